Source: an optimization exercise on an open RTL-to-GDS flow (aim: small area and a short achievable clock period). Production flows keep margins and buffers that such runs may drop.
Function was checked by simulation only, so behaviour that the tests miss may differ from the original.
Order is by start time. A run may have started before the one above it ended, and the first run may already hold edits.
Not every run is shown, and edits may drop behaviour that the tests do not exercise.
No activity file was given, so power comes from the tool's default toggle rates.

===== flow/design.v =====
module simd_vector_mac (
    input clk, input rst_n, input valid_i, input start_i, input last_i,
    input [63:0] A, input [63:0] B,
    output vector_mac_valid_o, output [37:0] vector_mac_data_o);
    wire one1;
    wire two2;
    wire neg3;
    wire bp4;
    wire bp5;
    wire bp6;
    wire bp7;
    wire bp8;
    wire bp9;
    wire bp10;
    wire bp11;
    wire bp12;
    wire bp13;
    wire bp14;
    wire bp15;
    wire bp16;
    wire bp17;
    wire bp18;
    wire bp19;
    wire bp20;
    wire bn21;
    wire one22;
    wire two23;
    wire neg24;
    wire bp25;
    wire bp26;
    wire bp27;
    wire bp28;
    wire bp29;
    wire bp30;
    wire bp31;
    wire bp32;
    wire bp33;
    wire bp34;
    wire bp35;
    wire bp36;
    wire bp37;
    wire bp38;
    wire bp39;
    wire bp40;
    wire bp41;
    wire bn42;
    wire one43;
    wire two44;
    wire neg45;
    wire bp46;
    wire bp47;
    wire bp48;
    wire bp49;
    wire bp50;
    wire bp51;
    wire bp52;
    wire bp53;
    wire bp54;
    wire bp55;
    wire bp56;
    wire bp57;
    wire bp58;
    wire bp59;
    wire bp60;
    wire bp61;
    wire bp62;
    wire bn63;
    wire one64;
    wire two65;
    wire neg66;
    wire bp67;
    wire bp68;
    wire bp69;
    wire bp70;
    wire bp71;
    wire bp72;
    wire bp73;
    wire bp74;
    wire bp75;
    wire bp76;
    wire bp77;
    wire bp78;
    wire bp79;
    wire bp80;
    wire bp81;
    wire bp82;
    wire bp83;
    wire bn84;
    wire one85;
    wire two86;
    wire neg87;
    wire bp88;
    wire bp89;
    wire bp90;
    wire bp91;
    wire bp92;
    wire bp93;
    wire bp94;
    wire bp95;
    wire bp96;
    wire bp97;
    wire bp98;
    wire bp99;
    wire bp100;
    wire bp101;
    wire bp102;
    wire bp103;
    wire bp104;
    wire bn105;
    wire one106;
    wire two107;
    wire neg108;
    wire bp109;
    wire bp110;
    wire bp111;
    wire bp112;
    wire bp113;
    wire bp114;
    wire bp115;
    wire bp116;
    wire bp117;
    wire bp118;
    wire bp119;
    wire bp120;
    wire bp121;
    wire bp122;
    wire bp123;
    wire bp124;
    wire bp125;
    wire bn126;
    wire one127;
    wire two128;
    wire neg129;
    wire bp130;
    wire bp131;
    wire bp132;
    wire bp133;
    wire bp134;
    wire bp135;
    wire bp136;
    wire bp137;
    wire bp138;
    wire bp139;
    wire bp140;
    wire bp141;
    wire bp142;
    wire bp143;
    wire bp144;
    wire bp145;
    wire bp146;
    wire bn147;
    wire one148;
    wire two149;
    wire neg150;
    wire bp151;
    wire bp152;
    wire bp153;
    wire bp154;
    wire bp155;
    wire bp156;
    wire bp157;
    wire bp158;
    wire bp159;
    wire bp160;
    wire bp161;
    wire bp162;
    wire bp163;
    wire bp164;
    wire bp165;
    wire bp166;
    wire bp167;
    wire bn168;
    wire one169;
    wire two170;
    wire neg171;
    wire bp172;
    wire bp173;
    wire bp174;
    wire bp175;
    wire bp176;
    wire bp177;
    wire bp178;
    wire bp179;
    wire bp180;
    wire bp181;
    wire bp182;
    wire bp183;
    wire bp184;
    wire bp185;
    wire bp186;
    wire bp187;
    wire bp188;
    wire bn189;
    wire one190;
    wire two191;
    wire neg192;
    wire bp193;
    wire bp194;
    wire bp195;
    wire bp196;
    wire bp197;
    wire bp198;
    wire bp199;
    wire bp200;
    wire bp201;
    wire bp202;
    wire bp203;
    wire bp204;
    wire bp205;
    wire bp206;
    wire bp207;
    wire bp208;
    wire bp209;
    wire bn210;
    wire one211;
    wire two212;
    wire neg213;
    wire bp214;
    wire bp215;
    wire bp216;
    wire bp217;
    wire bp218;
    wire bp219;
    wire bp220;
    wire bp221;
    wire bp222;
    wire bp223;
    wire bp224;
    wire bp225;
    wire bp226;
    wire bp227;
    wire bp228;
    wire bp229;
    wire bp230;
    wire bn231;
    wire one232;
    wire two233;
    wire neg234;
    wire bp235;
    wire bp236;
    wire bp237;
    wire bp238;
    wire bp239;
    wire bp240;
    wire bp241;
    wire bp242;
    wire bp243;
    wire bp244;
    wire bp245;
    wire bp246;
    wire bp247;
    wire bp248;
    wire bp249;
    wire bp250;
    wire bp251;
    wire bn252;
    wire one253;
    wire two254;
    wire neg255;
    wire bp256;
    wire bp257;
    wire bp258;
    wire bp259;
    wire bp260;
    wire bp261;
    wire bp262;
    wire bp263;
    wire bp264;
    wire bp265;
    wire bp266;
    wire bp267;
    wire bp268;
    wire bp269;
    wire bp270;
    wire bp271;
    wire bp272;
    wire bn273;
    wire one274;
    wire two275;
    wire neg276;
    wire bp277;
    wire bp278;
    wire bp279;
    wire bp280;
    wire bp281;
    wire bp282;
    wire bp283;
    wire bp284;
    wire bp285;
    wire bp286;
    wire bp287;
    wire bp288;
    wire bp289;
    wire bp290;
    wire bp291;
    wire bp292;
    wire bp293;
    wire bn294;
    wire one295;
    wire two296;
    wire neg297;
    wire bp298;
    wire bp299;
    wire bp300;
    wire bp301;
    wire bp302;
    wire bp303;
    wire bp304;
    wire bp305;
    wire bp306;
    wire bp307;
    wire bp308;
    wire bp309;
    wire bp310;
    wire bp311;
    wire bp312;
    wire bp313;
    wire bp314;
    wire bn315;
    wire one316;
    wire two317;
    wire neg318;
    wire bp319;
    wire bp320;
    wire bp321;
    wire bp322;
    wire bp323;
    wire bp324;
    wire bp325;
    wire bp326;
    wire bp327;
    wire bp328;
    wire bp329;
    wire bp330;
    wire bp331;
    wire bp332;
    wire bp333;
    wire bp334;
    wire bp335;
    wire bn336;
    wire one337;
    wire two338;
    wire neg339;
    wire bp340;
    wire bp341;
    wire bp342;
    wire bp343;
    wire bp344;
    wire bp345;
    wire bp346;
    wire bp347;
    wire bp348;
    wire bp349;
    wire bp350;
    wire bp351;
    wire bp352;
    wire bp353;
    wire bp354;
    wire bp355;
    wire bp356;
    wire bn357;
    wire one358;
    wire two359;
    wire neg360;
    wire bp361;
    wire bp362;
    wire bp363;
    wire bp364;
    wire bp365;
    wire bp366;
    wire bp367;
    wire bp368;
    wire bp369;
    wire bp370;
    wire bp371;
    wire bp372;
    wire bp373;
    wire bp374;
    wire bp375;
    wire bp376;
    wire bp377;
    wire bn378;
    wire one379;
    wire two380;
    wire neg381;
    wire bp382;
    wire bp383;
    wire bp384;
    wire bp385;
    wire bp386;
    wire bp387;
    wire bp388;
    wire bp389;
    wire bp390;
    wire bp391;
    wire bp392;
    wire bp393;
    wire bp394;
    wire bp395;
    wire bp396;
    wire bp397;
    wire bp398;
    wire bn399;
    wire one400;
    wire two401;
    wire neg402;
    wire bp403;
    wire bp404;
    wire bp405;
    wire bp406;
    wire bp407;
    wire bp408;
    wire bp409;
    wire bp410;
    wire bp411;
    wire bp412;
    wire bp413;
    wire bp414;
    wire bp415;
    wire bp416;
    wire bp417;
    wire bp418;
    wire bp419;
    wire bn420;
    wire one421;
    wire two422;
    wire neg423;
    wire bp424;
    wire bp425;
    wire bp426;
    wire bp427;
    wire bp428;
    wire bp429;
    wire bp430;
    wire bp431;
    wire bp432;
    wire bp433;
    wire bp434;
    wire bp435;
    wire bp436;
    wire bp437;
    wire bp438;
    wire bp439;
    wire bp440;
    wire bn441;
    wire one442;
    wire two443;
    wire neg444;
    wire bp445;
    wire bp446;
    wire bp447;
    wire bp448;
    wire bp449;
    wire bp450;
    wire bp451;
    wire bp452;
    wire bp453;
    wire bp454;
    wire bp455;
    wire bp456;
    wire bp457;
    wire bp458;
    wire bp459;
    wire bp460;
    wire bp461;
    wire bn462;
    wire one463;
    wire two464;
    wire neg465;
    wire bp466;
    wire bp467;
    wire bp468;
    wire bp469;
    wire bp470;
    wire bp471;
    wire bp472;
    wire bp473;
    wire bp474;
    wire bp475;
    wire bp476;
    wire bp477;
    wire bp478;
    wire bp479;
    wire bp480;
    wire bp481;
    wire bp482;
    wire bn483;
    wire one484;
    wire two485;
    wire neg486;
    wire bp487;
    wire bp488;
    wire bp489;
    wire bp490;
    wire bp491;
    wire bp492;
    wire bp493;
    wire bp494;
    wire bp495;
    wire bp496;
    wire bp497;
    wire bp498;
    wire bp499;
    wire bp500;
    wire bp501;
    wire bp502;
    wire bp503;
    wire bn504;
    wire one505;
    wire two506;
    wire neg507;
    wire bp508;
    wire bp509;
    wire bp510;
    wire bp511;
    wire bp512;
    wire bp513;
    wire bp514;
    wire bp515;
    wire bp516;
    wire bp517;
    wire bp518;
    wire bp519;
    wire bp520;
    wire bp521;
    wire bp522;
    wire bp523;
    wire bp524;
    wire bn525;
    wire one526;
    wire two527;
    wire neg528;
    wire bp529;
    wire bp530;
    wire bp531;
    wire bp532;
    wire bp533;
    wire bp534;
    wire bp535;
    wire bp536;
    wire bp537;
    wire bp538;
    wire bp539;
    wire bp540;
    wire bp541;
    wire bp542;
    wire bp543;
    wire bp544;
    wire bp545;
    wire bn546;
    wire one547;
    wire two548;
    wire neg549;
    wire bp550;
    wire bp551;
    wire bp552;
    wire bp553;
    wire bp554;
    wire bp555;
    wire bp556;
    wire bp557;
    wire bp558;
    wire bp559;
    wire bp560;
    wire bp561;
    wire bp562;
    wire bp563;
    wire bp564;
    wire bp565;
    wire bp566;
    wire bn567;
    wire one568;
    wire two569;
    wire neg570;
    wire bp571;
    wire bp572;
    wire bp573;
    wire bp574;
    wire bp575;
    wire bp576;
    wire bp577;
    wire bp578;
    wire bp579;
    wire bp580;
    wire bp581;
    wire bp582;
    wire bp583;
    wire bp584;
    wire bp585;
    wire bp586;
    wire bp587;
    wire bn588;
    wire one589;
    wire two590;
    wire neg591;
    wire bp592;
    wire bp593;
    wire bp594;
    wire bp595;
    wire bp596;
    wire bp597;
    wire bp598;
    wire bp599;
    wire bp600;
    wire bp601;
    wire bp602;
    wire bp603;
    wire bp604;
    wire bp605;
    wire bp606;
    wire bp607;
    wire bp608;
    wire bn609;
    wire one610;
    wire two611;
    wire neg612;
    wire bp613;
    wire bp614;
    wire bp615;
    wire bp616;
    wire bp617;
    wire bp618;
    wire bp619;
    wire bp620;
    wire bp621;
    wire bp622;
    wire bp623;
    wire bp624;
    wire bp625;
    wire bp626;
    wire bp627;
    wire bp628;
    wire bp629;
    wire bn630;
    wire one631;
    wire two632;
    wire neg633;
    wire bp634;
    wire bp635;
    wire bp636;
    wire bp637;
    wire bp638;
    wire bp639;
    wire bp640;
    wire bp641;
    wire bp642;
    wire bp643;
    wire bp644;
    wire bp645;
    wire bp646;
    wire bp647;
    wire bp648;
    wire bp649;
    wire bp650;
    wire bn651;
    wire one652;
    wire two653;
    wire neg654;
    wire bp655;
    wire bp656;
    wire bp657;
    wire bp658;
    wire bp659;
    wire bp660;
    wire bp661;
    wire bp662;
    wire bp663;
    wire bp664;
    wire bp665;
    wire bp666;
    wire bp667;
    wire bp668;
    wire bp669;
    wire bp670;
    wire bp671;
    wire bn672;
    wire s673;
    wire c674;
    wire s675;
    wire c676;
    wire s677;
    wire c678;
    wire s679;
    wire c680;
    wire s681;
    wire c682;
    wire s683;
    wire c684;
    wire s685;
    wire c686;
    wire s687;
    wire c688;
    wire s689;
    wire c690;
    wire s691;
    wire c692;
    wire s693;
    wire c694;
    wire s695;
    wire c696;
    wire s697;
    wire c698;
    wire s699;
    wire c700;
    wire s701;
    wire c702;
    wire s703;
    wire c704;
    wire s705;
    wire c706;
    wire s707;
    wire c708;
    wire s709;
    wire c710;
    wire s711;
    wire c712;
    wire s713;
    wire c714;
    wire s715;
    wire c716;
    wire s717;
    wire c718;
    wire s719;
    wire c720;
    wire s721;
    wire c722;
    wire s723;
    wire c724;
    wire s725;
    wire c726;
    wire s727;
    wire c728;
    wire s729;
    wire c730;
    wire s731;
    wire c732;
    wire s733;
    wire c734;
    wire s735;
    wire c736;
    wire s737;
    wire c738;
    wire s739;
    wire c740;
    wire s741;
    wire c742;
    wire s743;
    wire c744;
    wire s745;
    wire c746;
    wire s747;
    wire c748;
    wire s749;
    wire c750;
    wire s751;
    wire c752;
    wire s753;
    wire c754;
    wire s755;
    wire c756;
    wire s757;
    wire c758;
    wire s759;
    wire c760;
    wire s761;
    wire c762;
    wire s763;
    wire c764;
    wire s765;
    wire c766;
    wire s767;
    wire c768;
    wire s769;
    wire c770;
    wire s771;
    wire c772;
    wire s773;
    wire c774;
    wire s775;
    wire c776;
    wire s777;
    wire c778;
    wire s779;
    wire c780;
    wire s781;
    wire c782;
    wire s783;
    wire c784;
    wire s785;
    wire c786;
    wire s787;
    wire c788;
    wire s789;
    wire c790;
    wire s791;
    wire c792;
    wire s793;
    wire c794;
    wire s795;
    wire c796;
    wire s797;
    wire c798;
    wire s799;
    wire c800;
    wire s801;
    wire c802;
    wire s803;
    wire c804;
    wire s805;
    wire c806;
    wire s807;
    wire c808;
    wire s809;
    wire c810;
    wire s811;
    wire c812;
    wire s813;
    wire c814;
    wire s815;
    wire c816;
    wire s817;
    wire c818;
    wire s819;
    wire c820;
    wire s821;
    wire c822;
    wire s823;
    wire c824;
    wire s825;
    wire c826;
    wire s827;
    wire c828;
    wire s829;
    wire c830;
    wire s831;
    wire c832;
    wire s833;
    wire c834;
    wire s835;
    wire c836;
    wire s837;
    wire c838;
    wire s839;
    wire c840;
    wire s841;
    wire c842;
    wire s843;
    wire c844;
    wire s845;
    wire c846;
    wire s847;
    wire c848;
    wire s849;
    wire c850;
    wire s851;
    wire c852;
    wire s853;
    wire c854;
    wire s855;
    wire c856;
    wire s857;
    wire c858;
    wire s859;
    wire c860;
    wire s861;
    wire c862;
    wire s863;
    wire c864;
    wire s865;
    wire c866;
    wire s867;
    wire c868;
    wire s869;
    wire c870;
    wire s871;
    wire c872;
    wire s873;
    wire c874;
    wire s875;
    wire c876;
    wire s877;
    wire c878;
    wire s879;
    wire c880;
    wire s881;
    wire c882;
    wire s883;
    wire c884;
    wire s885;
    wire c886;
    wire s887;
    wire c888;
    wire s889;
    wire c890;
    wire s891;
    wire c892;
    wire s893;
    wire c894;
    wire s895;
    wire c896;
    wire s897;
    wire c898;
    wire s899;
    wire c900;
    wire s901;
    wire c902;
    wire s903;
    wire c904;
    wire s905;
    wire c906;
    wire s907;
    wire c908;
    wire s909;
    wire c910;
    wire s911;
    wire c912;
    wire s913;
    wire c914;
    wire s915;
    wire c916;
    wire s917;
    wire c918;
    wire s919;
    wire c920;
    wire s921;
    wire c922;
    wire s923;
    wire c924;
    wire s925;
    wire c926;
    wire s927;
    wire c928;
    wire s929;
    wire c930;
    wire s931;
    wire c932;
    wire s933;
    wire c934;
    wire s935;
    wire c936;
    wire s937;
    wire c938;
    wire s939;
    wire c940;
    wire s941;
    wire c942;
    wire s943;
    wire c944;
    wire s945;
    wire c946;
    wire s947;
    wire c948;
    wire s949;
    wire c950;
    wire s951;
    wire c952;
    wire s953;
    wire c954;
    wire s955;
    wire c956;
    wire s957;
    wire c958;
    wire s959;
    wire c960;
    wire s961;
    wire c962;
    wire s963;
    wire c964;
    wire s965;
    wire c966;
    wire s967;
    wire c968;
    wire s969;
    wire c970;
    wire s971;
    wire c972;
    wire s973;
    wire c974;
    wire s975;
    wire c976;
    wire s977;
    wire c978;
    wire s979;
    wire c980;
    wire s981;
    wire c982;
    wire s983;
    wire c984;
    wire s985;
    wire c986;
    wire s987;
    wire c988;
    wire s989;
    wire c990;
    wire s991;
    wire c992;
    wire s993;
    wire c994;
    wire s995;
    wire c996;
    wire s997;
    wire c998;
    wire s999;
    wire c1000;
    wire s1001;
    wire c1002;
    wire s1003;
    wire c1004;
    wire s1005;
    wire c1006;
    wire s1007;
    wire c1008;
    wire s1009;
    wire c1010;
    wire s1011;
    wire c1012;
    wire s1013;
    wire c1014;
    wire s1015;
    wire c1016;
    wire s1017;
    wire c1018;
    wire s1019;
    wire c1020;
    wire s1021;
    wire c1022;
    wire s1023;
    wire c1024;
    wire s1025;
    wire c1026;
    wire s1027;
    wire c1028;
    wire s1029;
    wire c1030;
    wire s1031;
    wire c1032;
    wire s1033;
    wire c1034;
    wire s1035;
    wire c1036;
    wire s1037;
    wire c1038;
    wire s1039;
    wire c1040;
    wire s1041;
    wire c1042;
    wire s1043;
    wire c1044;
    wire s1045;
    wire c1046;
    wire s1047;
    wire c1048;
    wire s1049;
    wire c1050;
    wire s1051;
    wire c1052;
    wire s1053;
    wire c1054;
    wire s1055;
    wire c1056;
    wire s1057;
    wire c1058;
    wire s1059;
    wire c1060;
    wire s1061;
    wire c1062;
    wire s1063;
    wire c1064;
    wire s1065;
    wire c1066;
    wire s1067;
    wire c1068;
    wire s1069;
    wire c1070;
    wire s1071;
    wire c1072;
    wire s1073;
    wire c1074;
    wire s1075;
    wire c1076;
    wire s1077;
    wire c1078;
    wire s1079;
    wire c1080;
    wire s1081;
    wire c1082;
    wire s1083;
    wire c1084;
    wire s1085;
    wire c1086;
    wire s1087;
    wire c1088;
    wire s1089;
    wire c1090;
    wire s1091;
    wire c1092;
    wire s1093;
    wire c1094;
    wire s1095;
    wire c1096;
    wire s1097;
    wire c1098;
    wire s1099;
    wire c1100;
    wire s1101;
    wire c1102;
    wire s1103;
    wire c1104;
    wire s1105;
    wire c1106;
    wire s1107;
    wire c1108;
    wire s1109;
    wire c1110;
    wire s1111;
    wire c1112;
    wire s1113;
    wire c1114;
    wire s1115;
    wire c1116;
    wire s1117;
    wire c1118;
    wire s1119;
    wire c1120;
    wire s1121;
    wire c1122;
    wire s1123;
    wire c1124;
    wire s1125;
    wire c1126;
    wire s1127;
    wire c1128;
    wire s1129;
    wire c1130;
    wire s1131;
    wire c1132;
    wire s1133;
    wire c1134;
    wire s1135;
    wire c1136;
    wire s1137;
    wire c1138;
    wire s1139;
    wire c1140;
    wire s1141;
    wire c1142;
    wire s1143;
    wire c1144;
    wire s1145;
    wire c1146;
    wire s1147;
    wire c1148;
    wire s1149;
    wire c1150;
    wire s1151;
    wire c1152;
    wire s1153;
    wire c1154;
    wire s1155;
    wire c1156;
    wire s1157;
    wire c1158;
    wire s1159;
    wire c1160;
    wire s1161;
    wire c1162;
    wire s1163;
    wire c1164;
    wire s1165;
    wire c1166;
    wire s1167;
    wire c1168;
    wire s1169;
    wire c1170;
    wire s1171;
    wire c1172;
    wire s1173;
    wire c1174;
    wire s1175;
    wire c1176;
    wire s1177;
    wire c1178;
    wire s1179;
    wire c1180;
    wire s1181;
    wire c1182;
    wire s1183;
    wire c1184;
    wire s1185;
    wire c1186;
    wire s1187;
    wire c1188;
    wire s1189;
    wire c1190;
    wire s1191;
    wire c1192;
    wire s1193;
    wire c1194;
    wire s1195;
    wire c1196;
    wire s1197;
    wire c1198;
    wire s1199;
    wire c1200;
    wire s1201;
    wire c1202;
    wire s1203;
    wire c1204;
    wire s1205;
    wire c1206;
    wire s1207;
    wire c1208;
    wire s1209;
    wire c1210;
    wire s1211;
    wire c1212;
    wire s1213;
    wire c1214;
    wire s1215;
    wire c1216;
    wire s1217;
    wire c1218;
    wire s1219;
    wire c1220;
    wire s1221;
    wire c1222;
    wire s1223;
    wire c1224;
    wire s1225;
    wire c1226;
    wire s1227;
    wire c1228;
    wire s1229;
    wire c1230;
    wire s1231;
    wire c1232;
    wire s1233;
    wire c1234;
    wire s1235;
    wire c1236;
    wire s1237;
    wire c1238;
    wire s1239;
    wire c1240;
    wire s1241;
    wire c1242;
    wire s1243;
    wire c1244;
    wire s1245;
    wire c1246;
    wire s1247;
    wire c1248;
    wire s1249;
    wire c1250;
    wire s1251;
    wire c1252;
    wire s1253;
    wire c1254;
    wire s1255;
    wire c1256;
    wire s1257;
    wire c1258;
    wire s1259;
    wire c1260;
    wire s1261;
    wire c1262;
    wire s1263;
    wire c1264;
    wire s1265;
    wire c1266;
    wire s1267;
    wire c1268;
    wire s1269;
    wire c1270;
    wire s1271;
    wire c1272;
    wire s1273;
    wire c1274;
    wire s1275;
    wire c1276;
    wire s1277;
    wire c1278;
    wire s1279;
    wire c1280;
    wire s1281;
    wire c1282;
    wire s1283;
    wire c1284;
    wire s1285;
    wire c1286;
    wire s1287;
    wire c1288;
    wire s1289;
    wire c1290;
    wire s1291;
    wire c1292;
    wire s1293;
    wire c1294;
    wire s1295;
    wire c1296;
    wire s1297;
    wire c1298;
    wire s1299;
    wire c1300;
    wire s1301;
    wire c1302;
    wire s1303;
    wire c1304;
    wire s1305;
    wire c1306;
    wire s1307;
    wire c1308;
    wire s1309;
    wire c1310;
    wire s1311;
    wire c1312;
    wire s1313;
    wire c1314;
    wire s1315;
    wire c1316;
    wire s1317;
    wire c1318;
    wire s1319;
    wire c1320;
    wire s1321;
    wire c1322;
    wire s1323;
    wire c1324;
    wire s1325;
    wire c1326;
    wire s1327;
    wire c1328;
    wire s1329;
    wire c1330;
    wire s1331;
    wire c1332;
    wire s1333;
    wire c1334;
    wire s1335;
    wire c1336;
    wire s1337;
    wire c1338;
    wire s1339;
    wire c1340;
    wire s1341;
    wire c1342;
    wire s1343;
    wire c1344;
    wire s1345;
    wire c1346;
    wire s1347;
    wire c1348;
    wire s1349;
    wire c1350;
    wire s1351;
    wire c1352;
    wire s1353;
    wire c1354;
    logic q4_0;
    logic q4_1;
    logic q4_2;
    logic q4_3;
    logic q4_4;
    logic q4_5;
    logic q4_6;
    logic q4_7;
    logic q4_8;
    logic q4_9;
    logic q4_10;
    logic q4_11;
    logic q4_12;
    logic q4_13;
    logic q4_14;
    logic q4_15;
    logic q4_16;
    logic q4_17;
    logic q4_18;
    logic q4_19;
    logic q4_20;
    logic q4_21;
    logic q4_22;
    logic q4_23;
    logic q4_24;
    logic q4_25;
    logic q4_26;
    logic q4_27;
    logic q4_28;
    logic q4_29;
    logic q4_30;
    logic q4_31;
    logic q4_32;
    logic q4_33;
    logic q4_34;
    logic q4_35;
    logic q4_36;
    logic q4_37;
    logic q4_38;
    logic q4_39;
    logic q4_40;
    logic q4_41;
    logic q4_42;
    logic q4_43;
    logic q4_44;
    logic q4_45;
    logic q4_46;
    logic q4_47;
    logic q4_48;
    logic q4_49;
    logic q4_50;
    logic q4_51;
    logic q4_52;
    logic q4_53;
    logic q4_54;
    logic q4_55;
    logic q4_56;
    logic q4_57;
    logic q4_58;
    logic q4_59;
    logic q4_60;
    logic q4_61;
    logic q4_62;
    logic q4_63;
    logic q4_64;
    logic q4_65;
    logic q4_66;
    logic q4_67;
    logic q4_68;
    logic q4_69;
    logic q4_70;
    logic q4_71;
    logic q4_72;
    logic q4_73;
    logic q4_74;
    logic q4_75;
    logic q4_76;
    logic q4_77;
    logic q4_78;
    logic q4_79;
    logic q4_80;
    logic q4_81;
    logic q4_82;
    logic q4_83;
    logic q4_84;
    logic q4_85;
    logic q4_86;
    logic q4_87;
    logic q4_88;
    logic q4_89;
    logic q4_90;
    logic q4_91;
    logic q4_92;
    logic q4_93;
    logic q4_94;
    logic q4_95;
    logic q4_96;
    logic q4_97;
    logic q4_98;
    logic q4_99;
    logic q4_100;
    logic q4_101;
    logic q4_102;
    logic q4_103;
    logic q4_104;
    logic q4_105;
    logic q4_106;
    logic q4_107;
    logic q4_108;
    logic q4_109;
    logic q4_110;
    logic q4_111;
    logic q4_112;
    logic q4_113;
    logic q4_114;
    logic q4_115;
    logic q4_116;
    logic q4_117;
    logic q4_118;
    logic q4_119;
    logic q4_120;
    logic q4_121;
    logic q4_122;
    logic q4_123;
    logic q4_124;
    logic q4_125;
    logic q4_126;
    logic q4_127;
    logic q4_128;
    logic q4_129;
    logic q4_130;
    logic q4_131;
    logic q4_132;
    logic q4_133;
    logic q4_134;
    logic q4_135;
    logic q4_136;
    logic q4_137;
    logic q4_138;
    logic q4_139;
    logic q4_140;
    logic q4_141;
    logic q4_142;
    logic q4_143;
    logic q4_144;
    logic q4_145;
    logic q4_146;
    logic q4_147;
    logic q4_148;
    logic q4_149;
    logic q4_150;
    logic q4_151;
    logic q4_152;
    logic q4_153;
    logic q4_154;
    logic q4_155;
    logic q4_156;
    logic q4_157;
    logic q4_158;
    logic q4_159;
    logic q4_160;
    logic q4_161;
    logic q4_162;
    logic q4_163;
    logic q4_164;
    logic q4_165;
    logic q4_166;
    logic q4_167;
    logic q4_168;
    logic q4_169;
    logic q4_170;
    logic q4_171;
    logic q4_172;
    logic q4_173;
    logic q4_174;
    logic q4_175;
    logic q4_176;
    logic q4_177;
    logic q4_178;
    logic q4_179;
    logic q4_180;
    logic q4_181;
    logic q4_182;
    logic q4_183;
    logic q4_184;
    logic q4_185;
    logic q4_186;
    logic q4_187;
    logic q4_188;
    logic q4_189;
    logic q4_190;
    logic q4_191;
    logic q4_192;
    logic q4_193;
    logic q4_194;
    logic q4_195;
    logic q4_196;
    logic q4_197;
    logic q4_198;
    logic q4_199;
    logic q4_200;
    logic q4_201;
    logic q4_202;
    logic q4_203;
    logic q4_204;
    logic q4_205;
    logic q4_206;
    logic q4_207;
    logic q4_208;
    logic q4_209;
    logic q4_210;
    logic q4_211;
    logic q4_212;
    logic q4_213;
    logic q4_214;
    logic q4_215;
    logic q4_216;
    logic q4_217;
    logic q4_218;
    logic q4_219;
    logic q4_220;
    logic q4_221;
    logic q4_222;
    logic q4_223;
    logic q4_224;
    logic q4_225;
    logic q4_226;
    logic q4_227;
    logic q4_228;
    logic q4_229;
    logic q4_230;
    logic q4_231;
    logic q4_232;
    logic q4_233;
    logic q4_234;
    logic q4_235;
    logic q4_236;
    logic q4_237;
    logic q4_238;
    logic q4_239;
    logic q4_240;
    logic q4_241;
    logic q4_242;
    logic q4_243;
    logic q4_244;
    logic q4_245;
    logic q4_246;
    logic q4_247;
    logic q4_248;
    logic q4_249;
    logic q4_250;
    logic q4_251;
    logic q4_252;
    logic q4_253;
    logic q4_254;
    logic q4_255;
    logic q4_256;
    logic q4_257;
    logic q4_258;
    logic q4_259;
    logic q4_260;
    logic q4_261;
    logic q4_262;
    wire s1355;
    wire c1356;
    wire s1357;
    wire c1358;
    wire s1359;
    wire c1360;
    wire s1361;
    wire c1362;
    wire s1363;
    wire c1364;
    wire s1365;
    wire c1366;
    wire s1367;
    wire c1368;
    wire s1369;
    wire c1370;
    wire s1371;
    wire c1372;
    wire s1373;
    wire c1374;
    wire s1375;
    wire c1376;
    wire s1377;
    wire c1378;
    wire s1379;
    wire c1380;
    wire s1381;
    wire c1382;
    wire s1383;
    wire c1384;
    wire s1385;
    wire c1386;
    wire s1387;
    wire c1388;
    wire s1389;
    wire c1390;
    wire s1391;
    wire c1392;
    wire s1393;
    wire c1394;
    wire s1395;
    wire c1396;
    wire s1397;
    wire c1398;
    wire s1399;
    wire c1400;
    wire s1401;
    wire c1402;
    wire s1403;
    wire c1404;
    wire s1405;
    wire c1406;
    wire s1407;
    wire c1408;
    wire s1409;
    wire c1410;
    wire s1411;
    wire c1412;
    wire s1413;
    wire c1414;
    wire s1415;
    wire c1416;
    wire s1417;
    wire c1418;
    wire s1419;
    wire c1420;
    wire s1421;
    wire c1422;
    wire s1423;
    wire c1424;
    wire s1425;
    wire c1426;
    wire s1427;
    wire c1428;
    wire s1429;
    wire c1430;
    wire s1431;
    wire c1432;
    wire s1433;
    wire c1434;
    wire s1435;
    wire c1436;
    wire s1437;
    wire c1438;
    wire s1439;
    wire c1440;
    wire s1441;
    wire c1442;
    wire s1443;
    wire c1444;
    wire s1445;
    wire c1446;
    wire s1447;
    wire c1448;
    wire s1449;
    wire c1450;
    wire s1451;
    wire c1452;
    wire s1453;
    wire c1454;
    wire s1455;
    wire c1456;
    wire s1457;
    wire c1458;
    wire s1459;
    wire c1460;
    wire s1461;
    wire c1462;
    wire s1463;
    wire c1464;
    wire s1465;
    wire c1466;
    wire s1467;
    wire c1468;
    wire s1469;
    wire c1470;
    wire s1471;
    wire c1472;
    wire s1473;
    wire c1474;
    wire s1475;
    wire c1476;
    wire s1477;
    wire c1478;
    wire s1479;
    wire c1480;
    wire s1481;
    wire c1482;
    wire s1483;
    wire c1484;
    wire s1485;
    wire c1486;
    wire s1487;
    wire c1488;
    wire s1489;
    wire c1490;
    wire s1491;
    wire c1492;
    wire s1493;
    wire c1494;
    wire s1495;
    wire c1496;
    wire s1497;
    wire c1498;
    wire s1499;
    wire c1500;
    wire s1501;
    wire c1502;
    wire s1503;
    wire c1504;
    wire s1505;
    wire c1506;
    wire s1507;
    wire c1508;
    wire s1509;
    wire c1510;
    wire s1511;
    wire c1512;
    wire s1513;
    wire c1514;
    wire s1515;
    wire c1516;
    wire s1517;
    wire c1518;
    wire s1519;
    wire c1520;
    wire s1521;
    wire c1522;
    wire s1523;
    wire c1524;
    wire s1525;
    wire c1526;
    wire s1527;
    wire c1528;
    wire s1529;
    wire c1530;
    wire s1531;
    wire c1532;
    wire s1533;
    wire c1534;
    wire s1535;
    wire c1536;
    wire s1537;
    wire c1538;
    wire s1539;
    wire c1540;
    wire s1541;
    wire c1542;
    wire s1543;
    wire c1544;
    wire s1545;
    wire c1546;
    wire s1547;
    wire c1548;
    wire s1549;
    wire c1550;
    wire s1551;
    wire c1552;
    wire s1553;
    wire c1554;
    wire s1555;
    wire c1556;
    wire s1557;
    wire c1558;
    wire s1559;
    wire c1560;
    wire s1561;
    wire c1562;
    wire s1563;
    wire c1564;
    wire s1565;
    wire c1566;
    wire s1567;
    wire c1568;
    wire s1569;
    wire c1570;
    wire s1571;
    wire c1572;
    wire s1573;
    wire c1574;
    wire s1575;
    wire c1576;
    wire s1577;
    wire c1578;
    wire s1579;
    wire c1580;
    wire s1581;
    wire c1582;
    wire s1583;
    wire c1584;
    wire s1585;
    wire c1586;
    wire s1587;
    wire c1588;
    wire s1589;
    wire c1590;
    wire s1591;
    wire c1592;
    wire s1593;
    wire c1594;
    wire s1595;
    wire c1596;
    wire s1597;
    wire c1598;
    wire s1599;
    wire c1600;
    wire s1601;
    wire c1602;
    wire s1603;
    wire c1604;
    wire s1605;
    wire c1606;
    wire s1607;
    wire c1608;
    wire s1609;
    wire c1610;
    wire s1611;
    wire c1612;
    wire s1613;
    wire c1614;
    wire s1615;
    wire c1616;
    wire s1617;
    wire c1618;
    wire s1619;
    wire c1620;
    wire s1621;
    wire c1622;
    wire s1623;
    wire c1624;
    wire s1625;
    wire c1626;
    wire s1627;
    wire c1628;
    wire s1629;
    wire c1630;
    wire s1631;
    wire c1632;
    wire s1633;
    wire c1634;
    wire s1635;
    wire c1636;
    wire s1637;
    wire c1638;
    wire s1639;
    wire c1640;
    wire s1641;
    wire c1642;
    wire s1643;
    wire c1644;
    wire s1645;
    wire c1646;
    wire s1647;
    wire c1648;
    wire s1649;
    wire c1650;
    wire s1651;
    wire c1652;
    wire s1653;
    wire c1654;
    wire s1655;
    wire c1656;
    wire s1657;
    wire c1658;
    wire s1659;
    wire c1660;
    wire s1661;
    wire c1662;
    wire s1663;
    wire c1664;
    wire s1665;
    wire c1666;
    wire s1667;
    wire c1668;
    wire s1669;
    wire c1670;
    wire s1671;
    wire c1672;
    wire s1673;
    wire c1674;
    wire s1675;
    wire c1676;
    wire s1677;
    wire c1678;
    wire s1679;
    wire c1680;
    wire s1681;
    wire c1682;
    wire s1683;
    wire c1684;
    wire s1685;
    wire c1686;
    wire s1687;
    wire c1688;
    wire s1689;
    wire c1690;
    wire s1691;
    wire c1692;
    wire s1693;
    wire c1694;
    wire s1695;
    wire c1696;
    wire s1697;
    wire c1698;
    wire s1699;
    wire c1700;
    wire s1701;
    wire c1702;
    wire s1703;
    wire c1704;
    wire s1705;
    wire c1706;
    wire s1707;
    wire c1708;
    wire s1709;
    wire c1710;
    wire s1711;
    wire c1712;
    wire s1713;
    wire c1714;
    wire s1715;
    wire c1716;
    wire s1717;
    wire c1718;
    wire s1719;
    wire c1720;
    wire s1721;
    wire c1722;
    wire s1723;
    wire c1724;
    wire s1725;
    wire c1726;
    wire s1727;
    wire c1728;
    wire s1729;
    wire c1730;
    wire s1731;
    wire c1732;
    wire s1733;
    wire c1734;
    wire s1735;
    wire c1736;
    wire s1737;
    wire c1738;
    wire s1739;
    wire c1740;
    wire s1741;
    wire c1742;
    wire s1743;
    wire c1744;
    wire s1745;
    wire c1746;
    wire s1747;
    wire c1748;
    wire s1749;
    wire c1750;
    wire s1751;
    wire c1752;
    wire s1753;
    wire c1754;
    wire s1755;
    wire c1756;
    wire s1757;
    wire c1758;
    wire s1759;
    wire c1760;
    wire s1761;
    wire c1762;
    wire s1763;
    wire c1764;
    wire s1765;
    wire c1766;
    wire s1767;
    wire c1768;
    assign one1 = B[0] ^ 1'b0;
    assign two2 = (B[1] & ~B[0] & ~1'b0) | (~B[1] & B[0] & 1'b0);
    assign neg3 = B[1];
    assign bp4 = ((one1 & A[0]) | (two2 & 1'b0)) ^ neg3;
    assign bp5 = ((one1 & A[1]) | (two2 & A[0])) ^ neg3;
    assign bp6 = ((one1 & A[2]) | (two2 & A[1])) ^ neg3;
    assign bp7 = ((one1 & A[3]) | (two2 & A[2])) ^ neg3;
    assign bp8 = ((one1 & A[4]) | (two2 & A[3])) ^ neg3;
    assign bp9 = ((one1 & A[5]) | (two2 & A[4])) ^ neg3;
    assign bp10 = ((one1 & A[6]) | (two2 & A[5])) ^ neg3;
    assign bp11 = ((one1 & A[7]) | (two2 & A[6])) ^ neg3;
    assign bp12 = ((one1 & A[8]) | (two2 & A[7])) ^ neg3;
    assign bp13 = ((one1 & A[9]) | (two2 & A[8])) ^ neg3;
    assign bp14 = ((one1 & A[10]) | (two2 & A[9])) ^ neg3;
    assign bp15 = ((one1 & A[11]) | (two2 & A[10])) ^ neg3;
    assign bp16 = ((one1 & A[12]) | (two2 & A[11])) ^ neg3;
    assign bp17 = ((one1 & A[13]) | (two2 & A[12])) ^ neg3;
    assign bp18 = ((one1 & A[14]) | (two2 & A[13])) ^ neg3;
    assign bp19 = ((one1 & A[15]) | (two2 & A[14])) ^ neg3;
    assign bp20 = ((one1 & A[15]) | (two2 & A[15])) ^ neg3;
    assign bn21 = ~bp20;
    assign one22 = B[2] ^ B[1];
    assign two23 = (B[3] & ~B[2] & ~B[1]) | (~B[3] & B[2] & B[1]);
    assign neg24 = B[3];
    assign bp25 = ((one22 & A[0]) | (two23 & 1'b0)) ^ neg24;
    assign bp26 = ((one22 & A[1]) | (two23 & A[0])) ^ neg24;
    assign bp27 = ((one22 & A[2]) | (two23 & A[1])) ^ neg24;
    assign bp28 = ((one22 & A[3]) | (two23 & A[2])) ^ neg24;
    assign bp29 = ((one22 & A[4]) | (two23 & A[3])) ^ neg24;
    assign bp30 = ((one22 & A[5]) | (two23 & A[4])) ^ neg24;
    assign bp31 = ((one22 & A[6]) | (two23 & A[5])) ^ neg24;
    assign bp32 = ((one22 & A[7]) | (two23 & A[6])) ^ neg24;
    assign bp33 = ((one22 & A[8]) | (two23 & A[7])) ^ neg24;
    assign bp34 = ((one22 & A[9]) | (two23 & A[8])) ^ neg24;
    assign bp35 = ((one22 & A[10]) | (two23 & A[9])) ^ neg24;
    assign bp36 = ((one22 & A[11]) | (two23 & A[10])) ^ neg24;
    assign bp37 = ((one22 & A[12]) | (two23 & A[11])) ^ neg24;
    assign bp38 = ((one22 & A[13]) | (two23 & A[12])) ^ neg24;
    assign bp39 = ((one22 & A[14]) | (two23 & A[13])) ^ neg24;
    assign bp40 = ((one22 & A[15]) | (two23 & A[14])) ^ neg24;
    assign bp41 = ((one22 & A[15]) | (two23 & A[15])) ^ neg24;
    assign bn42 = ~bp41;
    assign one43 = B[4] ^ B[3];
    assign two44 = (B[5] & ~B[4] & ~B[3]) | (~B[5] & B[4] & B[3]);
    assign neg45 = B[5];
    assign bp46 = ((one43 & A[0]) | (two44 & 1'b0)) ^ neg45;
    assign bp47 = ((one43 & A[1]) | (two44 & A[0])) ^ neg45;
    assign bp48 = ((one43 & A[2]) | (two44 & A[1])) ^ neg45;
    assign bp49 = ((one43 & A[3]) | (two44 & A[2])) ^ neg45;
    assign bp50 = ((one43 & A[4]) | (two44 & A[3])) ^ neg45;
    assign bp51 = ((one43 & A[5]) | (two44 & A[4])) ^ neg45;
    assign bp52 = ((one43 & A[6]) | (two44 & A[5])) ^ neg45;
    assign bp53 = ((one43 & A[7]) | (two44 & A[6])) ^ neg45;
    assign bp54 = ((one43 & A[8]) | (two44 & A[7])) ^ neg45;
    assign bp55 = ((one43 & A[9]) | (two44 & A[8])) ^ neg45;
    assign bp56 = ((one43 & A[10]) | (two44 & A[9])) ^ neg45;
    assign bp57 = ((one43 & A[11]) | (two44 & A[10])) ^ neg45;
    assign bp58 = ((one43 & A[12]) | (two44 & A[11])) ^ neg45;
    assign bp59 = ((one43 & A[13]) | (two44 & A[12])) ^ neg45;
    assign bp60 = ((one43 & A[14]) | (two44 & A[13])) ^ neg45;
    assign bp61 = ((one43 & A[15]) | (two44 & A[14])) ^ neg45;
    assign bp62 = ((one43 & A[15]) | (two44 & A[15])) ^ neg45;
    assign bn63 = ~bp62;
    assign one64 = B[6] ^ B[5];
    assign two65 = (B[7] & ~B[6] & ~B[5]) | (~B[7] & B[6] & B[5]);
    assign neg66 = B[7];
    assign bp67 = ((one64 & A[0]) | (two65 & 1'b0)) ^ neg66;
    assign bp68 = ((one64 & A[1]) | (two65 & A[0])) ^ neg66;
    assign bp69 = ((one64 & A[2]) | (two65 & A[1])) ^ neg66;
    assign bp70 = ((one64 & A[3]) | (two65 & A[2])) ^ neg66;
    assign bp71 = ((one64 & A[4]) | (two65 & A[3])) ^ neg66;
    assign bp72 = ((one64 & A[5]) | (two65 & A[4])) ^ neg66;
    assign bp73 = ((one64 & A[6]) | (two65 & A[5])) ^ neg66;
    assign bp74 = ((one64 & A[7]) | (two65 & A[6])) ^ neg66;
    assign bp75 = ((one64 & A[8]) | (two65 & A[7])) ^ neg66;
    assign bp76 = ((one64 & A[9]) | (two65 & A[8])) ^ neg66;
    assign bp77 = ((one64 & A[10]) | (two65 & A[9])) ^ neg66;
    assign bp78 = ((one64 & A[11]) | (two65 & A[10])) ^ neg66;
    assign bp79 = ((one64 & A[12]) | (two65 & A[11])) ^ neg66;
    assign bp80 = ((one64 & A[13]) | (two65 & A[12])) ^ neg66;
    assign bp81 = ((one64 & A[14]) | (two65 & A[13])) ^ neg66;
    assign bp82 = ((one64 & A[15]) | (two65 & A[14])) ^ neg66;
    assign bp83 = ((one64 & A[15]) | (two65 & A[15])) ^ neg66;
    assign bn84 = ~bp83;
    assign one85 = B[8] ^ B[7];
    assign two86 = (B[9] & ~B[8] & ~B[7]) | (~B[9] & B[8] & B[7]);
    assign neg87 = B[9];
    assign bp88 = ((one85 & A[0]) | (two86 & 1'b0)) ^ neg87;
    assign bp89 = ((one85 & A[1]) | (two86 & A[0])) ^ neg87;
    assign bp90 = ((one85 & A[2]) | (two86 & A[1])) ^ neg87;
    assign bp91 = ((one85 & A[3]) | (two86 & A[2])) ^ neg87;
    assign bp92 = ((one85 & A[4]) | (two86 & A[3])) ^ neg87;
    assign bp93 = ((one85 & A[5]) | (two86 & A[4])) ^ neg87;
    assign bp94 = ((one85 & A[6]) | (two86 & A[5])) ^ neg87;
    assign bp95 = ((one85 & A[7]) | (two86 & A[6])) ^ neg87;
    assign bp96 = ((one85 & A[8]) | (two86 & A[7])) ^ neg87;
    assign bp97 = ((one85 & A[9]) | (two86 & A[8])) ^ neg87;
    assign bp98 = ((one85 & A[10]) | (two86 & A[9])) ^ neg87;
    assign bp99 = ((one85 & A[11]) | (two86 & A[10])) ^ neg87;
    assign bp100 = ((one85 & A[12]) | (two86 & A[11])) ^ neg87;
    assign bp101 = ((one85 & A[13]) | (two86 & A[12])) ^ neg87;
    assign bp102 = ((one85 & A[14]) | (two86 & A[13])) ^ neg87;
    assign bp103 = ((one85 & A[15]) | (two86 & A[14])) ^ neg87;
    assign bp104 = ((one85 & A[15]) | (two86 & A[15])) ^ neg87;
    assign bn105 = ~bp104;
    assign one106 = B[10] ^ B[9];
    assign two107 = (B[11] & ~B[10] & ~B[9]) | (~B[11] & B[10] & B[9]);
    assign neg108 = B[11];
    assign bp109 = ((one106 & A[0]) | (two107 & 1'b0)) ^ neg108;
    assign bp110 = ((one106 & A[1]) | (two107 & A[0])) ^ neg108;
    assign bp111 = ((one106 & A[2]) | (two107 & A[1])) ^ neg108;
    assign bp112 = ((one106 & A[3]) | (two107 & A[2])) ^ neg108;
    assign bp113 = ((one106 & A[4]) | (two107 & A[3])) ^ neg108;
    assign bp114 = ((one106 & A[5]) | (two107 & A[4])) ^ neg108;
    assign bp115 = ((one106 & A[6]) | (two107 & A[5])) ^ neg108;
    assign bp116 = ((one106 & A[7]) | (two107 & A[6])) ^ neg108;
    assign bp117 = ((one106 & A[8]) | (two107 & A[7])) ^ neg108;
    assign bp118 = ((one106 & A[9]) | (two107 & A[8])) ^ neg108;
    assign bp119 = ((one106 & A[10]) | (two107 & A[9])) ^ neg108;
    assign bp120 = ((one106 & A[11]) | (two107 & A[10])) ^ neg108;
    assign bp121 = ((one106 & A[12]) | (two107 & A[11])) ^ neg108;
    assign bp122 = ((one106 & A[13]) | (two107 & A[12])) ^ neg108;
    assign bp123 = ((one106 & A[14]) | (two107 & A[13])) ^ neg108;
    assign bp124 = ((one106 & A[15]) | (two107 & A[14])) ^ neg108;
    assign bp125 = ((one106 & A[15]) | (two107 & A[15])) ^ neg108;
    assign bn126 = ~bp125;
    assign one127 = B[12] ^ B[11];
    assign two128 = (B[13] & ~B[12] & ~B[11]) | (~B[13] & B[12] & B[11]);
    assign neg129 = B[13];
    assign bp130 = ((one127 & A[0]) | (two128 & 1'b0)) ^ neg129;
    assign bp131 = ((one127 & A[1]) | (two128 & A[0])) ^ neg129;
    assign bp132 = ((one127 & A[2]) | (two128 & A[1])) ^ neg129;
    assign bp133 = ((one127 & A[3]) | (two128 & A[2])) ^ neg129;
    assign bp134 = ((one127 & A[4]) | (two128 & A[3])) ^ neg129;
    assign bp135 = ((one127 & A[5]) | (two128 & A[4])) ^ neg129;
    assign bp136 = ((one127 & A[6]) | (two128 & A[5])) ^ neg129;
    assign bp137 = ((one127 & A[7]) | (two128 & A[6])) ^ neg129;
    assign bp138 = ((one127 & A[8]) | (two128 & A[7])) ^ neg129;
    assign bp139 = ((one127 & A[9]) | (two128 & A[8])) ^ neg129;
    assign bp140 = ((one127 & A[10]) | (two128 & A[9])) ^ neg129;
    assign bp141 = ((one127 & A[11]) | (two128 & A[10])) ^ neg129;
    assign bp142 = ((one127 & A[12]) | (two128 & A[11])) ^ neg129;
    assign bp143 = ((one127 & A[13]) | (two128 & A[12])) ^ neg129;
    assign bp144 = ((one127 & A[14]) | (two128 & A[13])) ^ neg129;
    assign bp145 = ((one127 & A[15]) | (two128 & A[14])) ^ neg129;
    assign bp146 = ((one127 & A[15]) | (two128 & A[15])) ^ neg129;
    assign bn147 = ~bp146;
    assign one148 = B[14] ^ B[13];
    assign two149 = (B[15] & ~B[14] & ~B[13]) | (~B[15] & B[14] & B[13]);
    assign neg150 = B[15];
    assign bp151 = ((one148 & A[0]) | (two149 & 1'b0)) ^ neg150;
    assign bp152 = ((one148 & A[1]) | (two149 & A[0])) ^ neg150;
    assign bp153 = ((one148 & A[2]) | (two149 & A[1])) ^ neg150;
    assign bp154 = ((one148 & A[3]) | (two149 & A[2])) ^ neg150;
    assign bp155 = ((one148 & A[4]) | (two149 & A[3])) ^ neg150;
    assign bp156 = ((one148 & A[5]) | (two149 & A[4])) ^ neg150;
    assign bp157 = ((one148 & A[6]) | (two149 & A[5])) ^ neg150;
    assign bp158 = ((one148 & A[7]) | (two149 & A[6])) ^ neg150;
    assign bp159 = ((one148 & A[8]) | (two149 & A[7])) ^ neg150;
    assign bp160 = ((one148 & A[9]) | (two149 & A[8])) ^ neg150;
    assign bp161 = ((one148 & A[10]) | (two149 & A[9])) ^ neg150;
    assign bp162 = ((one148 & A[11]) | (two149 & A[10])) ^ neg150;
    assign bp163 = ((one148 & A[12]) | (two149 & A[11])) ^ neg150;
    assign bp164 = ((one148 & A[13]) | (two149 & A[12])) ^ neg150;
    assign bp165 = ((one148 & A[14]) | (two149 & A[13])) ^ neg150;
    assign bp166 = ((one148 & A[15]) | (two149 & A[14])) ^ neg150;
    assign bp167 = ((one148 & A[15]) | (two149 & A[15])) ^ neg150;
    assign bn168 = ~bp167;
    assign one169 = B[16] ^ 1'b0;
    assign two170 = (B[17] & ~B[16] & ~1'b0) | (~B[17] & B[16] & 1'b0);
    assign neg171 = B[17];
    assign bp172 = ((one169 & A[16]) | (two170 & 1'b0)) ^ neg171;
    assign bp173 = ((one169 & A[17]) | (two170 & A[16])) ^ neg171;
    assign bp174 = ((one169 & A[18]) | (two170 & A[17])) ^ neg171;
    assign bp175 = ((one169 & A[19]) | (two170 & A[18])) ^ neg171;
    assign bp176 = ((one169 & A[20]) | (two170 & A[19])) ^ neg171;
    assign bp177 = ((one169 & A[21]) | (two170 & A[20])) ^ neg171;
    assign bp178 = ((one169 & A[22]) | (two170 & A[21])) ^ neg171;
    assign bp179 = ((one169 & A[23]) | (two170 & A[22])) ^ neg171;
    assign bp180 = ((one169 & A[24]) | (two170 & A[23])) ^ neg171;
    assign bp181 = ((one169 & A[25]) | (two170 & A[24])) ^ neg171;
    assign bp182 = ((one169 & A[26]) | (two170 & A[25])) ^ neg171;
    assign bp183 = ((one169 & A[27]) | (two170 & A[26])) ^ neg171;
    assign bp184 = ((one169 & A[28]) | (two170 & A[27])) ^ neg171;
    assign bp185 = ((one169 & A[29]) | (two170 & A[28])) ^ neg171;
    assign bp186 = ((one169 & A[30]) | (two170 & A[29])) ^ neg171;
    assign bp187 = ((one169 & A[31]) | (two170 & A[30])) ^ neg171;
    assign bp188 = ((one169 & A[31]) | (two170 & A[31])) ^ neg171;
    assign bn189 = ~bp188;
    assign one190 = B[18] ^ B[17];
    assign two191 = (B[19] & ~B[18] & ~B[17]) | (~B[19] & B[18] & B[17]);
    assign neg192 = B[19];
    assign bp193 = ((one190 & A[16]) | (two191 & 1'b0)) ^ neg192;
    assign bp194 = ((one190 & A[17]) | (two191 & A[16])) ^ neg192;
    assign bp195 = ((one190 & A[18]) | (two191 & A[17])) ^ neg192;
    assign bp196 = ((one190 & A[19]) | (two191 & A[18])) ^ neg192;
    assign bp197 = ((one190 & A[20]) | (two191 & A[19])) ^ neg192;
    assign bp198 = ((one190 & A[21]) | (two191 & A[20])) ^ neg192;
    assign bp199 = ((one190 & A[22]) | (two191 & A[21])) ^ neg192;
    assign bp200 = ((one190 & A[23]) | (two191 & A[22])) ^ neg192;
    assign bp201 = ((one190 & A[24]) | (two191 & A[23])) ^ neg192;
    assign bp202 = ((one190 & A[25]) | (two191 & A[24])) ^ neg192;
    assign bp203 = ((one190 & A[26]) | (two191 & A[25])) ^ neg192;
    assign bp204 = ((one190 & A[27]) | (two191 & A[26])) ^ neg192;
    assign bp205 = ((one190 & A[28]) | (two191 & A[27])) ^ neg192;
    assign bp206 = ((one190 & A[29]) | (two191 & A[28])) ^ neg192;
    assign bp207 = ((one190 & A[30]) | (two191 & A[29])) ^ neg192;
    assign bp208 = ((one190 & A[31]) | (two191 & A[30])) ^ neg192;
    assign bp209 = ((one190 & A[31]) | (two191 & A[31])) ^ neg192;
    assign bn210 = ~bp209;
    assign one211 = B[20] ^ B[19];
    assign two212 = (B[21] & ~B[20] & ~B[19]) | (~B[21] & B[20] & B[19]);
    assign neg213 = B[21];
    assign bp214 = ((one211 & A[16]) | (two212 & 1'b0)) ^ neg213;
    assign bp215 = ((one211 & A[17]) | (two212 & A[16])) ^ neg213;
    assign bp216 = ((one211 & A[18]) | (two212 & A[17])) ^ neg213;
    assign bp217 = ((one211 & A[19]) | (two212 & A[18])) ^ neg213;
    assign bp218 = ((one211 & A[20]) | (two212 & A[19])) ^ neg213;
    assign bp219 = ((one211 & A[21]) | (two212 & A[20])) ^ neg213;
    assign bp220 = ((one211 & A[22]) | (two212 & A[21])) ^ neg213;
    assign bp221 = ((one211 & A[23]) | (two212 & A[22])) ^ neg213;
    assign bp222 = ((one211 & A[24]) | (two212 & A[23])) ^ neg213;
    assign bp223 = ((one211 & A[25]) | (two212 & A[24])) ^ neg213;
    assign bp224 = ((one211 & A[26]) | (two212 & A[25])) ^ neg213;
    assign bp225 = ((one211 & A[27]) | (two212 & A[26])) ^ neg213;
    assign bp226 = ((one211 & A[28]) | (two212 & A[27])) ^ neg213;
    assign bp227 = ((one211 & A[29]) | (two212 & A[28])) ^ neg213;
    assign bp228 = ((one211 & A[30]) | (two212 & A[29])) ^ neg213;
    assign bp229 = ((one211 & A[31]) | (two212 & A[30])) ^ neg213;
    assign bp230 = ((one211 & A[31]) | (two212 & A[31])) ^ neg213;
    assign bn231 = ~bp230;
    assign one232 = B[22] ^ B[21];
    assign two233 = (B[23] & ~B[22] & ~B[21]) | (~B[23] & B[22] & B[21]);
    assign neg234 = B[23];
    assign bp235 = ((one232 & A[16]) | (two233 & 1'b0)) ^ neg234;
    assign bp236 = ((one232 & A[17]) | (two233 & A[16])) ^ neg234;
    assign bp237 = ((one232 & A[18]) | (two233 & A[17])) ^ neg234;
    assign bp238 = ((one232 & A[19]) | (two233 & A[18])) ^ neg234;
    assign bp239 = ((one232 & A[20]) | (two233 & A[19])) ^ neg234;
    assign bp240 = ((one232 & A[21]) | (two233 & A[20])) ^ neg234;
    assign bp241 = ((one232 & A[22]) | (two233 & A[21])) ^ neg234;
    assign bp242 = ((one232 & A[23]) | (two233 & A[22])) ^ neg234;
    assign bp243 = ((one232 & A[24]) | (two233 & A[23])) ^ neg234;
    assign bp244 = ((one232 & A[25]) | (two233 & A[24])) ^ neg234;
    assign bp245 = ((one232 & A[26]) | (two233 & A[25])) ^ neg234;
    assign bp246 = ((one232 & A[27]) | (two233 & A[26])) ^ neg234;
    assign bp247 = ((one232 & A[28]) | (two233 & A[27])) ^ neg234;
    assign bp248 = ((one232 & A[29]) | (two233 & A[28])) ^ neg234;
    assign bp249 = ((one232 & A[30]) | (two233 & A[29])) ^ neg234;
    assign bp250 = ((one232 & A[31]) | (two233 & A[30])) ^ neg234;
    assign bp251 = ((one232 & A[31]) | (two233 & A[31])) ^ neg234;
    assign bn252 = ~bp251;
    assign one253 = B[24] ^ B[23];
    assign two254 = (B[25] & ~B[24] & ~B[23]) | (~B[25] & B[24] & B[23]);
    assign neg255 = B[25];
    assign bp256 = ((one253 & A[16]) | (two254 & 1'b0)) ^ neg255;
    assign bp257 = ((one253 & A[17]) | (two254 & A[16])) ^ neg255;
    assign bp258 = ((one253 & A[18]) | (two254 & A[17])) ^ neg255;
    assign bp259 = ((one253 & A[19]) | (two254 & A[18])) ^ neg255;
    assign bp260 = ((one253 & A[20]) | (two254 & A[19])) ^ neg255;
    assign bp261 = ((one253 & A[21]) | (two254 & A[20])) ^ neg255;
    assign bp262 = ((one253 & A[22]) | (two254 & A[21])) ^ neg255;
    assign bp263 = ((one253 & A[23]) | (two254 & A[22])) ^ neg255;
    assign bp264 = ((one253 & A[24]) | (two254 & A[23])) ^ neg255;
    assign bp265 = ((one253 & A[25]) | (two254 & A[24])) ^ neg255;
    assign bp266 = ((one253 & A[26]) | (two254 & A[25])) ^ neg255;
    assign bp267 = ((one253 & A[27]) | (two254 & A[26])) ^ neg255;
    assign bp268 = ((one253 & A[28]) | (two254 & A[27])) ^ neg255;
    assign bp269 = ((one253 & A[29]) | (two254 & A[28])) ^ neg255;
    assign bp270 = ((one253 & A[30]) | (two254 & A[29])) ^ neg255;
    assign bp271 = ((one253 & A[31]) | (two254 & A[30])) ^ neg255;
    assign bp272 = ((one253 & A[31]) | (two254 & A[31])) ^ neg255;
    assign bn273 = ~bp272;
    assign one274 = B[26] ^ B[25];
    assign two275 = (B[27] & ~B[26] & ~B[25]) | (~B[27] & B[26] & B[25]);
    assign neg276 = B[27];
    assign bp277 = ((one274 & A[16]) | (two275 & 1'b0)) ^ neg276;
    assign bp278 = ((one274 & A[17]) | (two275 & A[16])) ^ neg276;
    assign bp279 = ((one274 & A[18]) | (two275 & A[17])) ^ neg276;
    assign bp280 = ((one274 & A[19]) | (two275 & A[18])) ^ neg276;
    assign bp281 = ((one274 & A[20]) | (two275 & A[19])) ^ neg276;
    assign bp282 = ((one274 & A[21]) | (two275 & A[20])) ^ neg276;
    assign bp283 = ((one274 & A[22]) | (two275 & A[21])) ^ neg276;
    assign bp284 = ((one274 & A[23]) | (two275 & A[22])) ^ neg276;
    assign bp285 = ((one274 & A[24]) | (two275 & A[23])) ^ neg276;
    assign bp286 = ((one274 & A[25]) | (two275 & A[24])) ^ neg276;
    assign bp287 = ((one274 & A[26]) | (two275 & A[25])) ^ neg276;
    assign bp288 = ((one274 & A[27]) | (two275 & A[26])) ^ neg276;
    assign bp289 = ((one274 & A[28]) | (two275 & A[27])) ^ neg276;
    assign bp290 = ((one274 & A[29]) | (two275 & A[28])) ^ neg276;
    assign bp291 = ((one274 & A[30]) | (two275 & A[29])) ^ neg276;
    assign bp292 = ((one274 & A[31]) | (two275 & A[30])) ^ neg276;
    assign bp293 = ((one274 & A[31]) | (two275 & A[31])) ^ neg276;
    assign bn294 = ~bp293;
    assign one295 = B[28] ^ B[27];
    assign two296 = (B[29] & ~B[28] & ~B[27]) | (~B[29] & B[28] & B[27]);
    assign neg297 = B[29];
    assign bp298 = ((one295 & A[16]) | (two296 & 1'b0)) ^ neg297;
    assign bp299 = ((one295 & A[17]) | (two296 & A[16])) ^ neg297;
    assign bp300 = ((one295 & A[18]) | (two296 & A[17])) ^ neg297;
    assign bp301 = ((one295 & A[19]) | (two296 & A[18])) ^ neg297;
    assign bp302 = ((one295 & A[20]) | (two296 & A[19])) ^ neg297;
    assign bp303 = ((one295 & A[21]) | (two296 & A[20])) ^ neg297;
    assign bp304 = ((one295 & A[22]) | (two296 & A[21])) ^ neg297;
    assign bp305 = ((one295 & A[23]) | (two296 & A[22])) ^ neg297;
    assign bp306 = ((one295 & A[24]) | (two296 & A[23])) ^ neg297;
    assign bp307 = ((one295 & A[25]) | (two296 & A[24])) ^ neg297;
    assign bp308 = ((one295 & A[26]) | (two296 & A[25])) ^ neg297;
    assign bp309 = ((one295 & A[27]) | (two296 & A[26])) ^ neg297;
    assign bp310 = ((one295 & A[28]) | (two296 & A[27])) ^ neg297;
    assign bp311 = ((one295 & A[29]) | (two296 & A[28])) ^ neg297;
    assign bp312 = ((one295 & A[30]) | (two296 & A[29])) ^ neg297;
    assign bp313 = ((one295 & A[31]) | (two296 & A[30])) ^ neg297;
    assign bp314 = ((one295 & A[31]) | (two296 & A[31])) ^ neg297;
    assign bn315 = ~bp314;
    assign one316 = B[30] ^ B[29];
    assign two317 = (B[31] & ~B[30] & ~B[29]) | (~B[31] & B[30] & B[29]);
    assign neg318 = B[31];
    assign bp319 = ((one316 & A[16]) | (two317 & 1'b0)) ^ neg318;
    assign bp320 = ((one316 & A[17]) | (two317 & A[16])) ^ neg318;
    assign bp321 = ((one316 & A[18]) | (two317 & A[17])) ^ neg318;
    assign bp322 = ((one316 & A[19]) | (two317 & A[18])) ^ neg318;
    assign bp323 = ((one316 & A[20]) | (two317 & A[19])) ^ neg318;
    assign bp324 = ((one316 & A[21]) | (two317 & A[20])) ^ neg318;
    assign bp325 = ((one316 & A[22]) | (two317 & A[21])) ^ neg318;
    assign bp326 = ((one316 & A[23]) | (two317 & A[22])) ^ neg318;
    assign bp327 = ((one316 & A[24]) | (two317 & A[23])) ^ neg318;
    assign bp328 = ((one316 & A[25]) | (two317 & A[24])) ^ neg318;
    assign bp329 = ((one316 & A[26]) | (two317 & A[25])) ^ neg318;
    assign bp330 = ((one316 & A[27]) | (two317 & A[26])) ^ neg318;
    assign bp331 = ((one316 & A[28]) | (two317 & A[27])) ^ neg318;
    assign bp332 = ((one316 & A[29]) | (two317 & A[28])) ^ neg318;
    assign bp333 = ((one316 & A[30]) | (two317 & A[29])) ^ neg318;
    assign bp334 = ((one316 & A[31]) | (two317 & A[30])) ^ neg318;
    assign bp335 = ((one316 & A[31]) | (two317 & A[31])) ^ neg318;
    assign bn336 = ~bp335;
    assign one337 = B[32] ^ 1'b0;
    assign two338 = (B[33] & ~B[32] & ~1'b0) | (~B[33] & B[32] & 1'b0);
    assign neg339 = B[33];
    assign bp340 = ((one337 & A[32]) | (two338 & 1'b0)) ^ neg339;
    assign bp341 = ((one337 & A[33]) | (two338 & A[32])) ^ neg339;
    assign bp342 = ((one337 & A[34]) | (two338 & A[33])) ^ neg339;
    assign bp343 = ((one337 & A[35]) | (two338 & A[34])) ^ neg339;
    assign bp344 = ((one337 & A[36]) | (two338 & A[35])) ^ neg339;
    assign bp345 = ((one337 & A[37]) | (two338 & A[36])) ^ neg339;
    assign bp346 = ((one337 & A[38]) | (two338 & A[37])) ^ neg339;
    assign bp347 = ((one337 & A[39]) | (two338 & A[38])) ^ neg339;
    assign bp348 = ((one337 & A[40]) | (two338 & A[39])) ^ neg339;
    assign bp349 = ((one337 & A[41]) | (two338 & A[40])) ^ neg339;
    assign bp350 = ((one337 & A[42]) | (two338 & A[41])) ^ neg339;
    assign bp351 = ((one337 & A[43]) | (two338 & A[42])) ^ neg339;
    assign bp352 = ((one337 & A[44]) | (two338 & A[43])) ^ neg339;
    assign bp353 = ((one337 & A[45]) | (two338 & A[44])) ^ neg339;
    assign bp354 = ((one337 & A[46]) | (two338 & A[45])) ^ neg339;
    assign bp355 = ((one337 & A[47]) | (two338 & A[46])) ^ neg339;
    assign bp356 = ((one337 & A[47]) | (two338 & A[47])) ^ neg339;
    assign bn357 = ~bp356;
    assign one358 = B[34] ^ B[33];
    assign two359 = (B[35] & ~B[34] & ~B[33]) | (~B[35] & B[34] & B[33]);
    assign neg360 = B[35];
    assign bp361 = ((one358 & A[32]) | (two359 & 1'b0)) ^ neg360;
    assign bp362 = ((one358 & A[33]) | (two359 & A[32])) ^ neg360;
    assign bp363 = ((one358 & A[34]) | (two359 & A[33])) ^ neg360;
    assign bp364 = ((one358 & A[35]) | (two359 & A[34])) ^ neg360;
    assign bp365 = ((one358 & A[36]) | (two359 & A[35])) ^ neg360;
    assign bp366 = ((one358 & A[37]) | (two359 & A[36])) ^ neg360;
    assign bp367 = ((one358 & A[38]) | (two359 & A[37])) ^ neg360;
    assign bp368 = ((one358 & A[39]) | (two359 & A[38])) ^ neg360;
    assign bp369 = ((one358 & A[40]) | (two359 & A[39])) ^ neg360;
    assign bp370 = ((one358 & A[41]) | (two359 & A[40])) ^ neg360;
    assign bp371 = ((one358 & A[42]) | (two359 & A[41])) ^ neg360;
    assign bp372 = ((one358 & A[43]) | (two359 & A[42])) ^ neg360;
    assign bp373 = ((one358 & A[44]) | (two359 & A[43])) ^ neg360;
    assign bp374 = ((one358 & A[45]) | (two359 & A[44])) ^ neg360;
    assign bp375 = ((one358 & A[46]) | (two359 & A[45])) ^ neg360;
    assign bp376 = ((one358 & A[47]) | (two359 & A[46])) ^ neg360;
    assign bp377 = ((one358 & A[47]) | (two359 & A[47])) ^ neg360;
    assign bn378 = ~bp377;
    assign one379 = B[36] ^ B[35];
    assign two380 = (B[37] & ~B[36] & ~B[35]) | (~B[37] & B[36] & B[35]);
    assign neg381 = B[37];
    assign bp382 = ((one379 & A[32]) | (two380 & 1'b0)) ^ neg381;
    assign bp383 = ((one379 & A[33]) | (two380 & A[32])) ^ neg381;
    assign bp384 = ((one379 & A[34]) | (two380 & A[33])) ^ neg381;
    assign bp385 = ((one379 & A[35]) | (two380 & A[34])) ^ neg381;
    assign bp386 = ((one379 & A[36]) | (two380 & A[35])) ^ neg381;
    assign bp387 = ((one379 & A[37]) | (two380 & A[36])) ^ neg381;
    assign bp388 = ((one379 & A[38]) | (two380 & A[37])) ^ neg381;
    assign bp389 = ((one379 & A[39]) | (two380 & A[38])) ^ neg381;
    assign bp390 = ((one379 & A[40]) | (two380 & A[39])) ^ neg381;
    assign bp391 = ((one379 & A[41]) | (two380 & A[40])) ^ neg381;
    assign bp392 = ((one379 & A[42]) | (two380 & A[41])) ^ neg381;
    assign bp393 = ((one379 & A[43]) | (two380 & A[42])) ^ neg381;
    assign bp394 = ((one379 & A[44]) | (two380 & A[43])) ^ neg381;
    assign bp395 = ((one379 & A[45]) | (two380 & A[44])) ^ neg381;
    assign bp396 = ((one379 & A[46]) | (two380 & A[45])) ^ neg381;
    assign bp397 = ((one379 & A[47]) | (two380 & A[46])) ^ neg381;
    assign bp398 = ((one379 & A[47]) | (two380 & A[47])) ^ neg381;
    assign bn399 = ~bp398;
    assign one400 = B[38] ^ B[37];
    assign two401 = (B[39] & ~B[38] & ~B[37]) | (~B[39] & B[38] & B[37]);
    assign neg402 = B[39];
    assign bp403 = ((one400 & A[32]) | (two401 & 1'b0)) ^ neg402;
    assign bp404 = ((one400 & A[33]) | (two401 & A[32])) ^ neg402;
    assign bp405 = ((one400 & A[34]) | (two401 & A[33])) ^ neg402;
    assign bp406 = ((one400 & A[35]) | (two401 & A[34])) ^ neg402;
    assign bp407 = ((one400 & A[36]) | (two401 & A[35])) ^ neg402;
    assign bp408 = ((one400 & A[37]) | (two401 & A[36])) ^ neg402;
    assign bp409 = ((one400 & A[38]) | (two401 & A[37])) ^ neg402;
    assign bp410 = ((one400 & A[39]) | (two401 & A[38])) ^ neg402;
    assign bp411 = ((one400 & A[40]) | (two401 & A[39])) ^ neg402;
    assign bp412 = ((one400 & A[41]) | (two401 & A[40])) ^ neg402;
    assign bp413 = ((one400 & A[42]) | (two401 & A[41])) ^ neg402;
    assign bp414 = ((one400 & A[43]) | (two401 & A[42])) ^ neg402;
    assign bp415 = ((one400 & A[44]) | (two401 & A[43])) ^ neg402;
    assign bp416 = ((one400 & A[45]) | (two401 & A[44])) ^ neg402;
    assign bp417 = ((one400 & A[46]) | (two401 & A[45])) ^ neg402;
    assign bp418 = ((one400 & A[47]) | (two401 & A[46])) ^ neg402;
    assign bp419 = ((one400 & A[47]) | (two401 & A[47])) ^ neg402;
    assign bn420 = ~bp419;
    assign one421 = B[40] ^ B[39];
    assign two422 = (B[41] & ~B[40] & ~B[39]) | (~B[41] & B[40] & B[39]);
    assign neg423 = B[41];
    assign bp424 = ((one421 & A[32]) | (two422 & 1'b0)) ^ neg423;
    assign bp425 = ((one421 & A[33]) | (two422 & A[32])) ^ neg423;
    assign bp426 = ((one421 & A[34]) | (two422 & A[33])) ^ neg423;
    assign bp427 = ((one421 & A[35]) | (two422 & A[34])) ^ neg423;
    assign bp428 = ((one421 & A[36]) | (two422 & A[35])) ^ neg423;
    assign bp429 = ((one421 & A[37]) | (two422 & A[36])) ^ neg423;
    assign bp430 = ((one421 & A[38]) | (two422 & A[37])) ^ neg423;
    assign bp431 = ((one421 & A[39]) | (two422 & A[38])) ^ neg423;
    assign bp432 = ((one421 & A[40]) | (two422 & A[39])) ^ neg423;
    assign bp433 = ((one421 & A[41]) | (two422 & A[40])) ^ neg423;
    assign bp434 = ((one421 & A[42]) | (two422 & A[41])) ^ neg423;
    assign bp435 = ((one421 & A[43]) | (two422 & A[42])) ^ neg423;
    assign bp436 = ((one421 & A[44]) | (two422 & A[43])) ^ neg423;
    assign bp437 = ((one421 & A[45]) | (two422 & A[44])) ^ neg423;
    assign bp438 = ((one421 & A[46]) | (two422 & A[45])) ^ neg423;
    assign bp439 = ((one421 & A[47]) | (two422 & A[46])) ^ neg423;
    assign bp440 = ((one421 & A[47]) | (two422 & A[47])) ^ neg423;
    assign bn441 = ~bp440;
    assign one442 = B[42] ^ B[41];
    assign two443 = (B[43] & ~B[42] & ~B[41]) | (~B[43] & B[42] & B[41]);
    assign neg444 = B[43];
    assign bp445 = ((one442 & A[32]) | (two443 & 1'b0)) ^ neg444;
    assign bp446 = ((one442 & A[33]) | (two443 & A[32])) ^ neg444;
    assign bp447 = ((one442 & A[34]) | (two443 & A[33])) ^ neg444;
    assign bp448 = ((one442 & A[35]) | (two443 & A[34])) ^ neg444;
    assign bp449 = ((one442 & A[36]) | (two443 & A[35])) ^ neg444;
    assign bp450 = ((one442 & A[37]) | (two443 & A[36])) ^ neg444;
    assign bp451 = ((one442 & A[38]) | (two443 & A[37])) ^ neg444;
    assign bp452 = ((one442 & A[39]) | (two443 & A[38])) ^ neg444;
    assign bp453 = ((one442 & A[40]) | (two443 & A[39])) ^ neg444;
    assign bp454 = ((one442 & A[41]) | (two443 & A[40])) ^ neg444;
    assign bp455 = ((one442 & A[42]) | (two443 & A[41])) ^ neg444;
    assign bp456 = ((one442 & A[43]) | (two443 & A[42])) ^ neg444;
    assign bp457 = ((one442 & A[44]) | (two443 & A[43])) ^ neg444;
    assign bp458 = ((one442 & A[45]) | (two443 & A[44])) ^ neg444;
    assign bp459 = ((one442 & A[46]) | (two443 & A[45])) ^ neg444;
    assign bp460 = ((one442 & A[47]) | (two443 & A[46])) ^ neg444;
    assign bp461 = ((one442 & A[47]) | (two443 & A[47])) ^ neg444;
    assign bn462 = ~bp461;
    assign one463 = B[44] ^ B[43];
    assign two464 = (B[45] & ~B[44] & ~B[43]) | (~B[45] & B[44] & B[43]);
    assign neg465 = B[45];
    assign bp466 = ((one463 & A[32]) | (two464 & 1'b0)) ^ neg465;
    assign bp467 = ((one463 & A[33]) | (two464 & A[32])) ^ neg465;
    assign bp468 = ((one463 & A[34]) | (two464 & A[33])) ^ neg465;
    assign bp469 = ((one463 & A[35]) | (two464 & A[34])) ^ neg465;
    assign bp470 = ((one463 & A[36]) | (two464 & A[35])) ^ neg465;
    assign bp471 = ((one463 & A[37]) | (two464 & A[36])) ^ neg465;
    assign bp472 = ((one463 & A[38]) | (two464 & A[37])) ^ neg465;
    assign bp473 = ((one463 & A[39]) | (two464 & A[38])) ^ neg465;
    assign bp474 = ((one463 & A[40]) | (two464 & A[39])) ^ neg465;
    assign bp475 = ((one463 & A[41]) | (two464 & A[40])) ^ neg465;
    assign bp476 = ((one463 & A[42]) | (two464 & A[41])) ^ neg465;
    assign bp477 = ((one463 & A[43]) | (two464 & A[42])) ^ neg465;
    assign bp478 = ((one463 & A[44]) | (two464 & A[43])) ^ neg465;
    assign bp479 = ((one463 & A[45]) | (two464 & A[44])) ^ neg465;
    assign bp480 = ((one463 & A[46]) | (two464 & A[45])) ^ neg465;
    assign bp481 = ((one463 & A[47]) | (two464 & A[46])) ^ neg465;
    assign bp482 = ((one463 & A[47]) | (two464 & A[47])) ^ neg465;
    assign bn483 = ~bp482;
    assign one484 = B[46] ^ B[45];
    assign two485 = (B[47] & ~B[46] & ~B[45]) | (~B[47] & B[46] & B[45]);
    assign neg486 = B[47];
    assign bp487 = ((one484 & A[32]) | (two485 & 1'b0)) ^ neg486;
    assign bp488 = ((one484 & A[33]) | (two485 & A[32])) ^ neg486;
    assign bp489 = ((one484 & A[34]) | (two485 & A[33])) ^ neg486;
    assign bp490 = ((one484 & A[35]) | (two485 & A[34])) ^ neg486;
    assign bp491 = ((one484 & A[36]) | (two485 & A[35])) ^ neg486;
    assign bp492 = ((one484 & A[37]) | (two485 & A[36])) ^ neg486;
    assign bp493 = ((one484 & A[38]) | (two485 & A[37])) ^ neg486;
    assign bp494 = ((one484 & A[39]) | (two485 & A[38])) ^ neg486;
    assign bp495 = ((one484 & A[40]) | (two485 & A[39])) ^ neg486;
    assign bp496 = ((one484 & A[41]) | (two485 & A[40])) ^ neg486;
    assign bp497 = ((one484 & A[42]) | (two485 & A[41])) ^ neg486;
    assign bp498 = ((one484 & A[43]) | (two485 & A[42])) ^ neg486;
    assign bp499 = ((one484 & A[44]) | (two485 & A[43])) ^ neg486;
    assign bp500 = ((one484 & A[45]) | (two485 & A[44])) ^ neg486;
    assign bp501 = ((one484 & A[46]) | (two485 & A[45])) ^ neg486;
    assign bp502 = ((one484 & A[47]) | (two485 & A[46])) ^ neg486;
    assign bp503 = ((one484 & A[47]) | (two485 & A[47])) ^ neg486;
    assign bn504 = ~bp503;
    assign one505 = B[48] ^ 1'b0;
    assign two506 = (B[49] & ~B[48] & ~1'b0) | (~B[49] & B[48] & 1'b0);
    assign neg507 = B[49];
    assign bp508 = ((one505 & A[48]) | (two506 & 1'b0)) ^ neg507;
    assign bp509 = ((one505 & A[49]) | (two506 & A[48])) ^ neg507;
    assign bp510 = ((one505 & A[50]) | (two506 & A[49])) ^ neg507;
    assign bp511 = ((one505 & A[51]) | (two506 & A[50])) ^ neg507;
    assign bp512 = ((one505 & A[52]) | (two506 & A[51])) ^ neg507;
    assign bp513 = ((one505 & A[53]) | (two506 & A[52])) ^ neg507;
    assign bp514 = ((one505 & A[54]) | (two506 & A[53])) ^ neg507;
    assign bp515 = ((one505 & A[55]) | (two506 & A[54])) ^ neg507;
    assign bp516 = ((one505 & A[56]) | (two506 & A[55])) ^ neg507;
    assign bp517 = ((one505 & A[57]) | (two506 & A[56])) ^ neg507;
    assign bp518 = ((one505 & A[58]) | (two506 & A[57])) ^ neg507;
    assign bp519 = ((one505 & A[59]) | (two506 & A[58])) ^ neg507;
    assign bp520 = ((one505 & A[60]) | (two506 & A[59])) ^ neg507;
    assign bp521 = ((one505 & A[61]) | (two506 & A[60])) ^ neg507;
    assign bp522 = ((one505 & A[62]) | (two506 & A[61])) ^ neg507;
    assign bp523 = ((one505 & A[63]) | (two506 & A[62])) ^ neg507;
    assign bp524 = ((one505 & A[63]) | (two506 & A[63])) ^ neg507;
    assign bn525 = ~bp524;
    assign one526 = B[50] ^ B[49];
    assign two527 = (B[51] & ~B[50] & ~B[49]) | (~B[51] & B[50] & B[49]);
    assign neg528 = B[51];
    assign bp529 = ((one526 & A[48]) | (two527 & 1'b0)) ^ neg528;
    assign bp530 = ((one526 & A[49]) | (two527 & A[48])) ^ neg528;
    assign bp531 = ((one526 & A[50]) | (two527 & A[49])) ^ neg528;
    assign bp532 = ((one526 & A[51]) | (two527 & A[50])) ^ neg528;
    assign bp533 = ((one526 & A[52]) | (two527 & A[51])) ^ neg528;
    assign bp534 = ((one526 & A[53]) | (two527 & A[52])) ^ neg528;
    assign bp535 = ((one526 & A[54]) | (two527 & A[53])) ^ neg528;
    assign bp536 = ((one526 & A[55]) | (two527 & A[54])) ^ neg528;
    assign bp537 = ((one526 & A[56]) | (two527 & A[55])) ^ neg528;
    assign bp538 = ((one526 & A[57]) | (two527 & A[56])) ^ neg528;
    assign bp539 = ((one526 & A[58]) | (two527 & A[57])) ^ neg528;
    assign bp540 = ((one526 & A[59]) | (two527 & A[58])) ^ neg528;
    assign bp541 = ((one526 & A[60]) | (two527 & A[59])) ^ neg528;
    assign bp542 = ((one526 & A[61]) | (two527 & A[60])) ^ neg528;
    assign bp543 = ((one526 & A[62]) | (two527 & A[61])) ^ neg528;
    assign bp544 = ((one526 & A[63]) | (two527 & A[62])) ^ neg528;
    assign bp545 = ((one526 & A[63]) | (two527 & A[63])) ^ neg528;
    assign bn546 = ~bp545;
    assign one547 = B[52] ^ B[51];
    assign two548 = (B[53] & ~B[52] & ~B[51]) | (~B[53] & B[52] & B[51]);
    assign neg549 = B[53];
    assign bp550 = ((one547 & A[48]) | (two548 & 1'b0)) ^ neg549;
    assign bp551 = ((one547 & A[49]) | (two548 & A[48])) ^ neg549;
    assign bp552 = ((one547 & A[50]) | (two548 & A[49])) ^ neg549;
    assign bp553 = ((one547 & A[51]) | (two548 & A[50])) ^ neg549;
    assign bp554 = ((one547 & A[52]) | (two548 & A[51])) ^ neg549;
    assign bp555 = ((one547 & A[53]) | (two548 & A[52])) ^ neg549;
    assign bp556 = ((one547 & A[54]) | (two548 & A[53])) ^ neg549;
    assign bp557 = ((one547 & A[55]) | (two548 & A[54])) ^ neg549;
    assign bp558 = ((one547 & A[56]) | (two548 & A[55])) ^ neg549;
    assign bp559 = ((one547 & A[57]) | (two548 & A[56])) ^ neg549;
    assign bp560 = ((one547 & A[58]) | (two548 & A[57])) ^ neg549;
    assign bp561 = ((one547 & A[59]) | (two548 & A[58])) ^ neg549;
    assign bp562 = ((one547 & A[60]) | (two548 & A[59])) ^ neg549;
    assign bp563 = ((one547 & A[61]) | (two548 & A[60])) ^ neg549;
    assign bp564 = ((one547 & A[62]) | (two548 & A[61])) ^ neg549;
    assign bp565 = ((one547 & A[63]) | (two548 & A[62])) ^ neg549;
    assign bp566 = ((one547 & A[63]) | (two548 & A[63])) ^ neg549;
    assign bn567 = ~bp566;
    assign one568 = B[54] ^ B[53];
    assign two569 = (B[55] & ~B[54] & ~B[53]) | (~B[55] & B[54] & B[53]);
    assign neg570 = B[55];
    assign bp571 = ((one568 & A[48]) | (two569 & 1'b0)) ^ neg570;
    assign bp572 = ((one568 & A[49]) | (two569 & A[48])) ^ neg570;
    assign bp573 = ((one568 & A[50]) | (two569 & A[49])) ^ neg570;
    assign bp574 = ((one568 & A[51]) | (two569 & A[50])) ^ neg570;
    assign bp575 = ((one568 & A[52]) | (two569 & A[51])) ^ neg570;
    assign bp576 = ((one568 & A[53]) | (two569 & A[52])) ^ neg570;
    assign bp577 = ((one568 & A[54]) | (two569 & A[53])) ^ neg570;
    assign bp578 = ((one568 & A[55]) | (two569 & A[54])) ^ neg570;
    assign bp579 = ((one568 & A[56]) | (two569 & A[55])) ^ neg570;
    assign bp580 = ((one568 & A[57]) | (two569 & A[56])) ^ neg570;
    assign bp581 = ((one568 & A[58]) | (two569 & A[57])) ^ neg570;
    assign bp582 = ((one568 & A[59]) | (two569 & A[58])) ^ neg570;
    assign bp583 = ((one568 & A[60]) | (two569 & A[59])) ^ neg570;
    assign bp584 = ((one568 & A[61]) | (two569 & A[60])) ^ neg570;
    assign bp585 = ((one568 & A[62]) | (two569 & A[61])) ^ neg570;
    assign bp586 = ((one568 & A[63]) | (two569 & A[62])) ^ neg570;
    assign bp587 = ((one568 & A[63]) | (two569 & A[63])) ^ neg570;
    assign bn588 = ~bp587;
    assign one589 = B[56] ^ B[55];
    assign two590 = (B[57] & ~B[56] & ~B[55]) | (~B[57] & B[56] & B[55]);
    assign neg591 = B[57];
    assign bp592 = ((one589 & A[48]) | (two590 & 1'b0)) ^ neg591;
    assign bp593 = ((one589 & A[49]) | (two590 & A[48])) ^ neg591;
    assign bp594 = ((one589 & A[50]) | (two590 & A[49])) ^ neg591;
    assign bp595 = ((one589 & A[51]) | (two590 & A[50])) ^ neg591;
    assign bp596 = ((one589 & A[52]) | (two590 & A[51])) ^ neg591;
    assign bp597 = ((one589 & A[53]) | (two590 & A[52])) ^ neg591;
    assign bp598 = ((one589 & A[54]) | (two590 & A[53])) ^ neg591;
    assign bp599 = ((one589 & A[55]) | (two590 & A[54])) ^ neg591;
    assign bp600 = ((one589 & A[56]) | (two590 & A[55])) ^ neg591;
    assign bp601 = ((one589 & A[57]) | (two590 & A[56])) ^ neg591;
    assign bp602 = ((one589 & A[58]) | (two590 & A[57])) ^ neg591;
    assign bp603 = ((one589 & A[59]) | (two590 & A[58])) ^ neg591;
    assign bp604 = ((one589 & A[60]) | (two590 & A[59])) ^ neg591;
    assign bp605 = ((one589 & A[61]) | (two590 & A[60])) ^ neg591;
    assign bp606 = ((one589 & A[62]) | (two590 & A[61])) ^ neg591;
    assign bp607 = ((one589 & A[63]) | (two590 & A[62])) ^ neg591;
    assign bp608 = ((one589 & A[63]) | (two590 & A[63])) ^ neg591;
    assign bn609 = ~bp608;
    assign one610 = B[58] ^ B[57];
    assign two611 = (B[59] & ~B[58] & ~B[57]) | (~B[59] & B[58] & B[57]);
    assign neg612 = B[59];
    assign bp613 = ((one610 & A[48]) | (two611 & 1'b0)) ^ neg612;
    assign bp614 = ((one610 & A[49]) | (two611 & A[48])) ^ neg612;
    assign bp615 = ((one610 & A[50]) | (two611 & A[49])) ^ neg612;
    assign bp616 = ((one610 & A[51]) | (two611 & A[50])) ^ neg612;
    assign bp617 = ((one610 & A[52]) | (two611 & A[51])) ^ neg612;
    assign bp618 = ((one610 & A[53]) | (two611 & A[52])) ^ neg612;
    assign bp619 = ((one610 & A[54]) | (two611 & A[53])) ^ neg612;
    assign bp620 = ((one610 & A[55]) | (two611 & A[54])) ^ neg612;
    assign bp621 = ((one610 & A[56]) | (two611 & A[55])) ^ neg612;
    assign bp622 = ((one610 & A[57]) | (two611 & A[56])) ^ neg612;
    assign bp623 = ((one610 & A[58]) | (two611 & A[57])) ^ neg612;
    assign bp624 = ((one610 & A[59]) | (two611 & A[58])) ^ neg612;
    assign bp625 = ((one610 & A[60]) | (two611 & A[59])) ^ neg612;
    assign bp626 = ((one610 & A[61]) | (two611 & A[60])) ^ neg612;
    assign bp627 = ((one610 & A[62]) | (two611 & A[61])) ^ neg612;
    assign bp628 = ((one610 & A[63]) | (two611 & A[62])) ^ neg612;
    assign bp629 = ((one610 & A[63]) | (two611 & A[63])) ^ neg612;
    assign bn630 = ~bp629;
    assign one631 = B[60] ^ B[59];
    assign two632 = (B[61] & ~B[60] & ~B[59]) | (~B[61] & B[60] & B[59]);
    assign neg633 = B[61];
    assign bp634 = ((one631 & A[48]) | (two632 & 1'b0)) ^ neg633;
    assign bp635 = ((one631 & A[49]) | (two632 & A[48])) ^ neg633;
    assign bp636 = ((one631 & A[50]) | (two632 & A[49])) ^ neg633;
    assign bp637 = ((one631 & A[51]) | (two632 & A[50])) ^ neg633;
    assign bp638 = ((one631 & A[52]) | (two632 & A[51])) ^ neg633;
    assign bp639 = ((one631 & A[53]) | (two632 & A[52])) ^ neg633;
    assign bp640 = ((one631 & A[54]) | (two632 & A[53])) ^ neg633;
    assign bp641 = ((one631 & A[55]) | (two632 & A[54])) ^ neg633;
    assign bp642 = ((one631 & A[56]) | (two632 & A[55])) ^ neg633;
    assign bp643 = ((one631 & A[57]) | (two632 & A[56])) ^ neg633;
    assign bp644 = ((one631 & A[58]) | (two632 & A[57])) ^ neg633;
    assign bp645 = ((one631 & A[59]) | (two632 & A[58])) ^ neg633;
    assign bp646 = ((one631 & A[60]) | (two632 & A[59])) ^ neg633;
    assign bp647 = ((one631 & A[61]) | (two632 & A[60])) ^ neg633;
    assign bp648 = ((one631 & A[62]) | (two632 & A[61])) ^ neg633;
    assign bp649 = ((one631 & A[63]) | (two632 & A[62])) ^ neg633;
    assign bp650 = ((one631 & A[63]) | (two632 & A[63])) ^ neg633;
    assign bn651 = ~bp650;
    assign one652 = B[62] ^ B[61];
    assign two653 = (B[63] & ~B[62] & ~B[61]) | (~B[63] & B[62] & B[61]);
    assign neg654 = B[63];
    assign bp655 = ((one652 & A[48]) | (two653 & 1'b0)) ^ neg654;
    assign bp656 = ((one652 & A[49]) | (two653 & A[48])) ^ neg654;
    assign bp657 = ((one652 & A[50]) | (two653 & A[49])) ^ neg654;
    assign bp658 = ((one652 & A[51]) | (two653 & A[50])) ^ neg654;
    assign bp659 = ((one652 & A[52]) | (two653 & A[51])) ^ neg654;
    assign bp660 = ((one652 & A[53]) | (two653 & A[52])) ^ neg654;
    assign bp661 = ((one652 & A[54]) | (two653 & A[53])) ^ neg654;
    assign bp662 = ((one652 & A[55]) | (two653 & A[54])) ^ neg654;
    assign bp663 = ((one652 & A[56]) | (two653 & A[55])) ^ neg654;
    assign bp664 = ((one652 & A[57]) | (two653 & A[56])) ^ neg654;
    assign bp665 = ((one652 & A[58]) | (two653 & A[57])) ^ neg654;
    assign bp666 = ((one652 & A[59]) | (two653 & A[58])) ^ neg654;
    assign bp667 = ((one652 & A[60]) | (two653 & A[59])) ^ neg654;
    assign bp668 = ((one652 & A[61]) | (two653 & A[60])) ^ neg654;
    assign bp669 = ((one652 & A[62]) | (two653 & A[61])) ^ neg654;
    assign bp670 = ((one652 & A[63]) | (two653 & A[62])) ^ neg654;
    assign bp671 = ((one652 & A[63]) | (two653 & A[63])) ^ neg654;
    assign bn672 = ~bp671;
    assign s673 = bp16 ^ bp35 ^ bp54;
    assign c674 = (bp16 & bp35) | (bp16 & bp54) | (bp35 & bp54);
    assign s675 = bp73 ^ bp92 ^ bp111;
    assign c676 = (bp73 & bp92) | (bp73 & bp111) | (bp92 & bp111);
    assign s677 = bp17 ^ bp36 ^ bp55;
    assign c678 = (bp17 & bp36) | (bp17 & bp55) | (bp36 & bp55);
    assign s679 = bp18 ^ bp37 ^ bp56;
    assign c680 = (bp18 & bp37) | (bp18 & bp56) | (bp37 & bp56);
    assign s681 = bp75 ^ bp94 ^ bp113;
    assign c682 = (bp75 & bp94) | (bp75 & bp113) | (bp94 & bp113);
    assign s683 = bp132 ^ bp151 ^ neg150;
    assign c684 = (bp132 & bp151) | (bp132 & neg150) | (bp151 & neg150);
    assign s685 = bp186 ^ bp205 ^ bp224;
    assign c686 = (bp186 & bp205) | (bp186 & bp224) | (bp205 & bp224);
    assign s687 = bp243 ^ bp262;
    assign c688 = bp243 & bp262;
    assign s689 = bp19 ^ bp38 ^ bp57;
    assign c690 = (bp19 & bp38) | (bp19 & bp57) | (bp38 & bp57);
    assign s691 = bp76 ^ bp95 ^ bp114;
    assign c692 = (bp76 & bp95) | (bp76 & bp114) | (bp95 & bp114);
    assign s693 = bp133 ^ bp152 ^ bp187;
    assign c694 = (bp133 & bp152) | (bp133 & bp187) | (bp152 & bp187);
    assign s695 = bp206 ^ bp225 ^ bp244;
    assign c696 = (bp206 & bp225) | (bp206 & bp244) | (bp225 & bp244);
    assign s697 = bp263 ^ bp282;
    assign c698 = bp263 & bp282;
    assign s699 = bn21 ^ bp39 ^ bp58;
    assign c700 = (bn21 & bp39) | (bn21 & bp58) | (bp39 & bp58);
    assign s701 = bp77 ^ bp96 ^ bp115;
    assign c702 = (bp77 & bp96) | (bp77 & bp115) | (bp96 & bp115);
    assign s703 = bp134 ^ bp153 ^ bn189;
    assign c704 = (bp134 & bp153) | (bp134 & bn189) | (bp153 & bn189);
    assign s705 = bp207 ^ bp226 ^ bp245;
    assign c706 = (bp207 & bp226) | (bp207 & bp245) | (bp226 & bp245);
    assign s707 = bp264 ^ bp283;
    assign c708 = bp264 & bp283;
    assign s709 = bp40 ^ bp59 ^ bp78;
    assign c710 = (bp40 & bp59) | (bp40 & bp78) | (bp59 & bp78);
    assign s711 = bp97 ^ bp116 ^ bp135;
    assign c712 = (bp97 & bp116) | (bp97 & bp135) | (bp116 & bp135);
    assign s713 = bp154 ^ bp208;
    assign c714 = bp154 & bp208;
    assign s715 = bn42 ^ bp60 ^ bp79;
    assign c716 = (bn42 & bp60) | (bn42 & bp79) | (bp60 & bp79);
    assign s717 = bp98 ^ bp117 ^ bp136;
    assign c718 = (bp98 & bp117) | (bp98 & bp136) | (bp117 & bp136);
    assign s719 = bp10 ^ bp29;
    assign c720 = bp10 & bp29;
    assign s721 = bp12 ^ bp31 ^ bp50;
    assign c722 = (bp12 & bp31) | (bp12 & bp50) | (bp31 & bp50);
    assign s723 = bp69 ^ bp88 ^ neg87;
    assign c724 = (bp69 & bp88) | (bp69 & neg87) | (bp88 & neg87);
    assign s725 = bp180 ^ bp199;
    assign c726 = bp180 & bp199;
    assign s727 = bp13 ^ bp32 ^ bp51;
    assign c728 = (bp13 & bp32) | (bp13 & bp51) | (bp32 & bp51);
    assign s729 = bp70 ^ bp89 ^ bp181;
    assign c730 = (bp70 & bp89) | (bp70 & bp181) | (bp89 & bp181);
    assign s731 = bp14 ^ bp33 ^ bp52;
    assign c732 = (bp14 & bp33) | (bp14 & bp52) | (bp33 & bp52);
    assign s733 = bp71 ^ bp90 ^ bp109;
    assign c734 = (bp71 & bp90) | (bp71 & bp109) | (bp90 & bp109);
    assign s735 = neg108 ^ bp182 ^ bp201;
    assign c736 = (neg108 & bp182) | (neg108 & bp201) | (bp182 & bp201);
    assign s737 = bp220 ^ bp239 ^ bp258;
    assign c738 = (bp220 & bp239) | (bp220 & bp258) | (bp239 & bp258);
    assign s739 = bp277 ^ neg276 ^ bp350;
    assign c740 = (bp277 & neg276) | (bp277 & bp350) | (neg276 & bp350);
    assign s741 = bp369 ^ bp388;
    assign c742 = bp369 & bp388;
    assign s743 = bp15 ^ bp34 ^ bp53;
    assign c744 = (bp15 & bp34) | (bp15 & bp53) | (bp34 & bp53);
    assign s745 = bp72 ^ bp91 ^ bp110;
    assign c746 = (bp72 & bp91) | (bp72 & bp110) | (bp91 & bp110);
    assign s747 = bp183 ^ bp202 ^ bp221;
    assign c748 = (bp183 & bp202) | (bp183 & bp221) | (bp202 & bp221);
    assign s749 = bp240 ^ bp259 ^ bp278;
    assign c750 = (bp240 & bp259) | (bp240 & bp278) | (bp259 & bp278);
    assign s751 = bp351 ^ bp370 ^ bp389;
    assign c752 = (bp351 & bp370) | (bp351 & bp389) | (bp370 & bp389);
    assign s753 = bp408 ^ bp427;
    assign c754 = bp408 & bp427;
    assign s755 = s673 ^ s675 ^ bp130;
    assign c756 = (s673 & s675) | (s673 & bp130) | (s675 & bp130);
    assign s757 = neg129 ^ bp184 ^ bp203;
    assign c758 = (neg129 & bp184) | (neg129 & bp203) | (bp184 & bp203);
    assign s759 = bp222 ^ bp241 ^ bp260;
    assign c760 = (bp222 & bp241) | (bp222 & bp260) | (bp241 & bp260);
    assign s761 = bp279 ^ bp298 ^ neg297;
    assign c762 = (bp279 & bp298) | (bp279 & neg297) | (bp298 & neg297);
    assign s763 = bp352 ^ bp371 ^ bp390;
    assign c764 = (bp352 & bp371) | (bp352 & bp390) | (bp371 & bp390);
    assign s765 = bp409 ^ bp428 ^ bp447;
    assign c766 = (bp409 & bp428) | (bp409 & bp447) | (bp428 & bp447);
    assign s767 = bp466 ^ neg465 ^ bp520;
    assign c768 = (bp466 & neg465) | (bp466 & bp520) | (neg465 & bp520);
    assign s769 = bp539 ^ bp558;
    assign c770 = bp539 & bp558;
    assign s771 = s677 ^ bp74 ^ bp93;
    assign c772 = (s677 & bp74) | (s677 & bp93) | (bp74 & bp93);
    assign s773 = bp112 ^ bp131 ^ bp185;
    assign c774 = (bp112 & bp131) | (bp112 & bp185) | (bp131 & bp185);
    assign s775 = bp204 ^ bp223 ^ bp242;
    assign c776 = (bp204 & bp223) | (bp204 & bp242) | (bp223 & bp242);
    assign s777 = bp261 ^ bp280 ^ bp299;
    assign c778 = (bp261 & bp280) | (bp261 & bp299) | (bp280 & bp299);
    assign s779 = bp353 ^ bp372 ^ bp391;
    assign c780 = (bp353 & bp372) | (bp353 & bp391) | (bp372 & bp391);
    assign s781 = bp410 ^ bp429 ^ bp448;
    assign c782 = (bp410 & bp429) | (bp410 & bp448) | (bp429 & bp448);
    assign s783 = bp467 ^ bp521 ^ bp540;
    assign c784 = (bp467 & bp521) | (bp467 & bp540) | (bp521 & bp540);
    assign s785 = bp559 ^ bp578 ^ bp597;
    assign c786 = (bp559 & bp578) | (bp559 & bp597) | (bp578 & bp597);
    assign s787 = bp616 ^ bp635;
    assign c788 = bp616 & bp635;
    assign s789 = s679 ^ s681 ^ s683;
    assign c790 = (s679 & s681) | (s679 & s683) | (s681 & s683);
    assign s791 = s685 ^ s687 ^ bp281;
    assign c792 = (s685 & s687) | (s685 & bp281) | (s687 & bp281);
    assign s793 = bp300 ^ bp319 ^ neg318;
    assign c794 = (bp300 & bp319) | (bp300 & neg318) | (bp319 & neg318);
    assign s795 = bp354 ^ bp373 ^ bp392;
    assign c796 = (bp354 & bp373) | (bp354 & bp392) | (bp373 & bp392);
    assign s797 = bp411 ^ bp430 ^ bp449;
    assign c798 = (bp411 & bp430) | (bp411 & bp449) | (bp430 & bp449);
    assign s799 = bp468 ^ bp487 ^ neg486;
    assign c800 = (bp468 & bp487) | (bp468 & neg486) | (bp487 & neg486);
    assign s801 = bp522 ^ bp541 ^ bp560;
    assign c802 = (bp522 & bp541) | (bp522 & bp560) | (bp541 & bp560);
    assign s803 = bp579 ^ bp598 ^ bp617;
    assign c804 = (bp579 & bp598) | (bp579 & bp617) | (bp598 & bp617);
    assign s805 = bp636 ^ bp655 ^ neg654;
    assign c806 = (bp636 & bp655) | (bp636 & neg654) | (bp655 & neg654);
    assign s807 = s689 ^ s691 ^ s693;
    assign c808 = (s689 & s691) | (s689 & s693) | (s691 & s693);
    assign s809 = s695 ^ s697 ^ bp301;
    assign c810 = (s695 & s697) | (s695 & bp301) | (s697 & bp301);
    assign s811 = bp320 ^ bp355 ^ bp374;
    assign c812 = (bp320 & bp355) | (bp320 & bp374) | (bp355 & bp374);
    assign s813 = bp393 ^ bp412 ^ bp431;
    assign c814 = (bp393 & bp412) | (bp393 & bp431) | (bp412 & bp431);
    assign s815 = bp450 ^ bp469 ^ bp488;
    assign c816 = (bp450 & bp469) | (bp450 & bp488) | (bp469 & bp488);
    assign s817 = bp523 ^ bp542 ^ bp561;
    assign c818 = (bp523 & bp542) | (bp523 & bp561) | (bp542 & bp561);
    assign s819 = bp580 ^ bp599 ^ bp618;
    assign c820 = (bp580 & bp599) | (bp580 & bp618) | (bp599 & bp618);
    assign s821 = bp637 ^ bp656 ^ c680;
    assign c822 = (bp637 & bp656) | (bp637 & c680) | (bp656 & c680);
    assign s823 = c682 ^ c684 ^ c686;
    assign c824 = (c682 & c684) | (c682 & c686) | (c684 & c686);
    assign s825 = s699 ^ s701 ^ s703;
    assign c826 = (s699 & s701) | (s699 & s703) | (s701 & s703);
    assign s827 = s705 ^ s707 ^ bp302;
    assign c828 = (s705 & s707) | (s705 & bp302) | (s707 & bp302);
    assign s829 = bp321 ^ bn357 ^ bp375;
    assign c830 = (bp321 & bn357) | (bp321 & bp375) | (bn357 & bp375);
    assign s831 = bp394 ^ bp413 ^ bp432;
    assign c832 = (bp394 & bp413) | (bp394 & bp432) | (bp413 & bp432);
    assign s833 = bp451 ^ bp470 ^ bp489;
    assign c834 = (bp451 & bp470) | (bp451 & bp489) | (bp470 & bp489);
    assign s835 = bn525 ^ bp543 ^ bp562;
    assign c836 = (bn525 & bp543) | (bn525 & bp562) | (bp543 & bp562);
    assign s837 = bp581 ^ bp600 ^ bp619;
    assign c838 = (bp581 & bp600) | (bp581 & bp619) | (bp600 & bp619);
    assign s839 = bp638 ^ bp657 ^ c690;
    assign c840 = (bp638 & bp657) | (bp638 & c690) | (bp657 & c690);
    assign s841 = c692 ^ c694 ^ c696;
    assign c842 = (c692 & c694) | (c692 & c696) | (c694 & c696);
    assign s843 = s709 ^ s711 ^ s713;
    assign c844 = (s709 & s711) | (s709 & s713) | (s711 & s713);
    assign s845 = bp227 ^ bp246 ^ bp265;
    assign c846 = (bp227 & bp246) | (bp227 & bp265) | (bp246 & bp265);
    assign s847 = bp284 ^ bp303 ^ bp322;
    assign c848 = (bp284 & bp303) | (bp284 & bp322) | (bp303 & bp322);
    assign s849 = bp376 ^ bp395 ^ bp414;
    assign c850 = (bp376 & bp395) | (bp376 & bp414) | (bp395 & bp414);
    assign s851 = bp433 ^ bp452 ^ bp471;
    assign c852 = (bp433 & bp452) | (bp433 & bp471) | (bp452 & bp471);
    assign s853 = bp490 ^ bp544 ^ bp563;
    assign c854 = (bp490 & bp544) | (bp490 & bp563) | (bp544 & bp563);
    assign s855 = bp582 ^ bp601 ^ bp620;
    assign c856 = (bp582 & bp601) | (bp582 & bp620) | (bp601 & bp620);
    assign s857 = bp639 ^ bp658 ^ c700;
    assign c858 = (bp639 & bp658) | (bp639 & c700) | (bp658 & c700);
    assign s859 = c702 ^ c704 ^ c706;
    assign c860 = (c702 & c704) | (c702 & c706) | (c704 & c706);
    assign s861 = s715 ^ s717 ^ bp155;
    assign c862 = (s715 & s717) | (s715 & bp155) | (s717 & bp155);
    assign s863 = bn210 ^ bp228 ^ bp247;
    assign c864 = (bn210 & bp228) | (bn210 & bp247) | (bp228 & bp247);
    assign s865 = bp266 ^ bp285 ^ bp304;
    assign c866 = (bp266 & bp285) | (bp266 & bp304) | (bp285 & bp304);
    assign s867 = bp323 ^ bn378 ^ bp396;
    assign c868 = (bp323 & bn378) | (bp323 & bp396) | (bn378 & bp396);
    assign s869 = bp415 ^ bp434 ^ bp453;
    assign c870 = (bp415 & bp434) | (bp415 & bp453) | (bp434 & bp453);
    assign s871 = bp472 ^ bp491 ^ bn546;
    assign c872 = (bp472 & bp491) | (bp472 & bn546) | (bp491 & bn546);
    assign s873 = bp564 ^ bp583 ^ bp602;
    assign c874 = (bp564 & bp583) | (bp564 & bp602) | (bp583 & bp602);
    assign s875 = bp621 ^ bp640 ^ bp659;
    assign c876 = (bp621 & bp640) | (bp621 & bp659) | (bp640 & bp659);
    assign s877 = 1'b1 ^ c710 ^ c712;
    assign c878 = (1'b1 & c710) | (1'b1 & c712) | (c710 & c712);
    assign s879 = bp61 ^ bp80 ^ bp99;
    assign c880 = (bp61 & bp80) | (bp61 & bp99) | (bp80 & bp99);
    assign s881 = bp118 ^ bp137 ^ bp156;
    assign c882 = (bp118 & bp137) | (bp118 & bp156) | (bp137 & bp156);
    assign s883 = bp229 ^ bp248 ^ bp267;
    assign c884 = (bp229 & bp248) | (bp229 & bp267) | (bp248 & bp267);
    assign s885 = bp286 ^ bp305 ^ bp324;
    assign c886 = (bp286 & bp305) | (bp286 & bp324) | (bp305 & bp324);
    assign s887 = bp397 ^ bp416 ^ bp435;
    assign c888 = (bp397 & bp416) | (bp397 & bp435) | (bp416 & bp435);
    assign s889 = bp454 ^ bp473 ^ bp492;
    assign c890 = (bp454 & bp473) | (bp454 & bp492) | (bp473 & bp492);
    assign s891 = bp565 ^ bp584 ^ bp603;
    assign c892 = (bp565 & bp584) | (bp565 & bp603) | (bp584 & bp603);
    assign s893 = bp622 ^ bp641 ^ bp660;
    assign c894 = (bp622 & bp641) | (bp622 & bp660) | (bp641 & bp660);
    assign s895 = 1'b1 ^ c716;
    assign c896 = 1'b1 & c716;
    assign s897 = bn63 ^ bp81 ^ bp100;
    assign c898 = (bn63 & bp81) | (bn63 & bp100) | (bp81 & bp100);
    assign s899 = bp119 ^ bp138 ^ bp157;
    assign c900 = (bp119 & bp138) | (bp119 & bp157) | (bp138 & bp157);
    assign s901 = bn231 ^ bp249 ^ bp268;
    assign c902 = (bn231 & bp249) | (bn231 & bp268) | (bp249 & bp268);
    assign s903 = bp287 ^ bp306 ^ bp325;
    assign c904 = (bp287 & bp306) | (bp287 & bp325) | (bp306 & bp325);
    assign s905 = bn399 ^ bp417 ^ bp436;
    assign c906 = (bn399 & bp417) | (bn399 & bp436) | (bp417 & bp436);
    assign s907 = bp455 ^ bp474 ^ bp493;
    assign c908 = (bp455 & bp474) | (bp455 & bp493) | (bp474 & bp493);
    assign s909 = bn567 ^ bp585 ^ bp604;
    assign c910 = (bn567 & bp585) | (bn567 & bp604) | (bp585 & bp604);
    assign s911 = bp82 ^ bp101 ^ bp120;
    assign c912 = (bp82 & bp101) | (bp82 & bp120) | (bp101 & bp120);
    assign s913 = bp139 ^ bp158 ^ bp250;
    assign c914 = (bp139 & bp158) | (bp139 & bp250) | (bp158 & bp250);
    assign s915 = bp269 ^ bp288 ^ bp307;
    assign c916 = (bp269 & bp288) | (bp269 & bp307) | (bp288 & bp307);
    assign s917 = bp326 ^ bp418 ^ bp437;
    assign c918 = (bp326 & bp418) | (bp326 & bp437) | (bp418 & bp437);
    assign s919 = bp456 ^ bp475;
    assign c920 = bp456 & bp475;
    assign s921 = bn84 ^ bp102 ^ bp121;
    assign c922 = (bn84 & bp102) | (bn84 & bp121) | (bp102 & bp121);
    assign s923 = bp140 ^ bp159 ^ bn252;
    assign c924 = (bp140 & bp159) | (bp140 & bn252) | (bp159 & bn252);
    assign s925 = bp270 ^ bp289 ^ bp308;
    assign c926 = (bp270 & bp289) | (bp270 & bp308) | (bp289 & bp308);
    assign s927 = bp103 ^ bp122;
    assign c928 = bp103 & bp122;
    assign s929 = bp8 ^ bp27 ^ bp46;
    assign c930 = (bp8 & bp27) | (bp8 & bp46) | (bp27 & bp46);
    assign s931 = neg45 ^ bp176;
    assign c932 = neg45 & bp176;
    assign s933 = bp9 ^ bp28;
    assign c934 = bp9 & bp28;
    assign s935 = s719 ^ bp48 ^ bp67;
    assign c936 = (s719 & bp48) | (s719 & bp67) | (bp48 & bp67);
    assign s937 = neg66 ^ bp178 ^ bp197;
    assign c938 = (neg66 & bp178) | (neg66 & bp197) | (bp178 & bp197);
    assign s939 = bp216 ^ bp235 ^ neg234;
    assign c940 = (bp216 & bp235) | (bp216 & neg234) | (bp235 & neg234);
    assign s941 = bp346 ^ bp365;
    assign c942 = bp346 & bp365;
    assign s943 = bp11 ^ bp30 ^ bp49;
    assign c944 = (bp11 & bp30) | (bp11 & bp49) | (bp30 & bp49);
    assign s945 = bp68 ^ bp179 ^ bp198;
    assign c946 = (bp68 & bp179) | (bp68 & bp198) | (bp179 & bp198);
    assign s947 = bp217 ^ bp236 ^ bp347;
    assign c948 = (bp217 & bp236) | (bp217 & bp347) | (bp236 & bp347);
    assign s949 = bp366 ^ bp385 ^ bp404;
    assign c950 = (bp366 & bp385) | (bp366 & bp404) | (bp385 & bp404);
    assign s951 = s721 ^ s723 ^ s725;
    assign c952 = (s721 & s723) | (s721 & s725) | (s723 & s725);
    assign s953 = bp218 ^ bp237 ^ bp256;
    assign c954 = (bp218 & bp237) | (bp218 & bp256) | (bp237 & bp256);
    assign s955 = neg255 ^ bp348 ^ bp367;
    assign c956 = (neg255 & bp348) | (neg255 & bp367) | (bp348 & bp367);
    assign s957 = bp386 ^ bp405 ^ bp424;
    assign c958 = (bp386 & bp405) | (bp386 & bp424) | (bp405 & bp424);
    assign s959 = neg423 ^ bp516 ^ bp535;
    assign c960 = (neg423 & bp516) | (neg423 & bp535) | (bp516 & bp535);
    assign s961 = s727 ^ s729 ^ bp200;
    assign c962 = (s727 & s729) | (s727 & bp200) | (s729 & bp200);
    assign s963 = bp219 ^ bp238 ^ bp257;
    assign c964 = (bp219 & bp238) | (bp219 & bp257) | (bp238 & bp257);
    assign s965 = bp349 ^ bp368 ^ bp387;
    assign c966 = (bp349 & bp368) | (bp349 & bp387) | (bp368 & bp387);
    assign s967 = bp406 ^ bp425 ^ bp517;
    assign c968 = (bp406 & bp425) | (bp406 & bp517) | (bp425 & bp517);
    assign s969 = bp536 ^ bp555 ^ bp574;
    assign c970 = (bp536 & bp555) | (bp536 & bp574) | (bp555 & bp574);
    assign s971 = bp593 ^ c722;
    assign c972 = bp593 & c722;
    assign s973 = s731 ^ s733 ^ s735;
    assign c974 = (s731 & s733) | (s731 & s735) | (s733 & s735);
    assign s975 = s737 ^ s739 ^ s741;
    assign c976 = (s737 & s739) | (s737 & s741) | (s739 & s741);
    assign s977 = bp407 ^ bp426 ^ bp445;
    assign c978 = (bp407 & bp426) | (bp407 & bp445) | (bp426 & bp445);
    assign s979 = neg444 ^ bp518 ^ bp537;
    assign c980 = (neg444 & bp518) | (neg444 & bp537) | (bp518 & bp537);
    assign s981 = bp556 ^ bp575 ^ bp594;
    assign c982 = (bp556 & bp575) | (bp556 & bp594) | (bp575 & bp594);
    assign s983 = bp613 ^ neg612 ^ c728;
    assign c984 = (bp613 & neg612) | (bp613 & c728) | (neg612 & c728);
    assign s985 = s743 ^ s745 ^ s747;
    assign c986 = (s743 & s745) | (s743 & s747) | (s745 & s747);
    assign s987 = s749 ^ s751 ^ s753;
    assign c988 = (s749 & s751) | (s749 & s753) | (s751 & s753);
    assign s989 = bp446 ^ bp519 ^ bp538;
    assign c990 = (bp446 & bp519) | (bp446 & bp538) | (bp519 & bp538);
    assign s991 = bp557 ^ bp576 ^ bp595;
    assign c992 = (bp557 & bp576) | (bp557 & bp595) | (bp576 & bp595);
    assign s993 = bp614 ^ c732 ^ c734;
    assign c994 = (bp614 & c732) | (bp614 & c734) | (c732 & c734);
    assign s995 = c736 ^ c738 ^ c740;
    assign c996 = (c736 & c738) | (c736 & c740) | (c738 & c740);
    assign s997 = s755 ^ s757 ^ s759;
    assign c998 = (s755 & s757) | (s755 & s759) | (s757 & s759);
    assign s999 = s761 ^ s763 ^ s765;
    assign c1000 = (s761 & s763) | (s761 & s765) | (s763 & s765);
    assign s1001 = s767 ^ s769 ^ bp577;
    assign c1002 = (s767 & s769) | (s767 & bp577) | (s769 & bp577);
    assign s1003 = bp596 ^ bp615 ^ bp634;
    assign c1004 = (bp596 & bp615) | (bp596 & bp634) | (bp615 & bp634);
    assign s1005 = neg633 ^ c744 ^ c746;
    assign c1006 = (neg633 & c744) | (neg633 & c746) | (c744 & c746);
    assign s1007 = c748 ^ c750 ^ c752;
    assign c1008 = (c748 & c750) | (c748 & c752) | (c750 & c752);
    assign s1009 = s771 ^ s773 ^ s775;
    assign c1010 = (s771 & s773) | (s771 & s775) | (s773 & s775);
    assign s1011 = s777 ^ s779 ^ s781;
    assign c1012 = (s777 & s779) | (s777 & s781) | (s779 & s781);
    assign s1013 = s783 ^ s785 ^ s787;
    assign c1014 = (s783 & s785) | (s783 & s787) | (s785 & s787);
    assign s1015 = c674 ^ c676 ^ c756;
    assign c1016 = (c674 & c676) | (c674 & c756) | (c676 & c756);
    assign s1017 = c758 ^ c760 ^ c762;
    assign c1018 = (c758 & c760) | (c758 & c762) | (c760 & c762);
    assign s1019 = c764 ^ c766 ^ c768;
    assign c1020 = (c764 & c766) | (c764 & c768) | (c766 & c768);
    assign s1021 = s789 ^ s791 ^ s793;
    assign c1022 = (s789 & s791) | (s789 & s793) | (s791 & s793);
    assign s1023 = s795 ^ s797 ^ s799;
    assign c1024 = (s795 & s797) | (s795 & s799) | (s797 & s799);
    assign s1025 = s801 ^ s803 ^ s805;
    assign c1026 = (s801 & s803) | (s801 & s805) | (s803 & s805);
    assign s1027 = c678 ^ c772 ^ c774;
    assign c1028 = (c678 & c772) | (c678 & c774) | (c772 & c774);
    assign s1029 = c776 ^ c778 ^ c780;
    assign c1030 = (c776 & c778) | (c776 & c780) | (c778 & c780);
    assign s1031 = c782 ^ c784 ^ c786;
    assign c1032 = (c782 & c784) | (c782 & c786) | (c784 & c786);
    assign s1033 = s807 ^ s809 ^ s811;
    assign c1034 = (s807 & s809) | (s807 & s811) | (s809 & s811);
    assign s1035 = s813 ^ s815 ^ s817;
    assign c1036 = (s813 & s815) | (s813 & s817) | (s815 & s817);
    assign s1037 = s819 ^ s821 ^ s823;
    assign c1038 = (s819 & s821) | (s819 & s823) | (s821 & s823);
    assign s1039 = c688 ^ c790 ^ c792;
    assign c1040 = (c688 & c790) | (c688 & c792) | (c790 & c792);
    assign s1041 = c794 ^ c796 ^ c798;
    assign c1042 = (c794 & c796) | (c794 & c798) | (c796 & c798);
    assign s1043 = c800 ^ c802 ^ c804;
    assign c1044 = (c800 & c802) | (c800 & c804) | (c802 & c804);
    assign s1045 = s825 ^ s827 ^ s829;
    assign c1046 = (s825 & s827) | (s825 & s829) | (s827 & s829);
    assign s1047 = s831 ^ s833 ^ s835;
    assign c1048 = (s831 & s833) | (s831 & s835) | (s833 & s835);
    assign s1049 = s837 ^ s839 ^ s841;
    assign c1050 = (s837 & s839) | (s837 & s841) | (s839 & s841);
    assign s1051 = c698 ^ c808 ^ c810;
    assign c1052 = (c698 & c808) | (c698 & c810) | (c808 & c810);
    assign s1053 = c812 ^ c814 ^ c816;
    assign c1054 = (c812 & c814) | (c812 & c816) | (c814 & c816);
    assign s1055 = c818 ^ c820 ^ c822;
    assign c1056 = (c818 & c820) | (c818 & c822) | (c820 & c822);
    assign s1057 = s843 ^ s845 ^ s847;
    assign c1058 = (s843 & s845) | (s843 & s847) | (s845 & s847);
    assign s1059 = s849 ^ s851 ^ s853;
    assign c1060 = (s849 & s851) | (s849 & s853) | (s851 & s853);
    assign s1061 = s855 ^ s857 ^ s859;
    assign c1062 = (s855 & s857) | (s855 & s859) | (s857 & s859);
    assign s1063 = c708 ^ c826 ^ c828;
    assign c1064 = (c708 & c826) | (c708 & c828) | (c826 & c828);
    assign s1065 = c830 ^ c832 ^ c834;
    assign c1066 = (c830 & c832) | (c830 & c834) | (c832 & c834);
    assign s1067 = c836 ^ c838 ^ c840;
    assign c1068 = (c836 & c838) | (c836 & c840) | (c838 & c840);
    assign s1069 = s861 ^ s863 ^ s865;
    assign c1070 = (s861 & s863) | (s861 & s865) | (s863 & s865);
    assign s1071 = s867 ^ s869 ^ s871;
    assign c1072 = (s867 & s869) | (s867 & s871) | (s869 & s871);
    assign s1073 = s873 ^ s875 ^ s877;
    assign c1074 = (s873 & s875) | (s873 & s877) | (s875 & s877);
    assign s1075 = c714 ^ c844 ^ c846;
    assign c1076 = (c714 & c844) | (c714 & c846) | (c844 & c846);
    assign s1077 = c848 ^ c850 ^ c852;
    assign c1078 = (c848 & c850) | (c848 & c852) | (c850 & c852);
    assign s1079 = c854 ^ c856 ^ c858;
    assign c1080 = (c854 & c856) | (c854 & c858) | (c856 & c858);
    assign s1081 = s879 ^ s881 ^ s883;
    assign c1082 = (s879 & s881) | (s879 & s883) | (s881 & s883);
    assign s1083 = s885 ^ s887 ^ s889;
    assign c1084 = (s885 & s887) | (s885 & s889) | (s887 & s889);
    assign s1085 = s891 ^ s893 ^ s895;
    assign c1086 = (s891 & s893) | (s891 & s895) | (s893 & s895);
    assign s1087 = c718 ^ c862 ^ c864;
    assign c1088 = (c718 & c862) | (c718 & c864) | (c862 & c864);
    assign s1089 = c866 ^ c868 ^ c870;
    assign c1090 = (c866 & c868) | (c866 & c870) | (c868 & c870);
    assign s1091 = c872 ^ c874 ^ c876;
    assign c1092 = (c872 & c874) | (c872 & c876) | (c874 & c876);
    assign s1093 = s897 ^ s899 ^ s901;
    assign c1094 = (s897 & s899) | (s897 & s901) | (s899 & s901);
    assign s1095 = s903 ^ s905 ^ s907;
    assign c1096 = (s903 & s905) | (s903 & s907) | (s905 & s907);
    assign s1097 = s909 ^ bp623 ^ bp642;
    assign c1098 = (s909 & bp623) | (s909 & bp642) | (bp623 & bp642);
    assign s1099 = bp661 ^ c880 ^ c882;
    assign c1100 = (bp661 & c880) | (bp661 & c882) | (c880 & c882);
    assign s1101 = c884 ^ c886 ^ c888;
    assign c1102 = (c884 & c886) | (c884 & c888) | (c886 & c888);
    assign s1103 = c890 ^ c892 ^ c894;
    assign c1104 = (c890 & c892) | (c890 & c894) | (c892 & c894);
    assign s1105 = s911 ^ s913 ^ s915;
    assign c1106 = (s911 & s913) | (s911 & s915) | (s913 & s915);
    assign s1107 = s917 ^ s919 ^ bp494;
    assign c1108 = (s917 & s919) | (s917 & bp494) | (s919 & bp494);
    assign s1109 = bp586 ^ bp605 ^ bp624;
    assign c1110 = (bp586 & bp605) | (bp586 & bp624) | (bp605 & bp624);
    assign s1111 = bp643 ^ bp662 ^ 1'b1;
    assign c1112 = (bp643 & bp662) | (bp643 & 1'b1) | (bp662 & 1'b1);
    assign s1113 = c898 ^ c900 ^ c902;
    assign c1114 = (c898 & c900) | (c898 & c902) | (c900 & c902);
    assign s1115 = c904 ^ c906 ^ c908;
    assign c1116 = (c904 & c906) | (c904 & c908) | (c906 & c908);
    assign s1117 = s921 ^ s923 ^ s925;
    assign c1118 = (s921 & s923) | (s921 & s925) | (s923 & s925);
    assign s1119 = bp327 ^ bn420 ^ bp438;
    assign c1120 = (bp327 & bn420) | (bp327 & bp438) | (bn420 & bp438);
    assign s1121 = bp457 ^ bp476 ^ bp495;
    assign c1122 = (bp457 & bp476) | (bp457 & bp495) | (bp476 & bp495);
    assign s1123 = bn588 ^ bp606 ^ bp625;
    assign c1124 = (bn588 & bp606) | (bn588 & bp625) | (bp606 & bp625);
    assign s1125 = bp644 ^ bp663 ^ c912;
    assign c1126 = (bp644 & bp663) | (bp644 & c912) | (bp663 & c912);
    assign s1127 = c914 ^ c916 ^ c918;
    assign c1128 = (c914 & c916) | (c914 & c918) | (c916 & c918);
    assign s1129 = s927 ^ bp141 ^ bp160;
    assign c1130 = (s927 & bp141) | (s927 & bp160) | (bp141 & bp160);
    assign s1131 = bp271 ^ bp290 ^ bp309;
    assign c1132 = (bp271 & bp290) | (bp271 & bp309) | (bp290 & bp309);
    assign s1133 = bp328 ^ bp439 ^ bp458;
    assign c1134 = (bp328 & bp439) | (bp328 & bp458) | (bp439 & bp458);
    assign s1135 = bp477 ^ bp496 ^ bp607;
    assign c1136 = (bp477 & bp496) | (bp477 & bp607) | (bp496 & bp607);
    assign s1137 = bp626 ^ bp645 ^ bp664;
    assign c1138 = (bp626 & bp645) | (bp626 & bp664) | (bp645 & bp664);
    assign s1139 = 1'b1 ^ c922 ^ c924;
    assign c1140 = (1'b1 & c922) | (1'b1 & c924) | (c922 & c924);
    assign s1141 = bn105 ^ bp123 ^ bp142;
    assign c1142 = (bn105 & bp123) | (bn105 & bp142) | (bp123 & bp142);
    assign s1143 = bp161 ^ bn273 ^ bp291;
    assign c1144 = (bp161 & bn273) | (bp161 & bp291) | (bn273 & bp291);
    assign s1145 = bp310 ^ bp329 ^ bn441;
    assign c1146 = (bp310 & bp329) | (bp310 & bn441) | (bp329 & bn441);
    assign s1147 = bp459 ^ bp478 ^ bp497;
    assign c1148 = (bp459 & bp478) | (bp459 & bp497) | (bp478 & bp497);
    assign s1149 = bn609 ^ bp627 ^ bp646;
    assign c1150 = (bn609 & bp627) | (bn609 & bp646) | (bp627 & bp646);
    assign s1151 = bp124 ^ bp143 ^ bp162;
    assign c1152 = (bp124 & bp143) | (bp124 & bp162) | (bp143 & bp162);
    assign s1153 = bp292 ^ bp311 ^ bp330;
    assign c1154 = (bp292 & bp311) | (bp292 & bp330) | (bp311 & bp330);
    assign s1155 = bp460 ^ bp479;
    assign c1156 = bp460 & bp479;
    assign s1157 = bn126 ^ bp144 ^ bp163;
    assign c1158 = (bn126 & bp144) | (bn126 & bp163) | (bp144 & bp163);
    assign s1159 = bp6 ^ bp25 ^ neg24;
    assign c1160 = (bp6 & bp25) | (bp6 & neg24) | (bp25 & neg24);
    assign s1161 = bp174 ^ bp193;
    assign c1162 = bp174 & bp193;
    assign s1163 = bp7 ^ bp26;
    assign c1164 = bp7 & bp26;
    assign s1165 = s929 ^ s931 ^ bp195;
    assign c1166 = (s929 & s931) | (s929 & bp195) | (s931 & bp195);
    assign s1167 = bp214 ^ neg213 ^ bp344;
    assign c1168 = (bp214 & neg213) | (bp214 & bp344) | (neg213 & bp344);
    assign s1169 = bp363 ^ bp382;
    assign c1170 = bp363 & bp382;
    assign s1171 = s933 ^ bp47 ^ bp177;
    assign c1172 = (s933 & bp47) | (s933 & bp177) | (bp47 & bp177);
    assign s1173 = bp196 ^ bp215 ^ bp345;
    assign c1174 = (bp196 & bp215) | (bp196 & bp345) | (bp215 & bp345);
    assign s1175 = bp364 ^ bp383 ^ bp513;
    assign c1176 = (bp364 & bp383) | (bp364 & bp513) | (bp383 & bp513);
    assign s1177 = bp532 ^ bp551;
    assign c1178 = bp532 & bp551;
    assign s1179 = s935 ^ s937 ^ s939;
    assign c1180 = (s935 & s937) | (s935 & s939) | (s937 & s939);
    assign s1181 = s941 ^ bp384 ^ bp403;
    assign c1182 = (s941 & bp384) | (s941 & bp403) | (bp384 & bp403);
    assign s1183 = neg402 ^ bp514 ^ bp533;
    assign c1184 = (neg402 & bp514) | (neg402 & bp533) | (bp514 & bp533);
    assign s1185 = bp552 ^ bp571 ^ neg570;
    assign c1186 = (bp552 & bp571) | (bp552 & neg570) | (bp571 & neg570);
    assign s1187 = s943 ^ s945 ^ s947;
    assign c1188 = (s943 & s945) | (s943 & s947) | (s945 & s947);
    assign s1189 = s949 ^ bp515 ^ bp534;
    assign c1190 = (s949 & bp515) | (s949 & bp534) | (bp515 & bp534);
    assign s1191 = bp553 ^ bp572 ^ c720;
    assign c1192 = (bp553 & bp572) | (bp553 & c720) | (bp572 & c720);
    assign s1193 = c936 ^ c938 ^ c940;
    assign c1194 = (c936 & c938) | (c936 & c940) | (c938 & c940);
    assign s1195 = s951 ^ s953 ^ s955;
    assign c1196 = (s951 & s953) | (s951 & s955) | (s953 & s955);
    assign s1197 = s957 ^ s959 ^ bp554;
    assign c1198 = (s957 & s959) | (s957 & bp554) | (s959 & bp554);
    assign s1199 = bp573 ^ bp592 ^ neg591;
    assign c1200 = (bp573 & bp592) | (bp573 & neg591) | (bp592 & neg591);
    assign s1201 = c944 ^ c946 ^ c948;
    assign c1202 = (c944 & c946) | (c944 & c948) | (c946 & c948);
    assign s1203 = s961 ^ s963 ^ s965;
    assign c1204 = (s961 & s963) | (s961 & s965) | (s963 & s965);
    assign s1205 = s967 ^ s969 ^ s971;
    assign c1206 = (s967 & s969) | (s967 & s971) | (s969 & s971);
    assign s1207 = c724 ^ c726 ^ c952;
    assign c1208 = (c724 & c726) | (c724 & c952) | (c726 & c952);
    assign s1209 = c954 ^ c956 ^ c958;
    assign c1210 = (c954 & c956) | (c954 & c958) | (c956 & c958);
    assign s1211 = s973 ^ s975 ^ s977;
    assign c1212 = (s973 & s975) | (s973 & s977) | (s975 & s977);
    assign s1213 = s979 ^ s981 ^ s983;
    assign c1214 = (s979 & s981) | (s979 & s983) | (s981 & s983);
    assign s1215 = c730 ^ c962 ^ c964;
    assign c1216 = (c730 & c962) | (c730 & c964) | (c962 & c964);
    assign s1217 = c966 ^ c968 ^ c970;
    assign c1218 = (c966 & c968) | (c966 & c970) | (c968 & c970);
    assign s1219 = s985 ^ s987 ^ s989;
    assign c1220 = (s985 & s987) | (s985 & s989) | (s987 & s989);
    assign s1221 = s991 ^ s993 ^ s995;
    assign c1222 = (s991 & s993) | (s991 & s995) | (s993 & s995);
    assign s1223 = c742 ^ c974 ^ c976;
    assign c1224 = (c742 & c974) | (c742 & c976) | (c974 & c976);
    assign s1225 = c978 ^ c980 ^ c982;
    assign c1226 = (c978 & c980) | (c978 & c982) | (c980 & c982);
    assign s1227 = s997 ^ s999 ^ s1001;
    assign c1228 = (s997 & s999) | (s997 & s1001) | (s999 & s1001);
    assign s1229 = s1003 ^ s1005 ^ s1007;
    assign c1230 = (s1003 & s1005) | (s1003 & s1007) | (s1005 & s1007);
    assign s1231 = c754 ^ c986 ^ c988;
    assign c1232 = (c754 & c986) | (c754 & c988) | (c986 & c988);
    assign s1233 = c990 ^ c992 ^ c994;
    assign c1234 = (c990 & c992) | (c990 & c994) | (c992 & c994);
    assign s1235 = s1009 ^ s1011 ^ s1013;
    assign c1236 = (s1009 & s1011) | (s1009 & s1013) | (s1011 & s1013);
    assign s1237 = s1015 ^ s1017 ^ s1019;
    assign c1238 = (s1015 & s1017) | (s1015 & s1019) | (s1017 & s1019);
    assign s1239 = c770 ^ c998 ^ c1000;
    assign c1240 = (c770 & c998) | (c770 & c1000) | (c998 & c1000);
    assign s1241 = c1002 ^ c1004 ^ c1006;
    assign c1242 = (c1002 & c1004) | (c1002 & c1006) | (c1004 & c1006);
    assign s1243 = s1021 ^ s1023 ^ s1025;
    assign c1244 = (s1021 & s1023) | (s1021 & s1025) | (s1023 & s1025);
    assign s1245 = s1027 ^ s1029 ^ s1031;
    assign c1246 = (s1027 & s1029) | (s1027 & s1031) | (s1029 & s1031);
    assign s1247 = c788 ^ c1010 ^ c1012;
    assign c1248 = (c788 & c1010) | (c788 & c1012) | (c1010 & c1012);
    assign s1249 = c1014 ^ c1016 ^ c1018;
    assign c1250 = (c1014 & c1016) | (c1014 & c1018) | (c1016 & c1018);
    assign s1251 = s1033 ^ s1035 ^ s1037;
    assign c1252 = (s1033 & s1035) | (s1033 & s1037) | (s1035 & s1037);
    assign s1253 = s1039 ^ s1041 ^ s1043;
    assign c1254 = (s1039 & s1041) | (s1039 & s1043) | (s1041 & s1043);
    assign s1255 = c806 ^ c1022 ^ c1024;
    assign c1256 = (c806 & c1022) | (c806 & c1024) | (c1022 & c1024);
    assign s1257 = c1026 ^ c1028 ^ c1030;
    assign c1258 = (c1026 & c1028) | (c1026 & c1030) | (c1028 & c1030);
    assign s1259 = s1045 ^ s1047 ^ s1049;
    assign c1260 = (s1045 & s1047) | (s1045 & s1049) | (s1047 & s1049);
    assign s1261 = s1051 ^ s1053 ^ s1055;
    assign c1262 = (s1051 & s1053) | (s1051 & s1055) | (s1053 & s1055);
    assign s1263 = c824 ^ c1034 ^ c1036;
    assign c1264 = (c824 & c1034) | (c824 & c1036) | (c1034 & c1036);
    assign s1265 = c1038 ^ c1040 ^ c1042;
    assign c1266 = (c1038 & c1040) | (c1038 & c1042) | (c1040 & c1042);
    assign s1267 = s1057 ^ s1059 ^ s1061;
    assign c1268 = (s1057 & s1059) | (s1057 & s1061) | (s1059 & s1061);
    assign s1269 = s1063 ^ s1065 ^ s1067;
    assign c1270 = (s1063 & s1065) | (s1063 & s1067) | (s1065 & s1067);
    assign s1271 = c842 ^ c1046 ^ c1048;
    assign c1272 = (c842 & c1046) | (c842 & c1048) | (c1046 & c1048);
    assign s1273 = c1050 ^ c1052 ^ c1054;
    assign c1274 = (c1050 & c1052) | (c1050 & c1054) | (c1052 & c1054);
    assign s1275 = s1069 ^ s1071 ^ s1073;
    assign c1276 = (s1069 & s1071) | (s1069 & s1073) | (s1071 & s1073);
    assign s1277 = s1075 ^ s1077 ^ s1079;
    assign c1278 = (s1075 & s1077) | (s1075 & s1079) | (s1077 & s1079);
    assign s1279 = c860 ^ c1058 ^ c1060;
    assign c1280 = (c860 & c1058) | (c860 & c1060) | (c1058 & c1060);
    assign s1281 = c1062 ^ c1064 ^ c1066;
    assign c1282 = (c1062 & c1064) | (c1062 & c1066) | (c1064 & c1066);
    assign s1283 = s1081 ^ s1083 ^ s1085;
    assign c1284 = (s1081 & s1083) | (s1081 & s1085) | (s1083 & s1085);
    assign s1285 = s1087 ^ s1089 ^ s1091;
    assign c1286 = (s1087 & s1089) | (s1087 & s1091) | (s1089 & s1091);
    assign s1287 = c878 ^ c1070 ^ c1072;
    assign c1288 = (c878 & c1070) | (c878 & c1072) | (c1070 & c1072);
    assign s1289 = c1074 ^ c1076 ^ c1078;
    assign c1290 = (c1074 & c1076) | (c1074 & c1078) | (c1076 & c1078);
    assign s1291 = s1093 ^ s1095 ^ s1097;
    assign c1292 = (s1093 & s1095) | (s1093 & s1097) | (s1095 & s1097);
    assign s1293 = s1099 ^ s1101 ^ s1103;
    assign c1294 = (s1099 & s1101) | (s1099 & s1103) | (s1101 & s1103);
    assign s1295 = c896 ^ c1082 ^ c1084;
    assign c1296 = (c896 & c1082) | (c896 & c1084) | (c1082 & c1084);
    assign s1297 = c1086 ^ c1088 ^ c1090;
    assign c1298 = (c1086 & c1088) | (c1086 & c1090) | (c1088 & c1090);
    assign s1299 = s1105 ^ s1107 ^ s1109;
    assign c1300 = (s1105 & s1107) | (s1105 & s1109) | (s1107 & s1109);
    assign s1301 = s1111 ^ s1113 ^ s1115;
    assign c1302 = (s1111 & s1113) | (s1111 & s1115) | (s1113 & s1115);
    assign s1303 = c910 ^ c1094 ^ c1096;
    assign c1304 = (c910 & c1094) | (c910 & c1096) | (c1094 & c1096);
    assign s1305 = c1098 ^ c1100 ^ c1102;
    assign c1306 = (c1098 & c1100) | (c1098 & c1102) | (c1100 & c1102);
    assign s1307 = s1117 ^ s1119 ^ s1121;
    assign c1308 = (s1117 & s1119) | (s1117 & s1121) | (s1119 & s1121);
    assign s1309 = s1123 ^ s1125 ^ s1127;
    assign c1310 = (s1123 & s1125) | (s1123 & s1127) | (s1125 & s1127);
    assign s1311 = c920 ^ c1106 ^ c1108;
    assign c1312 = (c920 & c1106) | (c920 & c1108) | (c1106 & c1108);
    assign s1313 = c1110 ^ c1112 ^ c1114;
    assign c1314 = (c1110 & c1112) | (c1110 & c1114) | (c1112 & c1114);
    assign s1315 = s1129 ^ s1131 ^ s1133;
    assign c1316 = (s1129 & s1131) | (s1129 & s1133) | (s1131 & s1133);
    assign s1317 = s1135 ^ s1137 ^ s1139;
    assign c1318 = (s1135 & s1137) | (s1135 & s1139) | (s1137 & s1139);
    assign s1319 = c926 ^ c1118 ^ c1120;
    assign c1320 = (c926 & c1118) | (c926 & c1120) | (c1118 & c1120);
    assign s1321 = c1122 ^ c1124 ^ c1126;
    assign c1322 = (c1122 & c1124) | (c1122 & c1126) | (c1124 & c1126);
    assign s1323 = s1141 ^ s1143 ^ s1145;
    assign c1324 = (s1141 & s1143) | (s1141 & s1145) | (s1143 & s1145);
    assign s1325 = s1147 ^ s1149 ^ bp665;
    assign c1326 = (s1147 & s1149) | (s1147 & bp665) | (s1149 & bp665);
    assign s1327 = c928 ^ c1130 ^ c1132;
    assign c1328 = (c928 & c1130) | (c928 & c1132) | (c1130 & c1132);
    assign s1329 = c1134 ^ c1136 ^ c1138;
    assign c1330 = (c1134 & c1136) | (c1134 & c1138) | (c1136 & c1138);
    assign s1331 = s1151 ^ s1153 ^ s1155;
    assign c1332 = (s1151 & s1153) | (s1151 & s1155) | (s1153 & s1155);
    assign s1333 = bp498 ^ bp628 ^ bp647;
    assign c1334 = (bp498 & bp628) | (bp498 & bp647) | (bp628 & bp647);
    assign s1335 = bp666 ^ 1'b1 ^ c1142;
    assign c1336 = (bp666 & 1'b1) | (bp666 & c1142) | (1'b1 & c1142);
    assign s1337 = c1144 ^ c1146 ^ c1148;
    assign c1338 = (c1144 & c1146) | (c1144 & c1148) | (c1146 & c1148);
    assign s1339 = s1157 ^ bn294 ^ bp312;
    assign c1340 = (s1157 & bn294) | (s1157 & bp312) | (bn294 & bp312);
    assign s1341 = bp331 ^ bn462 ^ bp480;
    assign c1342 = (bp331 & bn462) | (bp331 & bp480) | (bn462 & bp480);
    assign s1343 = bp499 ^ bn630 ^ bp648;
    assign c1344 = (bp499 & bn630) | (bp499 & bp648) | (bn630 & bp648);
    assign s1345 = bp667 ^ c1152 ^ c1154;
    assign c1346 = (bp667 & c1152) | (bp667 & c1154) | (c1152 & c1154);
    assign s1347 = bp145 ^ bp164 ^ bp313;
    assign c1348 = (bp145 & bp164) | (bp145 & bp313) | (bp164 & bp313);
    assign s1349 = bp332 ^ bp481 ^ bp500;
    assign c1350 = (bp332 & bp481) | (bp332 & bp500) | (bp481 & bp500);
    assign s1351 = bp649 ^ bp668;
    assign c1352 = bp649 & bp668;
    assign s1353 = bn147 ^ bp165 ^ bn315;
    assign c1354 = (bn147 & bp165) | (bn147 & bn315) | (bp165 & bn315);
    assign s1355 = q4_0 ^ q4_1 ^ q4_2;
    assign c1356 = (q4_0 & q4_1) | (q4_0 & q4_2) | (q4_1 & q4_2);
    assign s1357 = q4_12 ^ q4_13 ^ q4_14;
    assign c1358 = (q4_12 & q4_13) | (q4_12 & q4_14) | (q4_13 & q4_14);
    assign s1359 = q4_15 ^ q4_16;
    assign c1360 = q4_15 & q4_16;
    assign s1361 = q4_21 ^ q4_22 ^ q4_23;
    assign c1362 = (q4_21 & q4_22) | (q4_21 & q4_23) | (q4_22 & q4_23);
    assign s1363 = q4_24 ^ q4_25 ^ q4_26;
    assign c1364 = (q4_24 & q4_25) | (q4_24 & q4_26) | (q4_25 & q4_26);
    assign s1365 = q4_27 ^ q4_28;
    assign c1366 = q4_27 & q4_28;
    assign s1367 = q4_30 ^ q4_31 ^ q4_32;
    assign c1368 = (q4_30 & q4_31) | (q4_30 & q4_32) | (q4_31 & q4_32);
    assign s1369 = q4_33 ^ q4_34 ^ q4_35;
    assign c1370 = (q4_33 & q4_34) | (q4_33 & q4_35) | (q4_34 & q4_35);
    assign s1371 = q4_36 ^ q4_37 ^ q4_38;
    assign c1372 = (q4_36 & q4_37) | (q4_36 & q4_38) | (q4_37 & q4_38);
    assign s1373 = q4_39 ^ q4_40 ^ q4_41;
    assign c1374 = (q4_39 & q4_40) | (q4_39 & q4_41) | (q4_40 & q4_41);
    assign s1375 = q4_42 ^ q4_43 ^ q4_44;
    assign c1376 = (q4_42 & q4_43) | (q4_42 & q4_44) | (q4_43 & q4_44);
    assign s1377 = q4_45 ^ q4_46 ^ q4_47;
    assign c1378 = (q4_45 & q4_46) | (q4_45 & q4_47) | (q4_46 & q4_47);
    assign s1379 = q4_48 ^ q4_49 ^ q4_50;
    assign c1380 = (q4_48 & q4_49) | (q4_48 & q4_50) | (q4_49 & q4_50);
    assign s1381 = q4_51 ^ q4_52 ^ q4_53;
    assign c1382 = (q4_51 & q4_52) | (q4_51 & q4_53) | (q4_52 & q4_53);
    assign s1383 = q4_54 ^ q4_55 ^ q4_56;
    assign c1384 = (q4_54 & q4_55) | (q4_54 & q4_56) | (q4_55 & q4_56);
    assign s1385 = q4_57 ^ q4_58 ^ q4_59;
    assign c1386 = (q4_57 & q4_58) | (q4_57 & q4_59) | (q4_58 & q4_59);
    assign s1387 = q4_60 ^ q4_61 ^ q4_62;
    assign c1388 = (q4_60 & q4_61) | (q4_60 & q4_62) | (q4_61 & q4_62);
    assign s1389 = q4_63 ^ q4_64 ^ q4_65;
    assign c1390 = (q4_63 & q4_64) | (q4_63 & q4_65) | (q4_64 & q4_65);
    assign s1391 = q4_66 ^ q4_67 ^ q4_68;
    assign c1392 = (q4_66 & q4_67) | (q4_66 & q4_68) | (q4_67 & q4_68);
    assign s1393 = q4_69 ^ q4_70 ^ q4_71;
    assign c1394 = (q4_69 & q4_70) | (q4_69 & q4_71) | (q4_70 & q4_71);
    assign s1395 = q4_72 ^ q4_73 ^ q4_74;
    assign c1396 = (q4_72 & q4_73) | (q4_72 & q4_74) | (q4_73 & q4_74);
    assign s1397 = q4_75 ^ q4_76 ^ q4_77;
    assign c1398 = (q4_75 & q4_76) | (q4_75 & q4_77) | (q4_76 & q4_77);
    assign s1399 = q4_78 ^ q4_79 ^ q4_80;
    assign c1400 = (q4_78 & q4_79) | (q4_78 & q4_80) | (q4_79 & q4_80);
    assign s1401 = q4_81 ^ q4_82 ^ q4_83;
    assign c1402 = (q4_81 & q4_82) | (q4_81 & q4_83) | (q4_82 & q4_83);
    assign s1403 = q4_84 ^ q4_85 ^ q4_86;
    assign c1404 = (q4_84 & q4_85) | (q4_84 & q4_86) | (q4_85 & q4_86);
    assign s1405 = q4_87 ^ q4_88 ^ q4_89;
    assign c1406 = (q4_87 & q4_88) | (q4_87 & q4_89) | (q4_88 & q4_89);
    assign s1407 = q4_90 ^ q4_91 ^ q4_92;
    assign c1408 = (q4_90 & q4_91) | (q4_90 & q4_92) | (q4_91 & q4_92);
    assign s1409 = q4_93 ^ q4_94 ^ q4_95;
    assign c1410 = (q4_93 & q4_94) | (q4_93 & q4_95) | (q4_94 & q4_95);
    assign s1411 = q4_96 ^ q4_97 ^ q4_98;
    assign c1412 = (q4_96 & q4_97) | (q4_96 & q4_98) | (q4_97 & q4_98);
    assign s1413 = q4_99 ^ q4_100 ^ q4_101;
    assign c1414 = (q4_99 & q4_100) | (q4_99 & q4_101) | (q4_100 & q4_101);
    assign s1415 = q4_102 ^ q4_103 ^ q4_104;
    assign c1416 = (q4_102 & q4_103) | (q4_102 & q4_104) | (q4_103 & q4_104);
    assign s1417 = q4_105 ^ q4_106 ^ q4_107;
    assign c1418 = (q4_105 & q4_106) | (q4_105 & q4_107) | (q4_106 & q4_107);
    assign s1419 = q4_108 ^ q4_109 ^ q4_110;
    assign c1420 = (q4_108 & q4_109) | (q4_108 & q4_110) | (q4_109 & q4_110);
    assign s1421 = q4_111 ^ q4_112 ^ q4_113;
    assign c1422 = (q4_111 & q4_112) | (q4_111 & q4_113) | (q4_112 & q4_113);
    assign s1423 = q4_114 ^ q4_115 ^ q4_116;
    assign c1424 = (q4_114 & q4_115) | (q4_114 & q4_116) | (q4_115 & q4_116);
    assign s1425 = q4_117 ^ q4_118 ^ q4_119;
    assign c1426 = (q4_117 & q4_118) | (q4_117 & q4_119) | (q4_118 & q4_119);
    assign s1427 = q4_120 ^ q4_121 ^ q4_122;
    assign c1428 = (q4_120 & q4_121) | (q4_120 & q4_122) | (q4_121 & q4_122);
    assign s1429 = q4_123 ^ q4_124 ^ q4_125;
    assign c1430 = (q4_123 & q4_124) | (q4_123 & q4_125) | (q4_124 & q4_125);
    assign s1431 = q4_126 ^ q4_127 ^ q4_128;
    assign c1432 = (q4_126 & q4_127) | (q4_126 & q4_128) | (q4_127 & q4_128);
    assign s1433 = q4_129 ^ q4_130 ^ q4_131;
    assign c1434 = (q4_129 & q4_130) | (q4_129 & q4_131) | (q4_130 & q4_131);
    assign s1435 = q4_132 ^ q4_133 ^ q4_134;
    assign c1436 = (q4_132 & q4_133) | (q4_132 & q4_134) | (q4_133 & q4_134);
    assign s1437 = q4_135 ^ q4_136 ^ q4_137;
    assign c1438 = (q4_135 & q4_136) | (q4_135 & q4_137) | (q4_136 & q4_137);
    assign s1439 = q4_138 ^ q4_139 ^ q4_140;
    assign c1440 = (q4_138 & q4_139) | (q4_138 & q4_140) | (q4_139 & q4_140);
    assign s1441 = q4_141 ^ q4_142 ^ q4_143;
    assign c1442 = (q4_141 & q4_142) | (q4_141 & q4_143) | (q4_142 & q4_143);
    assign s1443 = q4_144 ^ q4_145 ^ q4_146;
    assign c1444 = (q4_144 & q4_145) | (q4_144 & q4_146) | (q4_145 & q4_146);
    assign s1445 = q4_147 ^ q4_148 ^ q4_149;
    assign c1446 = (q4_147 & q4_148) | (q4_147 & q4_149) | (q4_148 & q4_149);
    assign s1447 = q4_150 ^ q4_151 ^ q4_152;
    assign c1448 = (q4_150 & q4_151) | (q4_150 & q4_152) | (q4_151 & q4_152);
    assign s1449 = q4_153 ^ q4_154 ^ q4_155;
    assign c1450 = (q4_153 & q4_154) | (q4_153 & q4_155) | (q4_154 & q4_155);
    assign s1451 = q4_156 ^ q4_157 ^ q4_158;
    assign c1452 = (q4_156 & q4_157) | (q4_156 & q4_158) | (q4_157 & q4_158);
    assign s1453 = q4_159 ^ q4_160 ^ q4_161;
    assign c1454 = (q4_159 & q4_160) | (q4_159 & q4_161) | (q4_160 & q4_161);
    assign s1455 = q4_162 ^ q4_163 ^ q4_164;
    assign c1456 = (q4_162 & q4_163) | (q4_162 & q4_164) | (q4_163 & q4_164);
    assign s1457 = q4_165 ^ q4_166 ^ q4_167;
    assign c1458 = (q4_165 & q4_166) | (q4_165 & q4_167) | (q4_166 & q4_167);
    assign s1459 = q4_168 ^ q4_169 ^ q4_170;
    assign c1460 = (q4_168 & q4_169) | (q4_168 & q4_170) | (q4_169 & q4_170);
    assign s1461 = q4_171 ^ q4_172 ^ q4_173;
    assign c1462 = (q4_171 & q4_172) | (q4_171 & q4_173) | (q4_172 & q4_173);
    assign s1463 = q4_174 ^ q4_175 ^ q4_176;
    assign c1464 = (q4_174 & q4_175) | (q4_174 & q4_176) | (q4_175 & q4_176);
    assign s1465 = q4_177 ^ q4_178 ^ q4_179;
    assign c1466 = (q4_177 & q4_178) | (q4_177 & q4_179) | (q4_178 & q4_179);
    assign s1467 = q4_180 ^ q4_181 ^ q4_182;
    assign c1468 = (q4_180 & q4_181) | (q4_180 & q4_182) | (q4_181 & q4_182);
    assign s1469 = q4_183 ^ q4_184 ^ q4_185;
    assign c1470 = (q4_183 & q4_184) | (q4_183 & q4_185) | (q4_184 & q4_185);
    assign s1471 = q4_186 ^ q4_187 ^ q4_188;
    assign c1472 = (q4_186 & q4_187) | (q4_186 & q4_188) | (q4_187 & q4_188);
    assign s1473 = q4_189 ^ q4_190 ^ q4_191;
    assign c1474 = (q4_189 & q4_190) | (q4_189 & q4_191) | (q4_190 & q4_191);
    assign s1475 = q4_192 ^ q4_193 ^ q4_194;
    assign c1476 = (q4_192 & q4_193) | (q4_192 & q4_194) | (q4_193 & q4_194);
    assign s1477 = q4_195 ^ q4_196 ^ q4_197;
    assign c1478 = (q4_195 & q4_196) | (q4_195 & q4_197) | (q4_196 & q4_197);
    assign s1479 = q4_198 ^ q4_199 ^ q4_200;
    assign c1480 = (q4_198 & q4_199) | (q4_198 & q4_200) | (q4_199 & q4_200);
    assign s1481 = q4_201 ^ q4_202 ^ q4_203;
    assign c1482 = (q4_201 & q4_202) | (q4_201 & q4_203) | (q4_202 & q4_203);
    assign s1483 = q4_204 ^ q4_205 ^ q4_206;
    assign c1484 = (q4_204 & q4_205) | (q4_204 & q4_206) | (q4_205 & q4_206);
    assign s1485 = q4_207 ^ q4_208 ^ q4_209;
    assign c1486 = (q4_207 & q4_208) | (q4_207 & q4_209) | (q4_208 & q4_209);
    assign s1487 = q4_210 ^ q4_211 ^ q4_212;
    assign c1488 = (q4_210 & q4_211) | (q4_210 & q4_212) | (q4_211 & q4_212);
    assign s1489 = q4_213 ^ q4_214 ^ q4_215;
    assign c1490 = (q4_213 & q4_214) | (q4_213 & q4_215) | (q4_214 & q4_215);
    assign s1491 = q4_216 ^ q4_217 ^ q4_218;
    assign c1492 = (q4_216 & q4_217) | (q4_216 & q4_218) | (q4_217 & q4_218);
    assign s1493 = q4_219 ^ q4_220 ^ q4_221;
    assign c1494 = (q4_219 & q4_220) | (q4_219 & q4_221) | (q4_220 & q4_221);
    assign s1495 = q4_222 ^ q4_223 ^ q4_224;
    assign c1496 = (q4_222 & q4_223) | (q4_222 & q4_224) | (q4_223 & q4_224);
    assign s1497 = q4_225 ^ q4_226 ^ q4_227;
    assign c1498 = (q4_225 & q4_226) | (q4_225 & q4_227) | (q4_226 & q4_227);
    assign s1499 = q4_228 ^ q4_229 ^ q4_230;
    assign c1500 = (q4_228 & q4_229) | (q4_228 & q4_230) | (q4_229 & q4_230);
    assign s1501 = q4_231 ^ q4_232 ^ q4_233;
    assign c1502 = (q4_231 & q4_232) | (q4_231 & q4_233) | (q4_232 & q4_233);
    assign s1503 = q4_234 ^ q4_235 ^ q4_236;
    assign c1504 = (q4_234 & q4_235) | (q4_234 & q4_236) | (q4_235 & q4_236);
    assign s1505 = q4_237 ^ q4_238 ^ q4_239;
    assign c1506 = (q4_237 & q4_238) | (q4_237 & q4_239) | (q4_238 & q4_239);
    assign s1507 = 1'b1 ^ q4_240 ^ q4_241;
    assign c1508 = (1'b1 & q4_240) | (1'b1 & q4_241) | (q4_240 & q4_241);
    assign s1509 = q4_242 ^ q4_243 ^ q4_244;
    assign c1510 = (q4_242 & q4_243) | (q4_242 & q4_244) | (q4_243 & q4_244);
    assign s1511 = q4_245 ^ q4_246 ^ q4_247;
    assign c1512 = (q4_245 & q4_246) | (q4_245 & q4_247) | (q4_246 & q4_247);
    assign s1513 = q4_248 ^ q4_249 ^ q4_250;
    assign c1514 = (q4_248 & q4_249) | (q4_248 & q4_250) | (q4_249 & q4_250);
    assign s1515 = q4_251 ^ q4_252 ^ q4_253;
    assign c1516 = (q4_251 & q4_252) | (q4_251 & q4_253) | (q4_252 & q4_253);
    assign s1517 = q4_254 ^ q4_255 ^ q4_256;
    assign c1518 = (q4_254 & q4_255) | (q4_254 & q4_256) | (q4_255 & q4_256);
    assign s1519 = q4_257 ^ 1'b1;
    assign c1520 = q4_257 & 1'b1;
    assign s1521 = s1355 ^ q4_3 ^ q4_4;
    assign c1522 = (s1355 & q4_3) | (s1355 & q4_4) | (q4_3 & q4_4);
    assign s1523 = q4_8 ^ q4_9 ^ q4_10;
    assign c1524 = (q4_8 & q4_9) | (q4_8 & q4_10) | (q4_9 & q4_10);
    assign s1525 = s1357 ^ s1359 ^ q4_17;
    assign c1526 = (s1357 & s1359) | (s1357 & q4_17) | (s1359 & q4_17);
    assign s1527 = q4_18 ^ q4_19;
    assign c1528 = q4_18 & q4_19;
    assign s1529 = s1361 ^ s1363 ^ s1365;
    assign c1530 = (s1361 & s1363) | (s1361 & s1365) | (s1363 & s1365);
    assign s1531 = q4_29 ^ c1358 ^ c1360;
    assign c1532 = (q4_29 & c1358) | (q4_29 & c1360) | (c1358 & c1360);
    assign s1533 = s1367 ^ s1369 ^ s1371;
    assign c1534 = (s1367 & s1369) | (s1367 & s1371) | (s1369 & s1371);
    assign s1535 = c1362 ^ c1364 ^ c1366;
    assign c1536 = (c1362 & c1364) | (c1362 & c1366) | (c1364 & c1366);
    assign s1537 = s1373 ^ s1375 ^ s1377;
    assign c1538 = (s1373 & s1375) | (s1373 & s1377) | (s1375 & s1377);
    assign s1539 = c1368 ^ c1370 ^ c1372;
    assign c1540 = (c1368 & c1370) | (c1368 & c1372) | (c1370 & c1372);
    assign s1541 = s1379 ^ s1381 ^ s1383;
    assign c1542 = (s1379 & s1381) | (s1379 & s1383) | (s1381 & s1383);
    assign s1543 = c1374 ^ c1376 ^ c1378;
    assign c1544 = (c1374 & c1376) | (c1374 & c1378) | (c1376 & c1378);
    assign s1545 = s1385 ^ s1387 ^ s1389;
    assign c1546 = (s1385 & s1387) | (s1385 & s1389) | (s1387 & s1389);
    assign s1547 = c1380 ^ c1382 ^ c1384;
    assign c1548 = (c1380 & c1382) | (c1380 & c1384) | (c1382 & c1384);
    assign s1549 = s1391 ^ s1393 ^ s1395;
    assign c1550 = (s1391 & s1393) | (s1391 & s1395) | (s1393 & s1395);
    assign s1551 = c1386 ^ c1388 ^ c1390;
    assign c1552 = (c1386 & c1388) | (c1386 & c1390) | (c1388 & c1390);
    assign s1553 = s1397 ^ s1399 ^ s1401;
    assign c1554 = (s1397 & s1399) | (s1397 & s1401) | (s1399 & s1401);
    assign s1555 = c1392 ^ c1394 ^ c1396;
    assign c1556 = (c1392 & c1394) | (c1392 & c1396) | (c1394 & c1396);
    assign s1557 = s1403 ^ s1405 ^ s1407;
    assign c1558 = (s1403 & s1405) | (s1403 & s1407) | (s1405 & s1407);
    assign s1559 = c1398 ^ c1400 ^ c1402;
    assign c1560 = (c1398 & c1400) | (c1398 & c1402) | (c1400 & c1402);
    assign s1561 = s1409 ^ s1411 ^ s1413;
    assign c1562 = (s1409 & s1411) | (s1409 & s1413) | (s1411 & s1413);
    assign s1563 = c1404 ^ c1406 ^ c1408;
    assign c1564 = (c1404 & c1406) | (c1404 & c1408) | (c1406 & c1408);
    assign s1565 = s1415 ^ s1417 ^ s1419;
    assign c1566 = (s1415 & s1417) | (s1415 & s1419) | (s1417 & s1419);
    assign s1567 = c1410 ^ c1412 ^ c1414;
    assign c1568 = (c1410 & c1412) | (c1410 & c1414) | (c1412 & c1414);
    assign s1569 = s1421 ^ s1423 ^ s1425;
    assign c1570 = (s1421 & s1423) | (s1421 & s1425) | (s1423 & s1425);
    assign s1571 = c1416 ^ c1418 ^ c1420;
    assign c1572 = (c1416 & c1418) | (c1416 & c1420) | (c1418 & c1420);
    assign s1573 = s1427 ^ s1429 ^ s1431;
    assign c1574 = (s1427 & s1429) | (s1427 & s1431) | (s1429 & s1431);
    assign s1575 = c1422 ^ c1424 ^ c1426;
    assign c1576 = (c1422 & c1424) | (c1422 & c1426) | (c1424 & c1426);
    assign s1577 = s1433 ^ s1435 ^ s1437;
    assign c1578 = (s1433 & s1435) | (s1433 & s1437) | (s1435 & s1437);
    assign s1579 = c1428 ^ c1430 ^ c1432;
    assign c1580 = (c1428 & c1430) | (c1428 & c1432) | (c1430 & c1432);
    assign s1581 = s1439 ^ s1441 ^ s1443;
    assign c1582 = (s1439 & s1441) | (s1439 & s1443) | (s1441 & s1443);
    assign s1583 = c1434 ^ c1436 ^ c1438;
    assign c1584 = (c1434 & c1436) | (c1434 & c1438) | (c1436 & c1438);
    assign s1585 = s1445 ^ s1447 ^ s1449;
    assign c1586 = (s1445 & s1447) | (s1445 & s1449) | (s1447 & s1449);
    assign s1587 = c1440 ^ c1442 ^ c1444;
    assign c1588 = (c1440 & c1442) | (c1440 & c1444) | (c1442 & c1444);
    assign s1589 = s1451 ^ s1453 ^ s1455;
    assign c1590 = (s1451 & s1453) | (s1451 & s1455) | (s1453 & s1455);
    assign s1591 = c1446 ^ c1448 ^ c1450;
    assign c1592 = (c1446 & c1448) | (c1446 & c1450) | (c1448 & c1450);
    assign s1593 = s1457 ^ s1459 ^ s1461;
    assign c1594 = (s1457 & s1459) | (s1457 & s1461) | (s1459 & s1461);
    assign s1595 = c1452 ^ c1454 ^ c1456;
    assign c1596 = (c1452 & c1454) | (c1452 & c1456) | (c1454 & c1456);
    assign s1597 = s1463 ^ s1465 ^ s1467;
    assign c1598 = (s1463 & s1465) | (s1463 & s1467) | (s1465 & s1467);
    assign s1599 = c1458 ^ c1460 ^ c1462;
    assign c1600 = (c1458 & c1460) | (c1458 & c1462) | (c1460 & c1462);
    assign s1601 = s1469 ^ s1471 ^ s1473;
    assign c1602 = (s1469 & s1471) | (s1469 & s1473) | (s1471 & s1473);
    assign s1603 = c1464 ^ c1466 ^ c1468;
    assign c1604 = (c1464 & c1466) | (c1464 & c1468) | (c1466 & c1468);
    assign s1605 = s1475 ^ s1477 ^ s1479;
    assign c1606 = (s1475 & s1477) | (s1475 & s1479) | (s1477 & s1479);
    assign s1607 = c1470 ^ c1472 ^ c1474;
    assign c1608 = (c1470 & c1472) | (c1470 & c1474) | (c1472 & c1474);
    assign s1609 = s1481 ^ s1483 ^ s1485;
    assign c1610 = (s1481 & s1483) | (s1481 & s1485) | (s1483 & s1485);
    assign s1611 = c1476 ^ c1478 ^ c1480;
    assign c1612 = (c1476 & c1478) | (c1476 & c1480) | (c1478 & c1480);
    assign s1613 = s1487 ^ s1489 ^ s1491;
    assign c1614 = (s1487 & s1489) | (s1487 & s1491) | (s1489 & s1491);
    assign s1615 = c1482 ^ c1484 ^ c1486;
    assign c1616 = (c1482 & c1484) | (c1482 & c1486) | (c1484 & c1486);
    assign s1617 = s1493 ^ s1495 ^ s1497;
    assign c1618 = (s1493 & s1495) | (s1493 & s1497) | (s1495 & s1497);
    assign s1619 = c1488 ^ c1490 ^ c1492;
    assign c1620 = (c1488 & c1490) | (c1488 & c1492) | (c1490 & c1492);
    assign s1621 = s1499 ^ s1501 ^ s1503;
    assign c1622 = (s1499 & s1501) | (s1499 & s1503) | (s1501 & s1503);
    assign s1623 = c1494 ^ c1496 ^ c1498;
    assign c1624 = (c1494 & c1496) | (c1494 & c1498) | (c1496 & c1498);
    assign s1625 = s1505 ^ s1507 ^ s1509;
    assign c1626 = (s1505 & s1507) | (s1505 & s1509) | (s1507 & s1509);
    assign s1627 = c1500 ^ c1502 ^ c1504;
    assign c1628 = (c1500 & c1502) | (c1500 & c1504) | (c1502 & c1504);
    assign s1629 = s1511 ^ s1513 ^ s1515;
    assign c1630 = (s1511 & s1513) | (s1511 & s1515) | (s1513 & s1515);
    assign s1631 = c1506 ^ c1508 ^ c1510;
    assign c1632 = (c1506 & c1508) | (c1506 & c1510) | (c1508 & c1510);
    assign s1633 = s1517 ^ s1519 ^ q4_258;
    assign c1634 = (s1517 & s1519) | (s1517 & q4_258) | (s1519 & q4_258);
    assign s1635 = c1512 ^ c1514 ^ c1516;
    assign c1636 = (c1512 & c1514) | (c1512 & c1516) | (c1514 & c1516);
    assign s1637 = q4_259 ^ q4_260 ^ q4_261;
    assign c1638 = (q4_259 & q4_260) | (q4_259 & q4_261) | (q4_260 & q4_261);
    assign s1639 = q4_262 ^ c1518 ^ c1520;
    assign c1640 = (q4_262 & c1518) | (q4_262 & c1520) | (c1518 & c1520);
    assign s1641 = s1521 ^ q4_5;
    assign c1642 = s1521 & q4_5;
    assign s1643 = s1523 ^ q4_11 ^ c1356;
    assign c1644 = (s1523 & q4_11) | (s1523 & c1356) | (q4_11 & c1356);
    assign s1645 = s1525 ^ s1527 ^ q4_20;
    assign c1646 = (s1525 & s1527) | (s1525 & q4_20) | (s1527 & q4_20);
    assign s1647 = s1529 ^ s1531 ^ c1526;
    assign c1648 = (s1529 & s1531) | (s1529 & c1526) | (s1531 & c1526);
    assign s1649 = s1533 ^ s1535 ^ c1530;
    assign c1650 = (s1533 & s1535) | (s1533 & c1530) | (s1535 & c1530);
    assign s1651 = s1537 ^ s1539 ^ c1534;
    assign c1652 = (s1537 & s1539) | (s1537 & c1534) | (s1539 & c1534);
    assign s1653 = s1541 ^ s1543 ^ c1538;
    assign c1654 = (s1541 & s1543) | (s1541 & c1538) | (s1543 & c1538);
    assign s1655 = s1545 ^ s1547 ^ c1542;
    assign c1656 = (s1545 & s1547) | (s1545 & c1542) | (s1547 & c1542);
    assign s1657 = s1549 ^ s1551 ^ c1546;
    assign c1658 = (s1549 & s1551) | (s1549 & c1546) | (s1551 & c1546);
    assign s1659 = s1553 ^ s1555 ^ c1550;
    assign c1660 = (s1553 & s1555) | (s1553 & c1550) | (s1555 & c1550);
    assign s1661 = s1557 ^ s1559 ^ c1554;
    assign c1662 = (s1557 & s1559) | (s1557 & c1554) | (s1559 & c1554);
    assign s1663 = s1561 ^ s1563 ^ c1558;
    assign c1664 = (s1561 & s1563) | (s1561 & c1558) | (s1563 & c1558);
    assign s1665 = s1565 ^ s1567 ^ c1562;
    assign c1666 = (s1565 & s1567) | (s1565 & c1562) | (s1567 & c1562);
    assign s1667 = s1569 ^ s1571 ^ c1566;
    assign c1668 = (s1569 & s1571) | (s1569 & c1566) | (s1571 & c1566);
    assign s1669 = s1573 ^ s1575 ^ c1570;
    assign c1670 = (s1573 & s1575) | (s1573 & c1570) | (s1575 & c1570);
    assign s1671 = s1577 ^ s1579 ^ c1574;
    assign c1672 = (s1577 & s1579) | (s1577 & c1574) | (s1579 & c1574);
    assign s1673 = s1581 ^ s1583 ^ c1578;
    assign c1674 = (s1581 & s1583) | (s1581 & c1578) | (s1583 & c1578);
    assign s1675 = s1585 ^ s1587 ^ c1582;
    assign c1676 = (s1585 & s1587) | (s1585 & c1582) | (s1587 & c1582);
    assign s1677 = s1589 ^ s1591 ^ c1586;
    assign c1678 = (s1589 & s1591) | (s1589 & c1586) | (s1591 & c1586);
    assign s1679 = s1593 ^ s1595 ^ c1590;
    assign c1680 = (s1593 & s1595) | (s1593 & c1590) | (s1595 & c1590);
    assign s1681 = s1597 ^ s1599 ^ c1594;
    assign c1682 = (s1597 & s1599) | (s1597 & c1594) | (s1599 & c1594);
    assign s1683 = s1601 ^ s1603 ^ c1598;
    assign c1684 = (s1601 & s1603) | (s1601 & c1598) | (s1603 & c1598);
    assign s1685 = s1605 ^ s1607 ^ c1602;
    assign c1686 = (s1605 & s1607) | (s1605 & c1602) | (s1607 & c1602);
    assign s1687 = s1609 ^ s1611 ^ c1606;
    assign c1688 = (s1609 & s1611) | (s1609 & c1606) | (s1611 & c1606);
    assign s1689 = s1613 ^ s1615 ^ c1610;
    assign c1690 = (s1613 & s1615) | (s1613 & c1610) | (s1615 & c1610);
    assign s1691 = s1617 ^ s1619 ^ c1614;
    assign c1692 = (s1617 & s1619) | (s1617 & c1614) | (s1619 & c1614);
    assign s1693 = s1621 ^ s1623 ^ c1618;
    assign c1694 = (s1621 & s1623) | (s1621 & c1618) | (s1623 & c1618);
    assign s1695 = s1625 ^ s1627 ^ c1622;
    assign c1696 = (s1625 & s1627) | (s1625 & c1622) | (s1627 & c1622);
    assign s1697 = s1629 ^ s1631 ^ c1626;
    assign c1698 = (s1629 & s1631) | (s1629 & c1626) | (s1631 & c1626);
    assign s1699 = s1633 ^ s1635 ^ c1630;
    assign c1700 = (s1633 & s1635) | (s1633 & c1630) | (s1635 & c1630);
    assign s1701 = s1637 ^ s1639 ^ c1634;
    assign c1702 = (s1637 & s1639) | (s1637 & c1634) | (s1639 & c1634);
    assign s1703 = 1'b1 ^ c1638;
    assign c1704 = 1'b1 & c1638;
    assign s1705 = s1641 ^ q4_6;
    assign c1706 = s1641 & q4_6;
    assign s1707 = s1643 ^ c1522 ^ c1642;
    assign c1708 = (s1643 & c1522) | (s1643 & c1642) | (c1522 & c1642);
    assign s1709 = s1645 ^ c1524 ^ c1644;
    assign c1710 = (s1645 & c1524) | (s1645 & c1644) | (c1524 & c1644);
    assign s1711 = s1647 ^ c1528 ^ c1646;
    assign c1712 = (s1647 & c1528) | (s1647 & c1646) | (c1528 & c1646);
    assign s1713 = s1649 ^ c1532 ^ c1648;
    assign c1714 = (s1649 & c1532) | (s1649 & c1648) | (c1532 & c1648);
    assign s1715 = s1651 ^ c1536 ^ c1650;
    assign c1716 = (s1651 & c1536) | (s1651 & c1650) | (c1536 & c1650);
    assign s1717 = s1653 ^ c1540 ^ c1652;
    assign c1718 = (s1653 & c1540) | (s1653 & c1652) | (c1540 & c1652);
    assign s1719 = s1655 ^ c1544 ^ c1654;
    assign c1720 = (s1655 & c1544) | (s1655 & c1654) | (c1544 & c1654);
    assign s1721 = s1657 ^ c1548 ^ c1656;
    assign c1722 = (s1657 & c1548) | (s1657 & c1656) | (c1548 & c1656);
    assign s1723 = s1659 ^ c1552 ^ c1658;
    assign c1724 = (s1659 & c1552) | (s1659 & c1658) | (c1552 & c1658);
    assign s1725 = s1661 ^ c1556 ^ c1660;
    assign c1726 = (s1661 & c1556) | (s1661 & c1660) | (c1556 & c1660);
    assign s1727 = s1663 ^ c1560 ^ c1662;
    assign c1728 = (s1663 & c1560) | (s1663 & c1662) | (c1560 & c1662);
    assign s1729 = s1665 ^ c1564 ^ c1664;
    assign c1730 = (s1665 & c1564) | (s1665 & c1664) | (c1564 & c1664);
    assign s1731 = s1667 ^ c1568 ^ c1666;
    assign c1732 = (s1667 & c1568) | (s1667 & c1666) | (c1568 & c1666);
    assign s1733 = s1669 ^ c1572 ^ c1668;
    assign c1734 = (s1669 & c1572) | (s1669 & c1668) | (c1572 & c1668);
    assign s1735 = s1671 ^ c1576 ^ c1670;
    assign c1736 = (s1671 & c1576) | (s1671 & c1670) | (c1576 & c1670);
    assign s1737 = s1673 ^ c1580 ^ c1672;
    assign c1738 = (s1673 & c1580) | (s1673 & c1672) | (c1580 & c1672);
    assign s1739 = s1675 ^ c1584 ^ c1674;
    assign c1740 = (s1675 & c1584) | (s1675 & c1674) | (c1584 & c1674);
    assign s1741 = s1677 ^ c1588 ^ c1676;
    assign c1742 = (s1677 & c1588) | (s1677 & c1676) | (c1588 & c1676);
    assign s1743 = s1679 ^ c1592 ^ c1678;
    assign c1744 = (s1679 & c1592) | (s1679 & c1678) | (c1592 & c1678);
    assign s1745 = s1681 ^ c1596 ^ c1680;
    assign c1746 = (s1681 & c1596) | (s1681 & c1680) | (c1596 & c1680);
    assign s1747 = s1683 ^ c1600 ^ c1682;
    assign c1748 = (s1683 & c1600) | (s1683 & c1682) | (c1600 & c1682);
    assign s1749 = s1685 ^ c1604 ^ c1684;
    assign c1750 = (s1685 & c1604) | (s1685 & c1684) | (c1604 & c1684);
    assign s1751 = s1687 ^ c1608 ^ c1686;
    assign c1752 = (s1687 & c1608) | (s1687 & c1686) | (c1608 & c1686);
    assign s1753 = s1689 ^ c1612 ^ c1688;
    assign c1754 = (s1689 & c1612) | (s1689 & c1688) | (c1612 & c1688);
    assign s1755 = s1691 ^ c1616 ^ c1690;
    assign c1756 = (s1691 & c1616) | (s1691 & c1690) | (c1616 & c1690);
    assign s1757 = s1693 ^ c1620 ^ c1692;
    assign c1758 = (s1693 & c1620) | (s1693 & c1692) | (c1620 & c1692);
    assign s1759 = s1695 ^ c1624 ^ c1694;
    assign c1760 = (s1695 & c1624) | (s1695 & c1694) | (c1624 & c1694);
    assign s1761 = s1697 ^ c1628 ^ c1696;
    assign c1762 = (s1697 & c1628) | (s1697 & c1696) | (c1628 & c1696);
    assign s1763 = s1699 ^ c1632 ^ c1698;
    assign c1764 = (s1699 & c1632) | (s1699 & c1698) | (c1632 & c1698);
    assign s1765 = s1701 ^ c1636 ^ c1700;
    assign c1766 = (s1701 & c1636) | (s1701 & c1700) | (c1636 & c1700);
    assign s1767 = s1703 ^ c1640 ^ c1702;
    assign c1768 = (s1703 & c1640) | (s1703 & c1702) | (c1640 & c1702);
    wire [37:0] row0 = {1'b1, 1'b1, 1'b1, 1'b1, 1'b1, c1704, s1767, s1765, s1763, s1761, s1759, s1757, s1755, s1753, s1751, s1749, s1747, s1745, s1743, s1741, s1739, s1737, s1735, s1733, s1731, s1729, s1727, s1725, s1723, s1721, s1719, s1717, s1715, s1713, s1711, s1709, s1707, s1705};
    wire [37:0] row1 = {1'b0, 1'b0, 1'b0, 1'b0, 1'b0, c1768, c1766, c1764, c1762, c1760, c1758, c1756, c1754, c1752, c1750, c1748, c1746, c1744, c1742, c1740, c1738, c1736, c1734, c1732, c1730, c1728, c1726, c1724, c1722, c1720, c1718, c1716, c1714, c1712, c1710, c1708, c1706, q4_7};
    logic [1:0] v_p, s_p, l_p;
    assign v_p[0] = valid_i; assign s_p[0] = start_i; assign l_p[0] = last_i;
    always_ff @(posedge clk or negedge rst_n)
        if (!rst_n) begin
            v_p[1:1] <= '0; s_p[1:1] <= '0; l_p[1:1] <= '0;
        end else begin
            v_p[1:1] <= v_p[0:0]; s_p[1:1] <= s_p[0:0]; l_p[1:1] <= l_p[0:0];
        end
    always_ff @(posedge clk) begin
        q4_0 <= bp4;
        q4_1 <= neg3;
        q4_2 <= bp172;
        q4_3 <= neg171;
        q4_4 <= bp340;
        q4_5 <= neg339;
        q4_6 <= bp508;
        q4_7 <= neg507;
        q4_8 <= bp5;
        q4_9 <= bp173;
        q4_10 <= bp341;
        q4_11 <= bp509;
        q4_12 <= s1159;
        q4_13 <= s1161;
        q4_14 <= neg192;
        q4_15 <= bp342;
        q4_16 <= bp361;
        q4_17 <= neg360;
        q4_18 <= bp510;
        q4_19 <= bp529;
        q4_20 <= neg528;
        q4_21 <= s1163;
        q4_22 <= bp175;
        q4_23 <= bp194;
        q4_24 <= bp343;
        q4_25 <= bp362;
        q4_26 <= bp511;
        q4_27 <= bp530;
        q4_28 <= c1160;
        q4_29 <= c1162;
        q4_30 <= s1165;
        q4_31 <= s1167;
        q4_32 <= s1169;
        q4_33 <= neg381;
        q4_34 <= bp512;
        q4_35 <= bp531;
        q4_36 <= bp550;
        q4_37 <= neg549;
        q4_38 <= c1164;
        q4_39 <= s1171;
        q4_40 <= s1173;
        q4_41 <= s1175;
        q4_42 <= s1177;
        q4_43 <= c930;
        q4_44 <= c932;
        q4_45 <= c1166;
        q4_46 <= c1168;
        q4_47 <= c1170;
        q4_48 <= s1179;
        q4_49 <= s1181;
        q4_50 <= s1183;
        q4_51 <= s1185;
        q4_52 <= c934;
        q4_53 <= c1172;
        q4_54 <= c1174;
        q4_55 <= c1176;
        q4_56 <= c1178;
        q4_57 <= s1187;
        q4_58 <= s1189;
        q4_59 <= s1191;
        q4_60 <= s1193;
        q4_61 <= c942;
        q4_62 <= c1180;
        q4_63 <= c1182;
        q4_64 <= c1184;
        q4_65 <= c1186;
        q4_66 <= s1195;
        q4_67 <= s1197;
        q4_68 <= s1199;
        q4_69 <= s1201;
        q4_70 <= c950;
        q4_71 <= c1188;
        q4_72 <= c1190;
        q4_73 <= c1192;
        q4_74 <= c1194;
        q4_75 <= s1203;
        q4_76 <= s1205;
        q4_77 <= s1207;
        q4_78 <= s1209;
        q4_79 <= c960;
        q4_80 <= c1196;
        q4_81 <= c1198;
        q4_82 <= c1200;
        q4_83 <= c1202;
        q4_84 <= s1211;
        q4_85 <= s1213;
        q4_86 <= s1215;
        q4_87 <= s1217;
        q4_88 <= c972;
        q4_89 <= c1204;
        q4_90 <= c1206;
        q4_91 <= c1208;
        q4_92 <= c1210;
        q4_93 <= s1219;
        q4_94 <= s1221;
        q4_95 <= s1223;
        q4_96 <= s1225;
        q4_97 <= c984;
        q4_98 <= c1212;
        q4_99 <= c1214;
        q4_100 <= c1216;
        q4_101 <= c1218;
        q4_102 <= s1227;
        q4_103 <= s1229;
        q4_104 <= s1231;
        q4_105 <= s1233;
        q4_106 <= c996;
        q4_107 <= c1220;
        q4_108 <= c1222;
        q4_109 <= c1224;
        q4_110 <= c1226;
        q4_111 <= s1235;
        q4_112 <= s1237;
        q4_113 <= s1239;
        q4_114 <= s1241;
        q4_115 <= c1008;
        q4_116 <= c1228;
        q4_117 <= c1230;
        q4_118 <= c1232;
        q4_119 <= c1234;
        q4_120 <= s1243;
        q4_121 <= s1245;
        q4_122 <= s1247;
        q4_123 <= s1249;
        q4_124 <= c1020;
        q4_125 <= c1236;
        q4_126 <= c1238;
        q4_127 <= c1240;
        q4_128 <= c1242;
        q4_129 <= s1251;
        q4_130 <= s1253;
        q4_131 <= s1255;
        q4_132 <= s1257;
        q4_133 <= c1032;
        q4_134 <= c1244;
        q4_135 <= c1246;
        q4_136 <= c1248;
        q4_137 <= c1250;
        q4_138 <= s1259;
        q4_139 <= s1261;
        q4_140 <= s1263;
        q4_141 <= s1265;
        q4_142 <= c1044;
        q4_143 <= c1252;
        q4_144 <= c1254;
        q4_145 <= c1256;
        q4_146 <= c1258;
        q4_147 <= s1267;
        q4_148 <= s1269;
        q4_149 <= s1271;
        q4_150 <= s1273;
        q4_151 <= c1056;
        q4_152 <= c1260;
        q4_153 <= c1262;
        q4_154 <= c1264;
        q4_155 <= c1266;
        q4_156 <= s1275;
        q4_157 <= s1277;
        q4_158 <= s1279;
        q4_159 <= s1281;
        q4_160 <= c1068;
        q4_161 <= c1268;
        q4_162 <= c1270;
        q4_163 <= c1272;
        q4_164 <= c1274;
        q4_165 <= s1283;
        q4_166 <= s1285;
        q4_167 <= s1287;
        q4_168 <= s1289;
        q4_169 <= c1080;
        q4_170 <= c1276;
        q4_171 <= c1278;
        q4_172 <= c1280;
        q4_173 <= c1282;
        q4_174 <= s1291;
        q4_175 <= s1293;
        q4_176 <= s1295;
        q4_177 <= s1297;
        q4_178 <= c1092;
        q4_179 <= c1284;
        q4_180 <= c1286;
        q4_181 <= c1288;
        q4_182 <= c1290;
        q4_183 <= s1299;
        q4_184 <= s1301;
        q4_185 <= s1303;
        q4_186 <= s1305;
        q4_187 <= c1104;
        q4_188 <= c1292;
        q4_189 <= c1294;
        q4_190 <= c1296;
        q4_191 <= c1298;
        q4_192 <= s1307;
        q4_193 <= s1309;
        q4_194 <= s1311;
        q4_195 <= s1313;
        q4_196 <= c1116;
        q4_197 <= c1300;
        q4_198 <= c1302;
        q4_199 <= c1304;
        q4_200 <= c1306;
        q4_201 <= s1315;
        q4_202 <= s1317;
        q4_203 <= s1319;
        q4_204 <= s1321;
        q4_205 <= c1128;
        q4_206 <= c1308;
        q4_207 <= c1310;
        q4_208 <= c1312;
        q4_209 <= c1314;
        q4_210 <= s1323;
        q4_211 <= s1325;
        q4_212 <= s1327;
        q4_213 <= s1329;
        q4_214 <= c1140;
        q4_215 <= c1316;
        q4_216 <= c1318;
        q4_217 <= c1320;
        q4_218 <= c1322;
        q4_219 <= s1331;
        q4_220 <= s1333;
        q4_221 <= s1335;
        q4_222 <= s1337;
        q4_223 <= c1150;
        q4_224 <= c1324;
        q4_225 <= c1326;
        q4_226 <= c1328;
        q4_227 <= c1330;
        q4_228 <= s1339;
        q4_229 <= s1341;
        q4_230 <= s1343;
        q4_231 <= s1345;
        q4_232 <= c1156;
        q4_233 <= c1332;
        q4_234 <= c1334;
        q4_235 <= c1336;
        q4_236 <= c1338;
        q4_237 <= s1347;
        q4_238 <= s1349;
        q4_239 <= s1351;
        q4_240 <= c1158;
        q4_241 <= c1340;
        q4_242 <= c1342;
        q4_243 <= c1344;
        q4_244 <= c1346;
        q4_245 <= s1353;
        q4_246 <= bp333;
        q4_247 <= bn483;
        q4_248 <= bp501;
        q4_249 <= bn651;
        q4_250 <= bp669;
        q4_251 <= c1348;
        q4_252 <= c1350;
        q4_253 <= c1352;
        q4_254 <= bp166;
        q4_255 <= bp334;
        q4_256 <= bp502;
        q4_257 <= bp670;
        q4_258 <= c1354;
        q4_259 <= bn168;
        q4_260 <= bn336;
        q4_261 <= bn504;
        q4_262 <= bn672;
    end
    logic [37:0] acc;
    logic res_v;
    wire [37:0] acc_g = s_p[1] ? 38'd0 : acc;
    wire [37:0] x_s = acc_g ^ row0 ^ row1;
    wire [37:0] x_c = (acc_g & row0) | (acc_g & row1) | (row0 & row1);
    wire [37:0] acc_n = x_s + {x_c[36:0], 1'b0};
    always_ff @(posedge clk or negedge rst_n)
        if (!rst_n) begin
            acc <= '0; res_v <= 1'b0;
        end else begin
            if (v_p[1]) acc <= acc_n;
            res_v <= v_p[1] & l_p[1];
        end
    assign vector_mac_valid_o = res_v;
    assign vector_mac_data_o = acc;
endmodule

===== flow/run.sh =====
#!/bin/bash
# synth_recipe.tcl (not shown) runs the flow's synth.tcl, then flattens the netlist and writes it again
# the make line also repeats each setting of config.mk as NAME=value (left out here)
make -C /OpenROAD-flow-scripts/flow DESIGN_CONFIG=/design/flow/config.mk WORK_HOME=/design/flow/orfs CLKGATE_MAP_FILE= SYNTH_SCRIPT=/design/flow/synth_recipe.tcl finish

===== flow/config.mk =====
export PLATFORM = sky130hd
export DESIGN_NAME = simd_vector_mac
export DESIGN_NICKNAME = simd_vector_mac
export VERILOG_FILES = /design/flow/design.v
export SDC_FILE = /design/flow/constraint.sdc
export NUM_CORES = 4
export LEC_CHECK = 0
export CAP_MARGIN = 20
export CORE_MARGIN = 2
export CORE_UTILIZATION = 40
export SLEW_MARGIN = 20

===== flow/constraint.sdc =====
create_clock -name core_clock -period 4.5 [get_ports {clk}]
set_input_delay 0.9000 -clock core_clock [delete_from_list [all_inputs] [get_ports {clk}]]
set_output_delay 0.9000 -clock core_clock [all_outputs]
set_load 0.01 [all_outputs]

==> key figures, run 1 <==
STA
  • RSZ-0062 raised after global routing: yes
  • Clock Skews: 20.6 ps
  • Final worst setup slack: -688 ps
  • Worst relative slew slack: 0.299
  • Final Hold Vio Count: 0
  • Setup violators final: 31
  • Final Max Tran Viols: 0
  • Worst-Margin Slew: 1040 ps
  • Fin crit period: 5190 ps
  • Hold_ws: 417 ps
  • Max Freq: 0.193 GHz
  • Fin crit share: 1.15

Synthesis
  • Register area share after synthesis: 0.151
  • Area contributors post-synth: fa_1 (26%), dfxtp_1 (13%), a21oi_1 (6.8%)
  • Yosys reg bits: 305
  • Top-count cell post-synth: inv_1
  • YS warnings: 1
  • Cell Area, Synth: 0.0418 mm²
  • Synth top cells by count: inv_1 (575), a21oi_1 (569), nand2_1 (553)
  • Gate Count Post-Synth: 5,443
  • Ys flop type: dfxtp_1
  • Syn_area_per_cell: 7.68 µm²
  • Synth area leader: fa_1
  • Post-Syn Nets: 6,177
  • Post-synth EDFFs: 0
  • Synth top area share: 0.255
  • Synth unique cells: 70
  • Post-synth ARST share: 0.138

Worst setup path
  • CP max FO: 3
  • Arrival time worst endpoint: 5660 ps
  • Worst Reg-to-Reg Cells: 21
  • Setup CP Type: register to register
  • R2R Setup Slk: -690 ps
  • Worst setup EP type: register
  • CP required: 4970 ps
  • R2r startpoint: q4_42$_DFF_P_
  • Critical R2R Capture: acc[34]$_DFFE_PN0P_
  • Setup crit start kind: register

Placement
  • RePlAce Congestion: 1.01
  • Detailed Place HPWL: 137,000 µm
  • I/O Buffers: 171

Drt
  • DRC viols: 0
  • Via count: 41,000
  • Vias per cell: 5.81
  • Met3 WL: 16,800 µm
  • 1st-iter DRT viols: 5,654
  • Routed WL: 169,000 µm
  • DR pass1 iterations: 9
  • DRT antenna net count: 0
  • Drt wl/cell: 24.0 µm
  • Met2 wire length: 75,100 µm
  • WL met1: 70,900 µm
  • Top Layer Used: met4

Finish
  • Area growth syn-to-layout: 18.8%
  • Number of flip-flops in the largest register: 38
  • Final net count: 6,375
  • Biggest register: acc
  • Layout cells sized above 1: 0.145

GRT
  • Tot GR Track Use: 0.309
  • Vias in the first global route: 37,200
  • Initial antenna violation count: 7
  • Largest net degree at the start of global routing: 66
  • Overflow after GRT: 0
  • Global-route wire length before repair: 248,000 µm

Clock tree
  • Worst-Skew Late Latency: 570 ps
  • Clock H-tree levels: 2
  • Clk root buf: clkbuf_16
  • CTS tree: built
  • Clock tree sinks: 305
  • CTS Buf Count: 36
  • Clock Pin Slew Worst Setup and Hold Paths: 60 ps
  • Max clock buf depth: 3

Worst hold path
  • Hold crit path type: input port to async pin

Floorplanning
  • Die Y: 327 µm
  • Chip width: 327 µm
  • IO Pins: 172
  • Initial core utilization: 0.403
  • Row count: 118
  • Die Footprint: 0.107 mm²
  • Core Box Area: 0.104 mm²

Run status
  • Layout check fault list: setup timing
  • Status: finished with violations

Job
  • Maxcap violations: 0
[per-stage QoR]
step / instances / util / worst slack, ps / instance area (µm²) / setup TNS, ps
after floorplan: 5443 / - / -465 / 42000 / -4220
after global placement: 6972 / 0.462 / -679 / 47800 / -17710
after detailed placement: 6972 / 0.462 / -736 / 47800 / -19650
after CTS: 7042 / 0.476 / -656 / 49400 / -11510
after global routing: 7049 / 0.479 / -829 / 49600 / -17760
final: 7057 / 0.479 / -688 / 49700 / -12440
[critical path: stages (launching register included)]
cell	delay [ps]
dfxtp_2	320
inv_2	30
fa_1	520
inv_1	50
fa_1	510
inv_2	40
fa_1	470
inv_1	50
fa_1	470
inv_1	50
fa_1	490
inv_2	50
ha_4	280
nand2_4	60
nor3_4	240
o211ai_4	130
a21oi_4	220
o21ai_2	90
or4_4	470
a211oi_4	260
nor3_2	70
o31ai_2	230
[cell usage in the layout, fill, tap and decap left out, drive strengths merged, types with 9 or more instances in the layout]
cell type	n
buf	603
inv	578
a21oi	570
nand2	554
fa	533
nor2	408
o21ai	393
dfxtp	263
a22oi	158
maj3	146
clkdlybuf4s50	145
o22ai	137
a211oi	130
nor2b	111
a221oi	92
xor2	82
xnor2	68
ha	68
o221ai	57
and2	48
clkbuf	48
nand3	43
o211ai	42
dfrtp	42
o31ai	40
nand2b	36
nor3	36
mux2	34
a31oi	32
clkinv	26
o311a	18
nor3b	16
a21o	15
o21a	13
nand4	9
[cell type report]
class                           count  area, µm²
Multi-Input combinational cell   3957      31600
Inverter                          593       2230
Fill cell                       10200      54000
Antenna cell                        8       20.0
Clock inverter                     18        238
Tap cell                         1380       1730
Timing Repair Buffer              748       6450
Clock buffer                       48       1050
Sequential cell                   305       6330
[kinds of logic after synthesis]
family	after synthesis	share of synthesized area
flip-flops	305	0.151
AND/OR/NAND/NOR	1288	0.134
multiplexers	42	0.0111
buffers and inverters	1181	0.106
adder cells (fa/ha/maj)	747	0.311
AO/OA/AOI/OAI	1730	0.256
XOR/XNOR	150	0.0314
[routing by layer]
metal | up-vias | global-route usage
met3 | 245 | 0.0521
li1 | 18800 | -
met4 | 0 | 0.106
met1 | 19900 | 0.437
met5 | - | 0
met2 | 2051 | 0.476
[repair_timing]
action | in CTS | in global routing
hold buffers | 0 | 0
endpoints found under the setup margin | 31 | 32
gates resized for setup | 52 | 48
buffers inserted | 5 | 7
pin swaps | 23 | 20
[worst max path at each step]
stage,startpoint,endpoint,slack [ps],depth (start not counted)
final,q4_42$_DFF_P_,acc[34]$_DFFE_PN0P_,-690,21
after global routing,q4_33$_DFF_P_,acc[34]$_DFFE_PN0P_,-830,19
after CTS,q4_33$_DFF_P_,acc[36]$_DFFE_PN0P_,-660,19
after detailed placement,q4_186$_DFF_P_,acc[36]$_DFFE_PN0P_,-740,19
after global placement,q4_42$_DFF_P_,acc[30]$_DFFE_PN0P_,-680,21
after floorplan,q4_33$_DFF_P_,acc[36]$_DFFE_PN0P_,-460,19
Power of run 1 is left out: the tool's default activity adds up to more than one toggle a clock period on the data nets, which glitch-free logic cannot reach.
--- run 2: outline of the changes from run 1 ---
flow/design.v: 4094 -> 6750 lines; modules unchanged: 0
  simd_vector_mac: edited, 4094 -> 6750 lines, shown in part
==> module simd_vector_mac as of run 2, first 50 of 6750 lines <==
module simd_vector_mac (
    input clk, input rst_n, input valid_i, input start_i, input last_i,
    input [63:0] A, input [63:0] B,
    output vector_mac_valid_o, output [37:0] vector_mac_data_o);
    wire pp1;
    wire pp2;
    wire pp3;
    wire pp4;
    wire pp5;
    wire pp6;
    wire pp7;
    wire pp8;
    wire pp9;
    wire pp10;
    wire pp11;
    wire pp12;
    wire pp13;
    wire pp14;
    wire pp15;
    wire pp16;
    wire pp17;
    wire pp18;
    wire pp19;
    wire pp20;
    wire pp21;
    wire pp22;
    wire pp23;
    wire pp24;
    wire pp25;
    wire pp26;
    wire pp27;
    wire pp28;
    wire pp29;
    wire pp30;
    wire pp31;
    wire pp32;
    wire pp33;
    wire pp34;
    wire pp35;
    wire pp36;
    wire pp37;
    wire pp38;
    wire pp39;
    wire pp40;
    wire pp41;
    wire pp42;
    wire pp43;
    wire pp44;
    wire pp45;
    wire pp46;
==> run 2 against run 1 <==
Effect of this change: still fails the layout checks on setup timing; via count down 32%; critical endpoint is now acc[33]$_DFFE_PN0P_; critical path depth did not move; clock skew is 23 ps higher; worst setup slack got worse by 490 ps; area after synthesis fell by 0.71%; sequential share of layout area up 4.8 points.
==> key figures, run 2 <==
Clock tree
  • Clk root buf: clkbuf_16 (unchanged)
  • Max clock buf depth: 3 (unchanged)
  • Post-CTS setup buffers: 13 (was 5)
  • Clock H-tree levels: 2 (unchanged)
  • CTS tree: built (unchanged)
  • Clock Pin Slew Worst Setup and Hold Paths: 70 ps (was 60 ps)
  • Worst-Skew Late Latency: 630 ps (was 570 ps)
  • Clock tree sinks: 419 (was 305)
  • CTS-repair resized insts: 76 (was 52)
  • CTS Buf Count: 48 (was 36)
  • CTS Hold Buffers Added: 0 (unchanged)

GRT
  • Vias in the first global route: 30,400 (was 37,200)
  • Overflow after GRT: 0 (unchanged)
  • Initial antenna violation count: 9 (was 7)
  • Largest net degree at the start of global routing: 47 (was 66)
  • Global-route wire length before repair: 198,000 µm (was 248,000 µm)
  • Tot GR Track Use: 0.255 (was 0.309)

Floorplanning
  • IO Pins: 172 (unchanged)
  • Row count: 118 (unchanged)
  • Initial core utilization: 0.402 (was 0.403)
  • Die Footprint: 0.106 mm² (was 0.107 mm²)
  • Chip width: 326 µm (was 327 µm)
  • Core Box Area: 0.103 mm² (was 0.104 mm²)
  • Die Y: 326 µm (was 327 µm)

Worst setup path
  • CP max FO: 4 (was 3)
  • CP required: 4990 ps (was 4970 ps)
  • Setup crit start kind: register (unchanged)
  • Arrival time worst endpoint: 6170 ps (was 5660 ps)
  • Setup CP Type: register to register (unchanged)
  • Worst setup EP type: register (unchanged)

Synthesis
  • Post-Syn Nets: 5,279 (was 6,177)
  • Gate Count Post-Synth: 4,097 (was 5,443)
  • Synth top cells by count: inv_1 (1,126), fa_1 (992), and2_1 (626) (was inv_1 (575), a21oi_1 (569), nand2_1 (553))
  • Post-synth EDFFs: 0 (unchanged)
  • Top-count cell post-synth: inv_1 (unchanged)
  • Yosys reg bits: 419 (was 305)
  • Area contributors post-synth: fa_1 (48%), dfxtp_1 (18%), inv_1 (10%) (was fa_1 (26%), dfxtp_1 (13%), a21oi_1 (6.8%))
  • Syn_area_per_cell: 10.1 µm² (was 7.68 µm²)
  • Post-synth ARST share: 0.100 (was 0.138)
  • Synth top area share: 0.479 (was 0.255)
  • Synth area leader: fa_1 (unchanged)
  • YS warnings: 1 (unchanged)
  • Synth unique cells: 63 (was 70)
  • Cell Area, Synth: 0.0415 mm² (was 0.0418 mm²)
  • Register area share after synthesis: 0.207 (was 0.151)
  • Ys flop type: dfxtp_1 (unchanged)

STA
  • Final worst setup slack: -1180 ps (was -688 ps)
  • Fin crit period: 5680 ps (was 5190 ps)
  • Final Hold Vio Count: 0 (unchanged)
  • Fin crit share: 1.26 (was 1.15)
  • Max Freq: 0.176 GHz (was 0.193 GHz)
  • Clock Skews: 43.2 ps (was 20.6 ps)
  • Setup violators final: 35 (was 31)
  • Final setup TNS: -31,310 ps (was -12,440 ps)
  • Worst relative slew slack: 0.468 (was 0.299)
  • Worst-Margin Slew: 797 ps (was 1040 ps)
  • RSZ-0062 raised after global routing: yes (unchanged)
  • Final Max Tran Viols: 0 (unchanged)

Worst hold path
  • Hold crit path type: input port to async pin (unchanged)

Run status
  • Status: finished with violations (unchanged)
  • Layout check fault list: setup timing (unchanged)

Finish
  • Most frequent cells in the layout: inv_1 (1,113), fa_1 (985), and2_1 (625) (was inv_1 (556), a21oi_1 (554), nand2_1 (552))
  • Final net count: 5,646 (was 6,375)
  • Sequential Area: 0.00861 mm² (was 0.00633 mm²)
  • Biggest register: acc (unchanged)
  • Layout cells sized above 1: 0.110 (was 0.145)
  • Number of flip-flops in the largest register: 38 (unchanged)
  • Post-Route Utilization: 0.475 (was 0.479)
  • Most common cell after layout, fill and taps aside: inv_1 (unchanged)
  • Fillers: 9,500 (was 10,200)
  • Area growth syn-to-layout: 18.2% (was 18.8%)
  • Area of the multi-input gates: 0.0287 mm² (was 0.0316 mm²)

Placement
  • Detailed Place HPWL: 114,000 µm (was 137,000 µm)
  • I/O Buffers: 171 (unchanged)
  • RePlAce Congestion: 0.918 (was 1.01)

Drt
  • 1st-iter DRT viols: 1,883 (was 5,654)
  • Vias per cell: 4.72 (was 5.81)
  • Met2 wire length: 55,000 µm (was 75,100 µm)
  • WL met1: 55,500 µm (was 70,900 µm)
  • Via count: 27,800 (was 41,000)
  • DRC viols: 0 (unchanged)
  • Met3 WL: 17,700 µm (was 16,800 µm)
  • Routed WL: 132,000 µm (was 169,000 µm)
  • DR pass1 iterations: 5 (was 9)
  • Drt wl/cell: 22.4 µm (was 24.0 µm)
  • DRT antenna net count: 0 (unchanged)
  • Top Layer Used: met5 (was met4)

Job
  • Maxcap violations: 0 (unchanged)
## run 2: changes by cell type after synthesis, moves of 136 or more
cell	change
and2_1	+581
a21oi_1	-530
o22ai_1	-136
nor2_1	-379
clkbuf_1	-344
o21ai_0	-377
fa_1	+459
a22oi_1	-157
maj3_1	-146
inv_1	+551
## run 2: final cells by class
cell class              instances  share of cell area
diodes                          1           0.0000510
multi-input cells            2404               0.585
clock inverters                28             0.00500
flip-flops and latches        419               0.176
repair buffers                464              0.0864
well taps                    1380              0.0352
clock buffers                  61              0.0270
inverters                    1127              0.0862
## run 2: path summary, 6_finish.rpt
path / depth (start not counted) / slack (ps) / to / start
worst max register to register: 21 / -1180 / acc[33]$_DFFE_PN0P_ / q5_79$_DFF_P_
min in group core_clock: 1 / 450 / res_v$_DFF_PN0_ / l_p[1]$_DFF_PN0_
worst min-delay path: 1 / 360 / acc[8]$_DFFE_PN0P_ / rst_n
worst min register to register: 1 / 450 / res_v$_DFF_PN0_ / l_p[1]$_DFF_PN0_
worst max-delay path: 21 / -1180 / acc[33]$_DFFE_PN0P_ / q5_79$_DFF_P_
max in group asynchronous: 2 / 3450 / acc[33]$_DFFE_PN0P_ / rst_n
## run 2: cell families after synthesis
group           after synthesis  share of synthesized area
xor+xnor                     20                    0.00422
simple gates               1182                      0.150
buf+inv                    1274                      0.116
flops                       419                      0.207
compound gates              131                     0.0210
fa+ha+maj                  1049                      0.496
mux                          22                    0.00606
## run 2: stage by stage
step | hold slack (ps) | std cells | cell area (µm²) | worst slack (ps)
4_1_cts | 374 | 5876 | 48900 | -1180
3_5_place_dp | 439 | 5776 | 46900 | -1250
5_1_grt | 408 | 5883 | 49000 | -1400
6_report | 356 | 5884 | 49000 | -1180
3_3_place_gp | 434 | 5776 | 46900 | -1270
2_1_floorplan | 428 | 4097 | 41700 | -950
## run 2: worst max-delay path, cell delays in order, from the launching register on
cell      delay (ps)
dfxtp_1          330
inv_1             60
fa_1             460
fa_1             500
inv_1             60
fa_1             570
fa_1             470
fa_1             500
inv_1             50
fa_1             510
inv_2             50
ha_4             280
a21o_1           120
nand3_2           80
a311o_1          320
a21oi_2          160
buf_6            150
o21ai_4           60
a21o_1           200
buf_6            130
a2111o_1         410
o311ai_2          70
## run 2: metal layers
layer | vias to the layer above | global-route usage
met5 | - | 0
met4 | 12 | 0.0619
met3 | 141 | 0.125
met2 | 1100 | 0.370
met1 | 14400 | 0.342
li1 | 12200 | -
Power of run 2 is left out for the same reason.
## Run 3: large edit since run 2, in outline
flow/design.v: 6750 -> 4421 lines; modules unchanged: 0
  simd_vector_mac: edited, 6750 -> 4421 lines, not shown
new, not shown: flow/flow/bubble2.py
removed: flow/run.sh
==> flow/flow/run.sh (new file) <==
#!/bin/bash
# Standard layout, with one netlist step between synthesis and floorplan: bubble2.py chooses the
# polarity of the full-adder cells, fa(~a,~b,~c) = ~fa(a,b,c), and of gates that have a
# complemented twin, so that the netlist needs fewer inverters. Registers are not touched.
set -euo pipefail
R=$PWD/orfs/results/$FLOW_PLATFORM/simd_vector_mac/base
LIB=$FLOW_HOME/platforms/$FLOW_PLATFORM/lib/sky130_fd_sc_hd__tt_025C_1v80.lib
bash standard.sh "$R/1_2_yosys.v" > synth.log 2>&1
cp "$R/1_2_yosys.v" "$PWD/1_2_yosys_standard.v"
python3 flow/bubble2.py "$LIB" "$PWD/1_2_yosys_standard.v" "$R/1_2_yosys.v" > bubble.log 2>&1
bash standard.sh finish > layout.log 2>&1
==> flow/standard.sh (new file) <==
#!/bin/bash
# synth_recipe.tcl (not shown) runs the flow's synth.tcl, then flattens the netlist and writes it again
# the make line also repeats each setting of config.mk as NAME=value (left out here)
make -C /OpenROAD-flow-scripts/flow DESIGN_CONFIG=/design/flow/config.mk WORK_HOME=/design/flow/orfs CLKGATE_MAP_FILE= SYNTH_SCRIPT=/design/flow/synth_recipe.tcl "${@:-finish}"
--- a/flow/config.mk
+++ b/flow/config.mk
@@ -10,2 +10,3 @@
 export CORE_UTILIZATION = 40
+export SETUP_SLACK_MARGIN = 2.2
 export SLEW_MARGIN = 20
==> run 3 against run 2 <==
Effect of this change: the run now finishes clean; worst hold slack lost 30 ps; synthesized cell count grew 31%; critical path depth shrank 11; core utilization grew 11 points; wire length grew 50%; final area grew 36%; sequential share of layout area shrank 0.13 points; highest routed layer unchanged; clock-buffer cell count grew 20; global-route usage grew 6.4 points; sequential cell count grew 159; via count grew 62%; non-clock buffer count grew 477.
==> key figures, run 3 <==
Finish
  • Sequential Area: 0.0117 mm² (was 0.00861 mm²)
  • Largest registers: acc_s (38), res_d (38), acc_c (37)
  • Area growth syn-to-layout: 45.5% (was 18.2%)
  • Fillers: 9,353 (was 9,500)
  • Most frequent cells in the layout: dfxtp_1 (551), nand2_1 (507), buf_4 (410) (was inv_1 (1,113), fa_1 (985), and2_1 (625))
  • Layout cells sized above 1: 0.407 (was 0.110)
  • Final net count: 6,565 (was 5,646)
  • Post-Route Utilization: 0.586 (was 0.475)
  • Most common cell after layout, fill and taps aside: dfxtp_1 (was inv_1)
  • Area of the multi-input gates: 0.0375 mm² (was 0.0287 mm²)

Worst setup path
  • Worst setup EP type: register (unchanged)
  • CP required: 4990 ps (about the same)
  • R2R Setup Slk: 2070 ps (was -1180 ps)
  • Setup CP Type: input port to register (was register to register)
  • Setup crit start kind: input port (was register)
  • Arrival time worst endpoint: 3260 ps (was 6170 ps)
  • CP max FO: 8 (was 4)

Run status
  • Status: no timing/DRC/antenna violations (was finished with violations)

Pwr
  • Pwr Density: 482 mW/mm²
  • Maximum vdd drop: 0.420 mV
  • Leak: 26.4 nW

Floorplanning
  • Initial core utilization: 0.403 (was 0.402)
  • Die Y: 343 µm (was 326 µm)
  • Row count: 124 (was 118)
  • Core Box Area: 0.114 mm² (was 0.103 mm²)
  • Chip width: 343 µm (was 326 µm)
  • Die Footprint: 0.118 mm² (was 0.106 mm²)
  • IO Pins: 172 (unchanged)

Synthesis
  • Gate Count Post-Synth: 5,356 (was 4,097)
  • Syn_area_per_cell: 8.58 µm² (was 10.1 µm²)
  • YS warnings: 1 (unchanged)
  • Post-Syn Nets: 6,118 (was 5,279)
  • Cell Area, Synth: 0.0460 mm² (was 0.0415 mm²)

STA
  • RSZ-0062 raised after global routing: yes (unchanged)
  • Max Freq: 0.362 GHz (was 0.176 GHz)
  • Worst-Margin Slew: 792 ps (was 797 ps)
  • Worst relative slew slack: 0.472 (was 0.468)
  • Setup violators final: 0 (was 35)
  • Clock Skews: 53.3 ps (was 43.2 ps)
  • Final Max Tran Viols: 0 (unchanged)
  • Final Hold Vio Count: 0 (unchanged)
  • Fin crit period: 2760 ps (was 5680 ps)
  • Fin crit share: 0.614 (was 1.26)
  • Final setup TNS: 0 ps (was -31,310 ps)

Drt
  • DRC viols: 0 (unchanged)
  • DRT antenna net count: 0 (unchanged)
  • Drt wl/cell: 26.8 µm (was 22.4 µm)
  • Routed WL: 197,000 µm (was 132,000 µm)
  • Vias per cell: 6.12 (was 4.72)
  • 1st-iter DRT viols: 5,563 (was 1,883)
  • Via count: 45,100 (was 27,800)
  • DR pass1 iterations: 8 (was 5)

Placement
  • Detailed Place HPWL: 129,000 µm (was 114,000 µm)
  • RePlAce Congestion: 0.942 (was 0.918)
  • I/O Buffers: 171 (unchanged)

GRT
  • Initial antenna violation count: 10 (was 9)
  • Vias in the first global route: 42,400 (was 30,400)
  • Global-route wire length before repair: 282,000 µm (was 198,000 µm)
  • Largest net degree at the start of global routing: 68 (was 47)
  • Tot GR Track Use: 0.319 (was 0.255)
  • Overflow after GRT: 0 (unchanged)

Clock tree
  • CTS tree: built (unchanged)
  • Clk root buf: clkbuf_16 (unchanged)
  • Clock tree sinks: 578 (was 419)
  • Clock Pin Slew Worst Setup and Hold Paths: 60 ps (was 70 ps)
  • CTS Hold Buffers Added: 0 (unchanged)
  • Max clock buf depth: 3 (unchanged)
  • Worst-Skew Late Latency: 670 ps (was 630 ps)
  • CTS Buf Count: 60 (was 48)
  • Clock H-tree levels: 2 (unchanged)

Job
  • Maxcap violations: 0 (unchanged)

Worst hold path
  • Hold crit path type: register to register (was input port to async pin)
run 3: worst max-delay path: stages:
cell and delay, ps:
buf_6 90, buf_6 120, buf_6 110, buf_12 140, a21oi_1 620, a21oi_2 70, o22ai_2 220, fa_2 480
inv_2 80, fa_2 410
run 3: what timing repair did:
action | CTS | global route
setup endpoints to repair | 389 | 187
buffers inserted | 332 | 109
pin swaps | 416 | 368
resized for setup | 1930 | 592
cloned | 114 | 16
run 3: cell type report:
class	count	share of cell area
clock buffer	81	0.0254
sequential	578	0.174
antenna	3	0.000112
clock inverter	32	0.00565
inverter	278	0.0181
multi-input combinational	3941	0.560
timing repair buffer	941	0.187
tap	1512	0.0283
timing repair inverter	3	0.000280
run 3: final timing paths:
kind	start	endpoint	cells after the start
min in group asynchronous	rst_n	out_v$_DFF_PN0_	1
max in group asynchronous	rst_n	s_p[3]$_DFF_PN0_	1
hold / removal	t2_1$_DFF_P_	t5_1$_DFF_P_	0
hold reg to reg	t2_1$_DFF_P_	t5_1$_DFF_P_	0
setup reg to reg	acc_s[1]$_DFF_P_	res_d[35]$_DFF_P_	12
setup / recovery	A[10]	t2_137$_DFF_P_	10
run 3: metal layers:
metal / global-route usage / share of wire / vias to the layer above
li1: - / - / 19400
met1: 0.421 / 0.38 / 22100
met2: 0.504 / 0.44 / 2860
met3: 0.0596 / 0.10 / 755
met4: 0.155 / 0.073 / 6
met5: 0 / 0.00051 / -
run 3: stage by stage:
stage	cells	setup WS (ps)	instance area, µm²	hold WS, ps	power, W
5_1_grt	7367	1710	66900	334	0.0345
4_1_cts	7241	1980	63300	327	0.0313
2_1_floorplan	5356	1560	50000	310	0.0184
3_3_place_gp	6682	409	50700	312	0.0244
6_report	7369	1740	66900	327	0.0322
3_5_place_dp	6682	400	50700	312	0.0248
run 3: power by group:
part | switching (W) | total (W) | internal [W] | leakage [nW]
combinational | 0.00968 | 0.0178 | 0.00808 | 20.5
clock | 0.00221 | 0.00513 | 0.00292 | 1.02
sequential | 0.00166 | 0.00933 | 0.00767 | 4.91
--- run 4: outline of the changes from run 3 ---
flow/design.v: 4421 -> 4241 lines; modules unchanged: 0
  simd_vector_mac: edited, 4421 -> 4241 lines, shown in part
==> module simd_vector_mac, changes in run 4, first 39 of 844 lines <==
@@ -1883,109 +1883,2 @@
     wire c1594;
-    logic t5_0;
-    logic t5_1;
-    logic t5_2;
-    logic t5_3;
-    logic t5_4;
-    logic t5_5;
-    logic t5_6;
-    logic t5_7;
-    logic t5_8;
-    logic t5_9;
-    logic t5_10;
-    logic t5_11;
-    logic t5_12;
-    logic t5_13;
-    logic t5_14;
-    logic t5_15;
-    logic t5_16;
-    logic t5_17;
-    logic t5_18;
-    logic t5_19;
-    logic t5_20;
-    logic t5_21;
-    logic t5_22;
-    logic t5_23;
-    logic t5_24;
-    logic t5_25;
-    logic t5_26;
-    logic t5_27;
-    logic t5_28;
-    logic t5_29;
-    logic t5_30;
-    logic t5_31;
-    logic t5_32;
-    logic t5_33;
-    logic t5_34;
-    logic t5_35;
-    logic t5_36;
--- a/flow/config.mk
+++ b/flow/config.mk
@@ -10,3 +10,3 @@
 export CORE_UTILIZATION = 40
-export SETUP_SLACK_MARGIN = 2.2
+export SETUP_SLACK_MARGIN = 1.8
 export SLEW_MARGIN = 20
==> run 4 against run 3 <==
Effect of this change: still clean on timing, DRC and antenna; wire length fell by 13%; first-iteration DRC count down 5.5%; die area is 1.1% lower.
==> key figures, run 4 <==
STA
  • Hold_ws: 348 ps (was 327 ps)
  • Worst relative slew slack: 0.445 (was 0.472)
  • Final Hold Vio Count: 0 (unchanged)
  • Fin crit share: 0.601 (was 0.614)
  • Final worst setup slack: 1790 ps (was 1740 ps)
  • Max Freq: 0.370 GHz (was 0.362 GHz)
  • Final setup TNS: 0 ps (unchanged)
  • RSZ-0062 raised after global routing: yes (unchanged)
  • Clock Skews: 16.8 ps (was 53.3 ps)
  • Fin crit period: 2710 ps (was 2760 ps)
  • Worst-Margin Slew: 823 ps (was 792 ps)
  • Final Max Tran Viols: 0 (unchanged)
  • Setup violators final: 0 (unchanged)

Finish
  • Largest registers: acc_s (38), res_d (38), acc_c (37) (unchanged)
  • Non-Filler Instances: 7,135 (was 7,369)
  • Most frequent cells in the layout: nand2_1 (735), a21oi_1 (463), fa_1 (444) (was dfxtp_1 (551), nand2_1 (507), buf_4 (410))
  • Layout cells sized above 1: 0.187 (was 0.407)
  • Antenna cells: 0 (was 3)
  • Most common cell after layout, fill and taps aside: nand2_1 (was dfxtp_1)
  • Area growth syn-to-layout: 20.0% (was 45.5%)
  • Final net count: 6,355 (was 6,565)

Clock tree
  • Clock Pin Slew Worst Setup and Hold Paths: 60 ps (about the same)
  • CTS Hold Buffers Added: 0 (unchanged)
  • Clock H-tree levels: 2 (unchanged)
  • Max clock buf depth: 3 (unchanged)
  • Worst-Skew Late Latency: 620 ps (was 670 ps)
  • Clock tree sinks: 484 (was 578)
  • CTS tree: built (unchanged)
  • Clk root buf: clkbuf_16 (unchanged)
  • CTS Buf Count: 52 (was 60)

Worst setup path
  • Setup crit start kind: register (was input port)
  • Crit path top cell by count: fa_1 (was buf_6)
  • Setup CP Type: register to register (was input port to register)
  • Arrival time worst endpoint: 3200 ps (was 3260 ps)
  • Critical Path Max Stage Delay: 570 ps (was 620 ps)
  • CP cell instances: fa_1, ha_1, fa_2, fa_1, fa_1 (was buf_6, buf_6, buf_6, buf_12, a21oi_1, a21oi_2, o22ai_2, fa_2, inv_2, fa_2)
  • CP required: 4990 ps (about the same)
  • Top delay family on crit path: adder cells (was compound AO/OA/AOI/OAI gates)
  • Critical path buffer and inverter count: 0 (was 5)
  • Worst setup EP type: register (unchanged)
  • CP max-delay cell: fa_1 (was a21oi_1)
  • CP max FO: 1 (was 8)

Run status
  • Status: no timing/DRC/antenna violations (unchanged)

Pwr
  • Leak: 22.0 nW (was 26.4 nW)
  • Maximum vdd drop: 0.552 mV (was 0.420 mV)
  • Pwr Density: 621 mW/mm² (was 482 mW/mm²)

Placement
  • RePlAce Congestion: 0.977 (was 0.942)
  • Post-Place Cells: 6,932 (was 6,682)
  • I/O Buffers: 171 (unchanged)
  • Dpl ws: 455 ps (was 400 ps)
  • Detailed Place HPWL: 127,000 µm (was 129,000 µm)

GRT
  • Overflow after GRT: 0 (unchanged)
  • Vias in the first global route: 37,700 (was 42,400)
  • Initial antenna violation count: 2 (was 10)
  • Tot GR Track Use: 0.284 (was 0.319)
  • Largest net degree at the start of global routing: 85 (was 68)
  • Global-route wire length before repair: 250,000 µm (was 282,000 µm)

Floorplanning
  • Row count: 123 (was 124)
  • Die Y: 341 µm (was 343 µm)
  • Die Footprint: 0.116 mm² (was 0.118 mm²)
  • Core Box Area: 0.113 mm² (was 0.114 mm²)
  • IO Pins: 172 (unchanged)
  • Initial core utilization: 0.404 (was 0.403)
  • Chip width: 341 µm (was 343 µm)

Drt
  • Drt wl/cell: 24.2 µm (was 26.8 µm)
  • DR pass1 iterations: 6 (was 8)
  • Routed WL: 172,000 µm (was 197,000 µm)
  • DRC viols: 0 (unchanged)
  • DRT antenna net count: 0 (unchanged)
  • Vias per cell: 5.84 (was 6.12)
  • 1st-iter DRT viols: 5,255 (was 5,563)
  • Via count: 41,700 (was 45,100)

Synthesis
  • Syn_area_per_cell: 8.06 µm² (was 8.58 µm²)
  • Gate Count Post-Synth: 5,639 (was 5,356)
  • Post-Syn Nets: 6,401 (was 6,118)
  • Cell Area, Synth: 0.0455 mm² (was 0.0460 mm²)
  • YS warnings: 1 (unchanged)

Worst hold path
  • Hold crit path type: register to register (unchanged)

Job
  • Maxcap violations: 0 (unchanged)
run 4: worst register-to-register path, cell delays in order (launching register included):
cell and delay [ps]:
dfxtp_1 320, fa_1 480, ha_1 320, fa_2 490, fa_1 570, fa_1 410
run 4: worst paths after layout:
kind                                  start           endpoint  slack, ps  depth (start not counted)
max                           t6_46$_DFF_P_  acc_s[19]$_DFF_P_       1790                          5
min                        l_p[2]$_DFF_PN0_    res_v$_DFF_PN0_        350                          0
max reg2reg                   t6_46$_DFF_P_  acc_s[19]$_DFF_P_       1790                          5
min reg2reg                l_p[2]$_DFF_PN0_    res_v$_DFF_PN0_        350                          0
max in group asynchronous             rst_n   clr[2]$_DFF_PN1_       3600                          1
min in group asynchronous             rst_n    out_v$_DFF_PN0_        580                          1
run 4: repair_timing:
action                                  in CTS  in global routing
pin swaps                                   44                 50
resized for setup                          571                300
endpoints found under the setup margin     255                158
gates cloned                                29                 12
setup buffers                               42                 24
run 4: cell type report:
type,instances,area (µm²)
repair buffers,511,5680
repair inverters,1,5.00
flip-flops and latches,484,9780
clock inverters,27,349
well taps,1500,1880
multi-input cells,4224,34200
inverters,319,1250
fillers,10700,58100
clock buffers,69,1490
run 4: metal layers:
metal	up-vias	routed length [µm]	track usage
li1	19100	-	-
met3	349	14400	0.0372
met5	-	23	0
met1	20200	70000	0.387
met4	4	8460	0.111
met2	2056	79500	0.460
run 4: where the power goes:
group	leakage, nW	internal (W)	switching, W
Sequential	4.10	0.00633	0.00153
Clock	0.894	0.00270	0.00190
Combinational	17.0	0.00943	0.0120
Total	22.0	0.0185	0.0155
run 4: stage by stage:
step | cell area, µm² | utilization | total power [W]
CTS | 53600 | 0.476 | 0.0335
global placement | 49300 | 0.437 | 0.0280
floorplan | 47800 | - | 0.0208
detailed placement | 49300 | 0.437 | 0.0285
finish | 54600 | 0.484 | 0.0339
global route | 54600 | 0.484 | 0.0370
==> run 5: changes to the inputs <==
--- a/flow/design.v
+++ b/flow/design.v
@@ -2014,7 +2014,2 @@
     logic t6_82;
-    logic t6_83;
-    logic t6_84;
-    logic t6_85;
-    logic t6_86;
-    logic t6_87;
     wire s1643;
@@ -2101,2 +2096,67 @@
     wire c1724;
+    logic t9_0;
+    logic t9_1;
+    logic t9_2;
+    logic t9_3;
+    logic t9_4;
+    logic t9_5;
+    logic t9_6;
+    logic t9_7;
+    logic t9_8;
+    logic t9_9;
+    logic t9_10;
+    logic t9_11;
+    logic t9_12;
+    logic t9_13;
+    logic t9_14;
+    logic t9_15;
+    logic t9_16;
+    logic t9_17;
+    logic t9_18;
+    logic t9_19;
+    logic t9_20;
+    logic t9_21;
+    logic t9_22;
+    logic t9_23;
+    logic t9_24;
+    logic t9_25;
+    logic t9_26;
+    logic t9_27;
+    logic t9_28;
+    logic t9_29;
+    logic t9_30;
+    logic t9_31;
+    logic t9_32;
+    logic t9_33;
+    logic t9_34;
+    logic t9_35;
+    logic t9_36;
+    logic t9_37;
+    logic t9_38;
+    logic t9_39;
+    logic t9_40;
+    logic t9_41;
+    logic t9_42;
+    logic t9_43;
+    logic t9_44;
+    logic t9_45;
+    logic t9_46;
+    logic t9_47;
+    logic t9_48;
+    logic t9_49;
+    logic t9_50;
+    logic t9_51;
+    logic t9_52;
+    logic t9_53;
+    logic t9_54;
+    logic t9_55;
+    logic t9_56;
+    logic t9_57;
+    logic t9_58;
+    logic t9_59;
+    logic t9_60;
+    logic t9_61;
+    logic t9_62;
+    logic t9_63;
+    logic t9_64;
     wire [63:0] a_g = A;
@@ -3826,6 +3886,6 @@
     assign c1724 = t6_76 & t6_77;
-    wire [37:0] row0 = {t6_87, t6_86, t6_85, t6_84, t6_83, t6_82, s1675, t6_78, s1723, s1673, s1721, s1671, s1719, s1717, s1715, s1713, s1711, s1709, s1707, s1705, s1703, s1701, s1699, s1697, s1695, s1693, s1691, s1689, s1687, s1685, s1683, s1681, s1643, t6_5, t6_4, t6_3, t6_2, t6_0};
-    wire [37:0] row1 = {1'b0, 1'b0, 1'b0, 1'b0, 1'b0, c1676, 1'b0, c1724, c1674, c1722, c1672, c1720, c1718, c1716, c1714, c1712, c1710, c1708, c1706, c1704, c1702, c1700, c1698, c1696, c1694, c1692, c1690, c1688, c1686, c1684, c1682, c1644, 1'b0, 1'b0, 1'b0, 1'b0, 1'b0, t6_1};
-    logic [2:0] v_p, s_p, l_p;
-    logic [2:0] clr;   
+    wire [37:0] row0 = {t9_64, t9_63, t9_62, t9_61, t9_60, t9_58, t9_57, t9_55, t9_53, t9_51, t9_49, t9_47, t9_45, t9_43, t9_41, t9_39, t9_37, t9_35, t9_33, t9_31, t9_29, t9_27, t9_25, t9_23, t9_21, t9_19, t9_17, t9_15, t9_13, t9_11, t9_9, t9_7, t9_6, t9_5, t9_4, t9_3, t9_2, t9_0};
+    wire [37:0] row1 = {1'b0, 1'b0, 1'b0, 1'b0, 1'b0, t9_59, 1'b0, t9_56, t9_54, t9_52, t9_50, t9_48, t9_46, t9_44, t9_42, t9_40, t9_38, t9_36, t9_34, t9_32, t9_30, t9_28, t9_26, t9_24, t9_22, t9_20, t9_18, t9_16, t9_14, t9_12, t9_10, t9_8, 1'b0, 1'b0, 1'b0, 1'b0, 1'b0, t9_1};
+    logic [3:0] v_p, s_p, l_p;
+    logic [3:0] clr;   
     assign v_p[0] = valid_i;
@@ -3836,11 +3896,11 @@
         if (!rst_n) begin
-            v_p[2:1] <= '0;
-            s_p[2:1] <= '0;
-            l_p[2:1] <= '0;
-            clr[2:1] <= '1;
+            v_p[3:1] <= '0;
+            s_p[3:1] <= '0;
+            l_p[3:1] <= '0;
+            clr[3:1] <= '1;
         end else begin
-            v_p[2:1] <= v_p[1:0];
-            s_p[2:1] <= s_p[1:0];
-            l_p[2:1] <= l_p[1:0];
-            clr[2:1] <= clr[1:0];
+            v_p[3:1] <= v_p[2:0];
+            s_p[3:1] <= s_p[2:0];
+            l_p[3:1] <= l_p[2:0];
+            clr[3:1] <= clr[2:0];
         end
@@ -4125,117 +4185,164 @@
         t2_277 <= c1250;
-        t6_0 <= t2_0 & v_p[1];
-        t6_1 <= t2_1 & v_p[1];
-        t6_2 <= s1251 & v_p[1];
-        t6_3 <= s1415 & v_p[1];
-        t6_4 <= s1523 & v_p[1];
-        t6_5 <= s1595 & v_p[1];
-        t6_6 <= s1525 & v_p[1];
-        t6_7 <= c1420 & v_p[1];
-        t6_8 <= c1596 & v_p[1];
-        t6_9 <= s1527 & v_p[1];
-        t6_10 <= c1526 & v_p[1];
-        t6_11 <= s1529 & v_p[1];
-        t6_12 <= c1528 & v_p[1];
-        t6_13 <= s1597 & v_p[1];
-        t6_14 <= c1530 & v_p[1];
-        t6_15 <= s1599 & v_p[1];
-        t6_16 <= c1598 & v_p[1];
-        t6_17 <= s1601 & v_p[1];
-        t6_18 <= c1600 & v_p[1];
-        t6_19 <= s1603 & v_p[1];
-        t6_20 <= c1536 & v_p[1];
-        t6_21 <= c1538 & v_p[1];
-        t6_22 <= c1602 & v_p[1];
-        t6_23 <= s1605 & v_p[1];
-        t6_24 <= c1540 & v_p[1];
-        t6_25 <= c1604 & v_p[1];
-        t6_26 <= s1607 & v_p[1];
-        t6_27 <= c1542 & v_p[1];
-        t6_28 <= c1606 & v_p[1];
-        t6_29 <= s1609 & v_p[1];
-        t6_30 <= c1546 & v_p[1];
-        t6_31 <= c1608 & v_p[1];
-        t6_32 <= s1611 & v_p[1];
-        t6_33 <= c1550 & v_p[1];
-        t6_34 <= c1610 & v_p[1];
-        t6_35 <= s1613 & v_p[1];
-        t6_36 <= s1615 & v_p[1];
-        t6_37 <= c1612 & v_p[1];
-        t6_38 <= s1617 & v_p[1];
-        t6_39 <= c1556 & v_p[1];
-        t6_40 <= c1558 & v_p[1];
-        t6_41 <= c1614 & v_p[1];
-        t6_42 <= c1616 & v_p[1];
-        t6_43 <= s1619 & v_p[1];
-        t6_44 <= s1621 & v_p[1];
-        t6_45 <= c1618 & v_p[1];
-        t6_46 <= s1623 & v_p[1];
-        t6_47 <= c1564 & v_p[1];
-        t6_48 <= c1566 & v_p[1];
-        t6_49 <= c1620 & v_p[1];
-        t6_50 <= c1622 & v_p[1];
-        t6_51 <= s1625 & v_p[1];
-        t6_52 <= c1570 & v_p[1];
-        t6_53 <= c1624 & v_p[1];
-        t6_54 <= s1627 & v_p[1];
-        t6_55 <= c1574 & v_p[1];
-        t6_56 <= c1626 & v_p[1];
-        t6_57 <= s1629 & v_p[1];
-        t6_58 <= c1576 & v_p[1];
-        t6_59 <= c1578 & v_p[1];
-        t6_60 <= c1628 & v_p[1];
-        t6_61 <= s1631 & v_p[1];
-        t6_62 <= c1580 & v_p[1];
-        t6_63 <= c1630 & v_p[1];
-        t6_64 <= s1633 & v_p[1];
-        t6_65 <= c1632 & v_p[1];
-        t6_66 <= s1635 & v_p[1];
-        t6_67 <= c1634 & v_p[1];
-        t6_68 <= s1637 & v_p[1];
-        t6_69 <= c1586 & v_p[1];
-        t6_70 <= c1636 & v_p[1];
-        t6_71 <= s1639 & v_p[1];
-        t6_72 <= c1638 & v_p[1];
-        t6_73 <= s1591 & v_p[1];
-        t6_74 <= c1590 & v_p[1];
-        t6_75 <= c1640 & v_p[1];
-        t6_76 <= s1593 & v_p[1];
-        t6_77 <= c1592 & v_p[1];
-        t6_78 <= s1641 & v_p[1];
-        t6_79 <= s1413 & v_p[1];
-        t6_80 <= c1522 & v_p[1];
-        t6_81 <= c1642 & v_p[1];
-        t6_82 <= c1414 & v_p[1];
-        t6_83 <= v_p[1];
-        t6_84 <= v_p[1];
-        t6_85 <= v_p[1];
-        t6_86 <= v_p[1];
-        t6_87 <= v_p[1];
+        t6_0 <= t2_0;
+        t6_1 <= t2_1;
+        t6_2 <= s1251;
+        t6_3 <= s1415;
+        t6_4 <= s1523;
+        t6_5 <= s1595;
+        t6_6 <= s1525;
+        t6_7 <= c1420;
+        t6_8 <= c1596;
+        t6_9 <= s1527;
+        t6_10 <= c1526;
+        t6_11 <= s1529;
+        t6_12 <= c1528;
+        t6_13 <= s1597;
+        t6_14 <= c1530;
+        t6_15 <= s1599;
+        t6_16 <= c1598;
+        t6_17 <= s1601;
+        t6_18 <= c1600;
+        t6_19 <= s1603;
+        t6_20 <= c1536;
+        t6_21 <= c1538;
+        t6_22 <= c1602;
+        t6_23 <= s1605;
+        t6_24 <= c1540;
+        t6_25 <= c1604;
+        t6_26 <= s1607;
+        t6_27 <= c1542;
+        t6_28 <= c1606;
+        t6_29 <= s1609;
+        t6_30 <= c1546;
+        t6_31 <= c1608;
+        t6_32 <= s1611;
+        t6_33 <= c1550;
+        t6_34 <= c1610;
+        t6_35 <= s1613;
+        t6_36 <= s1615;
+        t6_37 <= c1612;
+        t6_38 <= s1617;
+        t6_39 <= c1556;
+        t6_40 <= c1558;
+        t6_41 <= c1614;
+        t6_42 <= c1616;
+        t6_43 <= s1619;
+        t6_44 <= s1621;
+        t6_45 <= c1618;
+        t6_46 <= s1623;
+        t6_47 <= c1564;
+        t6_48 <= c1566;
+        t6_49 <= c1620;
+        t6_50 <= c1622;
+        t6_51 <= s1625;
+        t6_52 <= c1570;
+        t6_53 <= c1624;
+        t6_54 <= s1627;
+        t6_55 <= c1574;
+        t6_56 <= c1626;
+        t6_57 <= s1629;
+        t6_58 <= c1576;
+        t6_59 <= c1578;
+        t6_60 <= c1628;
+        t6_61 <= s1631;
+        t6_62 <= c1580;
+        t6_63 <= c1630;
+        t6_64 <= s1633;
+        t6_65 <= c1632;
+        t6_66 <= s1635;
+        t6_67 <= c1634;
+        t6_68 <= s1637;
+        t6_69 <= c1586;
+        t6_70 <= c1636;
+        t6_71 <= s1639;
+        t6_72 <= c1638;
+        t6_73 <= s1591;
+        t6_74 <= c1590;
+        t6_75 <= c1640;
+        t6_76 <= s1593;
+        t6_77 <= c1592;
+        t6_78 <= s1641;
+        t6_79 <= s1413;
+        t6_80 <= c1522;
+        t6_81 <= c1642;
+        t6_82 <= c1414;
+        t9_0 <= t6_0 & v_p[2];
+        t9_1 <= t6_1 & v_p[2];
+        t9_2 <= t6_2 & v_p[2];
+        t9_3 <= t6_3 & v_p[2];
+        t9_4 <= t6_4 & v_p[2];
+        t9_5 <= t6_5 & v_p[2];
+        t9_6 <= s1643 & v_p[2];
+        t9_7 <= s1681 & v_p[2];
+        t9_8 <= c1644 & v_p[2];
+        t9_9 <= s1683 & v_p[2];
+        t9_10 <= c1682 & v_p[2];
+        t9_11 <= s1685 & v_p[2];
+        t9_12 <= c1684 & v_p[2];
+        t9_13 <= s1687 & v_p[2];
+        t9_14 <= c1686 & v_p[2];
+        t9_15 <= s1689 & v_p[2];
+        t9_16 <= c1688 & v_p[2];
+        t9_17 <= s1691 & v_p[2];
+        t9_18 <= c1690 & v_p[2];
+        t9_19 <= s1693 & v_p[2];
+        t9_20 <= c1692 & v_p[2];
+        t9_21 <= s1695 & v_p[2];
+        t9_22 <= c1694 & v_p[2];
+        t9_23 <= s1697 & v_p[2];
+        t9_24 <= c1696 & v_p[2];
+        t9_25 <= s1699 & v_p[2];
+        t9_26 <= c1698 & v_p[2];
+        t9_27 <= s1701 & v_p[2];
+        t9_28 <= c1700 & v_p[2];
+        t9_29 <= s1703 & v_p[2];
+        t9_30 <= c1702 & v_p[2];
+        t9_31 <= s1705 & v_p[2];
+        t9_32 <= c1704 & v_p[2];
+        t9_33 <= s1707 & v_p[2];
+        t9_34 <= c1706 & v_p[2];
+        t9_35 <= s1709 & v_p[2];
+        t9_36 <= c1708 & v_p[2];
+        t9_37 <= s1711 & v_p[2];
+        t9_38 <= c1710 & v_p[2];
+        t9_39 <= s1713 & v_p[2];
+        t9_40 <= c1712 & v_p[2];
+        t9_41 <= s1715 & v_p[2];
+        t9_42 <= c1714 & v_p[2];
+        t9_43 <= s1717 & v_p[2];
+        t9_44 <= c1716 & v_p[2];
+        t9_45 <= s1719 & v_p[2];
+        t9_46 <= c1718 & v_p[2];
+        t9_47 <= s1671 & v_p[2];
+        t9_48 <= c1720 & v_p[2];
+        t9_49 <= s1721 & v_p[2];
+        t9_50 <= c1672 & v_p[2];
+        t9_51 <= s1673 & v_p[2];
+        t9_52 <= c1722 & v_p[2];
+        t9_53 <= s1723 & v_p[2];
+        t9_54 <= c1674 & v_p[2];
+        t9_55 <= t6_78 & v_p[2];
+        t9_56 <= c1724 & v_p[2];
+        t9_57 <= s1675 & v_p[2];
+        t9_58 <= t6_82 & v_p[2];
+        t9_59 <= c1676 & v_p[2];
+        t9_60 <= v_p[2];
+        t9_61 <= v_p[2];
+        t9_62 <= v_p[2];
+        t9_63 <= v_p[2];
+        t9_64 <= v_p[2];
     end
-    logic [37:0] acc_s, acc_c;
-    wire          acc_zero = s_p[2] | clr[2];
-    wire [37:0] as_g = acc_zero ? '0 : acc_s;
-    wire [37:0] ac_g = acc_zero ? '0 : acc_c;
-    wire [37:0] x_s = as_g ^ ac_g ^ row0;
-    wire [37:0] x_c = ((as_g & ac_g) | (as_g & row0) | (ac_g & row0)) << 1;
-    wire [37:0] y_s = x_s ^ x_c ^ row1;
-    wire [37:0] y_c = ((x_s & x_c) | (x_s & row1) | (x_c & row1)) << 1;
-    always_ff @(posedge clk) begin
-        acc_s <= y_s;
-        acc_c <= y_c;
-    end
-    logic [37:0] res_d;
-    logic res_v, out_v;
-    always_ff @(posedge clk or negedge rst_n)
-        if (!rst_n) begin
-            res_v <= 1'b0;
-            out_v <= 1'b0;
-        end else begin
-            res_v <= l_p[2];
-            out_v <= res_v;
-        end
+    logic [37:0] acc;
+    logic res_v;
+    wire          acc_zero = s_p[3] | clr[3];
+    wire [37:0] acc_g = acc_zero ? '0 : acc;
+    wire [37:0] x_s = acc_g ^ row0 ^ row1;
+    wire [37:0] x_c = ((acc_g & row0) | (acc_g & row1) | (row0 & row1)) << 1;
     always_ff @(posedge clk)
-        res_d <= acc_s + acc_c;
-    assign vector_mac_valid_o = out_v;
-    assign vector_mac_data_o = res_d;
+        acc <= x_s + x_c;
+    always_ff @(posedge clk or negedge rst_n)
+        if (!rst_n) res_v <= 1'b0;
+        else        res_v <= l_p[3];
+    assign vector_mac_valid_o = res_v;
+    assign vector_mac_data_o = acc;
 endmodule
--- a/flow/flow/bubble2.py
+++ b/flow/flow/bubble2.py
@@ -174,4 +174,45 @@
 start = total()
-best, best_pol = start, dict(pol)
-cur = start
+# Seed the search: adders joined sum/carry to input want p_g = p_f ^ parity; set them by a
+# breadth-first walk over those joins, then try each connected group in both polarities.
+adj = {f: [] for f in flip_ok}
+for r, ls in loads.items():
+    f = driver.get(r)
+    if f not in adj:
+        continue
+    for (g, p, q) in ls:
+        if g in adj and p in FA_IN and g != f:
+            adj[f].append((g, q))
+            adj[g].append((f, q))
+seen = set()
+groups = []
+for s0 in flip_ok:
+    if s0 in seen:
+        continue
+    seen.add(s0)
+    comp_l = [s0]
+    pol[s0] = 0
+    queue = [s0]
+    while queue:
+        f = queue.pop()
+        for g, q in adj[f]:
+            if g not in seen:
+                seen.add(g)
+                pol[g] = pol[f] ^ q
+                comp_l.append(g)
+                queue.append(g)
+    groups.append(comp_l)
+seeded = total()
+for comp_l in groups:
+    before = total()
+    for f in comp_l:
+        pol[f] ^= 1
+    if total() >= before:
+        for f in comp_l:
+            pol[f] ^= 1
+if total() > start:
+    for f in flip_ok:
+        pol[f] = 0
+start_seeded = total()
+best, best_pol = start_seeded, dict(pol)
+cur = start_seeded
 rng = random.Random(1)
@@ -237,3 +278,4 @@
                  f"{sum(pol[c] for c in twin)} of {len(twin)} gates swapped for their twin, "
-                 f"inverters {n_inv0} -> {len(comp)} (area cost {start:.1f} -> {best:.1f})\n")
+                 f"inverters {n_inv0} -> {len(comp)} (area cost {start:.1f}, seeded {start_seeded:.1f}, "
+                 f"{len(groups)} groups, final {best:.1f})\n")
 
--- a/flow/config.mk
+++ b/flow/config.mk
@@ -10,3 +10,3 @@
 export CORE_UTILIZATION = 40
-export SETUP_SLACK_MARGIN = 1.8
+export SETUP_SLACK_MARGIN = 1.9
 export SLEW_MARGIN = 20
==> run 5 against run 4 <==
Effect of this change: area after synthesis decreased by 4.9%; cell count decreased by 6.8%; non-clock buffer count increased by 176; still clean; core utilization increased by 3.9 points; final area increased by 2.7%; clock-buffer cell count decreased by 10; sequential cell count decreased by 12; clock power decreased by 5.2%; via count decreased by 1.3%; first-iteration DRC count increased by 4.2%.
==> key figures, run 5 <==
STA
  • Final worst setup slack: 1120 ps (was 1790 ps)
  • Fin crit share: 0.752 (was 0.601)
  • Max Freq: 0.296 GHz (was 0.370 GHz)
  • Final Hold Vio Count: 0 (unchanged)
  • Worst-Margin Slew: 948 ps (was 823 ps)
  • RSZ-0062 raised after global routing: yes (unchanged)
  • Worst relative slew slack: 0.361 (was 0.445)
  • Final Max Tran Viols: 0 (unchanged)

Worst setup path
  • Critical Path Max Stage Delay: 540 ps (was 570 ps)
  • Setup crit start kind: register (unchanged)
  • Setup CP Type: register to register (unchanged)
  • CP max FO: 6 (was 1)
  • Critical path buffer and inverter count: 3 (was 0)
  • CP cell instances: nor2_4, buf_12, clkbuf_16, and2_1, ha_1, ha_1, a21oi_1, o21ai_2, a211oi_4, o21a_4, or2_4, nand2_2, a311o_2, inv_2, xnor2_1 (was fa_1, ha_1, fa_2, fa_1, fa_1)
  • Worst setup EP type: register (unchanged)
  • R2R Setup Slk: 1120 ps (was 1790 ps)
  • CP max-delay cell: dfstp_2 (was fa_1)
  • Critical R2R Capture: acc[24]$_DFF_P_ (was acc_s[19]$_DFF_P_)
  • Crit path top cell by count: ha_1 (was fa_1)
  • CP required: 5040 ps (was 4990 ps)

Clock tree
  • CTS tree: built (unchanged)
  • Clock Pin Slew Worst Setup and Hold Paths: 60 ps (about the same)
  • Max clock buf depth: 3 (unchanged)
  • CTS Buf Count: 49 (was 52)
  • Worst-Skew Late Latency: 630 ps (was 620 ps)

Finish
  • Non-Filler Instances: 6,651 (was 7,135)
  • Final net count: 5,936 (was 6,355)
  • Layout cells sized above 1: 0.296 (was 0.187)
  • Area growth syn-to-layout: 29.6% (was 20.0%)
  • Antenna cells: 0 (unchanged)
  • Number of flip-flops in the largest register: 38
  • Design area: 0.0560 mm² (was 0.0546 mm²)
  • Sequential Area: 0.00957 mm² (was 0.00978 mm²)

Synthesis
  • Post-Syn Nets: 5,792 (was 6,401)
  • YS warnings: 1 (unchanged)
  • Cell Area, Synth: 0.0432 mm² (was 0.0455 mm²)

GRT
  • Grt peak-use layer: met2 (unchanged)
  • Tot GR Track Use: 0.308 (was 0.284)
  • Met2 usage: 0.489 (was 0.460)
  • Largest net degree at the start of global routing: 83 (was 85)
  • Overflow after GRT: 0 (unchanged)
  • Initial antenna violation count: 3 (was 2)
  • M1 GR Usage: 0.423 (was 0.387)
  • Met3 track demand over resource: 0.0445 (was 0.0372)
  • Global-route wire length before repair: 255,000 µm (was 250,000 µm)

Drt
  • DR pass1 iterations: 8 (was 6)
  • Vias per cell: 6.18 (was 5.84)
  • Via count: 41,100 (was 41,700)
  • DRC viols: 0 (unchanged)
  • 1st-iter DRT viols: 5,474 (was 5,255)
  • DRT antenna net count: 0 (unchanged)
  • Drt wl/cell: 27.0 µm (was 24.2 µm)

Pwr
  • Maximum vdd drop: 0.646 mV (was 0.552 mV)
  • Int Pwr: 0.0182 W (was 0.0185 W)
  • Sw Share: 0.437 (was 0.456)
  • P_sw: 0.0141 W (was 0.0155 W)
  • Pwr Density: 576 mW/mm² (was 621 mW/mm²)
  • Sequential share of power: 0.248 (was 0.232)

Floorplanning
  • Chip width: 333 µm (was 341 µm)
  • IO Pins: 172 (unchanged)
  • Row count: 120 (was 123)
  • Die Footprint: 0.111 mm² (was 0.116 mm²)
  • Initial core utilization: 0.404 (about the same)

Worst hold path
  • Hold Startpoint: t2_0$_DFF_P_ (was l_p[2]$_DFF_PN0_)
  • WHS Endpoint: t6_0$_DFF_P_ (was res_v$_DFF_PN0_)

Placement
  • Post-Place Cells: 6,282 (was 6,932)
  • Detailed Place HPWL: 126,000 µm (was 127,000 µm)
  • Dpl ws: 436 ps (was 455 ps)
  • RePlAce Congestion: 0.990 (was 0.977)
  • I/O Buffers: 171 (unchanged)

Run status
  • Status: no timing/DRC/antenna violations (unchanged)
## run 5: how the worst max path moves through the flow
stage / start / end / slack, ps / depth (start not counted)
final: clr[3]$_DFF_PN1_ / acc[24]$_DFF_P_ / 1120 / 15
after detailed placement: B[43] / t2_84$_DFF_P_ / 440 / 7
after CTS: clr[3]$_DFF_PN1_ / acc[33]$_DFF_P_ / 1150 / 13
after global routing: clr[3]$_DFF_PN1_ / acc[33]$_DFF_P_ / 1000 / 16
after floorplan: clr[3]$_DFF_PN1_ / acc[33]$_DFF_P_ / 1230 / 15
after global placement: B[43] / t2_84$_DFF_P_ / 480 / 7
## run 5: cell type report
| type | instances | share of cell area |
|---|---|---|
| sequential | 472 | 0.171 |
| multi-input combinational | 3887 | 0.617 |
| inverter | 113 | 0.00940 |
| clock buffer | 59 | 0.0238 |
| tap | 1403 | 0.0313 |
| timing repair buffer | 687 | 0.141 |
| timing repair inverter | 1 | 0.000134 |
| clock inverter | 29 | 0.00708 |
## run 5: repair_timing
item / CTS / global route
gates cloned: 47 / 19
gates resized for setup: 811 / 354
pin swaps: 102 / 126
hold buffers: 0 / 0
setup endpoints to repair: 297 / 158
setup buffers: 148 / 67
## run 5: through the flow
stage                     power (W)   util  hold slack, ps
final                        0.0323  0.523             325
after global routing         0.0345  0.523             327
after CTS                    0.0316  0.509             326
after detailed placement     0.0264  0.452             312
after global placement       0.0261  0.452             312
after floorplan              0.0192      -             310
## run 5: power by group through the flow
stage / registers [W] / clock network (W) / logic (W)
final: 0.00800 / 0.00436 / 0.0199
after global routing: 0.00808 / 0.00456 / 0.0218
after CTS: 0.00796 / 0.00440 / 0.0193
after detailed placement: 0.00803 / 0 / 0.0184
after global placement: 0.00802 / 0 / 0.0180
after floorplan: 0.00732 / 0 / 0.0119
## run 5: metal layers
metal,vias to the layer above,part of all wire
met5,-,0.000067
met4,2,0.053
met3,454,0.093
met2,2515,0.45
met1,20100,0.40
li1,18100,-
==> run 6: too many edits to list; what changed since run 5 <==
flow/design.v: 4348 -> 7040 lines; modules unchanged: 0
  simd_vector_mac: edited, 4348 -> 7040 lines, shown in part
==> module simd_vector_mac as of run 6, first 56 of 7040 lines <==
module simd_vector_mac (
    input clk,
    input rst_n,
    input valid_i,
    input start_i,
    input last_i,
    input [63:0] A,
    input [63:0] B,
    output vector_mac_valid_o,
    output [37:0] vector_mac_data_o
);
    wire pp1;
    wire pp2;
    wire pp3;
    wire pp4;
    wire pp5;
    wire pp6;
    wire pp7;
    wire pp8;
    wire pp9;
    wire pp10;
    wire pp11;
    wire pp12;
    wire pp13;
    wire pp14;
    wire pp15;
    wire pp16;
    wire pp17;
    wire pp18;
    wire pp19;
    wire pp20;
    wire pp21;
    wire pp22;
    wire pp23;
    wire pp24;
    wire pp25;
    wire pp26;
    wire pp27;
    wire pp28;
    wire pp29;
    wire pp30;
    wire pp31;
    wire pp32;
    wire pp33;
    wire pp34;
    wire pp35;
    wire pp36;
    wire pp37;
    wire pp38;
    wire pp39;
    wire pp40;
    wire pp41;
    wire pp42;
    wire pp43;
    wire pp44;
    wire pp45;
==> run 6 against run 5 <==
Effect of this change: register-to-register slack worse by 280 ps; still clean on timing, DRC and antenna; largest power group unchanged; sequential cell count is 96 higher; highest routed layer is now met4; global-route usage is 0.46 points higher; critical path type unchanged.
==> key figures, run 6 <==
Run status
  • Status: no timing/DRC/antenna violations (unchanged)

Placement
  • Post-DP Area: 0.0464 mm² (was 0.0484 mm²)
  • I/O Buffers: 171 (unchanged)
  • Dpl ws: 459 ps (was 436 ps)
  • Detailed Place HPWL: 103,000 µm (was 126,000 µm)
  • RePlAce Congestion: 0.916 (was 0.990)

Finish
  • Layout cells sized above 1: 0.342 (was 0.296)
  • Final net count: 4,795 (was 5,936)
  • Number of flip-flops in the largest register: 38 (unchanged)
  • Most frequent cells in the layout: and2_1 (691), fa_1 (652), dfxtp_1 (556) (was nand2_1 (495), a21oi_1 (484), dfxtp_1 (418))
  • Most common cell after layout, fill and taps aside: and2_1 (was nand2_1)
  • Area growth syn-to-layout: 31.3% (was 29.6%)
  • Design area: 0.0538 mm² (was 0.0560 mm²)
  • Biggest register: acc (unchanged)

Clock tree
  • CTS tree: built (unchanged)
  • CTS Buf Count: 66 (was 49)
  • Clock Pin Slew Worst Setup and Hold Paths: 60 ps (about the same)
  • Worst-Skew Late Latency: 650 ps (was 630 ps)
  • Clk root buf: clkbuf_16 (unchanged)
  • Max clock buf depth: 3 (unchanged)
  • Clock tree sinks: 568 (was 472)
  • Clock H-tree levels: 3 (was 2)

STA
  • Final Max Tran Viols: 0 (unchanged)
  • Final setup TNS: 0 ps (unchanged)
  • Clock Skews: 44.8 ps (was 57.2 ps)
  • Worst-Margin Slew: 964 ps (was 948 ps)
  • Final Hold Vio Count: 0 (unchanged)
  • Fin crit period: 3660 ps (was 3380 ps)
  • RSZ-0062 raised after global routing: yes (unchanged)
  • Setup violators final: 0 (unchanged)
  • Final worst setup slack: 841 ps (was 1120 ps)
  • Fin crit share: 0.813 (was 0.752)
  • Worst relative slew slack: 0.357 (was 0.361)
  • Max Freq: 0.273 GHz (was 0.296 GHz)

Floorplanning
  • Die Y: 324 µm (was 333 µm)
  • Initial core utilization: 0.403 (was 0.404)
  • Core Box Area: 0.102 mm² (was 0.107 mm²)
  • Row count: 117 (was 120)
  • IO Pins: 172 (unchanged)
  • Chip width: 324 µm (was 333 µm)
  • Die Footprint: 0.105 mm² (was 0.111 mm²)

Drt
  • DRC viols: 0 (unchanged)
  • DRT antenna net count: 0 (unchanged)
  • DR pass1 iterations: 5 (was 8)
  • Routed WL: 160,000 µm (was 179,000 µm)
  • Via count: 27,300 (was 41,100)
  • Vias per cell: 5.41 (was 6.18)
  • Drt wl/cell: 31.7 µm (was 27.0 µm)
  • 1st-iter DRT viols: 2,522 (was 5,474)

Pwr
  • Pwr Density: 614 mW/mm² (was 576 mW/mm²)
  • Leak: 23.0 nW (was 21.0 nW)
  • Maximum vdd drop: 0.494 mV (was 0.646 mV)
  • Power Total: 0.0330 W (was 0.0323 W)

GRT
  • Largest net degree at the start of global routing: 73 (was 83)
  • Tot GR Track Use: 0.313 (was 0.308)
  • Overflow after GRT: 0 (unchanged)
  • Global-route wire length before repair: 225,000 µm (was 255,000 µm)
  • Vias in the first global route: 29,500 (was 37,300)
  • Initial antenna violation count: 5 (was 3)

Worst setup path
  • Arrival time worst endpoint: 4180 ps (was 3930 ps)
  • Setup CP Type: register to register (unchanged)
  • CP max-delay cell: fa_2 (was dfstp_2)
  • CP required: 5020 ps (was 5040 ps)
  • Critical path buffer and inverter count: 2 (was 3)
  • Top delay family on crit path: compound AO/OA/AOI/OAI gates (unchanged)
  • Critical Path Max Stage Delay: 560 ps (was 540 ps)
  • Worst setup EP type: register (unchanged)
  • Setup crit start kind: register (unchanged)
  • CP cell instances: nor2_4, buf_12, buf_6, and2_4, fa_2, ha_4, a211oi_4, o211ai_2, a31oi_4, o21ai_4, a31o_4, a221o_1, o41a_1, xor2_1 (was nor2_4, buf_12, clkbuf_16, and2_1, ha_1, ha_1, a21oi_1, o21ai_2, a211oi_4, o21a_4, or2_4, nand2_2, a311o_2, inv_2, xnor2_1)
  • CP max FO: 5 (was 6)

Job
  • Maxcap violations: 0 (unchanged)

Synthesis
  • Syn_area_per_cell: 12.8 µm² (was 8.53 µm²)
  • YS warnings: 1 (unchanged)
  • Cell Area, Synth: 0.0410 mm² (was 0.0432 mm²)
  • Gate Count Post-Synth: 3,206 (was 5,067)
  • Post-Syn Nets: 4,388 (was 5,792)

Worst hold path
  • Hold crit path type: register to register (unchanged)
run 6: path summary, 6_finish.rpt:
| kind | start | endpoint | slack (ps) | cells after the start |
|---|---|---|---|---|
| worst max register to register | clr[3]$_DFF_PN1_ | acc[36]$_DFF_P_ | 840 | 14 |
| worst min register to register | t3_0$_DFF_P_ | t6_0$_DFF_P_ | 330 | 0 |
| max in group asynchronous | rst_n | v_p[2]$_DFF_PN0_ | 3530 | 1 |
| worst max-delay path | clr[3]$_DFF_PN1_ | acc[36]$_DFF_P_ | 840 | 14 |
| min in group asynchronous | rst_n | res_v$_DFF_PN0_ | 610 | 1 |
| worst min-delay path | t3_0$_DFF_P_ | t6_0$_DFF_P_ | 330 | 0 |
run 6: timing repair:
item | in CTS | in global routing
cloned | 89 | 0
setup endpoints to repair | 324 | 100
buffers inserted | 75 | 14
pin swaps | 105 | 121
gates resized for setup | 895 | 154
hold buffers | 0 | 0
run 6: worst reg2reg max path: stages (launching register included):
cell and delay (ps):
dfstp_2 540, nor2_4 50, buf_12 130, buf_6 110, and2_4 150, fa_2 560, ha_4 220, a211oi_4 230
o211ai_2 150, a31oi_4 220, o21ai_4 120, a31o_4 270, a221o_1 330, o41a_1 340, xor2_1 140
run 6: metrics by stage:
stage	cells	hold slack, ps	util
floorplan	3206	310	-
global route	5033	327	0.529
CTS	5019	325	0.527
detailed placement	4735	312	0.456
finish	5039	325	0.529
global placement	4735	312	0.456
run 6: where the power goes:
| part | total (W) | leakage, nW | internal, W | switching, W |
|---|---|---|---|---|
| sequential | 0.00892 | 4.80 | 0.00746 | 0.00146 |
| combinational | 0.0184 | 17.1 | 0.00865 | 0.00973 |
| clock | 0.00572 | 1.11 | 0.00334 | 0.00238 |
| total | 0.0330 | 23.0 | 0.0195 | 0.0136 |
run 6: metal layers:
metal / global-route usage / up-vias / wire length [µm]
met1: 0.401 / 14200 / 60100
met5: 0 / - / 0
li1: - / 10600 / -
met4: 0.178 / 0 / 11100
met2: 0.464 / 1949 / 68400
met3: 0.105 / 525 / 20000
run 6: area by class of cell:
cell class / instances / area [µm²]
fillers: 8403 / 47900
multi-input cells: 2404 / 30800
flip-flops and latches: 568 / 11400
repair buffers: 487 / 7260
clock buffers: 87 / 1840
well taps: 1368 / 1710
clock inverters: 33 / 449
inverters: 86 / 323
diodes: 6 / 15.0
==> run 7: changes to the inputs <==
==> flow/design.v: back to that of run 4 <==
--- a/flow/config.mk
+++ b/flow/config.mk
@@ -7,2 +7,3 @@
 export LEC_CHECK = 0
+export ABC_AREA = 1
 export CAP_MARGIN = 20
@@ -10,3 +11,3 @@
 export CORE_UTILIZATION = 40
-export SETUP_SLACK_MARGIN = 1.9
+export SETUP_SLACK_MARGIN = 1.8
 export SLEW_MARGIN = 20
==> run 7 against run 6 <==
Effect of this change: final area is 11% lower; die area is 12% lower; critical path depth is 7 lower; register-to-register slack better by 930 ps; global-route usage is 3.1 points lower; clock-buffer cell count is 23 lower; worst hold slack better by 24 ps; sequential cell count is 84 lower; synthesized cell count is 13% higher; area after synthesis is 12% lower; wire length is 17% lower; worst setup slack better by 920 ps; critical endpoint is now t2_168$_DFF_P_; largest cell class unchanged.
==> key figures, run 7 <==
Run status
  • Status: no timing/DRC/antenna violations (unchanged)

Pwr
  • Maximum vdd drop: 0.737 mV (was 0.494 mV)
  • Pwr Density: 794 mW/mm² (was 614 mW/mm²)
  • Leak: 20.3 nW (was 23.0 nW)

GRT
  • Global-route wire length before repair: 192,000 µm (was 225,000 µm)
  • Largest net degree at the start of global routing: 54 (was 73)
  • Overflow after GRT: 0 (unchanged)
  • Vias in the first global route: 29,000 (was 29,500)
  • Initial antenna violation count: 5 (unchanged)
  • Tot GR Track Use: 0.282 (was 0.313)

Clock tree
  • Clock tree sinks: 484 (was 568)
  • CTS tree: built (unchanged)
  • Clock H-tree levels: 2 (was 3)
  • Clk root buf: clkbuf_16 (unchanged)
  • Worst-Skew Late Latency: 620 ps (was 650 ps)
  • CTS Buf Count: 55 (was 66)
  • Max clock buf depth: 3 (unchanged)
  • Clock Pin Slew Worst Setup and Hold Paths: 60 ps (about the same)

Finish
  • Fillers: 7,843 (was 8,403)
  • Final net count: 4,805 (was 4,795)
  • Most common cell after layout, fill and taps aside: dfxtp_1 (was and2_1)
  • Area growth syn-to-layout: 32.2% (was 31.3%)
  • Layout cells sized above 1: 0.290 (was 0.342)
  • Post-Route Utilization: 0.532 (was 0.529)
  • Most frequent cells in the layout: dfxtp_1 (454), fa_1 (433), inv_1 (317) (was and2_1 (691), fa_1 (652), dfxtp_1 (556))
  • Non-Filler Instances: 5,267 (was 5,039)
  • Largest registers: acc_s (38), res_d (38), acc_c (37)

Floorplanning
  • Core Box Area: 0.0896 mm² (was 0.102 mm²)
  • Die Y: 304 µm (was 324 µm)
  • Initial core utilization: 0.402 (was 0.403)
  • IO Pins: 172 (unchanged)
  • Die Footprint: 0.0925 mm² (was 0.105 mm²)
  • Chip width: 304 µm (was 324 µm)
  • Row count: 110 (was 117)

Worst setup path
  • CP required: 5060 ps (was 5020 ps)
  • Setup crit start kind: input port (was register)
  • Setup CP Type: input port to register (was register to register)
  • Arrival time worst endpoint: 3300 ps (was 4180 ps)
  • R2R Setup Slk: 1770 ps (was 840 ps)
  • Critical path buffer and inverter count: 3 (was 2)
  • CP max FO: 10 (was 5)
  • CP cell instances: clkdlybuf4s50_1, clkinvlp_4, buf_12, o22ai_1, xnor2_1, fa_1, fa_2 (was nor2_4, buf_12, buf_6, and2_4, fa_2, ha_4, a211oi_4, o211ai_2, a31oi_4, o21ai_4, a31o_4, a221o_1, o41a_1, xor2_1)
  • CP max-delay cell: fa_2 (unchanged)
  • Worst setup EP type: register (unchanged)
  • Top delay family on crit path: adder cells (was compound AO/OA/AOI/OAI gates)
  • Critical Path Max Stage Delay: 600 ps (was 560 ps)

Drt
  • DRC viols: 0 (unchanged)
  • 1st-iter DRT viols: 2,832 (was 2,522)
  • Vias per cell: 5.43 (was 5.41)
  • Routed WL: 133,000 µm (was 160,000 µm)
  • DRT antenna net count: 0 (unchanged)
  • Drt wl/cell: 25.2 µm (was 31.7 µm)
  • DR pass1 iterations: 5 (unchanged)
  • Via count: 28,600 (was 27,300)

STA
  • RSZ-0062 raised after global routing: yes (unchanged)
  • Clock Skews: 22.3 ps (was 44.8 ps)
  • Setup violators final: 0 (unchanged)
  • Max Freq: 0.366 GHz (was 0.273 GHz)
  • Fin crit period: 2740 ps (was 3660 ps)
  • Final Hold Vio Count: 0 (unchanged)
  • Final setup TNS: 0 ps (unchanged)
  • Fin crit share: 0.608 (was 0.813)
  • Worst-Margin Slew: 886 ps (was 964 ps)
  • Worst relative slew slack: 0.403 (was 0.357)
  • Final worst setup slack: 1760 ps (was 841 ps)
  • Final Max Tran Viols: 0 (unchanged)

Synthesis
  • Syn_area_per_cell: 9.93 µm² (was 12.8 µm²)
  • Post-Syn Nets: 4,391 (was 4,388)
  • Cell Area, Synth: 0.0360 mm² (was 0.0410 mm²)
  • YS warnings: 1 (unchanged)
  • Gate Count Post-Synth: 3,629 (was 3,206)

Placement
  • Post-Place Cells: 4,865 (was 4,735)
  • Detailed Place HPWL: 98,900 µm (was 103,000 µm)
  • RePlAce Congestion: 0.941 (was 0.916)
  • Dpl ws: 136 ps (was 459 ps)
  • I/O Buffers: 171 (unchanged)

Job
  • Maxcap violations: 0 (unchanged)

Worst hold path
  • Hold crit path type: register to register (unchanged)
run 7: worst paths after layout:
path                                    end        startpoint  depth (start not counted)
min reg2reg                s_p[2]$_DFF_PN0_  s_p[1]$_DFF_PN0_                          0
max in group asynchronous  clr[2]$_DFF_PN1_             rst_n                          1
min                        s_p[2]$_DFF_PN0_  s_p[1]$_DFF_PN0_                          0
max reg2reg                   t6_61$_DFF_P_    t2_226$_DFF_P_                          6
max                          t2_168$_DFF_P_              A[3]                          7
min in group asynchronous   res_v$_DFF_PN0_             rst_n                          1
run 7: area by class of cell:
class,count,area (µm²),area share
Timing Repair Buffer,538,5410,0.114
Clock inverter,40,527,0.0111
Inverter,429,1950,0.0410
Tap cell,1176,1470,0.0309
Clock buffer,64,1460,0.0307
Sequential cell,484,9770,0.205
Timing Repair inverter,4,27.5,0.000578
Multi-Input combinational cell,2531,27000,0.567
Antenna cell,1,2.50,0.0000525
run 7: worst register-to-register path, delay by kind of cell, from the launching register on:
family,cells,cell delay (ps)
adders and majority gates,4,2030
buffers and inverters,1,60
DFF,1,480
and+or+nand+nor,1,80
run 7: what timing repair did:
action	CTS	global route
resized for setup	424	260
hold endpoints to repair	0	0
gates cloned	18	6
endpoints found under the setup margin	288	126
buffers inserted	232	41
hold buffers	0	0
pin swaps	143	165
run 7: report_power, final:
| part | total [W] | switching [W] | internal, W |
|---|---|---|---|
| logic | 0.0250 | 0.0142 | 0.0107 |
| registers | 0.00796 | 0.00147 | 0.00649 |
| clock network | 0.00488 | 0.00199 | 0.00289 |
run 7: per-stage QoR:
| stage | hold slack [ps] | total power [W] | area, µm² |
|---|---|---|---|
| 6_report | 349 | 0.0378 | 47600 |
| 5_1_grt | 360 | 0.0408 | 47600 |
| 4_1_cts | 354 | 0.0370 | 46200 |
| 3_5_place_dp | 336 | 0.0314 | 40300 |
| 3_3_place_gp | 334 | 0.0310 | 40300 |
| 2_1_floorplan | 331 | 0.0218 | 37900 |
run 7: metal layers:
| metal | wire [µm] | GRT usage |
|---|---|---|
| met2 | 59500 | 0.446 |
| met1 | 50900 | 0.359 |
| met3 | 12100 | 0.0550 |
| met4 | 10300 | 0.169 |
| met5 | 12 | 0 |
==> run 8: changes to the inputs <==
--- a/flow/config.mk
+++ b/flow/config.mk
@@ -10,3 +10,3 @@
 export CORE_MARGIN = 2
-export CORE_UTILIZATION = 40
+export CORE_UTILIZATION = 55
 export SETUP_SLACK_MARGIN = 1.8
==> run 8 against run 7 <==
Effect of this change: largest power group unchanged; critical endpoint is now t6_64$_DFF_P_; power down 1.3%; clock-buffer cell count up 7; cell count decreased by 7.0%; wire length is 1.9% higher; non-clock buffer count fell by 37; global-route usage grew 12 points; clock skew increased by 9.8 ps; maximum frequency fell by 0.35%.
==> key figures, run 8 <==
Run status
  • Status: no timing/DRC/antenna violations (unchanged)

GRT
  • Overflow after GRT: 0 (unchanged)
  • Met3 track demand over resource: 0.0908 (was 0.0550)
  • Largest net degree at the start of global routing: 51 (was 54)
  • M1 GR Usage: 0.487 (was 0.359)
  • Vias in the first global route: 30,400 (was 29,000)
  • Initial antenna violation count: 5 (unchanged)
  • Global-route wire length before repair: 195,000 µm (was 192,000 µm)
  • Met2 usage: 0.645 (was 0.446)
  • Tot GR Track Use: 0.398 (was 0.282)
  • Grt peak-use layer: met2 (unchanged)

Floorplanning
  • Chip width: 260 µm (was 304 µm)
  • Row count: 93 (was 110)
  • Die Footprint: 0.0676 mm² (was 0.0925 mm²)
  • Die Y: 260 µm (was 304 µm)
  • IO Pins: 172 (unchanged)
  • Initial core utilization: 0.558 (was 0.402)
  • Core Box Area: 0.0646 mm² (was 0.0896 mm²)

Clock tree
  • Worst-Skew Late Latency: 630 ps (was 620 ps)
  • Clock tree sinks: 484 (unchanged)
  • Max clock buf depth: 3 (unchanged)
  • Clk root buf: clkbuf_16 (unchanged)
  • Clock Pin Slew Worst Setup and Hold Paths: 70 ps (was 60 ps)
  • Clock H-tree levels: 2 (unchanged)
  • CTS Buf Count: 52 (was 55)
  • CTS tree: built (unchanged)

Finish
  • Sequential Area: 0.00977 mm² (about the same)
  • Fillers: 4,444 (was 7,843)
  • Final net count: 4,760 (was 4,805)
  • Layout cells sized above 1: 0.296 (was 0.290)
  • Area growth syn-to-layout: 31.1% (was 32.2%)
  • Area of the multi-input gates: 0.0275 mm² (was 0.0270 mm²)
  • Most frequent cells in the layout: dfxtp_1 (455), fa_1 (419), inv_1 (321) (was dfxtp_1 (454), fa_1 (433), inv_1 (317))
  • Most common cell after layout, fill and taps aside: dfxtp_1 (unchanged)
  • Largest registers: acc_s (38), res_d (38), acc_c (37) (unchanged)

Worst setup path
  • Worst setup EP type: register (unchanged)
  • R2R Setup Slk: 1750 ps (was 1770 ps)
  • Setup crit start kind: register (was input port)
  • Critical Path Max Stage Delay: 620 ps (was 600 ps)
  • CP max-delay cell: fa_2 (unchanged)
  • CP max FO: 1 (was 10)
  • CP required: 5040 ps (was 5060 ps)
  • R2r startpoint: t2_243$_DFF_P_ (was t2_226$_DFF_P_)
  • Critical path origin: t2_243$_DFF_P_ (was A[3])
  • Setup CP Type: register to register (was input port to register)
  • Arrival time worst endpoint: 3280 ps (was 3300 ps)
  • Top delay family on crit path: adder cells (unchanged)
  • Critical path buffer and inverter count: 1 (was 3)
  • CP cell instances: fa_1, fa_1, fa_2, fa_2, inv_2, nor2_1 (was clkdlybuf4s50_1, clkinvlp_4, buf_12, o22ai_1, xnor2_1, fa_1, fa_2)

Placement
  • RePlAce Congestion: 1.02 (was 0.941)
  • Detailed Place HPWL: 100,000 µm (was 98,900 µm)
  • Dpl ws: 280 ps (was 136 ps)
  • I/O Buffers: 171 (unchanged)

Pwr
  • Maximum vdd drop: 0.810 mV (was 0.737 mV)
  • Leak: 20.2 nW (was 20.3 nW)
  • Pwr Density: 790 mW/mm² (was 794 mW/mm²)

STA
  • RSZ-0062 raised after global routing: yes (unchanged)
  • Final Hold Vio Count: 0 (unchanged)
  • Worst relative slew slack: 0.399 (was 0.403)
  • Hold_ws: 351 ps (was 349 ps)
  • Final Max Tran Viols: 0 (unchanged)
  • Fin crit period: 2750 ps (was 2740 ps)
  • Fin crit share: 0.610 (was 0.608)
  • Worst-Margin Slew: 892 ps (was 886 ps)
  • Final worst setup slack: 1750 ps (was 1760 ps)
  • Clock Skews: 32.1 ps (was 22.3 ps)
  • Max Freq: 0.364 GHz (was 0.366 GHz)
  • Final setup TNS: 0 ps (unchanged)
  • Setup violators final: 0 (unchanged)

Synthesis
  • Gate Count Post-Synth: 3,629 (unchanged)
  • Syn_area_per_cell: 9.93 µm² (unchanged)
  • YS warnings: 1 (unchanged)
  • Cell Area, Synth: 0.0360 mm² (unchanged)
  • Post-Syn Nets: 4,391 (unchanged)

Drt
  • DRT antenna net count: 0 (unchanged)
  • DR pass1 iterations: 6 (was 5)
  • DRC viols: 0 (unchanged)
  • Routed WL: 135,000 µm (was 133,000 µm)
  • 1st-iter DRT viols: 3,460 (was 2,832)
  • Drt wl/cell: 27.6 µm (was 25.2 µm)
  • Vias per cell: 6.00 (was 5.43)
  • Via count: 29,400 (was 28,600)

Worst hold path
  • Hold Startpoint: l_p[1]$_DFF_PN0_ (was s_p[1]$_DFF_PN0_)
  • Hold crit path type: register to register (unchanged)

Job
  • Maxcap violations: 0 (unchanged)
[run 8: cell count changes in the layout (fill, tap and decap cells not counted), moves of 11 or more]
| cell | delta |
|---|---|
| buf_4 | -37 |
| clkinvlp_4 | -12 |
| fa_1 | -14 |
| fa_2 | +14 |
| o22ai_1 | -16 |
| o22ai_2 | +11 |
| xor2_1 | -23 |
| xor2_2 | +23 |
[run 8: report_power, final]
group	leakage, nW	total, W	internal, W	switching [W]
combinational	15.2	0.0248	0.0108	0.0140
sequential	4.10	0.00790	0.00649	0.00141
clock	0.900	0.00462	0.00275	0.00187
total	20.2	0.0373	0.0200	0.0173
[run 8: through the flow]
step	power (W)	instances	util	area, µm²
floorplan	0.0218	3629	-	37900
global placement	0.0297	4543	0.617	39900
detailed placement	0.0307	4543	0.617	39900
CTS	0.0363	4854	0.706	45600
global route	0.0400	4895	0.731	47200
finish	0.0373	4896	0.731	47200
[run 8: worst paths after layout]
path,endpoint,cells after the start
setup / recovery,t6_64$_DFF_P_,6
hold / removal,l_p[2]$_DFF_PN0_,0
setup reg to reg,t6_64$_DFF_P_,6
hold reg to reg,l_p[2]$_DFF_PN0_,0
max in group asynchronous,clr[2]$_DFF_PN1_,1
min in group asynchronous,v_p[1]$_DFF_PN0_,1
[run 8: worst reg2reg max path, delay by kind of cell (launching register included)]
family                   cells  cell delay [ps]
AND/OR/NAND/NOR              1               90
buffers and inverters        1               40
adder cells (fa/ha/maj)      4             2210
flip-flops                   1              320
[run 8: routing by layer]
metal,wire [µm],vias to the layer above
met1,48200,14600
li1,-,12400
met3,13500,567
met2,61800,1895
met4,11700,2
met5,13,-
[run 8: repair_timing]
item,CTS,global route
setup endpoints to repair,254,167
setup buffers,200,37
resized for setup,442,315
hold buffers,0,0
cloned,15,4
pin swaps,157,164
[run 8: area by class of cell]
| cell class | count | share of cell area |
|---|---|---|
| clock buffer | 71 | 0.0316 |
| clock inverter | 25 | 0.00771 |
| multi-input combinational | 2529 | 0.581 |
| inverter | 429 | 0.0405 |
| tap | 855 | 0.0226 |
| timing repair inverter | 1 | 0.000159 |
| antenna | 1 | 0.0000530 |
| sequential | 484 | 0.207 |
| timing repair buffer | 501 | 0.109 |
--- run 9: outline of the changes from run 8 ---
flow/design.v: 4241 -> 4424 lines; modules unchanged: 0
  simd_vector_mac: edited, 4241 -> 4424 lines, shown in part
==> module simd_vector_mac, changes in run 9, first 37 of 2284 lines <==
@@ -11,2 +11,3 @@
 );
+    logic [63:0] a_q, b_q;
     wire one1;
@@ -1883,2 +1884,109 @@
     wire c1594;
+    logic t5_0;
+    logic t5_1;
+    logic t5_2;
+    logic t5_3;
+    logic t5_4;
+    logic t5_5;
+    logic t5_6;
+    logic t5_7;
+    logic t5_8;
+    logic t5_9;
+    logic t5_10;
+    logic t5_11;
+    logic t5_12;
+    logic t5_13;
+    logic t5_14;
+    logic t5_15;
+    logic t5_16;
+    logic t5_17;
+    logic t5_18;
+    logic t5_19;
+    logic t5_20;
+    logic t5_21;
+    logic t5_22;
+    logic t5_23;
+    logic t5_24;
+    logic t5_25;
+    logic t5_26;
+    logic t5_27;
+    logic t5_28;
+    logic t5_29;
+    logic t5_30;
--- a/flow/config.mk
+++ b/flow/config.mk
@@ -10,4 +10,4 @@
 export CORE_MARGIN = 2
-export CORE_UTILIZATION = 55
-export SETUP_SLACK_MARGIN = 1.8
+export CORE_UTILIZATION = 40
+export SETUP_SLACK_MARGIN = 2.2
 export SLEW_MARGIN = 20
==> run 9 against run 8 <==
Effect of this change: worst setup slack improved by 120 ps; first-iteration DRC count is 11% higher; global-route usage fell by 11 points; still clean on timing, DRC and antenna; final area grew 21%; critical path depth is 1 lower; clock skew grew 6.2 ps; worst hold slack lost 27 ps; wire length grew 13%; sequential power is 39% higher; non-clock buffer count increased by 170; cell count up 17%; area after synthesis is 12% higher.
==> key figures, run 9 <==
GRT
  • Met2 usage: 0.425 (was 0.645)
  • Initial antenna violation count: 4 (was 5)
  • Global-route wire length before repair: 213,000 µm (was 195,000 µm)
  • Overflow after GRT: 0 (unchanged)
  • Tot GR Track Use: 0.285 (was 0.398)
  • Met3 track demand over resource: 0.0711 (was 0.0908)
  • Largest net degree at the start of global routing: 59 (was 51)
  • Vias in the first global route: 31,700 (was 30,400)

Floorplanning
  • Die Footprint: 0.103 mm² (was 0.0676 mm²)
  • IO Pins: 172 (unchanged)
  • Initial core utilization: 0.403 (was 0.558)
  • Core Box Area: 0.100 mm² (was 0.0646 mm²)
  • Row count: 116 (was 93)
  • Chip width: 321 µm (was 260 µm)

Pwr
  • Leak: 23.3 nW (was 20.2 nW)
  • Pwr Density: 634 mW/mm² (was 790 mW/mm²)

Worst setup path
  • Top delay family on crit path: adder cells (unchanged)
  • CP max FO: 10 (was 1)
  • Setup crit start kind: register (unchanged)
  • CP cell instances: buf_6, inv_1, xnor2_1, fa_2, fa_2 (was fa_1, fa_1, fa_2, fa_2, inv_2, nor2_1)
  • Worst setup EP type: register (unchanged)
  • R2r startpoint: b_q[1]$_DFF_P_ (was t2_243$_DFF_P_)
  • Critical path buffer and inverter count: 2 (was 1)
  • R2R Setup Slk: 1880 ps (was 1750 ps)
  • Setup CP Type: register to register (unchanged)
  • Arrival time worst endpoint: 3240 ps (was 3280 ps)
  • Crit path top cell by count: fa_2
  • Worst Reg-to-Reg Cells: 5 (was 6)

STA
  • Clock Skews: 38.3 ps (was 32.1 ps)
  • RSZ-0062 raised after global routing: yes (unchanged)
  • Max Freq: 0.381 GHz (was 0.364 GHz)
  • Fin crit period: 2620 ps (was 2750 ps)
  • Worst relative slew slack: 0.347 (was 0.399)
  • Fin crit share: 0.583 (was 0.610)
  • Final Hold Vio Count: 0 (unchanged)
  • Setup violators final: 0 (unchanged)
  • Hold_ws: 325 ps (was 351 ps)
  • Worst-Margin Slew: 952 ps (was 892 ps)

Finish
  • Non-Filler Instances: 5,714 (was 4,896)
  • Most frequent cells in the layout: dfxtp_1 (637), fa_1 (363), buf_4 (323) (was dfxtp_1 (455), fa_1 (419), inv_1 (321))
  • Final net count: 5,108 (was 4,760)
  • Post-Route Utilization: 0.573 (was 0.731)
  • Design area: 0.0573 mm² (was 0.0472 mm²)
  • Most common cell after layout, fill and taps aside: dfxtp_1 (unchanged)
  • Area growth syn-to-layout: 42.2% (was 31.1%)

Clock tree
  • Max clock buf depth: 3 (unchanged)
  • Clock H-tree levels: 3 (was 2)
  • Clock Pin Slew Worst Setup and Hold Paths: 60 ps (was 70 ps)
  • Clock tree sinks: 710 (was 484)
  • Worst-Skew Late Latency: 690 ps (was 630 ps)
  • Clk root buf: clkbuf_16 (unchanged)
  • CTS tree: built (unchanged)

Run status
  • Status: no timing/DRC/antenna violations (unchanged)

Placement
  • Post-Place Cells: 5,057 (was 4,543)
  • I/O Buffers: 171 (unchanged)
  • Post-DP Area: 0.0431 mm² (was 0.0399 mm²)
  • RePlAce Congestion: 0.976 (was 1.02)

Drt
  • Met2 wire length: 65,500 µm (was 61,800 µm)
  • 1st-iter DRT viols: 3,824 (was 3,460)
  • WL met1: 56,400 µm (was 48,200 µm)
  • Drt wl/cell: 26.7 µm (was 27.6 µm)
  • Routed WL: 153,000 µm (was 135,000 µm)
  • Met3 WL: 16,400 µm (was 13,500 µm)
  • DRT antenna net count: 0 (unchanged)

Synthesis
  • Cell Area, Synth: 0.0403 mm² (was 0.0360 mm²)
  • Syn_area_per_cell: 10.7 µm² (was 9.93 µm²)
  • Gate Count Post-Synth: 3,763 (was 3,629)
  • YS warnings: 1 (unchanged)

Worst hold path
  • Hold crit path type: register to register (unchanged)
  • Worst hold path stage count: 0 (unchanged)
  • WHS Endpoint: t5_0$_DFF_P_ (was l_p[2]$_DFF_PN0_)
## run 9: cell count changes in the layout (fill, tap and decap cells not counted), moves of 34 or more
cell | previous run | this run
dfxtp_1 | 455 | 637
inv_1 | 321 | 214
buf_12 | 61 | 101
xnor2_2 | 27 | 61
buf_4 | 225 | 323
o22ai_2 | 192 | 155
nor2_1 | 184 | 101
fa_2 | 136 | 192
buf_6 | 30 | 65
and2_1 | 67 | 121
fa_1 | 419 | 363
clkdlybuf4s50_1 | 79 | 132
nand2_8 | 25 | 60
o22ai_4 | 22 | 87
## run 9: report_power, final
| group | total [W] | switching [W] | internal (W) |
|---|---|---|---|
| combinational | 0.0181 | 0.0101 | 0.00802 |
| clock | 0.00719 | 0.00290 | 0.00429 |
| sequential | 0.0110 | 0.00192 | 0.00906 |
| total | 0.0363 | 0.0149 | 0.0214 |
## run 9: metrics by stage
step / setup slack, ps / total power, W
after global placement: 819 / 0.0266
final: 1880 / 0.0363
after global routing: 1840 / 0.0385
after floorplan: 2120 / 0.0198
after detailed placement: 869 / 0.0271
after CTS: 2010 / 0.0354
## run 9: cell type report
type | instances | area (µm²) | share of cell area
multi-input cells | 2525 | 29400 | 0.513
flip-flops and latches | 710 | 14500 | 0.252
repair buffers | 671 | 7060 | 0.123
clock buffers | 111 | 2300 | 0.0403
inverters | 354 | 1780 | 0.0311
well taps | 1298 | 1620 | 0.0284
clock inverters | 43 | 633 | 0.0111
diodes | 2 | 5.00 | 0.0000874
## run 9: how the worst max path moves through the flow
stage | cells past startpoint | startpoint | to | slack [ps]
after floorplan | 11 | b_q[41]$_DFF_P_ | t2_195$_DFF_P_ | 2120
after global placement | 8 | b_q[43]$_DFF_P_ | t2_259$_DFF_P_ | 820
after detailed placement | 8 | b_q[43]$_DFF_P_ | t2_259$_DFF_P_ | 870
after CTS | 9 | b_q[5]$_DFF_P_ | t2_82$_DFF_P_ | 2010
after global routing | 10 | b_q[5]$_DFF_P_ | t2_153$_DFF_P_ | 1840
final | 5 | b_q[1]$_DFF_P_ | t2_49$_DFF_P_ | 1880
## run 9: worst register-to-register path: stages, from the launching register on
cell     delay (ps)
dfxtp_4         390
buf_6           180
inv_1           270
xnor2_1         610
fa_2            590
fa_2            540
## run 9: timing repair
item | in CTS | in global routing
setup buffers | 366 | 102
hold buffers | 0 | 0
gates cloned | 30 | 3
pin swaps | 333 | 281
gates resized for setup | 944 | 444
endpoints found under the setup margin | 326 | 231
==> run 10: changes to the inputs <==
==> flow/design.v: back to that of run 4 <==
--- a/flow/config.mk
+++ b/flow/config.mk
@@ -11,3 +11,3 @@
 export CORE_UTILIZATION = 40
-export SETUP_SLACK_MARGIN = 2.2
+export SETUP_SLACK_MARGIN = 2.0
 export SLEW_MARGIN = 20
==> run 10 against run 9 <==
Effect of this change: non-clock buffer count fell by 36; core utilization up 0.35 points; combinational power up 51%; power up 10%; final area shrank 9.9%; clock-buffer cell count fell by 42; register-to-register slack worse by 60 ps; clock power down 35%; sequential power decreased by 28%; die area shrank 10%; area after synthesis shrank 11%; largest power group unchanged.
==> key figures, run 10 <==
Run status
  • Status: no timing/DRC/antenna violations (unchanged)

GRT
  • Largest net degree at the start of global routing: 51 (was 59)
  • Grt peak-use layer: met2 (unchanged)
  • Met3 track demand over resource: 0.0614 (was 0.0711)
  • Overflow after GRT: 0 (unchanged)
  • Global-route wire length before repair: 200,000 µm (was 213,000 µm)
  • Initial antenna violation count: 3 (was 4)
  • M1 GR Usage: 0.370 (was 0.360)
  • Met2 usage: 0.469 (was 0.425)
  • Tot GR Track Use: 0.293 (was 0.285)
  • Vias in the first global route: 30,000 (was 31,700)

Pwr
  • Pwr Density: 777 mW/mm² (was 634 mW/mm²)
  • Leak: 21.3 nW (was 23.3 nW)
  • Maximum vdd drop: 1.05 mV (was 0.540 mV)

Finish
  • Largest registers: acc_s (38), res_d (38), acc_c (37) (was a_q (64), b_q (64))
  • Most frequent cells in the layout: dfxtp_1 (405), fa_1 (324), buf_4 (298) (was dfxtp_1 (637), fa_1 (363), buf_4 (323))
  • Area growth syn-to-layout: 43.3% (was 42.2%)
  • Final net count: 4,907 (was 5,108)
  • Fillers: 7,275 (was 7,866)
  • Non-Filler Instances: 5,366 (was 5,714)
  • Layout cells sized above 1: 0.416 (was 0.369)
  • Most common cell after layout, fill and taps aside: dfxtp_1 (unchanged)
  • Area of the multi-input gates: 0.0297 mm² (was 0.0294 mm²)
  • Sequential Area: 0.00985 mm² (was 0.0145 mm²)

Worst setup path
  • Critical Path Max Stage Delay: 570 ps (was 600 ps)
  • CP required: 4970 ps (was 5110 ps)
  • R2r startpoint: t2_203$_DFF_P_ (was b_q[1]$_DFF_P_)
  • Arrival time worst endpoint: 3150 ps (was 3240 ps)
  • Critical path buffer and inverter count: 1 (was 2)
  • CP cell instances: fa_1, fa_2, fa_2, fa_2, inv_2, nor2_1 (was buf_6, inv_1, xnor2_1, fa_2, fa_2)
  • Setup CP Type: register to register (unchanged)
  • Crit path top cell by count: fa_2 (unchanged)
  • Worst setup EP type: register (unchanged)
  • CP max FO: 1 (was 10)
  • Top delay family on crit path: adder cells (unchanged)
  • Critical path origin: t2_203$_DFF_P_ (was b_q[1]$_DFF_P_)
  • Setup crit start kind: register (unchanged)
  • CP max-delay cell: fa_2 (was xnor2_1)

STA
  • Worst-Margin Slew: 884 ps (was 952 ps)
  • Final Max Tran Viols: 0 (unchanged)
  • Fin crit share: 0.596 (was 0.583)
  • Max Freq: 0.373 GHz (was 0.381 GHz)
  • RSZ-0062 raised after global routing: yes (unchanged)
  • Worst relative slew slack: 0.404 (was 0.347)
  • Setup violators final: 0 (unchanged)
  • Clock Skews: 17.4 ps (was 38.3 ps)
  • Final setup TNS: 0 ps (unchanged)
  • Final Hold Vio Count: 0 (unchanged)
  • Fin crit period: 2680 ps (was 2620 ps)

Clock tree
  • Worst-Skew Late Latency: 620 ps (was 690 ps)
  • Clk root buf: clkbuf_16 (unchanged)
  • CTS Hold Buffers Added: 0 (unchanged)
  • Max clock buf depth: 3 (unchanged)
  • Clock H-tree levels: 2 (was 3)
  • CTS Buf Count: 53 (was 84)
  • Clock tree sinks: 484 (was 710)
  • CTS tree: built (unchanged)
  • Clock Pin Slew Worst Setup and Hold Paths: 60 ps (about the same)

Floorplanning
  • Die Footprint: 0.0925 mm² (was 0.103 mm²)
  • IO Pins: 172 (unchanged)
  • Initial core utilization: 0.402 (was 0.403)
  • Core Box Area: 0.0896 mm² (was 0.100 mm²)
  • Row count: 110 (was 116)
  • Chip width: 304 µm (was 321 µm)
  • Die Y: 304 µm (was 321 µm)

Placement
  • Detailed Place HPWL: 99,300 µm (was 102,000 µm)
  • RePlAce Congestion: 0.989 (was 0.976)
  • Post-Place Cells: 4,863 (was 5,057)
  • I/O Buffers: 171 (unchanged)

Drt
  • DR pass1 iterations: 6 (unchanged)
  • DRC viols: 0 (unchanged)
  • DRT antenna net count: 0 (unchanged)
  • Via count: 29,300 (was 31,800)
  • Drt wl/cell: 26.2 µm (was 26.7 µm)
  • Routed WL: 140,000 µm (was 153,000 µm)
  • 1st-iter DRT viols: 2,659 (was 3,824)
  • Vias per cell: 5.47 (was 5.56)

Synthesis
  • Cell Area, Synth: 0.0360 mm² (was 0.0403 mm²)
  • YS warnings: 1 (unchanged)
  • Gate Count Post-Synth: 3,629 (was 3,763)
  • Syn_area_per_cell: 9.93 µm² (was 10.7 µm²)
  • Post-Syn Nets: 4,391 (was 4,525)

Job
  • Maxcap violations: 0 (unchanged)

Worst hold path
  • Hold Startpoint: l_p[1]$_DFF_PN0_ (was t2_0$_DFF_P_)
  • Hold crit path type: register to register (unchanged)
run 10: cell count changes in the layout (fill, tap and decap cells not counted), sizes merged, moves of 6 or more:
cell / previous run / this run
dfrtp: 13 / 7
clkbuf: 112 / 102
and2: 123 / 67
inv: 269 / 359
clkdlybuf4s50: 132 / 43
clkinvlp: 93 / 85
dfxtp: 693 / 475
nand2: 438 / 422
clkdlybuf4s15: 0 / 22
clkinv: 24 / 11
nor2: 120 / 202
xnor2: 179 / 173
buf: 498 / 492
run 10: final cells by class:
cell class,instances,area share
clock buffer,69,0.0296
sequential,484,0.191
timing repair buffer,635,0.129
inverter,429,0.0385
clock inverter,30,0.00732
tap,1176,0.0285
multi-input combinational,2540,0.575
antenna,1,0.0000485
timing repair inverter,2,0.000315
run 10: final timing paths:
kind	endpoint	slack [ps]	depth (start not counted)
max	t6_51$_DFF_P_	1820	6
min	l_p[2]$_DFF_PN0_	350	0
max reg2reg	t6_51$_DFF_P_	1820	6
min reg2reg	l_p[2]$_DFF_PN0_	350	0
max in group asynchronous	clr[2]$_DFF_PN1_	3620	1
min in group asynchronous	l_p[1]$_DFF_PN0_	570	1
run 10: what timing repair did:
action	CTS	global route
gates resized for setup	980	448
setup buffers	287	76
pin swaps	349	335
cloned	32	8
endpoints found under the setup margin	341	180
run 10: routing by layer:
metal | up-vias | wire length, µm
met5 | - | 13
met4 | 2 | 11500
met3 | 517 | 12800
met2 | 1689 | 63500
met1 | 14500 | 52600
li1 | 12700 | -
run 10: through the flow:
stage / util / total power [W] / worst slack [ps] / hold WS [ps] / instance area [µm²]
CTS: 0.547 / 0.0388 / 1830 / 350 / 49000
global route: 0.576 / 0.0430 / 1780 / 354 / 51600
global placement: 0.453 / 0.0315 / 542 / 334 / 40600
detailed placement: 0.453 / 0.0320 / 537 / 336 / 40600
finish: 0.576 / 0.0401 / 1820 / 346 / 51600
floorplan: - / 0.0219 / 1520 / 331 / 38400
run 10: where the power goes:
part           switching, W  leakage [nW]  internal [W]
combinational        0.0154          16.3        0.0120
sequential          0.00141          4.10       0.00655
clock               0.00192         0.916       0.00277
total                0.0187          21.3        0.0214
==> run 11: changes to the inputs <==
--- a/flow/flow/run.sh
+++ b/flow/flow/run.sh
@@ -4,2 +4,3 @@
 # complemented twin, so that the netlist needs fewer inverters. Registers are not touched.
+# Port buffers are buf_2 cells instead of the delay cells buffer_ports picks by itself.
 set -euo pipefail
@@ -10,2 +11,3 @@
 python3 flow/bubble2.py "$LIB" "$PWD/1_2_yosys_standard.v" "$R/1_2_yosys.v" > bubble.log 2>&1
+export BUFFER_PORTS_ARGS="-buffer_cell sky130_fd_sc_hd__buf_2"
 bash standard.sh finish > layout.log 2>&1
--- a/flow/config.mk
+++ b/flow/config.mk
@@ -11,3 +11,3 @@
 export CORE_UTILIZATION = 40
-export SETUP_SLACK_MARGIN = 2.0
+export SETUP_SLACK_MARGIN = 1.8
 export SLEW_MARGIN = 20
==> run 11 against run 10 <==
Effect of this change: wire length fell by 10%; sequential share of layout area rose by 4.0 points; synthesized cell count did not move; worst setup slack got worse by 83 ps; still clean on timing, DRC and antenna; cell count fell by 6.8%; critical path depth rose by 1; worst hold slack got worse by 220 ps; final area fell by 18%; non-clock buffer count fell by 342; die area did not move.
==> key figures, run 11 <==
Run status
  • Status: no timing/DRC/antenna violations (unchanged)

STA
  • Final Hold Vio Count: 0 (unchanged)
  • Fin crit period: 2760 ps (was 2680 ps)
  • Final Max Tran Viols: 0 (unchanged)
  • Fin crit share: 0.614 (was 0.596)
  • Final setup TNS: 0 ps (unchanged)
  • Worst-Margin Slew: 1000 ps (was 884 ps)
  • Worst relative slew slack: 0.323 (was 0.404)
  • Setup violators final: 0 (unchanged)
  • Clock Skews: 29.3 ps (was 17.4 ps)
  • RSZ-0062 raised after global routing: yes (unchanged)
  • Max Freq: 0.362 GHz (was 0.373 GHz)

Finish
  • Final net count: 4,543 (was 4,907)
  • Post-Route Utilization: 0.473 (was 0.576)
  • Most frequent cells in the layout: fa_1 (445), dfxtp_1 (441), inv_1 (370) (was dfxtp_1 (405), fa_1 (324), buf_4 (298))
  • Largest registers: acc_s (38), res_d (38), acc_c (37) (unchanged)
  • Design area: 0.0424 mm² (was 0.0516 mm²)
  • Area growth syn-to-layout: 17.7% (was 43.3%)
  • Most common cell after layout, fill and taps aside: fa_1 (was dfxtp_1)
  • Layout cells sized above 1: 0.226 (was 0.416)
  • Non-Filler Instances: 5,000 (was 5,366)

Placement
  • RePlAce Congestion: 0.986 (was 0.989)
  • Post-Place Cells: 4,813 (was 4,863)
  • Post-DP Area: 0.0390 mm² (was 0.0406 mm²)
  • I/O Buffers: 171 (unchanged)
  • Detailed Place HPWL: 98,400 µm (was 99,300 µm)

Drt
  • Vias per cell: 5.39 (was 5.47)
  • Routed WL: 126,000 µm (was 140,000 µm)
  • Via count: 27,000 (was 29,300)
  • Drt wl/cell: 25.3 µm (was 26.2 µm)
  • 1st-iter DRT viols: 2,491 (was 2,659)
  • DRT antenna net count: 0 (unchanged)
  • DR pass1 iterations: 6 (unchanged)
  • DRC viols: 0 (unchanged)

Floorplanning
  • IO Pins: 172 (unchanged)
  • Die Footprint: 0.0925 mm² (unchanged)
  • Core Box Area: 0.0896 mm² (unchanged)
  • Die Y: 304 µm (unchanged)
  • Row count: 110 (unchanged)
  • Chip width: 304 µm (unchanged)
  • Initial core utilization: 0.402 (unchanged)

GRT
  • Global-route wire length before repair: 184,000 µm (was 200,000 µm)
  • Largest net degree at the start of global routing: 52 (was 51)
  • Tot GR Track Use: 0.270 (was 0.293)
  • Overflow after GRT: 0 (unchanged)
  • Initial antenna violation count: 2 (was 3)
  • Vias in the first global route: 27,200 (was 30,000)

Worst setup path
  • R2R Setup Slk: 1780 ps (was 1820 ps)
  • Worst setup EP type: register (unchanged)
  • Crit path top cell by count: fa_1 (was fa_2)
  • CP required: 5000 ps (was 4970 ps)
  • Setup CP Type: input port to register (was register to register)
  • CP cell instances: buf_4, or2_2, nand2_4, o22ai_2, xor2_1, fa_1, fa_1 (was fa_1, fa_2, fa_2, fa_2, inv_2, nor2_1)
  • Arrival time worst endpoint: 3260 ps (was 3150 ps)
  • Setup crit start kind: input port (was register)
  • Critical Path Max Stage Delay: 760 ps (was 570 ps)
  • CP max-delay cell: fa_1 (was fa_2)
  • CP max FO: 16 (was 1)

Clock tree
  • CTS Buf Count: 54 (was 53)
  • Max clock buf depth: 3 (unchanged)
  • Worst-Skew Late Latency: 640 ps (was 620 ps)
  • Clock tree sinks: 484 (unchanged)
  • CTS tree: built (unchanged)
  • CTS Hold Buffers Added: 0 (unchanged)
  • Clk root buf: clkbuf_16 (unchanged)
  • Clock Pin Slew Worst Setup and Hold Paths: 60 ps (about the same)
  • Clock H-tree levels: 2 (unchanged)

Job
  • Maxcap violations: 0 (unchanged)

Synthesis
  • Cell Area, Synth: 0.0360 mm² (unchanged)
  • Gate Count Post-Synth: 3,629 (unchanged)
  • Syn_area_per_cell: 9.93 µm² (unchanged)
  • YS warnings: 1 (unchanged)
  • Post-Syn Nets: 4,391 (unchanged)

Worst hold path
  • Hold crit path type: input port to async pin (was register to register)
run 11: final timing paths:
| check | to | depth (start not counted) | startpoint |
|---|---|---|---|
| max | t2_236$_DFF_P_ | 7 | B[11] |
| min | v_p[1]$_DFF_PN0_ | 1 | rst_n |
| max reg2reg | t6_32$_DFF_P_ | 6 | t2_128$_DFF_P_ |
| min reg2reg | l_p[2]$_DFF_PN0_ | 0 | l_p[1]$_DFF_PN0_ |
| max in group asynchronous | clr[2]$_DFF_PN1_ | 1 | rst_n |
| min in group core_clock | l_p[2]$_DFF_PN0_ | 0 | l_p[1]$_DFF_PN0_ |
run 11: worst max-delay path: cells and delay by family:
kind | cells | cell delay, ps
AND/OR/NAND/NOR | 2 | 590
XOR/XNOR | 1 | 190
buffers and inverters | 1 | 190
AO/OA/AOI/OAI | 1 | 120
adder cells (fa/ha/maj) | 2 | 1260
run 11: metal layers:
layer	track usage	routed length [µm]
met4	0.151	8530
met3	0.0446	10600
met1	0.360	51300
met2	0.420	56100
met5	0	0
run 11: what timing repair did:
item,CTS,global route
pin swaps,20,57
buffers inserted,56,28
resized for setup,83,136
setup endpoints to repair,257,115
gates cloned,1,3
run 11: cell type report:
| class | count | area, µm² |
|---|---|---|
| fillers | 8385 | 47200 |
| multi-input cells | 2518 | 25500 |
| flip-flops and latches | 484 | 9790 |
| repair buffers | 293 | 2070 |
| inverters | 429 | 1810 |
| clock buffers | 73 | 1490 |
| well taps | 1176 | 1470 |
| clock inverters | 25 | 244 |
| repair inverters | 1 | 7.51 |
| diodes | 1 | 2.50 |
run 11: per-stage QoR:
stage / setup slack, ps / hold WS [ps]
2_1_floorplan: 1520 / 331
3_3_place_gp: 598 / 334
3_5_place_dp: 576 / 337
4_1_cts: 1680 / 93.4
5_1_grt: 1750 / 116
6_report: 1740 / 126
Power of run 11 is not shown: the default activity estimate is doubtful for this run.
==> run 12: changes to the inputs <==
--- a/flow/config.mk
+++ b/flow/config.mk
@@ -11,2 +11,3 @@
 export CORE_UTILIZATION = 40
+export CTS_BUF_LIST = sky130_fd_sc_hd__clkbuf_4 sky130_fd_sc_hd__clkbuf_8
 export SETUP_SLACK_MARGIN = 1.8
==> run 12 against run 11 <==
Effect of this change: clock skew rose by 8.4 ps; first-iteration DRC count fell by 4.3%; worst setup slack improved by 8.1 ps; sequential share of layout area rose by 0.22 points; register-to-register slack barely moved; worst hold slack improved by 210 ps.
==> key figures, run 12 <==
Run status
  • Status: no timing/DRC/antenna violations (unchanged)

Clock tree
  • Worst-Skew Late Latency: 700 ps (was 640 ps)
  • Max clock buf depth: 3 (unchanged)
  • CTS tree: built (unchanged)
  • Clock Pin Slew Worst Setup and Hold Paths: 60 ps (about the same)
  • CTS Buf Count: 83 (was 54)
  • Clk root buf: clkbuf_8 (was clkbuf_16)
  • Clock H-tree levels: 3 (was 2)
  • Clock tree sinks: 484 (unchanged)

STA
  • Final Hold Vio Count: 0 (unchanged)
  • Max Freq: 0.363 GHz (was 0.362 GHz)
  • Setup violators final: 0 (unchanged)
  • Fin crit share: 0.612 (was 0.614)
  • Worst relative slew slack: 0.337 (was 0.323)
  • Fin crit period: 2760 ps (about the same)
  • RSZ-0062 raised after global routing: yes (unchanged)
  • Worst-Margin Slew: 985 ps (was 1000 ps)
  • Hold_ws: 335 ps (was 126 ps)
  • Final setup TNS: 0 ps (unchanged)
  • Final Max Tran Viols: 0 (unchanged)
  • Clock Skews: 37.7 ps (was 29.3 ps)

GRT
  • Grt peak-use layer: met2 (unchanged)
  • Initial antenna violation count: 3 (was 2)
  • Global-route wire length before repair: 184,000 µm (about the same)
  • Tot GR Track Use: 0.270 (about the same)
  • Largest net degree at the start of global routing: 52 (unchanged)
  • Vias in the first global route: 27,200 (about the same)
  • Overflow after GRT: 0 (unchanged)
  • M1 GR Usage: 0.359 (was 0.360)
  • Met2 usage: 0.418 (was 0.420)
  • Met3 track demand over resource: 0.0493 (was 0.0446)

Floorplanning
  • Die Footprint: 0.0925 mm² (unchanged)
  • Initial core utilization: 0.402 (unchanged)
  • Die Y: 304 µm (unchanged)
  • IO Pins: 172 (unchanged)
  • Row count: 110 (unchanged)
  • Core Box Area: 0.0896 mm² (unchanged)
  • Chip width: 304 µm (unchanged)

Worst setup path
  • CP required: 5110 ps (was 5000 ps)
  • Setup CP Type: input port to register (unchanged)
  • Setup crit start kind: input port (unchanged)
  • Worst setup EP type: register (unchanged)
  • CP max FO: 16 (unchanged)
  • Arrival time worst endpoint: 3370 ps (was 3260 ps)

Finish
  • Area growth syn-to-layout: 16.5% (was 17.7%)
  • Largest registers: acc_s (38), res_d (38), acc_c (37) (unchanged)
  • Layout cells sized above 1: 0.224 (was 0.226)
  • Final net count: 4,558 (was 4,543)
  • Most common cell after layout, fill and taps aside: fa_1 (unchanged)
  • Most frequent cells in the layout: fa_1 (448), dfxtp_1 (446), inv_1 (383) (was fa_1 (445), dfxtp_1 (441), inv_1 (370))

Drt
  • Via count: 27,000 (about the same)
  • DRC viols: 0 (unchanged)
  • Routed WL: 126,000 µm (about the same)
  • DRT antenna net count: 0 (unchanged)
  • 1st-iter DRT viols: 2,385 (was 2,491)
  • DR pass1 iterations: 6 (unchanged)
  • Vias per cell: 5.37 (was 5.39)
  • Drt wl/cell: 25.0 µm (was 25.3 µm)

Placement
  • I/O Buffers: 171 (unchanged)
  • Detailed Place HPWL: 98,400 µm (unchanged)
  • RePlAce Congestion: 0.986 (unchanged)

Worst hold path
  • Hold crit path type: input port to register (was input port to async pin)

Job
  • Maxcap violations: 0 (unchanged)

Synthesis
  • YS warnings: 1 (unchanged)
  • Gate Count Post-Synth: 3,629 (unchanged)
  • Post-Syn Nets: 4,391 (unchanged)
  • Syn_area_per_cell: 9.93 µm² (unchanged)
  • Cell Area, Synth: 0.0360 mm² (unchanged)
run 12: layout make-up:
cell class	instances	area (µm²)
fill	8430	47600
inverter	429	1740
clock buffer	117	1500
antenna	2	5.00
clock inverter	24	289
multi-input combinational	2516	25300
timing repair inverter	1	7.51
sequential	484	9780
tap	1176	1470
timing repair buffer	281	1840
run 12: path summary, 6_finish.rpt:
check                      slack, ps          endpoint             start  depth (start not counted)
setup / recovery                1740    t2_124$_DFF_P_             A[58]                          6
hold / removal                   330  v_p[1]$_DFF_PN0_           valid_i                          1
setup reg to reg                1780     t6_66$_DFF_P_    t2_239$_DFF_P_                          6
hold reg to reg                  350  l_p[2]$_DFF_PN0_  l_p[1]$_DFF_PN0_                          0
max in group asynchronous       3680  clr[2]$_DFF_PN1_             rst_n                          2
min in group asynchronous        580  s_p[2]$_DFF_PN0_             rst_n                          2
run 12: what timing repair did:
action / CTS / global route
endpoints found under the setup margin: 228 / 126
hold buffers: 1 / 0
setup buffers: 46 / 25
cloned: 1 / 1
gates resized for setup: 50 / 96
pin swaps: 13 / 33
endpoints found under the hold margin: 7 / 0
run 12: per-stage QoR:
| step | area [µm²] | utilization | worst slack (ps) | cells |
|---|---|---|---|---|
| global route | 42000 | 0.468 | 1740 | 5029 |
| global placement | 39000 | 0.435 | 598 | 4813 |
| CTS | 41400 | 0.462 | 1760 | 5002 |
| finish | 42000 | 0.469 | 1740 | 5030 |
| floorplan | 37900 | - | 1520 | 3629 |
| detailed placement | 39000 | 0.435 | 576 | 4813 |
run 12: critical path, cell delays in order:
cell     delay [ps]
buf_2            90
inv_1           630
o22ai_1         220
xnor2_1         410
fa_2            540
fa_2            560
run 12: metal layers:
layer / up-vias / routed length [µm]
li1: 12000 / -
met1: 13400 / 50800
met2: 1364 / 55900
met3: 271 / 10600
met4: 0 / 8410
met5: - / 0
Power of run 12 is not shown: the default activity estimate is doubtful for this run.
==> run 13: changes to the inputs <==
--- a/flow/config.mk
+++ b/flow/config.mk
@@ -11,4 +11,3 @@
 export CORE_UTILIZATION = 40
-export CTS_BUF_LIST = sky130_fd_sc_hd__clkbuf_4 sky130_fd_sc_hd__clkbuf_8
-export SETUP_SLACK_MARGIN = 1.8
+export SETUP_SLACK_MARGIN = 1.6
 export SLEW_MARGIN = 20
==> run 13 against run 12 <==
Effect of this change: die area stayed put; worst hold slack worse by 220 ps; non-clock buffer count decreased by 41; wire length shrank 2.4%; register-to-register slack worse by 110 ps; largest cell class unchanged; via count is 1.4% lower; sequential share of layout area rose by 0.65 points.
==> key figures, run 13 <==
Worst setup path
  • Setup crit start kind: input port (unchanged)
  • R2r startpoint: t2_241$_DFF_P_ (was t2_239$_DFF_P_)
  • R2R Setup Slk: 1670 ps (was 1780 ps)
  • Arrival time worst endpoint: 3380 ps (was 3370 ps)
  • CP required: 4990 ps (was 5110 ps)
  • CP max FO: 14 (was 16)
  • Critical R2R Capture: t6_64$_DFF_P_ (was t6_66$_DFF_P_)
  • Worst Reg-to-Reg Cells: 6 (unchanged)
  • Worst setup EP type: register (unchanged)
  • Setup CP Type: input port to register (unchanged)

Clock tree
  • Clk root buf: clkbuf_16 (was clkbuf_8)
  • CTS Hold Buffers Added: 0 (was 1)
  • CTS tree: built (unchanged)
  • Max clock buf depth: 3 (unchanged)
  • Worst-Skew Late Latency: 640 ps (was 700 ps)
  • Clock Pin Slew Worst Setup and Hold Paths: 60 ps (about the same)
  • Clock H-tree levels: 2 (was 3)
  • CTS Buf Count: 57 (was 83)
  • Clock tree sinks: 484 (unchanged)

Finish
  • Non-Filler Instances: 4,949 (was 5,030)
  • Most common cell after layout, fill and taps aside: fa_1 (unchanged)
  • Layout cells sized above 1: 0.135 (was 0.224)
  • Largest registers: acc_s (38), res_d (38), acc_c (37) (unchanged)
  • Antenna cells: 0 (was 2)
  • Final net count: 4,491 (was 4,558)
  • Post-Route Utilization: 0.454 (was 0.469)
  • Most frequent cells in the layout: fa_1 (550), dfxtp_1 (475), o22ai_1 (426) (was fa_1 (448), dfxtp_1 (446), inv_1 (383))
  • Area growth syn-to-layout: 12.9% (was 16.5%)
  • Fillers: 8,484 (was 8,430)

Synthesis
  • YS warnings: 1 (unchanged)
  • Cell Area, Synth: 0.0360 mm² (unchanged)
  • Gate Count Post-Synth: 3,629 (unchanged)
  • Post-Syn Nets: 4,391 (unchanged)
  • Syn_area_per_cell: 9.93 µm² (unchanged)

Floorplanning
  • IO Pins: 172 (unchanged)
  • Die Footprint: 0.0925 mm² (unchanged)
  • Initial core utilization: 0.402 (unchanged)
  • Die Y: 304 µm (unchanged)
  • Chip width: 304 µm (unchanged)
  • Row count: 110 (unchanged)
  • Core Box Area: 0.0896 mm² (unchanged)

STA
  • Final Max Tran Viols: 0 (unchanged)
  • RSZ-0062 raised after global routing: no (was yes)
  • Final setup TNS: 0 ps (unchanged)
  • Final Hold Vio Count: 0 (unchanged)
  • Fin crit period: 2890 ps (was 2760 ps)
  • Max Freq: 0.346 GHz (was 0.363 GHz)
  • Worst relative slew slack: 0.298 (was 0.337)
  • Fin crit share: 0.642 (was 0.612)
  • Clock Skews: 26.4 ps (was 37.7 ps)
  • Worst-Margin Slew: 1040 ps (was 985 ps)
  • Setup violators final: 0 (unchanged)

GRT
  • Overflow after GRT: 0 (unchanged)
  • Tot GR Track Use: 0.262 (was 0.270)
  • Initial antenna violation count: 2 (was 3)
  • Global-route wire length before repair: 180,000 µm (was 184,000 µm)
  • Vias in the first global route: 26,800 (was 27,200)
  • Largest net degree at the start of global routing: 54 (was 52)

Worst hold path
  • Hold crit path type: input port to async pin (was input port to register)

Drt
  • DRC viols: 0 (unchanged)
  • DRT antenna net count: 0 (unchanged)
  • Routed WL: 123,000 µm (was 126,000 µm)
  • DR pass1 iterations: 6 (unchanged)
  • Vias per cell: 5.38 (was 5.37)
  • Via count: 26,600 (was 27,000)
  • 1st-iter DRT viols: 2,725 (was 2,385)
  • Drt wl/cell: 24.8 µm (was 25.0 µm)

Job
  • Maxcap violations: 0 (unchanged)

Placement
  • I/O Buffers: 171 (unchanged)
  • Detailed Place HPWL: 96,500 µm (was 98,400 µm)
  • Post-Place Cells: 4,807 (was 4,813)
  • RePlAce Congestion: 0.944 (was 0.986)

Run status
  • Status: no timing/DRC/antenna violations (unchanged)
## run 13: final cells by class
type	instances	area [µm²]	share of cell area
Clock buffer	74	1610	0.0396
Clock inverter	29	373	0.00917
Inverter	429	1700	0.0418
Multi-Input combinational cell	2516	24300	0.597
Sequential cell	484	9740	0.239
Tap cell	1176	1470	0.0362
Timing Repair Buffer	240	1510	0.0370
Timing Repair inverter	1	7.51	0.000185
## run 13: how the worst max path moves through the flow
stage | from | endpoint | slack (ps)
detailed placement | B[35] | t2_20$_DFF_P_ | 620
finish | B[16] | t2_2$_DFF_P_ | 1610
global placement | B[35] | t2_71$_DFF_P_ | 640
CTS | B[47] | t2_245$_DFF_P_ | 1580
global route | B[53] | t2_196$_DFF_P_ | 1590
floorplan | B[39] | t2_195$_DFF_P_ | 1520
## run 13: through the flow
| step | instance area (µm²) | worst slack, ps | hold WS [ps] |
|---|---|---|---|
| 6_report | 40700 | 1610 | 113 |
| 3_5_place_dp | 38000 | 618 | 337 |
| 3_3_place_gp | 38000 | 643 | 333 |
| 4_1_cts | 40200 | 1580 | 89.1 |
| 5_1_grt | 40700 | 1590 | 97.7 |
| 2_1_floorplan | 36600 | 1520 | 331 |
## run 13: metal layers
layer | global-route usage | up-vias | routed length, µm
li1 | - | 11800 | -
met1 | 0.351 | 13200 | 50200
met2 | 0.406 | 1330 | 54900
met3 | 0.0531 | 276 | 10300
met4 | 0.132 | 0 | 7390
met5 | 0 | - | 0
## run 13: what timing repair did
item,in CTS,in global routing
pin swaps,5,10
buffers inserted,18,19
gates resized for setup,28,51
endpoints found under the setup margin,208,135
gates cloned,0,2
## run 13: worst max-delay path, cell delays in order
cell	delay [ps]
buf_2	140
inv_1	320
nand2_2	260
o22ai_1	200
xor2_1	560
fa_1	560
fa_1	430
Power of run 13 is not shown: the default activity estimate is doubtful for this run.
==> run 14: changes to the inputs <==
--- a/flow/flow/run.sh
+++ b/flow/flow/run.sh
@@ -4,3 +4,3 @@
 # complemented twin, so that the netlist needs fewer inverters. Registers are not touched.
-# Port buffers are buf_2 cells instead of the delay cells buffer_ports picks by itself.
+# Port buffers are buf_1 cells instead of the delay cells buffer_ports picks by itself.
 set -euo pipefail
@@ -11,3 +11,3 @@
 python3 flow/bubble2.py "$LIB" "$PWD/1_2_yosys_standard.v" "$R/1_2_yosys.v" > bubble.log 2>&1
-export BUFFER_PORTS_ARGS="-buffer_cell sky130_fd_sc_hd__buf_2"
+export BUFFER_PORTS_ARGS="-buffer_cell sky130_fd_sc_hd__buf_1"
 bash standard.sh finish > layout.log 2>&1
--- a/flow/config.mk
+++ b/flow/config.mk
@@ -11,3 +11,3 @@
 export CORE_UTILIZATION = 40
-export SETUP_SLACK_MARGIN = 1.6
+export SETUP_SLACK_MARGIN = 1.8
 export SLEW_MARGIN = 20
==> run 14 against run 13 <==
Effect of this change: die area unchanged; core utilization up 2.3 points; global-route usage increased by 0.39 points; synthesized cell count unchanged; critical path type unchanged; critical endpoint is now t2_226$_DFF_P_.
==> key figures, run 14 <==
Run status
  • Status: no timing/DRC/antenna violations (unchanged)

Clock tree
  • Worst-Skew Late Latency: 640 ps (about the same)
  • Clock tree sinks: 484 (unchanged)
  • CTS tree: built (unchanged)
  • CTS Hold Buffers Added: 0 (unchanged)
  • Clock Pin Slew Worst Setup and Hold Paths: 60 ps (about the same)
  • Clk root buf: clkbuf_16 (unchanged)
  • Max clock buf depth: 3 (unchanged)
  • CTS Buf Count: 55 (was 57)
  • Clock H-tree levels: 2 (unchanged)

STA
  • Hold_ws: 196 ps (was 113 ps)
  • Setup violators final: 0 (unchanged)
  • Fin crit period: 2740 ps (was 2890 ps)
  • Fin crit share: 0.608 (was 0.642)
  • RSZ-0062 raised after global routing: yes (was no)
  • Max Freq: 0.365 GHz (was 0.346 GHz)
  • Final setup TNS: 0 ps (unchanged)
  • Final Max Tran Viols: 0 (unchanged)
  • Final Hold Vio Count: 0 (unchanged)
  • Worst relative slew slack: 0.323 (was 0.298)
  • Worst-Margin Slew: 1000 ps (was 1040 ps)
  • Clock Skews: 18.9 ps (was 26.4 ps)

Synthesis
  • Gate Count Post-Synth: 3,629 (unchanged)
  • Cell Area, Synth: 0.0360 mm² (unchanged)
  • YS warnings: 1 (unchanged)
  • Post-Syn Nets: 4,391 (unchanged)
  • Syn_area_per_cell: 9.93 µm² (unchanged)

Floorplanning
  • Die Y: 304 µm (unchanged)
  • Initial core utilization: 0.402 (unchanged)
  • Die Footprint: 0.0925 mm² (unchanged)
  • IO Pins: 172 (unchanged)
  • Chip width: 304 µm (unchanged)
  • Core Box Area: 0.0896 mm² (unchanged)
  • Row count: 110 (unchanged)

Worst setup path
  • CP max-delay cell: fa_2 (was xor2_1)
  • Crit path top cell by count: fa_2 (was fa_1)
  • CP max FO: 7 (was 14)
  • Critical Path Max Stage Delay: 580 ps (was 560 ps)
  • Arrival time worst endpoint: 3320 ps (was 3380 ps)
  • Setup CP Type: input port to register (unchanged)
  • Setup crit start kind: input port (unchanged)
  • R2R Setup Slk: 1770 ps (was 1670 ps)
  • Worst setup EP type: register (unchanged)
  • CP required: 5080 ps (was 4990 ps)
  • CP cell instances: clkbuf_4, or2_2, nand2_1, nand2_2, o22ai_1, xor2_1, fa_2, fa_2 (was buf_2, inv_1, nand2_2, o22ai_1, xor2_1, fa_1, fa_1)

Finish
  • Final net count: 4,586 (was 4,491)
  • Area growth syn-to-layout: 18.7% (was 12.9%)
  • Fillers: 8,293 (was 8,484)
  • Area of the multi-input gates: 0.0255 mm² (was 0.0243 mm²)
  • Layout cells sized above 1: 0.197 (was 0.135)
  • Antenna cells: 0 (unchanged)
  • Post-Route Utilization: 0.477 (was 0.454)
  • Design area: 0.0428 mm² (was 0.0407 mm²)
  • Most common cell after layout, fill and taps aside: fa_1 (unchanged)
  • Most frequent cells in the layout: fa_1 (446), dfxtp_1 (444), inv_1 (369) (was fa_1 (550), dfxtp_1 (475), o22ai_1 (426))
  • Sequential Area: 0.00979 mm² (was 0.00974 mm²)
  • Largest registers: acc_s (38), res_d (38), acc_c (37) (unchanged)

Drt
  • DRC viols: 0 (unchanged)
  • Drt wl/cell: 24.8 µm (about the same)
  • Vias per cell: 5.40 (was 5.38)
  • DR pass1 iterations: 6 (unchanged)
  • DRT antenna net count: 0 (unchanged)
  • Routed WL: 125,000 µm (was 123,000 µm)
  • Via count: 27,300 (was 26,600)
  • 1st-iter DRT viols: 2,465 (was 2,725)

Placement
  • RePlAce Congestion: 0.962 (was 0.944)
  • Detailed Place HPWL: 97,400 µm (was 96,500 µm)
  • Post-DP Area: 0.0389 mm² (was 0.0380 mm²)
  • I/O Buffers: 171 (unchanged)

GRT
  • Overflow after GRT: 0 (unchanged)
  • Global-route wire length before repair: 182,000 µm (was 180,000 µm)
  • Initial antenna violation count: 2 (unchanged)
  • Tot GR Track Use: 0.266 (was 0.262)
  • Largest net degree at the start of global routing: 59 (was 54)
  • Vias in the first global route: 26,900 (was 26,800)

Worst hold path
  • Hold crit path type: input port to async pin (unchanged)

Job
  • Maxcap violations: 0 (unchanged)
## run 14: area by class of cell
class	count	area share
well taps	1176	0.0344
flip-flops and latches	484	0.229
repair buffers	333	0.0510
inverters	429	0.0424
multi-input cells	2520	0.596
clock buffers	69	0.0362
repair inverters	1	0.000176
clock inverters	33	0.0108
## run 14: final timing paths
check,from,to,depth (start not counted)
setup / recovery,B[11],t2_226$_DFF_P_,8
hold / removal,rst_n,l_p[2]$_DFF_PN0_,1
setup reg to reg,t2_224$_DFF_P_,t6_57$_DFF_P_,6
hold reg to reg,l_p[2]$_DFF_PN0_,res_v$_DFF_PN0_,0
max in group asynchronous,rst_n,clr[1]$_DFF_PN1_,1
min in group core_clock,l_p[2]$_DFF_PN0_,res_v$_DFF_PN0_,0
## run 14: repair_timing
| action | in CTS | in global routing |
|---|---|---|
| endpoints found under the hold margin | 0 | 0 |
| resized for setup | 82 | 139 |
| gates cloned | 1 | 5 |
| pin swaps | 19 | 67 |
| buffers inserted | 55 | 61 |
| setup endpoints to repair | 252 | 125 |
## run 14: per-stage QoR
step | worst slack [ps] | cells
floorplan | 1520 | 3629
global placement | 687 | 4821
detailed placement | 658 | 4821
CTS | 1750 | 4979
global route | 1710 | 5045
finish | 1760 | 5045
## run 14: per-layer routing
layer | routed length, µm | GRT usage | vias to the layer above
met5 | 0 | 0 | -
met4 | 7920 | 0.135 | 0
met3 | 9930 | 0.0366 | 277
met2 | 55900 | 0.419 | 1397
met1 | 51300 | 0.360 | 13600
li1 | - | - | 12000
## run 14: worst max-delay path, delay by kind of cell
family / cells / cell delay, ps
xor gates and xnor gates: 1 / 270
adders and majority gates: 2 / 1110
buffers and inverters: 1 / 170
and+or+nand+nor: 3 / 670
AOI/OAI and AO/OA: 1 / 200
Power of run 14 is not shown: the default activity estimate is doubtful for this run.
==> run 15: changes to the inputs <==
--- a/flow/flow/run.sh
+++ b/flow/flow/run.sh
@@ -4,3 +4,3 @@
 # complemented twin, so that the netlist needs fewer inverters. Registers are not touched.
-# Port buffers are buf_1 cells instead of the delay cells buffer_ports picks by itself.
+# Port buffers are buf_2 cells instead of the delay cells buffer_ports picks by itself.
 set -euo pipefail
@@ -11,3 +11,3 @@
 python3 flow/bubble2.py "$LIB" "$PWD/1_2_yosys_standard.v" "$R/1_2_yosys.v" > bubble.log 2>&1
-export BUFFER_PORTS_ARGS="-buffer_cell sky130_fd_sc_hd__buf_1"
+export BUFFER_PORTS_ARGS="-buffer_cell sky130_fd_sc_hd__buf_2"
 bash standard.sh finish > layout.log 2>&1
--- a/flow/config.mk
+++ b/flow/config.mk
@@ -11,2 +11,3 @@
 export CORE_UTILIZATION = 40
+export PLACE_DENSITY = 0.8
 export SETUP_SLACK_MARGIN = 1.8
==> run 15 against run 14 <==
Effect of this change: largest cell class unchanged; register-to-register slack about the same; die area unchanged; cell count decreased by 0.71%; final area decreased by 0.50%; wire length about the same; critical endpoint is now t6_66$_DFF_P_; area after synthesis unchanged; critical path depth decreased by 2; worst hold slack got worse by 62 ps; core utilization decreased by 0.24 points; synthesized cell count unchanged; non-clock buffer count decreased by 30; critical path type is now register to register; clock-buffer cell count decreased by 8.
==> key figures, run 15 <==
GRT
  • Tot GR Track Use: 0.267 (was 0.266)
  • Overflow after GRT: 0 (unchanged)
  • Largest net degree at the start of global routing: 80 (was 59)
  • Initial antenna violation count: 3 (was 2)
  • Vias in the first global route: 28,100 (was 26,900)
  • Global-route wire length before repair: 183,000 µm (was 182,000 µm)

Finish
  • Non-Filler Instances: 5,009 (was 5,045)
  • Most common cell after layout, fill and taps aside: fa_1 (unchanged)
  • Sequential Area: 0.00982 mm² (was 0.00979 mm²)
  • Fillers: 8,016 (was 8,293)
  • Most frequent cells in the layout: fa_1 (444), dfxtp_1 (432), inv_1 (360) (was fa_1 (446), dfxtp_1 (444), inv_1 (369))
  • Final net count: 4,552 (was 4,586)
  • Area of the multi-input gates: 0.0255 mm² (about the same)
  • Area growth syn-to-layout: 18.1% (was 18.7%)
  • Largest registers: acc_s (38), res_d (38), acc_c (37) (unchanged)
  • Layout cells sized above 1: 0.234 (was 0.197)
  • Post-Route Utilization: 0.475 (was 0.477)

Synthesis
  • Syn_area_per_cell: 9.93 µm² (unchanged)
  • Cell Area, Synth: 0.0360 mm² (unchanged)
  • Post-Syn Nets: 4,391 (unchanged)
  • Gate Count Post-Synth: 3,629 (unchanged)
  • YS warnings: 1 (unchanged)

STA
  • Fin crit share: 0.607 (was 0.608)
  • Worst relative slew slack: 0.189 (was 0.323)
  • Worst-Margin Slew: 1200 ps (was 1000 ps)
  • Final Hold Vio Count: 0 (unchanged)
  • RSZ-0062 raised after global routing: yes (unchanged)
  • Max Freq: 0.366 GHz (was 0.365 GHz)
  • Clock Skews: 30.2 ps (was 18.9 ps)
  • Final setup TNS: 0 ps (unchanged)
  • Setup violators final: 0 (unchanged)
  • Final Max Tran Viols: 0 (unchanged)
  • Fin crit period: 2730 ps (was 2740 ps)

Clock tree
  • Clock tree sinks: 484 (unchanged)
  • Worst-Skew Late Latency: 630 ps (was 640 ps)
  • Max clock buf depth: 3 (unchanged)
  • Clock H-tree levels: 2 (unchanged)
  • Clock Pin Slew Worst Setup and Hold Paths: 70 ps (was 60 ps)
  • Clk root buf: clkbuf_16 (unchanged)
  • CTS Buf Count: 53 (was 55)
  • CTS tree: built (unchanged)

Drt
  • Drt wl/cell: 25.0 µm (was 24.8 µm)
  • DRC viols: 0 (unchanged)
  • Via count: 27,800 (was 27,300)
  • DRT antenna net count: 0 (unchanged)
  • 1st-iter DRT viols: 3,092 (was 2,465)
  • Routed WL: 125,000 µm (about the same)
  • Vias per cell: 5.55 (was 5.40)
  • DR pass1 iterations: 6 (unchanged)

Floorplanning
  • Chip width: 304 µm (unchanged)
  • IO Pins: 172 (unchanged)
  • Initial core utilization: 0.402 (unchanged)
  • Row count: 110 (unchanged)
  • Die Y: 304 µm (unchanged)
  • Core Box Area: 0.0896 mm² (unchanged)
  • Die Footprint: 0.0925 mm² (unchanged)

Worst hold path
  • Hold crit path type: input port to async pin (unchanged)

Worst setup path
  • Critical path origin: t2_245$_DFF_P_ (was B[11])
  • Setup crit start kind: register (was input port)
  • Arrival time worst endpoint: 3280 ps (was 3320 ps)
  • CP required: 5040 ps (was 5080 ps)
  • Worst setup EP type: register (unchanged)
  • CP max FO: 1 (was 7)
  • Setup CP Type: register to register (was input port to register)
  • R2r startpoint: t2_245$_DFF_P_ (was t2_224$_DFF_P_)
  • R2R Setup Slk: 1770 ps (about the same)

Placement
  • Detailed Place HPWL: 96,900 µm (was 97,400 µm)
  • RePlAce Congestion: 1.05 (was 0.962)
  • Post-Place Cells: 4,809 (was 4,821)
  • I/O Buffers: 171 (unchanged)

Job
  • Maxcap violations: 0 (unchanged)

Run status
  • Status: no timing/DRC/antenna violations (unchanged)
==> run 15: critical path: stages (launching register included) <==
cell     delay [ps]
dfxtp_4         410
fa_1            450
fa_1            500
fa_1            510
fa_2            660
inv_2            40
nor2_1           70
==> run 15: repair_timing <==
| item | in CTS | in global routing |
|---|---|---|
| gates cloned | 1 | 3 |
| hold buffers | 0 | 0 |
| buffers inserted | 49 | 49 |
| pin swaps | 29 | 72 |
| setup endpoints to repair | 271 | 130 |
| gates resized for setup | 101 | 139 |
==> run 15: cell type report <==
| type | count | area share |
|---|---|---|
| multi-input combinational | 2518 | 0.598 |
| sequential | 484 | 0.231 |
| timing repair buffer | 303 | 0.0493 |
| inverter | 429 | 0.0432 |
| tap | 1176 | 0.0346 |
| clock buffer | 61 | 0.0333 |
| clock inverter | 36 | 0.0102 |
| timing repair inverter | 1 | 0.000176 |
| antenna | 1 | 0.0000588 |
==> run 15: per-stage QoR <==
stage	hold WS (ps)	cell area (µm²)	worst slack [ps]
finish	134	42600	1770
global route	123	42600	1730
CTS	107	41700	1730
detailed placement	336	39000	541
global placement	334	39000	545
floorplan	331	37900	1520
==> run 15: final timing paths <==
| check | end | cells past startpoint |
|---|---|---|
| worst max-delay path | t6_66$_DFF_P_ | 6 |
| worst min-delay path | l_p[1]$_DFF_PN0_ | 1 |
| worst max register to register | t6_66$_DFF_P_ | 6 |
| worst min register to register | res_v$_DFF_PN0_ | 0 |
| max in group asynchronous | clr[2]$_DFF_PN1_ | 1 |
| min in group core_clock | res_v$_DFF_PN0_ | 0 |
==> run 15: routing by layer <==
layer  global-route usage  routed length [µm]
met1                0.338               46300
met4                0.175               10100
met3               0.0586               13100
met5                    0                  16
met2                0.413               55500
Power of run 15 is not shown: the default activity estimate is doubtful for this run.
==> run 16: changes to the inputs <==
--- a/flow/design.v
+++ b/flow/design.v
@@ -11,2 +11,4 @@
 );
+    logic [2:0] v_p, s_p, l_p;   
+    logic [2:0] clr;   
     wire one1;
@@ -651,2 +653,7 @@
     wire bn640;
+    logic [37:0] acc;
+    logic acc_cy;
+    wire acc_zero = s_p[2] | clr[2];   
+    wire [37:0] acc_g = acc_zero ? '0 : acc;
+    wire cy_g = acc_zero ? 1'b0 : acc_cy;
     wire s641;
@@ -2101,2 +2108,78 @@
     wire c1724;
+    wire s1725;
+    wire c1726;
+    wire s1727;
+    wire c1728;
+    wire s1729;
+    wire c1730;
+    wire s1731;
+    wire c1732;
+    wire s1733;
+    wire c1734;
+    wire s1735;
+    wire c1736;
+    wire s1737;
+    wire c1738;
+    wire s1739;
+    wire c1740;
+    wire s1741;
+    wire c1742;
+    wire s1743;
+    wire c1744;
+    wire s1745;
+    wire c1746;
+    wire s1747;
+    wire c1748;
+    wire s1749;
+    wire c1750;
+    wire s1751;
+    wire c1752;
+    wire s1753;
+    wire c1754;
+    wire s1755;
+    wire c1756;
+    wire s1757;
+    wire c1758;
+    wire s1759;
+    wire c1760;
+    wire s1761;
+    wire c1762;
+    wire s1763;
+    wire c1764;
+    wire s1765;
+    wire c1766;
+    wire s1767;
+    wire c1768;
+    wire s1769;
+    wire c1770;
+    wire s1771;
+    wire c1772;
+    wire s1773;
+    wire c1774;
+    wire s1775;
+    wire c1776;
+    wire s1777;
+    wire c1778;
+    wire s1779;
+    wire c1780;
+    wire s1781;
+    wire c1782;
+    wire s1783;
+    wire c1784;
+    wire s1785;
+    wire c1786;
+    wire s1787;
+    wire c1788;
+    wire s1789;
+    wire c1790;
+    wire s1791;
+    wire c1792;
+    wire s1793;
+    wire c1794;
+    wire s1795;
+    wire c1796;
+    wire s1797;
+    wire c1798;
+    wire s1799;
+    wire c1800;
     wire [63:0] a_g = A;
@@ -3744,88 +3827,162 @@
     assign c1642 = (s1521 & c1520) | (s1521 & c1594) | (c1520 & c1594);
-    assign s1643 = t6_6 ^ t6_7 ^ t6_8;
-    assign c1644 = (t6_6 & t6_7) | (t6_6 & t6_8) | (t6_7 & t6_8);
-    assign s1645 = t6_19 ^ t6_20 ^ t6_21;
-    assign c1646 = (t6_19 & t6_20) | (t6_19 & t6_21) | (t6_20 & t6_21);
-    assign s1647 = t6_23 ^ t6_24 ^ t6_25;
-    assign c1648 = (t6_23 & t6_24) | (t6_23 & t6_25) | (t6_24 & t6_25);
-    assign s1649 = t6_26 ^ t6_27 ^ t6_28;
-    assign c1650 = (t6_26 & t6_27) | (t6_26 & t6_28) | (t6_27 & t6_28);
-    assign s1651 = t6_29 ^ t6_30 ^ t6_31;
-    assign c1652 = (t6_29 & t6_30) | (t6_29 & t6_31) | (t6_30 & t6_31);
-    assign s1653 = t6_32 ^ t6_33 ^ t6_34;
-    assign c1654 = (t6_32 & t6_33) | (t6_32 & t6_34) | (t6_33 & t6_34);
-    assign s1655 = t6_35 ^ t6_36 ^ t6_37;
-    assign c1656 = (t6_35 & t6_36) | (t6_35 & t6_37) | (t6_36 & t6_37);
-    assign s1657 = t6_38 ^ t6_39 ^ t6_40;
-    assign c1658 = (t6_38 & t6_39) | (t6_38 & t6_40) | (t6_39 & t6_40);
-    assign s1659 = t6_43 ^ t6_44 ^ t6_45;
-    assign c1660 = (t6_43 & t6_44) | (t6_43 & t6_45) | (t6_44 & t6_45);
-    assign s1661 = t6_46 ^ t6_47 ^ t6_48;
-    assign c1662 = (t6_46 & t6_47) | (t6_46 & t6_48) | (t6_47 & t6_48);
-    assign s1663 = t6_51 ^ t6_52 ^ t6_53;
-    assign c1664 = (t6_51 & t6_52) | (t6_51 & t6_53) | (t6_52 & t6_53);
-    assign s1665 = t6_54 ^ t6_55 ^ t6_56;
-    assign c1666 = (t6_54 & t6_55) | (t6_54 & t6_56) | (t6_55 & t6_56);
-    assign s1667 = t6_57 ^ t6_58 ^ t6_59;
-    assign c1668 = (t6_57 & t6_58) | (t6_57 & t6_59) | (t6_58 & t6_59);
-    assign s1669 = t6_61 ^ t6_62 ^ t6_63;
-    assign c1670 = (t6_61 & t6_62) | (t6_61 & t6_63) | (t6_62 & t6_63);
-    assign s1671 = t6_68 ^ t6_69 ^ t6_70;
-    assign c1672 = (t6_68 & t6_69) | (t6_68 & t6_70) | (t6_69 & t6_70);
-    assign s1673 = t6_73 ^ t6_74 ^ t6_75;
-    assign c1674 = (t6_73 & t6_74) | (t6_73 & t6_75) | (t6_74 & t6_75);
-    assign s1675 = t6_79 ^ t6_80 ^ t6_81;
-    assign c1676 = (t6_79 & t6_80) | (t6_79 & t6_81) | (t6_80 & t6_81);
-    assign s1677 = s1657 ^ t6_41;
-    assign c1678 = s1657 & t6_41;
-    assign s1679 = s1661 ^ t6_49;
-    assign c1680 = s1661 & t6_49;
-    assign s1681 = t6_9 ^ t6_10;
-    assign c1682 = t6_9 & t6_10;
-    assign s1683 = t6_11 ^ t6_12;
-    assign c1684 = t6_11 & t6_12;
-    assign s1685 = t6_13 ^ t6_14;
-    assign c1686 = t6_13 & t6_14;
-    assign s1687 = t6_15 ^ t6_16;
-    assign c1688 = t6_15 & t6_16;
-    assign s1689 = t6_17 ^ t6_18;
-    assign c1690 = t6_17 & t6_18;
-    assign s1691 = s1645 ^ t6_22;
-    assign c1692 = s1645 & t6_22;
-    assign s1693 = s1647 ^ c1646;
-    assign c1694 = s1647 & c1646;
-    assign s1695 = s1649 ^ c1648;
-    assign c1696 = s1649 & c1648;
-    assign s1697 = s1651 ^ c1650;
-    assign c1698 = s1651 & c1650;
-    assign s1699 = s1653 ^ c1652;
-    assign c1700 = s1653 & c1652;
-    assign s1701 = s1655 ^ c1654;
-    assign c1702 = s1655 & c1654;
-    assign s1703 = s1677 ^ t6_42 ^ c1656;
-    assign c1704 = (s1677 & t6_42) | (s1677 & c1656) | (t6_42 & c1656);
-    assign s1705 = s1659 ^ c1658 ^ c1678;
-    assign c1706 = (s1659 & c1658) | (s1659 & c1678) | (c1658 & c1678);
-    assign s1707 = s1679 ^ t6_50 ^ c1660;
-    assign c1708 = (s1679 & t6_50) | (s1679 & c1660) | (t6_50 & c1660);
-    assign s1709 = s1663 ^ c1662 ^ c1680;
-    assign c1710 = (s1663 & c1662) | (s1663 & c1680) | (c1662 & c1680);
-    assign s1711 = s1665 ^ c1664;
-    assign c1712 = s1665 & c1664;
-    assign s1713 = s1667 ^ t6_60 ^ c1666;
-    assign c1714 = (s1667 & t6_60) | (s1667 & c1666) | (t6_60 & c1666);
-    assign s1715 = s1669 ^ c1668;
-    assign c1716 = s1669 & c1668;
-    assign s1717 = t6_64 ^ t6_65 ^ c1670;
-    assign c1718 = (t6_64 & t6_65) | (t6_64 & c1670) | (t6_65 & c1670);
-    assign s1719 = t6_66 ^ t6_67;
-    assign c1720 = t6_66 & t6_67;
-    assign s1721 = t6_71 ^ t6_72;
-    assign c1722 = t6_71 & t6_72;
-    assign s1723 = t6_76 ^ t6_77;
-    assign c1724 = t6_76 & t6_77;
-    wire [37:0] row0 = {t6_87, t6_86, t6_85, t6_84, t6_83, t6_82, s1675, t6_78, s1723, s1673, s1721, s1671, s1719, s1717, s1715, s1713, s1711, s1709, s1707, s1705, s1703, s1701, s1699, s1697, s1695, s1693, s1691, s1689, s1687, s1685, s1683, s1681, s1643, t6_5, t6_4, t6_3, t6_2, t6_0};
-    wire [37:0] row1 = {1'b0, 1'b0, 1'b0, 1'b0, 1'b0, c1676, 1'b0, c1724, c1674, c1722, c1672, c1720, c1718, c1716, c1714, c1712, c1710, c1708, c1706, c1704, c1702, c1700, c1698, c1696, c1694, c1692, c1690, c1688, c1686, c1684, c1682, c1644, 1'b0, 1'b0, 1'b0, 1'b0, 1'b0, t6_1};
-    logic [2:0] v_p, s_p, l_p;
-    logic [2:0] clr;   
+    assign s1643 = t6_0 ^ t6_1 ^ acc_g[0];
+    assign c1644 = (t6_0 & t6_1) | (t6_0 & acc_g[0]) | (t6_1 & acc_g[0]);
+    assign s1645 = t6_6 ^ t6_7 ^ t6_8;
+    assign c1646 = (t6_6 & t6_7) | (t6_6 & t6_8) | (t6_7 & t6_8);
+    assign s1647 = t6_9 ^ t6_10 ^ acc_g[6];
+    assign c1648 = (t6_9 & t6_10) | (t6_9 & acc_g[6]) | (t6_10 & acc_g[6]);
+    assign s1649 = t6_11 ^ t6_12 ^ acc_g[7];
+    assign c1650 = (t6_11 & t6_12) | (t6_11 & acc_g[7]) | (t6_12 & acc_g[7]);
+    assign s1651 = t6_13 ^ t6_14 ^ acc_g[8];
+    assign c1652 = (t6_13 & t6_14) | (t6_13 & acc_g[8]) | (t6_14 & acc_g[8]);
+    assign s1653 = t6_15 ^ t6_16 ^ acc_g[9];
+    assign c1654 = (t6_15 & t6_16) | (t6_15 & acc_g[9]) | (t6_16 & acc_g[9]);
+    assign s1655 = t6_17 ^ t6_18 ^ acc_g[10];
+    assign c1656 = (t6_17 & t6_18) | (t6_17 & acc_g[10]) | (t6_18 & acc_g[10]);
+    assign s1657 = t6_19 ^ t6_20 ^ t6_21;
+    assign c1658 = (t6_19 & t6_20) | (t6_19 & t6_21) | (t6_20 & t6_21);
+    assign s1659 = t6_23 ^ t6_24 ^ t6_25;
+    assign c1660 = (t6_23 & t6_24) | (t6_23 & t6_25) | (t6_24 & t6_25);
+    assign s1661 = t6_26 ^ t6_27 ^ t6_28;
+    assign c1662 = (t6_26 & t6_27) | (t6_26 & t6_28) | (t6_27 & t6_28);
+    assign s1663 = t6_29 ^ t6_30 ^ t6_31;
+    assign c1664 = (t6_29 & t6_30) | (t6_29 & t6_31) | (t6_30 & t6_31);
+    assign s1665 = t6_32 ^ t6_33 ^ t6_34;
+    assign c1666 = (t6_32 & t6_33) | (t6_32 & t6_34) | (t6_33 & t6_34);
+    assign s1667 = t6_35 ^ t6_36 ^ t6_37;
+    assign c1668 = (t6_35 & t6_36) | (t6_35 & t6_37) | (t6_36 & t6_37);
+    assign s1669 = t6_38 ^ t6_39 ^ t6_40;
+    assign c1670 = (t6_38 & t6_39) | (t6_38 & t6_40) | (t6_39 & t6_40);
+    assign s1671 = t6_41 ^ t6_42 ^ acc_g[17];
+    assign c1672 = (t6_41 & t6_42) | (t6_41 & acc_g[17]) | (t6_42 & acc_g[17]);
+    assign s1673 = t6_43 ^ t6_44 ^ t6_45;
+    assign c1674 = (t6_43 & t6_44) | (t6_43 & t6_45) | (t6_44 & t6_45);
+    assign s1675 = t6_46 ^ t6_47 ^ t6_48;
+    assign c1676 = (t6_46 & t6_47) | (t6_46 & t6_48) | (t6_47 & t6_48);
+    assign s1677 = t6_49 ^ t6_50 ^ acc_g[19];
+    assign c1678 = (t6_49 & t6_50) | (t6_49 & acc_g[19]) | (t6_50 & acc_g[19]);
+    assign s1679 = t6_51 ^ t6_52 ^ t6_53;
+    assign c1680 = (t6_51 & t6_52) | (t6_51 & t6_53) | (t6_52 & t6_53);
+    assign s1681 = t6_54 ^ t6_55 ^ t6_56;
+    assign c1682 = (t6_54 & t6_55) | (t6_54 & t6_56) | (t6_55 & t6_56);
+    assign s1683 = t6_57 ^ t6_58 ^ t6_59;
+    assign c1684 = (t6_57 & t6_58) | (t6_57 & t6_59) | (t6_58 & t6_59);
+    assign s1685 = t6_61 ^ t6_62 ^ t6_63;
+    assign c1686 = (t6_61 & t6_62) | (t6_61 & t6_63) | (t6_62 & t6_63);
+    assign s1687 = t6_64 ^ t6_65 ^ acc_g[24];
+    assign c1688 = (t6_64 & t6_65) | (t6_64 & acc_g[24]) | (t6_65 & acc_g[24]);
+    assign s1689 = t6_66 ^ t6_67 ^ acc_g[25];
+    assign c1690 = (t6_66 & t6_67) | (t6_66 & acc_g[25]) | (t6_67 & acc_g[25]);
+    assign s1691 = t6_68 ^ t6_69 ^ t6_70;
+    assign c1692 = (t6_68 & t6_69) | (t6_68 & t6_70) | (t6_69 & t6_70);
+    assign s1693 = t6_71 ^ t6_72 ^ acc_g[27];
+    assign c1694 = (t6_71 & t6_72) | (t6_71 & acc_g[27]) | (t6_72 & acc_g[27]);
+    assign s1695 = t6_73 ^ t6_74 ^ t6_75;
+    assign c1696 = (t6_73 & t6_74) | (t6_73 & t6_75) | (t6_74 & t6_75);
+    assign s1697 = t6_76 ^ t6_77 ^ acc_g[29];
+    assign c1698 = (t6_76 & t6_77) | (t6_76 & acc_g[29]) | (t6_77 & acc_g[29]);
+    assign s1699 = t6_79 ^ t6_80 ^ t6_81;
+    assign c1700 = (t6_79 & t6_80) | (t6_79 & t6_81) | (t6_80 & t6_81);
+    assign s1701 = s1657 ^ t6_22;
+    assign c1702 = s1657 & t6_22;
+    assign s1703 = s1659 ^ acc_g[12];
+    assign c1704 = s1659 & acc_g[12];
+    assign s1705 = s1661 ^ acc_g[13];
+    assign c1706 = s1661 & acc_g[13];
+    assign s1707 = s1663 ^ acc_g[14];
+    assign c1708 = s1663 & acc_g[14];
+    assign s1709 = s1665 ^ acc_g[15];
+    assign c1710 = s1665 & acc_g[15];
+    assign s1711 = s1667 ^ acc_g[16];
+    assign c1712 = s1667 & acc_g[16];
+    assign s1713 = s1669 ^ s1671;
+    assign c1714 = s1669 & s1671;
+    assign s1715 = s1673 ^ acc_g[18] ^ c1670;
+    assign c1716 = (s1673 & acc_g[18]) | (s1673 & c1670) | (acc_g[18] & c1670);
+    assign s1717 = s1675 ^ s1677 ^ cy_g;
+    assign c1718 = (s1675 & s1677) | (s1675 & cy_g) | (s1677 & cy_g);
+    assign s1719 = s1679 ^ acc_g[20] ^ c1676;
+    assign c1720 = (s1679 & acc_g[20]) | (s1679 & c1676) | (acc_g[20] & c1676);
+    assign s1721 = s1681 ^ acc_g[21];
+    assign c1722 = s1681 & acc_g[21];
+    assign s1723 = s1683 ^ t6_60 ^ acc_g[22];
+    assign c1724 = (s1683 & t6_60) | (s1683 & acc_g[22]) | (t6_60 & acc_g[22]);
+    assign s1725 = s1685 ^ acc_g[23];
+    assign c1726 = s1685 & acc_g[23];
+    assign s1727 = t6_2 ^ acc_g[1];
+    assign c1728 = t6_2 & acc_g[1];
+    assign s1729 = t6_3 ^ acc_g[2];
+    assign c1730 = t6_3 & acc_g[2];
+    assign s1731 = t6_4 ^ acc_g[3];
+    assign c1732 = t6_4 & acc_g[3];
+    assign s1733 = t6_5 ^ acc_g[4];
+    assign c1734 = t6_5 & acc_g[4];
+    assign s1735 = s1645 ^ acc_g[5];
+    assign c1736 = s1645 & acc_g[5];
+    assign s1737 = s1647 ^ c1646;
+    assign c1738 = s1647 & c1646;
+    assign s1739 = s1649 ^ c1648;
+    assign c1740 = s1649 & c1648;
+    assign s1741 = s1651 ^ c1650;
+    assign c1742 = s1651 & c1650;
+    assign s1743 = s1653 ^ c1652;
+    assign c1744 = s1653 & c1652;
+    assign s1745 = s1655 ^ c1654;
+    assign c1746 = s1655 & c1654;
+    assign s1747 = s1701 ^ acc_g[11] ^ c1656;
+    assign c1748 = (s1701 & acc_g[11]) | (s1701 & c1656) | (acc_g[11] & c1656);
+    assign s1749 = s1703 ^ c1658 ^ c1702;
+    assign c1750 = (s1703 & c1658) | (s1703 & c1702) | (c1658 & c1702);
+    assign s1751 = s1705 ^ c1660 ^ c1704;
+    assign c1752 = (s1705 & c1660) | (s1705 & c1704) | (c1660 & c1704);
+    assign s1753 = s1707 ^ c1662 ^ c1706;
+    assign c1754 = (s1707 & c1662) | (s1707 & c1706) | (c1662 & c1706);
+    assign s1755 = s1709 ^ c1664 ^ c1708;
+    assign c1756 = (s1709 & c1664) | (s1709 & c1708) | (c1664 & c1708);
+    assign s1757 = s1711 ^ c1666 ^ c1710;
+    assign c1758 = (s1711 & c1666) | (s1711 & c1710) | (c1666 & c1710);
+    assign s1759 = s1713 ^ c1668 ^ c1712;
+    assign c1760 = (s1713 & c1668) | (s1713 & c1712) | (c1668 & c1712);
+    assign s1761 = s1715 ^ c1672 ^ c1714;
+    assign c1762 = (s1715 & c1672) | (s1715 & c1714) | (c1672 & c1714);
+    assign s1763 = s1717 ^ c1674 ^ c1716;
+    assign c1764 = (s1717 & c1674) | (s1717 & c1716) | (c1674 & c1716);
+    assign s1765 = s1719 ^ c1678 ^ c1718;
+    assign c1766 = (s1719 & c1678) | (s1719 & c1718) | (c1678 & c1718);
+    assign s1767 = s1721 ^ c1680 ^ c1720;
+    assign c1768 = (s1721 & c1680) | (s1721 & c1720) | (c1680 & c1720);
+    assign s1769 = s1723 ^ c1682 ^ c1722;
+    assign c1770 = (s1723 & c1682) | (s1723 & c1722) | (c1682 & c1722);
+    assign s1771 = s1725 ^ c1684 ^ c1724;
+    assign c1772 = (s1725 & c1684) | (s1725 & c1724) | (c1684 & c1724);
+    assign s1773 = s1687 ^ c1686 ^ c1726;
+    assign c1774 = (s1687 & c1686) | (s1687 & c1726) | (c1686 & c1726);
+    assign s1775 = s1689 ^ c1688;
+    assign c1776 = s1689 & c1688;
+    assign s1777 = s1691 ^ acc_g[26] ^ c1690;
+    assign c1778 = (s1691 & acc_g[26]) | (s1691 & c1690) | (acc_g[26] & c1690);
+    assign s1779 = s1693 ^ c1692;
+    assign c1780 = s1693 & c1692;
+    assign s1781 = s1695 ^ acc_g[28] ^ c1694;
+    assign c1782 = (s1695 & acc_g[28]) | (s1695 & c1694) | (acc_g[28] & c1694);
+    assign s1783 = s1697 ^ c1696;
+    assign c1784 = s1697 & c1696;
+    assign s1785 = t6_78 ^ acc_g[30] ^ c1698;
+    assign c1786 = (t6_78 & acc_g[30]) | (t6_78 & c1698) | (acc_g[30] & c1698);
+    assign s1787 = s1699 ^ acc_g[31];
+    assign c1788 = s1699 & acc_g[31];
+    assign s1789 = t6_82 ^ acc_g[32] ^ c1700;
+    assign c1790 = (t6_82 & acc_g[32]) | (t6_82 & c1700) | (acc_g[32] & c1700);
+    assign s1791 = t6_83 ^ acc_g[33];
+    assign c1792 = t6_83 & acc_g[33];
+    assign s1793 = t6_84 ^ acc_g[34];
+    assign c1794 = t6_84 & acc_g[34];
+    assign s1795 = t6_85 ^ acc_g[35];
+    assign c1796 = t6_85 & acc_g[35];
+    assign s1797 = t6_86 ^ acc_g[36];
+    assign c1798 = t6_86 & acc_g[36];
+    assign s1799 = t6_87 ^ acc_g[37];
+    assign c1800 = t6_87 & acc_g[37];
+    wire [37:0] row0 = {s1799, s1797, s1795, s1793, s1791, s1789, s1787, s1785, s1783, s1781, s1779, s1777, s1775, s1773, s1771, s1769, s1767, s1765, s1763, s1761, s1759, s1757, s1755, s1753, s1751, s1749, s1747, s1745, s1743, s1741, s1739, s1737, s1735, s1733, s1731, s1729, s1727, s1643};
+    wire [37:0] row1 = {c1798, c1796, c1794, c1792, c1790, c1788, c1786, c1784, c1782, c1780, c1778, c1776, c1774, c1772, c1770, c1768, c1766, c1764, c1762, c1760, c1758, c1756, c1754, c1752, c1750, c1748, c1746, c1744, c1742, c1740, c1738, c1736, c1734, c1732, c1730, c1728, c1644, 1'b0};
     assign v_p[0] = valid_i;
@@ -4214,28 +4371,15 @@
     end
-    logic [37:0] acc_s, acc_c;
-    wire          acc_zero = s_p[2] | clr[2];
-    wire [37:0] as_g = acc_zero ? '0 : acc_s;
-    wire [37:0] ac_g = acc_zero ? '0 : acc_c;
-    wire [37:0] x_s = as_g ^ ac_g ^ row0;
-    wire [37:0] x_c = ((as_g & ac_g) | (as_g & row0) | (ac_g & row0)) << 1;
-    wire [37:0] y_s = x_s ^ x_c ^ row1;
-    wire [37:0] y_c = ((x_s & x_c) | (x_s & row1) | (x_c & row1)) << 1;
+    wire [19:0] lo_n = row0[18:0] + row1[18:0];
+    wire [18:0] hi_n = row0[37:19] + row1[37:19];
     always_ff @(posedge clk) begin
-        acc_s <= y_s;
-        acc_c <= y_c;
+        acc <= {hi_n, lo_n[18:0]};
+        acc_cy <= lo_n[19];
     end
-    logic [37:0] res_d;
-    logic res_v, out_v;
+    wire [37:0] acc_val = {acc[37:19] + {18'd0, acc_cy}, acc[18:0]};
+    logic res_v;
     always_ff @(posedge clk or negedge rst_n)
-        if (!rst_n) begin
-            res_v <= 1'b0;
-            out_v <= 1'b0;
-        end else begin
-            res_v <= l_p[2];
-            out_v <= res_v;
-        end
-    always_ff @(posedge clk)
-        res_d <= acc_s + acc_c;
-    assign vector_mac_valid_o = out_v;
-    assign vector_mac_data_o = res_d;
+        if (!rst_n) res_v <= 1'b0;
+        else        res_v <= l_p[2];
+    assign vector_mac_valid_o = res_v;
+    assign vector_mac_data_o = acc_val;
 endmodule
--- a/flow/config.mk
+++ b/flow/config.mk
@@ -11,3 +11,2 @@
 export CORE_UTILIZATION = 40
-export PLACE_DENSITY = 0.8
 export SETUP_SLACK_MARGIN = 1.8
==> run 16 against run 15 <==
Effect of this change: still clean; sequential cell count decreased by 75; worst hold slack improved by 13 ps; non-clock buffer count increased by 17; clock skew increased by 8.1 ps; largest cell class unchanged; clock-buffer cell count increased by 3; synthesized cell count decreased by 5.5%; highest routed layer is now met4; global-route usage increased by 1.4 points; maximum frequency decreased by 19%; critical path type unchanged; register-to-register slack got worse by 630 ps; cell count decreased by 4.9%; first-iteration DRC count decreased by 20%; via count decreased by 7.0%.
==> key figures, run 16 <==
Drt
  • 1st-iter DRT viols: 2,466 (was 3,092)
  • DRC viols: 0 (unchanged)
  • DR pass1 iterations: 5 (was 6)
  • Vias per cell: 5.42 (was 5.55)
  • DRT antenna net count: 0 (unchanged)
  • Via count: 25,800 (was 27,800)
  • Routed WL: 122,000 µm (was 125,000 µm)
  • Drt wl/cell: 25.7 µm (was 25.0 µm)

Clock tree
  • Clock tree sinks: 409 (was 484)
  • Clock H-tree levels: 2 (unchanged)
  • Clock Pin Slew Worst Setup and Hold Paths: 60 ps (was 70 ps)
  • Worst-Skew Late Latency: 610 ps (was 630 ps)
  • Clk root buf: clkbuf_16 (unchanged)
  • CTS Buf Count: 49 (was 53)
  • CTS tree: built (unchanged)
  • Max clock buf depth: 3 (unchanged)

Worst setup path
  • Arrival time worst endpoint: 3830 ps (was 3280 ps)
  • CP max FO: 4 (was 1)
  • Setup CP Type: register to register (unchanged)
  • CP required: 4970 ps (was 5040 ps)
  • Setup crit start kind: register (unchanged)
  • Worst setup EP type: register (unchanged)

Finish
  • Number of flip-flops in the largest register: 38
  • Layout cells sized above 1: 0.318 (was 0.234)
  • Most frequent cells in the layout: dfxtp_1 (363), fa_1 (362), nand2_1 (313), xor2_1 (313), inv_1 (270) (was fa_1 (444), dfxtp_1 (432), inv_1 (360))
  • Fillers: 7,716 (was 8,016)
  • Biggest register: acc
  • Final net count: 4,319 (was 4,552)
  • Area growth syn-to-layout: 21.4% (was 18.1%)
  • Most common cell after layout, fill and taps aside: dfxtp_1 (was fa_1)

Placement
  • I/O Buffers: 171 (unchanged)
  • RePlAce Congestion: 0.978 (was 1.05)
  • Detailed Place HPWL: 96,300 µm (was 96,900 µm)

STA
  • Final Hold Vio Count: 0 (unchanged)
  • Worst relative slew slack: 0.387 (was 0.189)
  • Final Max Tran Viols: 0 (unchanged)
  • Fin crit share: 0.747 (was 0.607)
  • Worst-Margin Slew: 919 ps (was 1200 ps)
  • Fin crit period: 3360 ps (was 2730 ps)
  • Max Freq: 0.297 GHz (was 0.366 GHz)
  • Clock Skews: 38.4 ps (was 30.2 ps)
  • Setup violators final: 0 (unchanged)
  • RSZ-0062 raised after global routing: yes (unchanged)
  • Final setup TNS: 0 ps (unchanged)

GRT
  • Tot GR Track Use: 0.281 (was 0.267)
  • Largest net degree at the start of global routing: 42 (was 80)
  • Initial antenna violation count: 2 (was 3)
  • Overflow after GRT: 0 (unchanged)
  • Vias in the first global route: 25,700 (was 28,100)
  • Global-route wire length before repair: 178,000 µm (was 183,000 µm)

Floorplanning
  • Core Box Area: 0.0840 mm² (was 0.0896 mm²)
  • Chip width: 296 µm (was 304 µm)
  • Die Y: 296 µm (was 304 µm)
  • Die Footprint: 0.0874 mm² (was 0.0925 mm²)
  • Row count: 106 (was 110)
  • IO Pins: 172 (unchanged)
  • Initial core utilization: 0.405 (was 0.402)

Worst hold path
  • Hold crit path type: input port to async pin (unchanged)

Synthesis
  • YS warnings: 1 (unchanged)
  • Gate Count Post-Synth: 3,428 (was 3,629)
  • Cell Area, Synth: 0.0340 mm² (was 0.0360 mm²)
  • Post-Syn Nets: 4,156 (was 4,391)
  • Syn_area_per_cell: 9.92 µm² (was 9.93 µm²)

Job
  • Maxcap violations: 0 (unchanged)

Run status
  • Status: no timing/DRC/antenna violations (unchanged)
## run 16: critical path: stages (launching register included)
cell and delay, ps:
dfstp_2 540, nor2_4 60, and2_4 140, fa_1 440
fa_1 510, fa_2 460, ha_4 180, fa_2 370
nand3_2 110, nand3_4 80, buf_4 140, buf_6 100
xor2_1 120
## run 16: final cells by class
| class | count | area, µm² | area share |
|---|---|---|---|
| timing repair buffer | 320 | 2250 | 0.0545 |
| clock inverter | 26 | 367 | 0.00888 |
| antenna | 2 | 5.00 | 0.000121 |
| inverter | 337 | 1480 | 0.0359 |
| sequential | 409 | 8300 | 0.201 |
| multi-input combinational | 2474 | 26000 | 0.631 |
| tap | 1134 | 1420 | 0.0344 |
| clock buffer | 64 | 1410 | 0.0343 |
## run 16: worst paths after layout
check,startpoint,endpoint,slack (ps),cells after the start
max,clr[2]$_DFF_PN1_,acc[23]$_DFF_P_,1140,12
min,rst_n,v_p[1]$_DFF_PN0_,150,1
max reg2reg,clr[2]$_DFF_PN1_,acc[23]$_DFF_P_,1140,12
min reg2reg,l_p[1]$_DFF_PN0_,l_p[2]$_DFF_PN0_,350,0
max in group asynchronous,rst_n,clr[2]$_DFF_PN1_,4110,1
min in group core_clock,l_p[1]$_DFF_PN0_,l_p[2]$_DFF_PN0_,350,0
## run 16: metal layers
layer	up-vias	global-route usage	share of wire
li1	11400	-	-
met1	12900	0.389	0.42
met2	1288	0.431	0.45
met3	223	0.0516	0.084
met4	0	0.119	0.050
met5	-	0	0
## run 16: stage by stage
stage | instances | setup slack (ps) | area, µm² | hold slack [ps] | util
CTS | 4705 | 1150 | 39800 | 121 | 0.475
detailed placement | 4563 | 687 | 36800 | 336 | 0.438
global placement | 4563 | 702 | 36800 | 332 | 0.438
global route | 4764 | 992 | 41300 | 138 | 0.492
floorplan | 3428 | 1180 | 35800 | 331 | -
finish | 4766 | 1140 | 41300 | 147 | 0.492
## run 16: timing repair
item	4_1_cts	5_1_grt
cloned	1	5
buffers inserted	51	54
pin swaps	46	89
hold buffers	0	0
setup endpoints to repair	275	152
gates resized for setup	205	227
Power of run 16 is not shown: the default activity estimate is doubtful for this run.
==> run 17: changes to the inputs <==
==> flow/design.v: back to that of run 4 <==
--- a/flow/config.mk
+++ b/flow/config.mk
@@ -11,3 +11,4 @@
 export CORE_UTILIZATION = 40
-export SETUP_SLACK_MARGIN = 1.8
+export PLACE_DENSITY = 0.8
+export SETUP_SLACK_MARGIN = 1.9
 export SLEW_MARGIN = 20
==> run 17 against run 16 <==
Effect of this change: via count is 11% higher; sequential share of layout area up 2.0 points; maximum frequency is 23% higher; global-route usage is 1.3 points lower; wire length is 4.4% higher; worst hold slack worse by 15 ps; area after synthesis up 6.0%.
==> key figures, run 17 <==
GRT
  • Global-route wire length before repair: 184,000 µm (was 178,000 µm)
  • Largest net degree at the start of global routing: 80 (was 42)
  • Overflow after GRT: 0 (unchanged)
  • Initial antenna violation count: 7 (was 2)
  • Tot GR Track Use: 0.267 (was 0.281)
  • Vias in the first global route: 28,500 (was 25,700)

STA
  • Fin crit period: 2740 ps (was 3360 ps)
  • Max Freq: 0.365 GHz (was 0.297 GHz)
  • RSZ-0062 raised after global routing: yes (unchanged)
  • Setup violators final: 0 (unchanged)
  • Fin crit share: 0.610 (was 0.747)
  • Final setup TNS: 0 ps (unchanged)
  • Clock Skews: 29.1 ps (was 38.4 ps)
  • Worst-Margin Slew: 1150 ps (was 919 ps)
  • Hold_ws: 133 ps (was 147 ps)
  • Final Hold Vio Count: 0 (unchanged)
  • Worst relative slew slack: 0.227 (was 0.387)
  • Final worst setup slack: 1760 ps (was 1140 ps)
  • Final Max Tran Viols: 0 (unchanged)

Finish
  • Area growth syn-to-layout: 23.8% (was 21.4%)
  • Most frequent cells in the layout: dfxtp_1 (404), fa_1 (361), xor2_1 (322), inv_1 (322), o22ai_1 (311) (was dfxtp_1 (363), fa_1 (362), nand2_1 (313), xor2_1 (313), inv_1 (270))
  • Final net count: 4,637 (was 4,319)
  • Most common cell after layout, fill and taps aside: dfxtp_1 (unchanged)
  • Largest registers: acc_s (38), res_d (38), acc_c (37)
  • Layout cells sized above 1: 0.307 (was 0.318)

Clock tree
  • CTS Buf Count: 54 (was 49)
  • Clk root buf: clkbuf_16 (unchanged)
  • Clock H-tree levels: 2 (unchanged)
  • Worst-Skew Late Latency: 630 ps (was 610 ps)
  • Clock Pin Slew Worst Setup and Hold Paths: 60 ps (about the same)
  • Clock tree sinks: 484 (was 409)
  • CTS Hold Buffers Added: 0 (unchanged)
  • CTS tree: built (unchanged)
  • Max clock buf depth: 3 (unchanged)

Worst setup path
  • Worst setup EP type: register (unchanged)
  • Arrival time worst endpoint: 3280 ps (was 3830 ps)
  • Critical path origin: t2_236$_DFF_P_ (was clr[2]$_DFF_PN1_)
  • R2r startpoint: t2_236$_DFF_P_ (was clr[2]$_DFF_PN1_)
  • CP required: 5040 ps (was 4970 ps)
  • Setup CP Type: register to register (unchanged)
  • CP max FO: 1 (was 4)
  • Setup crit start kind: register (unchanged)

Floorplanning
  • Chip width: 304 µm (was 296 µm)
  • Core Box Area: 0.0896 mm² (was 0.0840 mm²)
  • Initial core utilization: 0.402 (was 0.405)
  • Die Footprint: 0.0925 mm² (was 0.0874 mm²)
  • IO Pins: 172 (unchanged)
  • Die Y: 304 µm (was 296 µm)
  • Row count: 110 (was 106)

Placement
  • I/O Buffers: 171 (unchanged)
  • Dpl ws: 684 ps (was 687 ps)
  • Detailed Place HPWL: 95,900 µm (was 96,300 µm)
  • RePlAce Congestion: 1.04 (was 0.978)

Drt
  • Routed WL: 128,000 µm (was 122,000 µm)
  • 1st-iter DRT viols: 3,345 (was 2,466)
  • DRT antenna net count: 0 (unchanged)
  • DRC viols: 0 (unchanged)
  • Via count: 28,600 (was 25,800)
  • Drt wl/cell: 25.1 µm (was 25.7 µm)
  • Vias per cell: 5.60 (was 5.42)
  • DR pass1 iterations: 7 (was 5)

Worst hold path
  • Hold crit path type: input port to async pin (unchanged)

Synthesis
  • Syn_area_per_cell: 9.93 µm² (was 9.92 µm²)
  • Cell Area, Synth: 0.0360 mm² (was 0.0340 mm²)
  • Post-Syn Nets: 4,391 (was 4,156)
  • YS warnings: 1 (unchanged)
  • Gate Count Post-Synth: 3,629 (was 3,428)

Job
  • Maxcap violations: 0 (unchanged)

Run status
  • Status: no timing/DRC/antenna violations (unchanged)
-- run 17: cell count changes in the layout (fill, tap and decap cells not counted), sizes merged, moves of 11 or more --
cell and delta:
fa +33, xor2 +17, nand3 -33, or2 -15, o21ai +26, dfxtp +74, and2 +42, inv +68
clkinvlp +20, a21oi -11, buf +60, nor2 +30, nand2 -45
-- run 17: final timing paths --
check / slack, ps / cells past startpoint / endpoint
setup / recovery: 1760 / 6 / t6_64$_DFF_P_
hold / removal: 130 / 1 / out_v$_DFF_PN0_
setup reg to reg: 1760 / 6 / t6_64$_DFF_P_
hold reg to reg: 350 / 0 / s_p[2]$_DFF_PN0_
max in group asynchronous: 4130 / 1 / clr[1]$_DFF_PN1_
min in group core_clock: 350 / 0 / s_p[2]$_DFF_PN0_
-- run 17: layer usage --
layer	GRT usage	wire length (µm)	vias up
met5	0	44	-
met3	0.0570	13600	490
li1	-	-	12200
met1	0.334	46400	14000
met2	0.425	57600	1966
met4	0.164	10100	8
-- run 17: through the flow --
| stage | instance area, µm² | cells | utilization |
|---|---|---|---|
| floorplan | 38200 | 3629 | - |
| global placement | 39200 | 4804 | 0.438 |
| detailed placement | 39200 | 4804 | 0.438 |
| CTS | 42500 | 4975 | 0.474 |
| global route | 44600 | 5098 | 0.498 |
| finish | 44600 | 5099 | 0.498 |
-- run 17: layout make-up --
class	count	area, µm²
diodes	2	5.00
clock buffers	73	1530
clock inverters	29	374
fillers	7749	45000
inverters	429	1970
multi-input cells	2525	26300
flip-flops and latches	484	9850
well taps	1176	1470
repair buffers	380	3070
repair inverters	1	7.51
-- run 17: timing repair --
action	CTS	global route
cloned	4	7
pin swaps	56	139
gates resized for setup	190	255
setup buffers	65	115
endpoints found under the setup margin	301	162
hold endpoints to repair	0	0
-- run 17: critical path, cell delays in order, from the launching register on --
cell and delay [ps]:
dfxtp_2 390, fa_1 480, fa_1 550, fa_2 470, fa_2 610, inv_2 50
nor2_2 90
Power of run 17 is not shown: the default activity estimate is doubtful for this run.
==> run 18: changes to the inputs <==
--- a/flow/config.mk
+++ b/flow/config.mk
@@ -12,3 +12,3 @@
 export PLACE_DENSITY = 0.8
-export SETUP_SLACK_MARGIN = 1.9
+export SETUP_SLACK_MARGIN = 2.0
 export SLEW_MARGIN = 20
==> run 18 against run 17 <==
Effect of this change: sequential cell count stayed put; critical endpoint is now acc_s[17]$_DFF_P_; wire length is 6.5% higher; clock-buffer cell count is 7 lower; clock skew is 10 ps higher; critical path depth is 1 lower; register-to-register slack hardly changed; via count is 4.7% higher; non-clock buffer count is 164 higher; core utilization is 3.8 points higher.
==> key figures, run 18 <==
Finish
  • Layout cells sized above 1: 0.390 (was 0.307)
  • Most common cell after layout, fill and taps aside: dfxtp_1 (unchanged)
  • Non-Filler Instances: 5,263 (was 5,099)
  • Sequential Area: 0.00989 mm² (was 0.00985 mm²)
  • Antenna cells: 0 (was 2)
  • Largest registers: acc_s (38), res_d (38), acc_c (37) (unchanged)
  • Design area: 0.0480 mm² (was 0.0446 mm²)
  • Final net count: 4,808 (was 4,637)
  • Most frequent cells in the layout: dfxtp_1 (383), fa_1 (326), xor2_1 (303) (was dfxtp_1 (404), fa_1 (361), xor2_1 (322), inv_1 (322), o22ai_1 (311))
  • Area of the multi-input gates: 0.0278 mm² (was 0.0263 mm²)
  • Area growth syn-to-layout: 33.1% (was 23.8%)
  • Fillers: 7,322 (was 7,749)

Clock tree
  • Worst-Skew Late Latency: 620 ps (was 630 ps)
  • Clock Pin Slew Worst Setup and Hold Paths: 60 ps (about the same)
  • CTS tree: built (unchanged)
  • CTS Buf Count: 52 (was 54)
  • Clk root buf: clkbuf_16 (unchanged)
  • Clock tree sinks: 484 (unchanged)
  • Clock H-tree levels: 2 (unchanged)
  • Max clock buf depth: 3 (unchanged)

GRT
  • Vias in the first global route: 29,200 (was 28,500)
  • Global-route wire length before repair: 189,000 µm (was 184,000 µm)
  • Initial antenna violation count: 6 (was 7)
  • Overflow after GRT: 0 (unchanged)
  • Largest net degree at the start of global routing: 80 (unchanged)
  • Tot GR Track Use: 0.274 (was 0.267)

Synthesis
  • Syn_area_per_cell: 9.93 µm² (unchanged)
  • Cell Area, Synth: 0.0360 mm² (unchanged)
  • YS warnings: 1 (unchanged)
  • Post-Syn Nets: 4,391 (unchanged)
  • Gate Count Post-Synth: 3,629 (unchanged)

Floorplanning
  • IO Pins: 172 (unchanged)
  • Die Y: 304 µm (unchanged)
  • Initial core utilization: 0.402 (unchanged)
  • Die Footprint: 0.0925 mm² (unchanged)
  • Row count: 110 (unchanged)
  • Chip width: 304 µm (unchanged)
  • Core Box Area: 0.0896 mm² (unchanged)

Drt
  • Routed WL: 136,000 µm (was 128,000 µm)
  • 1st-iter DRT viols: 3,793 (was 3,345)
  • Vias per cell: 5.68 (was 5.60)
  • DRC viols: 0 (unchanged)
  • Via count: 29,900 (was 28,600)
  • DRT antenna net count: 0 (unchanged)
  • DR pass1 iterations: 8 (was 7)
  • Drt wl/cell: 25.9 µm (was 25.1 µm)

STA
  • Worst relative slew slack: 0.222 (was 0.227)
  • Final Max Tran Viols: 0 (unchanged)
  • RSZ-0062 raised after global routing: yes (unchanged)
  • Setup violators final: 0 (unchanged)
  • Max Freq: 0.365 GHz (about the same)
  • Worst-Margin Slew: 1160 ps (was 1150 ps)
  • Fin crit period: 2740 ps (about the same)
  • Final setup TNS: 0 ps (unchanged)
  • Fin crit share: 0.609 (was 0.610)
  • Clock Skews: 39.2 ps (was 29.1 ps)
  • Final Hold Vio Count: 0 (unchanged)

Placement
  • Post-Place Cells: 4,809 (was 4,804)
  • Detailed Place HPWL: 97,800 µm (was 95,900 µm)
  • I/O Buffers: 171 (unchanged)
  • RePlAce Congestion: 1.02 (was 1.04)
  • Post-DP Area: 0.0394 mm² (was 0.0392 mm²)

Worst setup path
  • R2R Setup Slk: 1760 ps (about the same)
  • Setup CP Type: register to register (unchanged)
  • Setup crit start kind: register (unchanged)
  • Worst setup EP type: register (unchanged)
  • CP required: 4970 ps (was 5040 ps)
  • Arrival time worst endpoint: 3210 ps (was 3280 ps)
  • CP max FO: 1 (unchanged)

Pwr
  • Maximum vdd drop: 0.927 mV
  • Pwr Density: 828 mW/mm²
  • Leak: 20.1 nW

Worst hold path
  • Hold crit path type: input port to async pin (unchanged)

Run status
  • Status: no timing/DRC/antenna violations (unchanged)

Job
  • Maxcap violations: 0 (unchanged)
-- run 18: worst max-delay path: stages, from the launching register on --
cell and delay [ps]:
dfxtp_2 320, fa_1 580, ha_4 220, fa_1 490, fa_2 560, fa_1 410
-- run 18: stage by stage --
step | utilization | worst slack, ps | power (W) | hold WS (ps)
floorplan | - | 1520 | 0.0219 | 331
finish | 0.535 | 1760 | 0.0397 | 133
CTS | 0.491 | 1780 | 0.0370 | 104
global route | 0.535 | 1740 | 0.0423 | 116
detailed placement | 0.439 | 701 | 0.0314 | 335
global placement | 0.439 | 719 | 0.0306 | 334
-- run 18: timing repair --
action / CTS / global route
gates cloned: 15 / 8
buffers inserted: 150 / 186
setup endpoints to repair: 330 / 169
resized for setup: 375 / 450
pin swaps: 135 / 301
hold buffers: 0 / 0
-- run 18: area by class of cell --
| class | instances | area share |
|---|---|---|
| clock buffers | 66 | 0.0301 |
| clock inverters | 29 | 0.00556 |
| inverters | 429 | 0.0421 |
| multi-input cells | 2533 | 0.579 |
| flip-flops and latches | 484 | 0.206 |
| well taps | 1176 | 0.0307 |
| repair buffers | 544 | 0.106 |
| repair inverters | 2 | 0.000261 |
-- run 18: worst paths after layout --
kind,startpoint,endpoint,cells after the start
worst max register to register,t6_40$_DFF_P_,acc_s[17]$_DFF_P_,5
worst min-delay path,rst_n,res_v$_DFF_PN0_,1
worst max-delay path,t6_40$_DFF_P_,acc_s[17]$_DFF_P_,5
max in group asynchronous,rst_n,clr[2]$_DFF_PN1_,1
min in group core_clock,l_p[2]$_DFF_PN0_,res_v$_DFF_PN0_,0
worst min register to register,l_p[2]$_DFF_PN0_,res_v$_DFF_PN0_,0
-- run 18: per-layer routing --
metal	GRT usage	vias to the layer above	share of wire
met2	0.433	2228	0.45
met3	0.0663	629	0.11
met1	0.345	14500	0.35
met4	0.158	12	0.083
met5	0	-	0.0012
li1	-	12500	-
-- run 18: where the power goes --
part           switching (W)  internal [W]
registers            0.00156       0.00659
logic                 0.0154        0.0119
clock network        0.00188       0.00241
## Run 19: large edit since run 18, in outline
flow/design.v: 4241 -> 4493 lines; modules unchanged: 0
  simd_vector_mac: edited, 4241 -> 4493 lines, shown in part
==> module simd_vector_mac, changes in run 19, first 34 of 460 lines <==
@@ -11,2 +11,4 @@
 );
+    logic [2:0] v_p, s_p, l_p;   
+    logic [2:0] clr;   
     wire one1;
@@ -651,2 +653,6 @@
     wire bn640;
+    logic [37:0] acc_s, acc_c;   
+    wire acc_zero = s_p[2] | clr[2];   
+    wire [37:0] as_g = acc_zero ? '0 : acc_s;
+    wire [37:0] ac_g = acc_zero ? '0 : acc_c;
     wire s641;
@@ -2101,2 +2107,130 @@
     wire c1724;
+    wire s1725;
+    wire c1726;
+    wire s1727;
+    wire c1728;
+    wire s1729;
+    wire c1730;
+    wire s1731;
+    wire c1732;
+    wire s1733;
+    wire c1734;
+    wire s1735;
+    wire c1736;
+    wire s1737;
+    wire c1738;
+    wire s1739;
+    wire c1740;
+    wire s1741;
+    wire c1742;
+    wire s1743;
+    wire c1744;
--- a/flow/config.mk
+++ b/flow/config.mk
@@ -12,3 +12,3 @@
 export PLACE_DENSITY = 0.8
-export SETUP_SLACK_MARGIN = 2.0
+export SETUP_SLACK_MARGIN = 1.8
 export SLEW_MARGIN = 20
==> run 19 against run 18 <==
Effect of this change: sequential cell count unchanged; cell count is 5.3% lower; worst hold slack improved by 12 ps; still clean on timing, DRC and antenna; non-clock buffer count is 261 lower; highest routed layer unchanged.
==> key figures, run 19 <==
Clock tree
  • CTS Hold Buffers Added: 0 (unchanged)
  • CTS tree: built (unchanged)
  • Max clock buf depth: 3 (unchanged)
  • Clock H-tree levels: 2 (unchanged)
  • CTS Buf Count: 53 (was 52)
  • Clk root buf: clkbuf_16 (unchanged)
  • Clock tree sinks: 484 (unchanged)
  • Worst-Skew Late Latency: 610 ps (was 620 ps)
  • Clock Pin Slew Worst Setup and Hold Paths: 70 ps (was 60 ps)

GRT
  • Largest net degree at the start of global routing: 48 (was 80)
  • Vias in the first global route: 28,100 (was 29,200)
  • Tot GR Track Use: 0.269 (was 0.274)
  • Global-route wire length before repair: 182,000 µm (was 189,000 µm)
  • Initial antenna violation count: 3 (was 6)
  • Overflow after GRT: 0 (unchanged)

Synthesis
  • Post-Syn Nets: 4,385 (was 4,391)
  • YS warnings: 1 (unchanged)
  • Cell Area, Synth: 0.0359 mm² (was 0.0360 mm²)
  • Syn_area_per_cell: 9.87 µm² (was 9.93 µm²)
  • Gate Count Post-Synth: 3,635 (was 3,629)

Run status
  • Status: no timing/DRC/antenna violations (unchanged)

STA
  • Max Freq: 0.361 GHz (was 0.365 GHz)
  • Worst-Margin Slew: 848 ps (was 1160 ps)
  • RSZ-0062 raised after global routing: yes (unchanged)
  • Final Hold Vio Count: 0 (unchanged)
  • Fin crit period: 2770 ps (was 2740 ps)
  • Final Max Tran Viols: 0 (unchanged)
  • Final setup TNS: 0 ps (unchanged)
  • Fin crit share: 0.616 (was 0.609)
  • Setup violators final: 0 (unchanged)
  • Worst relative slew slack: 0.434 (was 0.222)
  • Clock Skews: 24.5 ps (was 39.2 ps)

Floorplanning
  • IO Pins: 172 (unchanged)
  • Row count: 109 (was 110)
  • Die Footprint: 0.0921 mm² (was 0.0925 mm²)
  • Die Y: 303 µm (was 304 µm)
  • Core Box Area: 0.0886 mm² (was 0.0896 mm²)
  • Initial core utilization: 0.405 (was 0.402)
  • Chip width: 303 µm (was 304 µm)

Worst setup path
  • Worst setup EP type: register (unchanged)
  • Critical path buffer and inverter count: 1 (was 0)
  • Setup crit start kind: register (unchanged)
  • CP required: 5020 ps (was 4970 ps)
  • Crit path top cell by count: fa_1 (unchanged)
  • Top delay family on crit path: adder cells (unchanged)
  • CP max-delay cell: fa_2 (was fa_1)
  • Setup CP Type: register to register (unchanged)
  • Arrival time worst endpoint: 3300 ps (was 3210 ps)
  • Critical Path Max Stage Delay: 640 ps (was 580 ps)
  • CP max FO: 1 (unchanged)
  • CP cell instances: fa_1, fa_1, fa_1, fa_2, inv_1, nor2_1 (was fa_1, ha_4, fa_1, fa_2, fa_1)

Finish
  • Non-Filler Instances: 4,983 (was 5,263)
  • Sequential Area: 0.00979 mm² (was 0.00989 mm²)
  • Area of the multi-input gates: 0.0256 mm² (was 0.0278 mm²)
  • Final net count: 4,523 (was 4,808)
  • Most common cell after layout, fill and taps aside: fa_1 (was dfxtp_1)
  • Layout cells sized above 1: 0.237 (was 0.390)
  • Largest registers: acc_s (38), res_d (38), acc_c (37) (unchanged)
  • Most frequent cells in the layout: fa_1 (451), dfxtp_1 (442), inv_1 (369) (was dfxtp_1 (383), fa_1 (326), xor2_1 (303))
  • Area growth syn-to-layout: 18.7% (was 33.1%)
  • Fillers: 7,996 (was 7,322)

Drt
  • Vias per cell: 5.56 (was 5.68)
  • Routed WL: 125,000 µm (was 136,000 µm)
  • 1st-iter DRT viols: 3,443 (was 3,793)
  • Drt wl/cell: 25.1 µm (was 25.9 µm)
  • Via count: 27,700 (was 29,900)
  • DR pass1 iterations: 5 (was 8)
  • DRC viols: 0 (unchanged)
  • DRT antenna net count: 0 (unchanged)

Placement
  • I/O Buffers: 171 (unchanged)
  • Detailed Place HPWL: 95,900 µm (was 97,800 µm)
  • RePlAce Congestion: 1.01 (was 1.02)
  • Post-Place Cells: 4,801 (was 4,809)

Worst hold path
  • Hold crit path type: input port to async pin (unchanged)

Job
  • Maxcap violations: 0 (unchanged)
-- run 19: through the flow --
stage          instance area, µm²   util  worst slack, ps  hold WS (ps)
2_1_floorplan               37800      -             1530           324
3_3_place_gp                38900  0.439              706           335
3_5_place_dp                38900  0.439              718           339
4_1_cts                     41600  0.469             1760           107
5_1_grt                     42600  0.480             1700           140
6_report                    42600  0.480             1730           144
-- run 19: repair_timing --
item | 4_1_cts | 5_1_grt
pin swaps | 30 | 74
gates resized for setup | 110 | 175
gates cloned | 2 | 2
buffers inserted | 47 | 31
setup endpoints to repair | 256 | 117
-- run 19: worst reg2reg max path: stages (launching register included) --
cell     delay [ps]
dfxtp_1         370
fa_1            580
fa_1            460
fa_1            490
fa_2            640
inv_1            60
nor2_1          100
-- run 19: area by class of cell --
type / instances / share of cell area
antenna: 1 / 0.0000588
clock buffer: 65 / 0.0341
clock inverter: 34 / 0.00832
inverter: 440 / 0.0443
multi-input combinational: 2510 / 0.601
sequential: 484 / 0.230
tap: 1165 / 0.0342
timing repair buffer: 283 / 0.0479
timing repair inverter: 1 / 0.000118
-- run 19: final timing paths --
path                             startpoint  cells after the start  slack (ps)          endpoint
hold reg to reg            s_p[1]$_DFF_PN0_                      0         350  s_p[2]$_DFF_PN0_
min in group core_clock    s_p[1]$_DFF_PN0_                      0         350  s_p[2]$_DFF_PN0_
setup / recovery             t2_259$_DFF_P_                      6        1730     t6_71$_DFF_P_
hold / removal                        rst_n                      1         140  s_p[2]$_DFF_PN0_
max in group asynchronous             rst_n                      1        4120  clr[1]$_DFF_PN1_
setup reg to reg             t2_259$_DFF_P_                      6        1730     t6_71$_DFF_P_
-- run 19: routing by layer --
metal / track usage / up-vias / share of wire / routed length, µm
met1: 0.336 / 13600 / 0.36 / 45500
met5: 0 / - / 0.00023 / 29
li1: - / 11900 / - / -
met4: 0.181 / 4 / 0.087 / 10800
met2: 0.419 / 1776 / 0.44 / 55500
met3: 0.0584 / 452 / 0.11 / 13100
Power of run 19 is not shown: the default activity estimate is doubtful for this run.
==> run 20: changes to the inputs <==
--- a/flow/config.mk
+++ b/flow/config.mk
@@ -12,3 +12,3 @@
 export PLACE_DENSITY = 0.8
-export SETUP_SLACK_MARGIN = 1.8
+export SETUP_SLACK_MARGIN = 1.7
 export SLEW_MARGIN = 20
==> run 20 against run 19 <==
Effect of this change: area after synthesis unchanged; highest routed layer unchanged; register-to-register slack got worse by 80 ps; global-route usage decreased by 0.54 points; still clean; final area decreased by 2.9%; worst hold slack got worse by 13 ps.
==> key figures, run 20 <==
Run status
  • Status: no timing/DRC/antenna violations (unchanged)

STA
  • Max Freq: 0.351 GHz (was 0.361 GHz)
  • Final setup TNS: 0 ps (unchanged)
  • Fin crit period: 2850 ps (was 2770 ps)
  • Fin crit share: 0.634 (was 0.616)
  • Worst-Margin Slew: 953 ps (was 848 ps)
  • RSZ-0062 raised after global routing: yes (unchanged)
  • Final Max Tran Viols: 0 (unchanged)
  • Clock Skews: 39.0 ps (was 24.5 ps)
  • Final Hold Vio Count: 0 (unchanged)
  • Setup violators final: 0 (unchanged)
  • Hold_ws: 131 ps (was 144 ps)
  • Worst relative slew slack: 0.358 (was 0.434)

GRT
  • Global-route wire length before repair: 178,000 µm (was 182,000 µm)
  • Vias in the first global route: 27,600 (was 28,100)
  • Largest net degree at the start of global routing: 80 (was 48)
  • Overflow after GRT: 0 (unchanged)
  • Initial antenna violation count: 8 (was 3)
  • Tot GR Track Use: 0.264 (was 0.269)

Drt
  • DRC viols: 0 (unchanged)
  • Via count: 27,500 (was 27,700)
  • Routed WL: 122,000 µm (was 125,000 µm)
  • Vias per cell: 5.57 (was 5.56)
  • DR pass1 iterations: 8 (was 5)
  • DRT antenna net count: 0 (unchanged)
  • 1st-iter DRT viols: 3,124 (was 3,443)
  • Drt wl/cell: 24.8 µm (was 25.1 µm)

Job
  • Maxcap violations: 0 (unchanged)

Finish
  • Most frequent cells in the layout: fa_1 (524), dfxtp_1 (463), inv_1 (401) (was fa_1 (451), dfxtp_1 (442), inv_1 (369))
  • Largest registers: acc_s (38), res_d (38), acc_c (37) (unchanged)
  • Area of the multi-input gates: 0.0249 mm² (was 0.0256 mm²)
  • Most common cell after layout, fill and taps aside: fa_1 (unchanged)
  • Fillers: 8,096 (was 7,996)
  • Layout cells sized above 1: 0.172 (was 0.237)
  • Sequential Area: 0.00975 mm² (was 0.00979 mm²)
  • Area growth syn-to-layout: 15.2% (was 18.7%)
  • Non-Filler Instances: 4,942 (was 4,983)
  • Final net count: 4,482 (was 4,523)

Clock tree
  • Clock H-tree levels: 2 (unchanged)
  • Max clock buf depth: 3 (unchanged)
  • CTS Buf Count: 53 (unchanged)
  • Clock Pin Slew Worst Setup and Hold Paths: 60 ps (was 70 ps)
  • Worst-Skew Late Latency: 640 ps (was 610 ps)
  • Clk root buf: clkbuf_16 (unchanged)
  • CTS tree: built (unchanged)
  • Clock tree sinks: 484 (unchanged)

Placement
  • I/O Buffers: 171 (unchanged)
  • Detailed Place HPWL: 94,600 µm (was 95,900 µm)
  • Post-Place Cells: 4,793 (was 4,801)
  • RePlAce Congestion: 1.02 (was 1.01)

Synthesis
  • Syn_area_per_cell: 9.87 µm² (unchanged)
  • YS warnings: 1 (unchanged)
  • Post-Syn Nets: 4,385 (unchanged)
  • Cell Area, Synth: 0.0359 mm² (unchanged)
  • Gate Count Post-Synth: 3,635 (unchanged)

Worst setup path
  • Critical path origin: t2_197$_DFF_P_ (was t2_259$_DFF_P_)
  • CP required: 5020 ps (about the same)
  • Setup crit start kind: register (unchanged)
  • Setup CP Type: register to register (unchanged)
  • Critical R2R Capture: t6_51$_DFF_P_ (was t6_71$_DFF_P_)
  • Arrival time worst endpoint: 3370 ps (was 3300 ps)
  • Worst Reg-to-Reg Cells: 6 (unchanged)
  • R2r startpoint: t2_197$_DFF_P_ (was t2_259$_DFF_P_)
  • Worst setup EP type: register (unchanged)
  • CP max FO: 1 (unchanged)
  • R2R Setup Slk: 1650 ps (was 1730 ps)

Floorplanning
  • Chip width: 303 µm (unchanged)
  • Die Y: 303 µm (unchanged)
  • Row count: 109 (unchanged)
  • IO Pins: 172 (unchanged)
  • Initial core utilization: 0.405 (unchanged)
  • Die Footprint: 0.0921 mm² (unchanged)
  • Core Box Area: 0.0886 mm² (unchanged)

Worst hold path
  • Hold crit path type: input port to async pin (unchanged)
run 20: stage by stage:
stage	cell area, µm²	setup WS [ps]	utilization
after floorplan	37300	1530	-
after global placement	38400	445	0.433
after detailed placement	38400	436	0.433
after CTS	40800	1590	0.460
after global routing	41300	1680	0.466
final	41300	1650	0.466
run 20: cell type report:
class,count,area share
repair buffers,241,0.0384
clock buffers,73,0.0366
diodes,2,0.000121
inverters,440,0.0429
well taps,1165,0.0353
multi-input cells,2511,0.602
clock inverters,25,0.00806
flip-flops and latches,484,0.236
repair inverters,1,0.000121
run 20: worst max path at each step:
stage | slack (ps) | endpoint | cells past startpoint
detailed placement | 440 | t2_259$_DFF_P_ | 9
global placement | 450 | t2_259$_DFF_P_ | 9
finish | 1650 | t6_51$_DFF_P_ | 6
CTS | 1590 | t2_259$_DFF_P_ | 9
floorplan | 1530 | t2_195$_DFF_P_ | 11
global route | 1680 | t2_259$_DFF_P_ | 9
run 20: critical path: stages, from the launching register on:
cell and delay [ps]:
dfxtp_1 440, fa_1 480, fa_1 570, fa_1 460, fa_1 590, inv_1 60
nor2_1 130
run 20: repair_timing:
item                                    in CTS  in global routing
endpoints found under the setup margin     222                129
hold buffers                                 0                  0
setup buffers                               33                 12
gates resized for setup                     45                 97
pin swaps                                    8                 18
gates cloned                                 2                  2
run 20: metal layers:
metal	vias up	part of all wire	global-route usage
li1	11800	-	-
met1	13500	0.37	0.336
met2	1760	0.44	0.408
met3	400	0.11	0.0597
met4	10	0.076	0.162
met5	-	0.0011	0.00673
Power of run 20 is not shown: the default activity estimate is doubtful for this run.
## Run 21: large edit since run 20, in outline
flow/design.v: 4493 -> 4589 lines; modules unchanged: 0
  simd_vector_mac: edited, 4493 -> 4589 lines, shown in part
==> module simd_vector_mac, changes in run 21, first 39 of 983 lines <==
@@ -1889,2 +1889,114 @@
     wire c1594;
+    logic t5_0;
+    logic t5_1;
+    logic t5_2;
+    logic t5_3;
+    logic t5_4;
+    logic t5_5;
+    logic t5_6;
+    logic t5_7;
+    logic t5_8;
+    logic t5_9;
+    logic t5_10;
+    logic t5_11;
+    logic t5_12;
+    logic t5_13;
+    logic t5_14;
+    logic t5_15;
+    logic t5_16;
+    logic t5_17;
+    logic t5_18;
+    logic t5_19;
+    logic t5_20;
+    logic t5_21;
+    logic t5_22;
+    logic t5_23;
+    logic t5_24;
+    logic t5_25;
+    logic t5_26;
+    logic t5_27;
+    logic t5_28;
+    logic t5_29;
+    logic t5_30;
+    logic t5_31;
+    logic t5_32;
+    logic t5_33;
+    logic t5_34;
+    logic t5_35;
+    logic t5_36;
--- a/flow/config.mk
+++ b/flow/config.mk
@@ -12,3 +12,3 @@
 export PLACE_DENSITY = 0.8
-export SETUP_SLACK_MARGIN = 1.7
+export SETUP_SLACK_MARGIN = 1.8
 export SLEW_MARGIN = 20
==> run 21 against run 20 <==
Effect of this change: core utilization increased by 0.62 points; area after synthesis increased by 2.6%; sequential cell count increased by 24; highest routed layer unchanged; non-clock buffer count increased by 38; sequential share of layout area increased by 0.065 points; critical endpoint is now t2_264$_DFF_P_; clock skew decreased by 8.2 ps; still clean; wire length increased by 4.5%; worst setup slack improved by 120 ps.
==> key figures, run 21 <==
GRT
  • Global-route wire length before repair: 188,000 µm (was 178,000 µm)
  • Vias in the first global route: 28,500 (was 27,600)
  • Overflow after GRT: 0 (unchanged)
  • Initial antenna violation count: 6 (was 8)
  • Tot GR Track Use: 0.269 (was 0.264)
  • Largest net degree at the start of global routing: 58 (was 80)

Worst setup path
  • Critical R2R Capture: acc_s[11]$_DFF_P_ (was t6_51$_DFF_P_)
  • Crit path top cell by count: fa_1 (unchanged)
  • Worst Reg-to-Reg Cells: 8 (was 6)
  • R2R Setup Slk: 1850 ps (was 1650 ps)
  • Critical path origin: A[13] (was t2_197$_DFF_P_)
  • CP max FO: 16 (was 1)
  • Arrival time worst endpoint: 3240 ps (was 3370 ps)
  • CP max-delay cell: fa_1 (unchanged)
  • CP cell instances: buf_2, inv_1, o22ai_1, xor2_2, fa_1, fa_1 (was fa_1, fa_1, fa_1, fa_1, inv_1, nor2_1)
  • R2r startpoint: clr[2]$_DFF_PN1_ (was t2_197$_DFF_P_)
  • Critical path capture point: t2_264$_DFF_P_ (was t6_51$_DFF_P_)
  • Setup CP Type: input port to register (was register to register)
  • Setup crit start kind: input port (was register)
  • Worst setup EP type: register (unchanged)
  • Critical Path Max Stage Delay: 740 ps (was 590 ps)
  • CP required: 5010 ps (was 5020 ps)

Run status
  • Status: no timing/DRC/antenna violations (unchanged)

Finish
  • Non-Filler Instances: 5,068 (was 4,942)
  • Area growth syn-to-layout: 17.2% (was 15.2%)
  • Post-Route Utilization: 0.472 (was 0.466)
  • Most frequent cells in the layout: dfxtp_1 (499), fa_1 (462), inv_1 (380) (was fa_1 (524), dfxtp_1 (463), inv_1 (401))
  • Layout cells sized above 1: 0.215 (was 0.172)
  • Largest registers: acc_s (38), res_d (38), acc_c (37) (unchanged)
  • Final net count: 4,596 (was 4,482)
  • Most common cell after layout, fill and taps aside: dfxtp_1 (was fa_1)

Pwr
  • Maximum vdd drop: 0.499 mV
  • P_sw: 0.0156 W
  • Sequential share of power: 0.245
  • Leak: 18.6 nW
  • Sw Share: 0.464
  • Pwr Density: 779 mW/mm²
  • Clock power frac: 0.147
  • Combinational share of power: 0.608
  • Int Pwr: 0.0180 W

Synthesis
  • Post-Syn Nets: 4,461 (was 4,385)
  • YS warnings: 1 (unchanged)
  • Cell Area, Synth: 0.0368 mm² (was 0.0359 mm²)
  • Gate Count Post-Synth: 3,699 (was 3,635)
  • Syn_area_per_cell: 9.95 µm² (was 9.87 µm²)

Floorplanning
  • Die Footprint: 0.0945 mm² (was 0.0921 mm²)
  • IO Pins: 172 (unchanged)
  • Die Y: 307 µm (was 303 µm)
  • Chip width: 307 µm (was 303 µm)
  • Core Box Area: 0.0914 mm² (was 0.0886 mm²)
  • Row count: 111 (was 109)
  • Initial core utilization: 0.403 (was 0.405)

Drt
  • DRT antenna net count: 0 (unchanged)
  • Vias per cell: 5.55 (was 5.57)
  • 1st-iter DRT viols: 3,235 (was 3,124)
  • DR pass1 iterations: 6 (was 8)
  • Via count: 28,100 (was 27,500)
  • Routed WL: 128,000 µm (was 122,000 µm)
  • Drt wl/cell: 25.2 µm (was 24.8 µm)
  • DRC viols: 0 (unchanged)

Placement
  • Dpl ws: 732 ps (was 436 ps)
  • Detailed Place HPWL: 98,500 µm (was 94,600 µm)
  • I/O Buffers: 171 (unchanged)
  • Post-Place Cells: 4,885 (was 4,793)
  • RePlAce Congestion: 1.03 (was 1.02)

STA
  • Final worst setup slack: 1770 ps (was 1650 ps)
  • Clock Skews: 30.7 ps (was 39.0 ps)
  • Final Hold Vio Count: 0 (unchanged)
  • Final setup TNS: 0 ps (unchanged)
  • Fin crit period: 2730 ps (was 2850 ps)
  • Fin crit share: 0.607 (was 0.634)
  • Max Freq: 0.366 GHz (was 0.351 GHz)
  • Final Max Tran Viols: 0 (unchanged)
  • Worst-Margin Slew: 920 ps (was 953 ps)
  • RSZ-0062 raised after global routing: yes (unchanged)
  • Setup violators final: 0 (unchanged)
  • Worst relative slew slack: 0.386 (was 0.358)

Clock tree
  • Clock tree sinks: 508 (was 484)
  • Clock H-tree levels: 2 (unchanged)
  • Max clock buf depth: 3 (unchanged)
  • Clock Pin Slew Worst Setup and Hold Paths: 60 ps (about the same)
  • CTS tree: built (unchanged)
  • Worst-Skew Late Latency: 640 ps (about the same)
  • Clk root buf: clkbuf_16 (unchanged)
  • CTS Buf Count: 55 (was 53)

Worst hold path
  • Hold crit path type: input port to async pin (unchanged)

Job
  • Maxcap violations: 0 (unchanged)
## run 21: worst max-delay path: cells and delay by family
| kind | cells | cell delay, ps |
|---|---|---|
| xor gates and xnor gates | 1 | 240 |
| AOI/OAI and AO/OA | 1 | 260 |
| adders and majority gates | 2 | 1210 |
| buffers and inverters | 2 | 610 |
## run 21: worst min-delay path by stage
stage | cells after the start | slack (ps) | start | end
finish | 1 | 110 | rst_n | out_v$_DFF_PN0_
global route | 1 | 100 | rst_n | out_v$_DFF_PN0_
CTS | 1 | 90 | rst_n | out_v$_DFF_PN0_
detailed placement | 0 | 340 | s_p[1]$_DFF_PN0_ | s_p[2]$_DFF_PN0_
global placement | 0 | 330 | l_p[1]$_DFF_PN0_ | l_p[2]$_DFF_PN0_
floorplan | 0 | 330 | acc_s[0]$_DFF_P_ | res_d[0]$_DFF_P_
## run 21: power groups by stage
| stage | registers, W | clock network (W) | logic [W] |
|---|---|---|---|
| 5_1_grt | 0.00835 | 0.00516 | 0.0224 |
| 4_1_cts | 0.00822 | 0.00497 | 0.0198 |
| 6_report | 0.00823 | 0.00494 | 0.0205 |
| 3_3_place_gp | 0.00825 | 0 | 0.0185 |
| 2_1_floorplan | 0.00770 | 0 | 0.0121 |
| 3_5_place_dp | 0.00828 | 0 | 0.0193 |
## run 21: cell type report
type	count	area [µm²]
multi-input cells	2547	25700
repair buffers	279	1890
well taps	1186	1480
inverters	442	1860
fillers	8226	48200
clock buffers	63	1440
flip-flops and latches	508	10200
repair inverters	1	5.00
diodes	2	5.00
clock inverters	40	546
## run 21: through the flow
step	instance area, µm²	hold WS [ps]	total power, W
2_1_floorplan	38600	331	0.0198
3_3_place_gp	39700	333	0.0267
3_5_place_dp	39700	336	0.0276
4_1_cts	42400	85.5	0.0330
5_1_grt	43200	103	0.0359
6_report	43200	111	0.0336
## run 21: per-layer routing
metal  part of all wire  global-route usage  vias to the layer above
met4              0.077               0.166                        2
met1               0.38               0.342                    13800
met3              0.097              0.0535                      395
met2               0.45               0.422                     1836
met5           0.000063                   0                        -
li1                   -                   -                    12100
## run 21: timing repair
item,4_1_cts,5_1_grt
hold buffers,0,0
resized for setup,76,114
setup endpoints to repair,245,126
pin swaps,18,52
buffers inserted,41,31
gates cloned,2,4
==> run 22: changes to the inputs <==
==> flow/design.v: back to that of run 19 <==
--- a/flow/config.mk
+++ b/flow/config.mk
@@ -8,3 +8,3 @@
 export ABC_AREA = 1
-export CAP_MARGIN = 20
+export CAP_MARGIN = 5
 export CORE_MARGIN = 2
@@ -13,2 +13,2 @@
 export SETUP_SLACK_MARGIN = 1.8
-export SLEW_MARGIN = 20
+export SLEW_MARGIN = 5
==> run 22 against run 21 <==
Effect of this change: maximum frequency decreased by 1.5%; sequential cell count fell by 24; cell count shrank 1.7%; via count shrank 1.6%; sequential share of layout area fell by 0.68 points; critical path depth unchanged; clock skew is 6.3 ps lower; worst hold slack improved by 33 ps; register-to-register slack got worse by 120 ps; final area shrank 1.4%; non-clock buffer count is 4 higher; global-route usage about the same.
==> key figures, run 22 <==
STA
  • Final setup TNS: 0 ps (unchanged)
  • Clock Skews: 24.5 ps (was 30.7 ps)
  • Setup violators final: 0 (unchanged)
  • Final Max Tran Viols: 0 (unchanged)
  • Hold_ws: 144 ps (was 111 ps)
  • Fin crit share: 0.616 (was 0.607)
  • Fin crit period: 2770 ps (was 2730 ps)
  • Worst relative slew slack: 0.434 (was 0.386)
  • Final Hold Vio Count: 0 (unchanged)
  • Final worst setup slack: 1730 ps (was 1770 ps)
  • Worst-Margin Slew: 848 ps (was 920 ps)
  • Max Freq: 0.361 GHz (was 0.366 GHz)
  • RSZ-0062 raised after global routing: yes (unchanged)

Floorplanning
  • Die Y: 303 µm (was 307 µm)
  • Row count: 109 (was 111)
  • IO Pins: 172 (unchanged)
  • Chip width: 303 µm (was 307 µm)
  • Initial core utilization: 0.405 (was 0.403)
  • Core Box Area: 0.0886 mm² (was 0.0914 mm²)
  • Die Footprint: 0.0921 mm² (was 0.0945 mm²)

Worst setup path
  • Setup CP Type: register to register (was input port to register)
  • CP max FO: 1 (was 16)
  • Setup crit start kind: register (was input port)
  • CP cell instances: fa_1, fa_1, fa_1, fa_2, inv_1, nor2_1 (was buf_2, inv_1, o22ai_1, xor2_2, fa_1, fa_1)
  • Worst setup EP type: register (unchanged)
  • Critical Path Max Stage Delay: 640 ps (was 740 ps)
  • CP required: 5020 ps (was 5010 ps)
  • Arrival time worst endpoint: 3300 ps (was 3240 ps)
  • Crit path top cell by count: fa_1 (unchanged)
  • CP max-delay cell: fa_2 (was fa_1)
  • Worst Reg-to-Reg Cells: 6 (was 8)

Synthesis
  • Gate Count Post-Synth: 3,635 (was 3,699)
  • Syn_area_per_cell: 9.87 µm² (was 9.95 µm²)
  • Post-Syn Nets: 4,385 (was 4,461)
  • YS warnings: 1 (unchanged)
  • Cell Area, Synth: 0.0359 mm² (was 0.0368 mm²)

Drt
  • 1st-iter DRT viols: 3,443 (was 3,235)
  • DRT antenna net count: 0 (unchanged)
  • Vias per cell: 5.56 (was 5.55)
  • Drt wl/cell: 25.1 µm (was 25.2 µm)
  • Routed WL: 125,000 µm (was 128,000 µm)
  • DRC viols: 0 (unchanged)
  • Via count: 27,700 (was 28,100)
  • DR pass1 iterations: 5 (was 6)

Worst hold path
  • Hold crit path type: input port to async pin (unchanged)

Clock tree
  • Clk root buf: clkbuf_16 (unchanged)
  • CTS tree: built (unchanged)
  • Worst-Skew Late Latency: 610 ps (was 640 ps)
  • Clock H-tree levels: 2 (unchanged)
  • Clock Pin Slew Worst Setup and Hold Paths: 70 ps (was 60 ps)
  • CTS Hold Buffers Added: 0 (unchanged)
  • Max clock buf depth: 3 (unchanged)
  • CTS Buf Count: 53 (was 55)
  • Clock tree sinks: 484 (was 508)

GRT
  • Vias in the first global route: 28,100 (was 28,500)
  • Largest net degree at the start of global routing: 48 (was 58)
  • Tot GR Track Use: 0.269 (about the same)
  • Global-route wire length before repair: 182,000 µm (was 188,000 µm)
  • Overflow after GRT: 0 (unchanged)
  • Initial antenna violation count: 3 (was 6)

Job
  • Maxcap violations: 0 (unchanged)

Finish
  • Layout cells sized above 1: 0.237 (was 0.215)
  • Final net count: 4,523 (was 4,596)
  • Most frequent cells in the layout: fa_1 (451), dfxtp_1 (442), inv_1 (369) (was dfxtp_1 (499), fa_1 (462), inv_1 (380))
  • Most common cell after layout, fill and taps aside: fa_1 (was dfxtp_1)
  • Area growth syn-to-layout: 18.7% (was 17.2%)
  • Largest registers: acc_s (38), res_d (38), acc_c (37) (unchanged)

Placement
  • Detailed Place HPWL: 95,900 µm (was 98,500 µm)
  • RePlAce Congestion: 1.01 (was 1.03)
  • Dpl ws: 718 ps (was 732 ps)
  • I/O Buffers: 171 (unchanged)

Run status
  • Status: no timing/DRC/antenna violations (unchanged)
## run 22: cell type report
type                    instances  area, µm²
flip-flops and latches        484       9790
repair buffers                283       2040
clock buffers                  65       1450
multi-input cells            2510      25600
fillers                      7996      46100
well taps                    1165       1460
clock inverters                34        354
inverters                     440       1880
repair inverters                1       5.00
diodes                          1       2.50
## run 22: path summary, 6_finish.rpt
path                                   from          endpoint  slack (ps)
hold reg to reg            s_p[1]$_DFF_PN0_  s_p[2]$_DFF_PN0_         350
hold / removal                        rst_n  s_p[2]$_DFF_PN0_         140
setup / recovery             t2_259$_DFF_P_     t6_71$_DFF_P_        1730
min in group core_clock    s_p[1]$_DFF_PN0_  s_p[2]$_DFF_PN0_         350
setup reg to reg             t2_259$_DFF_P_     t6_71$_DFF_P_        1730
max in group asynchronous             rst_n  clr[1]$_DFF_PN1_        4120
## run 22: metrics by stage
step                utilization  cells  area, µm²
detailed placement        0.439   4801      38900
CTS                       0.469   4949      41600
global route              0.480   4983      42600
global placement          0.439   4801      38900
floorplan                     -   3635      37800
finish                    0.480   4983      42600
## run 22: timing repair
| action | CTS | global route |
|---|---|---|
| cloned | 2 | 2 |
| buffers inserted | 47 | 31 |
| setup endpoints to repair | 256 | 117 |
| resized for setup | 110 | 175 |
| pin swaps | 30 | 74 |
## run 22: critical path: cells and delay by family, from the launching register on
kind                     cells  cell delay, ps
buffers and inverters        1              60
flip-flops                   1             370
AND/OR/NAND/NOR              1             100
adder cells (fa/ha/maj)      4            2160
## run 22: per-layer routing
layer / vias up / part of all wire / global-route usage
li1: 11900 / - / -
met1: 13600 / 0.36 / 0.336
met2: 1776 / 0.44 / 0.419
met3: 452 / 0.11 / 0.0584
met4: 4 / 0.087 / 0.181
met5: - / 0.00023 / 0
Power of run 22 is not shown: the default activity estimate is doubtful for this run.
--- run 23: outline of the changes from run 22 ---
flow/design.v: 4493 -> 5027 lines; modules unchanged: 0
  simd_vector_mac: edited, 4493 -> 5027 lines, shown in part
==> module simd_vector_mac, changes in run 23, first 25 of 3648 lines <==
@@ -11,4 +11,4 @@
 );
-    logic [2:0] v_p, s_p, l_p;   
-    logic [2:0] clr;   
+    logic [3:0] v_p, s_p, l_p;   
+    logic [3:0] clr;   
     wire one1;
@@ -654,3 +654,3 @@
     logic [37:0] acc_s, acc_c;   
-    wire acc_zero = s_p[2] | clr[2];   
+    wire acc_zero = s_p[3] | clr[3];   
     wire [37:0] as_g = acc_zero ? '0 : acc_s;
@@ -1023,2 +1023,397 @@
     wire c1006;
+    logic t1_0;
+    logic t1_1;
+    logic t1_2;
+    logic t1_3;
+    logic t1_4;
+    logic t1_5;
+    logic t1_6;
+    logic t1_7;
+    logic t1_8;
+    logic t1_9;
+    logic t1_10;
--- a/flow/config.mk
+++ b/flow/config.mk
@@ -8,3 +8,3 @@
 export ABC_AREA = 1
-export CAP_MARGIN = 5
+export CAP_MARGIN = 20
 export CORE_MARGIN = 2
@@ -12,3 +12,3 @@
 export PLACE_DENSITY = 0.8
-export SETUP_SLACK_MARGIN = 1.8
-export SLEW_MARGIN = 5
+export SETUP_SLACK_MARGIN = 2.2
+export SLEW_MARGIN = 20
==> run 23 against run 22 <==
Effect of this change: sequential share of layout area is 8.8 points higher; first-iteration DRC count is 1.5% lower; critical endpoint is now t1_187$_DFF_P_; critical path depth is 1 lower; synthesized cell count is 3.3% higher; via count is 4.0% higher; worst hold slack worse by 2.9 ps; final area is 8.6% higher; worst setup slack better by 380 ps; sequential cell count is 247 higher; clock skew is 3.5 ps lower.
==> key figures, run 23 <==
Run status
  • Status: no timing/DRC/antenna violations (unchanged)

Finish
  • Design area: 0.0462 mm² (was 0.0426 mm²)
  • Fillers: 9,156 (was 7,996)
  • Post-Route Utilization: 0.455 (was 0.480)
  • Final net count: 4,605 (was 4,523)
  • Most frequent cells in the layout: dfxtp_1 (718), fa_1 (551), xor2_1 (512) (was fa_1 (451), dfxtp_1 (442), inv_1 (369))
  • Largest registers: acc_s (38), res_d (38), acc_c (37) (unchanged)
  • Non-Filler Instances: 5,277 (was 4,983)
  • Most common cell after layout, fill and taps aside: dfxtp_1 (was fa_1)
  • Area growth syn-to-layout: 13.1% (was 18.7%)
  • Layout cells sized above 1: 0.142 (was 0.237)

Pwr
  • Leak: 20.1 nW
  • Pwr Density: 785 mW/mm²
  • Maximum vdd drop: 0.677 mV

Floorplanning
  • Chip width: 324 µm (was 303 µm)
  • Row count: 117 (was 109)
  • Initial core utilization: 0.402 (was 0.405)
  • Die Footprint: 0.105 mm² (was 0.0921 mm²)
  • IO Pins: 172 (unchanged)
  • Core Box Area: 0.102 mm² (was 0.0886 mm²)
  • Die Y: 324 µm (was 303 µm)

Clock tree
  • Max clock buf depth: 3 (unchanged)
  • CTS Buf Count: 77 (was 53)
  • CTS Hold Buffers Added: 0 (unchanged)
  • Clk root buf: clkbuf_16 (unchanged)
  • Clock tree sinks: 731 (was 484)
  • Clock Pin Slew Worst Setup and Hold Paths: 60 ps (was 70 ps)
  • CTS tree: built (unchanged)
  • Clock H-tree levels: 3 (was 2)
  • Worst-Skew Late Latency: 640 ps (was 610 ps)

GRT
  • Vias in the first global route: 29,400 (was 28,100)
  • Tot GR Track Use: 0.252 (was 0.269)
  • Global-route wire length before repair: 192,000 µm (was 182,000 µm)
  • Initial antenna violation count: 11 (was 3)
  • Largest net degree at the start of global routing: 39 (was 48)
  • Overflow after GRT: 0 (unchanged)

Worst setup path
  • Critical path buffer and inverter count: 2 (was 1)
  • Top delay family on crit path: compound AO/OA/AOI/OAI gates (was adder cells)
  • WP depth: 5 (was 6)
  • Setup crit start kind: input port (was register)
  • Worst Reg-to-Reg Cells: 7 (was 6)
  • Critical Path Max Stage Delay: 630 ps (was 640 ps)
  • CP max-delay cell: a21boi_0 (was fa_2)
  • CP required: 5000 ps (was 5020 ps)
  • CP max FO: 16 (was 1)
  • Setup CP Type: input port to register (was register to register)
  • CP cell instances: buf_2, inv_1, o21ai_0, a21boi_0, fa_1 (was fa_1, fa_1, fa_1, fa_2, inv_1, nor2_1)
  • Worst setup EP type: register (unchanged)
  • Arrival time worst endpoint: 2890 ps (was 3300 ps)

Drt
  • Drt wl/cell: 25.0 µm (was 25.1 µm)
  • DR pass1 iterations: 8 (was 5)
  • Via count: 28,800 (was 27,700)
  • DRT antenna net count: 0 (unchanged)
  • Routed WL: 132,000 µm (was 125,000 µm)
  • DRC viols: 0 (unchanged)
  • Vias per cell: 5.46 (was 5.56)
  • 1st-iter DRT viols: 3,392 (was 3,443)

Placement
  • Post-Place Cells: 5,105 (was 4,801)
  • Post-DP Area: 0.0428 mm² (was 0.0389 mm²)
  • I/O Buffers: 171 (unchanged)
  • RePlAce Congestion: 1.01 (about the same)
  • Detailed Place HPWL: 98,300 µm (was 95,900 µm)

Synthesis
  • Post-Syn Nets: 4,520 (was 4,385)
  • Syn_area_per_cell: 10.9 µm² (was 9.87 µm²)
  • YS warnings: 1 (unchanged)
  • Cell Area, Synth: 0.0409 mm² (was 0.0359 mm²)
  • Gate Count Post-Synth: 3,756 (was 3,635)

STA
  • Worst-Margin Slew: 1040 ps (was 848 ps)
  • Final setup TNS: 0 ps (unchanged)
  • Worst relative slew slack: 0.305 (was 0.434)
  • Final Hold Vio Count: 0 (unchanged)
  • Fin crit period: 2390 ps (was 2770 ps)
  • Max Freq: 0.419 GHz (was 0.361 GHz)
  • Clock Skews: 20.9 ps (was 24.5 ps)
  • Setup violators final: 0 (unchanged)
  • RSZ-0062 raised after global routing: yes (unchanged)
  • Final Max Tran Viols: 0 (unchanged)
  • Fin crit share: 0.531 (was 0.616)

Job
  • Maxcap violations: 0 (unchanged)

Worst hold path
  • Hold crit path type: input port to async pin (unchanged)
==> run 23: worst paths after layout <==
check	endpoint	start	slack, ps
min	s_p[3]$_DFF_PN0_	rst_n	140
min reg2reg	t4_1$_DFF_P_	t1_3$_DFF_P_	330
min in group core_clock	t4_1$_DFF_P_	t1_3$_DFF_P_	330
max reg2reg	acc_s[18]$_DFF_P_	clr[3]$_DFF_PN1_	2170
max in group asynchronous	clr[2]$_DFF_PN1_	rst_n	4080
max	t1_187$_DFF_P_	A[30]	2110
==> run 23: report_power, final <==
group | switching [W] | total [W] | leakage (nW) | internal (W)
registers | 0.00199 | 0.0113 | 6.20 | 0.00930
logic | 0.0106 | 0.0182 | 12.6 | 0.00759
clock network | 0.00279 | 0.00683 | 1.31 | 0.00405
total | 0.0153 | 0.0363 | 20.1 | 0.0209
==> run 23: layer usage <==
layer | part of all wire | wire (µm) | GRT usage
met1 | 0.36 | 47500 | 0.309
met2 | 0.44 | 57300 | 0.384
met3 | 0.13 | 17300 | 0.0902
met4 | 0.073 | 9570 | 0.147
met5 | 0.00051 | 67 | 0
==> run 23: what timing repair did <==
action	in CTS	in global routing
gates resized for setup	58	40
cloned	3	1
setup buffers	10	11
pin swaps	12	28
endpoints found under the setup margin	301	134
==> run 23: cell type report <==
cell class,count,area (µm²),area share
well taps,1368,1710,0.0370
flip-flops and latches,731,14700,0.318
repair buffers,212,1380,0.0299
repair inverters,2,17.5,0.000379
diodes,6,15.0,0.000325
multi-input cells,2472,24300,0.527
clock inverters,31,414,0.00896
clock buffers,110,2310,0.0499
inverters,345,1320,0.0286
==> run 23: per-stage QoR <==
| step | hold WS (ps) | total power [W] | worst slack [ps] |
|---|---|---|---|
| 6_report | 141 | 0.0363 | 2110 |
| 4_1_cts | 120 | 0.0357 | 2070 |
| 3_5_place_dp | 315 | 0.0284 | 1120 |
| 5_1_grt | 147 | 0.0384 | 2100 |
| 3_3_place_gp | 314 | 0.0273 | 1150 |
| 2_1_floorplan | 310 | 0.0210 | 2120 |
==> run 24: changes to the inputs <==
--- a/flow/config.mk
+++ b/flow/config.mk
@@ -12,3 +12,3 @@
 export PLACE_DENSITY = 0.8
-export SETUP_SLACK_MARGIN = 2.2
+export SETUP_SLACK_MARGIN = 2.0
 export SLEW_MARGIN = 20
==> run 24 against run 23 <==
Effect of this change: still clean on timing, DRC and antenna; die area did not move; cell count decreased by 0.49%; sequential share of layout area increased by 0.60 points; clock skew rose by 8.8 ps; critical path type unchanged; largest cell class unchanged.
==> key figures, run 24 <==
Run status
  • Status: no timing/DRC/antenna violations (unchanged)

GRT
  • Initial antenna violation count: 13 (was 11)
  • Tot GR Track Use: 0.249 (was 0.252)
  • Largest net degree at the start of global routing: 42 (was 39)
  • Global-route wire length before repair: 191,000 µm (was 192,000 µm)
  • Vias in the first global route: 29,800 (was 29,400)
  • Overflow after GRT: 0 (unchanged)

Finish
  • Seq/total area: 0.324 (was 0.318)
  • Final net count: 4,582 (was 4,605)
  • Non-Filler Instances: 5,251 (was 5,277)
  • Sequential Area: 0.0147 mm² (unchanged)
  • Largest registers: acc_s (38), res_d (38), acc_c (37) (unchanged)
  • Final-layout clock-cell area share: 0.0615 (was 0.0589)
  • Buffering overhead: 0.0224 (was 0.0299)
  • Area growth syn-to-layout: 11.0% (was 13.1%)
  • Seq Cell Count: 731 (unchanged)
  • Cell type taking the most area: multi-input combinational cells (unchanged)
  • Most frequent cells in the layout: dfxtp_1 (718), fa_1 (557), xor2_1 (518) (was dfxtp_1 (718), fa_1 (551), xor2_1 (512))
  • Fraction of area in multi-input gates: 0.525 (was 0.527)
  • Number of non-clock buffers in the layout: 188 (was 212)
  • Area of the multi-input gates: 0.0238 mm² (was 0.0243 mm²)
  • Fillers: 9,304 (was 9,156)
  • Layout cells sized above 1: 0.113 (was 0.142)
  • Most common cell after layout, fill and taps aside: dfxtp_1 (unchanged)
  • # clk buffers: 101 (was 110)
  • Antenna cells: 2 (was 6)
  • Comb_multi_in: 2,472 (unchanged)
  • Inverter count: 346 (was 347)

Floorplanning
  • IO Pins: 172 (unchanged)
  • Die Footprint: 0.105 mm² (unchanged)
  • Chip width: 324 µm (unchanged)
  • Initial core utilization: 0.402 (unchanged)
  • Row count: 117 (unchanged)
  • Core Box Area: 0.102 mm² (unchanged)
  • Tapcell Cnt: 1,368 (unchanged)
  • Die Y: 324 µm (unchanged)

STA
  • RSZ-0062 raised after global routing: yes (unchanged)
  • Hold_ws: 133 ps (was 141 ps)
  • Fin crit period: 2510 ps (was 2390 ps)
  • Worst-Margin Slew: 1130 ps (was 1040 ps)
  • Worst relative slew slack: 0.238 (was 0.305)
  • Max Freq: 0.399 GHz (was 0.419 GHz)
  • Final Hold Vio Count: 0 (unchanged)
  • Setup violators final: 0 (unchanged)
  • Final worst setup slack: 1990 ps (was 2110 ps)
  • Clock Skews: 29.7 ps (was 20.9 ps)
  • Fin crit share: 0.557 (was 0.531)
  • Final Max Tran Viols: 0 (unchanged)
  • Final setup TNS: 0 ps (unchanged)

Worst setup path
  • Arrival time worst endpoint: 3020 ps (was 2890 ps)
  • CP max FO: 15 (was 16)
  • CP required: 5010 ps (was 5000 ps)
  • R2R Setup Slk: 2080 ps (was 2170 ps)
  • Setup CP Type: input port to register (unchanged)
  • Worst setup EP type: register (unchanged)
  • Setup crit start kind: input port (unchanged)

Pwr
  • Sw Share: 0.418 (was 0.423)
  • Leak: 19.8 nW (was 20.1 nW)
  • Int Pwr: 0.0209 W (about the same)
  • P_sw: 0.0150 W (was 0.0153 W)
  • Pwr Density: 789 mW/mm² (was 785 mW/mm²)
  • Combinational share of power: 0.493 (was 0.501)
  • Clock power frac: 0.196 (was 0.188)
  • Maximum vdd drop: 0.405 mV (was 0.677 mV)
  • Sequential share of power: 0.311 (about the same)

Job
  • Maxcap violations: 0 (unchanged)

Clock tree
  • Worst-Skew Late Latency: 650 ps (was 640 ps)
  • Clk root buf: clkbuf_16 (unchanged)
  • Max clock buf depth: 3 (unchanged)
  • Clock H-tree levels: 3 (unchanged)
  • CTS tree: built (unchanged)
  • CTS Buf Count: 79 (was 77)
  • Clock tree sinks: 731 (unchanged)
  • Clock Pin Slew Worst Setup and Hold Paths: 60 ps (about the same)

Placement
  • Detailed Place HPWL: 96,300 µm (was 98,300 µm)
  • I/O Buffers: 171 (unchanged)
  • Dpl ws: 1150 ps (was 1120 ps)
  • Post-Place Cells: 5,103 (was 5,105)
  • RePlAce Congestion: 0.958 (was 1.01)

Drt
  • Drt wl/cell: 24.7 µm (was 25.0 µm)
  • DR pass1 iterations: 8 (unchanged)
  • DRT antenna net count: 0 (unchanged)
  • Routed WL: 130,000 µm (was 132,000 µm)
  • Vias per cell: 5.45 (was 5.46)
  • DRC viols: 0 (unchanged)
  • 1st-iter DRT viols: 3,277 (was 3,392)
  • Via count: 28,600 (was 28,800)

Synthesis
  • Cell Area, Synth: 0.0409 mm² (unchanged)
  • Syn_area_per_cell: 10.9 µm² (unchanged)
  • YS warnings: 1 (unchanged)
  • Post-Syn Nets: 4,520 (unchanged)
  • Gate Count Post-Synth: 3,756 (unchanged)

Worst hold path
  • Hold crit path type: input port to async pin (unchanged)
## run 24: cell count changes in the layout (fill, tap and decap cells not counted), sizes merged
| cell | change |
|---|---|
| diode | -4 |
| clkinvlp | -5 |
| buf | -25 |
| clkbuf | -8 |
| bufinv | +3 |
| inv | +3 |
| clkinv | +10 |
## run 24: per-stage QoR
| step | power, W | cell area, µm² | utilization |
|---|---|---|---|
| after floorplan | 0.0209 | 40900 | - |
| after global placement | 0.0270 | 42400 | 0.417 |
| after detailed placement | 0.0280 | 42400 | 0.417 |
| after CTS | 0.0355 | 45300 | 0.445 |
| after global routing | 0.0381 | 45400 | 0.446 |
| final | 0.0358 | 45400 | 0.446 |
## run 24: worst paths after layout
path,from,to,cells after the start
max,B[39],t1_53$_DFF_P_,7
min,rst_n,out_v$_DFF_PN0_,1
max reg2reg,clr[3]$_DFF_PN1_,acc_s[20]$_DFF_P_,6
min reg2reg,t1_3$_DFF_P_,t4_1$_DFF_P_,0
max in group asynchronous,rst_n,clr[3]$_DFF_PN1_,1
min in group core_clock,t1_3$_DFF_P_,t4_1$_DFF_P_,0
## run 24: layer usage
metal / routed length (µm) / up-vias / part of all wire / track usage
li1: - / 12200 / - / -
met1: 47000 / 14000 / 0.36 / 0.302
met2: 58500 / 1861 / 0.45 / 0.393
met3: 15100 / 462 / 0.12 / 0.0775
met4: 8970 / 4 / 0.069 / 0.140
met5: 24 / - / 0.00019 / 0
## run 24: power groups by stage
stage                     Combinational (W)  Clock (W)  Sequential, W
after global routing                 0.0195    0.00729         0.0113
after floorplan                      0.0104          0         0.0105
after global placement               0.0159          0         0.0111
after CTS                            0.0174    0.00707         0.0111
final                                0.0177    0.00703         0.0111
after detailed placement             0.0169          0         0.0112
## run 24: critical path, stage by stage
cell and delay (ps):
buf_2 320, buf_4 280, nand2_1 90, nand2_2 290, o22ai_1 140, xor2_1 200
fa_1 800
## run 24: repair_timing
item | CTS | global route
endpoints found under the setup margin | 81 | 137
cloned | 1 | 0
pin swaps | 1 | 1
hold endpoints to repair | 0 | 0
gates resized for setup | 16 | 21
buffers inserted | 1 | 0
hold buffers | 0 | 0
==> run 25: changes to the inputs <==
--- a/flow/config.mk
+++ b/flow/config.mk
@@ -12,3 +12,3 @@
 export PLACE_DENSITY = 0.8
-export SETUP_SLACK_MARGIN = 2.0
+export SETUP_SLACK_MARGIN = 2.4
 export SLEW_MARGIN = 20
==> run 25 against run 24 <==
Effect of this change: still clean; final area rose by 12%; wire length rose by 6.3%; clock-buffer cell count rose by 5; synthesized cell count did not move; largest cell class unchanged.
==> key figures, run 25 <==
Pwr
  • P_sw: 0.0159 W (was 0.0150 W)
  • Clock power frac: 0.186 (was 0.196)
  • Pwr Density: 743 mW/mm² (was 789 mW/mm²)
  • Sw Share: 0.423 (was 0.418)
  • Int Pwr: 0.0217 W (was 0.0209 W)
  • Maximum vdd drop: 0.618 mV (was 0.405 mV)
  • Leak: 21.2 nW (was 19.8 nW)
  • Sequential share of power: 0.304 (was 0.311)
  • Power Total: 0.0376 W (was 0.0358 W)
  • Combinational share of power: 0.510 (was 0.493)

Finish
  • Final net count: 4,694 (was 4,582)
  • Most frequent cells in the layout: dfxtp_1 (667), xor2_1 (487), fa_1 (394) (was dfxtp_1 (718), fa_1 (557), xor2_1 (518))
  • Fillers: 8,623 (was 9,304)
  • Design area: 0.0507 mm² (was 0.0454 mm²)
  • Most common cell after layout, fill and taps aside: dfxtp_1 (unchanged)
  • Largest registers: acc_s (38), res_d (38), acc_c (37) (unchanged)
  • Layout cells sized above 1: 0.319 (was 0.113)
  • Sequential Area: 0.0148 mm² (was 0.0147 mm²)
  • Area growth syn-to-layout: 24.0% (was 11.0%)
  • Area of the multi-input gates: 0.0274 mm² (was 0.0238 mm²)

Run status
  • Status: no timing/DRC/antenna violations (unchanged)

Floorplanning
  • IO Pins: 172 (unchanged)
  • Die Footprint: 0.105 mm² (unchanged)
  • Chip width: 324 µm (unchanged)
  • Row count: 117 (unchanged)
  • Die Y: 324 µm (unchanged)
  • Initial core utilization: 0.402 (unchanged)
  • Core Box Area: 0.102 mm² (unchanged)

Drt
  • Via count: 29,200 (was 28,600)
  • DRT antenna net count: 0 (unchanged)
  • DRC viols: 0 (unchanged)
  • Routed WL: 138,000 µm (was 130,000 µm)
  • Drt wl/cell: 25.7 µm (was 24.7 µm)
  • 1st-iter DRT viols: 3,102 (was 3,277)
  • Vias per cell: 5.45 (about the same)
  • DR pass1 iterations: 5 (was 8)

Clock tree
  • Clock H-tree levels: 3 (unchanged)
  • CTS tree: built (unchanged)
  • Max clock buf depth: 3 (unchanged)
  • Clock Pin Slew Worst Setup and Hold Paths: 60 ps (about the same)
  • CTS Hold Buffers Added: 0 (unchanged)
  • Worst-Skew Late Latency: 650 ps (about the same)
  • Clk root buf: clkbuf_16 (unchanged)
  • CTS Buf Count: 80 (was 79)
  • Clock tree sinks: 731 (unchanged)

Synthesis
  • Cell Area, Synth: 0.0409 mm² (unchanged)
  • Post-Syn Nets: 4,520 (unchanged)
  • Syn_area_per_cell: 10.9 µm² (unchanged)
  • Gate Count Post-Synth: 3,756 (unchanged)
  • YS warnings: 1 (unchanged)

Worst setup path
  • Worst setup EP type: register (unchanged)
  • CP required: 5090 ps (was 5010 ps)
  • Setup crit start kind: register (was input port)
  • R2r startpoint: clr[3]$_DFF_PN1_ (unchanged)
  • Critical path origin: clr[3]$_DFF_PN1_ (was B[39])
  • CP max FO: 14 (was 15)
  • Critical Path Max Stage Delay: 580 ps (was 800 ps)
  • CP max-delay cell: fa_2 (was fa_1)
  • Setup CP Type: register to register (was input port to register)
  • CP cell instances: nor2_4, buf_4, buf_6, buf_12, and2_4, fa_1, fa_2 (was buf_2, buf_4, nand2_1, nand2_2, o22ai_1, xor2_1, fa_1)
  • Arrival time worst endpoint: 2880 ps (was 3020 ps)

STA
  • Fin crit period: 2290 ps (was 2510 ps)
  • Fin crit share: 0.508 (was 0.557)
  • Clock Skews: 20.8 ps (was 29.7 ps)
  • Final setup TNS: 0 ps (unchanged)
  • RSZ-0062 raised after global routing: yes (unchanged)
  • Worst relative slew slack: 0.365 (was 0.238)
  • Worst-Margin Slew: 942 ps (was 1130 ps)
  • Max Freq: 0.437 GHz (was 0.399 GHz)
  • Final Hold Vio Count: 0 (unchanged)
  • Final Max Tran Viols: 0 (unchanged)
  • Setup violators final: 0 (unchanged)

GRT
  • Global-route wire length before repair: 199,000 µm (was 191,000 µm)
  • Vias in the first global route: 29,700 (was 29,800)
  • Overflow after GRT: 0 (unchanged)
  • Initial antenna violation count: 8 (was 13)
  • Tot GR Track Use: 0.261 (was 0.249)
  • Largest net degree at the start of global routing: 29 (was 42)

Placement
  • Detailed Place HPWL: 102,000 µm (was 96,300 µm)
  • I/O Buffers: 171 (unchanged)
  • RePlAce Congestion: 0.997 (was 0.958)
  • Post-DP Area: 0.0454 mm² (was 0.0424 mm²)

Worst hold path
  • Hold crit path type: input port to async pin (unchanged)

Job
  • Maxcap violations: 0 (unchanged)
[run 25: timing repair]
item / CTS / global route
endpoints found under the setup margin: 435 / 242
buffers inserted: 44 / 56
pin swaps: 85 / 66
gates cloned: 5 / 5
resized for setup: 202 / 157
[run 25: layout make-up]
cell class / count / area share
multi-input combinational: 2473 / 0.540
sequential: 731 / 0.292
timing repair buffer: 294 / 0.0475
clock buffer: 106 / 0.0451
tap: 1368 / 0.0338
inverter: 345 / 0.0305
clock inverter: 39 / 0.00983
timing repair inverter: 5 / 0.00104
antenna: 8 / 0.000395
[run 25: power by group through the flow]
stage                     Combinational, W  Sequential, W  Clock (W)
after detailed placement            0.0176         0.0114          0
final                               0.0192         0.0114    0.00701
after floorplan                     0.0109         0.0105          0
after global placement              0.0167         0.0113          0
after global routing                0.0209         0.0115    0.00729
after CTS                           0.0183         0.0113    0.00704
[run 25: critical path, delay by kind of cell, from the launching register on]
kind	cells	cell delay, ps
buf+inv	3	420
simple gates	2	200
flops	1	540
fa+ha+maj	2	1070
[run 25: worst paths after layout]
path                               endpoint  slack, ps  cells after the start
max reg2reg                acc_s[8]$_DFF_P_       2210                      7
max                        acc_s[8]$_DFF_P_       2210                      7
min                        s_p[2]$_DFF_PN0_        130                      1
min reg2reg                    t4_1$_DFF_P_        320                      0
min in group core_clock        t4_1$_DFF_P_        320                      0
max in group asynchronous  clr[3]$_DFF_PN1_       4100                      1
[run 25: per-layer routing]
metal	global-route usage	vias up	wire, µm
met5	0	-	32
met1	0.335	14600	51400
met2	0.404	1743	61700
li1	-	12500	-
met4	0.146	4	9470
met3	0.0630	384	15100
[run 25: metrics by stage]
step                utilization  instances  hold slack, ps  setup WS [ps]
global placement          0.447       5105             312           1120
CTS                       0.487       5300            95.7           2200
detailed placement        0.447       5106             316           1120
floorplan                     -       3756             310           2120
finish                    0.499       5369             126           2210
global route              0.498       5362             132           2170
==> run 26: changes to the inputs <==
--- a/flow/config.mk
+++ b/flow/config.mk
@@ -12,3 +12,3 @@
 export PLACE_DENSITY = 0.8
-export SETUP_SLACK_MARGIN = 2.4
+export SETUP_SLACK_MARGIN = 2.6
 export SLEW_MARGIN = 20
==> run 26 against run 25 <==
Effect of this change: still clean; critical path depth down 2; sequential power about the same; power up 8.7%; worst hold slack worse by 12 ps; wire length up 15%.
==> key figures, run 26 <==
Worst setup path
  • Crit path top cell by count: fa_1
  • CP max FO: 1 (was 14)
  • R2R Setup Slk: 2060 ps (was 2210 ps)
  • Arrival time worst endpoint: 3030 ps (was 2880 ps)
  • Critical Path Max Stage Delay: 770 ps (was 580 ps)
  • CP cell instances: fa_1, fa_1, fa_2, inv_1, nor2_1 (was nor2_4, buf_4, buf_6, buf_12, and2_4, fa_1, fa_2)
  • CP max-delay cell: fa_1 (was fa_2)
  • Setup CP Type: register to register (unchanged)
  • Setup crit start kind: register (unchanged)
  • Critical path origin: t4_79$_DFF_P_ (was clr[3]$_DFF_PN1_)
  • Critical path capture point: t7_34$_DFF_P_ (was acc_s[8]$_DFF_P_)
  • R2r startpoint: t4_79$_DFF_P_ (was clr[3]$_DFF_PN1_)
  • Worst setup EP type: register (unchanged)
  • Worst Reg-to-Reg Cells: 5 (was 7)
  • CP required: 5090 ps (about the same)
  • Critical R2R Capture: t7_34$_DFF_P_ (was acc_s[8]$_DFF_P_)

STA
  • Fin crit period: 2440 ps (was 2290 ps)
  • Worst-Margin Slew: 704 ps (was 942 ps)
  • Setup violators final: 0 (unchanged)
  • Clock Skews: 28.9 ps (was 20.8 ps)
  • Max Freq: 0.411 GHz (was 0.437 GHz)
  • Final Hold Vio Count: 0 (unchanged)
  • Hold_ws: 114 ps (was 126 ps)
  • Final setup TNS: 0 ps (unchanged)
  • RSZ-0062 raised after global routing: yes (unchanged)
  • Final Max Tran Viols: 0 (unchanged)
  • Worst relative slew slack: 0.526 (was 0.365)
  • Fin crit share: 0.541 (was 0.508)

Pwr
  • Pwr Density: 720 mW/mm² (was 743 mW/mm²)
  • Sw Share: 0.430 (was 0.423)
  • P_sw: 0.0176 W (was 0.0159 W)
  • Leak: 22.7 nW (was 21.2 nW)
  • Maximum vdd drop: 0.594 mV (was 0.618 mV)
  • Combinational share of power: 0.544 (was 0.510)
  • Int Pwr: 0.0233 W (was 0.0217 W)
  • Power Total: 0.0409 W (was 0.0376 W)
  • Sequential share of power: 0.285 (was 0.304)
  • Clock power frac: 0.171 (was 0.186)

Floorplanning
  • Chip width: 324 µm (unchanged)
  • Die Footprint: 0.105 mm² (unchanged)
  • Core Box Area: 0.102 mm² (unchanged)
  • Initial core utilization: 0.402 (unchanged)
  • Row count: 117 (unchanged)
  • Die Y: 324 µm (unchanged)
  • IO Pins: 172 (unchanged)

Clock tree
  • Clk root buf: clkbuf_16 (unchanged)
  • Max clock buf depth: 3 (unchanged)
  • CTS tree: built (unchanged)
  • Clock H-tree levels: 3 (unchanged)
  • Worst-Skew Late Latency: 660 ps (was 650 ps)
  • Clock Pin Slew Worst Setup and Hold Paths: 60 ps (about the same)
  • CTS Buf Count: 80 (unchanged)
  • Clock tree sinks: 731 (unchanged)

Drt
  • DRT antenna net count: 0 (unchanged)
  • Via count: 31,600 (was 29,200)
  • Drt wl/cell: 28.6 µm (was 25.7 µm)
  • Routed WL: 159,000 µm (was 138,000 µm)
  • 1st-iter DRT viols: 3,405 (was 3,102)
  • DRC viols: 0 (unchanged)
  • Vias per cell: 5.71 (was 5.45)
  • DR pass1 iterations: 6 (was 5)

GRT
  • Overflow after GRT: 0 (unchanged)
  • Grt peak-use layer: met2 (unchanged)
  • M1 GR Usage: 0.325 (was 0.335)
  • Initial antenna violation count: 17 (was 8)
  • Met2 usage: 0.453 (was 0.404)
  • Vias in the first global route: 32,500 (was 29,700)
  • Largest net degree at the start of global routing: 28 (was 29)
  • Global-route wire length before repair: 214,000 µm (was 199,000 µm)
  • Met3 track demand over resource: 0.0763 (was 0.0630)
  • Tot GR Track Use: 0.281 (was 0.261)

Finish
  • Most frequent cells in the layout: dfxtp_1 (527), xor2_1 (397), fa_2 (354) (was dfxtp_1 (667), xor2_1 (487), fa_1 (394))
  • Layout cells sized above 1: 0.505 (was 0.319)
  • Area growth syn-to-layout: 39.2% (was 24.0%)
  • Non-Filler Instances: 5,544 (was 5,369)
  • Most common cell after layout, fill and taps aside: dfxtp_1 (unchanged)
  • Largest registers: acc_s (38), res_d (38), acc_c (37) (unchanged)
  • Final net count: 4,871 (was 4,694)
  • Design area: 0.0569 mm² (was 0.0507 mm²)

Synthesis
  • YS warnings: 1 (unchanged)
  • Syn_area_per_cell: 10.9 µm² (unchanged)
  • Cell Area, Synth: 0.0409 mm² (unchanged)
  • Gate Count Post-Synth: 3,756 (unchanged)
  • Post-Syn Nets: 4,520 (unchanged)

Placement
  • Post-Place Cells: 5,111 (was 5,106)
  • Detailed Place HPWL: 99,700 µm (was 102,000 µm)
  • Post-DP Area: 0.0459 mm² (was 0.0454 mm²)
  • RePlAce Congestion: 0.943 (was 0.997)
  • I/O Buffers: 171 (unchanged)

Job
  • Maxcap violations: 0 (unchanged)

Run status
  • Status: no timing/DRC/antenna violations (unchanged)

Worst hold path
  • Hold crit path type: input port to async pin (unchanged)
run 26: cell count changes in the layout (fill, tap and decap cells not counted), sizes merged:
cell,before,now
inv,311,278
nand2,389,397
bufbuf,1,5
clkinv,19,24
clkinvlp,50,82
or2,2,3
diode,8,7
clkbuf,113,104
buf,286,454
run 26: routing by layer:
layer / routed length (µm) / share of wire
met4: 15500 / 0.098
met3: 18600 / 0.12
met5: 12 / 0.000076
met2: 72600 / 0.46
met1: 52000 / 0.33
run 26: worst max-delay path: cells and delay by family, from the launching register on:
family / cells / cell delay [ps]
flip-flops: 1 / 380
adder cells (fa/ha/maj): 3 / 1860
buffers and inverters: 1 / 50
AND/OR/NAND/NOR: 1 / 80
run 26: stage by stage:
step	setup slack (ps)	utilization
floorplan	2120	-
global placement	1050	0.452
detailed placement	1030	0.452
finish	2060	0.560
global route	2070	0.559
CTS	2120	0.529
run 26: area by class of cell:
cell class / instances / area [µm²]
well taps: 1368 / 1710
repair buffers: 466 / 5230
clock buffers: 97 / 2170
diodes: 7 / 17.5
clock inverters: 47 / 547
flip-flops and latches: 731 / 15000
inverters: 345 / 1690
repair inverters: 1 / 7.51
multi-input cells: 2482 / 30500
fillers: 7574 / 44700
run 26: worst min path at each step:
stage                          start               end  slack (ps)  cells after the start
detailed placement  s_p[2]$_DFF_PN0_  s_p[3]$_DFF_PN0_         330                      0
global route                   rst_n  s_p[3]$_DFF_PN0_         120                      1
CTS                            rst_n   out_v$_DFF_PN0_         110                      1
floorplan               t1_3$_DFF_P_      t4_1$_DFF_P_         310                      0
finish                         rst_n  l_p[3]$_DFF_PN0_         110                      1
global placement    l_p[1]$_DFF_PN0_  l_p[2]$_DFF_PN0_         330                      0
run 26: timing repair:
action,4_1_cts,5_1_grt
pin swaps,270,244
hold buffers,0,0
endpoints found under the setup margin,613,403
setup buffers,195,61
gates resized for setup,728,480
cloned,17,9
run 26: power groups by stage:
stage,logic [W],clock network [W],registers (W)
after floorplan,0.0110,0,0.0105
after global placement,0.0166,0,0.0111
after detailed placement,0.0177,0,0.0112
after CTS,0.0199,0.00693,0.0113
after global routing,0.0237,0.00723,0.0117
final,0.0223,0.00698,0.0117
==> run 27: too many edits to list; what changed since run 26 <==
flow/design.v: 5027 -> 4793 lines; modules unchanged: 0
  simd_vector_mac: edited, 5027 -> 4793 lines, shown in part
==> module simd_vector_mac, changes in run 27, first 39 of 2300 lines <==
@@ -1023,397 +1023,2 @@
     wire c1006;
-    logic t1_0;
-    logic t1_1;
-    logic t1_2;
-    logic t1_3;
-    logic t1_4;
-    logic t1_5;
-    logic t1_6;
-    logic t1_7;
-    logic t1_8;
-    logic t1_9;
-    logic t1_10;
-    logic t1_11;
-    logic t1_12;
-    logic t1_13;
-    logic t1_14;
-    logic t1_15;
-    logic t1_16;
-    logic t1_17;
-    logic t1_18;
-    logic t1_19;
-    logic t1_20;
-    logic t1_21;
-    logic t1_22;
-    logic t1_23;
-    logic t1_24;
-    logic t1_25;
-    logic t1_26;
-    logic t1_27;
-    logic t1_28;
-    logic t1_29;
-    logic t1_30;
-    logic t1_31;
-    logic t1_32;
-    logic t1_33;
-    logic t1_34;
-    logic t1_35;
-    logic t1_36;
--- a/flow/config.mk
+++ b/flow/config.mk
@@ -12,3 +12,3 @@
 export PLACE_DENSITY = 0.8
-export SETUP_SLACK_MARGIN = 2.6
+export SETUP_SLACK_MARGIN = 2.2
 export SLEW_MARGIN = 20
==> run 27 against run 26 <==
Effect of this change: die area decreased by 5.7%; power decreased by 16%; sequential power decreased by 12%; worst hold slack improved by 32 ps; register-to-register slack improved by 20 ps; clock skew increased by 1.1 ps; core utilization increased by 0.30 points; maximum frequency decreased by 17%; critical path depth increased by 5; largest cell class unchanged.
==> key figures, run 27 <==
Run status
  • Status: no timing/DRC/antenna violations (unchanged)

Worst setup path
  • Setup CP Type: input port to register (was register to register)
  • CP max FO: 6 (was 1)
  • Crit path top cell by count: nand2_4 (was fa_1)
  • Top delay family on crit path: XOR/XNOR gates (was adder cells)
  • CP cell instances: buf_2, inv_1, nand2_4, nand2_2, nand2_4, buf_4, o22ai_1, xor2_1, xor2_2, fa_2 (was fa_1, fa_1, fa_2, inv_1, nor2_1)
  • Critical Path Max Stage Delay: 710 ps (was 770 ps)
  • R2r startpoint: clr[3]$_DFF_PN1_ (was t4_79$_DFF_P_)
  • R2R Setup Slk: 2080 ps (was 2060 ps)
  • Critical R2R Capture: acc_s[18]$_DFF_P_ (was t7_34$_DFF_P_)
  • Critical path buffer and inverter count: 3 (was 1)
  • Worst setup EP type: register (unchanged)
  • Setup crit start kind: input port (was register)
  • CP required: 5070 ps (was 5090 ps)
  • CP max-delay cell: xor2_1 (was fa_1)
  • Worst Reg-to-Reg Cells: 8 (was 5)
  • Arrival time worst endpoint: 3500 ps (was 3030 ps)

Synthesis
  • YS warnings: 1 (unchanged)
  • Cell Area, Synth: 0.0385 mm² (was 0.0409 mm²)
  • Post-Syn Nets: 4,473 (was 4,520)
  • Syn_area_per_cell: 10.4 µm² (was 10.9 µm²)
  • Gate Count Post-Synth: 3,711 (was 3,756)

GRT
  • Vias in the first global route: 32,800 (was 32,500)
  • Tot GR Track Use: 0.298 (was 0.281)
  • Largest net degree at the start of global routing: 41 (was 28)
  • Initial antenna violation count: 7 (was 17)
  • Global-route wire length before repair: 215,000 µm (was 214,000 µm)
  • Overflow after GRT: 0 (unchanged)

STA
  • Setup violators final: 0 (unchanged)
  • RSZ-0062 raised after global routing: yes (unchanged)
  • Worst-Margin Slew: 907 ps (was 704 ps)
  • Max Freq: 0.341 GHz (was 0.411 GHz)
  • Fin crit share: 0.651 (was 0.541)
  • Final Max Tran Viols: 0 (unchanged)
  • Final setup TNS: 0 ps (unchanged)
  • Final worst setup slack: 1570 ps (was 2060 ps)
  • Fin crit period: 2930 ps (was 2440 ps)
  • Clock Skews: 30.1 ps (was 28.9 ps)
  • Final Hold Vio Count: 0 (unchanged)
  • Hold_ws: 146 ps (was 114 ps)
  • Worst relative slew slack: 0.389 (was 0.526)

Placement
  • Dpl ws: 532 ps (was 1030 ps)
  • RePlAce Congestion: 1.02 (was 0.943)
  • I/O Buffers: 171 (unchanged)
  • Detailed Place HPWL: 98,500 µm (was 99,700 µm)

Clock tree
  • Max clock buf depth: 3 (unchanged)
  • Clock tree sinks: 614 (was 731)
  • CTS Hold Buffers Added: 0 (unchanged)
  • CTS tree: built (unchanged)
  • Clock H-tree levels: 3 (unchanged)
  • Clk root buf: clkbuf_16 (unchanged)
  • CTS Buf Count: 68 (was 80)
  • Worst-Skew Late Latency: 650 ps (was 660 ps)
  • Clock Pin Slew Worst Setup and Hold Paths: 60 ps (about the same)

Drt
  • Vias per cell: 5.92 (was 5.71)
  • DRC viols: 0 (unchanged)
  • Routed WL: 162,000 µm (was 159,000 µm)
  • DRT antenna net count: 0 (unchanged)
  • 1st-iter DRT viols: 4,716 (was 3,405)
  • Via count: 32,800 (was 31,600)
  • DR pass1 iterations: 9 (was 6)
  • Drt wl/cell: 29.3 µm (was 28.6 µm)

Floorplanning
  • Die Y: 314 µm (was 324 µm)
  • Row count: 113 (was 117)
  • Core Box Area: 0.0952 mm² (was 0.102 mm²)
  • Initial core utilization: 0.405 (was 0.402)
  • Die Footprint: 0.0987 mm² (was 0.105 mm²)
  • Chip width: 314 µm (was 324 µm)
  • IO Pins: 172 (unchanged)

Finish
  • Post-Route Utilization: 0.563 (was 0.560)
  • Largest registers: acc_s (38), res_d (38), acc_c (37) (unchanged)
  • Most frequent cells in the layout: dfxtp_1 (601), fa_1 (340), buf_4 (329) (was dfxtp_1 (527), xor2_1 (397), fa_2 (354))
  • Area growth syn-to-layout: 39.0% (was 39.2%)
  • Most common cell after layout, fill and taps aside: dfxtp_1 (unchanged)
  • Final net count: 4,986 (was 4,871)
  • Layout cells sized above 1: 0.400 (was 0.505)

Pwr
  • Pwr Density: 645 mW/mm² (was 720 mW/mm²)
  • Maximum vdd drop: 0.573 mV (was 0.594 mV)
  • Leak: 22.1 nW (was 22.7 nW)
  • Power Total: 0.0345 W (was 0.0409 W)

Worst hold path
  • Hold crit path type: input port to async pin (unchanged)

Job
  • Maxcap violations: 0 (unchanged)
run 27: area by class of cell:
type	instances	area, µm²
fillers	7078	41600
multi-input cells	2524	29400
flip-flops and latches	614	12400
repair buffers	613	5900
inverters	400	1990
clock buffers	94	1950
well taps	1265	1580
clock inverters	24	273
repair inverters	3	32.5
diodes	5	12.5
run 27: what timing repair did:
item                                    in CTS  in global routing
gates resized for setup                    717                343
endpoints found under the setup margin     302                209
endpoints found under the hold margin        0                  0
pin swaps                                  318                245
cloned                                      33                  4
setup buffers                              322                 81
run 27: worst reg2reg max path, stage by stage, from the launching register on:
cell     delay (ps)
dfstp_2         540
nor2_4           40
buf_12          140
inv_16           60
buf_12           90
nor2_4           30
fa_1            450
fa_2            540
fa_1            400
run 27: worst max path at each step:
stage | start | end | depth (start not counted)
after floorplan | B[55] | t2_196$_DFF_P_ | 10
after detailed placement | B[13] | t2_259$_DFF_P_ | 9
after global placement | B[13] | t2_259$_DFF_P_ | 9
after CTS | B[19] | t2_49$_DFF_P_ | 9
after global routing | B[54] | t2_42$_DFF_P_ | 10
final | B[54] | t2_42$_DFF_P_ | 10
run 27: routing by layer:
metal | track usage | vias up | part of all wire
li1 | - | 12900 | -
met1 | 0.350 | 15800 | 0.33
met2 | 0.457 | 3018 | 0.43
met3 | 0.0905 | 1041 | 0.13
met4 | 0.227 | 4 | 0.11
met5 | 0 | - | 0.00019
run 27: metrics by stage:
step	std cells	instance area, µm²
floorplan	3711	40700
global placement	4979	41800
detailed placement	4979	41800
CTS	5452	50800
global route	5539	53500
finish	5542	53500
run 27: power by group:
group | internal (W) | switching (W)
combinational | 0.00786 | 0.0107
clock | 0.00318 | 0.00244
sequential | 0.00825 | 0.00206
==> run 28: changes to the inputs <==
==> flow/design.v: back to that of run 23 <==
--- a/flow/config.mk
+++ b/flow/config.mk
@@ -12,3 +12,3 @@
 export PLACE_DENSITY = 0.8
-export SETUP_SLACK_MARGIN = 2.2
+export SETUP_SLACK_MARGIN = 2.3
 export SLEW_MARGIN = 20
==> run 28 against run 27 <==
Effect of this change: still clean; die area rose by 6.0%; power is 3.8% higher; core utilization decreased by 9.0 points; combinational power shrank 4%; critical endpoint is now acc_s[18]$_DFF_P_.
==> key figures, run 28 <==
Worst hold path
  • Hold crit path type: input port to async pin (unchanged)

Finish
  • Layout cells sized above 1: 0.209 (was 0.400)
  • Antenna cells: 0 (was 5)
  • Most frequent cells in the layout: dfxtp_1 (714), fa_1 (544), xor2_1 (512) (was dfxtp_1 (601), fa_1 (340), buf_4 (329))
  • Most common cell after layout, fill and taps aside: dfxtp_1 (unchanged)
  • Area growth syn-to-layout: 17.6% (was 39.0%)
  • Final net count: 4,625 (was 4,986)
  • Largest registers: acc_s (38), res_d (38), acc_c (37) (unchanged)

Pwr
  • Leak: 20.7 nW (was 22.1 nW)
  • Pwr Density: 746 mW/mm² (was 645 mW/mm²)
  • Maximum vdd drop: 0.429 mV (was 0.573 mV)

STA
  • Final worst setup slack: 2190 ps (was 1570 ps)
  • Setup violators final: 0 (unchanged)
  • Fin crit period: 2310 ps (was 2930 ps)
  • Final setup TNS: 0 ps (unchanged)
  • Worst-Margin Slew: 962 ps (was 907 ps)
  • Final Max Tran Viols: 0 (unchanged)
  • Max Freq: 0.434 GHz (was 0.341 GHz)
  • Worst relative slew slack: 0.358 (was 0.389)
  • RSZ-0062 raised after global routing: yes (unchanged)
  • Fin crit share: 0.512 (was 0.651)
  • Clock Skews: 27.8 ps (was 30.1 ps)
  • Final Hold Vio Count: 0 (unchanged)

Floorplanning
  • IO Pins: 172 (unchanged)
  • Initial core utilization: 0.402 (was 0.405)
  • Row count: 117 (was 113)
  • Core Box Area: 0.102 mm² (was 0.0952 mm²)
  • Die Y: 324 µm (was 314 µm)
  • Chip width: 324 µm (was 314 µm)
  • Die Footprint: 0.105 mm² (was 0.0987 mm²)

Drt
  • Routed WL: 129,000 µm (was 162,000 µm)
  • Vias per cell: 5.35 (was 5.92)
  • Drt wl/cell: 24.3 µm (was 29.3 µm)
  • DRT antenna net count: 0 (unchanged)
  • DRC viols: 0 (unchanged)
  • Via count: 28,300 (was 32,800)
  • 1st-iter DRT viols: 2,892 (was 4,716)
  • DR pass1 iterations: 5 (was 9)

Worst setup path
  • Setup CP Type: register to register (was input port to register)
  • Worst setup EP type: register (unchanged)
  • R2r startpoint: s_p[3]$_DFF_PN0_ (was clr[3]$_DFF_PN1_)
  • Arrival time worst endpoint: 2820 ps (was 3500 ps)
  • CP required: 5010 ps (was 5070 ps)
  • Setup crit start kind: register (was input port)
  • Critical path origin: s_p[3]$_DFF_PN0_ (was B[54])
  • CP max FO: 8 (was 6)

Clock tree
  • Clock tree sinks: 731 (was 614)
  • Max clock buf depth: 3 (unchanged)
  • Clock Pin Slew Worst Setup and Hold Paths: 60 ps (about the same)
  • CTS Hold Buffers Added: 0 (unchanged)
  • Worst-Skew Late Latency: 660 ps (was 650 ps)
  • CTS tree: built (unchanged)
  • Clk root buf: clkbuf_16 (unchanged)
  • Clock H-tree levels: 3 (unchanged)
  • CTS Buf Count: 78 (was 68)

Synthesis
  • YS warnings: 1 (unchanged)
  • Gate Count Post-Synth: 3,756 (was 3,711)
  • Cell Area, Synth: 0.0409 mm² (was 0.0385 mm²)
  • Syn_area_per_cell: 10.9 µm² (was 10.4 µm²)
  • Post-Syn Nets: 4,520 (was 4,473)

GRT
  • Initial antenna violation count: 5 (was 7)
  • Global-route wire length before repair: 190,000 µm (was 215,000 µm)
  • Overflow after GRT: 0 (unchanged)
  • Vias in the first global route: 29,400 (was 32,800)
  • Largest net degree at the start of global routing: 34 (was 41)
  • Tot GR Track Use: 0.246 (was 0.298)

Job
  • Maxcap violations: 0 (unchanged)

Placement
  • Detailed Place HPWL: 97,400 µm (was 98,500 µm)
  • RePlAce Congestion: 0.970 (was 1.02)
  • Dpl ws: 1270 ps (was 532 ps)
  • I/O Buffers: 171 (unchanged)

Run status
  • Status: no timing/DRC/antenna violations (unchanged)
[run 28: path summary, 6_finish.rpt]
| path | end | slack [ps] | cells past startpoint |
|---|---|---|---|
| setup / recovery | acc_s[18]$_DFF_P_ | 2190 | 6 |
| hold / removal | s_p[1]$_DFF_PN0_ | 120 | 1 |
| setup reg to reg | acc_s[18]$_DFF_P_ | 2190 | 6 |
| hold reg to reg | t4_1$_DFF_P_ | 330 | 0 |
| max in group asynchronous | clr[3]$_DFF_PN1_ | 4090 | 1 |
| min in group core_clock | t4_1$_DFF_P_ | 330 | 0 |
[run 28: what timing repair did]
action | in CTS | in global routing
gates cloned | 1 | 1
endpoints found under the setup margin | 374 | 169
endpoints found under the hold margin | 0 | 0
buffers inserted | 18 | 24
pin swaps | 12 | 30
resized for setup | 47 | 61
[run 28: area by class of cell]
cell class	instances	area, µm²
Clock inverter	43	552
Timing Repair Buffer	232	1620
Clock buffer	100	2150
Sequential cell	731	14700
Tap cell	1368	1710
Fill cell	8852	53600
Inverter	345	1380
Multi-Input combinational cell	2473	25900
[run 28: routing by layer]
layer	GRT usage	wire [µm]	vias up
met2	0.383	57800	1635
met5	0	21	-
met3	0.0576	13200	375
li1	-	-	12300
met4	0.152	9750	4
met1	0.310	48000	14000
[run 28: metrics by stage]
step           total power (W)  hold WS, ps  std cells  area (µm²)  utilization
2_1_floorplan           0.0212          310       3756       43500            -
3_3_place_gp            0.0273          315       5105       44400        0.437
3_5_place_dp            0.0282          325       5105       44400        0.437
4_1_cts                 0.0355          102       5267       47500        0.468
5_1_grt                 0.0380          119       5292       48000        0.473
6_report                0.0358          119       5292       48000        0.473
[run 28: where the power goes]
group / leakage (nW) / total (W) / switching (W) / internal (W)
clock network: 1.30 / 0.00682 / 0.00288 / 0.00394
logic: 13.2 / 0.0178 / 0.0102 / 0.00757
registers: 6.20 / 0.0112 / 0.00193 / 0.00930
[run 28: critical path, cell delays in order (launching register included)]
cell	delay, ps
dfrtp_1	390
nor2_4	200
inv_8	70
nor2_4	100
fa_1	440
fa_2	540
fa_2	430
==> run 29: changes to the inputs <==
--- a/flow/design.v
+++ b/flow/design.v
@@ -654,3 +654,3 @@
     logic [37:0] acc_s, acc_c;   
-    wire acc_zero = s_p[3] | clr[3];   
+    logic acc_zero;   
     wire [37:0] as_g = acc_zero ? '0 : acc_s;
@@ -5008,2 +5008,5 @@
     end
+    always_ff @(posedge clk or negedge rst_n)
+        if (!rst_n) acc_zero <= 1'b1;
+        else        acc_zero <= s_p[2] | clr[2];
     always_ff @(posedge clk) begin
==> run 29 against run 28 <==
Effect of this change: still clean; clock-buffer cell count is 11 higher; worst hold slack got worse by 5.1 ps; die area grew 0.23%; area after synthesis rose by 0.24%; critical endpoint is now acc_s[20]$_DFF_P_; largest power group unchanged.
==> key figures, run 29 <==
Run status
  • Status: no timing/DRC/antenna violations (unchanged)

Worst setup path
  • CP max FO: 7 (was 8)
  • Worst Reg-to-Reg Cells: 4 (was 6)
  • Critical path buffer and inverter count: 0 (was 1)
  • WP depth: 4 (was 6)
  • Critical Path Max Stage Delay: 740 ps (was 540 ps)
  • Arrival time worst endpoint: 2900 ps (was 2820 ps)
  • Setup crit start kind: register (unchanged)
  • CP max-delay cell: dfstp_4 (was fa_2)
  • CP cell instances: nor2_4, fa_1, fa_2, fa_2 (was nor2_4, inv_8, nor2_4, fa_1, fa_2, fa_2)
  • Crit path top cell by count: fa_2
  • Worst setup EP type: register (unchanged)
  • Top delay family on crit path: adder cells (unchanged)
  • CP required: 5010 ps (about the same)
  • Setup CP Type: register to register (unchanged)

Job
  • Maxcap violations: 0 (unchanged)

STA
  • Worst-Margin Slew: 975 ps (was 962 ps)
  • RSZ-0062 raised after global routing: yes (unchanged)
  • Max Freq: 0.418 GHz (was 0.434 GHz)
  • Final worst setup slack: 2110 ps (was 2190 ps)
  • Worst relative slew slack: 0.349 (was 0.358)
  • Fin crit period: 2390 ps (was 2310 ps)
  • Fin crit share: 0.531 (was 0.512)
  • Final setup TNS: 0 ps (unchanged)
  • Setup violators final: 0 (unchanged)
  • Final Hold Vio Count: 0 (unchanged)
  • Final Max Tran Viols: 0 (unchanged)
  • Hold_ws: 114 ps (was 119 ps)
  • Clock Skews: 28.3 ps (was 27.8 ps)

Clock tree
  • Clk root buf: clkbuf_16 (unchanged)
  • Clock tree sinks: 730 (was 731)
  • Clock Pin Slew Worst Setup and Hold Paths: 60 ps (about the same)
  • Max clock buf depth: 3 (unchanged)
  • Clock H-tree levels: 3 (unchanged)
  • Worst-Skew Late Latency: 650 ps (was 660 ps)
  • CTS Buf Count: 82 (was 78)
  • CTS tree: built (unchanged)

GRT
  • Global-route wire length before repair: 191,000 µm (was 190,000 µm)
  • Overflow after GRT: 0 (unchanged)
  • Vias in the first global route: 29,300 (was 29,400)
  • Tot GR Track Use: 0.248 (was 0.246)
  • Initial antenna violation count: 11 (was 5)
  • Largest net degree at the start of global routing: 42 (was 34)

Finish
  • Area growth syn-to-layout: 18.1% (was 17.6%)
  • Largest registers: acc_s (38), res_d (38), acc_c (37) (unchanged)
  • Most common cell after layout, fill and taps aside: dfxtp_1 (unchanged)
  • Fillers: 8,968 (was 8,852)
  • Non-Filler Instances: 5,312 (was 5,292)
  • Sequential Area: 0.0147 mm² (about the same)
  • Most frequent cells in the layout: dfxtp_1 (718), fa_1 (523), xor2_1 (513) (was dfxtp_1 (714), fa_1 (544), xor2_1 (512))
  • Final net count: 4,637 (was 4,625)
  • Area of the multi-input gates: 0.0261 mm² (was 0.0259 mm²)
  • Layout cells sized above 1: 0.221 (was 0.209)

Floorplanning
  • Row count: 117 (unchanged)
  • Die Y: 324 µm (about the same)
  • Chip width: 324 µm (about the same)
  • Core Box Area: 0.102 mm² (unchanged)
  • Die Footprint: 0.105 mm² (about the same)
  • IO Pins: 172 (unchanged)
  • Initial core utilization: 0.403 (was 0.402)

Drt
  • Vias per cell: 5.35 (about the same)
  • DRC viols: 0 (unchanged)
  • Routed WL: 130,000 µm (was 129,000 µm)
  • DRT antenna net count: 0 (unchanged)
  • Via count: 28,400 (was 28,300)
  • 1st-iter DRT viols: 2,991 (was 2,892)
  • DR pass1 iterations: 6 (was 5)
  • Drt wl/cell: 24.4 µm (was 24.3 µm)

Pwr
  • Leak: 20.8 nW (was 20.7 nW)
  • Power Total: 0.0361 W (was 0.0358 W)
  • Maximum vdd drop: 0.593 mV (was 0.429 mV)
  • Pwr Density: 746 mW/mm² (about the same)

Synthesis
  • Syn_area_per_cell: 10.9 µm² (about the same)
  • Post-Syn Nets: 4,519 (was 4,520)
  • Cell Area, Synth: 0.0410 mm² (was 0.0409 mm²)
  • Gate Count Post-Synth: 3,755 (was 3,756)
  • YS warnings: 1 (unchanged)

Placement
  • RePlAce Congestion: 0.964 (was 0.970)
  • Dpl ws: 1320 ps (was 1270 ps)
  • Detailed Place HPWL: 97,800 µm (was 97,400 µm)
  • Post-Place Cells: 5,101 (was 5,105)
  • I/O Buffers: 171 (unchanged)

Worst hold path
  • Hold crit path type: input port to async pin (unchanged)
## run 29: routing by layer
layer,track usage,part of all wire,vias up,wire (µm)
met3,0.0513,0.090,328,11700
met2,0.395,0.46,1487,59800
li1,-,-,12400,-
met5,0,0.00056,-,73
met1,0.316,0.38,14200,49400
met4,0.137,0.068,6,8790
## run 29: final timing paths
kind	from	end	slack [ps]
setup / recovery	acc_zero$_DFF_PN1_	acc_s[20]$_DFF_P_	2110
hold / removal	rst_n	out_v$_DFF_PN0_	110
setup reg to reg	acc_zero$_DFF_PN1_	acc_s[20]$_DFF_P_	2110
hold reg to reg	t1_3$_DFF_P_	t4_1$_DFF_P_	340
max in group asynchronous	rst_n	clr[2]$_DFF_PN1_	4120
min in group core_clock	t1_3$_DFF_P_	t4_1$_DFF_P_	340
## run 29: worst reg2reg max path, stage by stage (launching register included)
cell	delay (ps)
dfstp_4	740
nor2_4	70
fa_1	460
fa_2	560
fa_2	440
## run 29: cell type report
| type | instances | share of cell area |
|---|---|---|
| antenna | 3 | 0.000155 |
| timing repair inverter | 2 | 0.000310 |
| sequential | 730 | 0.304 |
| timing repair buffer | 240 | 0.0360 |
| inverter | 345 | 0.0286 |
| tap | 1368 | 0.0354 |
| clock buffer | 111 | 0.0482 |
| multi-input combinational | 2472 | 0.539 |
| clock inverter | 41 | 0.00908 |
## run 29: metrics by stage
| step | instance area [µm²] | utilization |
|---|---|---|
| after global placement | 44400 | 0.437 |
| final | 48400 | 0.476 |
| after global routing | 48400 | 0.476 |
| after detailed placement | 44400 | 0.437 |
| after CTS | 47900 | 0.471 |
| after floorplan | 43500 | - |
## run 29: repair_timing
action,in CTS,in global routing
gates resized for setup,95,71
pin swaps,55,40
cloned,4,0
buffers inserted,33,19
hold buffers,0,0
endpoints found under the setup margin,359,184
## run 29: report_power, final
part / switching (W) / internal (W)
sequential: 0.00187 / 0.00929
combinational: 0.0104 / 0.00765
clock: 0.00290 / 0.00403
==> run 30: too many edits to list; what changed since run 29 <==
flow/design.v: 5030 -> 4727 lines; modules unchanged: 0
  simd_vector_mac: edited, 5030 -> 4727 lines, shown in part
==> module simd_vector_mac as of run 30, first 53 of 4727 lines <==
module simd_vector_mac (
    input clk,
    input rst_n,
    input valid_i,
    input start_i,
    input last_i,
    input [63:0] A,
    input [63:0] B,
    output vector_mac_valid_o,
    output [37:0] vector_mac_data_o
);
    logic [4:0] v_p, s_p, l_p;   
    logic [4:0] clr;   
    logic [63:0] a_q, b_q;
    wire one1;
    wire two2;
    wire bp3;
    wire bp4;
    wire bp5;
    wire bp6;
    wire bp7;
    wire bp8;
    wire bp9;
    wire bp10;
    wire bp11;
    wire bp12;
    wire bp13;
    wire bp14;
    wire bp15;
    wire bp16;
    wire bp17;
    wire bp18;
    wire bp19;
    wire bn20;
    wire one21;
    wire two22;
    wire bp23;
    wire bp24;
    wire bp25;
    wire bp26;
    wire bp27;
    wire bp28;
    wire bp29;
    wire bp30;
    wire bp31;
    wire bp32;
    wire bp33;
    wire bp34;
    wire bp35;
    wire bp36;
    wire bp37;
    wire bp38;
    wire bp39;
==> run 30 against run 29 <==
Effect of this change: via count up 19%; worst setup slack worse by 630 ps; highest routed layer unchanged; non-clock buffer count up 387; critical endpoint is now t2_99$_DFF_P_; critical path depth up 4; global-route usage up 3.7 points; sequential cell count down 21; still clean; final area up 16%.
==> key figures, run 30 <==
Run status
  • Status: no timing/DRC/antenna violations (unchanged)

Clock tree
  • CTS Buf Count: 78 (was 82)
  • Clock H-tree levels: 3 (unchanged)
  • Worst-Skew Late Latency: 670 ps (was 650 ps)
  • CTS tree: built (unchanged)
  • Clock tree sinks: 709 (was 730)
  • Max clock buf depth: 3 (unchanged)
  • Clock Pin Slew Worst Setup and Hold Paths: 60 ps (about the same)
  • Clk root buf: clkbuf_16 (unchanged)

Synthesis
  • Cell Area, Synth: 0.0402 mm² (was 0.0410 mm²)
  • Gate Count Post-Synth: 3,782 (was 3,755)
  • Post-Syn Nets: 4,544 (was 4,519)
  • Syn_area_per_cell: 10.6 µm² (was 10.9 µm²)
  • YS warnings: 1 (unchanged)

GRT
  • Initial antenna violation count: 9 (was 11)
  • Largest net degree at the start of global routing: 51 (was 42)
  • Tot GR Track Use: 0.285 (was 0.248)
  • Global-route wire length before repair: 216,000 µm (was 191,000 µm)
  • Vias in the first global route: 33,400 (was 29,300)
  • Overflow after GRT: 0 (unchanged)

Worst setup path
  • Setup crit start kind: register (unchanged)
  • Setup CP Type: register to register (unchanged)
  • CP max FO: 7 (unchanged)
  • Critical path origin: b_q[11]$_DFF_P_ (was acc_zero$_DFF_PN1_)
  • Critical path capture point: t2_99$_DFF_P_ (was acc_s[20]$_DFF_P_)
  • Critical R2R Capture: t2_99$_DFF_P_ (was acc_s[20]$_DFF_P_)
  • Worst setup EP type: register (unchanged)
  • R2r startpoint: b_q[11]$_DFF_P_ (was acc_zero$_DFF_PN1_)
  • Worst Reg-to-Reg Cells: 8 (was 4)
  • R2R Setup Slk: 1480 ps (was 2110 ps)
  • CP required: 5030 ps (was 5010 ps)
  • Arrival time worst endpoint: 3540 ps (was 2900 ps)

Pwr
  • Combinational share of power: 0.515 (was 0.499)
  • Pwr Density: 664 mW/mm² (was 746 mW/mm²)
  • Sequential share of power: 0.300 (was 0.309)
  • P_sw: 0.0160 W (was 0.0151 W)
  • Maximum vdd drop: 0.562 mV (was 0.593 mV)
  • Clock power frac: 0.185 (was 0.192)
  • Leak: 23.0 nW (was 20.8 nW)
  • Power Total: 0.0373 W (was 0.0361 W)
  • Sw Share: 0.428 (was 0.419)
  • Int Pwr: 0.0214 W (was 0.0210 W)

STA
  • Max Freq: 0.331 GHz (was 0.418 GHz)
  • RSZ-0062 raised after global routing: yes (unchanged)
  • Hold_ws: 150 ps (was 114 ps)
  • Final setup TNS: 0 ps (unchanged)
  • Fin crit period: 3020 ps (was 2390 ps)
  • Worst relative slew slack: 0.211 (was 0.349)
  • Worst-Margin Slew: 1180 ps (was 975 ps)
  • Final Hold Vio Count: 0 (unchanged)
  • Final worst setup slack: 1480 ps (was 2110 ps)
  • Fin crit share: 0.671 (was 0.531)
  • Final Max Tran Viols: 0 (unchanged)
  • Setup violators final: 0 (unchanged)
  • Clock Skews: 38.0 ps (was 28.3 ps)

Finish
  • Area growth syn-to-layout: 39.9% (was 18.1%)
  • Fillers: 7,364 (was 8,968)
  • Sequential Area: 0.0145 mm² (was 0.0147 mm²)
  • Layout cells sized above 1: 0.429 (was 0.221)
  • Largest registers: a_q (64), b_q (64) (was acc_s (38), res_d (38), acc_c (37))
  • Final net count: 5,076 (was 4,637)
  • Post-Route Utilization: 0.563 (was 0.476)
  • Area of the multi-input gates: 0.0298 mm² (was 0.0261 mm²)
  • Most frequent cells in the layout: dfxtp_1 (620), fa_1 (328), buf_4 (304) (was dfxtp_1 (718), fa_1 (523), xor2_1 (513))
  • Most common cell after layout, fill and taps aside: dfxtp_1 (unchanged)

Drt
  • Via count: 33,700 (was 28,400)
  • Vias per cell: 5.94 (was 5.35)
  • DRC viols: 0 (unchanged)
  • DR pass1 iterations: 9 (was 6)
  • 1st-iter DRT viols: 4,947 (was 2,991)
  • Routed WL: 170,000 µm (was 130,000 µm)
  • Drt wl/cell: 29.9 µm (was 24.4 µm)
  • DRT antenna net count: 0 (unchanged)

Floorplanning
  • Initial core utilization: 0.403 (about the same)
  • Die Footprint: 0.103 mm² (was 0.105 mm²)
  • Die Y: 321 µm (was 324 µm)
  • IO Pins: 172 (unchanged)
  • Chip width: 321 µm (was 324 µm)
  • Core Box Area: 0.0999 mm² (was 0.102 mm²)
  • Row count: 116 (was 117)

Placement
  • RePlAce Congestion: 1.05 (was 0.964)
  • I/O Buffers: 171 (unchanged)
  • Dpl ws: 1330 ps (was 1320 ps)
  • Detailed Place HPWL: 98,000 µm (was 97,800 µm)

Worst hold path
  • Hold crit path type: input port to async pin (unchanged)

Job
  • Maxcap violations: 0 (unchanged)
==> run 30: routing by layer <==
layer  up-vias  wire, µm  track usage
met2      2944     74700        0.453
met1     16400     53900        0.328
li1      13300         -            -
met5         -       180            0
met3      1155     23200       0.0936
met4        14     17600        0.193
==> run 30: worst min path at each step <==
stage,endpoint,slack (ps),cells after the start
global route,out_v$_DFF_PN0_,150,1
CTS,out_v$_DFF_PN0_,130,1
detailed placement,t5_0$_DFF_P_,310,0
global placement,t5_0$_DFF_P_,320,0
finish,v_p[1]$_DFF_PN0_,150,1
floorplan,t5_0$_DFF_P_,310,0
==> run 30: critical path, stage by stage, from the launching register on <==
cell     delay [ps]
dfxtp_4         370
or2_4           320
buf_12          150
nand2_8         110
buf_4           130
buf_4           100
nor2_1           70
o21ai_1         920
fa_2            690
==> run 30: what timing repair did <==
item	in CTS	in global routing
pin swaps	344	315
endpoints found under the setup margin	326	284
hold buffers	0	0
gates cloned	25	8
setup buffers	372	66
gates resized for setup	829	450
==> run 30: power groups by stage <==
| stage | clock (W) | combinational [W] | sequential [W] |
|---|---|---|---|
| 6_report | 0.00692 | 0.0192 | 0.0112 |
| 5_1_grt | 0.00724 | 0.0205 | 0.0113 |
| 4_1_cts | 0.00691 | 0.0169 | 0.0109 |
| 3_5_place_dp | 0 | 0.0155 | 0.0110 |
| 3_3_place_gp | 0 | 0.0148 | 0.0109 |
| 2_1_floorplan | 0 | 0.00984 | 0.0102 |
==> run 30: area by class of cell <==
cell class | instances | area share
timing repair buffer | 627 | 0.101
tap | 1298 | 0.0289
antenna | 3 | 0.000133
sequential | 709 | 0.257
clock buffer | 100 | 0.0390
inverter | 378 | 0.0333
timing repair inverter | 2 | 0.000222
multi-input combinational | 2518 | 0.530
clock inverter | 44 | 0.00997
==> run 30: per-stage QoR <==
stage / instance area, µm² / std cells
global placement: 42800 / 5061
detailed placement: 42800 / 5061
CTS: 53100 / 5602
floorplan: 41600 / 3782
finish: 56200 / 5679
global route: 56200 / 5676
==> run 31: too many edits to list; what changed since run 30 <==
flow/design.v: 4727 -> 5030 lines; modules unchanged: 0
  simd_vector_mac: edited, 4727 -> 5030 lines, shown in part
==> module simd_vector_mac, changes in run 31, first 39 of 4944 lines <==
@@ -11,5 +11,4 @@
 );
-    logic [4:0] v_p, s_p, l_p;   
-    logic [4:0] clr;   
-    logic [63:0] a_q, b_q;
+    logic [3:0] v_p, s_p, l_p;   
+    logic [3:0] clr;   
     wire one1;
@@ -655,5 +654,5 @@
     logic [37:0] acc_s, acc_c;   
-    logic acc_zero;   
-    wire [37:0] as_g = acc_zero ? '0 : acc_s;
-    wire [37:0] ac_g = acc_zero ? '0 : acc_c;
+    logic acc_keep;   
+    wire [37:0] as_g = acc_s & {38{acc_keep}};
+    wire [37:0] ac_g = acc_c & {38{acc_keep}};
     wire s641;
@@ -1024,2 +1023,397 @@
     wire c1006;
+    logic t1_0;
+    logic t1_1;
+    logic t1_2;
+    logic t1_3;
+    logic t1_4;
+    logic t1_5;
+    logic t1_6;
+    logic t1_7;
+    logic t1_8;
+    logic t1_9;
+    logic t1_10;
+    logic t1_11;
+    logic t1_12;
+    logic t1_13;
+    logic t1_14;
+    logic t1_15;
+    logic t1_16;
+    logic t1_17;
+    logic t1_18;
+    logic t1_19;
==> run 31 against run 30 <==
Effect of this change: cell count fell by 6.7%; core utilization fell by 9.8 points; sequential share of layout area rose by 4.7 points; power fell by 4.7%; critical path type unchanged; largest cell class unchanged.
==> key figures, run 31 <==
Floorplanning
  • IO Pins: 172 (unchanged)
  • Die Footprint: 0.108 mm² (was 0.103 mm²)
  • Row count: 118 (was 116)
  • Die Y: 328 µm (was 321 µm)
  • Core Box Area: 0.104 mm² (was 0.0999 mm²)
  • Chip width: 328 µm (was 321 µm)
  • Initial core utilization: 0.404 (was 0.403)

Synthesis
  • Post-Syn Nets: 4,528 (was 4,544)
  • YS warnings: 1 (unchanged)
  • Syn_area_per_cell: 11.2 µm² (was 10.6 µm²)
  • Cell Area, Synth: 0.0420 mm² (was 0.0402 mm²)
  • Gate Count Post-Synth: 3,763 (was 3,782)

Placement
  • Post-DP Area: 0.0448 mm² (was 0.0428 mm²)
  • I/O Buffers: 171 (unchanged)
  • Detailed Place HPWL: 97,900 µm (was 98,000 µm)
  • RePlAce Congestion: 0.973 (was 1.05)
  • Dpl ws: 1140 ps (was 1330 ps)
  • Post-Place Cells: 5,125 (was 5,061)

STA
  • Fin crit share: 0.494 (was 0.671)
  • Worst relative slew slack: 0.376 (was 0.211)
  • Final Max Tran Viols: 0 (unchanged)
  • Final Hold Vio Count: 0 (unchanged)
  • Worst-Margin Slew: 927 ps (was 1180 ps)
  • Final setup TNS: 0 ps (unchanged)
  • Fin crit period: 2220 ps (was 3020 ps)
  • Max Freq: 0.449 GHz (was 0.331 GHz)
  • Clock Skews: 31.9 ps (was 38.0 ps)
  • Setup violators final: 0 (unchanged)
  • Final worst setup slack: 2280 ps (was 1480 ps)
  • RSZ-0062 raised after global routing: yes (unchanged)

Drt
  • 1st-iter DRT viols: 2,738 (was 4,947)
  • DR pass1 iterations: 6 (was 9)
  • Vias per cell: 5.42 (was 5.94)
  • Via count: 28,700 (was 33,700)
  • Routed WL: 128,000 µm (was 170,000 µm)
  • Drt wl/cell: 24.2 µm (was 29.9 µm)
  • DRT antenna net count: 0 (unchanged)
  • DRC viols: 0 (unchanged)

Clock tree
  • CTS Buf Count: 79 (was 78)
  • Clock Pin Slew Worst Setup and Hold Paths: 60 ps (about the same)
  • Clock H-tree levels: 3 (unchanged)
  • CTS Hold Buffers Added: 0 (unchanged)
  • Clk root buf: clkbuf_16 (unchanged)
  • Max clock buf depth: 3 (unchanged)
  • Worst-Skew Late Latency: 650 ps (was 670 ps)
  • CTS tree: built (unchanged)
  • Clock tree sinks: 731 (was 709)

GRT
  • Met2 usage: 0.375 (was 0.453)
  • Tot GR Track Use: 0.239 (was 0.285)
  • Initial antenna violation count: 7 (was 9)
  • Grt peak-use layer: met2 (unchanged)
  • Met3 track demand over resource: 0.0498 (was 0.0936)
  • M1 GR Usage: 0.303 (was 0.328)
  • Vias in the first global route: 29,500 (was 33,400)
  • Global-route wire length before repair: 190,000 µm (was 216,000 µm)
  • Overflow after GRT: 0 (unchanged)
  • Largest net degree at the start of global routing: 42 (was 51)

Run status
  • Status: no timing/DRC/antenna violations (unchanged)

Worst setup path
  • CP max FO: 1 (was 7)
  • Setup crit start kind: register (unchanged)
  • Arrival time worst endpoint: 2730 ps (was 3540 ps)
  • Setup CP Type: register to register (unchanged)
  • CP required: 5000 ps (was 5030 ps)
  • Worst setup EP type: register (unchanged)

Finish
  • Area growth syn-to-layout: 15.0% (was 39.9%)
  • Sequential Area: 0.0147 mm² (was 0.0145 mm²)
  • Most common cell after layout, fill and taps aside: dfxtp_1 (unchanged)
  • Most frequent cells in the layout: dfxtp_1 (716), fa_1 (544), xor2_1 (510) (was dfxtp_1 (620), fa_1 (328), buf_4 (304))
  • Final net count: 4,625 (was 5,076)
  • Design area: 0.0483 mm² (was 0.0562 mm²)
  • Area of the multi-input gates: 0.0264 mm² (was 0.0298 mm²)
  • Antenna cells: 0 (was 3)
  • Non-Filler Instances: 5,300 (was 5,679)
  • Fillers: 9,177 (was 7,364)
  • Largest registers: acc_c (38), acc_s (38), res_d (38) (was a_q (64), b_q (64))
  • Layout cells sized above 1: 0.214 (was 0.429)

Pwr
  • Pwr Density: 737 mW/mm² (was 664 mW/mm²)
  • Maximum vdd drop: 0.457 mV (was 0.562 mV)
  • Power Total: 0.0356 W (was 0.0373 W)
  • Leak: 20.8 nW (was 23.0 nW)

Worst hold path
  • Hold crit path type: input port to async pin (unchanged)

Job
  • Maxcap violations: 0 (unchanged)
[run 31: metal layers]
metal,wire length [µm],vias up
met2,58000,1567
met4,9090,0
met1,49200,14400
li1,-,12400
met3,12100,348
met5,0,-
[run 31: worst paths after layout]
check | startpoint | cells past startpoint | slack (ps) | end
worst max-delay path | t1_124$_DFF_P_ | 3 | 2280 | t4_39$_DFF_P_
worst max register to register | t1_124$_DFF_P_ | 3 | 2280 | t4_39$_DFF_P_
max in group asynchronous | rst_n | 1 | 4120 | clr[2]$_DFF_PN1_
worst min register to register | t1_3$_DFF_P_ | 0 | 330 | t4_1$_DFF_P_
min in group core_clock | t1_3$_DFF_P_ | 0 | 330 | t4_1$_DFF_P_
worst min-delay path | rst_n | 1 | 120 | l_p[3]$_DFF_PN0_
[run 31: cell type report]
cell class	count	area share
clock buffer	107	0.0469
clock inverter	34	0.00842
inverter	311	0.0260
multi-input combinational	2512	0.546
sequential	731	0.305
tap	1380	0.0358
timing repair buffer	225	0.0320
[run 31: metrics by stage]
| step | hold slack, ps | util |
|---|---|---|
| finish | 120 | 0.465 |
| global route | 112 | 0.465 |
| CTS | 91.6 | 0.462 |
| detailed placement | 317 | 0.432 |
| global placement | 317 | 0.432 |
| floorplan | 310 | - |
[run 31: report_power, final]
group | switching (W) | internal, W | leakage (nW)
sequential | 0.00182 | 0.00931 | 6.19
clock | 0.00279 | 0.00395 | 1.30
combinational | 0.0102 | 0.00750 | 13.4
[run 31: what timing repair did]
item,CTS,global route
pin swaps,11,15
endpoints found under the setup margin,320,131
setup buffers,26,8
resized for setup,42,58
[run 31: worst max-delay path, cell delays in order, from the launching register on]
cell     delay [ps]
dfxtp_1         350
fa_1            740
fa_1            490
fa_1            510
==> run 32: changes to the inputs <==
--- a/flow/config.mk
+++ b/flow/config.mk
@@ -11,3 +11,3 @@
 export CORE_UTILIZATION = 40
-export PLACE_DENSITY = 0.8
+export PLACE_DENSITY = 0.9
 export SETUP_SLACK_MARGIN = 2.3
==> run 32 against run 31 <==
Effect of this change: first-iteration DRC count up 33%; critical path type unchanged; combinational power grew 9%; synthesized cell count is the same; sequential cell count is the same; clock skew shrank 3.3 ps; via count increased by 4.1%; still clean on timing, DRC and antenna; worst setup slack worse by 64 ps.
==> key figures, run 32 <==
GRT
  • Initial antenna violation count: 12 (was 7)
  • Largest net degree at the start of global routing: 41 (was 42)
  • Overflow after GRT: 0 (unchanged)
  • Tot GR Track Use: 0.258 (was 0.239)
  • Vias in the first global route: 31,100 (was 29,500)
  • Global-route wire length before repair: 204,000 µm (was 190,000 µm)

Placement
  • Detailed Place HPWL: 100,000 µm (was 97,900 µm)
  • I/O Buffers: 171 (unchanged)
  • RePlAce Congestion: 0.988 (was 0.973)
  • Post-DP Area: 0.0448 mm² (about the same)

Clock tree
  • Worst-Skew Late Latency: 650 ps (about the same)
  • CTS tree: built (unchanged)
  • Clock tree sinks: 731 (unchanged)
  • Clock H-tree levels: 3 (unchanged)
  • CTS Hold Buffers Added: 0 (unchanged)
  • Clock Pin Slew Worst Setup and Hold Paths: 70 ps (was 60 ps)
  • CTS Buf Count: 77 (was 79)
  • Clk root buf: clkbuf_16 (unchanged)
  • Max clock buf depth: 3 (unchanged)

Pwr
  • Pwr Density: 776 mW/mm² (was 737 mW/mm²)
  • Leak: 20.9 nW (was 20.8 nW)
  • Maximum vdd drop: 0.534 mV (was 0.457 mV)

Finish
  • Fillers: 8,779 (was 9,177)
  • Design area: 0.0484 mm² (was 0.0483 mm²)
  • Most common cell after layout, fill and taps aside: dfxtp_1 (unchanged)
  • Area of the multi-input gates: 0.0264 mm² (about the same)
  • Largest registers: acc_c (38), acc_s (38), res_d (38) (unchanged)
  • Sequential Area: 0.0147 mm² (about the same)
  • Most frequent cells in the layout: dfxtp_1 (712), fa_1 (542), xor2_1 (507) (was dfxtp_1 (716), fa_1 (544), xor2_1 (510))
  • Antenna cells: 0 (unchanged)
  • Post-Route Utilization: 0.466 (was 0.465)
  • Layout cells sized above 1: 0.218 (was 0.214)
  • Final net count: 4,622 (was 4,625)
  • Area growth syn-to-layout: 15.4% (was 15.0%)

STA
  • Final Max Tran Viols: 0 (unchanged)
  • Final setup TNS: 0 ps (unchanged)
  • Fin crit period: 2290 ps (was 2220 ps)
  • Final Hold Vio Count: 0 (unchanged)
  • Worst-Margin Slew: 959 ps (was 927 ps)
  • Setup violators final: 0 (unchanged)
  • RSZ-0062 raised after global routing: yes (unchanged)
  • Worst relative slew slack: 0.360 (was 0.376)
  • Clock Skews: 28.6 ps (was 31.9 ps)
  • Hold_ws: 120 ps (about the same)
  • Fin crit share: 0.509 (was 0.494)
  • Max Freq: 0.437 GHz (was 0.449 GHz)

Worst setup path
  • Critical Path Max Stage Delay: 630 ps (was 740 ps)
  • CP required: 5040 ps (was 5000 ps)
  • Crit path top cell by count: fa_1 (unchanged)
  • CP max FO: 1 (unchanged)
  • Setup crit start kind: register (unchanged)
  • CP cell instances: fa_1, fa_1, fa_1, inv_1, nor2_1 (was fa_1, fa_1, fa_1)
  • Worst setup EP type: register (unchanged)
  • Setup CP Type: register to register (unchanged)
  • R2R Setup Slk: 2210 ps (was 2280 ps)
  • Arrival time worst endpoint: 2830 ps (was 2730 ps)
  • CP max-delay cell: fa_1 (unchanged)

Synthesis
  • YS warnings: 1 (unchanged)
  • Gate Count Post-Synth: 3,763 (unchanged)
  • Cell Area, Synth: 0.0420 mm² (unchanged)
  • Syn_area_per_cell: 11.2 µm² (unchanged)
  • Post-Syn Nets: 4,528 (unchanged)

Floorplanning
  • Row count: 118 (unchanged)
  • Core Box Area: 0.104 mm² (unchanged)
  • IO Pins: 172 (unchanged)
  • Chip width: 328 µm (unchanged)
  • Initial core utilization: 0.404 (unchanged)
  • Die Y: 328 µm (unchanged)
  • Die Footprint: 0.108 mm² (unchanged)

Drt
  • 1st-iter DRT viols: 3,638 (was 2,738)
  • Drt wl/cell: 26.3 µm (was 24.2 µm)
  • Routed WL: 140,000 µm (was 128,000 µm)
  • DR pass1 iterations: 7 (was 6)
  • DRC viols: 0 (unchanged)
  • Via count: 29,900 (was 28,700)
  • Vias per cell: 5.64 (was 5.42)
  • DRT antenna net count: 0 (unchanged)

Job
  • Maxcap violations: 0 (unchanged)

Run status
  • Status: no timing/DRC/antenna violations (unchanged)

Worst hold path
  • Hold crit path type: input port to async pin (unchanged)
-- run 32: cell count changes in the layout (fill, tap and decap cells not counted), sizes merged --
cell      delta
clkinv       -1
inv          -6
clkinvlp     +7
bufinv       +6
buf          +3
clkbuf      -13
-- run 32: what timing repair did --
item	CTS	global route
setup endpoints to repair	371	164
pin swaps	18	9
gates resized for setup	55	62
buffers inserted	30	10
-- run 32: power breakdown --
part	switching, W	internal [W]
registers	0.00197	0.00931
logic	0.0113	0.00795
clock network	0.00286	0.00418
-- run 32: worst paths after layout --
path	endpoint	start	cells past startpoint
setup / recovery	t7_28$_DFF_P_	t4_65$_DFF_P_	5
hold / removal	out_v$_DFF_PN0_	rst_n	1
setup reg to reg	t7_28$_DFF_P_	t4_65$_DFF_P_	5
hold reg to reg	out_v$_DFF_PN0_	res_v$_DFF_PN0_	0
max in group asynchronous	clr[1]$_DFF_PN1_	rst_n	1
min in group core_clock	out_v$_DFF_PN0_	res_v$_DFF_PN0_	0
-- run 32: stage by stage --
step	std cells	worst slack, ps	total power, W
2_1_floorplan	3763	2090	0.0213
6_report	5296	2210	0.0376
3_5_place_dp	5118	1100	0.0287
3_3_place_gp	5118	1180	0.0271
4_1_cts	5286	2240	0.0368
5_1_grt	5296	2240	0.0392
-- run 32: final cells by class --
type	count	share of cell area
Multi-Input combinational cell	2512	0.544
Sequential cell	731	0.304
Clock buffer	98	0.0448
Tap cell	1380	0.0357
Timing Repair Buffer	224	0.0328
Inverter	311	0.0262
Clock inverter	40	0.0122
-- run 32: critical path, delay by kind of cell (launching register included) --
family / cells / cell delay [ps]
adder cells (fa/ha/maj): 3 / 1610
buffers and inverters: 1 / 70
AND/OR/NAND/NOR: 1 / 160
flip-flops: 1 / 350
-- run 32: metal layers --
| metal | wire [µm] | up-vias | track usage |
|---|---|---|---|
| met2 | 62000 | 2175 | 0.401 |
| met4 | 13200 | 12 | 0.193 |
| li1 | - | 12400 | - |
| met1 | 47700 | 14700 | 0.297 |
| met3 | 16700 | 668 | 0.0822 |
| met5 | 88 | - | 0 |
==> run 33: changes to the inputs <==
--- a/flow/config.mk
+++ b/flow/config.mk
@@ -11,4 +11,4 @@
 export CORE_UTILIZATION = 40
-export PLACE_DENSITY = 0.9
-export SETUP_SLACK_MARGIN = 2.3
+export PLACE_DENSITY = 0.8
+export SETUP_SLACK_MARGIN = 2.4
 export SLEW_MARGIN = 20
==> run 33 against run 32 <==
Effect of this change: sequential share of layout area shrank 1.1 points; global-route usage shrank 1.4 points; largest cell class unchanged; sequential cell count is the same; synthesized cell count is the same; clock-buffer cell count grew 10; largest power group unchanged; critical endpoint is now t7_54$_DFF_P_; still clean; area after synthesis is the same; non-clock buffer count grew 51.
==> key figures, run 33 <==
STA
  • Fin crit share: 0.487 (was 0.509)
  • Final setup TNS: 0 ps (unchanged)
  • Clock Skews: 26.9 ps (was 28.6 ps)
  • Final Hold Vio Count: 0 (unchanged)
  • Worst-Margin Slew: 951 ps (was 959 ps)
  • Final Max Tran Viols: 0 (unchanged)
  • Fin crit period: 2190 ps (was 2290 ps)
  • Setup violators final: 0 (unchanged)
  • RSZ-0062 raised after global routing: yes (unchanged)
  • Max Freq: 0.457 GHz (was 0.437 GHz)
  • Worst relative slew slack: 0.359 (was 0.360)

Finish
  • Most frequent cells in the layout: dfxtp_1 (695), xor2_1 (493), fa_1 (432) (was dfxtp_1 (712), fa_1 (542), xor2_1 (507))
  • Most common cell after layout, fill and taps aside: dfxtp_1 (unchanged)
  • Layout cells sized above 1: 0.295 (was 0.218)
  • Design area: 0.0503 mm² (was 0.0484 mm²)
  • Post-Route Utilization: 0.484 (was 0.466)
  • Fillers: 8,882 (was 8,779)
  • Final net count: 4,675 (was 4,622)
  • Area growth syn-to-layout: 19.8% (was 15.4%)
  • Largest registers: acc_c (38), acc_s (38), res_d (38) (unchanged)

Pwr
  • Pwr Density: 729 mW/mm² (was 776 mW/mm²)
  • Leak: 21.2 nW (was 20.9 nW)
  • Maximum vdd drop: 0.539 mV (was 0.534 mV)

Drt
  • DR pass1 iterations: 6 (was 7)
  • Drt wl/cell: 24.7 µm (was 26.3 µm)
  • DRT antenna net count: 0 (unchanged)
  • Vias per cell: 5.38 (was 5.64)
  • DRC viols: 0 (unchanged)
  • 1st-iter DRT viols: 3,064 (was 3,638)
  • Via count: 28,800 (was 29,900)
  • Routed WL: 132,000 µm (was 140,000 µm)

Worst setup path
  • CP max FO: 1 (unchanged)
  • Setup CP Type: register to register (unchanged)
  • Worst setup EP type: register (unchanged)
  • Setup crit start kind: register (unchanged)
  • CP required: 5070 ps (was 5040 ps)
  • Arrival time worst endpoint: 2760 ps (was 2830 ps)

GRT
  • Tot GR Track Use: 0.244 (was 0.258)
  • Initial antenna violation count: 8 (was 12)
  • Overflow after GRT: 0 (unchanged)
  • Global-route wire length before repair: 193,000 µm (was 204,000 µm)
  • Largest net degree at the start of global routing: 45 (was 41)
  • Vias in the first global route: 29,500 (was 31,100)

Floorplanning
  • Die Footprint: 0.108 mm² (unchanged)
  • IO Pins: 172 (unchanged)
  • Chip width: 328 µm (unchanged)
  • Core Box Area: 0.104 mm² (unchanged)
  • Initial core utilization: 0.404 (unchanged)
  • Row count: 118 (unchanged)
  • Die Y: 328 µm (unchanged)

Placement
  • Detailed Place HPWL: 99,300 µm (was 100,000 µm)
  • Post-DP Area: 0.0456 mm² (was 0.0448 mm²)
  • RePlAce Congestion: 0.969 (was 0.988)
  • I/O Buffers: 171 (unchanged)

Clock tree
  • Clk root buf: clkbuf_16 (unchanged)
  • Clock Pin Slew Worst Setup and Hold Paths: 60 ps (was 70 ps)
  • Max clock buf depth: 3 (unchanged)
  • CTS Buf Count: 78 (was 77)
  • CTS Hold Buffers Added: 0 (unchanged)
  • Clock H-tree levels: 3 (unchanged)
  • Worst-Skew Late Latency: 640 ps (was 650 ps)
  • CTS tree: built (unchanged)
  • Clock tree sinks: 731 (unchanged)

Synthesis
  • YS warnings: 1 (unchanged)
  • Post-Syn Nets: 4,528 (unchanged)
  • Cell Area, Synth: 0.0420 mm² (unchanged)
  • Gate Count Post-Synth: 3,763 (unchanged)
  • Syn_area_per_cell: 11.2 µm² (unchanged)

Job
  • Maxcap violations: 0 (unchanged)

Run status
  • Status: no timing/DRC/antenna violations (unchanged)

Worst hold path
  • Hold crit path type: input port to async pin (unchanged)
## run 33: where the power goes
| part | leakage [nW] | switching (W) | internal [W] |
|---|---|---|---|
| combinational | 13.6 | 0.0106 | 0.00786 |
| sequential | 6.19 | 0.00186 | 0.00932 |
| clock | 1.35 | 0.00278 | 0.00420 |
## run 33: cell type report
| cell class | instances | area [µm²] | share of cell area |
|---|---|---|---|
| clock buffers | 108 | 2290 | 0.0455 |
| diodes | 2 | 5.00 | 0.0000996 |
| clock inverters | 34 | 494 | 0.00983 |
| flip-flops and latches | 731 | 14700 | 0.293 |
| repair buffers | 275 | 2220 | 0.0443 |
| well taps | 1380 | 1730 | 0.0343 |
| repair inverters | 1 | 5.00 | 0.0000996 |
| inverters | 311 | 1420 | 0.0282 |
| multi-input cells | 2512 | 27400 | 0.545 |
## run 33: worst paths after layout
check                                    start               end  slack [ps]  cells past startpoint
worst max-delay path            t4_123$_DFF_P_     t7_54$_DFF_P_        2310                      5
max in group asynchronous                rst_n  clr[1]$_DFF_PN1_        4090                      1
worst min register to register    t1_3$_DFF_P_      t4_1$_DFF_P_         320                      0
min in group core_clock           t1_3$_DFF_P_      t4_1$_DFF_P_         320                      0
worst max register to register  t4_123$_DFF_P_     t7_54$_DFF_P_        2310                      5
worst min-delay path                     rst_n   out_v$_DFF_PN0_         130                      1
## run 33: repair_timing
| item | 4_1_cts | 5_1_grt |
|---|---|---|
| setup buffers | 47 | 38 |
| endpoints found under the hold margin | 0 | 0 |
| pin swaps | 30 | 40 |
| endpoints found under the setup margin | 397 | 161 |
| resized for setup | 106 | 122 |
| gates cloned | 0 | 4 |
## run 33: routing by layer
| metal | vias to the layer above | global-route usage | routed length [µm] |
|---|---|---|---|
| met4 | 4 | 0.135 | 8970 |
| met3 | 342 | 0.0490 | 12000 |
| met1 | 14400 | 0.316 | 51000 |
| met5 | - | 0 | 23 |
| met2 | 1575 | 0.382 | 60300 |
| li1 | 12500 | - | - |
## run 33: worst max-delay path, stage by stage (launching register included)
cell and delay [ps]:
dfxtp_2 320, fa_1 590, fa_1 470, fa_2 620
inv_2 40, nor2_1 80
## run 33: stage by stage
step / instances / power (W) / setup WS, ps / hold WS [ps]
detailed placement: 5121 / 0.0285 / 1170 / 314
global placement: 5121 / 0.0277 / 1150 / 318
finish: 5354 / 0.0366 / 2310 / 134
global route: 5353 / 0.0389 / 2280 / 129
floorplan: 3763 / 0.0214 / 2090 / 310
CTS: 5310 / 0.0360 / 2320 / 96.2
==> run 34: changes to the inputs <==
--- a/flow/config.mk
+++ b/flow/config.mk
@@ -11,4 +11,5 @@
 export CORE_UTILIZATION = 40
+export CTS_BUF_LIST = sky130_fd_sc_hd__clkbuf_4 sky130_fd_sc_hd__clkbuf_8
 export PLACE_DENSITY = 0.8
-export SETUP_SLACK_MARGIN = 2.4
+export SETUP_SLACK_MARGIN = 2.3
 export SLEW_MARGIN = 20
==> run 34 against run 33 <==
Effect of this change: worst hold slack improved by 150 ps; sequential cell count did not move; critical path depth did not move; global-route usage fell by 0.62 points; combinational power fell by 4%; cell count rose by 0.64%; worst setup slack got worse by 72 ps; synthesized cell count did not move; maximum frequency fell by 3.2%; sequential power barely moved.
==> key figures, run 34 <==
STA
  • Fin crit share: 0.503 (was 0.487)
  • Final Max Tran Viols: 0 (unchanged)
  • RSZ-0062 raised after global routing: yes (unchanged)
  • Setup violators final: 0 (unchanged)
  • Fin crit period: 2260 ps (was 2190 ps)
  • Max Freq: 0.442 GHz (was 0.457 GHz)
  • Clock Skews: 51.5 ps (was 26.9 ps)
  • Hold_ws: 286 ps (was 134 ps)
  • Final Hold Vio Count: 0 (unchanged)
  • Worst relative slew slack: 0.202 (was 0.359)
  • Final setup TNS: 0 ps (unchanged)
  • Worst-Margin Slew: 1180 ps (was 951 ps)
  • Final worst setup slack: 2240 ps (was 2310 ps)

Finish
  • Post-Route Utilization: 0.464 (was 0.484)
  • Most frequent cells in the layout: dfxtp_1 (715), fa_1 (544), xor2_1 (512) (was dfxtp_1 (695), xor2_1 (493), fa_1 (432))
  • Final net count: 4,673 (was 4,675)
  • Area growth syn-to-layout: 14.9% (was 19.8%)
  • Largest registers: acc_c (38), acc_s (38), res_d (38) (unchanged)
  • Layout cells sized above 1: 0.231 (was 0.295)
  • Most common cell after layout, fill and taps aside: dfxtp_1 (unchanged)

GRT
  • Tot GR Track Use: 0.238 (was 0.244)
  • Overflow after GRT: 0 (unchanged)
  • Vias in the first global route: 29,800 (was 29,500)
  • Largest net degree at the start of global routing: 42 (was 45)
  • Global-route wire length before repair: 190,000 µm (was 193,000 µm)
  • Initial antenna violation count: 7 (was 8)

Clock tree
  • Clk root buf: clkbuf_8 (was clkbuf_16)
  • Max clock buf depth: 3 (unchanged)
  • Clock tree sinks: 731 (unchanged)
  • Clock Pin Slew Worst Setup and Hold Paths: 60 ps (about the same)
  • CTS tree: built (unchanged)
  • Clock H-tree levels: 3 (unchanged)
  • Worst-Skew Late Latency: 780 ps (was 640 ps)
  • CTS Buf Count: 120 (was 78)

Drt
  • Vias per cell: 5.34 (was 5.38)
  • Drt wl/cell: 23.8 µm (was 24.7 µm)
  • DRT antenna net count: 0 (unchanged)
  • Routed WL: 128,000 µm (was 132,000 µm)
  • DRC viols: 0 (unchanged)
  • Via count: 28,800 (about the same)
  • DR pass1 iterations: 6 (unchanged)
  • 1st-iter DRT viols: 2,677 (was 3,064)

Synthesis
  • Syn_area_per_cell: 11.2 µm² (unchanged)
  • YS warnings: 1 (unchanged)
  • Cell Area, Synth: 0.0420 mm² (unchanged)
  • Post-Syn Nets: 4,528 (unchanged)
  • Gate Count Post-Synth: 3,763 (unchanged)

Placement
  • Detailed Place HPWL: 97,900 µm (was 99,300 µm)
  • I/O Buffers: 171 (unchanged)
  • RePlAce Congestion: 0.973 (was 0.969)
  • Dpl ws: 1140 ps (was 1170 ps)

Worst setup path
  • CP cell instances: buf_2, inv_4, o21ai_0, fa_1, inv_1 (was fa_1, fa_1, fa_2, inv_2, nor2_1)
  • Setup CP Type: input port to register (was register to register)
  • Setup crit start kind: input port (was register)
  • CP max-delay cell: o21ai_0 (was fa_2)
  • CP max FO: 17 (was 1)
  • Worst setup EP type: register (unchanged)
  • Top delay family on crit path: compound AO/OA/AOI/OAI gates (was adder cells)
  • Critical Path Max Stage Delay: 940 ps (was 620 ps)
  • CP required: 5220 ps (was 5070 ps)
  • Arrival time worst endpoint: 2980 ps (was 2760 ps)
  • Critical path buffer and inverter count: 3 (was 1)

Floorplanning
  • IO Pins: 172 (unchanged)
  • Row count: 118 (unchanged)
  • Die Y: 328 µm (unchanged)
  • Chip width: 328 µm (unchanged)
  • Core Box Area: 0.104 mm² (unchanged)
  • Die Footprint: 0.108 mm² (unchanged)
  • Initial core utilization: 0.404 (unchanged)

Pwr
  • Leak: 21.0 nW (was 21.2 nW)
  • Pwr Density: 736 mW/mm² (was 729 mW/mm²)
  • Maximum vdd drop: 0.468 mV (was 0.539 mV)

Worst hold path
  • Hold crit path type: input port to register (was input port to async pin)

Job
  • Maxcap violations: 0 (unchanged)

Run status
  • Status: no timing/DRC/antenna violations (unchanged)
run 34: cell count changes in the layout (fill, tap and decap cells not counted), sizes merged, moves of 2 or more:
cell and delta:
bufinv -2, buf -44, clkinv +5, clkinvlp -50, inv +45, clkbuf +79
run 34: metal layers:
layer / part of all wire / global-route usage / up-vias
met4: 0.070 / 0.143 / 4
met2: 0.45 / 0.370 / 1542
li1: - / - / 12500
met3: 0.097 / 0.0562 / 369
met5: 0.00021 / 0 / -
met1: 0.38 / 0.300 / 14400
run 34: power by group:
group | leakage, nW | internal (W) | switching [W]
registers | 6.19 | 0.00931 | 0.00180
clock network | 1.49 | 0.00389 | 0.00280
logic | 13.3 | 0.00750 | 0.0102
run 34: path summary, 6_finish.rpt:
check	slack [ps]	cells past startpoint	end	startpoint
max in group asynchronous	3690	2	clr[1]$_DFF_PN1_	rst_n
max reg2reg	2310	3	t4_132$_DFF_P_	t1_382$_DFF_P_
min reg2reg	330	0	t4_1$_DFF_P_	t1_3$_DFF_P_
min	290	1	v_p[1]$_DFF_PN0_	valid_i
min in group asynchronous	550	2	l_p[2]$_DFF_PN0_	rst_n
max	2240	5	t1_391$_DFF_P_	B[47]
run 34: metrics by stage:
step                      total power, W  area, µm²  std cells
after floorplan                   0.0213      43800       3763
after global placement            0.0275      44800       5125
after detailed placement          0.0282      44800       5125
after CTS                         0.0351      47800       5353
after global routing              0.0378      48200       5387
final                             0.0355      48200       5388
run 34: timing repair:
item,in CTS,in global routing
pin swaps,4,16
cloned,0,0
gates resized for setup,27,27
hold buffers,1,0
setup buffers,7,33
hold endpoints to repair,10,0
endpoints found under the setup margin,222,100
run 34: area by class of cell:
| cell class | instances | area (µm²) |
|---|---|---|
| clock buffer | 187 | 2390 |
| sequential | 731 | 14700 |
| fill | 9143 | 55600 |
| multi-input combinational | 2512 | 26200 |
| antenna | 2 | 5.00 |
| clock inverter | 33 | 410 |
| inverter | 311 | 1230 |
| timing repair buffer | 232 | 1480 |
| tap | 1380 | 1730 |
==> run 35: changes to the inputs <==
--- a/flow/config.mk
+++ b/flow/config.mk
@@ -11,5 +11,4 @@
 export CORE_UTILIZATION = 40
-export CTS_BUF_LIST = sky130_fd_sc_hd__clkbuf_4 sky130_fd_sc_hd__clkbuf_8
 export PLACE_DENSITY = 0.8
-export SETUP_SLACK_MARGIN = 2.3
+export SETUP_SLACK_MARGIN = 2.35
 export SLEW_MARGIN = 20
==> run 35 against run 34 <==
Effect of this change: largest cell class unchanged; worst setup slack worse by 18 ps; sequential power about the same; largest power group unchanged; area after synthesis unchanged.
==> key figures, run 35 <==
Run status
  • Status: no timing/DRC/antenna violations (unchanged)

Pwr
  • Pwr Density: 737 mW/mm² (was 736 mW/mm²)
  • Maximum vdd drop: 0.442 mV (was 0.468 mV)
  • Power Total: 0.0362 W (was 0.0355 W)
  • Leak: 21.1 nW (was 21.0 nW)

Worst setup path
  • Crit path top cell by count: fa_1
  • Top delay family on crit path: adder cells (was compound AO/OA/AOI/OAI gates)
  • CP max-delay cell: fa_1 (was o21ai_0)
  • Setup crit start kind: register (was input port)
  • CP cell instances: fa_1, fa_1, fa_1, inv_1, nor2_1 (was buf_2, inv_4, o21ai_0, fa_1, inv_1)
  • CP max FO: 1 (was 17)
  • Critical Path Max Stage Delay: 610 ps (was 940 ps)
  • Setup CP Type: register to register (was input port to register)
  • CP required: 5060 ps (was 5220 ps)
  • Arrival time worst endpoint: 2840 ps (was 2980 ps)
  • WP depth: 5 (unchanged)
  • Worst Reg-to-Reg Cells: 5 (was 3)
  • Worst setup EP type: register (unchanged)
  • Critical path buffer and inverter count: 1 (was 3)

STA
  • Setup violators final: 0 (unchanged)
  • Max Freq: 0.439 GHz (was 0.442 GHz)
  • Fin crit share: 0.507 (was 0.503)
  • Final setup TNS: 0 ps (unchanged)
  • Final Hold Vio Count: 0 (unchanged)
  • Worst relative slew slack: 0.229 (was 0.202)
  • Final Max Tran Viols: 0 (unchanged)
  • RSZ-0062 raised after global routing: yes (unchanged)
  • Fin crit period: 2280 ps (was 2260 ps)
  • Worst-Margin Slew: 1140 ps (was 1180 ps)
  • Clock Skews: 33.9 ps (was 51.5 ps)

Floorplanning
  • Initial core utilization: 0.404 (unchanged)
  • Chip width: 328 µm (unchanged)
  • Core Box Area: 0.104 mm² (unchanged)
  • Row count: 118 (unchanged)
  • Die Y: 328 µm (unchanged)
  • Die Footprint: 0.108 mm² (unchanged)
  • IO Pins: 172 (unchanged)

Clock tree
  • Clock Pin Slew Worst Setup and Hold Paths: 70 ps (was 60 ps)
  • CTS Hold Buffers Added: 0 (was 1)
  • Clock tree sinks: 731 (unchanged)
  • Worst-Skew Late Latency: 660 ps (was 780 ps)
  • CTS Buf Count: 78 (was 120)
  • Clk root buf: clkbuf_16 (was clkbuf_8)
  • Clock H-tree levels: 3 (unchanged)
  • CTS tree: built (unchanged)
  • Max clock buf depth: 3 (unchanged)

GRT
  • Global-route wire length before repair: 196,000 µm (was 190,000 µm)
  • Largest net degree at the start of global routing: 42 (unchanged)
  • Overflow after GRT: 0 (unchanged)
  • Initial antenna violation count: 8 (was 7)
  • Vias in the first global route: 30,100 (was 29,800)
  • Tot GR Track Use: 0.247 (was 0.238)

Drt
  • DRC viols: 0 (unchanged)
  • DRT antenna net count: 0 (unchanged)
  • DR pass1 iterations: 5 (was 6)
  • Routed WL: 134,000 µm (was 128,000 µm)
  • Drt wl/cell: 25.1 µm (was 23.8 µm)
  • 1st-iter DRT viols: 2,984 (was 2,677)
  • Vias per cell: 5.47 (was 5.34)
  • Via count: 29,200 (was 28,800)

Finish
  • Largest registers: acc_c (38), acc_s (38), res_d (38) (unchanged)
  • Most frequent cells in the layout: dfxtp_1 (710), fa_1 (523), xor2_1 (507) (was dfxtp_1 (715), fa_1 (544), xor2_1 (512))
  • Final net count: 4,652 (was 4,673)
  • Most common cell after layout, fill and taps aside: dfxtp_1 (unchanged)
  • Sequential Area: 0.0147 mm² (about the same)
  • Layout cells sized above 1: 0.242 (was 0.231)
  • Area of the multi-input gates: 0.0268 mm² (was 0.0262 mm²)
  • Post-Route Utilization: 0.473 (was 0.464)
  • Area growth syn-to-layout: 17.1% (was 14.9%)
  • Non-Filler Instances: 5,334 (was 5,388)
  • Fillers: 9,059 (was 9,143)

Placement
  • Post-Place Cells: 5,128 (was 5,125)
  • Detailed Place HPWL: 100,000 µm (was 97,900 µm)
  • RePlAce Congestion: 0.990 (was 0.973)
  • I/O Buffers: 171 (unchanged)

Synthesis
  • Syn_area_per_cell: 11.2 µm² (unchanged)
  • Gate Count Post-Synth: 3,763 (unchanged)
  • YS warnings: 1 (unchanged)
  • Cell Area, Synth: 0.0420 mm² (unchanged)
  • Post-Syn Nets: 4,528 (unchanged)

Worst hold path
  • Hold crit path type: input port to async pin (was input port to register)

Job
  • Maxcap violations: 0 (unchanged)
==> run 35: worst register-to-register path, cell delays in order, from the launching register on <==
cell and delay, ps:
dfxtp_1 330, fa_1 610, fa_1 480, fa_1 580, inv_1 70, nor2_1 110
==> run 35: report_power, final <==
part           leakage [nW]  internal (W)  switching, W
clock                  1.31       0.00393       0.00287
combinational          13.6       0.00771        0.0105
sequential             6.19       0.00931       0.00193
total                  21.1        0.0209        0.0153
==> run 35: stage by stage <==
step	hold slack [ps]	worst slack, ps	area, µm²
3_5_place_dp	313	1250	45200
4_1_cts	79.2	2290	48400
6_report	114	2220	49100
5_1_grt	102	2240	49100
3_3_place_gp	318	1270	45200
2_1_floorplan	310	2090	44300
==> run 35: worst paths after layout <==
| path | from | end | slack, ps |
|---|---|---|---|
| max | t4_57$_DFF_P_ | t7_26$_DFF_P_ | 2220 |
| min in group core_clock | t1_3$_DFF_P_ | t4_1$_DFF_P_ | 330 |
| max reg2reg | t4_57$_DFF_P_ | t7_26$_DFF_P_ | 2220 |
| max in group asynchronous | rst_n | clr[1]$_DFF_PN1_ | 4110 |
| min reg2reg | t1_3$_DFF_P_ | t4_1$_DFF_P_ | 330 |
| min | rst_n | out_v$_DFF_PN0_ | 110 |
==> run 35: area by class of cell <==
class	count	area share
Timing Repair Buffer	253	0.0377
Clock inverter	39	0.00975
Antenna cell	1	0.0000509
Clock buffer	107	0.0454
Multi-Input combinational cell	2512	0.546
Inverter	311	0.0266
Sequential cell	731	0.299
Tap cell	1380	0.0351
==> run 35: timing repair <==
item | 4_1_cts | 5_1_grt
setup endpoints to repair | 361 | 169
cloned | 0 | 1
gates resized for setup | 64 | 85
buffers inserted | 23 | 35
endpoints found under the hold margin | 0 | 0
pin swaps | 13 | 26
==> run 35: metal layers <==
metal	GRT usage	wire length (µm)
met1	0.305	49500
met2	0.395	61700
met3	0.0588	13100
met4	0.146	9720
met5	0	61
==> run 36: changes to the inputs <==
--- a/flow/config.mk
+++ b/flow/config.mk
@@ -11,4 +11,5 @@
 export CORE_UTILIZATION = 40
+export GPL_ROUTABILITY_DRIVEN = 0
 export PLACE_DENSITY = 0.8
-export SETUP_SLACK_MARGIN = 2.35
+export SETUP_SLACK_MARGIN = 2.3
 export SLEW_MARGIN = 20
==> run 36 against run 35 <==
Effect of this change: still clean on timing, DRC and antenna; worst setup slack got worse by 11 ps; critical endpoint is now t1_14$_DFF_P_; final area fell by 1.7%; global-route usage rose by 0.29 points; die area did not move; first-iteration DRC count rose by 8.4%; cell count fell by 0.69%; register-to-register slack barely moved; synthesized cell count did not move; area after synthesis did not move; clock-buffer cell count fell by 3.
==> key figures, run 36 <==
Pwr
  • Clock power frac: 0.190 (was 0.188)
  • Int Pwr: 0.0212 W (was 0.0209 W)
  • Pwr Density: 762 mW/mm² (was 737 mW/mm²)
  • Maximum vdd drop: 0.448 mV (was 0.442 mV)
  • Sequential share of power: 0.307 (was 0.310)
  • P_sw: 0.0157 W (was 0.0153 W)
  • Leak: 20.8 nW (was 21.1 nW)
  • Combinational share of power: 0.503 (was 0.502)
  • Sw Share: 0.425 (was 0.422)

Worst setup path
  • CP max FO: 21 (was 1)
  • Setup CP Type: input port to register (was register to register)
  • R2R Setup Slk: 2230 ps (was 2220 ps)
  • Critical path origin: B[17] (was t4_57$_DFF_P_)
  • Worst Reg-to-Reg Cells: 3 (was 5)
  • CP required: 5000 ps (was 5060 ps)
  • Critical path capture point: t1_14$_DFF_P_ (was t7_26$_DFF_P_)
  • Critical R2R Capture: t4_137$_DFF_P_ (was t7_26$_DFF_P_)
  • Critical Path Max Stage Delay: 570 ps (was 610 ps)
  • WP depth: 8 (was 5)
  • R2r startpoint: t1_382$_DFF_P_ (was t4_57$_DFF_P_)
  • Arrival time worst endpoint: 2790 ps (was 2840 ps)
  • Top delay family on crit path: adder cells (unchanged)
  • Critical path buffer and inverter count: 2 (was 1)
  • Setup crit start kind: input port (was register)
  • CP cell instances: buf_6, nand2_1, nand2_2, o21ai_4, buf_12, o22ai_1, xor2_1, fa_1 (was fa_1, fa_1, fa_1, inv_1, nor2_1)
  • CP max-delay cell: fa_1 (unchanged)
  • Worst setup EP type: register (unchanged)

Clock tree
  • Max clock buf depth: 3 (unchanged)
  • Clock tree sinks: 731 (unchanged)
  • Clock H-tree levels: 3 (unchanged)
  • CTS tree: built (unchanged)
  • Worst-Skew Late Latency: 660 ps (about the same)
  • CTS Buf Count: 79 (was 78)
  • Clock Pin Slew Worst Setup and Hold Paths: 60 ps (was 70 ps)
  • Clk root buf: clkbuf_16 (unchanged)

Floorplanning
  • IO Pins: 172 (unchanged)
  • Core Box Area: 0.104 mm² (unchanged)
  • Row count: 118 (unchanged)
  • Die Footprint: 0.108 mm² (unchanged)
  • Chip width: 328 µm (unchanged)
  • Die Y: 328 µm (unchanged)
  • Initial core utilization: 0.404 (unchanged)

Synthesis
  • Syn_area_per_cell: 11.2 µm² (unchanged)
  • Cell Area, Synth: 0.0420 mm² (unchanged)
  • Post-Syn Nets: 4,528 (unchanged)
  • Gate Count Post-Synth: 3,763 (unchanged)
  • YS warnings: 1 (unchanged)

Job
  • Maxcap violations: 0 (unchanged)

STA
  • Worst-Margin Slew: 952 ps (was 1140 ps)
  • Final Max Tran Viols: 0 (unchanged)
  • Setup violators final: 0 (unchanged)
  • Final Hold Vio Count: 0 (unchanged)
  • Worst relative slew slack: 0.359 (was 0.229)
  • Max Freq: 0.437 GHz (was 0.439 GHz)
  • Fin crit share: 0.509 (was 0.507)
  • Final worst setup slack: 2210 ps (was 2220 ps)
  • Clock Skews: 21.4 ps (was 33.9 ps)
  • Final setup TNS: 0 ps (unchanged)
  • RSZ-0062 raised after global routing: yes (unchanged)
  • Fin crit period: 2290 ps (was 2280 ps)

Placement
  • Dpl ws: 1070 ps (was 1250 ps)
  • Detailed Place HPWL: 98,500 µm (was 100,000 µm)
  • I/O Buffers: 171 (unchanged)

Drt
  • Drt wl/cell: 25.5 µm (was 25.1 µm)
  • Via count: 29,200 (about the same)
  • 1st-iter DRT viols: 3,236 (was 2,984)
  • DRC viols: 0 (unchanged)
  • DRT antenna net count: 0 (unchanged)
  • Vias per cell: 5.52 (was 5.47)
  • DR pass1 iterations: 9 (was 5)
  • Routed WL: 135,000 µm (was 134,000 µm)

GRT
  • Overflow after GRT: 0 (unchanged)
  • Vias in the first global route: 30,500 (was 30,100)
  • Tot GR Track Use: 0.250 (was 0.247)
  • Global-route wire length before repair: 198,000 µm (was 196,000 µm)
  • Initial antenna violation count: 8 (unchanged)
  • Largest net degree at the start of global routing: 42 (unchanged)

Finish
  • Largest registers: acc_c (38), acc_s (38), res_d (38) (unchanged)
  • Most frequent cells in the layout: dfxtp_1 (710), fa_1 (536), xor2_1 (509) (was dfxtp_1 (710), fa_1 (523), xor2_1 (507))
  • Final net count: 4,618 (was 4,652)
  • Most common cell after layout, fill and taps aside: dfxtp_1 (unchanged)
  • Area growth syn-to-layout: 15.2% (was 17.1%)
  • Layout cells sized above 1: 0.217 (was 0.242)

Worst hold path
  • Hold crit path type: input port to async pin (unchanged)

Run status
  • Status: no timing/DRC/antenna violations (unchanged)
==> run 36: per-stage QoR <==
step	hold WS, ps	cells	util	instance area (µm²)	power [W]
floorplan	310	3763	-	43800	0.0213
global placement	327	5116	0.431	44700	0.0271
detailed placement	320	5116	0.431	44700	0.0283
CTS	87.0	5282	0.462	48000	0.0361
global route	113	5296	0.466	48300	0.0389
finish	115	5297	0.466	48300	0.0368
==> run 36: cell type report <==
type / instances / area [µm²]
antenna: 1 / 2.50
clock buffer: 104 / 2200
clock inverter: 40 / 591
fill: 8948 / 55500
inverter: 311 / 1260
multi-input combinational: 2512 / 26300
sequential: 731 / 14700
tap: 1380 / 1730
timing repair buffer: 218 / 1510
==> run 36: layer usage <==
metal  track usage  share of wire  vias up
met1         0.300           0.36    14400
met5             0        0.00011        -
li1              -              -    12400
met4         0.166          0.085        2
met3        0.0751           0.11      523
met2         0.390           0.45     1912
==> run 36: worst min path at each step <==
stage / to / depth (start not counted) / start / slack, ps
2_1_floorplan: t4_1$_DFF_P_ / 0 / t1_3$_DFF_P_ / 310
3_3_place_gp: t4_1$_DFF_P_ / 0 / t1_3$_DFF_P_ / 330
3_5_place_dp: t4_1$_DFF_P_ / 0 / t1_3$_DFF_P_ / 320
4_1_cts: l_p[3]$_DFF_PN0_ / 1 / rst_n / 90
5_1_grt: l_p[3]$_DFF_PN0_ / 1 / rst_n / 110
6_report: s_p[1]$_DFF_PN0_ / 1 / rst_n / 110
==> run 36: repair_timing <==
action | 4_1_cts | 5_1_grt
cloned | 0 | 1
hold buffers | 0 | 0
pin swaps | 14 | 21
setup buffers | 22 | 13
resized for setup | 57 | 51
endpoints found under the hold margin | 0 | 0
setup endpoints to repair | 368 | 127
==> run 36: worst register-to-register path: stages (launching register included) <==
cell and delay [ps]:
dfxtp_1 510, fa_1 490, fa_1 550, fa_1 560
==> run 36: power groups by stage <==
stage          logic, W  clock network [W]  registers, W
2_1_floorplan    0.0108                  0        0.0105
3_3_place_gp     0.0160                  0        0.0111
3_5_place_dp     0.0171                  0        0.0112
4_1_cts          0.0179            0.00702        0.0112
5_1_grt          0.0202            0.00728        0.0114
6_report         0.0185            0.00700        0.0113

afterwards: timing with drivers on the ports:
The flow's constraints put no driver on any port. The routed layouts listed below were extracted and timed again, unchanged, in two steps.
Step 1, drivers: a clkbuf_16 drives clk and a buf_2 each remaining input, both assumed.
Step 2 moves the port delays by t, midway between the first and last clock arrival at a register: inputs arrive t later, outputs are due t later. That takes back most of the time a late clock gives input paths.
Three values: ideal ports, drivers, drivers and shift; two values: the first two.
run | shift t [ns] | setup WS [ns] | latest minus earliest clock arrival (ns) | slew at the worst register clock pin (ns)
run 1 | 0.619 | -0.688 / -0.688 / -0.688 | 0.021 / 0.021 | 0.07 / 0.07
run 2 | 0.678 | -1.179 / -1.179 / -1.179 | 0.044 / 0.044 | 0.07 / 0.07
run 3 | 0.716 | 1.739 / 1.728 / 1.012 | 0.060 / 0.061 | 0.07 / 0.07
run 4 | 0.675 | 1.795 / 1.795 / 1.161 | 0.021 / 0.021 | 0.07 / 0.07
run 5 | 0.666 | 1.118 / 1.118 / 1.118 | 0.058 / 0.058 | 0.07 / 0.07
run 6 | 0.697 | 0.841 / 0.841 / 0.841 | 0.047 / 0.047 | 0.07 / 0.07
run 7 | 0.674 | 1.764 / 1.774 / 1.128 | 0.024 / 0.024 | 0.07 / 0.07
run 8 | 0.684 | 1.754 / 1.754 / 1.107 | 0.040 / 0.040 | 0.07 / 0.07
run 9 | 0.745 | 1.878 / 1.878 / 1.878 | 0.038 / 0.038 | 0.08 / 0.08
run 10 | 0.672 | 1.819 / 1.819 / 1.261 | 0.022 / 0.022 | 0.07 / 0.07
run 11 | 0.689 | 1.736 / 1.784 / 1.096 | 0.033 / 0.034 | 0.07 / 0.07
run 12 | 0.746 | 1.744 / 1.780 / 1.044 | 0.038 / 0.039 | 0.07 / 0.07
run 13 | 0.685 | 1.609 / 1.654 / 0.969 | 0.029 / 0.030 | 0.07 / 0.07
run 14 | 0.691 | 1.763 / 1.774 / 1.114 | 0.029 / 0.029 | 0.07 / 0.07
run 15 | 0.676 | 1.766 / 1.766 / 1.137 | 0.039 / 0.040 | 0.07 / 0.07
run 16 | 0.655 | 1.136 / 1.136 / 1.130 | 0.039 / 0.039 | 0.07 / 0.07
run 17 | 0.682 | 1.757 / 1.757 / 1.191 | 0.038 / 0.038 | 0.07 / 0.07
run 18 | 0.670 | 1.760 / 1.760 / 1.263 | 0.039 / 0.040 | 0.07 / 0.07
run 19 | 0.663 | 1.729 / 1.729 / 1.151 | 0.027 / 0.028 | 0.07 / 0.07
run 20 | 0.682 | 1.649 / 1.649 / 1.042 | 0.047 / 0.046 | 0.07 / 0.07
run 21 | 0.693 | 1.769 / 1.808 / 1.115 | 0.034 / 0.034 | 0.08 / 0.08
run 22 | 0.663 | 1.729 / 1.729 / 1.151 | 0.027 / 0.028 | 0.07 / 0.07
run 23 | 0.700 | 2.111 / 2.161 / 1.462 | 0.023 / 0.023 | 0.07 / 0.07
run 24 | 0.704 | 1.993 / 2.036 / 1.332 | 0.034 / 0.033 | 0.07 / 0.07
run 25 | 0.710 | 2.214 / 2.214 / 1.593 | 0.022 / 0.023 | 0.07 / 0.07
run 26 | 0.726 | 2.064 / 2.064 / 1.582 | 0.029 / 0.029 | 0.07 / 0.07
run 27 | 0.694 | 1.570 / 1.585 / 0.892 | 0.033 / 0.033 | 0.07 / 0.07
run 28 | 0.710 | 2.195 / 2.195 / 1.572 | 0.031 / 0.032 | 0.07 / 0.07
run 29 | 0.698 | 2.109 / 2.109 / 1.580 | 0.041 / 0.040 | 0.07 / 0.07
run 30 | 0.718 | 1.482 / 1.482 / 1.482 | 0.038 / 0.039 | 0.07 / 0.07
run 31 | 0.700 | 2.275 / 2.275 / 1.630 | 0.046 / 0.045 | 0.07 / 0.07
run 32 | 0.702 | 2.211 / 2.211 / 1.610 | 0.031 / 0.032 | 0.07 / 0.07
run 33 | 0.699 | 2.310 / 2.310 / 1.719 | 0.033 / 0.033 | 0.07 / 0.07
run 34 | 0.817 | 2.238 / 2.279 / 1.462 | 0.054 / 0.054 | 0.07 / 0.07
run 35 | 0.710 | 2.220 / 2.220 / 1.574 | 0.040 / 0.039 | 0.07 / 0.07
run 36 | 0.714 | 2.209 / 2.228 / 1.528 | 0.027 / 0.027 | 0.07 / 0.07
For run 34, which loses most, drivers alone change the setup slack by +0.041 ns; drivers and shift together by -0.776 ns.
